This design comes from an exercise in tuning for small area and a short achievable clock period on the open sky130 flow, not from production work.
At most, simulation tests tie the RTL to the original design; equivalence was not proved.
The runs stand in the order in which they began. Some may have run side by side, so a run need not build on the results above it, and the first need not be the original design.
The series may have gaps, and a smaller design here may also do less where the tests do not look.
For runs 1, 3, 12, 13, 17, 18, 20, 22 and 24, only the layout was checked, not whether the RTL still works.

File: design/flow/run.sh
#!/bin/bash
# synth_recipe.tcl (not shown) runs the flow's synth.tcl, then flattens the netlist and writes it again
# the make line also repeats each setting of config.mk as NAME=value (left out here)
make -C /OpenROAD-flow-scripts/flow DESIGN_CONFIG=/design/flow/config.mk WORK_HOME=/design/flow/orfs CLKGATE_MAP_FILE= SYNTH_SCRIPT=/design/flow/synth_recipe.tcl finish
File: design/flow/config.mk
export PLATFORM = sky130hd
export DESIGN_NAME = SRGL
export DESIGN_NICKNAME = SRGL
export VERILOG_FILES = /design/flow/design.v
export SDC_FILE = /design/flow/constraint.sdc
export NUM_CORES = 4
export LEC_CHECK = 0
export CAP_MARGIN = 20
export CORE_MARGIN = 2
export CORE_UTILIZATION = 40
export SLEW_MARGIN = 20
File: design/flow/constraint.sdc
create_clock -name core_clock -period 90.0 [get_ports {clk}]
set_input_delay 18.0000 -clock core_clock [delete_from_list [all_inputs] [get_ports {clk}]]
set_output_delay 18.0000 -clock core_clock [all_outputs]
set_load 0.01 [all_outputs]
File: design/flow/design.v
module SRGL(
    input wire clk,
    input wire reset,
    input wire mov,  
    input wire signed [31:0] mpu_valor,  
    input wire [7:0] letra_base,  
    input wire mpu_valid,            
    output reg ready,
    output reg [7:0] letra_final
);
localparam signed [31:0] TOLERANCIA_Z = 150;  
localparam signed [31:0] TOLERANCIA_J = 425;  
localparam signed [31:0] TOLERANCIA_H = 150;  
localparam signed [31:0] TOLERANCIA_V = 500;  
localparam signed [31:0] TOLERANCIA_T = 450;  
localparam signed [31:0] TOLERANCIA_K = 150;  
localparam signed [31:0] TOLERANCIA_G = 450;  
reg signed [31:0] mem_rom [29:0];
reg signed [31:0] mem_ram [29:0];
integer i;
reg [4:0] write_ptr;  
reg buffer_full;      
always @(posedge clk or posedge reset) begin
    if (reset) begin
        write_ptr <= 0;
        buffer_full <= 0;
    end else begin
        if (mpu_valid && !buffer_full) begin
            mem_ram[write_ptr] <= mpu_valor;
            if (write_ptr == 29) begin
                buffer_full <= 1;  
            end else begin
                write_ptr <= write_ptr + 1;
            end
        end
        if (!mov) begin 
            write_ptr <= 0;
            buffer_full <= 0;
        end
    end
end
reg signed [31:0] tolerancia_atual;
reg [7:0] letra_alvo_movimento;  
reg verificar_movimento;
always @(*) begin
        verificar_movimento = 0;
        tolerancia_atual = 0;
        letra_alvo_movimento = letra_base;
        for(i=0; i<30; i=i+1) mem_rom[i] = 0;
        case (letra_base)
            "D": begin  
                verificar_movimento = 1;
                letra_alvo_movimento = "Z";
                tolerancia_atual = TOLERANCIA_Z;
                mem_rom[0] = -865; mem_rom[1] = -854; mem_rom[2] = -685;
                mem_rom[3] = -813; mem_rom[4] = -809; mem_rom[5] = -784;
                mem_rom[6] = -836; mem_rom[7] = -781; mem_rom[8] = -598;
                mem_rom[9] = -341; mem_rom[10] = -313; mem_rom[11] = -347;
                mem_rom[12] = -270; mem_rom[13] = -225; mem_rom[14] = -209;
                mem_rom[15] = -283; mem_rom[16] = -472; mem_rom[17] = -886;
                mem_rom[18] = -1141; mem_rom[19] = -873; mem_rom[20] = -757;
                mem_rom[21] = -656; mem_rom[22] = -509; mem_rom[23] = -349;
                mem_rom[24] = -352; mem_rom[25] = -358; mem_rom[26] = -522;
                mem_rom[27] = -556; mem_rom[28] = -612; mem_rom[29] = -550;
            end
            "H": begin
                verificar_movimento = 1;
                letra_alvo_movimento = "K";
                tolerancia_atual = TOLERANCIA_K;
                mem_rom[0] = -674; mem_rom[1] = -601; mem_rom[2] = -628;
                mem_rom[3] = -549; mem_rom[4] = -586; mem_rom[5] = -576;
                mem_rom[6] = -615; mem_rom[7] = -594; mem_rom[8] = -637;
                mem_rom[9] = -592; mem_rom[10] = -685; mem_rom[11] = -577;
                mem_rom[12] = -470; mem_rom[13] = -329; mem_rom[14] = -176;
                mem_rom[15] = -332; mem_rom[16] = -116; mem_rom[17] = -313;
                mem_rom[18] = -470; mem_rom[19] = -513; mem_rom[20] = -469;
                mem_rom[21] = -567; mem_rom[22] = -563; mem_rom[23] = -540;
                mem_rom[24] = -502; mem_rom[25] = -448; mem_rom[26] = -470;
                mem_rom[27] = -381; mem_rom[28] = -353; mem_rom[29] = -380;
            end
            "F": begin
                verificar_movimento = 1;
                letra_alvo_movimento = "T";
                tolerancia_atual = TOLERANCIA_T;
                mem_rom[0] = -642; mem_rom[1] = -535; mem_rom[2] = -446;
                mem_rom[3] = -482; mem_rom[4] = -432; mem_rom[5] = -520;
                mem_rom[6] = -491; mem_rom[7] = -398; mem_rom[8] = -397;
                mem_rom[9] = -216; mem_rom[10] = -185; mem_rom[11] = -165;
                mem_rom[12] = -1; mem_rom[13] = 164; mem_rom[14] = 248;
                mem_rom[15] = 340; mem_rom[16] = 441; mem_rom[17] = 690;
                mem_rom[18] = 600; mem_rom[19] = 540; mem_rom[20] = 476;
                mem_rom[21] = 450; mem_rom[22] = 448; mem_rom[23] = 419;
                mem_rom[24] = 330; mem_rom[25] = 439; mem_rom[26] = 20;
                mem_rom[27] = -165; mem_rom[28] = -433; mem_rom[29] = -420;
            end
            "L": begin
                verificar_movimento = 1;
                letra_alvo_movimento = "G";
                tolerancia_atual = TOLERANCIA_G;
                mem_rom[0] = -503; mem_rom[1] = -376; mem_rom[2] = -276;
                mem_rom[3] = -275; mem_rom[4] = -311; mem_rom[5] = -617;
                mem_rom[6] = -2; mem_rom[7] = -482; mem_rom[8] = -28;
                mem_rom[9] = 199; mem_rom[10] = 489; mem_rom[11] = 540;
                mem_rom[12] = 682; mem_rom[13] = 743; mem_rom[14] = 846;
                mem_rom[15] = 787; mem_rom[16] = 808; mem_rom[17] = 627;
                mem_rom[18] = 491; mem_rom[19] = 397; mem_rom[20] = 253;
                mem_rom[21] = 206; mem_rom[22] = 32; mem_rom[23] = -64;
                mem_rom[24] = -234; mem_rom[25] = -178; mem_rom[26] = -192;
                mem_rom[27] = -361; mem_rom[28] = -354; mem_rom[29] = -381;
            end
        endcase
end
wire signed [31:0] sub, soma_indice, media;
reg signed [31:0] soma_buffer;
reg signed [31:0] soma_modelo;
reg signed [31:0] media_buffer;
reg signed [31:0] media_modelo;
reg signed [31:0] diff_norm;
reg signed [31:0] soma_erro_abs;
reg signed [31:0] erro_final;
always @(*) begin
    soma_buffer = 0;
    soma_modelo = 0;
    soma_erro_abs = 0;
    for (i = 0; i < 30; i = i + 1) begin
        soma_buffer = soma_buffer + mem_ram[i];
        soma_modelo = soma_modelo + mem_rom[i];
    end
    media_buffer = soma_buffer / 30;
    media_modelo = soma_modelo / 30;
    for (i = 0; i < 30; i = i + 1) begin
        diff_norm = (mem_ram[i] - media_buffer) - (mem_rom[i] - media_modelo);
        if (diff_norm < 0) 
            soma_erro_abs = soma_erro_abs - diff_norm;
        else
            soma_erro_abs = soma_erro_abs + diff_norm;
    end
    erro_final = soma_erro_abs / 30;
end
always @(posedge clk or posedge reset) begin
    if (reset) begin
        letra_final <= "?";
        ready <= 0;
    end else begin
        if (buffer_full) begin
            ready <= 1;  
            if (mov && verificar_movimento && (erro_final < tolerancia_atual)) begin
                letra_final <= letra_alvo_movimento;  
            end else begin
                letra_final <= letra_base;  
            end
        end else begin
            ready <= 0;  
            letra_final <= letra_base; 
        end
    end
end
endmodule
==> out/qor.tcl, run 1 <==
set qor(outcome) {finished clean}
set qor(worstPathBufferInverterCount) 31
set qor(routed_wirelength_um) 703000
set qor(htree_num_levels) 4
set qor(worst_path_largest_cell_delay_ns) 0.77
set qor(endpoint_kind) {register}
set qor(floorplan.initialDensity_pct) 40.2
set qor(area.growth.synth_to_final_pct) 8.86
set qor(finalClockSkew_ns) 0.0552
set qor(chipWidth_um) 689
set qor(regToRegStartpoint) {mem_ram[18][1]$_DFFE_PP_}
set qor(route.detailed.wl_per_inst_um) 26.1
set qor(final.min_clock_period_ns) 85.85
set qor(slew_headroom_pct) 10.6
set qor(drt-initial-drc-count) 13200
set qor(design.final.nets) 25000
set qor(detailedPlacementHpwl_um) 619000
set qor(dieArea_um2) 475000
set qor(num_rows) 251
set qor(layout-drive-gt1-share_pct) 5.41
set qor(synth.ff_latch_count) 975
set qor(post_synth_inst_count) 20200
set qor(core_um2) 467000
set qor(tritoncts) {built}
set qor(cts-root-buf) {sky130_fd_sc_hd__clkbuf_16}
set qor(worst_hold_slack_ns) 0.546
set qor(worst_reg2reg_path_endpoint) {letra_final[1]$_DFF_PP1_}
set qor(cts_max_path_buffers) 4
set qor(yosysUniqueCellTypes) 146
set qor(largest_net_degree_at_the_start_of_global_routing) 39
set qor(required_time_at_the_endpoint_of_the_critical_path_ns) 90.77
set qor(synth_async_sr_flop_share_pct) 1.54
set qor(grt_setup_unrepaired) {no}
set qor(insertion_delay_ns) 0.84
set qor(tightest_slew_ns) 1.33
set qor(cts_buffers) 141
set qor(antenna_found_initial) 21
set qor(mostFrequentLayoutCell) {sky130_fd_sc_hd__inv_1}
set qor(achievable-frequency_mhz) 11.6
set qor(critical_path_arrival_ns) 86.62
set qor(post_syn_area_per_cell_um2) 9.30
set qor(first_pass_drt_iterations) 6
set qor(final_cell_mix) {3689 x sky130_fd_sc_hd__inv_1, 2229 x sky130_fd_sc_hd__fa_1, 2041 x sky130_fd_sc_hd__ha_1}
set qor(tritoncts_num_sinks) 975
set qor(grt_first_pass_wirelength_um) 1010000
set qor(clkSlewWorstSetupHoldPaths_ns) 0.08
set qor(pin_count) 53
set qor(cap_violations) 0
set qor(sequential_area_share_after_synthesis_pct) 15.6
set qor(finalWeightedCongestion) 1.01
set qor(critical_path_cell_count) 250
set qor(max_fo_critical_path) 28
set qor(tns_ns) 0
set qor(first_global_vias) 144000
set qor(most_used_flip_flop_cell_after_synthesis) {sky130_fd_sc_hd__edfxtp_1}
set qor(drc_errors) 0
set qor(drt-vias-per-instance) 5.37
set qor(synthesis.yosys.warnings) 3
set qor(critical_path.startpoint_type) {input pin}
set qor(final_hold_viol_count) 0
set qor(route.antenna.remaining_nets) 0
set qor(cts.hold.buffers_added) 0
set qor(port_buffers) 52
set qor(postSynthNetCount) 24500
set qor(dr_total_vias) 145000
set qor(min_period_over_period_pct) 95.4
set qor(worstSetupStartpoint) {letra_base[0]}
set qor(globalRouteOverflowTotal) 0
set qor(synth_enable_flop_cells) 960
set qor(grtUsageTotal_pct) 29.4
set qor(crit_path_end) {letra_final[1]$_DFF_PP1_}
set qor(cpLargestDelayFamily) {compound AO/OA/AOI/OAI gates}
set qor(die-height_um) 689
set qor(reg2reg_slack_ns) 14.97
set qor(fillers) 45600
set qor(finalSetupViolCount) 0
set qor(crit_slowest_cell) {sky130_fd_sc_hd__or4b_2}
set qor(synth.cell_area_um2) 188000
set qor(min_path_type) {reg -> reg}
set qor(critical-path-top-cell-by-count) {sky130_fd_sc_hd__a21oi_1}
set qor(ff2ff_path_depth) 257
set qor(critical_path_class) {in -> reg}
set qor(finalMaxSlewViolations) 0
==> cell usage after synthesis (57+ instances only) <==
library cell	number	area, um^2
sky130_fd_sc_hd__inv_1	3693	13900
sky130_fd_sc_hd__fa_1	2230	44600
sky130_fd_sc_hd__xnor2_1	2087	18300
sky130_fd_sc_hd__ha_1	2043	25600
sky130_fd_sc_hd__a21oi_1	2017	10100
sky130_fd_sc_hd__xor2_1	1035	9060
sky130_fd_sc_hd__o21bai_1	974	7310
sky130_fd_sc_hd__edfxtp_1	960	28800
sky130_fd_sc_hd__nor2_1	780	2930
sky130_fd_sc_hd__o21ai_0	769	3850
sky130_fd_sc_hd__nand2_1	720	2700
sky130_fd_sc_hd__nor3_1	314	1570
sky130_fd_sc_hd__a21o_1	302	2270
sky130_fd_sc_hd__or3_1	232	1450
sky130_fd_sc_hd__clkbuf_1	149	559
sky130_fd_sc_hd__nand3_1	128	641
sky130_fd_sc_hd__nand2b_1	120	751
sky130_fd_sc_hd__and2_1	117	732
sky130_fd_sc_hd__nor2b_1	108	676
sky130_fd_sc_hd__a31oi_1	85	532
sky130_fd_sc_hd__nor4_1	79	494
sky130_fd_sc_hd__or3b_2	76	666
sky130_fd_sc_hd__mux2i_1	58	581
sky130_fd_sc_hd__and3_1	57	357
sky130_fd_sc_hd__or2_2	57	357
==> logic make-up (layout without fill, tap and decap cells) <==
family	Yosys count	count (layout)	share of synthesized area (%)
other cells	0	16	0
compound gates	4806	4806	15.9
xor+xnor	3137	3137	14.7
buf+inv	3892	4443	7.82
simple gates	3016	3016	8.07
flops	975	975	15.6
fa+ha+maj	4280	4280	37.4
mux	84	84	0.490
==> registers in the layout, summed over array words and instances, names as in the netlist <==
signal,count
buffer_full,1
write_ptr,5
ready,1
letra_final,8
mem_ram,960
==> metal layers <==
metal	part of all wire, %	routed length (um)	track usage (%)
met1	41	287000	37.8
met4	7.6	53600	18.1
met5	0.0074	52	0
met3	6.9	48400	4.13
met2	45	314000	46.9
==> cell type report <==
type	instances	area [um^2]	area share, %
timing repair buffer	503	3920	1.92
sequential	975	29200	14.3
antenna	16	40.0	0.0196
clock buffer	164	3700	1.81
inverter	3699	13900	6.79
clock inverter	77	785	0.384
tap	6198	7750	3.79
multi-input combinational	15300	145000	71.0
==> worst min-delay path by stage <==
stage,cells past startpoint,from,endpoint
after global placement,0,buffer_full$_DFFE_PP0P_,ready$_DFF_PP0_
after detailed placement,0,buffer_full$_DFFE_PP0P_,ready$_DFF_PP0_
after global routing,0,buffer_full$_DFFE_PP0P_,ready$_DFF_PP0_
final,0,buffer_full$_DFFE_PP0P_,ready$_DFF_PP0_
after CTS,0,buffer_full$_DFFE_PP0P_,ready$_DFF_PP0_
after floorplan,0,buffer_full$_DFFE_PP0P_,ready$_DFF_PP0_
==> metrics by stage <==
step | utilization [%] | setup slack (ns) | instance area [um^2] | cells
finish | 43.8 | 4.15 | 204000 | 27000
CTS | 43.7 | 3.08 | 204000 | 26900
floorplan | - | 6.09 | 188000 | 20200
detailed placement | 42.7 | 2.44 | 200000 | 26700
global placement | 42.7 | 3.29 | 200000 | 26700
global route | 43.7 | 0.00371 | 204000 | 26900
==> timing repair <==
| action | 4_1_cts | 5_1_grt |
|---|---|---|
| gates resized for setup | 0 | 46 |
| buffers inserted | 0 | 3 |
| endpoints found under the setup margin | 0 | 8 |
Power of run 1 is left out: the tool's default activity adds up to more than one toggle a clock period on the data nets, which glitch-free logic cannot reach.
## Run 2: large edit since run 1, in outline
design/flow/design.v: 158 -> 6236 lines; modules unchanged: 0
  SRGL: edited, 158 -> 6236 lines, shown in part
==> module SRGL, changes in run 2, first 70 of 6372 lines <==
@@ -1,158 +1,6236 @@
 module SRGL(
     input wire clk,
     input wire reset,
-    input wire mov,  
-    input wire signed [31:0] mpu_valor,  
-    input wire [7:0] letra_base,  
-    input wire mpu_valid,            
+    input wire mov,
+    input wire signed [31:0] mpu_valor,
+    input wire [7:0] letra_base,
+    input wire mpu_valid,
     output reg ready,
     output reg [7:0] letra_final
 );
-localparam signed [31:0] TOLERANCIA_Z = 150;  
-localparam signed [31:0] TOLERANCIA_J = 425;  
-localparam signed [31:0] TOLERANCIA_H = 150;  
-localparam signed [31:0] TOLERANCIA_V = 500;  
-localparam signed [31:0] TOLERANCIA_T = 450;  
-localparam signed [31:0] TOLERANCIA_K = 150;  
-localparam signed [31:0] TOLERANCIA_G = 450;  
-reg signed [31:0] mem_rom [29:0];
-reg signed [31:0] mem_ram [29:0];
-integer i;
-reg [4:0] write_ptr;  
-reg buffer_full;      
+reg [4:0] write_ptr;
+reg buffer_full;
+reg [13:0] sr0;
+reg [13:0] sr1;
+reg [13:0] sr2;
+reg [13:0] sr3;
+reg [13:0] sr4;
+reg [13:0] sr5;
+reg [13:0] sr6;
+reg [13:0] sr7;
+reg [13:0] sr8;
+reg [13:0] sr9;
+reg [13:0] sr10;
+reg [13:0] sr11;
+reg [13:0] sr12;
+reg [13:0] sr13;
+reg [13:0] sr14;
+reg [13:0] sr15;
+reg [13:0] sr16;
+reg [13:0] sr17;
+reg [13:0] sr18;
+reg [13:0] sr19;
+reg [13:0] sr20;
+reg [13:0] sr21;
+reg [13:0] sr22;
+reg [13:0] sr23;
+reg [13:0] sr24;
+reg [13:0] sr25;
+reg [13:0] sr26;
+reg [13:0] sr27;
+reg [13:0] sr28;
+reg [13:0] sr29;
+reg [20:0] acc;         
+reg signed [5:0] hmin, hmax;  
+wire en = mpu_valid & ~buffer_full;
+wire first = (write_ptr == 5'd0);
+wire [15:0] x = mpu_valor[15:0];
+wire signed [5:0] xh = mpu_valor[15:10];
 always @(posedge clk or posedge reset) begin
     if (reset) begin
-        write_ptr <= 0;
-        buffer_full <= 0;
+        write_ptr <= 5'd0;
==> run 2 against run 1 <==
  * Non-clock buffer count is 397 lower
  * Flip-flop and latch count down 507
  * Register-to-register slack improved by 53 ns
  * Synthesized cell count down 82%
  * Sequential share of layout area rose by 11 points
  * Hold slack worse by 0.094 ns
  * Cell count down 80%
  * Via count decreased by 83%
  * Critical endpoint is now letra_final[3]$_DFF_PP1_
==> out/qor.tcl, run 2 <==
set qor(cts_max_path_buffers) 3 ;# -1
set qor(critical_path_arrival_ns) 33.49 ;# -53.13 ns
set qor(antenna_found_initial) 1 ;# -95%
set qor(post_synth_most_frequent_cells) {1063 x sky130_fd_sc_hd__fa_1, 916 x sky130_fd_sc_hd__inv_1, 453 x sky130_fd_sc_hd__edfxtp_1}
set qor(finalSetupViolCount) 0 ;# unchanged
set qor(route.detailed.wl_per_inst_um) 20.4 ;# -22%
set qor(finalWeightedCongestion) 0.854 ;# -15%
set qor(pin_count) 53 ;# unchanged
set qor(globalRouteOverflowTotal) 0 ;# unchanged
set qor(flip_flop_count_of_the_largest_register_all_copies_and_words_added) 21 ;# -98%
set qor(worst_path_largest_cell_delay_ns) 0.94 ;# +0.17 ns
set qor(grtUsageTotal_pct) 19.1 ;# -10 points
set qor(post_synth_main_area_contributors) {sky130_fd_sc_hd__fa_1 43%, sky130_fd_sc_hd__edfxtp_1 27%, sky130_fd_sc_hd__inv_1 6.9%}
set qor(max_fo_critical_path) 31 ;# +11%
set qor(outcome) {finished clean}
set qor(num_antenna_cells) 0 ;# -16
set qor(cts-root-buf) {sky130_fd_sc_hd__clkbuf_16}
set qor(yosys.area.top_type) {sky130_fd_sc_hd__fa_1}
set qor(cpLargestDelayFamily) {adder cells}
set qor(min_path_type) {reg -> reg}
set qor(reg2reg_slack_ns) 68.10 ;# +53.13 ns
set qor(slew_headroom_pct) 23.8 ;# +13 points
set qor(largest_net_degree_at_the_start_of_global_routing) 168 ;# +330%
set qor(fillers) 11200 ;# -75%
set qor(synth_largest_type_area_fraction_pct) 42.9 ;# +19 points
set qor(final.min_clock_period_ns) 32.89 ;# -52.96 ns
set qor(mostFrequentLayoutCell) {sky130_fd_sc_hd__fa_1}
set qor(grt_setup_unrepaired) {no}
set qor(most_used_flip_flop_cell_after_synthesis) {sky130_fd_sc_hd__edfxtp_1}
set qor(sequential_area_share_after_synthesis_pct) 28.2 ;# +13 points
set qor(dieArea_um2) 127000 ;# -73%
set qor(drt-initial-drc-count) 1386 ;# -90%
set qor(synth_async_sr_flop_share_pct) 3.21 ;# +1.7 points
set qor(post_syn_area_per_cell_um2) 13.4 ;# +44%
set qor(synthesis.yosys.warnings) 1 ;# -2
set qor(chipWidth_um) 356 ;# -48%
set qor(ctsResizeCount) 0 ;# unchanged
set qor(route.antenna.remaining_nets) 0 ;# unchanged
set qor(tns_ns) 0 ;# unchanged
set qor(cts_buffers) 61 ;# -57%
set qor(endpoint_kind) {register}
set qor(largest-register) {acc}
set qor(cts.hold.buffers_added) 0 ;# unchanged
set qor(detailedPlacementHpwl_um) 91600 ;# -85%
set qor(yosysUniqueCellTypes) 73 ;# -50%
set qor(tightest_slew_ns) 1.14 ;# -0.194 ns
set qor(synth.most_common_cell) {sky130_fd_sc_hd__fa_1}
set qor(final_cell_mix) {1063 x sky130_fd_sc_hd__fa_1, 909 x sky130_fd_sc_hd__inv_1, 453 x sky130_fd_sc_hd__edfxtp_1}
set qor(crit_slowest_cell) {sky130_fd_sc_hd__a211oi_1}
set qor(finalMaxSlewViolations) 0 ;# unchanged
set qor(required_time_at_the_endpoint_of_the_critical_path_ns) 90.60 ;# -0.17 ns
set qor(synth.ff_latch_count) 468 ;# -52%
set qor(final_hold_viol_count) 0 ;# unchanged
set qor(floorplan.initialDensity_pct) 40.2 ;# about the same
set qor(layout-drive-gt1-share_pct) 5.98 ;# +0.57 points
set qor(critical_path.startpoint_type) {input pin}
set qor(clkSlewWorstSetupHoldPaths_ns) 0.06 ;# -0.02 ns
set qor(num_rows) 129 ;# -49%
set qor(grt_first_pass_wirelength_um) 179000 ;# -82%
set qor(core_um2) 123000 ;# -74%
set qor(area.growth.synth_to_final_pct) 9.59
set qor(drc_errors) 0 ;# unchanged
set qor(insertion_delay_ns) 0.69 ;# -0.15 ns
set qor(tritoncts) {built}
set qor(worstPathBufferInverterCount) 18 ;# -42%
set qor(achievable-frequency_mhz) 30.4 ;# +160%
set qor(cap_violations) 0 ;# unchanged
set qor(design.final.nets) 5151 ;# -79%
set qor(first_global_vias) 28300 ;# -80%
set qor(postSynthNetCount) 5046 ;# -79%
set qor(finalClockSkew_ns) 0.0265 ;# -0.0288 ns
set qor(port_buffers) 36 ;# -31%
set qor(critical_path_class) {in -> reg}
set qor(first_pass_drt_iterations) 7 ;# +1
set qor(synth_enable_flop_cells) 453 ;# -53%
set qor(die-height_um) 356 ;# -48%
set qor(dr_total_vias) 25100 ;# -83%
set qor(critical-path-top-cell-by-count) {sky130_fd_sc_hd__fa_1}
set qor(cts_post_setup_buffers_inserted) 0 ;# unchanged
set qor(min_period_over_period_pct) 36.5 ;# -59 points
set qor(post_synth_inst_count) 3710 ;# -82%
set qor(synth.cell_area_um2) 49600 ;# -74%
set qor(tritoncts_num_sinks) 468 ;# -52%
set qor(routed_wirelength_um) 112000 ;# -84%
set qor(drt-vias-per-instance) 4.56 ;# -15%
set qor(htree_num_levels) 2 ;# -2
-- run 2: cell count changes in the layout (fill, tap and decap cells not counted), sizes merged, moves of 721 or more --
cell,delta
inv,-2780
a21oi,-1977
fa,-1167
xnor2,-1758
o21ai,-787
nor2,-721
ha,-1814
o21bai,-971
xor2,-806
-- run 2: worst reg2reg max path: cells and delay by family (launching register included) --
family	cells	cell delay (ns)
AO/OA/AOI/OAI	8	2.17
XOR/XNOR	6	1.53
adder cells (fa/ha/maj)	34	14.71
buffers and inverters	13	1.89
flip-flops	1	0.50
multiplexers	2	0.43
AND/OR/NAND/NOR	4	0.59
-- run 2: area by class of cell --
cell class              count  area, um^2  share of cell area [%]
clock buffers              77        1650                    3.03
clock inverters            37         364                   0.670
inverters                 917        3450                    6.34
multi-input cells        2261       32000                    58.8
flip-flops and latches    468       14000                    25.7
well taps                1637        2050                    3.77
repair buffers            106         893                    1.64
-- run 2: per-stage QoR --
step	instance area [um^2]	instances	util (%)	hold WS [ns]	setup WS [ns]
CTS	54400	5503	44.0	0.454	57.10
detailed placement	52400	5389	42.4	0.435	56.42
floorplan	49600	3710	-	0.387	56.18
finish	54400	5503	44.0	0.452	57.11
global route	54400	5503	44.0	0.464	56.37
global placement	52400	5389	42.4	0.433	56.55
-- run 2: layer usage --
metal	GRT usage [%]	wire length (um)
met1	27.1	50500
met2	30.7	53800
met3	2.45	4430
met5	0	0
met4	5.99	3770
-- run 2: worst paths after layout --
kind                                        start                  endpoint  cells past startpoint
worst max-delay path                letra_base[3]  letra_final[3]$_DFF_PP1_                     52
worst min-delay path             sr0[7]$_DFFE_PP_          sr1[7]$_DFFE_PP_                      0
worst max register to register  acc[13]$_DFFE_PP_  letra_final[3]$_DFF_PP1_                     67
worst min register to register   sr0[7]$_DFFE_PP_          sr1[7]$_DFFE_PP_                      0
max in group asynchronous                   reset  write_ptr[1]$_DFFE_PP0P_                      2
min in group asynchronous                   reset           ready$_DFF_PP0_                      2
-- run 2: logic make-up (layout without fill, tap and decap cells) --
| family | after synthesis | in the layout | synth area share, % |
|---|---|---|---|
| and+or+nand+nor | 220 | 220 | 2.35 |
| buffers and inverters | 981 | 1137 | 7.57 |
| other | 1 | 1 | 0.00756 |
| adders and majority gates | 1317 | 1317 | 49.2 |
| xor gates and xnor gates | 569 | 569 | 10.4 |
| DFF | 468 | 468 | 28.2 |
| AOI/OAI and AO/OA | 138 | 138 | 1.98 |
| muxes | 16 | 16 | 0.333 |
Power of run 2 is left out for the same reason.
==> run 3: too many edits to list; what changed since run 2 <==
design/flow/design.v: 6236 -> 4992 lines; modules unchanged: 0
  SRGL: edited, 6236 -> 4981 lines, shown in part
  srgl_fa: new, 4 lines
  srgl_nor: new, 3 lines
  srgl_ha: new, 4 lines
==> module SRGL, changes in run 3, first 46 of 8755 lines <==
@@ -41,11 +41,11 @@
 reg [13:0] sr28;
 reg [13:0] sr29;
 reg [20:0] acc;         
-reg signed [5:0] hmin, hmax;  
+reg signed [6:0] hmin, hmax;  
 wire en = mpu_valid & ~buffer_full;
 wire first = (write_ptr == 5'd0);
 wire [15:0] x = mpu_valor[15:0];
-wire signed [5:0] xh = mpu_valor[15:10];
+wire signed [6:0] xh = mpu_valor[15:9];
 always @(posedge clk or posedge reset) begin
     if (reset) begin
         write_ptr <= 5'd0;
@@ -65,7 +65,7 @@
 wire [20:0] acc_next;
 always @(posedge clk) begin
     if (en) begin
-        sr0 <= x[13:0];
+        sr0 <= ~x[13:0];
         sr1 <= sr0;
         sr2 <= sr1;
         sr3 <= sr2;
@@ -105,24 +105,35 @@
 wire [4:0] f1 = nsum[6:4] + nsum[3:0];         
 wire [4:0] f2 = f1[4] + f1[3:0];                
 wire [3:0] r15 = (f2 >= 5'd15) ? f2 - 5'd15 : f2[3:0];
-wire [4:0] r30 = (r15[0] == acc[0]) ? {1'b0, r15} : {1'b0, r15} + 5'd15;
+wire [4:0] r30 = (r15[0] == acc[0]) ? {1'b0, r15} : {1'b0, r15} + 5'd15;   
 wire adj = neg & (r30 != 5'd0);
-wire [14:0] dd = acc[14:0] - {10'd0, r30};      
-wire [13:0] yy = dd[14:1];
-wire [13:0] y1 = yy + {yy[9:0], 4'd0};
-wire [13:0] y2 = y1 + {y1[5:0], 8'd0};           
-wire [13:0] zz = y2 - {13'd0, adj};               
-wire [6:0] hspan = {hmax[5], hmax} - {hmin[5], hmin};
-wire span_ok = (hspan <= 7'd15);
+wire [5:0] rem = adj ? {1'b0, r30} - 6'd30 : {1'b0, r30};   
+wire [5:0] nrem = ~rem;
+wire [15:0] zz;                                   
+wire [13:0] nzz = ~zz[13:0];
+wire [6:0] mxh = ~zz[15:9] + {6'd0, (zz[8:0] == 9'd0)};   
+wire [7:0] dmax = {hmax[6], hmax} - {mxh[6], mxh};
+wire [7:0] dmin = {mxh[6], mxh} - {hmin[6], hmin};
+wire span_ok = ($signed(dmax) <= 8'sd15) & ($signed(dmin) <= 8'sd15);
 wire [1:0] msel = {letra_base[3], letra_base[3] ? letra_base[2] : letra_base[1]};    
==> module srgl_fa as of run 3 <==
module srgl_fa(input wire a, input wire b, input wire c, output wire s, output wire co);
assign s = a ^ b ^ c;
assign co = (a & b) | (a & c) | (b & c);
endmodule
==> module srgl_nor as of run 3 <==
module srgl_nor(input wire a, input wire b, output wire y);
assign y = ~(a | b);
endmodule
==> module srgl_ha as of run 3 <==
module srgl_ha(input wire a, input wire b, output wire s, output wire co);
assign s = a ^ b;
assign co = a & b;
endmodule
--- a/design/flow/config.mk
+++ b/design/flow/config.mk
@@ -5,7 +5,10 @@
 export SDC_FILE = /design/flow/constraint.sdc
 export NUM_CORES = 4
 export LEC_CHECK = 0
+export ABC_AREA = 1
 export CAP_MARGIN = 20
 export CORE_MARGIN = 2
 export CORE_UTILIZATION = 40
 export SLEW_MARGIN = 20
+export SYNTH_HIERARCHICAL = 1
+export SYNTH_MINIMUM_KEEP_SIZE = 0
==> run 3 against run 2 <==
  * Still clean on timing, DRC and antenna
  * Fmax decreased by 1.1%
  * Die area fell by 11%
  * Hold slack worse by 0.0074 ns
  * Global-route usage up 0.40 points
  * Non-clock buffer count shrank 16
  * Clock skew up 0.0073 ns
  * Synthesized area is 11% lower
  * Critical endpoint is now letra_final[1]$_DFF_PP1_
==> out/qor.tcl, run 3 <==
set qor(htree_num_levels) 2 ;# unchanged
set qor(synth.ff_latch_count) 470 ;# +0.43%
set qor(flip_flop_count_of_the_largest_register_all_copies_and_words_added) 21 ;# unchanged
set qor(grtUsageTotal_pct) 19.5 ;# +0.40 points
set qor(clkSlewWorstSetupHoldPaths_ns) 0.06 ;# about the same
set qor(critical_path.startpoint_type) {input pin}
set qor(slew_headroom_pct) 26.2 ;# +2.4 points
set qor(cts_post_setup_buffers_inserted) 0 ;# unchanged
set qor(critical_path_arrival_ns) 33.85 ;# +0.36 ns
set qor(post_syn_area_per_cell_um2) 14.7 ;# +9.7%
set qor(final.min_clock_period_ns) 33.27 ;# +0.378 ns
set qor(max_fo_critical_path) 28 ;# -9.7%
set qor(post_synth_main_area_contributors) {sky130_fd_sc_hd__fa_1 49%, sky130_fd_sc_hd__edfxtp_1 31%, sky130_fd_sc_hd__ha_1 6.5%}
set qor(core_um2) 110000 ;# -11%
set qor(worst_path_largest_cell_delay_ns) 0.67 ;# -0.27 ns
set qor(crit_slowest_cell) {sky130_fd_sc_hd__clkdlybuf4s50_1}
set qor(largest-register) {acc}
set qor(finalWeightedCongestion) 0.823 ;# -3.6%
set qor(grt_first_pass_wirelength_um) 162000 ;# -9.6%
set qor(outcome) {finished clean}
set qor(globalRouteOverflowTotal) 0 ;# unchanged
set qor(synthesis.yosys.warnings) 7 ;# +6
set qor(largest_net_degree_at_the_start_of_global_routing) 172 ;# +2.4%
set qor(cts_max_path_buffers) 3 ;# unchanged
set qor(chipWidth_um) 337 ;# -5.4%
set qor(finalMaxSlewViolations) 0 ;# unchanged
set qor(ctsResizeCount) 0 ;# unchanged
set qor(port_buffers) 36 ;# unchanged
set qor(drc_errors) 0 ;# unchanged
set qor(cts_buffers) 59 ;# -3.3%
set qor(min_period_over_period_pct) 37.0 ;# +0.42 points
set qor(yosysUniqueCellTypes) 39 ;# -47%
set qor(sequential_area_share_after_synthesis_pct) 31.7 ;# +3.5 points
set qor(dr_total_vias) 22400 ;# -11%
set qor(endpoint_kind) {register}
set qor(tns_ns) 0 ;# unchanged
set qor(synth.most_common_cell) {sky130_fd_sc_hd__fa_1}
set qor(critical-path-top-cell-by-count) {sky130_fd_sc_hd__fa_1}
set qor(cpLargestDelayFamily) {adder cells}
set qor(finalSetupViolCount) 0 ;# unchanged
set qor(area.growth.synth_to_final_pct) 10.0
set qor(num_rows) 122 ;# -5.4%
set qor(post_synth_most_frequent_cells) {1091 x sky130_fd_sc_hd__fa_1, 486 x sky130_fd_sc_hd__nor2_1, 455 x sky130_fd_sc_hd__edfxtp_1}
set qor(synth_enable_flop_cells) 455 ;# +0.44%
set qor(drt-vias-per-instance) 4.78 ;# +4.7%
set qor(worstPathBufferInverterCount) 10 ;# -8
set qor(finalClockSkew_ns) 0.0338 ;# +0.00732 ns
set qor(insertion_delay_ns) 0.66 ;# -0.03 ns
set qor(route.antenna.remaining_nets) 0 ;# unchanged
set qor(design.final.nets) 4528 ;# -12%
set qor(achievable-frequency_mhz) 30.1 ;# -1.1%
set qor(route.detailed.wl_per_inst_um) 22.1 ;# +7.9%
set qor(drt-initial-drc-count) 1534 ;# +11%
set qor(postSynthNetCount) 4390 ;# -13%
set qor(synth_async_sr_flop_share_pct) 3.19 ;# -0.014 points
set qor(grt_setup_unrepaired) {no}
set qor(first_pass_drt_iterations) 5 ;# -2
set qor(timing.hold.worst.start) {sr0[0]$_DFFE_PP_}
set qor(dpl_cell_area_um2) 47000 ;# -10%
set qor(first_global_vias) 25600 ;# -9.5%
set qor(floorplan.initialDensity_pct) 40.2 ;# about the same
set qor(critical_path_class) {in -> reg}
set qor(tightest_slew_ns) 1.11 ;# -0.0296 ns
set qor(cts-root-buf) {sky130_fd_sc_hd__clkbuf_16}
set qor(dieArea_um2) 114000 ;# -11%
set qor(die-height_um) 337 ;# -5.4%
set qor(cap_violations) 0 ;# unchanged
set qor(pin_count) 53 ;# unchanged
set qor(final_hold_viol_count) 0 ;# unchanged
set qor(cts.hold.buffers_added) 0 ;# unchanged
set qor(post-route-cell-area_um2) 48800 ;# -10%
set qor(antenna_found_initial) 2 ;# +1
set qor(tritoncts) {built}
set qor(min_path_type) {reg -> reg}
set qor(layout-drive-gt1-share_pct) 5.62 ;# -0.36 points
set qor(post_synth_inst_count) 3024 ;# -18%
set qor(yosys.area.top_type) {sky130_fd_sc_hd__fa_1}
set qor(regToRegStartpoint) {acc[20]$_DFFE_PP_}
set qor(routed_wirelength_um) 104000 ;# -7.9%
set qor(fillers) 9856 ;# -12%
set qor(mostFrequentLayoutCell) {sky130_fd_sc_hd__fa_1}
set qor(detailedPlacementHpwl_um) 86000 ;# -6.1%
set qor(final_cell_mix) {1091 x sky130_fd_sc_hd__fa_1, 481 x sky130_fd_sc_hd__nor2_1, 455 x sky130_fd_sc_hd__edfxtp_1}
set qor(worstSetupStartpoint) {letra_base[1]}
set qor(required_time_at_the_endpoint_of_the_critical_path_ns) 90.59 ;# about the same
set qor(most_used_flip_flop_cell_after_synthesis) {sky130_fd_sc_hd__edfxtp_1}
set qor(tritoncts_num_sinks) 470 ;# +0.43%
set qor(synth_largest_type_area_fraction_pct) 49.2 ;# +6.4 points
set qor(synth.cell_area_um2) 44400 ;# -11%
run 3: cell count changes after synthesis, sizes merged, moves of 25 or more:
cell,previous run,this run
maj3,25,0
nand3,10,36
fa,1063,1091
nand2,58,89
nor2,59,489
inv,917,383
xor2,229,81
xnor2,331,43
clkbuf,39,10
run 3: area by class of cell:
type	count	area [um^2]	area share, %
antenna	2	5.00	0.0103
clock buffer	75	1540	3.15
clock inverter	29	270	0.554
inverter	383	1440	2.95
multi-input combinational	2158	28900	59.1
sequential	470	14000	28.8
tap	1488	1860	3.82
timing repair buffer	90	786	1.61
run 3: stage by stage:
stage / worst slack, ns / cells / util, % / hold slack (ns)
after floorplan: 50.61 / 3024 / - / 0.395
after global routing: 56.14 / 4695 / 44.2 / 0.459
final: 56.73 / 4695 / 44.2 / 0.445
after CTS: 56.81 / 4693 / 44.2 / 0.447
after global placement: 56.23 / 4589 / 42.6 / 0.437
after detailed placement: 56.12 / 4589 / 42.6 / 0.432
run 3: logic make-up (layout without fill, tap and decap cells):
| logic type | Yosys count | after routing | share of synthesized area [%] |
|---|---|---|---|
| flops | 470 | 470 | 31.7 |
| buf+inv | 396 | 577 | 3.37 |
| other cells | 1 | 3 | 0.00845 |
| simple gates | 650 | 650 | 5.96 |
| xor+xnor | 124 | 124 | 2.45 |
| compound gates | 61 | 61 | 0.784 |
| fa+ha+maj | 1322 | 1322 | 55.8 |
run 3: Yosys stat by module, one instance, submodules excluded:
module,flip-flops and latches,cells inside
srgl_fa,0,1
srgl_nor,0,1
SRGL,470,1454
srgl_ha,0,1
run 3: path summary, 6_finish.rpt:
check | endpoint | slack (ns) | depth (start not counted)
min in group asynchronous | letra_final[6]$_DFF_PP0_ | 17.70 | 2
max | letra_final[1]$_DFF_PP1_ | 56.73 | 45
max reg2reg | letra_final[1]$_DFF_PP1_ | 67.81 | 72
min | sr1[0]$_DFFE_PP_ | 0.44 | 0
max in group asynchronous | letra_final[5]$_DFF_PP1_ | 71.90 | 2
min reg2reg | sr1[0]$_DFFE_PP_ | 0.44 | 0
run 3: routing by layer:
layer	vias to the layer above	GRT usage [%]	wire, um	share of wire, %
met1	11900	27.1	45200	44
li1	9882	-	-	-
met5	-	0	0	0
met4	0	5.28	2870	2.8
met3	114	3.66	5930	5.7
met2	540	31.6	49600	48
Power of run 3 is left out for the same reason.
==> inputs of run 4 (changes only) <==
--- a/design/flow/design.v
+++ b/design/flow/design.v
@@ -114,7 +114,7 @@
 wire [6:0] mxh = ~zz[15:9] + {6'd0, (zz[8:0] == 9'd0)};   
 wire [7:0] dmax = {hmax[6], hmax} - {mxh[6], mxh};
 wire [7:0] dmin = {mxh[6], mxh} - {hmin[6], hmin};
-wire span_ok = ($signed(dmax) <= 8'sd15) & ($signed(dmin) <= 8'sd15);
+wire span_ok = (dmax[7] | ~|dmax[6:4]) & (dmin[7] | ~|dmin[6:4]);    
 wire [1:0] msel = {letra_base[3], letra_base[3] ? letra_base[2] : letra_base[1]};    
 wire [15:0] mf;
 genvar g;
==> run 4 against run 3 <==
  * Synthesized area about the same
  * Non-clock buffer count increased by 1
  * Hold slack improved by 0.0078 ns
  * Critical path depth decreased by 3
  * Register-to-register slack improved by 0.10 ns
  * Critical endpoint is now letra_final[3]$_DFF_PP1_
  * Synthesized cell count increased by 0.17%
==> out/qor.tcl, run 4 <==
set qor(outcome) {finished clean}
set qor(grtUsageTotal_pct) 19.9 ;# +0.41 points
set qor(insertion_delay_ns) 0.65 ;# about the same
set qor(dieArea_um2) 114000 ;# about the same
set qor(synth_xor_xnor_area_share_pct) 2.50 ;# +0.056 points
set qor(synth.ff_latch_count) 470 ;# unchanged
set qor(reg2reg_slack_ns) 67.91 ;# +0.10 ns
set qor(cts_buffers) 56 ;# -5.1%
set qor(port_buffers) 36 ;# unchanged
set qor(drt-initial-drc-count) 1545 ;# +0.72%
set qor(post_synth_inst_count) 3029 ;# +0.17%
set qor(htree_num_levels) 2 ;# unchanged
set qor(finalClockSkew_ns) 0.0226 ;# -0.0112 ns
set qor(ctsResizeCount) 0 ;# unchanged
set qor(layout-drive-gt1-share_pct) 5.89 ;# +0.28 points
set qor(cap_violations) 0 ;# unchanged
set qor(synth_async_sr_flop_share_pct) 3.19 ;# unchanged
set qor(cts-root-buf) {sky130_fd_sc_hd__clkbuf_16}
set qor(grt_setup_unrepaired) {no}
set qor(cts_max_path_buffers) 3 ;# unchanged
set qor(flip_flop_count_of_the_largest_register_all_copies_and_words_added) 21 ;# unchanged
set qor(tritoncts) {built}
set qor(chipWidth_um) 337 ;# about the same
set qor(synthesized_area_fraction_occupied_by_ao_oa_aoi_and_oai_cells_pct) 0.804 ;# +0.020 points
set qor(synthesis.yosys.warnings) 7 ;# unchanged
set qor(synth.most_common_cell) {sky130_fd_sc_hd__fa_1}
set qor(worst_path_largest_cell_delay_ns) 0.68 ;# about the same
set qor(drc_errors) 0 ;# unchanged
set qor(synth_enable_flop_cells) 455 ;# unchanged
set qor(worst_reg2reg_path_endpoint) {letra_final[3]$_DFF_PP1_}
set qor(route.detailed.wl_per_inst_um) 22.5 ;# +2.0%
set qor(finalMaxSlewViolations) 0 ;# unchanged
set qor(dr_total_vias) 22500 ;# +0.16%
set qor(mostFrequentLayoutCell) {sky130_fd_sc_hd__fa_1}
set qor(yosysUniqueCellTypes) 41 ;# +5.1%
set qor(worstHoldEndpoint) {sr2[0]$_DFFE_PP_}
set qor(slew_headroom_pct) 22.2 ;# -4.0 points
set qor(crit_slowest_cell) {sky130_fd_sc_hd__buf_4}
set qor(sequential_area_share_after_synthesis_pct) 31.7 ;# about the same
set qor(num_rows) 122 ;# unchanged
set qor(largest_net_degree_at_the_start_of_global_routing) 173 ;# +0.58%
set qor(finalWeightedCongestion) 0.858 ;# +4.2%
set qor(endpoint_kind) {register}
set qor(regToRegStartpoint) {acc[20]$_DFFE_PP_}
set qor(final.min_clock_period_ns) 32.69 ;# -0.573 ns
set qor(finalSetupViolCount) 0 ;# unchanged
set qor(num_antenna_cells) 0 ;# -2
set qor(final_cell_mix) {1088 x sky130_fd_sc_hd__fa_1, 470 x sky130_fd_sc_hd__nor2_1, 455 x sky130_fd_sc_hd__edfxtp_1}
set qor(tightest_slew_ns) 1.17 ;# +0.0598 ns
set qor(largest-register) {acc}
set qor(critical_path_arrival_ns) 33.25 ;# -0.60 ns
set qor(critical_path_class) {in -> reg}
set qor(globalRouteOverflowTotal) 0 ;# unchanged
set qor(first_pass_drt_iterations) 5 ;# unchanged
set qor(worstSetupStartpoint) {letra_base[2]}
set qor(final_hold_viol_count) 0 ;# unchanged
set qor(worstHoldPathCells) 0 ;# unchanged
set qor(critical_path.startpoint_type) {input pin}
set qor(synth.cell_area_um2) 44400 ;# about the same
set qor(yosys.area.top_type) {sky130_fd_sc_hd__fa_1}
set qor(postSynthNetCount) 4391 ;# +0.023%
set qor(max_fo_critical_path) 33 ;# +18%
set qor(post_syn_area_per_cell_um2) 14.6 ;# -0.14%
set qor(routed_wirelength_um) 106000 ;# +2.0%
set qor(synth_largest_type_area_fraction_pct) 49.1 ;# -0.10 points
set qor(most_used_flip_flop_cell_after_synthesis) {sky130_fd_sc_hd__edfxtp_1}
set qor(die-height_um) 337 ;# about the same
set qor(drt-vias-per-instance) 4.79 ;# +0.16%
set qor(cts_post_setup_buffers_inserted) 0 ;# unchanged
set qor(critical-path-top-cell-by-count) {sky130_fd_sc_hd__fa_1}
set qor(tritoncts_num_sinks) 470 ;# unchanged
set qor(min_path_type) {reg -> reg}
set qor(tns_ns) 0 ;# unchanged
set qor(cts.hold.buffers_added) 0 ;# unchanged
set qor(synth-simple-area-share_pct) 6.01 ;# +0.049 points
set qor(min_period_over_period_pct) 36.3 ;# -0.64 points
set qor(achievable-frequency_mhz) 30.6 ;# +1.8%
set qor(yosys.area_share.adder_pct) 55.6 ;# -0.16 points
set qor(timing.hold.worst.start) {sr1[0]$_DFFE_PP_}
set qor(post_synth_most_frequent_cells) {1089 x sky130_fd_sc_hd__fa_1, 476 x sky130_fd_sc_hd__nor2_1, 455 x sky130_fd_sc_hd__edfxtp_1}
set qor(detailedPlacementHpwl_um) 86700 ;# +0.72%
set qor(post_synth_main_area_contributors) {sky130_fd_sc_hd__fa_1 49%, sky130_fd_sc_hd__edfxtp_1 31%, sky130_fd_sc_hd__ha_1 6.5%}
set qor(synthMuxAreaShare_pct) 0 ;# unchanged
set qor(design.final.nets) 4528 ;# unchanged
set qor(required_time_at_the_endpoint_of_the_critical_path_ns) 90.56 ;# -0.03 ns
set qor(grt_first_pass_wirelength_um) 164000 ;# +1.7%
set qor(clkSlewWorstSetupHoldPaths_ns) 0.06 ;# about the same
set qor(floorplan.initialDensity_pct) 40.2 ;# about the same
set qor(ff2ff_path_depth) 72 ;# unchanged
set qor(route.antenna.remaining_nets) 0 ;# unchanged
set qor(largest_family_of_logic_cells_by_synthesized_area) {adder cells}
set qor(first_global_vias) 25700 ;# +0.32%
set qor(pin_count) 53 ;# unchanged
set qor(area.growth.synth_to_final_pct) 9.76
set qor(core_um2) 110000 ;# unchanged
set qor(antenna_found_initial) 1 ;# -1
==> run 4: worst max-delay path by stage <==
| stage | end |
|---|---|
| after detailed placement | letra_final[3]$_DFF_PP1_ |
| final | letra_final[3]$_DFF_PP1_ |
| after global routing | letra_final[3]$_DFF_PP1_ |
| after CTS | letra_final[3]$_DFF_PP1_ |
| after floorplan | write_ptr[4]$_DFFE_PP0P_ |
| after global placement | letra_final[3]$_DFF_PP1_ |
==> run 4: critical path: cells and delay by family <==
family | cells | cell delay (ns)
adder cells (fa/ha/maj) | 21 | 9.33
buffers and inverters | 8 | 3.16
AND/OR/NAND/NOR | 8 | 1.33
AO/OA/AOI/OAI | 3 | 1.00
XOR/XNOR | 2 | 0.32
==> run 4: metal layers <==
metal  share of wire [%]  GRT usage, %
met1                  43          27.4
met2                  49          33.1
met3                 5.2          3.01
met4                 2.8          5.37
met5                   0             0
==> run 4: Yosys stat by module (local to each module, per instance) <==
module | flops+latches | cells | area [um^2] | times used
srgl_nor | 0 | 1 | 3.75 | 420
srgl_fa | 0 | 1 | 20.0 | 1072
SRGL | 470 | 1459 | 20400 | 1
srgl_ha | 0 | 1 | 12.5 | 78
==> run 4: kinds of logic (layout without fill, tap and decap cells) <==
family	count (synthesis)	in the layout
buffers and inverters	401	579
xor gates and xnor gates	126	126
AOI/OAI and AO/OA	61	61
adders and majority gates	1318	1318
other	1	1
and+or+nand+nor	652	652
DFF	470	470
==> run 4: area by class of cell <==
class | count | area, um^2
inverters | 389 | 1460
fillers | 9882 | 61700
clock buffers | 67 | 1440
multi-input cells | 2158 | 28900
repair buffers | 91 | 793
flip-flops and latches | 470 | 14000
well taps | 1488 | 1860
clock inverters | 32 | 223
==> run 4: through the flow <==
stage	setup slack, ns	cells	instance area [um^2]	util, %	hold WS (ns)
2_1_floorplan	50.61	3029	44400	-	0.375
3_3_place_gp	56.88	4596	47000	42.6	0.436
3_5_place_dp	56.77	4596	47000	42.6	0.439
4_1_cts	57.44	4695	48700	44.1	0.453
5_1_grt	56.85	4695	48700	44.1	0.463
6_report	57.31	4695	48700	44.1	0.452
Power of run 4 is left out for the same reason.
==> inputs of run 5 (changes only) <==
--- a/design/flow/config.mk
+++ b/design/flow/config.mk
@@ -8,7 +8,7 @@
 export ABC_AREA = 1
 export CAP_MARGIN = 20
 export CORE_MARGIN = 2
-export CORE_UTILIZATION = 40
+export CORE_UTILIZATION = 65
 export SLEW_MARGIN = 20
 export SYNTH_HIERARCHICAL = 1
 export SYNTH_MINIMUM_KEEP_SIZE = 0
==> run 5 against run 4 <==
  * Still clean
  * Clock skew fell by 0.0065 ns
  * Sequential share of layout area rose by 0.38 points
  * Count of clock-buffer cells in the layout rose by 7
  * Synthesized area did not move
  * Fmax fell by 1.1%
  * Cell area fell by 1.3%
  * First-iteration DRC count rose by 20%
  * Setup slack got worse by 0.36 ns
  * Critical endpoint unchanged
  * Largest cell class unchanged
==> out/qor.tcl, run 5 <==
set qor(met1_track_demand_over_resource_pct) 46.6 ;# +19 points
set qor(achievable-frequency_mhz) 30.3 ;# -1.1%
set qor(most_used_flip_flop_cell_after_synthesis) {sky130_fd_sc_hd__edfxtp_1}
set qor(layout-drive-gt1-share_pct) 6.41 ;# +0.51 points
set qor(synth.cell_area_um2) 44400 ;# unchanged
set qor(worst_path_largest_cell_delay_ns) 0.68 ;# about the same
set qor(required_time_at_the_endpoint_of_the_critical_path_ns) 90.55 ;# about the same
set qor(crit_slowest_cell) {sky130_fd_sc_hd__buf_4}
set qor(drt-vias-per-instance) 5.77 ;# +21%
set qor(synth_largest_type_area_fraction_pct) 49.1 ;# unchanged
set qor(endpoint_kind) {register}
set qor(clkSlewWorstSetupHoldPaths_ns) 0.06 ;# about the same
set qor(mostFrequentLayoutCell) {sky130_fd_sc_hd__fa_1}
set qor(synth.most_common_cell) {sky130_fd_sc_hd__fa_1}
set qor(reg2reg_slack_ns) 67.75 ;# -0.16 ns
set qor(worst_hold_slack_ns) 0.448 ;# -0.00452 ns
set qor(grtUsageTotal_pct) 32.5 ;# +13 points
set qor(drt-initial-drc-count) 1858 ;# +20%
set qor(first_global_vias) 26900 ;# +4.8%
set qor(finalMaxSlewViolations) 0 ;# unchanged
set qor(die-height_um) 265 ;# -21%
set qor(globalRouteOverflowTotal) 0 ;# unchanged
set qor(worst_reg2reg_path_endpoint) {letra_final[3]$_DFF_PP1_}
set qor(cts_max_path_buffers) 3 ;# unchanged
set qor(postLayoutCoreUtil_pct) 71.3 ;# +27 points
set qor(routed_wirelength_um) 105000 ;# -0.80%
set qor(final.min_clock_period_ns) 33.05 ;# +0.358 ns
set qor(cts_post_setup_buffers_inserted) 0 ;# unchanged
set qor(post_syn_area_per_cell_um2) 14.6 ;# unchanged
set qor(max_fo_critical_path) 30 ;# -9.1%
set qor(yosys.area.top_type) {sky130_fd_sc_hd__fa_1}
set qor(synth.ff_latch_count) 470 ;# unchanged
set qor(critical_path_class) {in -> reg}
set qor(area.growth.synth_to_final_pct) 8.35
set qor(drc_errors) 0 ;# unchanged
set qor(outcome) {finished clean}
set qor(largest_net_degree_at_the_start_of_global_routing) 83 ;# -52%
set qor(min_period_over_period_pct) 36.7 ;# +0.40 points
set qor(finalWeightedCongestion) 0.895 ;# +4.3%
set qor(synth-simple-area-share_pct) 6.01 ;# unchanged
set qor(port_buffers) 36 ;# unchanged
set qor(finalSetupViolCount) 0 ;# unchanged
set qor(min_path_type) {reg -> reg}
set qor(tightest_slew_ns) 1.08 ;# -0.0867 ns
set qor(final_hold_viol_count) 0 ;# unchanged
set qor(num_antenna_cells) 0 ;# unchanged
set qor(route.detailed.wl_per_inst_um) 25.6 ;# +14%
set qor(insertion_delay_ns) 0.63 ;# -0.02 ns
set qor(critical_path_arrival_ns) 33.60 ;# +0.35 ns
set qor(ff2ff_path_depth) 72 ;# unchanged
set qor(synthesis.yosys.warnings) 7 ;# unchanged
set qor(dr_total_vias) 23600 ;# +5.0%
set qor(final_cell_mix) {1089 x sky130_fd_sc_hd__fa_1, 470 x sky130_fd_sc_hd__nor2_1, 455 x sky130_fd_sc_hd__edfxtp_1}
set qor(post_synth_most_frequent_cells) {1089 x sky130_fd_sc_hd__fa_1, 476 x sky130_fd_sc_hd__nor2_1, 455 x sky130_fd_sc_hd__edfxtp_1}
set qor(timing.hold.worst.start) {sr26[0]$_DFFE_PP_}
set qor(dieArea_um2) 70400 ;# -38%
set qor(largest_family_of_logic_cells_by_synthesized_area) {adder cells}
set qor(sequential_area_share_after_synthesis_pct) 31.7 ;# unchanged
set qor(cap_violations) 0 ;# unchanged
set qor(tns_ns) 0 ;# unchanged
set qor(htree_num_levels) 2 ;# unchanged
set qor(postSynthNetCount) 4391 ;# unchanged
set qor(fin_ws_ns) 56.95 ;# -0.358 ns
set qor(tritoncts) {built}
set qor(num_rows) 95 ;# -22%
set qor(worstHoldEndpoint) {sr27[0]$_DFFE_PP_}
set qor(core_um2) 67400 ;# -39%
set qor(grt_setup_unrepaired) {no}
set qor(detailedPlace.worstSlack_ns) 56.36 ;# -0.411 ns
set qor(tritoncts_num_sinks) 470 ;# unchanged
set qor(cts_buffers) 56 ;# unchanged
set qor(synth_async_sr_flop_share_pct) 3.19 ;# unchanged
set qor(gr-usage-met2_pct) 52.0 ;# +19 points
set qor(synthesized_area_fraction_occupied_by_ao_oa_aoi_and_oai_cells_pct) 0.804 ;# unchanged
set qor(critical_path.startpoint_type) {input pin}
set qor(ctsResizeCount) 0 ;# unchanged
set qor(worstHoldPathCells) 0 ;# unchanged
set qor(antenna_found_initial) 0 ;# -1
set qor(regToRegStartpoint) {acc[20]$_DFFE_PP_}
set qor(busiest_layer) {met2}
set qor(first_pass_drt_iterations) 5 ;# unchanged
set qor(floorplan.initialDensity_pct) 65.8 ;# +26 points
set qor(critical-path-top-cell-by-count) {sky130_fd_sc_hd__fa_1}
set qor(fillers) 4543 ;# -54%
set qor(cts.hold.buffers_added) 0 ;# unchanged
set qor(yosys.area_share.adder_pct) 55.6 ;# unchanged
set qor(synth_enable_flop_cells) 455 ;# unchanged
set qor(yosysUniqueCellTypes) 41 ;# unchanged
set qor(pin_count) 53 ;# unchanged
set qor(slew_headroom_pct) 28.0 ;# +5.8 points
set qor(grt_first_pass_wirelength_um) 165000 ;# +0.16%
set qor(grt.met3_usage_pct) 5.80 ;# +2.8 points
set qor(chipWidth_um) 265 ;# -21%
set qor(detailedPlacementHpwl_um) 86400 ;# -0.35%
set qor(synth_xor_xnor_area_share_pct) 2.50 ;# unchanged
set qor(cts-root-buf) {sky130_fd_sc_hd__clkbuf_16}
set qor(flip_flop_count_of_the_largest_register_all_copies_and_words_added) 21 ;# unchanged
set qor(post_synth_main_area_contributors) {sky130_fd_sc_hd__fa_1 49%, sky130_fd_sc_hd__edfxtp_1 31%, sky130_fd_sc_hd__ha_1 6.5%}
set qor(post_synth_inst_count) 3029 ;# unchanged
set qor(route.antenna.remaining_nets) 0 ;# unchanged
set qor(largest-register) {acc}
set qor(finalClockSkew_ns) 0.0160 ;# -0.00651 ns
set qor(design.final.nets) 4531 ;# +0.066%
set qor(synthMuxAreaShare_pct) 0 ;# unchanged
==> run 5: cell counts after synthesis <==
Identical to the previous run, type by type.
==> run 5: per-stage QoR <==
stage	area, um^2	cells
global route	48100	4088
CTS	48100	4088
finish	48100	4088
detailed placement	46200	3984
global placement	46200	3984
floorplan	44400	3029
==> run 5: how the worst max path moves through the flow <==
stage / startpoint / end / slack [ns] / cells past startpoint
global placement: letra_base[2] / letra_final[3]$_DFF_PP1_ / 56.52 / 43
finish: letra_base[2] / letra_final[3]$_DFF_PP1_ / 56.95 / 43
CTS: letra_base[2] / letra_final[3]$_DFF_PP1_ / 56.98 / 43
floorplan: mpu_valid / write_ptr[4]$_DFFE_PP0P_ / 50.61 / 9
global route: letra_base[2] / letra_final[3]$_DFF_PP1_ / 56.31 / 43
detailed placement: letra_base[2] / letra_final[3]$_DFF_PP1_ / 56.36 / 43
==> run 5: critical path, delay by kind of cell <==
kind	cells	cell delay [ns]
buf+inv	8	3.23
compound gates	3	0.94
xor+xnor	2	0.35
fa+ha+maj	22	9.51
simple gates	8	1.54
==> run 5: cells by family (layout without fill, tap and decap cells) <==
group	count (synthesis)	count (layout)
fa+ha+maj	1318	1318
xor+xnor	126	126
compound gates	61	61
buf+inv	401	587
other cells	1	1
flops	470	470
simple gates	652	652
==> run 5: routing by layer <==
layer | wire [um] | part of all wire [%]
met5 | 0 | 0
met4 | 3910 | 3.7
met3 | 7320 | 7.0
met2 | 50800 | 49
met1 | 42700 | 41
==> run 5: cell type report <==
class	count	area, um^2	area share, %
multi-input combinational	2158	28900	60.0
sequential	470	14000	29.2
clock buffer	74	1560	3.25
inverter	389	1460	3.04
tap	873	1090	2.27
timing repair buffer	94	791	1.65
clock inverter	30	263	0.547
==> run 5: Yosys stat by module (local to each module, per instance) <==
module    flops+latches  times used  cells
SRGL                470           1   1459
srgl_fa               0        1072      1
srgl_ha               0          78      1
srgl_nor              0         420      1
Power of run 5 is left out for the same reason.
==> inputs of run 6 (changes only) <==
--- a/design/flow/config.mk
+++ b/design/flow/config.mk
@@ -9,6 +9,7 @@
 export CAP_MARGIN = 20
 export CORE_MARGIN = 2
 export CORE_UTILIZATION = 65
+export CTS_BUF_LIST = sky130_fd_sc_hd__clkbuf_4
 export SLEW_MARGIN = 20
 export SYNTH_HIERARCHICAL = 1
 export SYNTH_MINIMUM_KEEP_SIZE = 0
==> run 6 against run 5 <==
  * Still clean on timing, DRC and antenna
  * Flip-flop and latch count unchanged
  * Wire length increased by 1.0%
  * Synthesized area unchanged
  * Synthesized cell count unchanged
  * Hold slack got worse by 0.020 ns
  * Via count increased by 2.1%
  * Non-clock buffer count unchanged
  * Critical path depth unchanged
  * Global-route usage increased by 0.56 points
  * Setup slack improved by 0.44 ns
  * Critical path type unchanged
  * Largest cell class unchanged
==> out/qor.tcl, run 6 <==
set qor(ctsResizeCount) 0 ;# unchanged
set qor(route.antenna.remaining_nets) 0 ;# unchanged
set qor(grt_setup_unrepaired) {no}
set qor(reg2reg_slack_ns) 67.79 ;# +0.04 ns
set qor(largest-register) {acc}
set qor(timing.hold.worst.start) {sr22[0]$_DFFE_PP_}
set qor(num_rows) 95 ;# unchanged
set qor(yosys.area.top_type) {sky130_fd_sc_hd__fa_1}
set qor(detailedPlacementHpwl_um) 86400 ;# unchanged
set qor(final.min_clock_period_ns) 32.62 ;# -0.435 ns
set qor(finalClockSkew_ns) 0.0677 ;# +0.0516 ns
set qor(flip_flop_count_of_the_largest_register_all_copies_and_words_added) 21 ;# unchanged
set qor(finalMaxSlewViolations) 0 ;# unchanged
set qor(synth.cell_area_um2) 44400 ;# unchanged
set qor(antenna_found_initial) 2 ;# +2
set qor(endpoint_kind) {register}
set qor(grtUsageTotal_pct) 33.0 ;# +0.56 points
set qor(finalSetupViolCount) 0 ;# unchanged
set qor(htree_num_levels) 4 ;# +2
set qor(finalWeightedCongestion) 0.895 ;# unchanged
set qor(synthesis.yosys.warnings) 7 ;# unchanged
set qor(port_buffers) 36 ;# unchanged
set qor(cap_violations) 0 ;# unchanged
set qor(globalRouteOverflowTotal) 0 ;# unchanged
set qor(design.final.nets) 4617 ;# +1.9%
set qor(synth_async_sr_flop_share_pct) 3.19 ;# unchanged
set qor(max_fo_critical_path) 30 ;# unchanged
set qor(sequential_area_share_after_synthesis_pct) 31.7 ;# unchanged
set qor(ff2ff_path_depth) 72 ;# unchanged
set qor(final_hold_viol_count) 0 ;# unchanged
set qor(largest_net_degree_at_the_start_of_global_routing) 83 ;# unchanged
set qor(cts.hold.buffers_added) 0 ;# unchanged
set qor(drc_errors) 0 ;# unchanged
set qor(min_period_over_period_pct) 36.2 ;# -0.48 points
set qor(pin_count) 53 ;# unchanged
set qor(chipWidth_um) 265 ;# unchanged
set qor(tritoncts) {built}
set qor(yosysUniqueCellTypes) 41 ;# unchanged
set qor(achievable-frequency_mhz) 30.7 ;# +1.3%
set qor(critical-path-top-cell-by-count) {sky130_fd_sc_hd__fa_1}
set qor(dieArea_um2) 70400 ;# unchanged
set qor(synth_enable_flop_cells) 455 ;# unchanged
set qor(fin_ws_ns) 57.38 ;# +0.435 ns
set qor(most_used_flip_flop_cell_after_synthesis) {sky130_fd_sc_hd__edfxtp_1}
set qor(fillers) 4626 ;# +1.8%
set qor(drt-initial-drc-count) 1941 ;# +4.5%
set qor(core_um2) 67400 ;# unchanged
set qor(synth.ff_latch_count) 470 ;# unchanged
set qor(insertion_delay_ns) 1.02 ;# +0.39 ns
set qor(post_synth_inst_count) 3029 ;# unchanged
set qor(first_global_vias) 27700 ;# +2.8%
set qor(drt-vias-per-instance) 5.67 ;# -1.8%
set qor(post_syn_area_per_cell_um2) 14.6 ;# unchanged
set qor(outcome) {finished clean}
set qor(mostFrequentLayoutCell) {sky130_fd_sc_hd__fa_1}
set qor(worstHoldEndpoint) {sr23[0]$_DFFE_PP_}
set qor(synth_largest_type_area_fraction_pct) 49.1 ;# unchanged
set qor(final_cell_mix) {1089 x sky130_fd_sc_hd__fa_1, 470 x sky130_fd_sc_hd__nor2_1, 455 x sky130_fd_sc_hd__edfxtp_1}
set qor(synth.most_common_cell) {sky130_fd_sc_hd__fa_1}
set qor(detailedPlace.worstSlack_ns) 56.36 ;# unchanged
set qor(clkSlewWorstSetupHoldPaths_ns) 0.06 ;# about the same
set qor(floorplan.initialDensity_pct) 65.8 ;# unchanged
set qor(cts_max_path_buffers) 3 ;# unchanged
set qor(area.growth.synth_to_final_pct) 8.60
set qor(dr_total_vias) 24100 ;# +2.1%
set qor(post_synth_main_area_contributors) {sky130_fd_sc_hd__fa_1 49%, sky130_fd_sc_hd__edfxtp_1 31%, sky130_fd_sc_hd__ha_1 6.5%}
set qor(required_time_at_the_endpoint_of_the_critical_path_ns) 90.89 ;# +0.34 ns
set qor(regToRegStartpoint) {acc[20]$_DFFE_PP_}
set qor(tns_ns) 0 ;# unchanged
set qor(first_pass_drt_iterations) 5 ;# unchanged
set qor(critical_path.startpoint_type) {input pin}
set qor(critical_path_class) {in -> reg}
set qor(slew_headroom_pct) 27.5 ;# -0.51 points
set qor(worst_hold_slack_ns) 0.427 ;# -0.0204 ns
set qor(crit_slowest_cell) {sky130_fd_sc_hd__buf_4}
set qor(routed_wirelength_um) 106000 ;# +1.0%
set qor(tritoncts_num_sinks) 470 ;# unchanged
set qor(layout-drive-gt1-share_pct) 10.2 ;# +3.8 points
set qor(worst_reg2reg_path_endpoint) {letra_final[3]$_DFF_PP1_}
set qor(postLayoutCoreUtil_pct) 71.5 ;# +0.17 points
set qor(postSynthNetCount) 4391 ;# unchanged
set qor(worst_path_largest_cell_delay_ns) 0.67 ;# about the same
set qor(route.detailed.wl_per_inst_um) 24.9 ;# -2.8%
set qor(tightest_slew_ns) 1.09 ;# +0.00758 ns
set qor(critical_path_arrival_ns) 33.50 ;# -0.10 ns
set qor(die-height_um) 265 ;# unchanged
set qor(cts-root-buf) {sky130_fd_sc_hd__clkbuf_4}
set qor(post_synth_most_frequent_cells) {1089 x sky130_fd_sc_hd__fa_1, 476 x sky130_fd_sc_hd__nor2_1, 455 x sky130_fd_sc_hd__edfxtp_1}
set qor(cts_post_setup_buffers_inserted) 0 ;# unchanged
set qor(grt_first_pass_wirelength_um) 167000 ;# +1.2%
set qor(min_path_type) {reg -> reg}
set qor(cts_buffers) 142 ;# +150%
set qor(worstHoldPathCells) 0 ;# unchanged
## run 6: logic make-up after synthesis
family | share of synthesized area (%)
AOI/OAI and AO/OA | 0.804
xor gates and xnor gates | 2.50
adders and majority gates | 55.6
buffers and inverters | 3.41
DFF | 31.7
other | 0.00845
and+or+nand+nor | 6.01
## run 6: metrics by stage
step | cells | cell area (um^2)
after floorplan | 3029 | 44400
after global placement | 3984 | 46200
after detailed placement | 3984 | 46200
after CTS | 4242 | 48200
after global routing | 4248 | 48200
final | 4248 | 48200
## run 6: final cells by class
type	count	area, um^2	share of cell area, %
clock buffers	208	1560	3.24
well taps	873	1090	2.27
clock inverters	50	358	0.743
inverters	389	1460	3.03
diodes	6	15.0	0.0312
flip-flops and latches	470	14000	29.2
repair buffers	94	791	1.64
multi-input cells	2158	28900	59.9
## run 6: worst max-delay path, delay by kind of cell
family | cells | cell delay, ns
and+or+nand+nor | 8 | 1.53
buffers and inverters | 8 | 3.24
xor gates and xnor gates | 2 | 0.35
adders and majority gates | 22 | 9.42
AOI/OAI and AO/OA | 3 | 0.91
## run 6: worst max path at each step
| stage | slack, ns | cells past startpoint | start | endpoint |
|---|---|---|---|---|
| 2_1_floorplan | 50.61 | 9 | mpu_valid | write_ptr[4]$_DFFE_PP0P_ |
| 3_3_place_gp | 56.52 | 43 | letra_base[2] | letra_final[3]$_DFF_PP1_ |
| 3_5_place_dp | 56.36 | 43 | letra_base[2] | letra_final[3]$_DFF_PP1_ |
| 4_1_cts | 57.42 | 43 | letra_base[2] | letra_final[3]$_DFF_PP1_ |
| 5_1_grt | 56.68 | 43 | letra_base[2] | letra_final[3]$_DFF_PP1_ |
| 6_report | 57.38 | 43 | letra_base[2] | letra_final[3]$_DFF_PP1_ |
## run 6: Yosys stat by module, one instance, submodules excluded
module / cells inside / flops+latches
SRGL: 1459 / 470
srgl_fa: 1 / 0
srgl_ha: 1 / 0
srgl_nor: 1 / 0
## run 6: metal layers
metal  vias to the layer above  part of all wire (%)  wire [um]  global-route usage (%)
met5                         -                     0          0                       0
met4                         0                   3.6       3760                    11.8
met1                     12800                    41      43100                    46.5
met2                       911                    48      51100                    51.8
met3                       190                   7.5       7930                    7.78
li1                      10200                     -          -                       -
Power of run 6 is left out for the same reason.
==> inputs of run 7 (changes only) <==
--- a/design/flow/config.mk
+++ b/design/flow/config.mk
@@ -9,7 +9,8 @@
 export CAP_MARGIN = 20
 export CORE_MARGIN = 2
 export CORE_UTILIZATION = 65
-export CTS_BUF_LIST = sky130_fd_sc_hd__clkbuf_4
+export CTS_BUF_LIST = sky130_fd_sc_hd__clkbuf_8
+export CTS_CLUSTER_SIZE = 30
 export SLEW_MARGIN = 20
 export SYNTH_HIERARCHICAL = 1
 export SYNTH_MINIMUM_KEEP_SIZE = 0
==> run 7 against run 6 <==
  * Count of clock-buffer cells in the layout is 115 lower
  * Wire length is 0.70% lower
  * Cell area is 0.53% lower
  * Core utilization is 0.38 points lower
  * Fmax is 1.1% lower
  * Global-route usage is 0.37 points lower
  * First-iteration DRC count is 3.8% lower
  * Flip-flop and latch count stayed put
  * Critical path type unchanged
  * Highest routed layer unchanged
==> out/qor.tcl, run 7 <==
set qor(drt-initial-drc-count) 1868 ;# -3.8%
set qor(min_period_over_period_pct) 36.6 ;# +0.39 points
set qor(finalClockSkew_ns) 0.0201 ;# -0.0475 ns
set qor(achievable-frequency_mhz) 30.3 ;# -1.1%
set qor(final.min_clock_period_ns) 32.97 ;# +0.354 ns
set qor(mostFrequentLayoutCell) {sky130_fd_sc_hd__fa_1}
set qor(tritoncts) {built}
set qor(endpoint_kind) {register}
set qor(grt_first_pass_wirelength_um) 165000 ;# -0.76%
set qor(worstHoldEndpoint) {sr1[0]$_DFFE_PP_}
set qor(max_fo_critical_path) 30 ;# unchanged
set qor(post_synth_most_frequent_cells) {1089 x sky130_fd_sc_hd__fa_1, 476 x sky130_fd_sc_hd__nor2_1, 455 x sky130_fd_sc_hd__edfxtp_1}
set qor(largest_net_degree_at_the_start_of_global_routing) 83 ;# unchanged
set qor(grtUsageTotal_pct) 32.7 ;# -0.37 points
set qor(reg2reg_slack_ns) 67.70 ;# -0.09 ns
set qor(die-height_um) 265 ;# unchanged
set qor(globalRouteOverflowTotal) 0 ;# unchanged
set qor(required_time_at_the_endpoint_of_the_critical_path_ns) 90.62 ;# -0.27 ns
set qor(cts.hold.buffers_added) 0 ;# unchanged
set qor(critical_path.startpoint_type) {input pin}
set qor(worst_reg2reg_path_endpoint) {letra_final[3]$_DFF_PP1_}
set qor(worstSetupStartpoint) {letra_base[2]}
set qor(synth.most_common_cell) {sky130_fd_sc_hd__fa_1}
set qor(design.final.nets) 4566 ;# -1.1%
set qor(cts_max_path_buffers) 3 ;# unchanged
set qor(synth.cell_area_um2) 44400 ;# unchanged
set qor(antenna_found_initial) 1 ;# -1
set qor(outcome) {finished clean}
set qor(core_um2) 67400 ;# unchanged
set qor(htree_num_levels) 3 ;# -1
set qor(synth.ff_latch_count) 470 ;# unchanged
set qor(synth_enable_flop_cells) 455 ;# unchanged
set qor(post_synth_main_area_contributors) {sky130_fd_sc_hd__fa_1 49%, sky130_fd_sc_hd__edfxtp_1 31%, sky130_fd_sc_hd__ha_1 6.5%}
set qor(tns_ns) 0 ;# unchanged
set qor(timing.hold.worst.start) {sr0[0]$_DFFE_PP_}
set qor(drt-vias-per-instance) 5.69 ;# +0.42%
set qor(min_path_type) {reg -> reg}
set qor(critical_path_arrival_ns) 33.59 ;# +0.09 ns
set qor(worstHoldPathCells) 0 ;# unchanged
set qor(crit_slowest_cell) {sky130_fd_sc_hd__buf_4}
set qor(dieArea_um2) 70400 ;# unchanged
set qor(yosysUniqueCellTypes) 41 ;# unchanged
set qor(finalSetupViolCount) 0 ;# unchanged
set qor(fillers) 4618 ;# -0.17%
set qor(insertion_delay_ns) 0.70 ;# -0.32 ns
set qor(cts_post_setup_buffers_inserted) 0 ;# unchanged
set qor(pin_count) 53 ;# unchanged
set qor(route.detailed.wl_per_inst_um) 25.4 ;# +1.8%
set qor(post_syn_area_per_cell_um2) 14.6 ;# unchanged
set qor(most_used_flip_flop_cell_after_synthesis) {sky130_fd_sc_hd__edfxtp_1}
set qor(flip_flop_count_of_the_largest_register_all_copies_and_words_added) 21 ;# unchanged
set qor(final_cell_mix) {1089 x sky130_fd_sc_hd__fa_1, 470 x sky130_fd_sc_hd__nor2_1, 455 x sky130_fd_sc_hd__edfxtp_1}
set qor(synth_largest_type_area_fraction_pct) 49.1 ;# unchanged
set qor(post_synth_inst_count) 3029 ;# unchanged
set qor(cts-root-buf) {sky130_fd_sc_hd__clkbuf_8}
set qor(dr_total_vias) 23600 ;# -2.1%
set qor(ff2ff_path_depth) 72 ;# unchanged
set qor(cts_buffers) 91 ;# -36%
set qor(tritoncts_num_sinks) 470 ;# unchanged
set qor(largest-register) {acc}
set qor(critical-path-top-cell-by-count) {sky130_fd_sc_hd__fa_1}
set qor(floorplan.initialDensity_pct) 65.8 ;# unchanged
set qor(first_pass_drt_iterations) 5 ;# unchanged
set qor(finalWeightedCongestion) 0.895 ;# unchanged
set qor(grt_setup_unrepaired) {no}
set qor(clkSlewWorstSetupHoldPaths_ns) 0.05 ;# about the same
set qor(final_hold_viol_count) 0 ;# unchanged
set qor(drc_errors) 0 ;# unchanged
set qor(port_buffers) 36 ;# unchanged
set qor(ctsResizeCount) 0 ;# unchanged
set qor(area.growth.synth_to_final_pct) 8.02
set qor(yosys.area.top_type) {sky130_fd_sc_hd__fa_1}
set qor(first_global_vias) 27100 ;# -2.0%
set qor(slew_headroom_pct) 29.4 ;# +1.9 points
set qor(chipWidth_um) 265 ;# unchanged
set qor(route.antenna.remaining_nets) 0 ;# unchanged
set qor(synth_async_sr_flop_share_pct) 3.19 ;# unchanged
set qor(finalMaxSlewViolations) 0 ;# unchanged
set qor(synthesis.yosys.warnings) 7 ;# unchanged
set qor(tightest_slew_ns) 1.06 ;# -0.0292 ns
set qor(num_rows) 95 ;# unchanged
set qor(regToRegStartpoint) {acc[20]$_DFFE_PP_}
set qor(postSynthNetCount) 4391 ;# unchanged
set qor(routed_wirelength_um) 105000 ;# -0.70%
set qor(sequential_area_share_after_synthesis_pct) 31.7 ;# unchanged
set qor(cap_violations) 0 ;# unchanged
set qor(detailedPlacementHpwl_um) 86400 ;# unchanged
set qor(worst_path_largest_cell_delay_ns) 0.68 ;# about the same
set qor(layout-drive-gt1-share_pct) 6.97 ;# -3.2 points
set qor(critical_path_class) {in -> reg}
run 7: how the worst max path moves through the flow:
stage                          endpoint  slack, ns  cells past startpoint
4_1_cts        letra_final[3]$_DFF_PP1_      57.11                     43
3_3_place_gp   letra_final[3]$_DFF_PP1_      56.52                     43
6_report       letra_final[3]$_DFF_PP1_      57.03                     43
5_1_grt        letra_final[3]$_DFF_PP1_      56.45                     43
2_1_floorplan  write_ptr[4]$_DFFE_PP0P_      50.61                      9
3_5_place_dp   letra_final[3]$_DFF_PP1_      56.36                     43
run 7: critical path, delay by kind of cell:
kind	cells	cell delay, ns
xor gates and xnor gates	2	0.35
and+or+nand+nor	8	1.55
adders and majority gates	22	9.42
AOI/OAI and AO/OA	3	0.97
buffers and inverters	8	3.23
run 7: routing by layer:
| layer | GRT usage (%) | up-vias | routed length [um] | part of all wire [%] |
|---|---|---|---|---|
| met5 | 0 | - | 0 | 0 |
| met4 | 11.2 | 0 | 4210 | 4.0 |
| met3 | 6.95 | 195 | 7620 | 7.3 |
| met2 | 51.5 | 866 | 50300 | 48 |
| met1 | 46.5 | 12500 | 43000 | 41 |
| li1 | - | 9992 | - | - |
run 7: logic make-up (layout without fill, tap and decap cells):
logic type / Yosys count / count (layout) / synth area share, %
other: 1 / 2 / 0.00845
and+or+nand+nor: 652 / 652 / 6.01
buffers and inverters: 401 / 641 / 3.41
DFF: 470 / 470 / 31.7
xor gates and xnor gates: 126 / 126 / 2.50
AOI/OAI and AO/OA: 61 / 61 / 0.804
adders and majority gates: 1318 / 1318 / 55.6
run 7: layout make-up:
| class | instances | area, um^2 | area share (%) |
|---|---|---|---|
| flip-flops and latches | 470 | 14000 | 29.3 |
| multi-input cells | 2158 | 28900 | 60.2 |
| diodes | 1 | 2.50 | 0.00522 |
| well taps | 873 | 1090 | 2.28 |
| clock buffers | 93 | 1280 | 2.67 |
| clock inverters | 65 | 397 | 0.828 |
| repair buffers | 94 | 791 | 1.65 |
| inverters | 389 | 1460 | 3.05 |
run 7: Yosys stat by module, one instance, submodules excluded:
| module | cell area (um^2) | flip-flops and latches |
|---|---|---|
| srgl_ha | 12.5 | 0 |
| srgl_nor | 3.75 | 0 |
| SRGL | 20400 | 470 |
| srgl_fa | 20.0 | 0 |
run 7: through the flow:
step / setup WS [ns] / util (%) / cells / hold slack (ns) / area (um^2)
after global placement: 56.52 / 68.6 / 3984 / 0.434 / 46200
after global routing: 56.45 / 71.1 / 4143 / 0.460 / 47900
after CTS: 57.11 / 71.1 / 4142 / 0.443 / 47900
final: 57.03 / 71.1 / 4143 / 0.445 / 47900
after detailed placement: 56.36 / 68.6 / 3984 / 0.436 / 46200
after floorplan: 50.61 / - / 3029 / 0.375 / 44400
Power of run 7 is left out for the same reason.
==> inputs of run 8 (changes only) <==
--- a/design/flow/config.mk
+++ b/design/flow/config.mk
@@ -9,8 +9,8 @@
 export CAP_MARGIN = 20
 export CORE_MARGIN = 2
 export CORE_UTILIZATION = 65
-export CTS_BUF_LIST = sky130_fd_sc_hd__clkbuf_8
-export CTS_CLUSTER_SIZE = 30
+export CTS_CLUSTER_DIAMETER = 100
+export CTS_CLUSTER_SIZE = 40
 export SLEW_MARGIN = 20
 export SYNTH_HIERARCHICAL = 1
 export SYNTH_MINIMUM_KEEP_SIZE = 0
==> run 8 against run 7 <==
  * Clock skew increased by 0.0032 ns
  * Global-route usage fell by 0.64 points
  * First-iteration DRC count grew 1.9%
  * Critical path depth unchanged
  * Non-clock buffer count unchanged
  * Core utilization down 0.75 points
  * Die area did not move
  * Synthesized cell count unchanged
  * Fmax hardly changed
  * Sequential share of layout area rose by 0.31 points
==> out/qor.tcl, run 8 <==
set qor(min_period_over_period_pct) 36.6 ;# about the same
set qor(largest_net_degree_at_the_start_of_global_routing) 83 ;# unchanged
set qor(final_cell_mix) {1089 x sky130_fd_sc_hd__fa_1, 470 x sky130_fd_sc_hd__nor2_1, 455 x sky130_fd_sc_hd__edfxtp_1}
set qor(cts_buffers) 31 ;# -66%
set qor(endpoint_kind) {register}
set qor(globalRouteOverflowTotal) 0 ;# unchanged
set qor(critical-path-top-cell-by-count) {sky130_fd_sc_hd__fa_1}
set qor(clkSlewWorstSetupHoldPaths_ns) 0.09 ;# +0.04 ns
set qor(detailedPlacementHpwl_um) 86400 ;# unchanged
set qor(worstHoldEndpoint) {sr21[0]$_DFFE_PP_}
set qor(critical_path.startpoint_type) {input pin}
set qor(crit_slowest_cell) {sky130_fd_sc_hd__buf_4}
set qor(grtUsageTotal_pct) 32.0 ;# -0.64 points
set qor(cts.hold.buffers_added) 0 ;# unchanged
set qor(route.antenna.remaining_nets) 0 ;# unchanged
set qor(cts_post_setup_buffers_inserted) 0 ;# unchanged
set qor(drt-initial-drc-count) 1904 ;# +1.9%
set qor(min_path_type) {reg -> reg}
set qor(routed_wirelength_um) 104000 ;# -1.4%
set qor(fillers) 4597 ;# -0.45%
set qor(dieArea_um2) 70400 ;# unchanged
set qor(outcome) {finished clean}
set qor(chipWidth_um) 265 ;# unchanged
set qor(core_um2) 67400 ;# unchanged
set qor(finalMaxSlewViolations) 0 ;# unchanged
set qor(cap_violations) 0 ;# unchanged
set qor(post_synth_inst_count) 3029 ;# unchanged
set qor(critical_path_class) {in -> reg}
set qor(worst_path_largest_cell_delay_ns) 0.67 ;# about the same
set qor(yosys.area.top_type) {sky130_fd_sc_hd__fa_1}
set qor(first_pass_drt_iterations) 7 ;# +2
set qor(mostFrequentLayoutCell) {sky130_fd_sc_hd__fa_1}
set qor(num_antenna_cells) 0 ;# -1
set qor(max_fo_critical_path) 30 ;# unchanged
set qor(post_syn_area_per_cell_um2) 14.6 ;# unchanged
set qor(grt_first_pass_wirelength_um) 163000 ;# -1.5%
set qor(drt-vias-per-instance) 5.75 ;# +0.95%
set qor(worstSetupStartpoint) {letra_base[2]}
set qor(synth_largest_type_area_fraction_pct) 49.1 ;# unchanged
set qor(post_synth_main_area_contributors) {sky130_fd_sc_hd__fa_1 49%, sky130_fd_sc_hd__edfxtp_1 31%, sky130_fd_sc_hd__ha_1 6.5%}
set qor(floorplan.initialDensity_pct) 65.8 ;# unchanged
set qor(largest-register) {acc}
set qor(timing.hold.worst.start) {sr20[0]$_DFFE_PP_}
set qor(slew_headroom_pct) 28.4 ;# -1.0 points
set qor(route.detailed.wl_per_inst_um) 25.6 ;# +1.1%
set qor(synth_async_sr_flop_share_pct) 3.19 ;# unchanged
set qor(final.min_clock_period_ns) 32.98 ;# +0.00650 ns
set qor(postSynthNetCount) 4391 ;# unchanged
set qor(worst_reg2reg_path_endpoint) {letra_final[3]$_DFF_PP1_}
set qor(drc_errors) 0 ;# unchanged
set qor(reg2reg_slack_ns) 67.70 ;# about the same
set qor(cts-root-buf) {sky130_fd_sc_hd__clkbuf_16}
set qor(most_used_flip_flop_cell_after_synthesis) {sky130_fd_sc_hd__edfxtp_1}
set qor(synth.ff_latch_count) 470 ;# unchanged
set qor(synthesis.yosys.warnings) 7 ;# unchanged
set qor(die-height_um) 265 ;# unchanged
set qor(layout-drive-gt1-share_pct) 5.46 ;# -1.5 points
set qor(first_global_vias) 26500 ;# -2.2%
set qor(port_buffers) 36 ;# unchanged
set qor(finalSetupViolCount) 0 ;# unchanged
set qor(grt_setup_unrepaired) {no}
set qor(cts_max_path_buffers) 3 ;# unchanged
set qor(pin_count) 53 ;# unchanged
set qor(achievable-frequency_mhz) 30.3 ;# about the same
set qor(required_time_at_the_endpoint_of_the_critical_path_ns) 90.57 ;# -0.05 ns
set qor(dr_total_vias) 23200 ;# -1.5%
set qor(post_synth_most_frequent_cells) {1089 x sky130_fd_sc_hd__fa_1, 476 x sky130_fd_sc_hd__nor2_1, 455 x sky130_fd_sc_hd__edfxtp_1}
set qor(critical_path_arrival_ns) 33.55 ;# -0.04 ns
set qor(ff2ff_path_depth) 72 ;# unchanged
set qor(finalWeightedCongestion) 0.895 ;# unchanged
set qor(htree_num_levels) 1 ;# -2
set qor(worstHoldPathCells) 0 ;# unchanged
set qor(area.growth.synth_to_final_pct) 6.89
set qor(design.final.nets) 4506 ;# -1.3%
set qor(ctsResizeCount) 0 ;# unchanged
set qor(synth.most_common_cell) {sky130_fd_sc_hd__fa_1}
set qor(finalClockSkew_ns) 0.0233 ;# +0.00316 ns
set qor(tritoncts_num_sinks) 470 ;# unchanged
set qor(insertion_delay_ns) 0.65 ;# -0.05 ns
set qor(final_hold_viol_count) 0 ;# unchanged
set qor(tritoncts) {built}
set qor(multi_input_logic_area_um2) 28900 ;# unchanged
set qor(regToRegStartpoint) {acc[20]$_DFFE_PP_}
set qor(yosysUniqueCellTypes) 41 ;# unchanged
set qor(tightest_slew_ns) 1.07 ;# +0.0150 ns
set qor(tns_ns) 0 ;# unchanged
set qor(num_rows) 95 ;# unchanged
set qor(sequential_area_share_after_synthesis_pct) 31.7 ;# unchanged
set qor(antenna_found_initial) 0 ;# -1
set qor(synth_enable_flop_cells) 455 ;# unchanged
set qor(flip_flop_count_of_the_largest_register_all_copies_and_words_added) 21 ;# unchanged
set qor(synth.cell_area_um2) 44400 ;# unchanged
set qor(total_area_of_sequential_cells_um2) 14000 ;# unchanged
==> run 8: cell counts after synthesis <==
Identical to the previous run, type by type.
==> run 8: layout make-up <==
class                   instances  area share, %
well taps                     873           2.30
repair buffers                 94           1.67
clock buffers                  32           1.66
flip-flops and latches        470           29.6
inverters                     389           3.08
multi-input cells            2158           60.8
clock inverters                25          0.815
==> run 8: kinds of logic after synthesis <==
logic type / synth area share (%)
fa+ha+maj: 55.6
buf+inv: 3.41
compound gates: 0.804
simple gates: 6.01
other cells: 0.00845
flops: 31.7
xor+xnor: 2.50
==> run 8: through the flow <==
step	utilization (%)	setup WS (ns)	std cells	hold WS [ns]	area (um^2)
CTS	70.4	57.05	4041	0.459	47400
global route	70.4	56.40	4041	0.465	47400
floorplan	-	50.61	3029	0.375	44400
global placement	68.6	56.52	3984	0.434	46200
detailed placement	68.6	56.36	3984	0.436	46200
finish	70.4	57.02	4041	0.455	47400
==> run 8: worst max-delay path by stage <==
| stage | depth (start not counted) | endpoint |
|---|---|---|
| 2_1_floorplan | 9 | write_ptr[4]$_DFFE_PP0P_ |
| 3_3_place_gp | 43 | letra_final[3]$_DFF_PP1_ |
| 3_5_place_dp | 43 | letra_final[3]$_DFF_PP1_ |
| 4_1_cts | 43 | letra_final[3]$_DFF_PP1_ |
| 5_1_grt | 43 | letra_final[3]$_DFF_PP1_ |
| 6_report | 43 | letra_final[3]$_DFF_PP1_ |
==> run 8: worst max-delay path, delay by kind of cell <==
| family | cells | cell delay (ns) |
|---|---|---|
| AO/OA/AOI/OAI | 3 | 0.95 |
| AND/OR/NAND/NOR | 8 | 1.54 |
| buffers and inverters | 8 | 3.21 |
| XOR/XNOR | 2 | 0.35 |
| adder cells (fa/ha/maj) | 22 | 9.41 |
==> run 8: per-layer routing <==
metal	routed length (um)	vias up	global-route usage [%]
li1	-	9846	-
met1	43000	12400	46.9
met2	50200	795	51.4
met3	6800	127	5.20
met4	3580	0	8.72
met5	0	-	0
==> run 8: modules after synthesis (local to each module, per instance) <==
module / cell area, um^2 / cells / flops+latches
SRGL: 20400 / 1459 / 470
srgl_fa: 20.0 / 1 / 0
srgl_ha: 12.5 / 1 / 0
srgl_nor: 3.75 / 1 / 0
Power of run 8 is left out for the same reason.
==> run 9: too many edits to list; what changed since run 8 <==
design/flow/design.v: 4992 -> 4962 lines; modules unchanged: 3
  SRGL: edited, 4981 -> 4951 lines, shown in part
==> module SRGL, changes in run 9, first 113 of 1495 lines <==
@@ -110,7 +110,7 @@
 wire [5:0] rem = adj ? {1'b0, r30} - 6'd30 : {1'b0, r30};   
 wire [5:0] nrem = ~rem;
 wire [15:0] zz;                                   
-wire [13:0] nzz = ~zz[13:0];
+wire [13:0] mx = -zz[13:0];
 wire [6:0] mxh = ~zz[15:9] + {6'd0, (zz[8:0] == 9'd0)};   
 wire [7:0] dmax = {hmax[6], hmax} - {mxh[6], mxh};
 wire [7:0] dmin = {mxh[6], mxh} - {hmin[6], hmin};
@@ -203,8 +203,8 @@
 wire fs69;
 wire fc70;
 wire xs71;
-wire fs72;
-wire fc73;
+wire hs72;
+wire hc73;
 wire fs74;
 wire fc75;
 wire fs76;
@@ -274,8 +274,8 @@
 wire pm140;
 wire pm141;
 wire pm142;
-wire fs143;
-wire fc144;
+wire hs143;
+wire hc144;
 wire fs145;
 wire fc146;
 wire fs147;
@@ -345,8 +345,8 @@
 wire pm211;
 wire pm212;
 wire pm213;
-wire fs214;
-wire fc215;
+wire hs214;
+wire hc215;
 wire fs216;
 wire fc217;
 wire fs218;
@@ -416,8 +416,8 @@
 wire pm282;
 wire pm283;
 wire pm284;
-wire fs285;
-wire fc286;
+wire hs285;
+wire hc286;
 wire fs287;
 wire fc288;
 wire fs289;
@@ -485,8 +485,8 @@
 wire pm351;
 wire pm352;
 wire pm353;
-wire fs354;
-wire fc355;
+wire hs354;
+wire hc355;
 wire fs356;
 wire fc357;
 wire fs358;
@@ -556,8 +556,8 @@
 wire pm422;
 wire pm423;
 wire pm424;
-wire fs425;
-wire fc426;
+wire hs425;
+wire hc426;
 wire fs427;
 wire fc428;
 wire fs429;
@@ -625,8 +625,8 @@
 wire pm491;
 wire pm492;
 wire pm493;
-wire fs494;
-wire fc495;
+wire hs494;
+wire hc495;
 wire fs496;
 wire fc497;
 wire fs498;
@@ -696,8 +696,8 @@
 wire pm562;
 wire pm563;
 wire pm564;
-wire fs565;
-wire fc566;
+wire hs565;
+wire hc566;
 wire fs567;
 wire fc568;
 wire fs569;
@@ -767,8 +767,8 @@
 wire pm633;
 wire pm634;
 wire pm635;
-wire fs636;
-wire fc637;
+wire hs636;
+wire hc637;
 wire fs638;
 wire fc639;
 wire fs640;
@@ -838,8 +838,8 @@
 wire pm704;
 wire pm705;
 wire pm706;
-wire fs707;
--- a/design/flow/config.mk
+++ b/design/flow/config.mk
@@ -9,8 +9,8 @@
 export CAP_MARGIN = 20
 export CORE_MARGIN = 2
 export CORE_UTILIZATION = 65
-export CTS_CLUSTER_DIAMETER = 100
-export CTS_CLUSTER_SIZE = 40
+export CTS_CLUSTER_DIAMETER = 80
+export CTS_CLUSTER_SIZE = 30
 export SLEW_MARGIN = 20
 export SYNTH_HIERARCHICAL = 1
 export SYNTH_MINIMUM_KEEP_SIZE = 0
==> run 9 against run 8 <==
  * Cell area about the same
  * Sequential share of layout area about the same
  * Synthesized area down 0.41%
  * Fmax up 1.2%
  * Global-route usage up 1.1 points
  * Count of clock-buffer cells in the layout up 8
  * Core utilization up 0.15 points
  * Setup slack better by 0.39 ns
  * Die area down 0.40%
  * Non-clock buffer count down 7
  * Flip-flop and latch count unchanged
  * Still clean
==> out/qor.tcl, run 9 <==
set qor(outcome) {finished clean}
set qor(flip_flop_count_of_the_largest_register_all_copies_and_words_added) 21 ;# unchanged
set qor(crit_slowest_cell) {sky130_fd_sc_hd__inv_1}
set qor(postSynthNetCount) 4314 ;# -1.8%
set qor(post_synth_most_frequent_cells) {1089 x sky130_fd_sc_hd__fa_1, 474 x sky130_fd_sc_hd__nor2_1, 455 x sky130_fd_sc_hd__edfxtp_1}
set qor(final.min_clock_period_ns) 32.58 ;# -0.391 ns
set qor(post-route-cell-area_um2) 47400 ;# about the same
set qor(cts_max_path_buffers) 3 ;# unchanged
set qor(finalMaxSlewViolations) 0 ;# unchanged
set qor(synth.ff_latch_count) 470 ;# unchanged
set qor(pin_count) 53 ;# unchanged
set qor(synth_xor_xnor_area_share_pct) 2.71 ;# +0.21 points
set qor(synth-simple-area-share_pct) 6.24 ;# +0.23 points
set qor(critical_path_class) {in -> reg}
set qor(detailedPlace.worstSlack_ns) 56.83 ;# +0.477 ns
set qor(layout-drive-gt1-share_pct) 5.89 ;# +0.43 points
set qor(post_synth_inst_count) 2951 ;# -2.6%
set qor(synth_enable_flop_cells) 455 ;# unchanged
set qor(largest_net_degree_at_the_start_of_global_routing) 183 ;# +120%
set qor(synth_async_sr_flop_share_pct) 3.19 ;# unchanged
set qor(route.detailed.wl_per_inst_um) 26.6 ;# +3.8%
set qor(synthesis.yosys.warnings) 7 ;# unchanged
set qor(synth.most_common_cell) {sky130_fd_sc_hd__fa_1}
set qor(sequential_area_share_after_synthesis_pct) 31.8 ;# +0.13 points
set qor(largest_family_of_logic_cells_by_synthesized_area) {adder cells}
set qor(synthesized_area_fraction_occupied_by_ao_oa_aoi_and_oai_cells_pct) 0.765 ;# -0.039 points
set qor(critical_path_arrival_ns) 33.11 ;# -0.44 ns
set qor(post_synth_main_area_contributors) {sky130_fd_sc_hd__fa_1 49%, sky130_fd_sc_hd__edfxtp_1 31%, sky130_fd_sc_hd__ha_1 6.5%}
set qor(core_um2) 67300 ;# -0.18%
set qor(tritoncts_num_sinks) 470 ;# unchanged
set qor(drc_errors) 0 ;# unchanged
set qor(cts.hold.buffers_added) 0 ;# unchanged
set qor(worst_path_largest_cell_delay_ns) 0.59 ;# -0.08 ns
set qor(worstHoldPathCells) 0 ;# unchanged
set qor(ff2ff_path_depth) 74 ;# +2.8%
set qor(regToRegStartpoint) {acc[20]$_DFFE_PP_}
set qor(yosysUniqueCellTypes) 46 ;# +12%
set qor(globalRouteOverflowTotal) 0 ;# unchanged
set qor(finalClockSkew_ns) 0.0391 ;# +0.0158 ns
set qor(ctsResizeCount) 0 ;# unchanged
set qor(required_time_at_the_endpoint_of_the_critical_path_ns) 90.52 ;# -0.05 ns
set qor(antenna_found_initial) 0 ;# unchanged
set qor(first_pass_drt_iterations) 5 ;# -2
set qor(drt-initial-drc-count) 1709 ;# -10%
set qor(worst_reg2reg_path_endpoint) {letra_final[1]$_DFF_PP1_}
set qor(num_antenna_cells) 0 ;# unchanged
set qor(yosys.area_share.adder_pct) 55.9 ;# +0.26 points
set qor(reg2reg_slack_ns) 67.34 ;# -0.36 ns
set qor(finalSetupViolCount) 0 ;# unchanged
set qor(clkSlewWorstSetupHoldPaths_ns) 0.09 ;# about the same
set qor(most_used_flip_flop_cell_after_synthesis) {sky130_fd_sc_hd__edfxtp_1}
set qor(insertion_delay_ns) 0.60 ;# -0.05 ns
set qor(slew_headroom_pct) 28.5 ;# +0.090 points
set qor(min_period_over_period_pct) 36.2 ;# -0.43 points
set qor(post_syn_area_per_cell_um2) 15.0 ;# +2.2%
set qor(htree_num_levels) 2 ;# +1
set qor(critical_path.startpoint_type) {input pin}
set qor(routed_wirelength_um) 106000 ;# +1.8%
set qor(min_path_type) {reg -> reg}
set qor(layoutNonFillerInstCount) 3964 ;# -1.9%
set qor(cts_post_setup_buffers_inserted) 0 ;# unchanged
set qor(grt_setup_unrepaired) {no}
set qor(first_global_vias) 27600 ;# +3.9%
set qor(tritoncts) {built}
set qor(critical-path-top-cell-by-count) {sky130_fd_sc_hd__fa_1}
set qor(route.antenna.remaining_nets) 0 ;# unchanged
set qor(fin_ws_ns) 57.42 ;# +0.391 ns
set qor(grt_first_pass_wirelength_um) 167000 ;# +2.7%
set qor(yosys.area.top_type) {sky130_fd_sc_hd__fa_1}
set qor(endpoint_kind) {register}
set qor(drt-vias-per-instance) 5.91 ;# +2.8%
set qor(design.final.nets) 4428 ;# -1.7%
set qor(cts-root-buf) {sky130_fd_sc_hd__clkbuf_16}
set qor(synthMuxAreaShare_pct) 0 ;# unchanged
set qor(grtUsageTotal_pct) 33.1 ;# +1.1 points
set qor(largest-register) {acc}
set qor(num_rows) 95 ;# unchanged
set qor(area.growth.synth_to_final_pct) 7.37
set qor(tns_ns) 0 ;# unchanged
set qor(cts_buffers) 36 ;# +16%
set qor(floorplan.initialDensity_pct) 65.7 ;# -0.15 points
set qor(chipWidth_um) 265 ;# -0.20%
set qor(placedCellCount) 3900 ;# -2.1%
set qor(fillers) 4482 ;# -2.5%
set qor(mostFrequentLayoutCell) {sky130_fd_sc_hd__fa_1}
set qor(dieArea_um2) 70100 ;# -0.40%
set qor(dr_total_vias) 23400 ;# +0.84%
set qor(tightest_slew_ns) 1.07 ;# -0.00135 ns
set qor(final_hold_viol_count) 0 ;# unchanged
set qor(worstHoldEndpoint) {sr1[0]$_DFFE_PP_}
set qor(final_cell_mix) {1089 x sky130_fd_sc_hd__fa_1, 469 x sky130_fd_sc_hd__nor2_1, 455 x sky130_fd_sc_hd__edfxtp_1}
set qor(finalWeightedCongestion) 0.912 ;# +1.9%
set qor(max_fo_critical_path) 15 ;# -50%
set qor(synth.cell_area_um2) 44200 ;# -0.41%
set qor(detailedPlacementHpwl_um) 88600 ;# +2.6%
set qor(synth_largest_type_area_fraction_pct) 49.3 ;# +0.20 points
set qor(timing.hold.worst.start) {sr0[0]$_DFFE_PP_}
set qor(dpl_cell_area_um2) 46200 ;# about the same
set qor(die-height_um) 265 ;# -0.20%
set qor(cap_violations) 0 ;# unchanged
set qor(port_buffers) 36 ;# unchanged
set qor(achievable-frequency_mhz) 30.7 ;# +1.2%
[run 9: cells by family (layout without fill, tap and decap cells)]
group / after synthesis / count (layout)
other: 1 / 1
flip-flops: 470 / 470
adder cells (fa/ha/maj): 1319 / 1319
XOR/XNOR: 136 / 136
AND/OR/NAND/NOR: 665 / 665
AO/OA/AOI/OAI: 56 / 56
buffers and inverters: 304 / 444
[run 9: worst max-delay path, delay by kind of cell]
| family | cells | cell delay (ns) |
|---|---|---|
| buf+inv | 10 | 2.65 |
| fa+ha+maj | 22 | 9.59 |
| compound gates | 4 | 1.09 |
| simple gates | 8 | 1.27 |
| xor+xnor | 2 | 0.37 |
[run 9: worst max-delay path by stage]
stage	endpoint	slack, ns	startpoint
after floorplan	hmax[0]$_DFFE_PP_	50.66	mpu_valid
after global placement	letra_final[3]$_DFF_PP1_	56.94	letra_base[3]
after detailed placement	letra_final[3]$_DFF_PP1_	56.83	letra_base[3]
after CTS	letra_final[1]$_DFF_PP1_	57.47	letra_base[3]
after global routing	letra_final[3]$_DFF_PP1_	56.66	letra_base[3]
final	letra_final[1]$_DFF_PP1_	57.42	letra_base[3]
[run 9: cell type report]
class                           instances  area (um^2)  area share [%]
Clock buffer                           40          937            1.98
Clock inverter                         24          253           0.533
Inverter                              293         1100            2.32
Multi-Input combinational cell       2177        29300            61.7
Sequential cell                       470        14000            29.6
Tap cell                              873         1090            2.30
Timing Repair Buffer                   87          751            1.58
[run 9: layer usage]
layer / share of wire, % / global-route usage, % / up-vias
li1: - / - / 9694
met1: 39 / 44.9 / 12800
met2: 50 / 54.2 / 773
met3: 6.4 / 5.95 / 192
met4: 5.2 / 13.7 / 0
met5: 0 / 0 / -
[run 9: per-module statistics from Yosys (local to each module, per instance)]
module    flip-flops and latches  cells inside  cell area [um^2]
srgl_ha                        0             1              12.5
srgl_nor                       0             1              3.75
srgl_fa                        0             1              20.0
SRGL                         470          1351             19800
[run 9: stage by stage]
step	hold WS [ns]	utilization, %
after floorplan	0.374	-
after global placement	0.443	68.7
after detailed placement	0.445	68.7
after CTS	0.450	70.5
after global routing	0.466	70.5
final	0.448	70.5
Power of run 9 is left out for the same reason.
==> inputs of run 10 (changes only) <==
--- a/design/flow/config.mk
+++ b/design/flow/config.mk
@@ -5,10 +5,10 @@
 export SDC_FILE = /design/flow/constraint.sdc
 export NUM_CORES = 4
 export LEC_CHECK = 0
-export ABC_AREA = 1
+export ABC_AREA = 0
 export CAP_MARGIN = 20
 export CORE_MARGIN = 2
-export CORE_UTILIZATION = 65
+export CORE_UTILIZATION = 80
 export CTS_CLUSTER_DIAMETER = 80
 export CTS_CLUSTER_SIZE = 30
 export SLEW_MARGIN = 20
==> run 10 against run 9 <==
  * Non-clock buffer count shrank 2
  * Register-to-register slack lost 1.3 ns
  * Still clean
  * Fmax is 0.12% lower
  * Core utilization increased by 16 points
  * Critical path depth is 5 lower
  * Sequential share of layout area increased by 0.17 points
  * Die area down 19%
  * Cell area decreased by 0.57%
==> out/qor.tcl, run 10 <==
set qor(worstHoldEndpoint) {sr23[0]$_DFFE_PP_}
set qor(htree_num_levels) 2 ;# unchanged
set qor(reg2reg_slack_ns) 66.04 ;# -1.30 ns
set qor(critical-path-top-cell-by-count) {sky130_fd_sc_hd__fa_1}
set qor(post_synth_most_frequent_cells) {1089 x sky130_fd_sc_hd__fa_1, 462 x sky130_fd_sc_hd__nor2_1, 455 x sky130_fd_sc_hd__edfxtp_1}
set qor(post_syn_area_per_cell_um2) 15.5 ;# +3.2%
set qor(synth_async_sr_flop_share_pct) 3.19 ;# unchanged
set qor(chipWidth_um) 239 ;# -9.8%
set qor(largest_net_degree_at_the_start_of_global_routing) 163 ;# -11%
set qor(critical_path.startpoint_type) {input pin}
set qor(yosys.area.top_type) {sky130_fd_sc_hd__fa_1}
set qor(dr_total_vias) 24500 ;# +4.6%
set qor(ctsResizeCount) 0 ;# unchanged
set qor(regToRegStartpoint) {acc[20]$_DFFE_PP_}
set qor(port_buffers) 36 ;# unchanged
set qor(dieArea_um2) 57000 ;# -19%
set qor(route.antenna.remaining_nets) 0 ;# unchanged
set qor(floorplan.initialDensity_pct) 80.5 ;# +15 points
set qor(detailedPlacementHpwl_um) 86800 ;# -2.0%
set qor(globalRouteOverflowTotal) 0 ;# unchanged
set qor(cts.hold.buffers_added) 0 ;# unchanged
set qor(dpl_cell_area_um2) 45900 ;# -0.72%
set qor(tritoncts_num_sinks) 470 ;# unchanged
set qor(synth.most_common_cell) {sky130_fd_sc_hd__fa_1}
set qor(slew_headroom_pct) 27.4 ;# -1.1 points
set qor(timing.hold.worst.start) {sr22[0]$_DFFE_PP_}
set qor(tns_ns) 0 ;# unchanged
set qor(cap_violations) 0 ;# unchanged
set qor(post_synth_inst_count) 2854 ;# -3.3%
set qor(synth.ff_latch_count) 470 ;# unchanged
set qor(min_period_over_period_pct) 36.2 ;# +0.043 points
set qor(first_pass_drt_iterations) 6 ;# +1
set qor(min_path_type) {reg -> reg}
set qor(yosysUniqueCellTypes) 65 ;# +41%
set qor(cts_max_path_buffers) 3 ;# unchanged
set qor(finalMaxSlewViolations) 0 ;# unchanged
set qor(cts-root-buf) {sky130_fd_sc_hd__clkbuf_16}
set qor(cts_post_setup_buffers_inserted) 0 ;# unchanged
set qor(largest-register) {acc}
set qor(max_fo_critical_path) 29 ;# +14
set qor(drt-vias-per-instance) 6.63 ;# +12%
set qor(post-route-cell-area_um2) 47200 ;# -0.57%
set qor(final_cell_mix) {1089 x sky130_fd_sc_hd__fa_1, 460 x sky130_fd_sc_hd__nor2_1, 455 x sky130_fd_sc_hd__edfxtp_1}
set qor(route.detailed.wl_per_inst_um) 29.5 ;# +11%
set qor(finalClockSkew_ns) 0.0294 ;# -0.00976 ns
set qor(worst_reg2reg_path_endpoint) {letra_final[2]$_DFF_PP1_}
set qor(ff2ff_path_depth) 66 ;# -11%
set qor(core_um2) 54800 ;# -19%
set qor(required_time_at_the_endpoint_of_the_critical_path_ns) 90.53 ;# about the same
set qor(most_used_flip_flop_cell_after_synthesis) {sky130_fd_sc_hd__edfxtp_1}
set qor(fin_ws_ns) 57.38 ;# -0.0389 ns
set qor(grtUsageTotal_pct) 42.0 ;# +8.9 points
set qor(worstHoldPathCells) 0 ;# unchanged
set qor(insertion_delay_ns) 0.61 ;# about the same
set qor(highest-signal-layer) {met4}
set qor(die-height_um) 239 ;# -9.8%
set qor(sequential_area_share_after_synthesis_pct) 31.8 ;# +0.053 points
set qor(num_antenna_cells) 0 ;# unchanged
set qor(outcome) {finished clean}
set qor(routed_wirelength_um) 109000 ;# +3.1%
set qor(synth_enable_flop_cells) 455 ;# unchanged
set qor(first_global_vias) 28700 ;# +4.1%
set qor(endpoint_kind) {register}
set qor(layout-drive-gt1-share_pct) 5.72 ;# -0.17 points
set qor(critical_path_class) {in -> reg}
set qor(detailroute.wirelength.met2_um) 51900 ;# -0.82%
set qor(clkSlewWorstSetupHoldPaths_ns) 0.09 ;# about the same
set qor(num_rows) 86 ;# -9.5%
set qor(final_hold_viol_count) 0 ;# unchanged
set qor(tritoncts) {built}
set qor(synthesis.yosys.warnings) 7 ;# unchanged
set qor(drc_errors) 0 ;# unchanged
set qor(area.growth.synth_to_final_pct) 6.94
set qor(post_synth_main_area_contributors) {sky130_fd_sc_hd__fa_1 49%, sky130_fd_sc_hd__edfxtp_1 31%, sky130_fd_sc_hd__ha_1 6.5%}
set qor(synth.cell_area_um2) 44100 ;# -0.17%
set qor(crit_slowest_cell) {sky130_fd_sc_hd__xnor2_2}
set qor(drt-initial-drc-count) 2521 ;# +48%
set qor(finalSetupViolCount) 0 ;# unchanged
set qor(pin_count) 53 ;# unchanged
set qor(tightest_slew_ns) 1.08 ;# +0.0109 ns
set qor(antenna_found_initial) 0 ;# unchanged
set qor(flip_flop_count_of_the_largest_register_all_copies_and_words_added) 21 ;# unchanged
set qor(synth_largest_type_area_fraction_pct) 49.4 ;# +0.083 points
set qor(worst_path_largest_cell_delay_ns) 0.81 ;# +0.22 ns
set qor(grt_setup_unrepaired) {no}
set qor(cts_buffers) 37 ;# +2.8%
set qor(final.min_clock_period_ns) 32.62 ;# +0.0389 ns
set qor(design.final.nets) 4328 ;# -2.3%
set qor(critical_path_arrival_ns) 33.15 ;# +0.04 ns
set qor(achievable-frequency_mhz) 30.7 ;# -0.12%
set qor(met1_length_um) 38100 ;# -7.1%
set qor(postSynthNetCount) 4217 ;# -2.2%
set qor(mostFrequentLayoutCell) {sky130_fd_sc_hd__fa_1}
set qor(finalWeightedCongestion) 0.915 ;# +0.38%
set qor(grt_first_pass_wirelength_um) 170000 ;# +1.7%
set qor(detailedPlace.worstSlack_ns) 56.94 ;# +0.109 ns
set qor(met3_wirelength_um) 10700 ;# +57%
==> run 10: how the worst max path moves through the flow <==
stage | start | endpoint | slack, ns | cells after the start
6_report | letra_base[2] | letra_final[2]$_DFF_PP1_ | 57.38 | 41
3_3_place_gp | letra_base[2] | letra_final[2]$_DFF_PP1_ | 57.25 | 41
2_1_floorplan | letra_base[3] | letra_final[2]$_DFF_PP1_ | 55.58 | 38
5_1_grt | letra_base[2] | letra_final[2]$_DFF_PP1_ | 56.82 | 40
3_5_place_dp | letra_base[2] | letra_final[2]$_DFF_PP1_ | 56.94 | 41
4_1_cts | letra_base[2] | letra_final[2]$_DFF_PP1_ | 57.53 | 39
==> run 10: layout make-up <==
cell class / count / area, um^2
clock buffer: 39 / 933
clock inverter: 26 / 328
fill: 2413 / 7600
inverter: 223 / 850
multi-input combinational: 2148 / 29400
sequential: 470 / 14000
tap: 704 / 881
timing repair buffer: 85 / 736
==> run 10: routing by layer <==
| metal | global-route usage, % | vias to the layer above |
|---|---|---|
| met2 | 64.8 | 1582 |
| met3 | 9.43 | 379 |
| met5 | 0 | - |
| met4 | 25.1 | 0 |
| li1 | - | 9506 |
| met1 | 56.5 | 13000 |
==> run 10: kinds of logic after synthesis <==
| family | count (synthesis) | synth area share [%] |
|---|---|---|
| adders and majority gates | 1319 | 55.9 |
| xor gates and xnor gates | 148 | 2.99 |
| DFF | 470 | 31.8 |
| AOI/OAI and AO/OA | 83 | 1.36 |
| other | 1 | 0.00850 |
| muxes | 7 | 0.167 |
| and+or+nand+nor | 590 | 5.65 |
| buffers and inverters | 236 | 2.03 |
==> run 10: modules after synthesis, one instance, submodules excluded <==
module	cell area, um^2	cells	copies in the design	flops+latches
srgl_ha	12.5	1	108	0
SRGL	19700	1254	1	470
srgl_fa	20.0	1	1072	0
srgl_nor	3.75	1	420	0
==> run 10: worst max-delay path, delay by kind of cell <==
kind / cells / cell delay [ns]
AOI/OAI and AO/OA: 2 / 0.63
xor gates and xnor gates: 2 / 0.99
and+or+nand+nor: 8 / 1.87
muxes: 1 / 0.36
adders and majority gates: 22 / 9.49
buffers and inverters: 6 / 1.75
==> run 10: through the flow <==
stage / cells / hold WS, ns / utilization, %
floorplan: 2854 / 0.386 / -
global placement: 3630 / 0.453 / 83.8
detailed placement: 3630 / 0.443 / 83.8
CTS: 3695 / 0.466 / 86.1
global route: 3695 / 0.482 / 86.1
finish: 3695 / 0.470 / 86.1
Power of run 10 is left out for the same reason.
==> inputs of run 11 (changes only) <==
--- a/design/flow/config.mk
+++ b/design/flow/config.mk
@@ -8,7 +8,7 @@
 export ABC_AREA = 0
 export CAP_MARGIN = 20
 export CORE_MARGIN = 2
-export CORE_UTILIZATION = 80
+export CORE_UTILIZATION = 65
 export CTS_CLUSTER_DIAMETER = 80
 export CTS_CLUSTER_SIZE = 30
 export SLEW_MARGIN = 20
==> run 11 against run 10 <==
  * Still clean
  * Synthesized area stayed put
  * Setup slack better by 0.085 ns
  * Count of clock-buffer cells in the layout is 1 lower
  * Cell area is 0.63% higher
  * Largest cell class unchanged
==> out/qor.tcl, run 11 <==
set qor(clkSlewWorstSetupHoldPaths_ns) 0.10 ;# about the same
set qor(tritoncts) {built}
set qor(cap_violations) 0 ;# unchanged
set qor(max_fo_critical_path) 15 ;# -48%
set qor(placedCellCount) 3807 ;# +4.9%
set qor(route.detailed.wl_per_inst_um) 27.2 ;# -7.6%
set qor(design.final.nets) 4336 ;# +0.18%
set qor(yosys.area.top_type) {sky130_fd_sc_hd__fa_1}
set qor(critical_path_class) {in -> reg}
set qor(synthesis.yosys.warnings) 7 ;# unchanged
set qor(most_used_flip_flop_cell_after_synthesis) {sky130_fd_sc_hd__edfxtp_1}
set qor(grtUsageTotal_pct) 32.9 ;# -9.1 points
set qor(synth_enable_flop_cells) 455 ;# unchanged
set qor(floorplan.initialDensity_pct) 65.7 ;# -15 points
set qor(ctsResizeCount) 0 ;# unchanged
set qor(worst_path_largest_cell_delay_ns) 0.79 ;# -0.02 ns
set qor(cts_buffers) 37 ;# unchanged
set qor(synth_largest_type_area_fraction_pct) 49.4 ;# unchanged
set qor(achievable-frequency_mhz) 30.7 ;# +0.26%
set qor(layout-drive-gt1-share_pct) 5.94 ;# +0.22 points
set qor(critical-path-top-cell-by-count) {sky130_fd_sc_hd__fa_1}
set qor(post_synth_inst_count) 2854 ;# unchanged
set qor(largest-register) {acc}
set qor(grt_first_pass_wirelength_um) 166000 ;# -2.6%
set qor(fin_ws_ns) 57.46 ;# +0.0847 ns
set qor(tightest_slew_ns) 1.06 ;# -0.0244 ns
set qor(pin_count) 53 ;# unchanged
set qor(first_global_vias) 26700 ;# -7.0%
set qor(antenna_found_initial) 1 ;# +1
set qor(cts-root-buf) {sky130_fd_sc_hd__clkbuf_16}
set qor(routed_wirelength_um) 105000 ;# -3.2%
set qor(dieArea_um2) 70000 ;# +23%
set qor(cts_post_setup_buffers_inserted) 0 ;# unchanged
set qor(final.min_clock_period_ns) 32.54 ;# -0.0847 ns
set qor(globalRouteOverflowTotal) 0 ;# unchanged
set qor(met3_wirelength_um) 7180 ;# -33%
set qor(synth.ff_latch_count) 470 ;# unchanged
set qor(mostFrequentLayoutCell) {sky130_fd_sc_hd__fa_1}
set qor(finalWeightedCongestion) 0.907 ;# -0.87%
set qor(required_time_at_the_endpoint_of_the_critical_path_ns) 90.54 ;# about the same
set qor(crit_slowest_cell) {sky130_fd_sc_hd__xnor2_2}
set qor(tritoncts_num_sinks) 470 ;# unchanged
set qor(area.growth.synth_to_final_pct) 7.61
set qor(cts_max_path_buffers) 3 ;# unchanged
set qor(final_cell_mix) {1089 x sky130_fd_sc_hd__fa_1, 460 x sky130_fd_sc_hd__nor2_1, 455 x sky130_fd_sc_hd__edfxtp_1}
set qor(layoutNonFillerInstCount) 3873 ;# +4.8%
set qor(detailedPlacementHpwl_um) 87600 ;# +0.88%
set qor(sequential_area_share_after_synthesis_pct) 31.8 ;# unchanged
set qor(insertion_delay_ns) 0.61 ;# about the same
set qor(post_syn_area_per_cell_um2) 15.5 ;# unchanged
set qor(post_synth_main_area_contributors) {sky130_fd_sc_hd__fa_1 49%, sky130_fd_sc_hd__edfxtp_1 31%, sky130_fd_sc_hd__ha_1 6.5%}
set qor(postSynthNetCount) 4217 ;# unchanged
set qor(synth.cell_area_um2) 44100 ;# unchanged
set qor(synth.most_common_cell) {sky130_fd_sc_hd__fa_1}
set qor(min_path_type) {reg -> reg}
set qor(chipWidth_um) 265 ;# +11%
set qor(synth_async_sr_flop_share_pct) 3.19 ;# unchanged
set qor(endpoint_kind) {register}
set qor(htree_num_levels) 2 ;# unchanged
set qor(dr_total_vias) 22900 ;# -6.7%
set qor(cts.hold.buffers_added) 0 ;# unchanged
set qor(slew_headroom_pct) 29.1 ;# +1.6 points
set qor(tns_ns) 0 ;# unchanged
set qor(final_hold_viol_count) 0 ;# unchanged
set qor(core_um2) 67200 ;# +23%
set qor(outcome) {finished clean}
set qor(first_pass_drt_iterations) 5 ;# -1
set qor(die-height_um) 265 ;# +11%
set qor(finalClockSkew_ns) 0.0324 ;# +0.00301 ns
set qor(post_synth_most_frequent_cells) {1089 x sky130_fd_sc_hd__fa_1, 462 x sky130_fd_sc_hd__nor2_1, 455 x sky130_fd_sc_hd__edfxtp_1}
set qor(largest_net_degree_at_the_start_of_global_routing) 117 ;# -28%
set qor(route.antenna.remaining_nets) 0 ;# unchanged
set qor(drc_errors) 0 ;# unchanged
set qor(drt-vias-per-instance) 5.90 ;# -11%
set qor(yosysUniqueCellTypes) 65 ;# unchanged
set qor(critical_path_arrival_ns) 33.08 ;# -0.07 ns
set qor(finalSetupViolCount) 0 ;# unchanged
set qor(worst_hold_slack_ns) 0.455 ;# -0.0155 ns
set qor(detailedPlace.worstSlack_ns) 56.85 ;# -0.0892 ns
set qor(finalMaxSlewViolations) 0 ;# unchanged
set qor(min_period_over_period_pct) 36.2 ;# -0.094 points
set qor(detailroute.wirelength.met2_um) 51600 ;# -0.52%
set qor(met1_length_um) 42900 ;# +13%
set qor(drt-initial-drc-count) 1872 ;# -26%
set qor(critical_path.startpoint_type) {input pin}
set qor(port_buffers) 36 ;# unchanged
set qor(num_rows) 95 ;# +10%
set qor(grt_setup_unrepaired) {no}
set qor(highest-signal-layer) {met4}
set qor(flip_flop_count_of_the_largest_register_all_copies_and_words_added) 21 ;# unchanged
[run 11: cell types whose count changed in the layout (fill, tap and decap cells not counted), moves of 2 or more]
cell and delta:
sky130_fd_sc_hd__buf_4 +8, sky130_fd_sc_hd__clkinv_1 -2, sky130_fd_sc_hd__clkinv_2 -4, sky130_fd_sc_hd__clkinv_8 -2
sky130_fd_sc_hd__clkinvlp_4 +2, sky130_fd_sc_hd__inv_6 +6, sky130_fd_sc_hd__xnor2_1 +4, sky130_fd_sc_hd__xnor2_2 -4
[run 11: layout make-up]
type	instances	area (um^2)
Sequential cell	470	14000
Fill cell	4476	19700
Inverter	223	850
Antenna cell	1	2.50
Tap cell	873	1090
Clock buffer	38	930
Timing Repair Buffer	93	796
Clock inverter	27	384
Multi-Input combinational cell	2148	29400
[run 11: final timing paths]
path                                     from                  endpoint  slack [ns]  cells past startpoint
min reg2reg                sr11[13]$_DFFE_PP_        sr12[13]$_DFFE_PP_        0.45                      0
max in group asynchronous               reset  write_ptr[4]$_DFFE_PP0P_       71.87                      2
min in group asynchronous               reset           ready$_DFF_PP0_       17.73                      2
max reg2reg                 acc[20]$_DFFE_PP_  letra_final[2]$_DFF_PP1_       66.05                     67
min                        sr11[13]$_DFFE_PP_        sr12[13]$_DFFE_PP_        0.45                      0
max                             letra_base[3]  letra_final[2]$_DFF_PP1_       57.46                     39
[run 11: cells by family after synthesis]
kind of cell,share of synthesized area [%]
mux,0.167
compound gates,1.36
buf+inv,2.03
xor+xnor,2.99
fa+ha+maj,55.9
simple gates,5.65
flops,31.8
other cells,0.00850
[run 11: metal layers]
layer / vias to the layer above / track usage, %
li1: 9543 / -
met1: 12400 / 46.8
met2: 775 / 52.9
met3: 144 / 6.46
met4: 0 / 10.1
met5: - / 0
[run 11: through the flow]
stage,util [%],cell area (um^2)
after floorplan,-,44100
after global placement,68.7,46100
after detailed placement,68.7,46100
after CTS,70.7,47500
after global routing,70.7,47500
final,70.7,47500
[run 11: per-module statistics from Yosys (local to each module, per instance)]
module    copies in the design  flip-flops and latches
SRGL                         1                     470
srgl_ha                    108                       0
srgl_nor                   420                       0
srgl_fa                   1072                       0
[run 11: worst max-delay path: cells and delay by family]
family                     cells  cell delay [ns]
xor gates and xnor gates       2             0.96
and+or+nand+nor                5             1.18
muxes                          1             0.36
adders and majority gates     23            10.17
AOI/OAI and AO/OA              3             0.97
buffers and inverters          5             1.37
Power of run 11 is left out for the same reason.
==> run 12: too many edits to list; what changed since run 11 <==
design/flow/design.v: 4962 -> 6729 lines; modules unchanged: 3
  SRGL: edited, 4951 -> 6697 lines, shown in part
  srgl_inv: new, 3 lines
  srgl_nand: new, 3 lines
  srgl_nor2: new, 3 lines
  srgl_andn: new, 3 lines
  srgl_orn: new, 3 lines
  srgl_aoi: new, 3 lines
  srgl_oai: new, 3 lines
==> module SRGL, changes in run 12, first 141 of 10443 lines <==
@@ -232,75 +232,75 @@
 wire xs98;
 wire hs99;
 wire hc100;
-wire fs101;
-wire fc102;
-wire fs103;
-wire fc104;
-wire fs105;
-wire fc106;
-wire fs107;
-wire fc108;
-wire fs109;
-wire fc110;
-wire fs111;
-wire fc112;
-wire hs113;
-wire hc114;
-wire hs115;
-wire hc116;
-wire fs117;
-wire fc118;
-wire fs119;
-wire fc120;
-wire fs121;
-wire fc122;
-wire fs123;
-wire fc124;
-wire fs125;
-wire fc126;
-wire xs127;
-wire np128;
-wire sat129;
-wire pm130;
-wire pm131;
-wire pm132;
-wire pm133;
-wire pm134;
-wire pm135;
-wire pm136;
-wire pm137;
-wire pm138;
-wire pm139;
-wire pm140;
-wire pm141;
-wire pm142;
-wire hs143;
-wire hc144;
-wire fs145;
-wire fc146;
-wire fs147;
-wire fc148;
-wire fs149;
-wire fc150;
-wire fs151;
-wire fc152;
-wire fs153;
-wire fc154;
-wire fs155;
-wire fc156;
-wire fs157;
-wire fc158;
-wire fs159;
-wire fc160;
-wire fs161;
-wire fc162;
-wire fs163;
-wire fc164;
-wire fs165;
-wire fc166;
-wire fs167;
-wire fc168;
-wire xs169;
+wire hs101;
+wire hc102;
+wire x103;
+wire g104;
+wire x105;
+wire x106;
+wire g107;
+wire g108;
+wire g109;
+wire hs110;
+wire hc111;
+wire x112;
+wire g113;
+wire x114;
+wire x115;
+wire g116;
+wire g117;
+wire g118;
+wire x119;
+wire g120;
+wire x121;
+wire x122;
+wire g123;
+wire g124;
+wire g125;
+wire x126;
+wire g127;
+wire x128;
+wire g129;
+wire hs130;
+wire hc131;
+wire x132;
+wire g133;
+wire x134;
+wire x135;
+wire g136;
+wire g137;
+wire g138;
+wire hs139;
+wire hc140;
+wire x141;
+wire g142;
+wire x143;
+wire x144;
+wire g145;
+wire g146;
+wire g147;
+wire hs148;
+wire hc149;
+wire x150;
+wire g151;
+wire x152;
+wire x153;
+wire np154;
+wire np155;
+wire sat156;
+wire pm157;
+wire pm158;
+wire pm159;
+wire pm160;
+wire pm161;
+wire pm162;
+wire pm163;
+wire pm164;
+wire pm165;
+wire pm166;
+wire pm167;
+wire pm168;
==> module srgl_inv as of run 12 <==
module srgl_inv(input wire a, output wire y);
assign y = ~a;
endmodule
==> module srgl_nand as of run 12 <==
module srgl_nand(input wire a, input wire b, output wire y);
assign y = ~(a & b);
endmodule
==> module srgl_nor2 as of run 12 <==
module srgl_nor2(input wire a, input wire b, output wire y);
assign y = ~(a | b);
endmodule
==> module srgl_andn as of run 12 <==
module srgl_andn(input wire a, input wire b, output wire y);
assign y = a & ~b;
endmodule
==> module srgl_orn as of run 12 <==
module srgl_orn(input wire a, input wire b, output wire y);
assign y = a | ~b;
endmodule
==> module srgl_aoi as of run 12 <==
module srgl_aoi(input wire g, input wire x, input wire c, output wire y);
assign y = ~(g | (x & c));
endmodule
==> module srgl_oai as of run 12 <==
module srgl_oai(input wire pn, input wire cn, input wire gn, output wire y);
assign y = ~((pn | cn) & gn);
endmodule
==> run 12 against run 11 <==
  * Clock skew is 0.0039 ns lower
  * Flip-flop and latch count unchanged
  * Largest cell class unchanged
  * Synthesized area up 8.1%
==> out/qor.tcl, run 12 <==
set qor(tns_ns) 0 ;# unchanged
set qor(min_path_type) {reg -> reg}
set qor(slew_headroom_pct) 29.9 ;# +0.88 points
set qor(synth.ff_latch_count) 470 ;# unchanged
set qor(min_period_over_period_pct) 33.9 ;# -2.2 points
set qor(route.antenna.remaining_nets) 0 ;# unchanged
set qor(post-route-cell-area_um2) 50900 ;# +7.3%
set qor(port_buffers) 36 ;# unchanged
set qor(post_syn_area_per_cell_um2) 12.6 ;# -19%
set qor(met1_track_demand_over_resource_pct) 50.0 ;# +3.2 points
set qor(dr_total_vias) 29300 ;# +28%
set qor(gr-usage-met2_pct) 52.6 ;# -0.22 points
set qor(achievable-frequency_mhz) 32.7 ;# +6.6%
set qor(max_fo_critical_path) 46 ;# +31
set qor(tritoncts_num_sinks) 470 ;# unchanged
set qor(cap_violations) 0 ;# unchanged
set qor(postLayoutCoreUtil_pct) 69.9 ;# -0.76 points
set qor(pin_count) 53 ;# unchanged
set qor(post_synth_main_area_contributors) {sky130_fd_sc_hd__fa_1 33%, sky130_fd_sc_hd__edfxtp_1 29%, sky130_fd_sc_hd__ha_1 7.9%}
set qor(largest_net_degree_at_the_start_of_global_routing) 173 ;# +48%
set qor(drt-vias-per-instance) 6.02 ;# +2.0%
set qor(die-height_um) 275 ;# +3.9%
set qor(routed_wirelength_um) 122000 ;# +16%
set qor(tritoncts) {built}
set qor(postSynthNetCount) 4934 ;# +17%
set qor(synth_async_sr_flop_share_pct) 3.19 ;# unchanged
set qor(chipWidth_um) 275 ;# +3.9%
set qor(outcome) {finished clean}
set qor(mostFrequentLayoutCell) {sky130_fd_sc_hd__fa_1}
set qor(endpoint_kind) {register}
set qor(crit_slowest_cell) {sky130_fd_sc_hd__clkdlybuf4s50_1}
set qor(grtUsageTotal_pct) 34.0 ;# +1.1 points
set qor(cts.hold.buffers_added) 0 ;# unchanged
set qor(synth.cell_area_um2) 47700 ;# +8.1%
set qor(most_used_flip_flop_cell_after_synthesis) {sky130_fd_sc_hd__edfxtp_1}
set qor(globalRouteOverflowTotal) 0 ;# unchanged
set qor(floorplan.initialDensity_pct) 65.5 ;# -0.19 points
set qor(antenna_found_initial) 1 ;# unchanged
set qor(synth_enable_flop_cells) 455 ;# unchanged
set qor(post_synth_inst_count) 3798 ;# +33%
set qor(cts_max_path_buffers) 3 ;# unchanged
set qor(detailedPlace.worstSlack_ns) 59.08 ;# +2.22 ns
set qor(finalSetupViolCount) 0 ;# unchanged
set qor(critical_path_class) {in -> reg}
set qor(first_global_vias) 31600 ;# +19%
set qor(route.detailed.wl_per_inst_um) 25.1 ;# -7.9%
set qor(critical_path_arrival_ns) 31.07 ;# -2.01 ns
set qor(yosysUniqueCellTypes) 71 ;# +9.2%
set qor(drt-initial-drc-count) 2509 ;# +34%
set qor(dieArea_um2) 75600 ;# +8.0%
set qor(synthesis.yosys.warnings) 7 ;# unchanged
set qor(num_antenna_cells) 0 ;# -1
set qor(design.final.nets) 5019 ;# +16%
set qor(drc_errors) 0 ;# unchanged
set qor(ctsResizeCount) 0 ;# unchanged
set qor(final.min_clock_period_ns) 30.54 ;# -2.00 ns
set qor(area.growth.synth_to_final_pct) 6.76
set qor(busiest_layer) {met2}
set qor(cts_post_setup_buffers_inserted) 0 ;# unchanged
set qor(insertion_delay_ns) 0.61 ;# about the same
set qor(clkSlewWorstSetupHoldPaths_ns) 0.08 ;# -0.02 ns
set qor(flip_flop_count_of_the_largest_register_all_copies_and_words_added) 21 ;# unchanged
set qor(cts_buffers) 37 ;# unchanged
set qor(final_hold_viol_count) 0 ;# unchanged
set qor(critical-path-top-cell-by-count) {sky130_fd_sc_hd__fa_1}
set qor(finalClockSkew_ns) 0.0284 ;# -0.00392 ns
set qor(cts-root-buf) {sky130_fd_sc_hd__clkbuf_16}
set qor(grt.met3_usage_pct) 4.25 ;# -2.2 points
set qor(dpl_cell_area_um2) 49600 ;# +7.4%
set qor(fillers) 5180 ;# +16%
set qor(num_rows) 99 ;# +4.2%
set qor(detailedPlacementHpwl_um) 97300 ;# +11%
set qor(fin_ws_ns) 59.46 ;# +2.00 ns
set qor(htree_num_levels) 2 ;# unchanged
set qor(required_time_at_the_endpoint_of_the_critical_path_ns) 90.54 ;# about the same
set qor(synth_largest_type_area_fraction_pct) 33.1 ;# -16 points
set qor(yosys.area.top_type) {sky130_fd_sc_hd__fa_1}
set qor(first_pass_drt_iterations) 6 ;# +1
set qor(finalWeightedCongestion) 0.973 ;# +7.3%
set qor(largest-register) {acc}
set qor(finalMaxSlewViolations) 0 ;# unchanged
set qor(critical_path.startpoint_type) {input pin}
set qor(tightest_slew_ns) 1.05 ;# -0.00793 ns
set qor(sequential_area_share_after_synthesis_pct) 29.4 ;# -2.4 points
set qor(worst_path_largest_cell_delay_ns) 0.90 ;# +0.11 ns
set qor(final_cell_mix) {789 x sky130_fd_sc_hd__fa_1, 615 x sky130_fd_sc_hd__nor2_1, 455 x sky130_fd_sc_hd__edfxtp_1}
set qor(grt_setup_unrepaired) {no}
set qor(post_synth_most_frequent_cells) {789 x sky130_fd_sc_hd__fa_1, 617 x sky130_fd_sc_hd__nor2_1, 455 x sky130_fd_sc_hd__edfxtp_1}
set qor(grt_first_pass_wirelength_um) 189000 ;# +14%
set qor(core_um2) 72800 ;# +8.5%
set qor(synth.most_common_cell) {sky130_fd_sc_hd__fa_1}
set qor(layout-drive-gt1-share_pct) 8.72 ;# +2.8 points
[run 12: routing by layer]
layer | wire (um) | up-vias | part of all wire [%]
met1 | 52100 | 15200 | 43
met2 | 56200 | 1128 | 46
met4 | 5210 | 0 | 4.3
li1 | - | 12800 | -
met3 | 8610 | 206 | 7.0
met5 | 0 | - | 0
[run 12: stage by stage]
step,std cells,hold WS [ns]
global route,4871,0.484
detailed placement,4803,0.451
floorplan,3798,0.393
global placement,4803,0.444
CTS,4871,0.467
finish,4871,0.466
[run 12: cells by family after synthesis]
kind of cell | Yosys count | synth area share [%]
AO/OA/AOI/OAI | 388 | 5.68
flip-flops | 470 | 29.4
multiplexers | 10 | 0.223
AND/OR/NAND/NOR | 961 | 8.77
buffers and inverters | 191 | 1.58
other | 1 | 0.00786
XOR/XNOR | 685 | 13.2
adder cells (fa/ha/maj) | 1092 | 41.1
[run 12: per-module statistics from Yosys (local to each module, per instance)]
| module | cell area, um^2 | cells inside | flops+latches | times used |
|---|---|---|---|---|
| SRGL | 23800 | 1644 | 470 | 1 |
| srgl_fa | 20.0 | 1 | 0 | 772 |
| srgl_andn | 13.8 | 1 | 0 | 15 |
| srgl_ha | 12.5 | 1 | 0 | 234 |
| srgl_aoi | 8.76 | 1 | 0 | 160 |
| srgl_orn | 6.26 | 1 | 0 | 25 |
| srgl_oai | 5.00 | 1 | 0 | 140 |
| srgl_inv | 3.75 | 1 | 0 | 60 |
| srgl_nand | 3.75 | 1 | 0 | 159 |
| srgl_nor | 3.75 | 1 | 0 | 420 |
| srgl_nor2 | 3.75 | 1 | 0 | 169 |
[run 12: area by class of cell]
cell class / instances / area [um^2] / share of cell area (%)
clock buffer: 42 / 997 / 1.96
clock inverter: 26 / 345 / 0.678
inverter: 162 / 616 / 1.21
multi-input combinational: 3137 / 33100 / 64.9
sequential: 470 / 14000 / 27.6
tap: 959 / 1200 / 2.36
timing repair buffer: 75 / 661 / 1.30
[run 12: critical path: cells and delay by family]
family | cells | cell delay, ns
AO/OA/AOI/OAI | 15 | 3.25
multiplexers | 1 | 0.35
buffers and inverters | 6 | 2.52
XOR/XNOR | 2 | 0.40
adder cells (fa/ha/maj) | 10 | 4.79
AND/OR/NAND/NOR | 6 | 1.70
[run 12: final timing paths]
path	start	endpoint	slack, ns	depth (start not counted)
worst max-delay path	letra_base[1]	letra_final[2]$_DFF_PP1_	59.46	40
worst min-delay path	sr1[0]$_DFFE_PP_	sr2[0]$_DFFE_PP_	0.47	0
worst max register to register	acc[20]$_DFFE_PP_	letra_final[2]$_DFF_PP1_	66.60	65
worst min register to register	sr1[0]$_DFFE_PP_	sr2[0]$_DFFE_PP_	0.47	0
max in group asynchronous	reset	letra_final[6]$_DFF_PP0_	71.83	2
min in group asynchronous	reset	buffer_full$_DFFE_PP0P_	17.77	2
Power of run 12 is left out for the same reason.
==> inputs of run 13 (changes only) <==
--- a/design/flow/design.v
+++ b/design/flow/design.v
@@ -117,10 +117,22 @@
 wire span_ok = (dmax[7] | ~|dmax[6:4]) & (dmin[7] | ~|dmin[6:4]);    
 wire [1:0] msel = {letra_base[3], letra_base[3] ? letra_base[2] : letra_base[1]};    
 wire [15:0] mf;
-genvar g;
-generate for (g = 0; g < 16; g = g + 1) begin : mfg
-    assign mf[g] = (msel == 2'd0) ? g[0] : (msel == 2'd1) ? g[1] : (msel == 2'd2) ? g[2] : g[3];
-end endgenerate
+assign mf[0] = letra_base[3] ? 1'b0 : 1'b0;
+assign mf[1] = letra_base[3] ? 1'b0 : ~letra_base[1];
+assign mf[2] = letra_base[3] ? 1'b0 : letra_base[1];
+assign mf[3] = letra_base[3] ? 1'b0 : 1'b1;
+assign mf[4] = letra_base[3] ? ~letra_base[2] : 1'b0;
+assign mf[5] = letra_base[3] ? ~letra_base[2] : ~letra_base[1];
+assign mf[6] = letra_base[3] ? ~letra_base[2] : letra_base[1];
+assign mf[7] = letra_base[3] ? ~letra_base[2] : 1'b1;
+assign mf[8] = letra_base[3] ? letra_base[2] : 1'b0;
+assign mf[9] = letra_base[3] ? letra_base[2] : ~letra_base[1];
+assign mf[10] = letra_base[3] ? letra_base[2] : letra_base[1];
+assign mf[11] = letra_base[3] ? letra_base[2] : 1'b1;
+assign mf[12] = letra_base[3] ? 1'b1 : 1'b0;
+assign mf[13] = letra_base[3] ? 1'b1 : ~letra_base[1];
+assign mf[14] = letra_base[3] ? 1'b1 : letra_base[1];
+assign mf[15] = letra_base[3] ? 1'b1 : 1'b1;
 reg [14:0] qsel;
 always @(*) begin
     case (msel)
==> run 13 against run 12 <==
  * Flip-flop and latch count unchanged
  * Cell count increased by 0.41%
  * Synthesized area down 0.37%
  * Register-to-register slack lost 0.21 ns
  * Fmax is 0.21% higher
  * First-iteration DRC count grew 8.9%
  * Setup slack better by 0.063 ns
  * Count of clock-buffer cells in the layout shrank 1
  * Core utilization barely moved
  * Critical path depth increased by 2
  * Sequential share of layout area about the same
  * Highest routed layer unchanged
==> out/qor.tcl, run 13 <==
set qor(pin_count) 53 ;# unchanged
set qor(largest-register) {acc}
set qor(synth.ff_latch_count) 470 ;# unchanged
set qor(yosys.area.top_type) {sky130_fd_sc_hd__fa_1}
set qor(route.antenna.remaining_nets) 0 ;# unchanged
set qor(drt-initial-drc-count) 2733 ;# +8.9%
set qor(total_area_of_sequential_cells_um2) 14000 ;# unchanged
set qor(grt_first_pass_wirelength_um) 189000 ;# -0.24%
set qor(outcome) {finished clean}
set qor(chipWidth_um) 274 ;# -0.18%
set qor(post_synth_most_frequent_cells) {789 x sky130_fd_sc_hd__fa_1, 624 x sky130_fd_sc_hd__nor2_1, 455 x sky130_fd_sc_hd__edfxtp_1}
set qor(fin_ws_ns) 59.53 ;# +0.0634 ns
set qor(max_fo_critical_path) 23 ;# -50%
set qor(min_period_over_period_pct) 33.9 ;# -0.070 points
set qor(cts.hold.buffers_added) 0 ;# unchanged
set qor(postSynthNetCount) 4947 ;# +0.26%
set qor(synth.most_common_cell) {sky130_fd_sc_hd__fa_1}
set qor(first_global_vias) 31700 ;# +0.095%
set qor(tns_ns) 0 ;# unchanged
set qor(layout-drive-gt1-share_pct) 9.05 ;# +0.34 points
set qor(finalSetupViolCount) 0 ;# unchanged
set qor(synth_async_sr_flop_share_pct) 3.19 ;# unchanged
set qor(finalWeightedCongestion) 0.892 ;# -8.3%
set qor(htree_num_levels) 2 ;# unchanged
set qor(multi_input_logic_area_um2) 32900 ;# -0.50%
set qor(sequential_area_share_after_synthesis_pct) 29.6 ;# +0.11 points
set qor(core_um2) 72700 ;# -0.17%
set qor(required_time_at_the_endpoint_of_the_critical_path_ns) 90.55 ;# about the same
set qor(crit_slowest_cell) {sky130_fd_sc_hd__nor4_1}
set qor(final_cell_mix) {789 x sky130_fd_sc_hd__fa_1, 619 x sky130_fd_sc_hd__nor2_1, 455 x sky130_fd_sc_hd__edfxtp_1}
set qor(tightest_slew_ns) 1.09 ;# +0.0425 ns
set qor(grt_setup_unrepaired) {no}
set qor(num_antenna_cells) 0 ;# unchanged
set qor(dpl_cell_area_um2) 49500 ;# -0.23%
set qor(detailedPlacementHpwl_um) 97700 ;# +0.37%
set qor(largest_net_degree_at_the_start_of_global_routing) 187 ;# +8.1%
set qor(layoutNonFillerInstCount) 4891 ;# +0.41%
set qor(dr_total_vias) 29200 ;# -0.31%
set qor(detailedPlace.worstSlack_ns) 58.98 ;# -0.100 ns
set qor(final.min_clock_period_ns) 30.47 ;# -0.0634 ns
set qor(num_rows) 99 ;# unchanged
set qor(mostFrequentLayoutCell) {sky130_fd_sc_hd__fa_1}
set qor(post-route-cell-area_um2) 50800 ;# -0.16%
set qor(finalMaxSlewViolations) 0 ;# unchanged
set qor(post_synth_inst_count) 3811 ;# +0.34%
set qor(critical_path.startpoint_type) {input pin}
set qor(floorplan.initialDensity_pct) 65.4 ;# -0.13 points
set qor(synth_enable_flop_cells) 455 ;# unchanged
set qor(drt-vias-per-instance) 5.98 ;# -0.72%
set qor(antenna_found_initial) 0 ;# -1
set qor(design.final.nets) 5039 ;# +0.40%
set qor(globalRouteOverflowTotal) 0 ;# unchanged
set qor(critical_path_class) {in -> reg}
set qor(achievable-frequency_mhz) 32.8 ;# +0.21%
set qor(cap_violations) 0 ;# unchanged
set qor(placedCellCount) 4821 ;# +0.37%
set qor(area.growth.synth_to_final_pct) 6.99
set qor(worst_path_largest_cell_delay_ns) 0.82 ;# -0.08 ns
set qor(cts_buffers) 38 ;# +2.7%
set qor(min_path_type) {reg -> reg}
set qor(finalClockSkew_ns) 0.0468 ;# +0.0184 ns
set qor(clkSlewWorstSetupHoldPaths_ns) 0.09 ;# about the same
set qor(drc_errors) 0 ;# unchanged
set qor(synth_largest_type_area_fraction_pct) 33.2 ;# +0.12 points
set qor(cts_post_setup_buffers_inserted) 0 ;# unchanged
set qor(synth.cell_area_um2) 47500 ;# -0.37%
set qor(port_buffers) 36 ;# unchanged
set qor(route.detailed.wl_per_inst_um) 25.0 ;# -0.32%
set qor(critical-path-top-cell-by-count) {sky130_fd_sc_hd__fa_1}
set qor(tritoncts) {built}
set qor(first_pass_drt_iterations) 6 ;# unchanged
set qor(insertion_delay_ns) 0.62 ;# about the same
set qor(dieArea_um2) 75300 ;# -0.37%
set qor(cts_max_path_buffers) 3 ;# unchanged
set qor(tritoncts_num_sinks) 470 ;# unchanged
set qor(routed_wirelength_um) 122000 ;# about the same
set qor(flip_flop_count_of_the_largest_register_all_copies_and_words_added) 21 ;# unchanged
set qor(synthesis.yosys.warnings) 7 ;# unchanged
set qor(cts-root-buf) {sky130_fd_sc_hd__clkbuf_16}
set qor(die-height_um) 274 ;# -0.18%
set qor(slew_headroom_pct) 27.1 ;# -2.8 points
set qor(post_syn_area_per_cell_um2) 12.5 ;# -0.71%
set qor(fillers) 5130 ;# -0.97%
set qor(endpoint_kind) {register}
set qor(yosysUniqueCellTypes) 78 ;# +9.9%
set qor(most_used_flip_flop_cell_after_synthesis) {sky130_fd_sc_hd__edfxtp_1}
set qor(post_synth_main_area_contributors) {sky130_fd_sc_hd__fa_1 33%, sky130_fd_sc_hd__edfxtp_1 29%, sky130_fd_sc_hd__ha_1 8.0%}
set qor(final_hold_viol_count) 0 ;# unchanged
set qor(critical_path_arrival_ns) 31.03 ;# -0.04 ns
set qor(grtUsageTotal_pct) 34.2 ;# +0.14 points
set qor(ctsResizeCount) 0 ;# unchanged
run 13: metal layers:
| layer | track usage [%] | up-vias | wire, um |
|---|---|---|---|
| li1 | - | 12900 | - |
| met3 | 4.90 | 166 | 9270 |
| met5 | 0 | - | 0 |
| met4 | 11.0 | 0 | 4200 |
| met2 | 54.0 | 1132 | 57000 |
| met1 | 49.5 | 15100 | 51800 |
run 13: final timing paths:
check	startpoint	end	slack [ns]	depth (start not counted)
setup / recovery	letra_base[1]	letra_final[2]$_DFF_PP1_	59.53	42
hold / removal	buffer_full$_DFFE_PP0P_	ready$_DFF_PP0_	0.43	0
setup reg to reg	acc[20]$_DFFE_PP_	letra_final[2]$_DFF_PP1_	66.39	69
hold reg to reg	buffer_full$_DFFE_PP0P_	ready$_DFF_PP0_	0.43	0
max in group asynchronous	reset	letra_final[7]$_DFF_PP0_	71.85	2
min in group asynchronous	reset	write_ptr[0]$_DFFE_PP0P_	17.74	2
run 13: per-module statistics from Yosys (local to each module, per instance):
module     flops+latches  cells  copies in the design
SRGL                 470   1657                     1
srgl_aoi               0      1                   160
srgl_nor2              0      1                   169
srgl_nand              0      1                   159
srgl_oai               0      1                   140
srgl_nor               0      1                   420
srgl_inv               0      1                    60
srgl_orn               0      1                    25
srgl_fa                0      1                   772
srgl_ha                0      1                   234
srgl_andn              0      1                    15
run 13: cell families (layout without fill, tap and decap cells):
family | after synthesis | in the layout | synth area share (%)
buffers and inverters | 194 | 315 | 1.59
xor gates and xnor gates | 678 | 678 | 12.6
other | 1 | 1 | 0.00789
adders and majority gates | 1092 | 1092 | 41.2
muxes | 11 | 11 | 0.242
and+or+nand+nor | 967 | 967 | 8.84
DFF | 470 | 470 | 29.6
AOI/OAI and AO/OA | 398 | 398 | 5.94
run 13: final cells by class:
cell class                 instances  area share (%)
clock buffer                      41            1.95
clock inverter                    28           0.704
inverter                         166            1.25
multi-input combinational       3147            64.7
sequential                       470            27.6
tap                              959            2.36
timing repair buffer              80            1.41
run 13: critical path, delay by kind of cell:
family	cells	cell delay (ns)
XOR/XNOR	2	0.47
AND/OR/NAND/NOR	10	2.36
AO/OA/AOI/OAI	12	2.43
adder cells (fa/ha/maj)	10	4.83
buffers and inverters	7	2.54
multiplexers	1	0.32
run 13: metrics by stage:
stage	hold WS [ns]	utilization (%)
global route	0.444	69.9
finish	0.429	69.9
floorplan	0.387	-
global placement	0.410	68.0
CTS	0.434	69.9
detailed placement	0.414	68.0
Power of run 13 is left out for the same reason.
==> run 14: too many edits to list; what changed since run 13 <==
design/flow/design.v: 6741 -> 6666 lines; modules unchanged: 9
  SRGL: edited, 6709 -> 6637 lines, shown in part
  removed: srgl_inv
==> module SRGL, changes in run 14, first 63 of 10519 lines <==
@@ -117,22 +117,10 @@
 wire span_ok = (dmax[7] | ~|dmax[6:4]) & (dmin[7] | ~|dmin[6:4]);    
 wire [1:0] msel = {letra_base[3], letra_base[3] ? letra_base[2] : letra_base[1]};    
 wire [15:0] mf;
-assign mf[0] = letra_base[3] ? 1'b0 : 1'b0;
-assign mf[1] = letra_base[3] ? 1'b0 : ~letra_base[1];
-assign mf[2] = letra_base[3] ? 1'b0 : letra_base[1];
-assign mf[3] = letra_base[3] ? 1'b0 : 1'b1;
-assign mf[4] = letra_base[3] ? ~letra_base[2] : 1'b0;
-assign mf[5] = letra_base[3] ? ~letra_base[2] : ~letra_base[1];
-assign mf[6] = letra_base[3] ? ~letra_base[2] : letra_base[1];
-assign mf[7] = letra_base[3] ? ~letra_base[2] : 1'b1;
-assign mf[8] = letra_base[3] ? letra_base[2] : 1'b0;
-assign mf[9] = letra_base[3] ? letra_base[2] : ~letra_base[1];
-assign mf[10] = letra_base[3] ? letra_base[2] : letra_base[1];
-assign mf[11] = letra_base[3] ? letra_base[2] : 1'b1;
-assign mf[12] = letra_base[3] ? 1'b1 : 1'b0;
-assign mf[13] = letra_base[3] ? 1'b1 : ~letra_base[1];
-assign mf[14] = letra_base[3] ? 1'b1 : letra_base[1];
-assign mf[15] = letra_base[3] ? 1'b1 : 1'b1;
+genvar g;
+generate for (g = 0; g < 16; g = g + 1) begin : mfg
+    assign mf[g] = (msel == 2'd0) ? g[0] : (msel == 2'd1) ? g[1] : (msel == 2'd2) ? g[2] : g[3];
+end endgenerate
 reg [14:0] qsel;
 always @(*) begin
     case (msel)
@@ -298,8 +286,8 @@
 wire x152;
 wire x153;
 wire np154;
-wire np155;
-wire sat156;
+wire sat155;
+wire pm156;
 wire pm157;
 wire pm158;
 wire pm159;
@@ -312,99 +300,99 @@
 wire pm166;
 wire pm167;
 wire pm168;
-wire pm169;
-wire hs170;
-wire hc171;
-wire fs172;
-wire fc173;
-wire fs174;
-wire fc175;
-wire fs176;
-wire fc177;
-wire fs178;
-wire fc179;
-wire fs180;
-wire fc181;
-wire fs182;
-wire fc183;
-wire fs184;
-wire fc185;
-wire fs186;
-wire fc187;
-wire fs188;
-wire fc189;
==> run 14 against run 13 <==
  * Core utilization increased by 0.25 points
  * Critical path depth decreased by 3
  * Register-to-register slack improved by 0.26 ns
  * Via count decreased by 2.1%
  * Synthesized area about the same
  * Setup slack improved by 0.18 ns
  * Synthesized cell count decreased by 1.8%
  * Critical endpoint unchanged
==> out/qor.tcl, run 14 <==
set qor(post_synth_main_area_contributors) {sky130_fd_sc_hd__fa_1 33%, sky130_fd_sc_hd__edfxtp_1 29%, sky130_fd_sc_hd__ha_1 8.0%}
set qor(grt_first_pass_wirelength_um) 184000 ;# -2.4%
set qor(critical-path-top-cell-by-count) {sky130_fd_sc_hd__fa_1}
set qor(min_path_type) {reg -> reg}
set qor(drt-vias-per-instance) 5.91 ;# -1.1%
set qor(tns_ns) 0 ;# unchanged
set qor(tritoncts) {built}
set qor(globalRouteOverflowTotal) 0 ;# unchanged
set qor(cap_violations) 0 ;# unchanged
set qor(post_synth_most_frequent_cells) {789 x sky130_fd_sc_hd__fa_1, 625 x sky130_fd_sc_hd__nor2_1, 455 x sky130_fd_sc_hd__edfxtp_1}
set qor(postLayoutCoreUtil_pct) 70.2 ;# +0.25 points
set qor(endpoint_kind) {register}
set qor(first_global_vias) 31300 ;# -1.0%
set qor(clkSlewWorstSetupHoldPaths_ns) 0.10 ;# about the same
set qor(cts_post_setup_buffers_inserted) 0 ;# unchanged
set qor(synth.cell_area_um2) 47500 ;# about the same
set qor(outcome) {finished clean}
set qor(final_cell_mix) {789 x sky130_fd_sc_hd__fa_1, 623 x sky130_fd_sc_hd__nor2_1, 455 x sky130_fd_sc_hd__edfxtp_1}
set qor(tritoncts_num_sinks) 470 ;# unchanged
set qor(yosysUniqueCellTypes) 75 ;# -3.8%
set qor(flip_flop_count_of_the_largest_register_all_copies_and_words_added) 21 ;# unchanged
set qor(post_syn_area_per_cell_um2) 12.7 ;# +1.7%
set qor(drc_errors) 0 ;# unchanged
set qor(postSynthNetCount) 4880 ;# -1.4%
set qor(tightest_slew_ns) 1.13 ;# +0.0407 ns
set qor(critical_path_arrival_ns) 30.83 ;# -0.20 ns
set qor(route.detailed.wl_per_inst_um) 24.3 ;# -2.6%
set qor(grt_setup_unrepaired) {no}
set qor(insertion_delay_ns) 0.61 ;# about the same
set qor(crit_slowest_cell) {sky130_fd_sc_hd__xnor2_2}
set qor(num_rows) 99 ;# unchanged
set qor(finalWeightedCongestion) 0.870 ;# -2.5%
set qor(routed_wirelength_um) 118000 ;# -3.6%
set qor(finalClockSkew_ns) 0.0418 ;# -0.00498 ns
set qor(cts.hold.buffers_added) 0 ;# unchanged
set qor(chipWidth_um) 274 ;# about the same
set qor(final_hold_viol_count) 0 ;# unchanged
set qor(synth.ff_latch_count) 470 ;# unchanged
set qor(sequential_area_share_after_synthesis_pct) 29.6 ;# about the same
set qor(antenna_found_initial) 0 ;# unchanged
set qor(slew_headroom_pct) 24.4 ;# -2.7 points
set qor(floorplan.initialDensity_pct) 65.4 ;# about the same
set qor(achievable-frequency_mhz) 33.0 ;# +0.61%
set qor(cts_max_path_buffers) 3 ;# unchanged
set qor(finalSetupViolCount) 0 ;# unchanged
set qor(area.growth.synth_to_final_pct) 7.30
set qor(layout-drive-gt1-share_pct) 9.92 ;# +0.87 points
set qor(ctsResizeCount) 0 ;# unchanged
set qor(pin_count) 53 ;# unchanged
set qor(die-height_um) 274 ;# about the same
set qor(dieArea_um2) 75200 ;# about the same
set qor(final.min_clock_period_ns) 30.29 ;# -0.184 ns
set qor(dr_total_vias) 28600 ;# -2.1%
set qor(port_buffers) 36 ;# unchanged
set qor(grtUsageTotal_pct) 33.2 ;# -1.0 points
set qor(max_fo_critical_path) 46 ;# +100%
set qor(required_time_at_the_endpoint_of_the_critical_path_ns) 90.54 ;# about the same
set qor(synth_largest_type_area_fraction_pct) 33.3 ;# about the same
set qor(drt-initial-drc-count) 2283 ;# -16%
set qor(htree_num_levels) 2 ;# unchanged
set qor(finalMaxSlewViolations) 0 ;# unchanged
set qor(cpLargestDelayFamily) {adder cells}
set qor(cts-root-buf) {sky130_fd_sc_hd__clkbuf_16}
set qor(worstPathBufferInverterCount) 4 ;# -3
set qor(num_antenna_cells) 0 ;# unchanged
set qor(design.final.nets) 4988 ;# -1.0%
set qor(synth_enable_flop_cells) 455 ;# unchanged
set qor(route.antenna.remaining_nets) 0 ;# unchanged
set qor(first_pass_drt_iterations) 5 ;# -1
set qor(worst_path_largest_cell_delay_ns) 0.87 ;# +0.05 ns
set qor(critical_path_class) {in -> reg}
set qor(core_um2) 72600 ;# -0.17%
set qor(detailedPlacementHpwl_um) 94500 ;# -3.2%
set qor(min_period_over_period_pct) 33.7 ;# -0.20 points
set qor(synth.most_common_cell) {sky130_fd_sc_hd__fa_1}
set qor(fin_ws_ns) 59.71 ;# +0.184 ns
set qor(synth_async_sr_flop_share_pct) 3.19 ;# unchanged
set qor(synthesis.yosys.warnings) 7 ;# unchanged
set qor(critical_path.startpoint_type) {input pin}
set qor(most_used_flip_flop_cell_after_synthesis) {sky130_fd_sc_hd__edfxtp_1}
set qor(cts_buffers) 38 ;# unchanged
set qor(largest-register) {acc}
set qor(mostFrequentLayoutCell) {sky130_fd_sc_hd__fa_1}
set qor(detailedPlace.worstSlack_ns) 58.92 ;# -0.0563 ns
set qor(largest_net_degree_at_the_start_of_global_routing) 122 ;# -35%
set qor(post_synth_inst_count) 3744 ;# -1.8%
set qor(yosys.area.top_type) {sky130_fd_sc_hd__fa_1}
==> run 14: changes by cell type in the layout (fill, tap and decap cells not counted), moves of 5 or more <==
| cell | previous run | this run |
|---|---|---|
| sky130_fd_sc_hd__nand4_1 | 15 | 9 |
| sky130_fd_sc_hd__inv_12 | 1 | 7 |
| sky130_fd_sc_hd__inv_1 | 159 | 100 |
| sky130_fd_sc_hd__xor2_1 | 264 | 281 |
| sky130_fd_sc_hd__nand2_1 | 180 | 189 |
| sky130_fd_sc_hd__a211oi_1 | 8 | 2 |
| sky130_fd_sc_hd__or2_2 | 7 | 1 |
| sky130_fd_sc_hd__xnor2_4 | 1 | 17 |
| sky130_fd_sc_hd__nand3_1 | 7 | 12 |
| sky130_fd_sc_hd__xnor2_1 | 397 | 362 |
| sky130_fd_sc_hd__buf_4 | 42 | 64 |
==> run 14: cells by family (layout without fill, tap and decap cells) <==
family | Yosys count | in the layout | share of synthesized area (%)
AO/OA/AOI/OAI | 383 | 383 | 5.63
adder cells (fa/ha/maj) | 1092 | 1092 | 41.3
multiplexers | 8 | 8 | 0.203
AND/OR/NAND/NOR | 967 | 967 | 8.77
other | 1 | 1 | 0.00790
flip-flops | 470 | 470 | 29.6
buffers and inverters | 142 | 279 | 1.22
XOR/XNOR | 681 | 681 | 13.3
==> run 14: stage by stage <==
step,hold WS [ns],std cells,instance area [um^2]
after floorplan,0.379,3744,47500
after global placement,0.446,4771,49600
after detailed placement,0.448,4771,49600
after CTS,0.466,4840,50900
after global routing,0.482,4840,50900
final,0.466,4840,50900
==> run 14: routing by layer <==
layer | share of wire [%] | track usage, % | vias to the layer above
met2 | 48 | 54.3 | 988
met5 | 0 | 0 | -
li1 | - | - | 12700
met1 | 42 | 47.4 | 14700
met4 | 3.3 | 9.70 | 0
met3 | 6.5 | 3.93 | 156
==> run 14: cell type report <==
cell class	instances	area, um^2
multi-input cells	3132	33100
fillers	5166	21600
flip-flops and latches	470	14000
well taps	959	1200
clock buffers	41	1010
repair buffers	101	847
inverters	109	417
clock inverters	28	368
==> run 14: final timing paths <==
check / end / slack, ns / cells after the start / from
max in group asynchronous: letra_final[7]$_DFF_PP0_ / 71.81 / 2 / reset
setup reg to reg: letra_final[2]$_DFF_PP1_ / 66.65 / 64 / acc[20]$_DFFE_PP_
min in group asynchronous: write_ptr[2]$_DFFE_PP0P_ / 17.78 / 2 / reset
hold / removal: sr4[0]$_DFFE_PP_ / 0.47 / 0 / sr3[0]$_DFFE_PP_
hold reg to reg: sr4[0]$_DFFE_PP_ / 0.47 / 0 / sr3[0]$_DFFE_PP_
setup / recovery: letra_final[2]$_DFF_PP1_ / 59.71 / 39 / letra_base[2]
==> run 14: per-module statistics from Yosys, one instance, submodules excluded <==
| module | flops+latches | area [um^2] | cells |
|---|---|---|---|
| srgl_nand | 0 | 3.75 | 1 |
| srgl_nor2 | 0 | 3.75 | 1 |
| srgl_orn | 0 | 6.26 | 1 |
| srgl_nor | 0 | 3.75 | 1 |
| srgl_oai | 0 | 5.00 | 1 |
| srgl_andn | 0 | 13.8 | 1 |
| srgl_fa | 0 | 20.0 | 1 |
| srgl_aoi | 0 | 8.76 | 1 |
| SRGL | 470 | 23800 | 1650 |
| srgl_ha | 0 | 12.5 | 1 |
Power of run 14 is left out for the same reason.
## Run 15: large edit since run 14, in outline
design/flow/design.v: 6666 -> 6744 lines; modules unchanged: 9
  SRGL: edited, 6637 -> 6694 lines, shown in part
  srgl_dec: new, 18 lines
  srgl_inv: new, 3 lines
==> module SRGL, changes in run 15, first 114 of 10504 lines <==
@@ -117,10 +117,7 @@
 wire span_ok = (dmax[7] | ~|dmax[6:4]) & (dmin[7] | ~|dmin[6:4]);    
 wire [1:0] msel = {letra_base[3], letra_base[3] ? letra_base[2] : letra_base[1]};    
 wire [15:0] mf;
-genvar g;
-generate for (g = 0; g < 16; g = g + 1) begin : mfg
-    assign mf[g] = (msel == 2'd0) ? g[0] : (msel == 2'd1) ? g[1] : (msel == 2'd2) ? g[2] : g[3];
-end endgenerate
+srgl_dec u_dec (.b(letra_base[3:1]), .mf(mf));
 reg [14:0] qsel;
 always @(*) begin
     case (msel)
@@ -286,8 +283,8 @@
 wire x152;
 wire x153;
 wire np154;
-wire sat155;
-wire pm156;
+wire np155;
+wire sat156;
 wire pm157;
 wire pm158;
 wire pm159;
@@ -300,99 +297,99 @@
 wire pm166;
 wire pm167;
 wire pm168;
-wire hs169;
-wire hc170;
-wire fs171;
-wire fc172;
-wire fs173;
-wire fc174;
-wire fs175;
-wire fc176;
-wire fs177;
-wire fc178;
-wire fs179;
-wire fc180;
-wire fs181;
-wire fc182;
-wire fs183;
-wire fc184;
-wire fs185;
-wire fc186;
-wire fs187;
-wire fc188;
-wire fs189;
-wire fc190;
-wire fs191;
-wire fc192;
-wire fs193;
-wire fc194;
-wire xs195;
-wire hs196;
-wire hc197;
-wire hs198;
-wire hc199;
-wire x200;
-wire g201;
-wire x202;
+wire pm169;
+wire hs170;
+wire hc171;
+wire fs172;
+wire fc173;
+wire fs174;
+wire fc175;
+wire fs176;
+wire fc177;
+wire fs178;
+wire fc179;
+wire fs180;
+wire fc181;
+wire fs182;
+wire fc183;
+wire fs184;
+wire fc185;
+wire fs186;
+wire fc187;
+wire fs188;
+wire fc189;
+wire fs190;
+wire fc191;
+wire fs192;
+wire fc193;
+wire fs194;
+wire fc195;
+wire xs196;
+wire hs197;
+wire hc198;
+wire hs199;
+wire hc200;
+wire x201;
+wire g202;
 wire x203;
-wire g204;
+wire x204;
 wire g205;
 wire g206;
-wire hs207;
-wire hc208;
-wire x209;
-wire g210;
-wire x211;
+wire g207;
+wire hs208;
+wire hc209;
+wire x210;
+wire g211;
 wire x212;
-wire g213;
+wire x213;
 wire g214;
==> module srgl_dec as of run 15 <==
module srgl_dec(input wire [3:1] b, output wire [15:0] mf);
assign mf[0] = b[3] ? 1'b0 : 1'b0;
assign mf[1] = b[3] ? 1'b0 : ~b[1];
assign mf[2] = b[3] ? 1'b0 : b[1];
assign mf[3] = b[3] ? 1'b0 : 1'b1;
assign mf[4] = b[3] ? ~b[2] : 1'b0;
assign mf[5] = b[3] ? ~b[2] : ~b[1];
assign mf[6] = b[3] ? ~b[2] : b[1];
assign mf[7] = b[3] ? ~b[2] : 1'b1;
assign mf[8] = b[3] ? b[2] : 1'b0;
assign mf[9] = b[3] ? b[2] : ~b[1];
assign mf[10] = b[3] ? b[2] : b[1];
assign mf[11] = b[3] ? b[2] : 1'b1;
assign mf[12] = b[3] ? 1'b1 : 1'b0;
assign mf[13] = b[3] ? 1'b1 : ~b[1];
assign mf[14] = b[3] ? 1'b1 : b[1];
assign mf[15] = b[3] ? 1'b1 : 1'b1;
endmodule
==> module srgl_inv as of run 15 <==
module srgl_inv(input wire a, output wire y);
assign y = ~a;
endmodule
==> run 15 against run 14 <==
  * Sequential share of layout area about the same
  * Clock skew is 0.019 ns lower
  * Non-clock buffer count shrank 28
  * Setup slack better by 0.19 ns
  * Global-route usage barely moved
  * Die area is 0.15% higher
  * Count of clock-buffer cells in the layout up 3
  * Fmax up 0.64%
  * Register-to-register slack better by 0.70 ns
  * Cell count grew 0.72%
  * Critical path depth increased by 2
  * Hold slack worse by 0.031 ns
  * Critical path type unchanged
==> out/qor.tcl, run 15 <==
set qor(outcome) {finished clean}
set qor(first_pass_drt_iterations) 6 ;# +1
set qor(min_period_over_period_pct) 33.4 ;# -0.21 points
set qor(worst_reg2reg_path_endpoint) {letra_final[2]$_DFF_PP1_}
set qor(cts_buffers) 38 ;# unchanged
set qor(cts.hold.buffers_added) 0 ;# unchanged
set qor(achievable-frequency_mhz) 33.2 ;# +0.64%
set qor(max_fo_critical_path) 43 ;# -6.5%
set qor(ctsResizeCount) 0 ;# unchanged
set qor(clkSlewWorstSetupHoldPaths_ns) 0.08 ;# -0.02 ns
set qor(post_synth_inst_count) 3809 ;# +1.7%
set qor(cpLargestDelayFamily) {adder cells}
set qor(dr_total_vias) 28800 ;# +0.69%
set qor(postSynthNetCount) 4945 ;# +1.3%
set qor(critical_path_arrival_ns) 30.62 ;# -0.21 ns
set qor(layout-drive-gt1-share_pct) 8.81 ;# -1.1 points
set qor(antenna_found_initial) 0 ;# unchanged
set qor(drt-vias-per-instance) 5.91 ;# about the same
set qor(tightest_slew_ns) 1.10 ;# -0.0366 ns
set qor(crit_path_end) {letra_final[2]$_DFF_PP1_}
set qor(area.growth.synth_to_final_pct) 7.00
set qor(tns_ns) 0 ;# unchanged
set qor(detailedPlacementHpwl_um) 96500 ;# +2.1%
set qor(first_global_vias) 31000 ;# -1.1%
set qor(tritoncts_num_sinks) 470 ;# unchanged
set qor(critical-path-top-cell-by-count) {sky130_fd_sc_hd__fa_1}
set qor(dieArea_um2) 75300 ;# +0.15%
set qor(final_hold_viol_count) 0 ;# unchanged
set qor(slew_headroom_pct) 26.8 ;# +2.4 points
set qor(drc_errors) 0 ;# unchanged
set qor(routed_wirelength_um) 119000 ;# +0.72%
set qor(design.final.nets) 5024 ;# +0.72%
set qor(worst_path_largest_cell_delay_ns) 0.61 ;# -0.26 ns
set qor(layoutNonFillerInstCount) 4875 ;# +0.72%
set qor(final.min_clock_period_ns) 30.09 ;# -0.193 ns
set qor(flip_flop_count_of_the_largest_register_all_copies_and_words_added) 21 ;# unchanged
set qor(port_buffers) 36 ;# unchanged
set qor(finalSetupViolCount) 0 ;# unchanged
set qor(cts_post_setup_buffers_inserted) 0 ;# unchanged
set qor(floorplan.initialDensity_pct) 65.4 ;# about the same
set qor(grt_first_pass_wirelength_um) 184000 ;# -0.17%
set qor(critical_path_class) {in -> reg}
set qor(finalClockSkew_ns) 0.0229 ;# -0.0190 ns
set qor(num_rows) 99 ;# unchanged
set qor(route.detailed.wl_per_inst_um) 24.3 ;# about the same
set qor(worstSetupStartpoint) {letra_base[3]}
set qor(required_time_at_the_endpoint_of_the_critical_path_ns) 90.52 ;# -0.02 ns
set qor(largest_net_degree_at_the_start_of_global_routing) 172 ;# +41%
set qor(critical_path.startpoint_type) {input pin}
set qor(grtUsageTotal_pct) 33.2 ;# about the same
set qor(chipWidth_um) 274 ;# about the same
set qor(regToRegStartpoint) {acc[20]$_DFFE_PP_}
set qor(route.antenna.remaining_nets) 0 ;# unchanged
set qor(cap_violations) 0 ;# unchanged
set qor(insertion_delay_ns) 0.61 ;# about the same
set qor(die-height_um) 274 ;# about the same
set qor(cts-root-buf) {sky130_fd_sc_hd__clkbuf_16}
set qor(finalWeightedCongestion) 0.905 ;# +4.0%
set qor(num_antenna_cells) 0 ;# unchanged
set qor(reg2reg_slack_ns) 67.35 ;# +0.70 ns
set qor(endpoint_kind) {register}
set qor(crit_slowest_cell) {sky130_fd_sc_hd__buf_4}
set qor(globalRouteOverflowTotal) 0 ;# unchanged
set qor(mostFrequentLayoutCell) {sky130_fd_sc_hd__fa_1}
set qor(min_path_type) {reg -> reg}
set qor(worstPathBufferInverterCount) 7 ;# +3
set qor(finalMaxSlewViolations) 0 ;# unchanged
set qor(post_syn_area_per_cell_um2) 12.5 ;# -1.6%
set qor(pin_count) 53 ;# unchanged
set qor(ff2ff_path_depth) 68 ;# +6.3%
set qor(synth.cell_area_um2) 47500 ;# +0.15%
set qor(tritoncts) {built}
set qor(placedCellCount) 4807 ;# +0.75%
set qor(critical_path_cell_count) 41 ;# +5.1%
set qor(cts_max_path_buffers) 3 ;# unchanged
set qor(synthesis.yosys.warnings) 7 ;# unchanged
set qor(largest-register) {acc}
set qor(core_um2) 72700 ;# +0.17%
set qor(grt_setup_unrepaired) {no}
set qor(final_cell_mix) {789 x sky130_fd_sc_hd__fa_1, 626 x sky130_fd_sc_hd__nor2_1, 455 x sky130_fd_sc_hd__edfxtp_1}
set qor(drt-initial-drc-count) 2347 ;# +2.8%
set qor(fillers) 5178 ;# +0.23%
set qor(htree_num_levels) 2 ;# unchanged
[run 15: layout make-up]
type | instances | area, um^2 | area share [%]
Multi-Input combinational cell | 3140 | 32900 | 64.6
Sequential cell | 470 | 14000 | 27.6
Timing Repair Buffer | 73 | 646 | 1.27
Clock inverter | 24 | 400 | 0.787
Tap cell | 959 | 1200 | 2.36
Inverter | 165 | 628 | 1.23
Clock buffer | 44 | 1070 | 2.10
[run 15: metal layers]
layer	wire, um	vias up	global-route usage [%]	share of wire, %
li1	-	12800	-	-
met1	51000	14900	47.8	43
met2	55500	963	52.8	47
met3	7580	169	3.94	6.4
met4	4560	0	11.4	3.8
met5	0	-	0	0
[run 15: how the worst min path moves through the flow]
stage / to / slack, ns / startpoint / cells past startpoint
6_report: ready$_DFF_PP0_ / 0.43 / buffer_full$_DFFE_PP0P_ / 0
5_1_grt: ready$_DFF_PP0_ / 0.45 / buffer_full$_DFFE_PP0P_ / 0
4_1_cts: ready$_DFF_PP0_ / 0.44 / buffer_full$_DFFE_PP0P_ / 0
3_5_place_dp: ready$_DFF_PP0_ / 0.41 / buffer_full$_DFFE_PP0P_ / 0
3_3_place_gp: ready$_DFF_PP0_ / 0.41 / buffer_full$_DFFE_PP0P_ / 0
2_1_floorplan: ready$_DFF_PP0_ / 0.39 / buffer_full$_DFFE_PP0P_ / 0
[run 15: metrics by stage]
| step | worst slack, ns | util (%) | area [um^2] | hold WS [ns] |
|---|---|---|---|---|
| floorplan | 60.76 | - | 47500 | 0.387 |
| global placement | 59.65 | 68.0 | 49400 | 0.409 |
| detailed placement | 59.48 | 68.0 | 49400 | 0.415 |
| CTS | 60.09 | 70.0 | 50900 | 0.441 |
| global route | 59.31 | 70.0 | 50900 | 0.447 |
| finish | 59.91 | 70.0 | 50900 | 0.435 |
Power of run 15 is left out for the same reason.
==> inputs of run 16 (changes only) <==
--- a/design/flow/config.mk
+++ b/design/flow/config.mk
@@ -5,7 +5,7 @@
 export SDC_FILE = /design/flow/constraint.sdc
 export NUM_CORES = 4
 export LEC_CHECK = 0
-export ABC_AREA = 0
+export ABC_AREA = 1
 export CAP_MARGIN = 20
 export CORE_MARGIN = 2
 export CORE_UTILIZATION = 65
==> run 16 against run 15 <==
  * Synthesized area shrank 0.48%
  * Setup slack gained 0.21 ns
  * Hold slack gained 0.014 ns
  * Flip-flop and latch count is the same
  * Global-route usage shrank 0.076 points
  * Sequential share of layout area grew 0.20 points
  * Synthesized cell count grew 2.8%
  * Critical endpoint is now letra_final[1]$_DFF_PP1_
==> out/qor.tcl, run 16 <==
set qor(outcome) {finished clean}
set qor(htree_num_levels) 2 ;# unchanged
set qor(flip_flop_count_of_the_largest_register_all_copies_and_words_added) 21 ;# unchanged
set qor(dr_total_vias) 29000 ;# +0.60%
set qor(first_global_vias) 31600 ;# +2.0%
set qor(min_period_over_period_pct) 33.2 ;# -0.23 points
set qor(drt-initial-drc-count) 2565 ;# +9.3%
set qor(globalRouteOverflowTotal) 0 ;# unchanged
set qor(required_time_at_the_endpoint_of_the_critical_path_ns) 90.54 ;# +0.02 ns
set qor(num_antenna_cells) 0 ;# unchanged
set qor(critical_path.startpoint_type) {input pin}
set qor(grtUsageTotal_pct) 33.1 ;# -0.076 points
set qor(final_cell_mix) {789 x sky130_fd_sc_hd__fa_1, 637 x sky130_fd_sc_hd__nor2_1, 455 x sky130_fd_sc_hd__edfxtp_1}
set qor(postSynthNetCount) 5052 ;# +2.2%
set qor(tightest_slew_ns) 0.997 ;# -0.101 ns
set qor(final_hold_viol_count) 0 ;# unchanged
set qor(min_path_type) {reg -> reg}
set qor(tritoncts_num_sinks) 470 ;# unchanged
set qor(insertion_delay_ns) 0.62 ;# about the same
set qor(clkSlewWorstSetupHoldPaths_ns) 0.10 ;# +0.02 ns
set qor(finalClockSkew_ns) 0.0411 ;# +0.0182 ns
set qor(critical_path_class) {in -> reg}
set qor(cts-root-buf) {sky130_fd_sc_hd__clkbuf_16}
set qor(cts_max_path_buffers) 3 ;# unchanged
set qor(drt-vias-per-instance) 5.82 ;# -1.5%
set qor(route.antenna.remaining_nets) 0 ;# unchanged
set qor(largest_net_degree_at_the_start_of_global_routing) 85 ;# -51%
set qor(tritoncts) {built}
set qor(port_buffers) 36 ;# unchanged
set qor(post_synth_inst_count) 3916 ;# +2.8%
set qor(slew_headroom_pct) 33.5 ;# +6.7 points
set qor(tns_ns) 0 ;# unchanged
set qor(core_um2) 71700 ;# -1.3%
set qor(max_fo_critical_path) 51 ;# +19%
set qor(placedCellCount) 4910 ;# +2.1%
set qor(floorplan.initialDensity_pct) 66.0 ;# +0.58 points
set qor(crit_slowest_cell) {sky130_fd_sc_hd__buf_4}
set qor(cts_buffers) 38 ;# unchanged
set qor(detailedPlacementHpwl_um) 94900 ;# -1.6%
set qor(num_rows) 98 ;# -1.0%
set qor(drc_errors) 0 ;# unchanged
set qor(finalWeightedCongestion) 0.917 ;# +1.4%
set qor(finalMaxSlewViolations) 0 ;# unchanged
set qor(total_area_of_sequential_cells_um2) 14000 ;# unchanged
set qor(cts.hold.buffers_added) 0 ;# unchanged
set qor(first_pass_drt_iterations) 6 ;# unchanged
set qor(fillers) 5018 ;# -3.1%
set qor(grt_first_pass_wirelength_um) 183000 ;# -0.44%
set qor(cap_violations) 0 ;# unchanged
set qor(design.final.nets) 5136 ;# +2.2%
set qor(route.detailed.wl_per_inst_um) 23.7 ;# -2.8%
set qor(worst_path_largest_cell_delay_ns) 0.70 ;# +0.09 ns
set qor(endpoint_kind) {register}
set qor(finalSetupViolCount) 0 ;# unchanged
set qor(mostFrequentLayoutCell) {sky130_fd_sc_hd__fa_1}
set qor(die-height_um) 274 ;# -0.24%
set qor(ctsResizeCount) 0 ;# unchanged
set qor(achievable-frequency_mhz) 33.5 ;# +0.70%
set qor(cts_post_setup_buffers_inserted) 0 ;# unchanged
set qor(final.min_clock_period_ns) 29.89 ;# -0.209 ns
set qor(routed_wirelength_um) 118000 ;# -0.76%
set qor(largest-register) {acc}
set qor(critical_path_arrival_ns) 30.42 ;# -0.20 ns
set qor(layout-drive-gt1-share_pct) 8.15 ;# -0.66 points
set qor(multi_input_logic_area_um2) 32300 ;# -1.6%
set qor(layoutNonFillerInstCount) 4977 ;# +2.1%
set qor(antenna_found_initial) 1 ;# +1
set qor(synthesis.yosys.warnings) 7 ;# unchanged
set qor(chipWidth_um) 274 ;# -0.24%
set qor(area.growth.synth_to_final_pct) 6.75
set qor(post_syn_area_per_cell_um2) 12.1 ;# -3.2%
set qor(synth.cell_area_um2) 47300 ;# -0.48%
set qor(grt_setup_unrepaired) {no}
set qor(dieArea_um2) 75000 ;# -0.47%
set qor(pin_count) 53 ;# unchanged
==> run 16: cell types whose count changed in the layout (fill, tap and decap cells not counted), moves of 7 or more <==
cell and delta:
sky130_fd_sc_hd__xor2_4 +10, sky130_fd_sc_hd__nor2b_4 -15, sky130_fd_sc_hd__nor2_1 +11, sky130_fd_sc_hd__xor2_1 +18, sky130_fd_sc_hd__nand2b_1 -32, sky130_fd_sc_hd__nand3_1 +35, sky130_fd_sc_hd__a21o_1 -17, sky130_fd_sc_hd__nor2b_1 -23
sky130_fd_sc_hd__nand2_2 +7, sky130_fd_sc_hd__nand4_1 +8, sky130_fd_sc_hd__nor2_2 +14, sky130_fd_sc_hd__inv_1 +92, sky130_fd_sc_hd__nand2_1 +109, sky130_fd_sc_hd__xnor2_1 -41
==> run 16: through the flow <==
step                area [um^2]  setup slack (ns)  hold WS (ns)  utilization (%)
finish                    50500             60.11         0.449             70.4
global route              50500             59.80         0.472             70.4
CTS                       50500             60.32         0.453             70.4
detailed placement        49200             59.70         0.447             68.6
global placement          49200             59.95         0.439             68.6
floorplan                 47300             51.09         0.375                -
==> run 16: area by class of cell <==
cell class,instances,share of cell area (%)
Timing Repair Buffer,73,1.27
Clock buffer,39,1.93
Inverter,256,1.90
Clock inverter,28,0.698
Sequential cell,470,27.8
Multi-Input combinational cell,3161,64.0
Tap cell,950,2.35
==> run 16: path summary, 6_finish.rpt <==
| path | slack, ns | startpoint | cells after the start | endpoint |
|---|---|---|---|---|
| hold reg to reg | 0.45 | sr28[0]$_DFFE_PP_ | 0 | sr29[0]$_DFFE_PP_ |
| setup / recovery | 60.11 | letra_base[3] | 40 | letra_final[1]$_DFF_PP1_ |
| setup reg to reg | 67.35 | acc[20]$_DFFE_PP_ | 73 | letra_final[1]$_DFF_PP1_ |
| hold / removal | 0.45 | sr28[0]$_DFFE_PP_ | 0 | sr29[0]$_DFFE_PP_ |
| min in group asynchronous | 17.77 | reset | 2 | letra_final[6]$_DFF_PP0_ |
| max in group asynchronous | 71.80 | reset | 2 | letra_final[7]$_DFF_PP0_ |
==> run 16: critical path, delay by kind of cell <==
kind | cells | cell delay (ns)
adders and majority gates | 9 | 4.27
AOI/OAI and AO/OA | 15 | 2.87
buffers and inverters | 6 | 2.00
xor gates and xnor gates | 2 | 0.39
and+or+nand+nor | 8 | 2.83
==> run 16: routing by layer <==
| metal | GRT usage (%) | wire, um | up-vias |
|---|---|---|---|
| met5 | 0 | 13 | - |
| met4 | 9.55 | 3630 | 2 |
| met3 | 3.92 | 7840 | 147 |
| met2 | 53.2 | 55800 | 962 |
| met1 | 48.1 | 50500 | 14900 |
| li1 | - | - | 13000 |
Power of run 16 is left out for the same reason.
==> inputs of run 17 (changes only) <==
--- a/design/flow/design.v
+++ b/design/flow/design.v
@@ -6669,8 +6669,9 @@
 srgl_fa u_fs3729 (.a(fc3670), .b(fs3701), .c(fc3700), .s(fs3729), .co(fc3730));
 wire [13:0] row_a = {fs3729, fs3727, fs3725, fs3723, fs3721, fs3719, fs3717, fs3715, fs3713, fs3711, fs3709, fs3707, fs3705, hs3675};
 wire [13:0] row_b = {fc3728, fc3726, fc3724, fc3722, fc3720, fc3718, fc3716, fc3714, fc3712, fc3710, fc3708, fc3706, hc3704, hs3703};
-wire [14:0] row_sum = {1'b0, row_a} + {1'b0, row_b};
-wire big = fc3428 | fc3430 | fc3432 | fc3532 | fc3534 | fc3536 | fc3538 | fc3616 | fc3618 | fc3620 | fc3672 | fc3674 | fc3702 | fc3730 | sat156 | sat261 | sat361 | sat460 | sat565 | sat664 | sat761 | sat866 | sat971 | sat1076 | sat1179 | sat1284 | sat1384 | sat1471 | sat1565 | sat1659 | sat1753 | sat1843 | sat1945 | sat2043 | sat2145 | sat2237 | sat2327 | sat2416 | sat2510 | sat2602 | sat2694 | sat2786 | sat2875 | sat2969 | row_sum[14];
+wire row_co;
+srgl_cout u_cout (.a(row_a), .b(row_b), .co(row_co));
+wire big = fc3428 | fc3430 | fc3432 | fc3532 | fc3534 | fc3536 | fc3538 | fc3616 | fc3618 | fc3620 | fc3672 | fc3674 | fc3702 | fc3730 | sat156 | sat261 | sat361 | sat460 | sat565 | sat664 | sat761 | sat866 | sat971 | sat1076 | sat1179 | sat1284 | sat1384 | sat1471 | sat1565 | sat1659 | sat1753 | sat1843 | sat1945 | sat2043 | sat2145 | sat2237 | sat2327 | sat2416 | sat2510 | sat2602 | sat2694 | sat2786 | sat2875 | sat2969 | row_co;
 wire match = ~big & span_ok;
 wire is_model = (letra_base == "D") | (letra_base == "H") | (letra_base == "F") | (letra_base == "L");
 reg [7:0] target;
@@ -6717,6 +6718,22 @@
 assign mf[14] = b[3] ? 1'b1 : b[1];
 assign mf[15] = b[3] ? 1'b1 : 1'b1;
 endmodule
+module srgl_cout(input wire [13:0] a, input wire [13:0] b, output wire co);
+wire [13:0] g0 = a & b, p0 = a | b;
+wire [13:0] g1, p1, g2, p2, g3, p3, g4;
+genvar i;
+generate for (i = 0; i < 14; i = i + 1) begin : pf
+    if (i >= 1) begin assign g1[i] = g0[i] | (p0[i] & g0[i-1]); assign p1[i] = p0[i] & p0[i-1]; end
+    else begin assign g1[i] = g0[i]; assign p1[i] = p0[i]; end
+    if (i >= 2) begin assign g2[i] = g1[i] | (p1[i] & g1[i-2]); assign p2[i] = p1[i] & p1[i-2]; end
+    else begin assign g2[i] = g1[i]; assign p2[i] = p1[i]; end
+    if (i >= 4) begin assign g3[i] = g2[i] | (p2[i] & g2[i-4]); assign p3[i] = p2[i] & p2[i-4]; end
+    else begin assign g3[i] = g2[i]; assign p3[i] = p2[i]; end
+    if (i >= 8) begin assign g4[i] = g3[i] | (p3[i] & g3[i-8]); end
+    else begin assign g4[i] = g3[i]; end
+end endgenerate
+assign co = g4[13];
+endmodule
 module srgl_inv(input wire a, output wire y);
 assign y = ~a;
 endmodule
==> run 17 against run 16 <==
  * Core utilization fell by 0.79 points
  * Cell area rose by 0.23%
  * Synthesized cell count rose by 1.1%
  * Non-clock buffer count rose by 1
  * Global-route usage fell by 0.20 points
  * Flip-flop and latch count did not move
  * Clock skew fell by 0.0055 ns
  * Largest cell class unchanged
  * Wire length barely moved
  * Die area rose by 0.50%
  * Synthesized area rose by 0.51%
  * First-iteration DRC count fell by 6.3%
  * Still clean on timing, DRC and antenna
==> out/qor.tcl, run 17 <==
set qor(postLayoutCoreUtil_pct) 69.6 ;# -0.79 points
set qor(flip_flop_count_of_the_largest_register_all_copies_and_words_added) 21 ;# unchanged
set qor(grt_first_pass_wirelength_um) 182000 ;# -0.71%
set qor(cts-root-buf) {sky130_fd_sc_hd__clkbuf_16}
set qor(dr_total_vias) 29100 ;# +0.35%
set qor(first_pass_drt_iterations) 5 ;# -1
set qor(finalWeightedCongestion) 0.911 ;# -0.72%
set qor(fillers) 5169 ;# +3.0%
set qor(ctsResizeCount) 0 ;# unchanged
set qor(dieArea_um2) 75400 ;# +0.50%
set qor(die-height_um) 275 ;# +0.25%
set qor(largest-register) {acc}
set qor(cts_post_setup_buffers_inserted) 0 ;# unchanged
set qor(mostFrequentLayoutCell) {sky130_fd_sc_hd__fa_1}
set qor(clkSlewWorstSetupHoldPaths_ns) 0.09 ;# about the same
set qor(final_hold_viol_count) 0 ;# unchanged
set qor(critical_path.startpoint_type) {input pin}
set qor(fin_ws_ns) 59.47 ;# -0.640 ns
set qor(area.growth.synth_to_final_pct) 6.45
set qor(insertion_delay_ns) 0.61 ;# about the same
set qor(critical_path_arrival_ns) 31.08 ;# +0.66 ns
set qor(finalClockSkew_ns) 0.0355 ;# -0.00553 ns
set qor(tritoncts_num_sinks) 470 ;# unchanged
set qor(finalMaxSlewViolations) 0 ;# unchanged
set qor(antenna_found_initial) 0 ;# -1
set qor(design.final.nets) 5165 ;# +0.56%
set qor(synth.cell_area_um2) 47600 ;# +0.51%
set qor(drc_errors) 0 ;# unchanged
set qor(cap_violations) 0 ;# unchanged
set qor(tns_ns) 0 ;# unchanged
set qor(route.detailed.wl_per_inst_um) 23.4 ;# -1.1%
set qor(highest-signal-layer) {met4}
set qor(tightest_slew_ns) 1.04 ;# +0.0430 ns
set qor(core_um2) 72700 ;# +1.4%
set qor(chipWidth_um) 275 ;# +0.25%
set qor(achievable-frequency_mhz) 32.8 ;# -2.1%
set qor(final_cell_mix) {789 x sky130_fd_sc_hd__fa_1, 644 x sky130_fd_sc_hd__nor2_1, 455 x sky130_fd_sc_hd__edfxtp_1}
set qor(route.antenna.remaining_nets) 0 ;# unchanged
set qor(post_synth_inst_count) 3958 ;# +1.1%
set qor(pin_count) 53 ;# unchanged
set qor(cts.hold.buffers_added) 0 ;# unchanged
set qor(worst_path_largest_cell_delay_ns) 0.60 ;# -0.10 ns
set qor(routed_wirelength_um) 118000 ;# about the same
set qor(cts_buffers) 37 ;# -2.6%
set qor(cts_max_path_buffers) 3 ;# unchanged
set qor(detailedPlace.worstSlack_ns) 59.02 ;# -0.681 ns
set qor(port_buffers) 36 ;# unchanged
set qor(htree_num_levels) 2 ;# unchanged
set qor(min_path_type) {reg -> reg}
set qor(first_global_vias) 31200 ;# -1.3%
set qor(num_antenna_cells) 0 ;# unchanged
set qor(endpoint_kind) {register}
set qor(detailedPlacementHpwl_um) 96000 ;# +1.1%
set qor(slew_headroom_pct) 30.7 ;# -2.9 points
set qor(met1_length_um) 50300 ;# -0.30%
set qor(layout-drive-gt1-share_pct) 8.72 ;# +0.58 points
set qor(synthesis.yosys.warnings) 7 ;# unchanged
set qor(critical_path_class) {in -> reg}
set qor(max_fo_critical_path) 35 ;# -31%
set qor(final.min_clock_period_ns) 30.53 ;# +0.640 ns
set qor(drt-vias-per-instance) 5.78 ;# -0.67%
set qor(met3_wirelength_um) 8740 ;# +11%
set qor(outcome) {finished clean}
set qor(postSynthNetCount) 5081 ;# +0.57%
set qor(drt-initial-drc-count) 2404 ;# -6.3%
set qor(globalRouteOverflowTotal) 0 ;# unchanged
set qor(min_period_over_period_pct) 33.9 ;# +0.71 points
set qor(num_rows) 99 ;# +1.0%
set qor(grtUsageTotal_pct) 32.9 ;# -0.20 points
set qor(tritoncts) {built}
set qor(finalSetupViolCount) 0 ;# unchanged
set qor(required_time_at_the_endpoint_of_the_critical_path_ns) 90.56 ;# +0.02 ns
set qor(crit_slowest_cell) {sky130_fd_sc_hd__clkdlybuf4s50_1}
set qor(detailroute.wirelength.met2_um) 53500 ;# -4.1%
set qor(largest_net_degree_at_the_start_of_global_routing) 169 ;# +99%
set qor(grt_setup_unrepaired) {no}
set qor(post_syn_area_per_cell_um2) 12.0 ;# -0.56%
set qor(floorplan.initialDensity_pct) 65.4 ;# -0.56 points
==> run 17: worst max-delay path: cells and delay by family <==
family	cells	cell delay, ns
adders and majority gates	8	4.02
and+or+nand+nor	16	3.44
AOI/OAI and AO/OA	14	2.72
buffers and inverters	6	2.45
xor gates and xnor gates	2	0.36
==> run 17: layout make-up <==
cell class	count	area (um^2)	area share [%]
Multi-Input combinational cell	3195	32500	64.3
Sequential cell	470	14000	27.7
Tap cell	959	1200	2.37
Inverter	264	993	1.96
Clock buffer	40	937	1.85
Timing Repair Buffer	74	653	1.29
Clock inverter	26	263	0.519
==> run 17: path summary, 6_finish.rpt <==
kind	from	endpoint	slack, ns	cells after the start
worst max-delay path	letra_base[2]	letra_final[3]$_DFF_PP1_	59.47	46
worst min-delay path	sr17[0]$_DFFE_PP_	sr18[0]$_DFFE_PP_	0.46	0
worst min register to register	sr17[0]$_DFFE_PP_	sr18[0]$_DFFE_PP_	0.46	0
worst max register to register	acc[20]$_DFFE_PP_	letra_final[3]$_DFF_PP1_	66.84	80
min in group asynchronous	reset	buffer_full$_DFFE_PP0P_	17.79	2
max in group asynchronous	reset	letra_final[6]$_DFF_PP0_	71.78	2
==> run 17: per-stage QoR <==
stage | area [um^2] | instances | hold slack (ns)
4_1_cts | 50600 | 5028 | 0.462
5_1_grt | 50600 | 5028 | 0.482
3_3_place_gp | 49400 | 4962 | 0.437
3_5_place_dp | 49400 | 4962 | 0.443
6_report | 50600 | 5028 | 0.460
2_1_floorplan | 47600 | 3958 | 0.375
==> run 17: routing by layer <==
metal,vias to the layer above,track usage (%)
met2,1037,50.8
met5,-,0
met1,14800,47.8
met4,0,12.5
li1,13100,-
met3,193,4.89
Power of run 17 is left out for the same reason.
==> run 18: too many edits to list; what changed since run 17 <==
design/flow/design.v: 6761 -> 6884 lines; modules unchanged: 11
  SRGL: edited, 6695 -> 6834 lines, shown in part
  removed: srgl_cout
==> module SRGL, changes in run 18, first 142 of 11266 lines <==
@@ -233,63 +233,63 @@
 wire hc102;
 wire x103;
 wire g104;
-wire x105;
-wire x106;
-wire g107;
+wire hs105;
+wire hc106;
+wire x107;
 wire g108;
 wire g109;
-wire hs110;
-wire hc111;
-wire x112;
-wire g113;
-wire x114;
-wire x115;
-wire g116;
-wire g117;
+wire g110;
+wire hs111;
+wire hc112;
+wire x113;
+wire g114;
+wire hs115;
+wire hc116;
+wire x117;
 wire g118;
-wire x119;
+wire g119;
 wire g120;
 wire x121;
-wire x122;
-wire g123;
-wire g124;
-wire g125;
-wire x126;
+wire g122;
+wire hs123;
+wire hc124;
+wire x125;
+wire g126;
 wire g127;
-wire x128;
-wire g129;
-wire hs130;
-wire hc131;
-wire x132;
-wire g133;
-wire x134;
+wire g128;
+wire x129;
+wire g130;
+wire x131;
+wire g132;
+wire hs133;
+wire hc134;
 wire x135;
 wire g136;
-wire g137;
-wire g138;
-wire hs139;
-wire hc140;
-wire x141;
+wire hs137;
+wire hc138;
+wire x139;
+wire g140;
+wire g141;
 wire g142;
-wire x143;
-wire x144;
-wire g145;
+wire hs143;
+wire hc144;
+wire x145;
 wire g146;
-wire g147;
-wire hs148;
-wire hc149;
-wire x150;
+wire hs147;
+wire hc148;
+wire x149;
+wire g150;
 wire g151;
-wire x152;
-wire x153;
-wire np154;
-wire np155;
-wire sat156;
-wire pm157;
-wire pm158;
-wire pm159;
-wire pm160;
-wire pm161;
+wire g152;
+wire hs153;
+wire hc154;
+wire x155;
+wire g156;
+wire x157;
+wire x158;
+wire np159;
+wire np160;
+wire sat161;
 wire pm162;
 wire pm163;
 wire pm164;
@@ -298,76 +298,76 @@
 wire pm167;
 wire pm168;
 wire pm169;
-wire hs170;
-wire hc171;
-wire fs172;
-wire fc173;
-wire fs174;
-wire fc175;
-wire fs176;
-wire fc177;
-wire fs178;
-wire fc179;
-wire fs180;
-wire fc181;
-wire fs182;
-wire fc183;
-wire fs184;
-wire fc185;
-wire fs186;
-wire fc187;
-wire fs188;
-wire fc189;
-wire fs190;
-wire fc191;
-wire fs192;
-wire fc193;
-wire fs194;
-wire fc195;
-wire xs196;
-wire hs197;
==> run 18 against run 17 <==
  * Global-route usage down 0.069 points
  * First-iteration DRC count down 6.0%
  * Synthesized area up 1.1%
  * Highest routed layer unchanged
  * Hold slack about the same
  * Count of clock-buffer cells in the layout up 4
  * Critical path type unchanged
  * Critical endpoint is now letra_final[1]$_DFF_PP1_
==> out/qor.tcl, run 18 <==
set qor(dr_total_vias) 29000 ;# -0.15%
set qor(cts.hold.buffers_added) 0 ;# unchanged
set qor(outcome) {finished clean}
set qor(finalSetupViolCount) 0 ;# unchanged
set qor(endpoint_kind) {register}
set qor(floorplan.initialDensity_pct) 65.8 ;# +0.36 points
set qor(max_fo_critical_path) 28 ;# -20%
set qor(synthesis.yosys.warnings) 7 ;# unchanged
set qor(route.detailed.wl_per_inst_um) 23.7 ;# +1.4%
set qor(min_period_over_period_pct) 33.5 ;# -0.47 points
set qor(area.growth.synth_to_final_pct) 6.80
set qor(critical-path-top-cell-by-count) {sky130_fd_sc_hd__fa_1}
set qor(cts_post_setup_buffers_inserted) 0 ;# unchanged
set qor(post_syn_area_per_cell_um2) 12.4 ;# +2.8%
set qor(postSynthNetCount) 5168 ;# +1.7%
set qor(final_hold_viol_count) 0 ;# unchanged
set qor(synth.cell_area_um2) 48100 ;# +1.1%
set qor(fillers) 5064 ;# -2.0%
set qor(post_synth_inst_count) 3892 ;# -1.7%
set qor(worst_path_largest_cell_delay_ns) 0.58 ;# -0.02 ns
set qor(grt_first_pass_wirelength_um) 184000 ;# +0.92%
set qor(grt_setup_unrepaired) {no}
set qor(reg2reg_slack_ns) 67.34 ;# +0.50 ns
set qor(die-height_um) 276 ;# +0.52%
set qor(critical_path.startpoint_type) {input pin}
set qor(drt-initial-drc-count) 2259 ;# -6.0%
set qor(final_cell_mix) {789 x sky130_fd_sc_hd__fa_1, 643 x sky130_fd_sc_hd__nor2_1, 455 x sky130_fd_sc_hd__edfxtp_1}
set qor(largest-register) {acc}
set qor(flip_flop_count_of_the_largest_register_all_copies_and_words_added) 21 ;# unchanged
set qor(insertion_delay_ns) 0.61 ;# about the same
set qor(num_rows) 99 ;# unchanged
set qor(finalWeightedCongestion) 0.921 ;# +1.2%
set qor(mostFrequentLayoutCell) {sky130_fd_sc_hd__fa_1}
set qor(finalMaxSlewViolations) 0 ;# unchanged
set qor(htree_num_levels) 2 ;# unchanged
set qor(tritoncts_num_sinks) 470 ;# unchanged
set qor(first_global_vias) 31800 ;# +1.9%
set qor(achievable-frequency_mhz) 33.2 ;# +1.4%
set qor(finalClockSkew_ns) 0.0275 ;# -0.00802 ns
set qor(first_pass_drt_iterations) 5 ;# unchanged
set qor(largest_net_degree_at_the_start_of_global_routing) 88 ;# -48%
set qor(route.antenna.remaining_nets) 0 ;# unchanged
set qor(clkSlewWorstSetupHoldPaths_ns) 0.09 ;# about the same
set qor(layout-drive-gt1-share_pct) 8.73 ;# about the same
set qor(design.final.nets) 5268 ;# +2.0%
set qor(crit_slowest_cell) {sky130_fd_sc_hd__buf_2}
set qor(globalRouteOverflowTotal) 0 ;# unchanged
set qor(cap_violations) 0 ;# unchanged
set qor(final.min_clock_period_ns) 30.11 ;# -0.419 ns
set qor(min_path_type) {reg -> reg}
set qor(tritoncts) {built}
set qor(slew_headroom_pct) 28.2 ;# -2.4 points
set qor(cts-root-buf) {sky130_fd_sc_hd__clkbuf_16}
set qor(drt-vias-per-instance) 5.83 ;# +0.81%
set qor(critical_path_arrival_ns) 30.62 ;# -0.46 ns
set qor(num_antenna_cells) 0 ;# unchanged
set qor(pin_count) 53 ;# unchanged
set qor(drc_errors) 0 ;# unchanged
set qor(grtUsageTotal_pct) 32.8 ;# -0.069 points
set qor(chipWidth_um) 276 ;# +0.52%
set qor(cts_buffers) 38 ;# +2.7%
set qor(routed_wirelength_um) 118000 ;# +0.48%
set qor(cts_max_path_buffers) 3 ;# unchanged
set qor(port_buffers) 36 ;# unchanged
set qor(tns_ns) 0 ;# unchanged
set qor(dieArea_um2) 76100 ;# +1.0%
set qor(critical_path_class) {in -> reg}
set qor(tightest_slew_ns) 1.08 ;# +0.0367 ns
set qor(core_um2) 73100 ;# +0.51%
set qor(antenna_found_initial) 0 ;# unchanged
set qor(ctsResizeCount) 0 ;# unchanged
set qor(detailedPlacementHpwl_um) 96700 ;# +0.67%
set qor(required_time_at_the_endpoint_of_the_critical_path_ns) 90.52 ;# -0.04 ns
set qor(worst_hold_slack_ns) 0.461 ;# +0.000482 ns
run 18: through the flow:
step	setup WS (ns)	std cells	utilization, %	area (um^2)
detailed placement	59.44	4911	68.4	50000
CTS	60.04	4980	70.2	51300
finish	59.89	4980	70.2	51300
floorplan	50.61	3892	-	48100
global route	59.58	4980	70.2	51300
global placement	59.77	4911	68.4	50000
run 18: final cells by class:
type	instances	area (um^2)	area share, %
multi-input cells	3020	32700	63.6
flip-flops and latches	470	14000	27.4
inverters	391	1470	2.86
well taps	959	1200	2.34
clock buffers	44	1040	2.02
repair buffers	71	622	1.21
clock inverters	25	308	0.600
run 18: worst paths after layout:
kind / start / end / depth (start not counted)
max in group asynchronous: reset / write_ptr[2]$_DFFE_PP0P_ / 2
worst max register to register: acc[20]$_DFFE_PP_ / letra_final[1]$_DFF_PP1_ / 71
worst min-delay path: sr28[0]$_DFFE_PP_ / sr29[0]$_DFFE_PP_ / 0
min in group asynchronous: reset / buffer_full$_DFFE_PP0P_ / 2
worst min register to register: sr28[0]$_DFFE_PP_ / sr29[0]$_DFFE_PP_ / 0
worst max-delay path: letra_base[3] / letra_final[1]$_DFF_PP1_ / 41
run 18: worst max-delay path: cells and delay by family:
family,cells,cell delay [ns]
simple gates,8,2.42
buf+inv,6,1.88
compound gates,15,2.98
xor+xnor,2,0.39
fa+ha+maj,10,4.82
run 18: per-layer routing:
layer	share of wire [%]	routed length (um)	up-vias	global-route usage, %
met5	0	0	-	0.0627
met4	4.1	4820	0	12.0
met3	6.6	7830	197	4.03
met2	46	54400	957	51.2
met1	43	51200	14900	48.1
li1	-	-	13000	-
Power of run 18 is left out for the same reason.
==> inputs of run 19 (changes only) <==
==> design/flow/design.v: back to that of run 15 <==
--- a/design/flow/config.mk
+++ b/design/flow/config.mk
@@ -11,6 +11,7 @@
 export CORE_UTILIZATION = 65
 export CTS_CLUSTER_DIAMETER = 80
 export CTS_CLUSTER_SIZE = 30
+export PLACE_DENSITY = 0.88
 export SLEW_MARGIN = 20
 export SYNTH_HIERARCHICAL = 1
 export SYNTH_MINIMUM_KEEP_SIZE = 0
==> run 19 against run 18 <==
  * Count of clock-buffer cells in the layout shrank 10
  * Cell area down 2.0%
  * Synthesized cell count grew 0.62%
  * Flip-flop and latch count stayed put
  * Clock skew down 0.0015 ns
  * Highest routed layer unchanged
  * Via count grew 4.0%
  * Critical path depth shrank 3
  * Global-route usage decreased by 0.67 points
==> out/qor.tcl, run 19 <==
set qor(largest-register) {acc}
set qor(drt-initial-drc-count) 3381 ;# +50%
set qor(num_antenna_cells) 0 ;# unchanged
set qor(synthesis.yosys.warnings) 7 ;# unchanged
set qor(min_path_type) {reg -> reg}
set qor(post_synth_inst_count) 3916 ;# +0.62%
set qor(ff2ff_path_depth) 73 ;# +2.8%
set qor(met1_track_demand_over_resource_pct) 43.4 ;# -4.7 points
set qor(htree_num_levels) 1 ;# -1
set qor(route.detailed.wl_per_inst_um) 23.3 ;# -1.7%
set qor(drt-vias-per-instance) 6.08 ;# +4.3%
set qor(regToRegStartpoint) {acc[20]$_DFFE_PP_}
set qor(outcome) {finished clean}
set qor(crit_path_end) {letra_final[1]$_DFF_PP1_}
set qor(endpoint_kind) {register}
set qor(antenna_found_initial) 0 ;# unchanged
set qor(worst_hold_slack_ns) 0.463 ;# +0.00249 ns
set qor(synth.cell_area_um2) 47300 ;# -1.6%
set qor(tritoncts) {built}
set qor(worst_reg2reg_path_endpoint) {letra_final[1]$_DFF_PP1_}
set qor(tightest_slew_ns) 1.08 ;# +0.00749 ns
set qor(final_cell_mix) {789 x sky130_fd_sc_hd__fa_1, 637 x sky130_fd_sc_hd__nor2_1, 455 x sky130_fd_sc_hd__edfxtp_1}
set qor(cpLargestDelayFamily) {adder cells}
set qor(critical_path_arrival_ns) 30.26 ;# -0.36 ns
set qor(final_hold_viol_count) 0 ;# unchanged
set qor(grtUsageTotal_pct) 32.2 ;# -0.67 points
set qor(post_syn_area_per_cell_um2) 12.1 ;# -2.2%
set qor(grt_first_pass_wirelength_um) 182000 ;# -0.89%
set qor(first_pass_drt_iterations) 5 ;# unchanged
set qor(first_global_vias) 32600 ;# +2.5%
set qor(cts_buffers) 31 ;# -18%
set qor(dieArea_um2) 75000 ;# -1.5%
set qor(layout-drive-gt1-share_pct) 7.92 ;# -0.81 points
set qor(globalRouteOverflowTotal) 0 ;# unchanged
set qor(insertion_delay_ns) 0.65 ;# +0.04 ns
set qor(critical_path.startpoint_type) {input pin}
set qor(num_rows) 98 ;# -1.0%
set qor(die-height_um) 274 ;# -0.77%
set qor(worstSetupStartpoint) {letra_base[2]}
set qor(finalSetupViolCount) 0 ;# unchanged
set qor(cts.hold.buffers_added) 0 ;# unchanged
set qor(area.growth.synth_to_final_pct) 6.27
set qor(largest_net_degree_at_the_start_of_global_routing) 80 ;# -9.1%
set qor(reg2reg_slack_ns) 67.68 ;# +0.34 ns
set qor(design.final.nets) 5130 ;# -2.6%
set qor(finalClockSkew_ns) 0.0260 ;# -0.00148 ns
set qor(fillers) 4504 ;# -11%
set qor(grt.met3_usage_pct) 4.96 ;# +0.93 points
set qor(final.min_clock_period_ns) 29.69 ;# -0.419 ns
set qor(finalMaxSlewViolations) 0 ;# unchanged
set qor(tritoncts_num_sinks) 470 ;# unchanged
set qor(tns_ns) 0 ;# unchanged
set qor(critical_path_class) {in -> reg}
set qor(min_period_over_period_pct) 33.0 ;# -0.47 points
set qor(dr_total_vias) 30200 ;# +4.0%
set qor(core_um2) 71700 ;# -1.8%
set qor(worstPathBufferInverterCount) 4 ;# -2
set qor(critical_path_cell_count) 38 ;# -7.3%
set qor(postSynthNetCount) 5052 ;# -2.2%
set qor(route.antenna.remaining_nets) 0 ;# unchanged
set qor(cap_violations) 0 ;# unchanged
set qor(finalWeightedCongestion) 0.940 ;# +2.1%
set qor(floorplan.initialDensity_pct) 66.0 ;# +0.20 points
set qor(achievable-frequency_mhz) 33.7 ;# +1.4%
set qor(critical-path-top-cell-by-count) {sky130_fd_sc_hd__fa_1}
set qor(ctsResizeCount) 0 ;# unchanged
set qor(post-route-cell-area_um2) 50300 ;# -2.0%
set qor(routed_wirelength_um) 116000 ;# -2.0%
set qor(drc_errors) 0 ;# unchanged
set qor(required_time_at_the_endpoint_of_the_critical_path_ns) 90.57 ;# +0.05 ns
set qor(gr-usage-met2_pct) 51.0 ;# -0.17 points
set qor(total_area_of_sequential_cells_um2) 14000 ;# unchanged
set qor(cts_post_setup_buffers_inserted) 0 ;# unchanged
set qor(cts_max_path_buffers) 3 ;# unchanged
set qor(pin_count) 53 ;# unchanged
set qor(multi_input_logic_area_um2) 32300 ;# -0.94%
set qor(busiest_layer) {met2}
set qor(port_buffers) 36 ;# unchanged
set qor(dpl_cell_area_um2) 49200 ;# -1.6%
set qor(crit_slowest_cell) {sky130_fd_sc_hd__clkdlybuf4s50_1}
set qor(max_fo_critical_path) 45 ;# +61%
set qor(grt_setup_unrepaired) {no}
set qor(flip_flop_count_of_the_largest_register_all_copies_and_words_added) 21 ;# unchanged
set qor(detailedPlacementHpwl_um) 92300 ;# -4.5%
set qor(fin_ws_ns) 60.31 ;# +0.419 ns
set qor(chipWidth_um) 274 ;# -0.77%
set qor(worst_path_largest_cell_delay_ns) 0.66 ;# +0.08 ns
set qor(cts-root-buf) {sky130_fd_sc_hd__clkbuf_16}
set qor(clkSlewWorstSetupHoldPaths_ns) 0.10 ;# about the same
set qor(slew_headroom_pct) 27.7 ;# -0.50 points
set qor(mostFrequentLayoutCell) {sky130_fd_sc_hd__fa_1}
set qor(detailedPlace.worstSlack_ns) 59.97 ;# +0.534 ns
## run 19: per-stage QoR
step,cells,util (%)
after floorplan,3916,-
after global placement,4911,68.6
after detailed placement,4911,68.6
after CTS,4967,70.1
after global routing,4967,70.1
final,4967,70.1
## run 19: layer usage
metal / vias up / wire length (um) / share of wire, %
li1: 13000 / - / -
met4: 0 / 7220 / 6.2
met3: 312 / 11600 / 10
met1: 15200 / 43000 / 37
met5: - / 0 / 0
met2: 1695 / 54100 / 47
## run 19: how the worst min path moves through the flow
stage | to | slack, ns | startpoint | cells past startpoint
floorplan | ready$_DFF_PP0_ | 0.37 | buffer_full$_DFFE_PP0P_ | 0
global placement | sr2[0]$_DFFE_PP_ | 0.44 | sr1[0]$_DFFE_PP_ | 0
detailed placement | sr1[0]$_DFFE_PP_ | 0.44 | sr0[0]$_DFFE_PP_ | 0
CTS | sr1[0]$_DFFE_PP_ | 0.46 | sr0[0]$_DFFE_PP_ | 0
global route | sr1[0]$_DFFE_PP_ | 0.49 | sr0[0]$_DFFE_PP_ | 0
finish | sr1[0]$_DFFE_PP_ | 0.46 | sr0[0]$_DFFE_PP_ | 0
## run 19: cell type report
| class | count | share of cell area [%] |
|---|---|---|
| multi-input cells | 3161 | 64.3 |
| inverters | 256 | 1.91 |
| clock inverters | 22 | 0.610 |
| repair buffers | 74 | 1.27 |
| flip-flops and latches | 470 | 27.9 |
| well taps | 950 | 2.36 |
| clock buffers | 34 | 1.58 |
Power of run 19 is left out for the same reason.
==> inputs of run 20 (changes only) <==
--- a/design/flow/design.v
+++ b/design/flow/design.v
@@ -128,7 +128,7 @@
     endcase
 end
 wire [14:0] qr = qsel + {{9{rem[5]}}, rem};
-wire [13:0] cc = ~qr[14:1];
+wire [12:0] cc = ~qr[13:1];                      
 wire fs1;
 wire fc2;
 wire fs3;
@@ -3571,14 +3571,14 @@
 wire fc3440;
 wire fs3441;
 wire fc3442;
-wire fs3443;
-wire fc3444;
+wire hs3443;
+wire hc3444;
 wire fs3445;
 wire fc3446;
 wire fs3447;
 wire fc3448;
-wire hs3449;
-wire hc3450;
+wire fs3449;
+wire fc3450;
 wire fs3451;
 wire fc3452;
 wire fs3453;
@@ -3655,28 +3655,28 @@
 wire fc3524;
 wire fs3525;
 wire fc3526;
-wire fs3527;
-wire fc3528;
+wire hs3527;
+wire hc3528;
 wire fs3529;
 wire fc3530;
 wire fs3531;
 wire fc3532;
-wire fs3533;
-wire fc3534;
+wire hs3533;
+wire hc3534;
 wire fs3535;
 wire fc3536;
 wire fs3537;
 wire fc3538;
 wire fs3539;
 wire fc3540;
-wire hs3541;
-wire hc3542;
+wire fs3541;
+wire fc3542;
 wire fs3543;
 wire fc3544;
 wire fs3545;
 wire fc3546;
-wire hs3547;
-wire hc3548;
+wire fs3547;
+wire fc3548;
 wire fs3549;
 wire fc3550;
 wire fs3551;
@@ -3733,8 +3733,8 @@
 wire fc3602;
 wire fs3603;
 wire fc3604;
-wire fs3605;
-wire fc3606;
+wire hs3605;
+wire hc3606;
 wire fs3607;
 wire fc3608;
 wire fs3609;
@@ -3753,8 +3753,8 @@
 wire fc3622;
 wire fs3623;
 wire fc3624;
-wire hs3625;
-wire hc3626;
+wire fs3625;
+wire fc3626;
 wire fs3627;
 wire fc3628;
 wire fs3629;
@@ -3779,8 +3779,8 @@
 wire fc3648;
 wire fs3649;
 wire fc3650;
-wire fs3651;
-wire fc3652;
+wire hs3651;
+wire hc3652;
 wire fs3653;
 wire fc3654;
 wire fs3655;
@@ -3803,10 +3803,10 @@
 wire fc3672;
 wire fs3673;
 wire fc3674;
-wire hs3675;
-wire hc3676;
-wire fs3677;
-wire fc3678;
+wire fs3675;
+wire fc3676;
+wire hs3677;
+wire hc3678;
 wire fs3679;
 wire fc3680;
 wire fs3681;
@@ -3859,8 +3859,8 @@
 wire fc3728;
 wire fs3729;
 wire fc3730;
-wire hs3731;
-wire hc3732;
+wire fs3731;
+wire fc3732;
 wire fs3733;
 wire fc3734;
 wire fs3735;
@@ -3871,57 +3871,29 @@
 wire fc3740;
 wire fs3741;
 wire fc3742;
-wire fs3743;
-wire fc3744;
-wire fs3745;
-wire fc3746;
-wire fs3747;
-wire fc3748;
-wire fs3749;
-wire fc3750;
-wire fs3751;
-wire fc3752;
-wire fs3753;
-wire fc3754;
-wire fs3755;
-wire fc3756;
-wire fs3757;
-wire fc3758;
-wire fs3759;
-wire fc3760;
-wire fs3761;
-wire fc3762;
-wire fs3763;
-wire fc3764;
-wire fs3765;
-wire fc3766;
-wire fs3767;
-wire fc3768;
-wire fs3769;
-wire fc3770;
-wire xs3771;
-srgl_ha u_hs3731 (.a(acc_base[0]), .b(x[0]), .s(hs3731), .co(hc3732));
-srgl_fa u_fs3733 (.a(acc_base[1]), .b(x[1]), .c(hc3732), .s(fs3733), .co(fc3734));
-srgl_fa u_fs3735 (.a(acc_base[2]), .b(x[2]), .c(fc3734), .s(fs3735), .co(fc3736));
-srgl_fa u_fs3737 (.a(acc_base[3]), .b(x[3]), .c(fc3736), .s(fs3737), .co(fc3738));
-srgl_fa u_fs3739 (.a(acc_base[4]), .b(x[4]), .c(fc3738), .s(fs3739), .co(fc3740));
-srgl_fa u_fs3741 (.a(acc_base[5]), .b(x[5]), .c(fc3740), .s(fs3741), .co(fc3742));
-srgl_fa u_fs3743 (.a(acc_base[6]), .b(x[6]), .c(fc3742), .s(fs3743), .co(fc3744));
-srgl_fa u_fs3745 (.a(acc_base[7]), .b(x[7]), .c(fc3744), .s(fs3745), .co(fc3746));
-srgl_fa u_fs3747 (.a(acc_base[8]), .b(x[8]), .c(fc3746), .s(fs3747), .co(fc3748));
-srgl_fa u_fs3749 (.a(acc_base[9]), .b(x[9]), .c(fc3748), .s(fs3749), .co(fc3750));
-srgl_fa u_fs3751 (.a(acc_base[10]), .b(x[10]), .c(fc3750), .s(fs3751), .co(fc3752));
-srgl_fa u_fs3753 (.a(acc_base[11]), .b(x[11]), .c(fc3752), .s(fs3753), .co(fc3754));
-srgl_fa u_fs3755 (.a(acc_base[12]), .b(x[12]), .c(fc3754), .s(fs3755), .co(fc3756));
-srgl_fa u_fs3757 (.a(acc_base[13]), .b(x[13]), .c(fc3756), .s(fs3757), .co(fc3758));
-srgl_fa u_fs3759 (.a(acc_base[14]), .b(x[14]), .c(fc3758), .s(fs3759), .co(fc3760));
-srgl_fa u_fs3761 (.a(acc_base[15]), .b(x[15]), .c(fc3760), .s(fs3761), .co(fc3762));
-srgl_fa u_fs3763 (.a(acc_base[16]), .b(x[15]), .c(fc3762), .s(fs3763), .co(fc3764));
-srgl_fa u_fs3765 (.a(acc_base[17]), .b(x[15]), .c(fc3764), .s(fs3765), .co(fc3766));
-srgl_fa u_fs3767 (.a(acc_base[18]), .b(x[15]), .c(fc3766), .s(fs3767), .co(fc3768));
-srgl_fa u_fs3769 (.a(acc_base[19]), .b(x[15]), .c(fc3768), .s(fs3769), .co(fc3770));
-assign xs3771 = acc_base[20] ^ x[15] ^ fc3770;
-assign acc_next = {xs3771, fs3769, fs3767, fs3765, fs3763, fs3761, fs3759, fs3757, fs3755, fs3753, fs3751, fs3749, fs3747, fs3745, fs3743, fs3741, fs3739, fs3737, fs3735, fs3733, hs3731};
+wire xs3743;
+srgl_ha u_hs3703 (.a(acc_base[0]), .b(x[0]), .s(hs3703), .co(hc3704));
+srgl_fa u_fs3705 (.a(acc_base[1]), .b(x[1]), .c(hc3704), .s(fs3705), .co(fc3706));
+srgl_fa u_fs3707 (.a(acc_base[2]), .b(x[2]), .c(fc3706), .s(fs3707), .co(fc3708));
+srgl_fa u_fs3709 (.a(acc_base[3]), .b(x[3]), .c(fc3708), .s(fs3709), .co(fc3710));
+srgl_fa u_fs3711 (.a(acc_base[4]), .b(x[4]), .c(fc3710), .s(fs3711), .co(fc3712));
+srgl_fa u_fs3713 (.a(acc_base[5]), .b(x[5]), .c(fc3712), .s(fs3713), .co(fc3714));
+srgl_fa u_fs3715 (.a(acc_base[6]), .b(x[6]), .c(fc3714), .s(fs3715), .co(fc3716));
+srgl_fa u_fs3717 (.a(acc_base[7]), .b(x[7]), .c(fc3716), .s(fs3717), .co(fc3718));
+srgl_fa u_fs3719 (.a(acc_base[8]), .b(x[8]), .c(fc3718), .s(fs3719), .co(fc3720));
+srgl_fa u_fs3721 (.a(acc_base[9]), .b(x[9]), .c(fc3720), .s(fs3721), .co(fc3722));
+srgl_fa u_fs3723 (.a(acc_base[10]), .b(x[10]), .c(fc3722), .s(fs3723), .co(fc3724));
+srgl_fa u_fs3725 (.a(acc_base[11]), .b(x[11]), .c(fc3724), .s(fs3725), .co(fc3726));
+srgl_fa u_fs3727 (.a(acc_base[12]), .b(x[12]), .c(fc3726), .s(fs3727), .co(fc3728));
+srgl_fa u_fs3729 (.a(acc_base[13]), .b(x[13]), .c(fc3728), .s(fs3729), .co(fc3730));
+srgl_fa u_fs3731 (.a(acc_base[14]), .b(x[14]), .c(fc3730), .s(fs3731), .co(fc3732));
+srgl_fa u_fs3733 (.a(acc_base[15]), .b(x[15]), .c(fc3732), .s(fs3733), .co(fc3734));
+srgl_fa u_fs3735 (.a(acc_base[16]), .b(x[15]), .c(fc3734), .s(fs3735), .co(fc3736));
+srgl_fa u_fs3737 (.a(acc_base[17]), .b(x[15]), .c(fc3736), .s(fs3737), .co(fc3738));
+srgl_fa u_fs3739 (.a(acc_base[18]), .b(x[15]), .c(fc3738), .s(fs3739), .co(fc3740));
+srgl_fa u_fs3741 (.a(acc_base[19]), .b(x[15]), .c(fc3740), .s(fs3741), .co(fc3742));
+assign xs3743 = acc_base[20] ^ x[15] ^ fc3742;
+assign acc_next = {xs3743, fs3741, fs3739, fs3737, fs3735, fs3733, fs3731, fs3729, fs3727, fs3725, fs3723, fs3721, fs3719, fs3717, fs3715, fs3713, fs3711, fs3709, fs3707, fs3705, hs3703};
 assign fs1 = ~(acc[0] ^ nrem[0]);
 assign fc2 = acc[0] | nrem[0];
 srgl_fa u_fs3 (.a(acc[1]), .b(nrem[1]), .c(fc2), .s(fs3), .co(fc4));
@@ -6515,162 +6487,148 @@
 srgl_fa u_fs3421 (.a(fs3277), .b(fc3244), .c(fc3246), .s(fs3421), .co(fc3422));
 srgl_fa u_fs3423 (.a(fc3248), .b(fc3250), .c(fc3252), .s(fs3423), .co(fc3424));
 srgl_fa u_fs3425 (.a(fc3254), .b(fc3256), .c(fc3258), .s(fs3425), .co(fc3426));
-srgl_fa u_fs3427 (.a(cc[13]), .b(fc3054), .c(fc3056), .s(fs3427), .co(fc3428));
-srgl_fa u_fs3429 (.a(fc3058), .b(fc3262), .c(fc3264), .s(fs3429), .co(fc3430));
-srgl_fa u_fs3431 (.a(fc3266), .b(fc3268), .c(fc3270), .s(fs3431), .co(fc3432));
-srgl_fa u_fs3433 (.a(pm2787), .b(pm2876), .c(pm2970), .s(fs3433), .co(fc3434));
-srgl_fa u_fs3435 (.a(fs2983), .b(hs2985), .c(fs3059), .s(fs3435), .co(fc3436));
-srgl_fa u_fs3437 (.a(fc3060), .b(fc3062), .c(fc3064), .s(fs3437), .co(fc3438));
-srgl_fa u_fs3439 (.a(fc3066), .b(hc3068), .c(fs3285), .s(fs3439), .co(fc3440));
-srgl_fa u_fs3441 (.a(fs3287), .b(fs3289), .c(fs3291), .s(fs3441), .co(fc3442));
-srgl_fa u_fs3443 (.a(fc3080), .b(fc3082), .c(fs3295), .s(fs3443), .co(fc3444));
-srgl_fa u_fs3445 (.a(fs3297), .b(fs3299), .c(fs3301), .s(fs3445), .co(fc3446));
-srgl_fa u_fs3447 (.a(fs3303), .b(hs3305), .c(fc3286), .s(fs3447), .co(fc3448));
-srgl_ha u_hs3449 (.a(fc3288), .b(fc3290), .s(hs3449), .co(hc3450));
-srgl_fa u_fs3451 (.a(fc3098), .b(fs3307), .c(fs3309), .s(fs3451), .co(fc3452));
-srgl_fa u_fs3453 (.a(fs3311), .b(fs3313), .c(fs3315), .s(fs3453), .co(fc3454));
-srgl_fa u_fs3455 (.a(fs3317), .b(fc3296), .c(fc3298), .s(fs3455), .co(fc3456));
-srgl_fa u_fs3457 (.a(fc3300), .b(fc3302), .c(fc3304), .s(fs3457), .co(fc3458));
-srgl_fa u_fs3459 (.a(hc3116), .b(fs3319), .c(fs3321), .s(fs3459), .co(fc3460));
-srgl_fa u_fs3461 (.a(fs3323), .b(fs3325), .c(fs3327), .s(fs3461), .co(fc3462));
-srgl_fa u_fs3463 (.a(fs3329), .b(fc3308), .c(fc3310), .s(fs3463), .co(fc3464));
-srgl_fa u_fs3465 (.a(fc3312), .b(fc3314), .c(fc3316), .s(fs3465), .co(fc3466));
-srgl_fa u_fs3467 (.a(fc3134), .b(fs3331), .c(fs3333), .s(fs3467), .co(fc3468));
-srgl_fa u_fs3469 (.a(fs3335), .b(fs3337), .c(fs3339), .s(fs3469), .co(fc3470));
-srgl_fa u_fs3471 (.a(fs3341), .b(fc3320), .c(fc3322), .s(fs3471), .co(fc3472));
-srgl_fa u_fs3473 (.a(fc3324), .b(fc3326), .c(fc3328), .s(fs3473), .co(fc3474));
-srgl_fa u_fs3475 (.a(fc3152), .b(fs3343), .c(fs3345), .s(fs3475), .co(fc3476));
-srgl_fa u_fs3477 (.a(fs3347), .b(fs3349), .c(fs3351), .s(fs3477), .co(fc3478));
-srgl_fa u_fs3479 (.a(fs3353), .b(fc3332), .c(fc3334), .s(fs3479), .co(fc3480));
-srgl_fa u_fs3481 (.a(fc3336), .b(fc3338), .c(fc3340), .s(fs3481), .co(fc3482));
-srgl_fa u_fs3483 (.a(fc3170), .b(fs3355), .c(fs3357), .s(fs3483), .co(fc3484));
-srgl_fa u_fs3485 (.a(fs3359), .b(fs3361), .c(fs3363), .s(fs3485), .co(fc3486));
-srgl_fa u_fs3487 (.a(fs3365), .b(fc3344), .c(fc3346), .s(fs3487), .co(fc3488));
-srgl_fa u_fs3489 (.a(fc3348), .b(fc3350), .c(fc3352), .s(fs3489), .co(fc3490));
-srgl_fa u_fs3491 (.a(fc3188), .b(fs3367), .c(fs3369), .s(fs3491), .co(fc3492));
-srgl_fa u_fs3493 (.a(fs3371), .b(fs3373), .c(fs3375), .s(fs3493), .co(fc3494));
-srgl_fa u_fs3495 (.a(fs3377), .b(fc3356), .c(fc3358), .s(fs3495), .co(fc3496));
-srgl_fa u_fs3497 (.a(fc3360), .b(fc3362), .c(fc3364), .s(fs3497), .co(fc3498));
-srgl_fa u_fs3499 (.a(fc3206), .b(fs3379), .c(fs3381), .s(fs3499), .co(fc3500));
-srgl_fa u_fs3501 (.a(fs3383), .b(fs3385), .c(fs3387), .s(fs3501), .co(fc3502));
-srgl_fa u_fs3503 (.a(fs3389), .b(fc3368), .c(fc3370), .s(fs3503), .co(fc3504));
-srgl_fa u_fs3505 (.a(fc3372), .b(fc3374), .c(fc3376), .s(fs3505), .co(fc3506));
-srgl_fa u_fs3507 (.a(fc3224), .b(fs3391), .c(fs3393), .s(fs3507), .co(fc3508));
-srgl_fa u_fs3509 (.a(fs3395), .b(fs3397), .c(fs3399), .s(fs3509), .co(fc3510));
-srgl_fa u_fs3511 (.a(fs3401), .b(fc3380), .c(fc3382), .s(fs3511), .co(fc3512));
-srgl_fa u_fs3513 (.a(fc3384), .b(fc3386), .c(fc3388), .s(fs3513), .co(fc3514));
-srgl_fa u_fs3515 (.a(fc3242), .b(fs3403), .c(fs3405), .s(fs3515), .co(fc3516));
-srgl_fa u_fs3517 (.a(fs3407), .b(fs3409), .c(fs3411), .s(fs3517), .co(fc3518));
-srgl_fa u_fs3519 (.a(fs3413), .b(fc3392), .c(fc3394), .s(fs3519), .co(fc3520));
-srgl_fa u_fs3521 (.a(fc3396), .b(fc3398), .c(fc3400), .s(fs3521), .co(fc3522));
-srgl_fa u_fs3523 (.a(fc3260), .b(fs3415), .c(fs3417), .s(fs3523), .co(fc3524));
-srgl_fa u_fs3525 (.a(fs3419), .b(fs3421), .c(fs3423), .s(fs3525), .co(fc3526));
-srgl_fa u_fs3527 (.a(fs3425), .b(fc3404), .c(fc3406), .s(fs3527), .co(fc3528));
-srgl_fa u_fs3529 (.a(fc3408), .b(fc3410), .c(fc3412), .s(fs3529), .co(fc3530));
-srgl_fa u_fs3531 (.a(fc3272), .b(fc3274), .c(fc3276), .s(fs3531), .co(fc3532));
-srgl_fa u_fs3533 (.a(fc3278), .b(fs3427), .c(fs3429), .s(fs3533), .co(fc3534));
-srgl_fa u_fs3535 (.a(fs3431), .b(fc3416), .c(fc3418), .s(fs3535), .co(fc3536));
-srgl_fa u_fs3537 (.a(fc3420), .b(fc3422), .c(fc3424), .s(fs3537), .co(fc3538));
-srgl_fa u_fs3539 (.a(fs3061), .b(fs3063), .c(fs3065), .s(fs3539), .co(fc3540));
-srgl_ha u_hs3541 (.a(hs3067), .b(fs3279), .s(hs3541), .co(hc3542));
-srgl_fa u_fs3543 (.a(hs3293), .b(fc3280), .c(fc3282), .s(fs3543), .co(fc3544));
-srgl_fa u_fs3545 (.a(fc3284), .b(fs3437), .c(fs3439), .s(fs3545), .co(fc3546));
-srgl_ha u_hs3547 (.a(fs3441), .b(fc3434), .s(hs3547), .co(hc3548));
-srgl_fa u_fs3549 (.a(fc3292), .b(hc3294), .c(fs3443), .s(fs3549), .co(fc3550));
-srgl_fa u_fs3551 (.a(fs3445), .b(fs3447), .c(hs3449), .s(fs3551), .co(fc3552));
-srgl_fa u_fs3553 (.a(fc3438), .b(fc3440), .c(fc3442), .s(fs3553), .co(fc3554));
-srgl_fa u_fs3555 (.a(hc3306), .b(fs3451), .c(fs3453), .s(fs3555), .co(fc3556));
-srgl_fa u_fs3557 (.a(fs3455), .b(fs3457), .c(fc3444), .s(fs3557), .co(fc3558));
-srgl_fa u_fs3559 (.a(fc3446), .b(fc3448), .c(hc3450), .s(fs3559), .co(fc3560));
-srgl_fa u_fs3561 (.a(fc3318), .b(fs3459), .c(fs3461), .s(fs3561), .co(fc3562));
-srgl_fa u_fs3563 (.a(fs3463), .b(fs3465), .c(fc3452), .s(fs3563), .co(fc3564));
-srgl_fa u_fs3565 (.a(fc3454), .b(fc3456), .c(fc3458), .s(fs3565), .co(fc3566));
-srgl_fa u_fs3567 (.a(fc3330), .b(fs3467), .c(fs3469), .s(fs3567), .co(fc3568));
-srgl_fa u_fs3569 (.a(fs3471), .b(fs3473), .c(fc3460), .s(fs3569), .co(fc3570));
-srgl_fa u_fs3571 (.a(fc3462), .b(fc3464), .c(fc3466), .s(fs3571), .co(fc3572));
-srgl_fa u_fs3573 (.a(fc3342), .b(fs3475), .c(fs3477), .s(fs3573), .co(fc3574));
-srgl_fa u_fs3575 (.a(fs3479), .b(fs3481), .c(fc3468), .s(fs3575), .co(fc3576));
-srgl_fa u_fs3577 (.a(fc3470), .b(fc3472), .c(fc3474), .s(fs3577), .co(fc3578));
-srgl_fa u_fs3579 (.a(fc3354), .b(fs3483), .c(fs3485), .s(fs3579), .co(fc3580));
-srgl_fa u_fs3581 (.a(fs3487), .b(fs3489), .c(fc3476), .s(fs3581), .co(fc3582));
-srgl_fa u_fs3583 (.a(fc3478), .b(fc3480), .c(fc3482), .s(fs3583), .co(fc3584));
-srgl_fa u_fs3585 (.a(fc3366), .b(fs3491), .c(fs3493), .s(fs3585), .co(fc3586));
-srgl_fa u_fs3587 (.a(fs3495), .b(fs3497), .c(fc3484), .s(fs3587), .co(fc3588));
-srgl_fa u_fs3589 (.a(fc3486), .b(fc3488), .c(fc3490), .s(fs3589), .co(fc3590));
-srgl_fa u_fs3591 (.a(fc3378), .b(fs3499), .c(fs3501), .s(fs3591), .co(fc3592));
-srgl_fa u_fs3593 (.a(fs3503), .b(fs3505), .c(fc3492), .s(fs3593), .co(fc3594));
-srgl_fa u_fs3595 (.a(fc3494), .b(fc3496), .c(fc3498), .s(fs3595), .co(fc3596));
-srgl_fa u_fs3597 (.a(fc3390), .b(fs3507), .c(fs3509), .s(fs3597), .co(fc3598));
-srgl_fa u_fs3599 (.a(fs3511), .b(fs3513), .c(fc3500), .s(fs3599), .co(fc3600));
-srgl_fa u_fs3601 (.a(fc3502), .b(fc3504), .c(fc3506), .s(fs3601), .co(fc3602));
-srgl_fa u_fs3603 (.a(fc3402), .b(fs3515), .c(fs3517), .s(fs3603), .co(fc3604));
-srgl_fa u_fs3605 (.a(fs3519), .b(fs3521), .c(fc3508), .s(fs3605), .co(fc3606));
-srgl_fa u_fs3607 (.a(fc3510), .b(fc3512), .c(fc3514), .s(fs3607), .co(fc3608));
-srgl_fa u_fs3609 (.a(fc3414), .b(fs3523), .c(fs3525), .s(fs3609), .co(fc3610));
-srgl_fa u_fs3611 (.a(fs3527), .b(fs3529), .c(fc3516), .s(fs3611), .co(fc3612));
-srgl_fa u_fs3613 (.a(fc3518), .b(fc3520), .c(fc3522), .s(fs3613), .co(fc3614));
-srgl_fa u_fs3615 (.a(fc3426), .b(fs3531), .c(fs3533), .s(fs3615), .co(fc3616));
-srgl_fa u_fs3617 (.a(fs3535), .b(fs3537), .c(fc3524), .s(fs3617), .co(fc3618));
-srgl_fa u_fs3619 (.a(fc3526), .b(fc3528), .c(fc3530), .s(fs3619), .co(fc3620));
-srgl_fa u_fs3621 (.a(fs3281), .b(fs3283), .c(fs3433), .s(fs3621), .co(fc3622));
-srgl_fa u_fs3623 (.a(fc3436), .b(fs3543), .c(fs3545), .s(fs3623), .co(fc3624));
-srgl_ha u_hs3625 (.a(hs3547), .b(fc3540), .s(hs3625), .co(hc3626));
-srgl_fa u_fs3627 (.a(fs3549), .b(fs3551), .c(fs3553), .s(fs3627), .co(fc3628));
-srgl_fa u_fs3629 (.a(fc3544), .b(fc3546), .c(hc3548), .s(fs3629), .co(fc3630));
-srgl_fa u_fs3631 (.a(fs3555), .b(fs3557), .c(fs3559), .s(fs3631), .co(fc3632));
-srgl_fa u_fs3633 (.a(fc3550), .b(fc3552), .c(fc3554), .s(fs3633), .co(fc3634));
-srgl_fa u_fs3635 (.a(fs3561), .b(fs3563), .c(fs3565), .s(fs3635), .co(fc3636));
-srgl_fa u_fs3637 (.a(fc3556), .b(fc3558), .c(fc3560), .s(fs3637), .co(fc3638));
-srgl_fa u_fs3639 (.a(fs3567), .b(fs3569), .c(fs3571), .s(fs3639), .co(fc3640));
-srgl_fa u_fs3641 (.a(fc3562), .b(fc3564), .c(fc3566), .s(fs3641), .co(fc3642));
-srgl_fa u_fs3643 (.a(fs3573), .b(fs3575), .c(fs3577), .s(fs3643), .co(fc3644));
-srgl_fa u_fs3645 (.a(fc3568), .b(fc3570), .c(fc3572), .s(fs3645), .co(fc3646));
-srgl_fa u_fs3647 (.a(fs3579), .b(fs3581), .c(fs3583), .s(fs3647), .co(fc3648));
-srgl_fa u_fs3649 (.a(fc3574), .b(fc3576), .c(fc3578), .s(fs3649), .co(fc3650));
-srgl_fa u_fs3651 (.a(fs3585), .b(fs3587), .c(fs3589), .s(fs3651), .co(fc3652));
-srgl_fa u_fs3653 (.a(fc3580), .b(fc3582), .c(fc3584), .s(fs3653), .co(fc3654));
-srgl_fa u_fs3655 (.a(fs3591), .b(fs3593), .c(fs3595), .s(fs3655), .co(fc3656));
-srgl_fa u_fs3657 (.a(fc3586), .b(fc3588), .c(fc3590), .s(fs3657), .co(fc3658));
-srgl_fa u_fs3659 (.a(fs3597), .b(fs3599), .c(fs3601), .s(fs3659), .co(fc3660));
-srgl_fa u_fs3661 (.a(fc3592), .b(fc3594), .c(fc3596), .s(fs3661), .co(fc3662));
-srgl_fa u_fs3663 (.a(fs3603), .b(fs3605), .c(fs3607), .s(fs3663), .co(fc3664));
-srgl_fa u_fs3665 (.a(fc3598), .b(fc3600), .c(fc3602), .s(fs3665), .co(fc3666));
-srgl_fa u_fs3667 (.a(fs3609), .b(fs3611), .c(fs3613), .s(fs3667), .co(fc3668));
-srgl_fa u_fs3669 (.a(fc3604), .b(fc3606), .c(fc3608), .s(fs3669), .co(fc3670));
-srgl_fa u_fs3671 (.a(fs3615), .b(fs3617), .c(fs3619), .s(fs3671), .co(fc3672));
-srgl_fa u_fs3673 (.a(fc3610), .b(fc3612), .c(fc3614), .s(fs3673), .co(fc3674));
-srgl_ha u_hs3675 (.a(fs3435), .b(fs3539), .s(hs3675), .co(hc3676));
-srgl_fa u_fs3677 (.a(hc3542), .b(fs3623), .c(hs3625), .s(fs3677), .co(fc3678));
-srgl_fa u_fs3679 (.a(fs3627), .b(fs3629), .c(fc3624), .s(fs3679), .co(fc3680));
-srgl_fa u_fs3681 (.a(fs3631), .b(fs3633), .c(fc3628), .s(fs3681), .co(fc3682));
-srgl_fa u_fs3683 (.a(fs3635), .b(fs3637), .c(fc3632), .s(fs3683), .co(fc3684));
-srgl_fa u_fs3685 (.a(fs3639), .b(fs3641), .c(fc3636), .s(fs3685), .co(fc3686));
-srgl_fa u_fs3687 (.a(fs3643), .b(fs3645), .c(fc3640), .s(fs3687), .co(fc3688));
-srgl_fa u_fs3689 (.a(fs3647), .b(fs3649), .c(fc3644), .s(fs3689), .co(fc3690));
-srgl_fa u_fs3691 (.a(fs3651), .b(fs3653), .c(fc3648), .s(fs3691), .co(fc3692));
-srgl_fa u_fs3693 (.a(fs3655), .b(fs3657), .c(fc3652), .s(fs3693), .co(fc3694));
-srgl_fa u_fs3695 (.a(fs3659), .b(fs3661), .c(fc3656), .s(fs3695), .co(fc3696));
-srgl_fa u_fs3697 (.a(fs3663), .b(fs3665), .c(fc3660), .s(fs3697), .co(fc3698));
-srgl_fa u_fs3699 (.a(fs3667), .b(fs3669), .c(fc3664), .s(fs3699), .co(fc3700));
-srgl_fa u_fs3701 (.a(fs3671), .b(fs3673), .c(fc3668), .s(fs3701), .co(fc3702));
-srgl_ha u_hs3703 (.a(hs3541), .b(fs3621), .s(hs3703), .co(hc3704));
-srgl_fa u_fs3705 (.a(fc3622), .b(fs3677), .c(hc3676), .s(fs3705), .co(fc3706));
-srgl_fa u_fs3707 (.a(hc3626), .b(fs3679), .c(fc3678), .s(fs3707), .co(fc3708));
-srgl_fa u_fs3709 (.a(fc3630), .b(fs3681), .c(fc3680), .s(fs3709), .co(fc3710));
-srgl_fa u_fs3711 (.a(fc3634), .b(fs3683), .c(fc3682), .s(fs3711), .co(fc3712));
-srgl_fa u_fs3713 (.a(fc3638), .b(fs3685), .c(fc3684), .s(fs3713), .co(fc3714));
-srgl_fa u_fs3715 (.a(fc3642), .b(fs3687), .c(fc3686), .s(fs3715), .co(fc3716));
-srgl_fa u_fs3717 (.a(fc3646), .b(fs3689), .c(fc3688), .s(fs3717), .co(fc3718));
-srgl_fa u_fs3719 (.a(fc3650), .b(fs3691), .c(fc3690), .s(fs3719), .co(fc3720));
-srgl_fa u_fs3721 (.a(fc3654), .b(fs3693), .c(fc3692), .s(fs3721), .co(fc3722));
-srgl_fa u_fs3723 (.a(fc3658), .b(fs3695), .c(fc3694), .s(fs3723), .co(fc3724));
-srgl_fa u_fs3725 (.a(fc3662), .b(fs3697), .c(fc3696), .s(fs3725), .co(fc3726));
-srgl_fa u_fs3727 (.a(fc3666), .b(fs3699), .c(fc3698), .s(fs3727), .co(fc3728));
-srgl_fa u_fs3729 (.a(fc3670), .b(fs3701), .c(fc3700), .s(fs3729), .co(fc3730));
-wire [13:0] row_a = {fs3729, fs3727, fs3725, fs3723, fs3721, fs3719, fs3717, fs3715, fs3713, fs3711, fs3709, fs3707, fs3705, hs3675};
-wire [13:0] row_b = {fc3728, fc3726, fc3724, fc3722, fc3720, fc3718, fc3716, fc3714, fc3712, fc3710, fc3708, fc3706, hc3704, hs3703};
-wire [14:0] row_sum = {1'b0, row_a} + {1'b0, row_b};
-wire big = fc3428 | fc3430 | fc3432 | fc3532 | fc3534 | fc3536 | fc3538 | fc3616 | fc3618 | fc3620 | fc3672 | fc3674 | fc3702 | fc3730 | sat156 | sat261 | sat361 | sat460 | sat565 | sat664 | sat761 | sat866 | sat971 | sat1076 | sat1179 | sat1284 | sat1384 | sat1471 | sat1565 | sat1659 | sat1753 | sat1843 | sat1945 | sat2043 | sat2145 | sat2237 | sat2327 | sat2416 | sat2510 | sat2602 | sat2694 | sat2786 | sat2875 | sat2969 | row_sum[14];
+srgl_fa u_fs3427 (.a(pm2787), .b(pm2876), .c(pm2970), .s(fs3427), .co(fc3428));
+srgl_fa u_fs3429 (.a(fs2983), .b(hs2985), .c(fs3059), .s(fs3429), .co(fc3430));
+srgl_fa u_fs3431 (.a(fc3060), .b(fc3062), .c(fc3064), .s(fs3431), .co(fc3432));
+srgl_fa u_fs3433 (.a(fc3066), .b(hc3068), .c(fs3285), .s(fs3433), .co(fc3434));
+srgl_fa u_fs3435 (.a(fs3287), .b(fs3289), .c(fs3291), .s(fs3435), .co(fc3436));
+srgl_fa u_fs3437 (.a(fc3080), .b(fc3082), .c(fs3295), .s(fs3437), .co(fc3438));
+srgl_fa u_fs3439 (.a(fs3297), .b(fs3299), .c(fs3301), .s(fs3439), .co(fc3440));
+srgl_fa u_fs3441 (.a(fs3303), .b(hs3305), .c(fc3286), .s(fs3441), .co(fc3442));
+srgl_ha u_hs3443 (.a(fc3288), .b(fc3290), .s(hs3443), .co(hc3444));
+srgl_fa u_fs3445 (.a(fc3098), .b(fs3307), .c(fs3309), .s(fs3445), .co(fc3446));
+srgl_fa u_fs3447 (.a(fs3311), .b(fs3313), .c(fs3315), .s(fs3447), .co(fc3448));
+srgl_fa u_fs3449 (.a(fs3317), .b(fc3296), .c(fc3298), .s(fs3449), .co(fc3450));
+srgl_fa u_fs3451 (.a(fc3300), .b(fc3302), .c(fc3304), .s(fs3451), .co(fc3452));
+srgl_fa u_fs3453 (.a(hc3116), .b(fs3319), .c(fs3321), .s(fs3453), .co(fc3454));
+srgl_fa u_fs3455 (.a(fs3323), .b(fs3325), .c(fs3327), .s(fs3455), .co(fc3456));
+srgl_fa u_fs3457 (.a(fs3329), .b(fc3308), .c(fc3310), .s(fs3457), .co(fc3458));
+srgl_fa u_fs3459 (.a(fc3312), .b(fc3314), .c(fc3316), .s(fs3459), .co(fc3460));
+srgl_fa u_fs3461 (.a(fc3134), .b(fs3331), .c(fs3333), .s(fs3461), .co(fc3462));
+srgl_fa u_fs3463 (.a(fs3335), .b(fs3337), .c(fs3339), .s(fs3463), .co(fc3464));
+srgl_fa u_fs3465 (.a(fs3341), .b(fc3320), .c(fc3322), .s(fs3465), .co(fc3466));
+srgl_fa u_fs3467 (.a(fc3324), .b(fc3326), .c(fc3328), .s(fs3467), .co(fc3468));
+srgl_fa u_fs3469 (.a(fc3152), .b(fs3343), .c(fs3345), .s(fs3469), .co(fc3470));
+srgl_fa u_fs3471 (.a(fs3347), .b(fs3349), .c(fs3351), .s(fs3471), .co(fc3472));
+srgl_fa u_fs3473 (.a(fs3353), .b(fc3332), .c(fc3334), .s(fs3473), .co(fc3474));
+srgl_fa u_fs3475 (.a(fc3336), .b(fc3338), .c(fc3340), .s(fs3475), .co(fc3476));
+srgl_fa u_fs3477 (.a(fc3170), .b(fs3355), .c(fs3357), .s(fs3477), .co(fc3478));
+srgl_fa u_fs3479 (.a(fs3359), .b(fs3361), .c(fs3363), .s(fs3479), .co(fc3480));
+srgl_fa u_fs3481 (.a(fs3365), .b(fc3344), .c(fc3346), .s(fs3481), .co(fc3482));
+srgl_fa u_fs3483 (.a(fc3348), .b(fc3350), .c(fc3352), .s(fs3483), .co(fc3484));
+srgl_fa u_fs3485 (.a(fc3188), .b(fs3367), .c(fs3369), .s(fs3485), .co(fc3486));
+srgl_fa u_fs3487 (.a(fs3371), .b(fs3373), .c(fs3375), .s(fs3487), .co(fc3488));
+srgl_fa u_fs3489 (.a(fs3377), .b(fc3356), .c(fc3358), .s(fs3489), .co(fc3490));
+srgl_fa u_fs3491 (.a(fc3360), .b(fc3362), .c(fc3364), .s(fs3491), .co(fc3492));
+srgl_fa u_fs3493 (.a(fc3206), .b(fs3379), .c(fs3381), .s(fs3493), .co(fc3494));
+srgl_fa u_fs3495 (.a(fs3383), .b(fs3385), .c(fs3387), .s(fs3495), .co(fc3496));
+srgl_fa u_fs3497 (.a(fs3389), .b(fc3368), .c(fc3370), .s(fs3497), .co(fc3498));
+srgl_fa u_fs3499 (.a(fc3372), .b(fc3374), .c(fc3376), .s(fs3499), .co(fc3500));
+srgl_fa u_fs3501 (.a(fc3224), .b(fs3391), .c(fs3393), .s(fs3501), .co(fc3502));
+srgl_fa u_fs3503 (.a(fs3395), .b(fs3397), .c(fs3399), .s(fs3503), .co(fc3504));
+srgl_fa u_fs3505 (.a(fs3401), .b(fc3380), .c(fc3382), .s(fs3505), .co(fc3506));
+srgl_fa u_fs3507 (.a(fc3384), .b(fc3386), .c(fc3388), .s(fs3507), .co(fc3508));
+srgl_fa u_fs3509 (.a(fc3242), .b(fs3403), .c(fs3405), .s(fs3509), .co(fc3510));
+srgl_fa u_fs3511 (.a(fs3407), .b(fs3409), .c(fs3411), .s(fs3511), .co(fc3512));
+srgl_fa u_fs3513 (.a(fs3413), .b(fc3392), .c(fc3394), .s(fs3513), .co(fc3514));
+srgl_fa u_fs3515 (.a(fc3396), .b(fc3398), .c(fc3400), .s(fs3515), .co(fc3516));
+srgl_fa u_fs3517 (.a(fc3260), .b(fs3415), .c(fs3417), .s(fs3517), .co(fc3518));
+srgl_fa u_fs3519 (.a(fs3419), .b(fs3421), .c(fs3423), .s(fs3519), .co(fc3520));
+srgl_fa u_fs3521 (.a(fs3425), .b(fc3404), .c(fc3406), .s(fs3521), .co(fc3522));
+srgl_fa u_fs3523 (.a(fc3408), .b(fc3410), .c(fc3412), .s(fs3523), .co(fc3524));
+srgl_fa u_fs3525 (.a(fs3061), .b(fs3063), .c(fs3065), .s(fs3525), .co(fc3526));
+srgl_ha u_hs3527 (.a(hs3067), .b(fs3279), .s(hs3527), .co(hc3528));
+srgl_fa u_fs3529 (.a(hs3293), .b(fc3280), .c(fc3282), .s(fs3529), .co(fc3530));
+srgl_fa u_fs3531 (.a(fc3284), .b(fs3431), .c(fs3433), .s(fs3531), .co(fc3532));
+srgl_ha u_hs3533 (.a(fs3435), .b(fc3428), .s(hs3533), .co(hc3534));
+srgl_fa u_fs3535 (.a(fc3292), .b(hc3294), .c(fs3437), .s(fs3535), .co(fc3536));
+srgl_fa u_fs3537 (.a(fs3439), .b(fs3441), .c(hs3443), .s(fs3537), .co(fc3538));
+srgl_fa u_fs3539 (.a(fc3432), .b(fc3434), .c(fc3436), .s(fs3539), .co(fc3540));
+srgl_fa u_fs3541 (.a(hc3306), .b(fs3445), .c(fs3447), .s(fs3541), .co(fc3542));
+srgl_fa u_fs3543 (.a(fs3449), .b(fs3451), .c(fc3438), .s(fs3543), .co(fc3544));
+srgl_fa u_fs3545 (.a(fc3440), .b(fc3442), .c(hc3444), .s(fs3545), .co(fc3546));
+srgl_fa u_fs3547 (.a(fc3318), .b(fs3453), .c(fs3455), .s(fs3547), .co(fc3548));
+srgl_fa u_fs3549 (.a(fs3457), .b(fs3459), .c(fc3446), .s(fs3549), .co(fc3550));
+srgl_fa u_fs3551 (.a(fc3448), .b(fc3450), .c(fc3452), .s(fs3551), .co(fc3552));
+srgl_fa u_fs3553 (.a(fc3330), .b(fs3461), .c(fs3463), .s(fs3553), .co(fc3554));
+srgl_fa u_fs3555 (.a(fs3465), .b(fs3467), .c(fc3454), .s(fs3555), .co(fc3556));
+srgl_fa u_fs3557 (.a(fc3456), .b(fc3458), .c(fc3460), .s(fs3557), .co(fc3558));
+srgl_fa u_fs3559 (.a(fc3342), .b(fs3469), .c(fs3471), .s(fs3559), .co(fc3560));
+srgl_fa u_fs3561 (.a(fs3473), .b(fs3475), .c(fc3462), .s(fs3561), .co(fc3562));
+srgl_fa u_fs3563 (.a(fc3464), .b(fc3466), .c(fc3468), .s(fs3563), .co(fc3564));
+srgl_fa u_fs3565 (.a(fc3354), .b(fs3477), .c(fs3479), .s(fs3565), .co(fc3566));
+srgl_fa u_fs3567 (.a(fs3481), .b(fs3483), .c(fc3470), .s(fs3567), .co(fc3568));
+srgl_fa u_fs3569 (.a(fc3472), .b(fc3474), .c(fc3476), .s(fs3569), .co(fc3570));
+srgl_fa u_fs3571 (.a(fc3366), .b(fs3485), .c(fs3487), .s(fs3571), .co(fc3572));
+srgl_fa u_fs3573 (.a(fs3489), .b(fs3491), .c(fc3478), .s(fs3573), .co(fc3574));
+srgl_fa u_fs3575 (.a(fc3480), .b(fc3482), .c(fc3484), .s(fs3575), .co(fc3576));
+srgl_fa u_fs3577 (.a(fc3378), .b(fs3493), .c(fs3495), .s(fs3577), .co(fc3578));
+srgl_fa u_fs3579 (.a(fs3497), .b(fs3499), .c(fc3486), .s(fs3579), .co(fc3580));
+srgl_fa u_fs3581 (.a(fc3488), .b(fc3490), .c(fc3492), .s(fs3581), .co(fc3582));
+srgl_fa u_fs3583 (.a(fc3390), .b(fs3501), .c(fs3503), .s(fs3583), .co(fc3584));
+srgl_fa u_fs3585 (.a(fs3505), .b(fs3507), .c(fc3494), .s(fs3585), .co(fc3586));
+srgl_fa u_fs3587 (.a(fc3496), .b(fc3498), .c(fc3500), .s(fs3587), .co(fc3588));
+srgl_fa u_fs3589 (.a(fc3402), .b(fs3509), .c(fs3511), .s(fs3589), .co(fc3590));
+srgl_fa u_fs3591 (.a(fs3513), .b(fs3515), .c(fc3502), .s(fs3591), .co(fc3592));
+srgl_fa u_fs3593 (.a(fc3504), .b(fc3506), .c(fc3508), .s(fs3593), .co(fc3594));
+srgl_fa u_fs3595 (.a(fc3414), .b(fs3517), .c(fs3519), .s(fs3595), .co(fc3596));
+srgl_fa u_fs3597 (.a(fs3521), .b(fs3523), .c(fc3510), .s(fs3597), .co(fc3598));
+srgl_fa u_fs3599 (.a(fc3512), .b(fc3514), .c(fc3516), .s(fs3599), .co(fc3600));
+srgl_fa u_fs3601 (.a(fs3281), .b(fs3283), .c(fs3427), .s(fs3601), .co(fc3602));
+srgl_fa u_fs3603 (.a(fc3430), .b(fs3529), .c(fs3531), .s(fs3603), .co(fc3604));
+srgl_ha u_hs3605 (.a(hs3533), .b(fc3526), .s(hs3605), .co(hc3606));
+srgl_fa u_fs3607 (.a(fs3535), .b(fs3537), .c(fs3539), .s(fs3607), .co(fc3608));
+srgl_fa u_fs3609 (.a(fc3530), .b(fc3532), .c(hc3534), .s(fs3609), .co(fc3610));
+srgl_fa u_fs3611 (.a(fs3541), .b(fs3543), .c(fs3545), .s(fs3611), .co(fc3612));
+srgl_fa u_fs3613 (.a(fc3536), .b(fc3538), .c(fc3540), .s(fs3613), .co(fc3614));
+srgl_fa u_fs3615 (.a(fs3547), .b(fs3549), .c(fs3551), .s(fs3615), .co(fc3616));
+srgl_fa u_fs3617 (.a(fc3542), .b(fc3544), .c(fc3546), .s(fs3617), .co(fc3618));
+srgl_fa u_fs3619 (.a(fs3553), .b(fs3555), .c(fs3557), .s(fs3619), .co(fc3620));
+srgl_fa u_fs3621 (.a(fc3548), .b(fc3550), .c(fc3552), .s(fs3621), .co(fc3622));
+srgl_fa u_fs3623 (.a(fs3559), .b(fs3561), .c(fs3563), .s(fs3623), .co(fc3624));
+srgl_fa u_fs3625 (.a(fc3554), .b(fc3556), .c(fc3558), .s(fs3625), .co(fc3626));
+srgl_fa u_fs3627 (.a(fs3565), .b(fs3567), .c(fs3569), .s(fs3627), .co(fc3628));
+srgl_fa u_fs3629 (.a(fc3560), .b(fc3562), .c(fc3564), .s(fs3629), .co(fc3630));
+srgl_fa u_fs3631 (.a(fs3571), .b(fs3573), .c(fs3575), .s(fs3631), .co(fc3632));
+srgl_fa u_fs3633 (.a(fc3566), .b(fc3568), .c(fc3570), .s(fs3633), .co(fc3634));
+srgl_fa u_fs3635 (.a(fs3577), .b(fs3579), .c(fs3581), .s(fs3635), .co(fc3636));
+srgl_fa u_fs3637 (.a(fc3572), .b(fc3574), .c(fc3576), .s(fs3637), .co(fc3638));
+srgl_fa u_fs3639 (.a(fs3583), .b(fs3585), .c(fs3587), .s(fs3639), .co(fc3640));
+srgl_fa u_fs3641 (.a(fc3578), .b(fc3580), .c(fc3582), .s(fs3641), .co(fc3642));
+srgl_fa u_fs3643 (.a(fs3589), .b(fs3591), .c(fs3593), .s(fs3643), .co(fc3644));
+srgl_fa u_fs3645 (.a(fc3584), .b(fc3586), .c(fc3588), .s(fs3645), .co(fc3646));
+srgl_fa u_fs3647 (.a(fs3595), .b(fs3597), .c(fs3599), .s(fs3647), .co(fc3648));
+srgl_fa u_fs3649 (.a(fc3590), .b(fc3592), .c(fc3594), .s(fs3649), .co(fc3650));
+srgl_ha u_hs3651 (.a(fs3429), .b(fs3525), .s(hs3651), .co(hc3652));
+srgl_fa u_fs3653 (.a(hc3528), .b(fs3603), .c(hs3605), .s(fs3653), .co(fc3654));
+srgl_fa u_fs3655 (.a(fs3607), .b(fs3609), .c(fc3604), .s(fs3655), .co(fc3656));
+srgl_fa u_fs3657 (.a(fs3611), .b(fs3613), .c(fc3608), .s(fs3657), .co(fc3658));
+srgl_fa u_fs3659 (.a(fs3615), .b(fs3617), .c(fc3612), .s(fs3659), .co(fc3660));
+srgl_fa u_fs3661 (.a(fs3619), .b(fs3621), .c(fc3616), .s(fs3661), .co(fc3662));
+srgl_fa u_fs3663 (.a(fs3623), .b(fs3625), .c(fc3620), .s(fs3663), .co(fc3664));
+srgl_fa u_fs3665 (.a(fs3627), .b(fs3629), .c(fc3624), .s(fs3665), .co(fc3666));
+srgl_fa u_fs3667 (.a(fs3631), .b(fs3633), .c(fc3628), .s(fs3667), .co(fc3668));
+srgl_fa u_fs3669 (.a(fs3635), .b(fs3637), .c(fc3632), .s(fs3669), .co(fc3670));
+srgl_fa u_fs3671 (.a(fs3639), .b(fs3641), .c(fc3636), .s(fs3671), .co(fc3672));
+srgl_fa u_fs3673 (.a(fs3643), .b(fs3645), .c(fc3640), .s(fs3673), .co(fc3674));
+srgl_fa u_fs3675 (.a(fs3647), .b(fs3649), .c(fc3644), .s(fs3675), .co(fc3676));
+srgl_ha u_hs3677 (.a(hs3527), .b(fs3601), .s(hs3677), .co(hc3678));
+srgl_fa u_fs3679 (.a(fc3602), .b(fs3653), .c(hc3652), .s(fs3679), .co(fc3680));
+srgl_fa u_fs3681 (.a(hc3606), .b(fs3655), .c(fc3654), .s(fs3681), .co(fc3682));
+srgl_fa u_fs3683 (.a(fc3610), .b(fs3657), .c(fc3656), .s(fs3683), .co(fc3684));
+srgl_fa u_fs3685 (.a(fc3614), .b(fs3659), .c(fc3658), .s(fs3685), .co(fc3686));
+srgl_fa u_fs3687 (.a(fc3618), .b(fs3661), .c(fc3660), .s(fs3687), .co(fc3688));
+srgl_fa u_fs3689 (.a(fc3622), .b(fs3663), .c(fc3662), .s(fs3689), .co(fc3690));
+srgl_fa u_fs3691 (.a(fc3626), .b(fs3665), .c(fc3664), .s(fs3691), .co(fc3692));
+srgl_fa u_fs3693 (.a(fc3630), .b(fs3667), .c(fc3666), .s(fs3693), .co(fc3694));
+srgl_fa u_fs3695 (.a(fc3634), .b(fs3669), .c(fc3668), .s(fs3695), .co(fc3696));
+srgl_fa u_fs3697 (.a(fc3638), .b(fs3671), .c(fc3670), .s(fs3697), .co(fc3698));
+srgl_fa u_fs3699 (.a(fc3642), .b(fs3673), .c(fc3672), .s(fs3699), .co(fc3700));
+srgl_fa u_fs3701 (.a(fc3646), .b(fs3675), .c(fc3674), .s(fs3701), .co(fc3702));
+wire [12:0] row_a = {fs3701, fs3699, fs3697, fs3695, fs3693, fs3691, fs3689, fs3687, fs3685, fs3683, fs3681, fs3679, hs3651};
+wire [12:0] row_b = {fc3700, fc3698, fc3696, fc3694, fc3692, fc3690, fc3688, fc3686, fc3684, fc3682, fc3680, hc3678, hs3677};
+wire [13:0] row_sum = {1'b0, row_a} + {1'b0, row_b};
+wire big = fc3054 | fc3056 | fc3058 | fc3262 | fc3264 | fc3266 | fc3268 | fc3270 | fc3272 | fc3274 | fc3276 | fc3278 | fc3416 | fc3418 | fc3420 | fc3422 | fc3424 | fc3426 | fc3518 | fc3520 | fc3522 | fc3524 | fc3596 | fc3598 | fc3600 | fc3648 | fc3650 | fc3676 | fc3702 | sat156 | sat261 | sat361 | sat460 | sat565 | sat664 | sat761 | sat866 | sat971 | sat1076 | sat1179 | sat1284 | sat1384 | sat1471 | sat1565 | sat1659 | sat1753 | sat1843 | sat1945 | sat2043 | sat2145 | sat2237 | sat2327 | sat2416 | sat2510 | sat2602 | sat2694 | sat2786 | sat2875 | sat2969 | row_sum[13];
 wire match = ~big & span_ok;
 wire is_model = (letra_base == "D") | (letra_base == "H") | (letra_base == "F") | (letra_base == "L");
 reg [7:0] target;
--- a/design/flow/config.mk
+++ b/design/flow/config.mk
@@ -11,7 +11,7 @@
 export CORE_UTILIZATION = 65
 export CTS_CLUSTER_DIAMETER = 80
 export CTS_CLUSTER_SIZE = 30
-export PLACE_DENSITY = 0.88
+export PLACE_DENSITY = 0.75
 export SLEW_MARGIN = 20
 export SYNTH_HIERARCHICAL = 1
 export SYNTH_MINIMUM_KEEP_SIZE = 0
==> run 20 against run 19 <==
  * First-iteration DRC count shrank 26%
  * Clock skew grew 0.0050 ns
  * Via count shrank 3.9%
  * Critical path type unchanged
  * Still clean
==> out/qor.tcl, run 20 <==
set qor(outcome) {finished clean}
set qor(min_path_type) {reg -> reg}
set qor(slew_headroom_pct) 32.0 ;# +4.3 points
set qor(largest-register) {acc}
set qor(fillers) 5216 ;# +16%
set qor(area.growth.synth_to_final_pct) 6.65
set qor(chipWidth_um) 274 ;# about the same
set qor(core_um2) 72600 ;# +1.2%
set qor(drc_errors) 0 ;# unchanged
set qor(synth.cell_area_um2) 47400 ;# +0.16%
set qor(critical_path_class) {in -> reg}
set qor(first_pass_drt_iterations) 5 ;# unchanged
set qor(ctsResizeCount) 0 ;# unchanged
set qor(postSynthNetCount) 5050 ;# -0.040%
set qor(cts_buffers) 37 ;# +19%
set qor(tritoncts_num_sinks) 470 ;# unchanged
set qor(die-height_um) 274 ;# about the same
set qor(cpLargestDelayFamily) {adder cells}
set qor(grt.met3_usage_pct) 3.52 ;# -1.4 points
set qor(met1_track_demand_over_resource_pct) 46.9 ;# +3.5 points
set qor(critical_path.startpoint_type) {input pin}
set qor(num_rows) 99 ;# +1.0%
set qor(grt_first_pass_wirelength_um) 176000 ;# -3.3%
set qor(crit_slowest_cell) {sky130_fd_sc_hd__nand2_2}
set qor(final.min_clock_period_ns) 29.82 ;# +0.133 ns
set qor(post_synth_inst_count) 3930 ;# +0.36%
set qor(globalRouteOverflowTotal) 0 ;# unchanged
set qor(htree_num_levels) 2 ;# +1
set qor(max_fo_critical_path) 42 ;# -6.7%
set qor(finalMaxSlewViolations) 0 ;# unchanged
set qor(final_cell_mix) {775 x sky130_fd_sc_hd__fa_1, 640 x sky130_fd_sc_hd__nor2_1, 455 x sky130_fd_sc_hd__edfxtp_1}
set qor(busiest_layer) {met2}
set qor(finalSetupViolCount) 0 ;# unchanged
set qor(required_time_at_the_endpoint_of_the_critical_path_ns) 90.54 ;# -0.03 ns
set qor(grtUsageTotal_pct) 31.6 ;# -0.57 points
set qor(tns_ns) 0 ;# unchanged
set qor(endpoint_kind) {register}
set qor(dieArea_um2) 75100 ;# +0.16%
set qor(drt-initial-drc-count) 2511 ;# -26%
set qor(cts_post_setup_buffers_inserted) 0 ;# unchanged
set qor(route.antenna.remaining_nets) 0 ;# unchanged
set qor(dr_total_vias) 29000 ;# -3.9%
set qor(worstPathBufferInverterCount) 7 ;# +3
set qor(clkSlewWorstSetupHoldPaths_ns) 0.09 ;# about the same
set qor(worst_path_largest_cell_delay_ns) 0.62 ;# -0.04 ns
set qor(gr-usage-met2_pct) 49.9 ;# -1.1 points
set qor(critical_path_arrival_ns) 30.36 ;# +0.10 ns
set qor(synthesis.yosys.warnings) 7 ;# unchanged
set qor(mostFrequentLayoutCell) {sky130_fd_sc_hd__fa_1}
set qor(design.final.nets) 5133 ;# +0.058%
set qor(cts-root-buf) {sky130_fd_sc_hd__clkbuf_16}
set qor(floorplan.initialDensity_pct) 65.3 ;# -0.67 points
set qor(tightest_slew_ns) 1.02 ;# -0.0642 ns
set qor(achievable-frequency_mhz) 33.5 ;# -0.45%
set qor(num_antenna_cells) 0 ;# unchanged
set qor(grt_setup_unrepaired) {no}
set qor(cts_max_path_buffers) 3 ;# unchanged
set qor(antenna_found_initial) 1 ;# +1
set qor(cap_violations) 0 ;# unchanged
set qor(port_buffers) 36 ;# unchanged
set qor(largest_net_degree_at_the_start_of_global_routing) 162 ;# +100%
set qor(post_syn_area_per_cell_um2) 12.1 ;# -0.19%
set qor(routed_wirelength_um) 113000 ;# -2.8%
set qor(finalClockSkew_ns) 0.0310 ;# +0.00495 ns
set qor(first_global_vias) 30100 ;# -7.6%
set qor(pin_count) 53 ;# unchanged
set qor(min_period_over_period_pct) 33.1 ;# +0.15 points
set qor(insertion_delay_ns) 0.60 ;# -0.05 ns
set qor(layout-drive-gt1-share_pct) 8.67 ;# +0.75 points
set qor(critical-path-top-cell-by-count) {sky130_fd_sc_hd__fa_1}
set qor(tritoncts) {built}
set qor(route.detailed.wl_per_inst_um) 22.6 ;# -3.4%
set qor(drt-vias-per-instance) 5.81 ;# -4.4%
set qor(cts.hold.buffers_added) 0 ;# unchanged
set qor(final_hold_viol_count) 0 ;# unchanged
set qor(detailedPlacementHpwl_um) 90600 ;# -1.8%
set qor(flip_flop_count_of_the_largest_register_all_copies_and_words_added) 21 ;# unchanged
set qor(finalWeightedCongestion) 0.913 ;# -2.9%
==> run 20: metrics by stage <==
stage               setup slack, ns  utilization [%]  instance area, um^2  cells  hold WS [ns]
floorplan                     50.63                -                47400   3930         0.375
global placement              60.12             67.9                49300   4933         0.440
detailed placement            59.88             67.9                49300   4933         0.443
CTS                           60.44             69.6                50600   4997         0.467
global route                  59.74             69.6                50600   4997         0.481
finish                        60.18             69.6                50600   4997         0.462
==> run 20: path summary, 6_finish.rpt <==
path	startpoint	end	slack, ns	cells past startpoint
max	letra_base[3]	letra_final[4]$_DFF_PP1_	60.18	45
min	sr11[0]$_DFFE_PP_	sr12[0]$_DFFE_PP_	0.46	0
max reg2reg	acc[20]$_DFFE_PP_	letra_final[4]$_DFF_PP1_	67.97	79
min reg2reg	sr11[0]$_DFFE_PP_	sr12[0]$_DFFE_PP_	0.46	0
max in group asynchronous	reset	write_ptr[3]$_DFFE_PP0P_	71.77	2
min in group asynchronous	reset	buffer_full$_DFFE_PP0P_	17.78	2
==> run 20: per-layer routing <==
layer | vias up | share of wire [%]
met1 | 14800 | 43
met3 | 148 | 6.9
met4 | 0 | 3.2
met5 | - | 0
li1 | 13100 | -
met2 | 1034 | 47
==> run 20: final cells by class <==
type	instances	area, um^2	share of cell area, %
clock buffer	38	930	1.84
clock inverter	26	342	0.676
inverter	251	943	1.87
multi-input combinational	3179	32400	64.2
sequential	470	14000	27.8
tap	959	1200	2.37
timing repair buffer	74	653	1.29
Power of run 20 is left out for the same reason.
==> inputs of run 21 (changes only) <==
==> design/flow/design.v: back to that of run 15 <==
==> run 21 against run 20 <==
  * Synthesized cell count shrank 0.36%
  * Hold slack gained 0.00096 ns
  * Setup slack gained 0.44 ns
  * Core utilization grew 0.70 points
  * Via count shrank 1.1%
  * Fmax grew 1.5%
  * Sequential share of layout area grew 0.051 points
  * Die area shrank 0.16%
  * Flip-flop and latch count is the same
  * Clock skew grew 0.0027 ns
  * Global-route usage shrank 0.30 points
==> out/qor.tcl, run 21 <==
set qor(outcome) {finished clean}
set qor(grtUsageTotal_pct) 31.3 ;# -0.30 points
set qor(critical_path.startpoint_type) {input pin}
set qor(core_um2) 71700 ;# -1.2%
set qor(max_fo_critical_path) 26 ;# -38%
set qor(worst_path_largest_cell_delay_ns) 0.57 ;# -0.05 ns
set qor(tns_ns) 0 ;# unchanged
set qor(crit_slowest_cell) {sky130_fd_sc_hd__fa_1}
set qor(synth.cell_area_um2) 47300 ;# -0.16%
set qor(critical_path_class) {in -> reg}
set qor(mostFrequentLayoutCell) {sky130_fd_sc_hd__fa_1}
set qor(drt-initial-drc-count) 2590 ;# +3.1%
set qor(finalMaxSlewViolations) 0 ;# unchanged
set qor(insertion_delay_ns) 0.61 ;# about the same
set qor(design.final.nets) 5136 ;# +0.058%
set qor(cts_post_setup_buffers_inserted) 0 ;# unchanged
set qor(cts.hold.buffers_added) 0 ;# unchanged
set qor(first_global_vias) 29300 ;# -2.5%
set qor(pin_count) 53 ;# unchanged
set qor(grt_setup_unrepaired) {no}
set qor(fillers) 5064 ;# -2.9%
set qor(placedCellCount) 4911 ;# -0.45%
set qor(required_time_at_the_endpoint_of_the_critical_path_ns) 90.51 ;# -0.03 ns
set qor(route.detailed.wl_per_inst_um) 22.4 ;# -0.76%
set qor(multi_input_logic_area_um2) 32300 ;# -0.28%
set qor(cts-root-buf) {sky130_fd_sc_hd__clkbuf_16}
set qor(flip_flop_count_of_the_largest_register_all_copies_and_words_added) 21 ;# unchanged
set qor(tritoncts) {built}
set qor(first_pass_drt_iterations) 6 ;# +1
set qor(chipWidth_um) 274 ;# about the same
set qor(final.min_clock_period_ns) 29.38 ;# -0.437 ns
set qor(num_rows) 98 ;# -1.0%
set qor(tightest_slew_ns) 1.05 ;# +0.0252 ns
set qor(die-height_um) 274 ;# about the same
set qor(tritoncts_num_sinks) 470 ;# unchanged
set qor(min_period_over_period_pct) 32.6 ;# -0.49 points
set qor(post_syn_area_per_cell_um2) 12.1 ;# +0.19%
set qor(largest_net_degree_at_the_start_of_global_routing) 166 ;# +2.5%
set qor(globalRouteOverflowTotal) 0 ;# unchanged
set qor(achievable-frequency_mhz) 34.0 ;# +1.5%
set qor(clkSlewWorstSetupHoldPaths_ns) 0.08 ;# about the same
set qor(grt_first_pass_wirelength_um) 173000 ;# -1.8%
set qor(dieArea_um2) 75000 ;# -0.16%
set qor(layoutNonFillerInstCount) 4978 ;# -0.38%
set qor(cts_buffers) 37 ;# unchanged
set qor(cts_max_path_buffers) 3 ;# unchanged
set qor(largest-register) {acc}
set qor(layout-drive-gt1-share_pct) 8.14 ;# -0.52 points
set qor(slew_headroom_pct) 30.3 ;# -1.7 points
set qor(final_cell_mix) {789 x sky130_fd_sc_hd__fa_1, 637 x sky130_fd_sc_hd__nor2_1, 455 x sky130_fd_sc_hd__edfxtp_1}
set qor(detailedPlacementHpwl_um) 90100 ;# -0.50%
set qor(critical_path_arrival_ns) 29.89 ;# -0.47 ns
set qor(final_hold_viol_count) 0 ;# unchanged
set qor(ctsResizeCount) 0 ;# unchanged
set qor(synthesis.yosys.warnings) 7 ;# unchanged
set qor(finalClockSkew_ns) 0.0336 ;# +0.00266 ns
set qor(min_path_type) {reg -> reg}
set qor(floorplan.initialDensity_pct) 66.0 ;# +0.67 points
set qor(postSynthNetCount) 5052 ;# +0.040%
set qor(htree_num_levels) 2 ;# unchanged
set qor(critical-path-top-cell-by-count) {sky130_fd_sc_hd__fa_1}
set qor(antenna_found_initial) 0 ;# -1
set qor(postLayoutCoreUtil_pct) 70.3 ;# +0.70 points
set qor(route.antenna.remaining_nets) 0 ;# unchanged
set qor(cap_violations) 0 ;# unchanged
set qor(worst_hold_slack_ns) 0.463 ;# +0.000961 ns
set qor(endpoint_kind) {register}
set qor(routed_wirelength_um) 111000 ;# -1.1%
set qor(num_antenna_cells) 0 ;# unchanged
set qor(finalSetupViolCount) 0 ;# unchanged
set qor(drt-vias-per-instance) 5.77 ;# -0.70%
set qor(total_area_of_sequential_cells_um2) 14000 ;# unchanged
set qor(dr_total_vias) 28700 ;# -1.1%
set qor(port_buffers) 36 ;# unchanged
set qor(post_synth_inst_count) 3916 ;# -0.36%
set qor(finalWeightedCongestion) 0.891 ;# -2.4%
set qor(area.growth.synth_to_final_pct) 6.63 ;# about the same
set qor(drc_errors) 0 ;# unchanged
-- run 21: per-stage QoR --
stage	cell area, um^2	setup slack (ns)
floorplan	47300	51.09
CTS	50500	60.68
global placement	49200	60.26
global route	50500	60.09
detailed placement	49200	60.09
finish	50500	60.62
-- run 21: layout make-up --
| class | count | share of cell area (%) |
|---|---|---|
| Timing Repair Buffer | 74 | 1.29 |
| Clock inverter | 26 | 0.511 |
| Clock buffer | 41 | 1.99 |
| Tap cell | 950 | 2.36 |
| Sequential cell | 470 | 27.8 |
| Multi-Input combinational cell | 3161 | 64.1 |
| Inverter | 256 | 1.91 |
-- run 21: final timing paths --
check / startpoint / to / slack [ns] / depth (start not counted)
max: letra_base[3] / letra_final[1]$_DFF_PP1_ / 60.62 / 39
min: sr21[0]$_DFFE_PP_ / sr22[0]$_DFFE_PP_ / 0.46 / 0
max reg2reg: acc[20]$_DFFE_PP_ / letra_final[1]$_DFF_PP1_ / 67.84 / 73
min reg2reg: sr21[0]$_DFFE_PP_ / sr22[0]$_DFFE_PP_ / 0.46 / 0
max in group asynchronous: reset / letra_final[7]$_DFF_PP0_ / 71.74 / 2
min in group asynchronous: reset / buffer_full$_DFFE_PP0P_ / 17.82 / 2
-- run 21: metal layers --
metal	wire [um]	vias to the layer above	GRT usage, %	part of all wire, %
met2	49500	1082	46.8	44
met4	4970	0	12.3	4.5
li1	-	13000	-	-
met3	8690	181	4.51	7.8
met5	0	-	0	0
met1	48300	14500	46.8	43
-- run 21: critical path, delay by kind of cell --
family          cells  cell delay [ns]
buf+inv             5             1.52
simple gates        8             2.67
compound gates     15             2.92
fa+ha+maj           9             4.32
xor+xnor            2             0.42
Power of run 21 is left out for the same reason.
==> inputs of run 22 (changes only) <==
--- a/design/flow/design.v
+++ b/design/flow/design.v
@@ -128,7 +128,7 @@
     endcase
 end
 wire [14:0] qr = qsel + {{9{rem[5]}}, rem};
-wire [13:0] cc = ~qr[14:1];
+wire [12:0] cc = ~qr[13:1];                      
 wire fs1;
 wire fc2;
 wire fs3;
@@ -3571,14 +3571,14 @@
 wire fc3440;
 wire fs3441;
 wire fc3442;
-wire fs3443;
-wire fc3444;
+wire hs3443;
+wire hc3444;
 wire fs3445;
 wire fc3446;
 wire fs3447;
 wire fc3448;
-wire hs3449;
-wire hc3450;
+wire fs3449;
+wire fc3450;
 wire fs3451;
 wire fc3452;
 wire fs3453;
@@ -3655,28 +3655,28 @@
 wire fc3524;
 wire fs3525;
 wire fc3526;
-wire fs3527;
-wire fc3528;
+wire hs3527;
+wire hc3528;
 wire fs3529;
 wire fc3530;
 wire fs3531;
 wire fc3532;
-wire fs3533;
-wire fc3534;
+wire hs3533;
+wire hc3534;
 wire fs3535;
 wire fc3536;
 wire fs3537;
 wire fc3538;
 wire fs3539;
 wire fc3540;
-wire hs3541;
-wire hc3542;
+wire fs3541;
+wire fc3542;
 wire fs3543;
 wire fc3544;
 wire fs3545;
 wire fc3546;
-wire hs3547;
-wire hc3548;
+wire fs3547;
+wire fc3548;
 wire fs3549;
 wire fc3550;
 wire fs3551;
@@ -3733,8 +3733,8 @@
 wire fc3602;
 wire fs3603;
 wire fc3604;
-wire fs3605;
-wire fc3606;
+wire hs3605;
+wire hc3606;
 wire fs3607;
 wire fc3608;
 wire fs3609;
@@ -3753,8 +3753,8 @@
 wire fc3622;
 wire fs3623;
 wire fc3624;
-wire hs3625;
-wire hc3626;
+wire fs3625;
+wire fc3626;
 wire fs3627;
 wire fc3628;
 wire fs3629;
@@ -3779,8 +3779,8 @@
 wire fc3648;
 wire fs3649;
 wire fc3650;
-wire fs3651;
-wire fc3652;
+wire hs3651;
+wire hc3652;
 wire fs3653;
 wire fc3654;
 wire fs3655;
@@ -3803,10 +3803,10 @@
 wire fc3672;
 wire fs3673;
 wire fc3674;
-wire hs3675;
-wire hc3676;
-wire fs3677;
-wire fc3678;
+wire fs3675;
+wire fc3676;
+wire hs3677;
+wire hc3678;
 wire fs3679;
 wire fc3680;
 wire fs3681;
@@ -3833,52 +3833,52 @@
 wire fc3702;
 wire hs3703;
 wire hc3704;
-wire fs3705;
-wire fc3706;
-wire fs3707;
-wire fc3708;
-wire fs3709;
-wire fc3710;
-wire fs3711;
-wire fc3712;
-wire fs3713;
-wire fc3714;
-wire fs3715;
-wire fc3716;
-wire fs3717;
-wire fc3718;
-wire fs3719;
-wire fc3720;
-wire fs3721;
-wire fc3722;
-wire fs3723;
-wire fc3724;
-wire fs3725;
-wire fc3726;
-wire fs3727;
-wire fc3728;
-wire fs3729;
-wire fc3730;
-wire hs3731;
-wire hc3732;
-wire fs3733;
-wire fc3734;
-wire fs3735;
-wire fc3736;
-wire fs3737;
-wire fc3738;
-wire fs3739;
-wire fc3740;
-wire fs3741;
-wire fc3742;
-wire fs3743;
-wire fc3744;
-wire fs3745;
-wire fc3746;
-wire fs3747;
-wire fc3748;
-wire fs3749;
-wire fc3750;
+wire hs3705;
+wire hc3706;
+wire hs3707;
+wire hc3708;
+wire hs3709;
+wire hc3710;
+wire hs3711;
+wire hc3712;
+wire hs3713;
+wire hc3714;
+wire hs3715;
+wire hc3716;
+wire hs3717;
+wire hc3718;
+wire hs3719;
+wire hc3720;
+wire hs3721;
+wire hc3722;
+wire hs3723;
+wire hc3724;
+wire hs3725;
+wire hc3726;
+wire hs3727;
+wire hc3728;
+wire g3729;
+wire g3730;
+wire g3731;
+wire g3732;
+wire g3733;
+wire g3734;
+wire g3735;
+wire g3736;
+wire g3737;
+wire g3738;
+wire g3739;
+wire g3740;
+wire g3741;
+wire g3742;
+wire g3743;
+wire g3744;
+wire g3745;
+wire g3746;
+wire g3747;
+wire g3748;
+wire hs3749;
+wire hc3750;
 wire fs3751;
 wire fc3752;
 wire fs3753;
@@ -3899,29 +3899,47 @@
 wire fc3768;
 wire fs3769;
 wire fc3770;
-wire xs3771;
-srgl_ha u_hs3731 (.a(acc_base[0]), .b(x[0]), .s(hs3731), .co(hc3732));
-srgl_fa u_fs3733 (.a(acc_base[1]), .b(x[1]), .c(hc3732), .s(fs3733), .co(fc3734));
-srgl_fa u_fs3735 (.a(acc_base[2]), .b(x[2]), .c(fc3734), .s(fs3735), .co(fc3736));
-srgl_fa u_fs3737 (.a(acc_base[3]), .b(x[3]), .c(fc3736), .s(fs3737), .co(fc3738));
-srgl_fa u_fs3739 (.a(acc_base[4]), .b(x[4]), .c(fc3738), .s(fs3739), .co(fc3740));
-srgl_fa u_fs3741 (.a(acc_base[5]), .b(x[5]), .c(fc3740), .s(fs3741), .co(fc3742));
-srgl_fa u_fs3743 (.a(acc_base[6]), .b(x[6]), .c(fc3742), .s(fs3743), .co(fc3744));
-srgl_fa u_fs3745 (.a(acc_base[7]), .b(x[7]), .c(fc3744), .s(fs3745), .co(fc3746));
-srgl_fa u_fs3747 (.a(acc_base[8]), .b(x[8]), .c(fc3746), .s(fs3747), .co(fc3748));
-srgl_fa u_fs3749 (.a(acc_base[9]), .b(x[9]), .c(fc3748), .s(fs3749), .co(fc3750));
-srgl_fa u_fs3751 (.a(acc_base[10]), .b(x[10]), .c(fc3750), .s(fs3751), .co(fc3752));
-srgl_fa u_fs3753 (.a(acc_base[11]), .b(x[11]), .c(fc3752), .s(fs3753), .co(fc3754));
-srgl_fa u_fs3755 (.a(acc_base[12]), .b(x[12]), .c(fc3754), .s(fs3755), .co(fc3756));
-srgl_fa u_fs3757 (.a(acc_base[13]), .b(x[13]), .c(fc3756), .s(fs3757), .co(fc3758));
-srgl_fa u_fs3759 (.a(acc_base[14]), .b(x[14]), .c(fc3758), .s(fs3759), .co(fc3760));
-srgl_fa u_fs3761 (.a(acc_base[15]), .b(x[15]), .c(fc3760), .s(fs3761), .co(fc3762));
-srgl_fa u_fs3763 (.a(acc_base[16]), .b(x[15]), .c(fc3762), .s(fs3763), .co(fc3764));
-srgl_fa u_fs3765 (.a(acc_base[17]), .b(x[15]), .c(fc3764), .s(fs3765), .co(fc3766));
-srgl_fa u_fs3767 (.a(acc_base[18]), .b(x[15]), .c(fc3766), .s(fs3767), .co(fc3768));
-srgl_fa u_fs3769 (.a(acc_base[19]), .b(x[15]), .c(fc3768), .s(fs3769), .co(fc3770));
-assign xs3771 = acc_base[20] ^ x[15] ^ fc3770;
-assign acc_next = {xs3771, fs3769, fs3767, fs3765, fs3763, fs3761, fs3759, fs3757, fs3755, fs3753, fs3751, fs3749, fs3747, fs3745, fs3743, fs3741, fs3739, fs3737, fs3735, fs3733, hs3731};
+wire fs3771;
+wire fc3772;
+wire fs3773;
+wire fc3774;
+wire fs3775;
+wire fc3776;
+wire fs3777;
+wire fc3778;
+wire fs3779;
+wire fc3780;
+wire fs3781;
+wire fc3782;
+wire fs3783;
+wire fc3784;
+wire fs3785;
+wire fc3786;
+wire fs3787;
+wire fc3788;
+wire xs3789;
+srgl_ha u_hs3749 (.a(acc_base[0]), .b(x[0]), .s(hs3749), .co(hc3750));
+srgl_fa u_fs3751 (.a(acc_base[1]), .b(x[1]), .c(hc3750), .s(fs3751), .co(fc3752));
+srgl_fa u_fs3753 (.a(acc_base[2]), .b(x[2]), .c(fc3752), .s(fs3753), .co(fc3754));
+srgl_fa u_fs3755 (.a(acc_base[3]), .b(x[3]), .c(fc3754), .s(fs3755), .co(fc3756));
+srgl_fa u_fs3757 (.a(acc_base[4]), .b(x[4]), .c(fc3756), .s(fs3757), .co(fc3758));
+srgl_fa u_fs3759 (.a(acc_base[5]), .b(x[5]), .c(fc3758), .s(fs3759), .co(fc3760));
+srgl_fa u_fs3761 (.a(acc_base[6]), .b(x[6]), .c(fc3760), .s(fs3761), .co(fc3762));
+srgl_fa u_fs3763 (.a(acc_base[7]), .b(x[7]), .c(fc3762), .s(fs3763), .co(fc3764));
+srgl_fa u_fs3765 (.a(acc_base[8]), .b(x[8]), .c(fc3764), .s(fs3765), .co(fc3766));
+srgl_fa u_fs3767 (.a(acc_base[9]), .b(x[9]), .c(fc3766), .s(fs3767), .co(fc3768));
+srgl_fa u_fs3769 (.a(acc_base[10]), .b(x[10]), .c(fc3768), .s(fs3769), .co(fc3770));
+srgl_fa u_fs3771 (.a(acc_base[11]), .b(x[11]), .c(fc3770), .s(fs3771), .co(fc3772));
+srgl_fa u_fs3773 (.a(acc_base[12]), .b(x[12]), .c(fc3772), .s(fs3773), .co(fc3774));
+srgl_fa u_fs3775 (.a(acc_base[13]), .b(x[13]), .c(fc3774), .s(fs3775), .co(fc3776));
+srgl_fa u_fs3777 (.a(acc_base[14]), .b(x[14]), .c(fc3776), .s(fs3777), .co(fc3778));
+srgl_fa u_fs3779 (.a(acc_base[15]), .b(x[15]), .c(fc3778), .s(fs3779), .co(fc3780));
+srgl_fa u_fs3781 (.a(acc_base[16]), .b(x[15]), .c(fc3780), .s(fs3781), .co(fc3782));
+srgl_fa u_fs3783 (.a(acc_base[17]), .b(x[15]), .c(fc3782), .s(fs3783), .co(fc3784));
+srgl_fa u_fs3785 (.a(acc_base[18]), .b(x[15]), .c(fc3784), .s(fs3785), .co(fc3786));
+srgl_fa u_fs3787 (.a(acc_base[19]), .b(x[15]), .c(fc3786), .s(fs3787), .co(fc3788));
+assign xs3789 = acc_base[20] ^ x[15] ^ fc3788;
+assign acc_next = {xs3789, fs3787, fs3785, fs3783, fs3781, fs3779, fs3777, fs3775, fs3773, fs3771, fs3769, fs3767, fs3765, fs3763, fs3761, fs3759, fs3757, fs3755, fs3753, fs3751, hs3749};
 assign fs1 = ~(acc[0] ^ nrem[0]);
 assign fc2 = acc[0] | nrem[0];
 srgl_fa u_fs3 (.a(acc[1]), .b(nrem[1]), .c(fc2), .s(fs3), .co(fc4));
@@ -6515,162 +6533,180 @@
 srgl_fa u_fs3421 (.a(fs3277), .b(fc3244), .c(fc3246), .s(fs3421), .co(fc3422));
 srgl_fa u_fs3423 (.a(fc3248), .b(fc3250), .c(fc3252), .s(fs3423), .co(fc3424));
 srgl_fa u_fs3425 (.a(fc3254), .b(fc3256), .c(fc3258), .s(fs3425), .co(fc3426));
-srgl_fa u_fs3427 (.a(cc[13]), .b(fc3054), .c(fc3056), .s(fs3427), .co(fc3428));
-srgl_fa u_fs3429 (.a(fc3058), .b(fc3262), .c(fc3264), .s(fs3429), .co(fc3430));
-srgl_fa u_fs3431 (.a(fc3266), .b(fc3268), .c(fc3270), .s(fs3431), .co(fc3432));
-srgl_fa u_fs3433 (.a(pm2787), .b(pm2876), .c(pm2970), .s(fs3433), .co(fc3434));
-srgl_fa u_fs3435 (.a(fs2983), .b(hs2985), .c(fs3059), .s(fs3435), .co(fc3436));
-srgl_fa u_fs3437 (.a(fc3060), .b(fc3062), .c(fc3064), .s(fs3437), .co(fc3438));
-srgl_fa u_fs3439 (.a(fc3066), .b(hc3068), .c(fs3285), .s(fs3439), .co(fc3440));
-srgl_fa u_fs3441 (.a(fs3287), .b(fs3289), .c(fs3291), .s(fs3441), .co(fc3442));
-srgl_fa u_fs3443 (.a(fc3080), .b(fc3082), .c(fs3295), .s(fs3443), .co(fc3444));
-srgl_fa u_fs3445 (.a(fs3297), .b(fs3299), .c(fs3301), .s(fs3445), .co(fc3446));
-srgl_fa u_fs3447 (.a(fs3303), .b(hs3305), .c(fc3286), .s(fs3447), .co(fc3448));
-srgl_ha u_hs3449 (.a(fc3288), .b(fc3290), .s(hs3449), .co(hc3450));
-srgl_fa u_fs3451 (.a(fc3098), .b(fs3307), .c(fs3309), .s(fs3451), .co(fc3452));
-srgl_fa u_fs3453 (.a(fs3311), .b(fs3313), .c(fs3315), .s(fs3453), .co(fc3454));
-srgl_fa u_fs3455 (.a(fs3317), .b(fc3296), .c(fc3298), .s(fs3455), .co(fc3456));
-srgl_fa u_fs3457 (.a(fc3300), .b(fc3302), .c(fc3304), .s(fs3457), .co(fc3458));
-srgl_fa u_fs3459 (.a(hc3116), .b(fs3319), .c(fs3321), .s(fs3459), .co(fc3460));
-srgl_fa u_fs3461 (.a(fs3323), .b(fs3325), .c(fs3327), .s(fs3461), .co(fc3462));
-srgl_fa u_fs3463 (.a(fs3329), .b(fc3308), .c(fc3310), .s(fs3463), .co(fc3464));
-srgl_fa u_fs3465 (.a(fc3312), .b(fc3314), .c(fc3316), .s(fs3465), .co(fc3466));
-srgl_fa u_fs3467 (.a(fc3134), .b(fs3331), .c(fs3333), .s(fs3467), .co(fc3468));
-srgl_fa u_fs3469 (.a(fs3335), .b(fs3337), .c(fs3339), .s(fs3469), .co(fc3470));
-srgl_fa u_fs3471 (.a(fs3341), .b(fc3320), .c(fc3322), .s(fs3471), .co(fc3472));
-srgl_fa u_fs3473 (.a(fc3324), .b(fc3326), .c(fc3328), .s(fs3473), .co(fc3474));
-srgl_fa u_fs3475 (.a(fc3152), .b(fs3343), .c(fs3345), .s(fs3475), .co(fc3476));
-srgl_fa u_fs3477 (.a(fs3347), .b(fs3349), .c(fs3351), .s(fs3477), .co(fc3478));
-srgl_fa u_fs3479 (.a(fs3353), .b(fc3332), .c(fc3334), .s(fs3479), .co(fc3480));
-srgl_fa u_fs3481 (.a(fc3336), .b(fc3338), .c(fc3340), .s(fs3481), .co(fc3482));
-srgl_fa u_fs3483 (.a(fc3170), .b(fs3355), .c(fs3357), .s(fs3483), .co(fc3484));
-srgl_fa u_fs3485 (.a(fs3359), .b(fs3361), .c(fs3363), .s(fs3485), .co(fc3486));
-srgl_fa u_fs3487 (.a(fs3365), .b(fc3344), .c(fc3346), .s(fs3487), .co(fc3488));
-srgl_fa u_fs3489 (.a(fc3348), .b(fc3350), .c(fc3352), .s(fs3489), .co(fc3490));
-srgl_fa u_fs3491 (.a(fc3188), .b(fs3367), .c(fs3369), .s(fs3491), .co(fc3492));
-srgl_fa u_fs3493 (.a(fs3371), .b(fs3373), .c(fs3375), .s(fs3493), .co(fc3494));
-srgl_fa u_fs3495 (.a(fs3377), .b(fc3356), .c(fc3358), .s(fs3495), .co(fc3496));
-srgl_fa u_fs3497 (.a(fc3360), .b(fc3362), .c(fc3364), .s(fs3497), .co(fc3498));
-srgl_fa u_fs3499 (.a(fc3206), .b(fs3379), .c(fs3381), .s(fs3499), .co(fc3500));
-srgl_fa u_fs3501 (.a(fs3383), .b(fs3385), .c(fs3387), .s(fs3501), .co(fc3502));
-srgl_fa u_fs3503 (.a(fs3389), .b(fc3368), .c(fc3370), .s(fs3503), .co(fc3504));
-srgl_fa u_fs3505 (.a(fc3372), .b(fc3374), .c(fc3376), .s(fs3505), .co(fc3506));
-srgl_fa u_fs3507 (.a(fc3224), .b(fs3391), .c(fs3393), .s(fs3507), .co(fc3508));
-srgl_fa u_fs3509 (.a(fs3395), .b(fs3397), .c(fs3399), .s(fs3509), .co(fc3510));
-srgl_fa u_fs3511 (.a(fs3401), .b(fc3380), .c(fc3382), .s(fs3511), .co(fc3512));
-srgl_fa u_fs3513 (.a(fc3384), .b(fc3386), .c(fc3388), .s(fs3513), .co(fc3514));
-srgl_fa u_fs3515 (.a(fc3242), .b(fs3403), .c(fs3405), .s(fs3515), .co(fc3516));
-srgl_fa u_fs3517 (.a(fs3407), .b(fs3409), .c(fs3411), .s(fs3517), .co(fc3518));
-srgl_fa u_fs3519 (.a(fs3413), .b(fc3392), .c(fc3394), .s(fs3519), .co(fc3520));
-srgl_fa u_fs3521 (.a(fc3396), .b(fc3398), .c(fc3400), .s(fs3521), .co(fc3522));
-srgl_fa u_fs3523 (.a(fc3260), .b(fs3415), .c(fs3417), .s(fs3523), .co(fc3524));
-srgl_fa u_fs3525 (.a(fs3419), .b(fs3421), .c(fs3423), .s(fs3525), .co(fc3526));
-srgl_fa u_fs3527 (.a(fs3425), .b(fc3404), .c(fc3406), .s(fs3527), .co(fc3528));
-srgl_fa u_fs3529 (.a(fc3408), .b(fc3410), .c(fc3412), .s(fs3529), .co(fc3530));
-srgl_fa u_fs3531 (.a(fc3272), .b(fc3274), .c(fc3276), .s(fs3531), .co(fc3532));
-srgl_fa u_fs3533 (.a(fc3278), .b(fs3427), .c(fs3429), .s(fs3533), .co(fc3534));
-srgl_fa u_fs3535 (.a(fs3431), .b(fc3416), .c(fc3418), .s(fs3535), .co(fc3536));
-srgl_fa u_fs3537 (.a(fc3420), .b(fc3422), .c(fc3424), .s(fs3537), .co(fc3538));
-srgl_fa u_fs3539 (.a(fs3061), .b(fs3063), .c(fs3065), .s(fs3539), .co(fc3540));
-srgl_ha u_hs3541 (.a(hs3067), .b(fs3279), .s(hs3541), .co(hc3542));
-srgl_fa u_fs3543 (.a(hs3293), .b(fc3280), .c(fc3282), .s(fs3543), .co(fc3544));
-srgl_fa u_fs3545 (.a(fc3284), .b(fs3437), .c(fs3439), .s(fs3545), .co(fc3546));
-srgl_ha u_hs3547 (.a(fs3441), .b(fc3434), .s(hs3547), .co(hc3548));
-srgl_fa u_fs3549 (.a(fc3292), .b(hc3294), .c(fs3443), .s(fs3549), .co(fc3550));
-srgl_fa u_fs3551 (.a(fs3445), .b(fs3447), .c(hs3449), .s(fs3551), .co(fc3552));
-srgl_fa u_fs3553 (.a(fc3438), .b(fc3440), .c(fc3442), .s(fs3553), .co(fc3554));
-srgl_fa u_fs3555 (.a(hc3306), .b(fs3451), .c(fs3453), .s(fs3555), .co(fc3556));
-srgl_fa u_fs3557 (.a(fs3455), .b(fs3457), .c(fc3444), .s(fs3557), .co(fc3558));
-srgl_fa u_fs3559 (.a(fc3446), .b(fc3448), .c(hc3450), .s(fs3559), .co(fc3560));
-srgl_fa u_fs3561 (.a(fc3318), .b(fs3459), .c(fs3461), .s(fs3561), .co(fc3562));
-srgl_fa u_fs3563 (.a(fs3463), .b(fs3465), .c(fc3452), .s(fs3563), .co(fc3564));
-srgl_fa u_fs3565 (.a(fc3454), .b(fc3456), .c(fc3458), .s(fs3565), .co(fc3566));
-srgl_fa u_fs3567 (.a(fc3330), .b(fs3467), .c(fs3469), .s(fs3567), .co(fc3568));
-srgl_fa u_fs3569 (.a(fs3471), .b(fs3473), .c(fc3460), .s(fs3569), .co(fc3570));
-srgl_fa u_fs3571 (.a(fc3462), .b(fc3464), .c(fc3466), .s(fs3571), .co(fc3572));
-srgl_fa u_fs3573 (.a(fc3342), .b(fs3475), .c(fs3477), .s(fs3573), .co(fc3574));
-srgl_fa u_fs3575 (.a(fs3479), .b(fs3481), .c(fc3468), .s(fs3575), .co(fc3576));
-srgl_fa u_fs3577 (.a(fc3470), .b(fc3472), .c(fc3474), .s(fs3577), .co(fc3578));
-srgl_fa u_fs3579 (.a(fc3354), .b(fs3483), .c(fs3485), .s(fs3579), .co(fc3580));
-srgl_fa u_fs3581 (.a(fs3487), .b(fs3489), .c(fc3476), .s(fs3581), .co(fc3582));
-srgl_fa u_fs3583 (.a(fc3478), .b(fc3480), .c(fc3482), .s(fs3583), .co(fc3584));
-srgl_fa u_fs3585 (.a(fc3366), .b(fs3491), .c(fs3493), .s(fs3585), .co(fc3586));
-srgl_fa u_fs3587 (.a(fs3495), .b(fs3497), .c(fc3484), .s(fs3587), .co(fc3588));
-srgl_fa u_fs3589 (.a(fc3486), .b(fc3488), .c(fc3490), .s(fs3589), .co(fc3590));
-srgl_fa u_fs3591 (.a(fc3378), .b(fs3499), .c(fs3501), .s(fs3591), .co(fc3592));
-srgl_fa u_fs3593 (.a(fs3503), .b(fs3505), .c(fc3492), .s(fs3593), .co(fc3594));
-srgl_fa u_fs3595 (.a(fc3494), .b(fc3496), .c(fc3498), .s(fs3595), .co(fc3596));
-srgl_fa u_fs3597 (.a(fc3390), .b(fs3507), .c(fs3509), .s(fs3597), .co(fc3598));
-srgl_fa u_fs3599 (.a(fs3511), .b(fs3513), .c(fc3500), .s(fs3599), .co(fc3600));
-srgl_fa u_fs3601 (.a(fc3502), .b(fc3504), .c(fc3506), .s(fs3601), .co(fc3602));
-srgl_fa u_fs3603 (.a(fc3402), .b(fs3515), .c(fs3517), .s(fs3603), .co(fc3604));
-srgl_fa u_fs3605 (.a(fs3519), .b(fs3521), .c(fc3508), .s(fs3605), .co(fc3606));
-srgl_fa u_fs3607 (.a(fc3510), .b(fc3512), .c(fc3514), .s(fs3607), .co(fc3608));
-srgl_fa u_fs3609 (.a(fc3414), .b(fs3523), .c(fs3525), .s(fs3609), .co(fc3610));
-srgl_fa u_fs3611 (.a(fs3527), .b(fs3529), .c(fc3516), .s(fs3611), .co(fc3612));
-srgl_fa u_fs3613 (.a(fc3518), .b(fc3520), .c(fc3522), .s(fs3613), .co(fc3614));
-srgl_fa u_fs3615 (.a(fc3426), .b(fs3531), .c(fs3533), .s(fs3615), .co(fc3616));
-srgl_fa u_fs3617 (.a(fs3535), .b(fs3537), .c(fc3524), .s(fs3617), .co(fc3618));
-srgl_fa u_fs3619 (.a(fc3526), .b(fc3528), .c(fc3530), .s(fs3619), .co(fc3620));
-srgl_fa u_fs3621 (.a(fs3281), .b(fs3283), .c(fs3433), .s(fs3621), .co(fc3622));
-srgl_fa u_fs3623 (.a(fc3436), .b(fs3543), .c(fs3545), .s(fs3623), .co(fc3624));
-srgl_ha u_hs3625 (.a(hs3547), .b(fc3540), .s(hs3625), .co(hc3626));
-srgl_fa u_fs3627 (.a(fs3549), .b(fs3551), .c(fs3553), .s(fs3627), .co(fc3628));
-srgl_fa u_fs3629 (.a(fc3544), .b(fc3546), .c(hc3548), .s(fs3629), .co(fc3630));
-srgl_fa u_fs3631 (.a(fs3555), .b(fs3557), .c(fs3559), .s(fs3631), .co(fc3632));
-srgl_fa u_fs3633 (.a(fc3550), .b(fc3552), .c(fc3554), .s(fs3633), .co(fc3634));
-srgl_fa u_fs3635 (.a(fs3561), .b(fs3563), .c(fs3565), .s(fs3635), .co(fc3636));
-srgl_fa u_fs3637 (.a(fc3556), .b(fc3558), .c(fc3560), .s(fs3637), .co(fc3638));
-srgl_fa u_fs3639 (.a(fs3567), .b(fs3569), .c(fs3571), .s(fs3639), .co(fc3640));
-srgl_fa u_fs3641 (.a(fc3562), .b(fc3564), .c(fc3566), .s(fs3641), .co(fc3642));
-srgl_fa u_fs3643 (.a(fs3573), .b(fs3575), .c(fs3577), .s(fs3643), .co(fc3644));
-srgl_fa u_fs3645 (.a(fc3568), .b(fc3570), .c(fc3572), .s(fs3645), .co(fc3646));
-srgl_fa u_fs3647 (.a(fs3579), .b(fs3581), .c(fs3583), .s(fs3647), .co(fc3648));
-srgl_fa u_fs3649 (.a(fc3574), .b(fc3576), .c(fc3578), .s(fs3649), .co(fc3650));
-srgl_fa u_fs3651 (.a(fs3585), .b(fs3587), .c(fs3589), .s(fs3651), .co(fc3652));
-srgl_fa u_fs3653 (.a(fc3580), .b(fc3582), .c(fc3584), .s(fs3653), .co(fc3654));
-srgl_fa u_fs3655 (.a(fs3591), .b(fs3593), .c(fs3595), .s(fs3655), .co(fc3656));
-srgl_fa u_fs3657 (.a(fc3586), .b(fc3588), .c(fc3590), .s(fs3657), .co(fc3658));
-srgl_fa u_fs3659 (.a(fs3597), .b(fs3599), .c(fs3601), .s(fs3659), .co(fc3660));
-srgl_fa u_fs3661 (.a(fc3592), .b(fc3594), .c(fc3596), .s(fs3661), .co(fc3662));
-srgl_fa u_fs3663 (.a(fs3603), .b(fs3605), .c(fs3607), .s(fs3663), .co(fc3664));
-srgl_fa u_fs3665 (.a(fc3598), .b(fc3600), .c(fc3602), .s(fs3665), .co(fc3666));
-srgl_fa u_fs3667 (.a(fs3609), .b(fs3611), .c(fs3613), .s(fs3667), .co(fc3668));
-srgl_fa u_fs3669 (.a(fc3604), .b(fc3606), .c(fc3608), .s(fs3669), .co(fc3670));
-srgl_fa u_fs3671 (.a(fs3615), .b(fs3617), .c(fs3619), .s(fs3671), .co(fc3672));
-srgl_fa u_fs3673 (.a(fc3610), .b(fc3612), .c(fc3614), .s(fs3673), .co(fc3674));
-srgl_ha u_hs3675 (.a(fs3435), .b(fs3539), .s(hs3675), .co(hc3676));
-srgl_fa u_fs3677 (.a(hc3542), .b(fs3623), .c(hs3625), .s(fs3677), .co(fc3678));
-srgl_fa u_fs3679 (.a(fs3627), .b(fs3629), .c(fc3624), .s(fs3679), .co(fc3680));
-srgl_fa u_fs3681 (.a(fs3631), .b(fs3633), .c(fc3628), .s(fs3681), .co(fc3682));
-srgl_fa u_fs3683 (.a(fs3635), .b(fs3637), .c(fc3632), .s(fs3683), .co(fc3684));
-srgl_fa u_fs3685 (.a(fs3639), .b(fs3641), .c(fc3636), .s(fs3685), .co(fc3686));
-srgl_fa u_fs3687 (.a(fs3643), .b(fs3645), .c(fc3640), .s(fs3687), .co(fc3688));
-srgl_fa u_fs3689 (.a(fs3647), .b(fs3649), .c(fc3644), .s(fs3689), .co(fc3690));
-srgl_fa u_fs3691 (.a(fs3651), .b(fs3653), .c(fc3648), .s(fs3691), .co(fc3692));
-srgl_fa u_fs3693 (.a(fs3655), .b(fs3657), .c(fc3652), .s(fs3693), .co(fc3694));
-srgl_fa u_fs3695 (.a(fs3659), .b(fs3661), .c(fc3656), .s(fs3695), .co(fc3696));
-srgl_fa u_fs3697 (.a(fs3663), .b(fs3665), .c(fc3660), .s(fs3697), .co(fc3698));
-srgl_fa u_fs3699 (.a(fs3667), .b(fs3669), .c(fc3664), .s(fs3699), .co(fc3700));
-srgl_fa u_fs3701 (.a(fs3671), .b(fs3673), .c(fc3668), .s(fs3701), .co(fc3702));
-srgl_ha u_hs3703 (.a(hs3541), .b(fs3621), .s(hs3703), .co(hc3704));
-srgl_fa u_fs3705 (.a(fc3622), .b(fs3677), .c(hc3676), .s(fs3705), .co(fc3706));
-srgl_fa u_fs3707 (.a(hc3626), .b(fs3679), .c(fc3678), .s(fs3707), .co(fc3708));
-srgl_fa u_fs3709 (.a(fc3630), .b(fs3681), .c(fc3680), .s(fs3709), .co(fc3710));
-srgl_fa u_fs3711 (.a(fc3634), .b(fs3683), .c(fc3682), .s(fs3711), .co(fc3712));
-srgl_fa u_fs3713 (.a(fc3638), .b(fs3685), .c(fc3684), .s(fs3713), .co(fc3714));
-srgl_fa u_fs3715 (.a(fc3642), .b(fs3687), .c(fc3686), .s(fs3715), .co(fc3716));
-srgl_fa u_fs3717 (.a(fc3646), .b(fs3689), .c(fc3688), .s(fs3717), .co(fc3718));
-srgl_fa u_fs3719 (.a(fc3650), .b(fs3691), .c(fc3690), .s(fs3719), .co(fc3720));
-srgl_fa u_fs3721 (.a(fc3654), .b(fs3693), .c(fc3692), .s(fs3721), .co(fc3722));
-srgl_fa u_fs3723 (.a(fc3658), .b(fs3695), .c(fc3694), .s(fs3723), .co(fc3724));
-srgl_fa u_fs3725 (.a(fc3662), .b(fs3697), .c(fc3696), .s(fs3725), .co(fc3726));
-srgl_fa u_fs3727 (.a(fc3666), .b(fs3699), .c(fc3698), .s(fs3727), .co(fc3728));
-srgl_fa u_fs3729 (.a(fc3670), .b(fs3701), .c(fc3700), .s(fs3729), .co(fc3730));
-wire [13:0] row_a = {fs3729, fs3727, fs3725, fs3723, fs3721, fs3719, fs3717, fs3715, fs3713, fs3711, fs3709, fs3707, fs3705, hs3675};
-wire [13:0] row_b = {fc3728, fc3726, fc3724, fc3722, fc3720, fc3718, fc3716, fc3714, fc3712, fc3710, fc3708, fc3706, hc3704, hs3703};
-wire [14:0] row_sum = {1'b0, row_a} + {1'b0, row_b};
-wire big = fc3428 | fc3430 | fc3432 | fc3532 | fc3534 | fc3536 | fc3538 | fc3616 | fc3618 | fc3620 | fc3672 | fc3674 | fc3702 | fc3730 | sat156 | sat261 | sat361 | sat460 | sat565 | sat664 | sat761 | sat866 | sat971 | sat1076 | sat1179 | sat1284 | sat1384 | sat1471 | sat1565 | sat1659 | sat1753 | sat1843 | sat1945 | sat2043 | sat2145 | sat2237 | sat2327 | sat2416 | sat2510 | sat2602 | sat2694 | sat2786 | sat2875 | sat2969 | row_sum[14];
+srgl_fa u_fs3427 (.a(pm2787), .b(pm2876), .c(pm2970), .s(fs3427), .co(fc3428));
+srgl_fa u_fs3429 (.a(fs2983), .b(hs2985), .c(fs3059), .s(fs3429), .co(fc3430));
+srgl_fa u_fs3431 (.a(fc3060), .b(fc3062), .c(fc3064), .s(fs3431), .co(fc3432));
+srgl_fa u_fs3433 (.a(fc3066), .b(hc3068), .c(fs3285), .s(fs3433), .co(fc3434));
+srgl_fa u_fs3435 (.a(fs3287), .b(fs3289), .c(fs3291), .s(fs3435), .co(fc3436));
+srgl_fa u_fs3437 (.a(fc3080), .b(fc3082), .c(fs3295), .s(fs3437), .co(fc3438));
+srgl_fa u_fs3439 (.a(fs3297), .b(fs3299), .c(fs3301), .s(fs3439), .co(fc3440));
+srgl_fa u_fs3441 (.a(fs3303), .b(hs3305), .c(fc3286), .s(fs3441), .co(fc3442));
+srgl_ha u_hs3443 (.a(fc3288), .b(fc3290), .s(hs3443), .co(hc3444));
+srgl_fa u_fs3445 (.a(fc3098), .b(fs3307), .c(fs3309), .s(fs3445), .co(fc3446));
+srgl_fa u_fs3447 (.a(fs3311), .b(fs3313), .c(fs3315), .s(fs3447), .co(fc3448));
+srgl_fa u_fs3449 (.a(fs3317), .b(fc3296), .c(fc3298), .s(fs3449), .co(fc3450));
+srgl_fa u_fs3451 (.a(fc3300), .b(fc3302), .c(fc3304), .s(fs3451), .co(fc3452));
+srgl_fa u_fs3453 (.a(hc3116), .b(fs3319), .c(fs3321), .s(fs3453), .co(fc3454));
+srgl_fa u_fs3455 (.a(fs3323), .b(fs3325), .c(fs3327), .s(fs3455), .co(fc3456));
+srgl_fa u_fs3457 (.a(fs3329), .b(fc3308), .c(fc3310), .s(fs3457), .co(fc3458));
+srgl_fa u_fs3459 (.a(fc3312), .b(fc3314), .c(fc3316), .s(fs3459), .co(fc3460));
+srgl_fa u_fs3461 (.a(fc3134), .b(fs3331), .c(fs3333), .s(fs3461), .co(fc3462));
+srgl_fa u_fs3463 (.a(fs3335), .b(fs3337), .c(fs3339), .s(fs3463), .co(fc3464));
+srgl_fa u_fs3465 (.a(fs3341), .b(fc3320), .c(fc3322), .s(fs3465), .co(fc3466));
+srgl_fa u_fs3467 (.a(fc3324), .b(fc3326), .c(fc3328), .s(fs3467), .co(fc3468));
+srgl_fa u_fs3469 (.a(fc3152), .b(fs3343), .c(fs3345), .s(fs3469), .co(fc3470));
+srgl_fa u_fs3471 (.a(fs3347), .b(fs3349), .c(fs3351), .s(fs3471), .co(fc3472));
+srgl_fa u_fs3473 (.a(fs3353), .b(fc3332), .c(fc3334), .s(fs3473), .co(fc3474));
+srgl_fa u_fs3475 (.a(fc3336), .b(fc3338), .c(fc3340), .s(fs3475), .co(fc3476));
+srgl_fa u_fs3477 (.a(fc3170), .b(fs3355), .c(fs3357), .s(fs3477), .co(fc3478));
+srgl_fa u_fs3479 (.a(fs3359), .b(fs3361), .c(fs3363), .s(fs3479), .co(fc3480));
+srgl_fa u_fs3481 (.a(fs3365), .b(fc3344), .c(fc3346), .s(fs3481), .co(fc3482));
+srgl_fa u_fs3483 (.a(fc3348), .b(fc3350), .c(fc3352), .s(fs3483), .co(fc3484));
+srgl_fa u_fs3485 (.a(fc3188), .b(fs3367), .c(fs3369), .s(fs3485), .co(fc3486));
+srgl_fa u_fs3487 (.a(fs3371), .b(fs3373), .c(fs3375), .s(fs3487), .co(fc3488));
+srgl_fa u_fs3489 (.a(fs3377), .b(fc3356), .c(fc3358), .s(fs3489), .co(fc3490));
+srgl_fa u_fs3491 (.a(fc3360), .b(fc3362), .c(fc3364), .s(fs3491), .co(fc3492));
+srgl_fa u_fs3493 (.a(fc3206), .b(fs3379), .c(fs3381), .s(fs3493), .co(fc3494));
+srgl_fa u_fs3495 (.a(fs3383), .b(fs3385), .c(fs3387), .s(fs3495), .co(fc3496));
+srgl_fa u_fs3497 (.a(fs3389), .b(fc3368), .c(fc3370), .s(fs3497), .co(fc3498));
+srgl_fa u_fs3499 (.a(fc3372), .b(fc3374), .c(fc3376), .s(fs3499), .co(fc3500));
+srgl_fa u_fs3501 (.a(fc3224), .b(fs3391), .c(fs3393), .s(fs3501), .co(fc3502));
+srgl_fa u_fs3503 (.a(fs3395), .b(fs3397), .c(fs3399), .s(fs3503), .co(fc3504));
+srgl_fa u_fs3505 (.a(fs3401), .b(fc3380), .c(fc3382), .s(fs3505), .co(fc3506));
+srgl_fa u_fs3507 (.a(fc3384), .b(fc3386), .c(fc3388), .s(fs3507), .co(fc3508));
+srgl_fa u_fs3509 (.a(fc3242), .b(fs3403), .c(fs3405), .s(fs3509), .co(fc3510));
+srgl_fa u_fs3511 (.a(fs3407), .b(fs3409), .c(fs3411), .s(fs3511), .co(fc3512));
+srgl_fa u_fs3513 (.a(fs3413), .b(fc3392), .c(fc3394), .s(fs3513), .co(fc3514));
+srgl_fa u_fs3515 (.a(fc3396), .b(fc3398), .c(fc3400), .s(fs3515), .co(fc3516));
+srgl_fa u_fs3517 (.a(fc3260), .b(fs3415), .c(fs3417), .s(fs3517), .co(fc3518));
+srgl_fa u_fs3519 (.a(fs3419), .b(fs3421), .c(fs3423), .s(fs3519), .co(fc3520));
+srgl_fa u_fs3521 (.a(fs3425), .b(fc3404), .c(fc3406), .s(fs3521), .co(fc3522));
+srgl_fa u_fs3523 (.a(fc3408), .b(fc3410), .c(fc3412), .s(fs3523), .co(fc3524));
+srgl_fa u_fs3525 (.a(fs3061), .b(fs3063), .c(fs3065), .s(fs3525), .co(fc3526));
+srgl_ha u_hs3527 (.a(hs3067), .b(fs3279), .s(hs3527), .co(hc3528));
+srgl_fa u_fs3529 (.a(hs3293), .b(fc3280), .c(fc3282), .s(fs3529), .co(fc3530));
+srgl_fa u_fs3531 (.a(fc3284), .b(fs3431), .c(fs3433), .s(fs3531), .co(fc3532));
+srgl_ha u_hs3533 (.a(fs3435), .b(fc3428), .s(hs3533), .co(hc3534));
+srgl_fa u_fs3535 (.a(fc3292), .b(hc3294), .c(fs3437), .s(fs3535), .co(fc3536));
+srgl_fa u_fs3537 (.a(fs3439), .b(fs3441), .c(hs3443), .s(fs3537), .co(fc3538));
+srgl_fa u_fs3539 (.a(fc3432), .b(fc3434), .c(fc3436), .s(fs3539), .co(fc3540));
+srgl_fa u_fs3541 (.a(hc3306), .b(fs3445), .c(fs3447), .s(fs3541), .co(fc3542));
+srgl_fa u_fs3543 (.a(fs3449), .b(fs3451), .c(fc3438), .s(fs3543), .co(fc3544));
+srgl_fa u_fs3545 (.a(fc3440), .b(fc3442), .c(hc3444), .s(fs3545), .co(fc3546));
+srgl_fa u_fs3547 (.a(fc3318), .b(fs3453), .c(fs3455), .s(fs3547), .co(fc3548));
+srgl_fa u_fs3549 (.a(fs3457), .b(fs3459), .c(fc3446), .s(fs3549), .co(fc3550));
+srgl_fa u_fs3551 (.a(fc3448), .b(fc3450), .c(fc3452), .s(fs3551), .co(fc3552));
+srgl_fa u_fs3553 (.a(fc3330), .b(fs3461), .c(fs3463), .s(fs3553), .co(fc3554));
+srgl_fa u_fs3555 (.a(fs3465), .b(fs3467), .c(fc3454), .s(fs3555), .co(fc3556));
+srgl_fa u_fs3557 (.a(fc3456), .b(fc3458), .c(fc3460), .s(fs3557), .co(fc3558));
+srgl_fa u_fs3559 (.a(fc3342), .b(fs3469), .c(fs3471), .s(fs3559), .co(fc3560));
+srgl_fa u_fs3561 (.a(fs3473), .b(fs3475), .c(fc3462), .s(fs3561), .co(fc3562));
+srgl_fa u_fs3563 (.a(fc3464), .b(fc3466), .c(fc3468), .s(fs3563), .co(fc3564));
+srgl_fa u_fs3565 (.a(fc3354), .b(fs3477), .c(fs3479), .s(fs3565), .co(fc3566));
+srgl_fa u_fs3567 (.a(fs3481), .b(fs3483), .c(fc3470), .s(fs3567), .co(fc3568));
+srgl_fa u_fs3569 (.a(fc3472), .b(fc3474), .c(fc3476), .s(fs3569), .co(fc3570));
+srgl_fa u_fs3571 (.a(fc3366), .b(fs3485), .c(fs3487), .s(fs3571), .co(fc3572));
+srgl_fa u_fs3573 (.a(fs3489), .b(fs3491), .c(fc3478), .s(fs3573), .co(fc3574));
+srgl_fa u_fs3575 (.a(fc3480), .b(fc3482), .c(fc3484), .s(fs3575), .co(fc3576));
+srgl_fa u_fs3577 (.a(fc3378), .b(fs3493), .c(fs3495), .s(fs3577), .co(fc3578));
+srgl_fa u_fs3579 (.a(fs3497), .b(fs3499), .c(fc3486), .s(fs3579), .co(fc3580));
+srgl_fa u_fs3581 (.a(fc3488), .b(fc3490), .c(fc3492), .s(fs3581), .co(fc3582));
+srgl_fa u_fs3583 (.a(fc3390), .b(fs3501), .c(fs3503), .s(fs3583), .co(fc3584));
+srgl_fa u_fs3585 (.a(fs3505), .b(fs3507), .c(fc3494), .s(fs3585), .co(fc3586));
+srgl_fa u_fs3587 (.a(fc3496), .b(fc3498), .c(fc3500), .s(fs3587), .co(fc3588));
+srgl_fa u_fs3589 (.a(fc3402), .b(fs3509), .c(fs3511), .s(fs3589), .co(fc3590));
+srgl_fa u_fs3591 (.a(fs3513), .b(fs3515), .c(fc3502), .s(fs3591), .co(fc3592));
+srgl_fa u_fs3593 (.a(fc3504), .b(fc3506), .c(fc3508), .s(fs3593), .co(fc3594));
+srgl_fa u_fs3595 (.a(fc3414), .b(fs3517), .c(fs3519), .s(fs3595), .co(fc3596));
+srgl_fa u_fs3597 (.a(fs3521), .b(fs3523), .c(fc3510), .s(fs3597), .co(fc3598));
+srgl_fa u_fs3599 (.a(fc3512), .b(fc3514), .c(fc3516), .s(fs3599), .co(fc3600));
+srgl_fa u_fs3601 (.a(fs3281), .b(fs3283), .c(fs3427), .s(fs3601), .co(fc3602));
+srgl_fa u_fs3603 (.a(fc3430), .b(fs3529), .c(fs3531), .s(fs3603), .co(fc3604));
+srgl_ha u_hs3605 (.a(hs3533), .b(fc3526), .s(hs3605), .co(hc3606));
+srgl_fa u_fs3607 (.a(fs3535), .b(fs3537), .c(fs3539), .s(fs3607), .co(fc3608));
+srgl_fa u_fs3609 (.a(fc3530), .b(fc3532), .c(hc3534), .s(fs3609), .co(fc3610));
+srgl_fa u_fs3611 (.a(fs3541), .b(fs3543), .c(fs3545), .s(fs3611), .co(fc3612));
+srgl_fa u_fs3613 (.a(fc3536), .b(fc3538), .c(fc3540), .s(fs3613), .co(fc3614));
+srgl_fa u_fs3615 (.a(fs3547), .b(fs3549), .c(fs3551), .s(fs3615), .co(fc3616));
+srgl_fa u_fs3617 (.a(fc3542), .b(fc3544), .c(fc3546), .s(fs3617), .co(fc3618));
+srgl_fa u_fs3619 (.a(fs3553), .b(fs3555), .c(fs3557), .s(fs3619), .co(fc3620));
+srgl_fa u_fs3621 (.a(fc3548), .b(fc3550), .c(fc3552), .s(fs3621), .co(fc3622));
+srgl_fa u_fs3623 (.a(fs3559), .b(fs3561), .c(fs3563), .s(fs3623), .co(fc3624));
+srgl_fa u_fs3625 (.a(fc3554), .b(fc3556), .c(fc3558), .s(fs3625), .co(fc3626));
+srgl_fa u_fs3627 (.a(fs3565), .b(fs3567), .c(fs3569), .s(fs3627), .co(fc3628));
+srgl_fa u_fs3629 (.a(fc3560), .b(fc3562), .c(fc3564), .s(fs3629), .co(fc3630));
+srgl_fa u_fs3631 (.a(fs3571), .b(fs3573), .c(fs3575), .s(fs3631), .co(fc3632));
+srgl_fa u_fs3633 (.a(fc3566), .b(fc3568), .c(fc3570), .s(fs3633), .co(fc3634));
+srgl_fa u_fs3635 (.a(fs3577), .b(fs3579), .c(fs3581), .s(fs3635), .co(fc3636));
+srgl_fa u_fs3637 (.a(fc3572), .b(fc3574), .c(fc3576), .s(fs3637), .co(fc3638));
+srgl_fa u_fs3639 (.a(fs3583), .b(fs3585), .c(fs3587), .s(fs3639), .co(fc3640));
+srgl_fa u_fs3641 (.a(fc3578), .b(fc3580), .c(fc3582), .s(fs3641), .co(fc3642));
+srgl_fa u_fs3643 (.a(fs3589), .b(fs3591), .c(fs3593), .s(fs3643), .co(fc3644));
+srgl_fa u_fs3645 (.a(fc3584), .b(fc3586), .c(fc3588), .s(fs3645), .co(fc3646));
+srgl_fa u_fs3647 (.a(fs3595), .b(fs3597), .c(fs3599), .s(fs3647), .co(fc3648));
+srgl_fa u_fs3649 (.a(fc3590), .b(fc3592), .c(fc3594), .s(fs3649), .co(fc3650));
+srgl_ha u_hs3651 (.a(fs3429), .b(fs3525), .s(hs3651), .co(hc3652));
+srgl_fa u_fs3653 (.a(hc3528), .b(fs3603), .c(hs3605), .s(fs3653), .co(fc3654));
+srgl_fa u_fs3655 (.a(fs3607), .b(fs3609), .c(fc3604), .s(fs3655), .co(fc3656));
+srgl_fa u_fs3657 (.a(fs3611), .b(fs3613), .c(fc3608), .s(fs3657), .co(fc3658));
+srgl_fa u_fs3659 (.a(fs3615), .b(fs3617), .c(fc3612), .s(fs3659), .co(fc3660));
+srgl_fa u_fs3661 (.a(fs3619), .b(fs3621), .c(fc3616), .s(fs3661), .co(fc3662));
+srgl_fa u_fs3663 (.a(fs3623), .b(fs3625), .c(fc3620), .s(fs3663), .co(fc3664));
+srgl_fa u_fs3665 (.a(fs3627), .b(fs3629), .c(fc3624), .s(fs3665), .co(fc3666));
+srgl_fa u_fs3667 (.a(fs3631), .b(fs3633), .c(fc3628), .s(fs3667), .co(fc3668));
+srgl_fa u_fs3669 (.a(fs3635), .b(fs3637), .c(fc3632), .s(fs3669), .co(fc3670));
+srgl_fa u_fs3671 (.a(fs3639), .b(fs3641), .c(fc3636), .s(fs3671), .co(fc3672));
+srgl_fa u_fs3673 (.a(fs3643), .b(fs3645), .c(fc3640), .s(fs3673), .co(fc3674));
+srgl_fa u_fs3675 (.a(fs3647), .b(fs3649), .c(fc3644), .s(fs3675), .co(fc3676));
+srgl_ha u_hs3677 (.a(hs3527), .b(fs3601), .s(hs3677), .co(hc3678));
+srgl_fa u_fs3679 (.a(fc3602), .b(fs3653), .c(hc3652), .s(fs3679), .co(fc3680));
+srgl_fa u_fs3681 (.a(hc3606), .b(fs3655), .c(fc3654), .s(fs3681), .co(fc3682));
+srgl_fa u_fs3683 (.a(fc3610), .b(fs3657), .c(fc3656), .s(fs3683), .co(fc3684));
+srgl_fa u_fs3685 (.a(fc3614), .b(fs3659), .c(fc3658), .s(fs3685), .co(fc3686));
+srgl_fa u_fs3687 (.a(fc3618), .b(fs3661), .c(fc3660), .s(fs3687), .co(fc3688));
+srgl_fa u_fs3689 (.a(fc3622), .b(fs3663), .c(fc3662), .s(fs3689), .co(fc3690));
+srgl_fa u_fs3691 (.a(fc3626), .b(fs3665), .c(fc3664), .s(fs3691), .co(fc3692));
+srgl_fa u_fs3693 (.a(fc3630), .b(fs3667), .c(fc3666), .s(fs3693), .co(fc3694));
+srgl_fa u_fs3695 (.a(fc3634), .b(fs3669), .c(fc3668), .s(fs3695), .co(fc3696));
+srgl_fa u_fs3697 (.a(fc3638), .b(fs3671), .c(fc3670), .s(fs3697), .co(fc3698));
+srgl_fa u_fs3699 (.a(fc3642), .b(fs3673), .c(fc3672), .s(fs3699), .co(fc3700));
+srgl_fa u_fs3701 (.a(fc3646), .b(fs3675), .c(fc3674), .s(fs3701), .co(fc3702));
+wire [12:0] row_a = {fs3701, fs3699, fs3697, fs3695, fs3693, fs3691, fs3689, fs3687, fs3685, fs3683, fs3681, fs3679, hs3651};
+wire [12:0] row_b = {fc3700, fc3698, fc3696, fc3694, fc3692, fc3690, fc3688, fc3686, fc3684, fc3682, fc3680, hc3678, hs3677};
+srgl_ha u_hs3703 (.a(hs3651), .b(hs3677), .s(hs3703), .co(hc3704));
+srgl_ha u_hs3705 (.a(fs3679), .b(hc3678), .s(hs3705), .co(hc3706));
+srgl_ha u_hs3707 (.a(fs3681), .b(fc3680), .s(hs3707), .co(hc3708));
+srgl_ha u_hs3709 (.a(fs3683), .b(fc3682), .s(hs3709), .co(hc3710));
+srgl_ha u_hs3711 (.a(fs3685), .b(fc3684), .s(hs3711), .co(hc3712));
+srgl_ha u_hs3713 (.a(fs3687), .b(fc3686), .s(hs3713), .co(hc3714));
+srgl_ha u_hs3715 (.a(fs3689), .b(fc3688), .s(hs3715), .co(hc3716));
+srgl_ha u_hs3717 (.a(fs3691), .b(fc3690), .s(hs3717), .co(hc3718));
+srgl_ha u_hs3719 (.a(fs3693), .b(fc3692), .s(hs3719), .co(hc3720));
+srgl_ha u_hs3721 (.a(fs3695), .b(fc3694), .s(hs3721), .co(hc3722));
+srgl_ha u_hs3723 (.a(fs3697), .b(fc3696), .s(hs3723), .co(hc3724));
+srgl_ha u_hs3725 (.a(fs3699), .b(fc3698), .s(hs3725), .co(hc3726));
+srgl_ha u_hs3727 (.a(fs3701), .b(fc3700), .s(hs3727), .co(hc3728));
+srgl_ao21 u_g3729 (.a(hs3705), .b(hc3704), .c(hc3706), .y(g3729));
+srgl_ao21 u_g3730 (.a(hs3709), .b(hc3708), .c(hc3710), .y(g3730));
+srgl_and2 u_g3731 (.a(hs3709), .b(hs3707), .y(g3731));
+srgl_ao21 u_g3732 (.a(g3731), .b(g3729), .c(g3730), .y(g3732));
+srgl_ao21 u_g3733 (.a(hs3713), .b(hc3712), .c(hc3714), .y(g3733));
+srgl_and2 u_g3734 (.a(hs3713), .b(hs3711), .y(g3734));
+srgl_ao21 u_g3735 (.a(hs3715), .b(g3733), .c(hc3716), .y(g3735));
+srgl_and2 u_g3736 (.a(hs3715), .b(g3734), .y(g3736));
+srgl_ao21 u_g3737 (.a(g3736), .b(g3732), .c(g3735), .y(g3737));
+srgl_ao21 u_g3738 (.a(hs3719), .b(hc3718), .c(hc3720), .y(g3738));
+srgl_and2 u_g3739 (.a(hs3719), .b(hs3717), .y(g3739));
+srgl_ao21 u_g3740 (.a(hs3721), .b(g3738), .c(hc3722), .y(g3740));
+srgl_and2 u_g3741 (.a(hs3721), .b(g3739), .y(g3741));
+srgl_ao21 u_g3742 (.a(hs3725), .b(hc3724), .c(hc3726), .y(g3742));
+srgl_and2 u_g3743 (.a(hs3725), .b(hs3723), .y(g3743));
+srgl_ao21 u_g3744 (.a(hs3727), .b(g3742), .c(hc3728), .y(g3744));
+srgl_and2 u_g3745 (.a(hs3727), .b(g3743), .y(g3745));
+srgl_ao21 u_g3746 (.a(g3745), .b(g3740), .c(g3744), .y(g3746));
+srgl_and2 u_g3747 (.a(g3745), .b(g3741), .y(g3747));
+srgl_ao21 u_g3748 (.a(g3747), .b(g3737), .c(g3746), .y(g3748));
+wire big = fc3054 | fc3056 | fc3058 | fc3262 | fc3264 | fc3266 | fc3268 | fc3270 | fc3272 | fc3274 | fc3276 | fc3278 | fc3416 | fc3418 | fc3420 | fc3422 | fc3424 | fc3426 | fc3518 | fc3520 | fc3522 | fc3524 | fc3596 | fc3598 | fc3600 | fc3648 | fc3650 | fc3676 | fc3702 | sat156 | sat261 | sat361 | sat460 | sat565 | sat664 | sat761 | sat866 | sat971 | sat1076 | sat1179 | sat1284 | sat1384 | sat1471 | sat1565 | sat1659 | sat1753 | sat1843 | sat1945 | sat2043 | sat2145 | sat2237 | sat2327 | sat2416 | sat2510 | sat2602 | sat2694 | sat2786 | sat2875 | sat2969 | g3748;
 wire match = ~big & span_ok;
 wire is_model = (letra_base == "D") | (letra_base == "H") | (letra_base == "F") | (letra_base == "L");
 reg [7:0] target;
@@ -6717,6 +6753,12 @@
 assign mf[14] = b[3] ? 1'b1 : b[1];
 assign mf[15] = b[3] ? 1'b1 : 1'b1;
 endmodule
+module srgl_ao21(input wire a, input wire b, input wire c, output wire y);
+assign y = (a & b) | c;
+endmodule
+module srgl_and2(input wire a, input wire b, output wire y);
+assign y = a & b;
+endmodule
 module srgl_inv(input wire a, output wire y);
 assign y = ~a;
 endmodule
==> run 22 against run 21 <==
  * Still clean
  * Critical endpoint is now letra_final[4]$_DFF_PP1_
  * Cell count up 0.26%
  * Synthesized cell count rose by 0.54%
  * Register-to-register slack lost 0.34 ns
  * Die area about the same
==> out/qor.tcl, run 22 <==
set qor(core_um2) 71700 ;# unchanged
set qor(worst_hold_slack_ns) 0.465 ;# +0.00278 ns
set qor(slew_headroom_pct) 29.9 ;# -0.45 points
set qor(dr_total_vias) 28700 ;# -0.15%
set qor(area.growth.synth_to_final_pct) 6.60 ;# about the same
set qor(cts.hold.buffers_added) 0 ;# unchanged
set qor(num_rows) 98 ;# unchanged
set qor(worst_path_largest_cell_delay_ns) 0.64 ;# +0.07 ns
set qor(post_synth_inst_count) 3937 ;# +0.54%
set qor(cts_max_path_buffers) 3 ;# unchanged
set qor(busiest_layer) {met2}
set qor(tns_ns) 0 ;# unchanged
set qor(worst_reg2reg_path_endpoint) {letra_final[4]$_DFF_PP1_}
set qor(route.antenna.remaining_nets) 0 ;# unchanged
set qor(insertion_delay_ns) 0.59 ;# -0.02 ns
set qor(postLayoutCoreUtil_pct) 70.3 ;# about the same
set qor(die-height_um) 274 ;# about the same
set qor(design.final.nets) 5137 ;# +0.019%
set qor(grt.met3_usage_pct) 5.11 ;# +0.61 points
set qor(min_path_type) {reg -> reg}
set qor(critical_path_class) {in -> reg}
set qor(cts_post_setup_buffers_inserted) 0 ;# unchanged
set qor(tightest_slew_ns) 1.05 ;# +0.00680 ns
set qor(detailedPlacementHpwl_um) 89000 ;# -1.3%
set qor(drt-vias-per-instance) 5.75 ;# -0.41%
set qor(post-route-cell-area_um2) 50400 ;# about the same
set qor(grtUsageTotal_pct) 31.4 ;# +0.074 points
set qor(first_global_vias) 30300 ;# +3.3%
set qor(worstSetupStartpoint) {letra_base[2]}
set qor(endpoint_kind) {register}
set qor(ctsResizeCount) 0 ;# unchanged
set qor(routed_wirelength_um) 111000 ;# -0.54%
set qor(met1_track_demand_over_resource_pct) 45.9 ;# -0.92 points
set qor(max_fo_critical_path) 45 ;# +73%
set qor(largest-register) {acc}
set qor(tritoncts) {built}
set qor(critical_path.startpoint_type) {input pin}
set qor(first_pass_drt_iterations) 5 ;# -1
set qor(clkSlewWorstSetupHoldPaths_ns) 0.09 ;# about the same
set qor(cts-root-buf) {sky130_fd_sc_hd__clkbuf_16}
set qor(finalMaxSlewViolations) 0 ;# unchanged
set qor(route.detailed.wl_per_inst_um) 22.2 ;# -0.80%
set qor(layout-drive-gt1-share_pct) 9.08 ;# +0.94 points
set qor(finalClockSkew_ns) 0.0224 ;# -0.0112 ns
set qor(finalWeightedCongestion) 0.882 ;# -1.0%
set qor(antenna_found_initial) 0 ;# unchanged
set qor(min_period_over_period_pct) 33.3 ;# +0.69 points
set qor(num_antenna_cells) 0 ;# unchanged
set qor(critical-path-top-cell-by-count) {sky130_fd_sc_hd__nand2_1}
set qor(dpl_cell_area_um2) 49200 ;# about the same
set qor(reg2reg_slack_ns) 67.50 ;# -0.34 ns
set qor(required_time_at_the_endpoint_of_the_critical_path_ns) 90.52 ;# about the same
set qor(largest_net_degree_at_the_start_of_global_routing) 154 ;# -7.2%
set qor(pin_count) 53 ;# unchanged
set qor(regToRegStartpoint) {acc[20]$_DFFE_PP_}
set qor(port_buffers) 36 ;# unchanged
set qor(chipWidth_um) 274 ;# about the same
set qor(globalRouteOverflowTotal) 0 ;# unchanged
set qor(htree_num_levels) 2 ;# unchanged
set qor(crit_path_end) {letra_final[4]$_DFF_PP1_}
set qor(cts_buffers) 36 ;# -2.7%
set qor(critical_path_arrival_ns) 30.52 ;# +0.63 ns
set qor(gr-usage-met2_pct) 48.8 ;# +2.0 points
set qor(drc_errors) 0 ;# unchanged
set qor(synth.cell_area_um2) 47300 ;# about the same
set qor(outcome) {finished clean}
set qor(postSynthNetCount) 5058 ;# +0.12%
set qor(flip_flop_count_of_the_largest_register_all_copies_and_words_added) 21 ;# unchanged
set qor(achievable-frequency_mhz) 33.3 ;# -2.1%
set qor(synthesis.yosys.warnings) 7 ;# unchanged
set qor(final.min_clock_period_ns) 30.00 ;# +0.617 ns
set qor(final_cell_mix) {775 x sky130_fd_sc_hd__fa_1, 633 x sky130_fd_sc_hd__nor2_1, 455 x sky130_fd_sc_hd__edfxtp_1}
set qor(timing.hold.worst.start) {buffer_full$_DFFE_PP0P_}
set qor(dieArea_um2) 75000 ;# about the same
set qor(post_syn_area_per_cell_um2) 12.0 ;# -0.54%
set qor(drt-initial-drc-count) 2451 ;# -5.4%
set qor(finalSetupViolCount) 0 ;# unchanged
set qor(ff2ff_path_depth) 80 ;# +9.6%
set qor(tritoncts_num_sinks) 470 ;# unchanged
set qor(final_hold_viol_count) 0 ;# unchanged
set qor(crit_slowest_cell) {sky130_fd_sc_hd__fa_1}
set qor(floorplan.initialDensity_pct) 66.0 ;# about the same
set qor(cap_violations) 0 ;# unchanged
set qor(mostFrequentLayoutCell) {sky130_fd_sc_hd__fa_1}
set qor(grt_setup_unrepaired) {no}
set qor(grt_first_pass_wirelength_um) 174000 ;# +0.86%
[run 22: cell type report]
class	count	area, um^2
multi-input cells	3174	32300
fillers	5059	21300
clock buffers	37	926
inverters	264	992
clock inverters	26	353
repair buffers	70	623
well taps	950	1190
flip-flops and latches	470	14000
[run 22: routing by layer]
layer / up-vias / routed length (um)
li1: 13000 / -
met2: 1012 / 50700
met1: 14500 / 47800
met3: 148 / 8580
met4: 0 / 3680
met5: - / 0
[run 22: worst max-delay path, delay by kind of cell]
kind,cells,cell delay [ns]
compound gates,12,2.13
xor+xnor,2,0.35
fa+ha+maj,10,5.08
buf+inv,5,1.74
simple gates,18,3.16
[run 22: how the worst min path moves through the flow]
stage / cells after the start / slack (ns) / endpoint
after detailed placement: 0 / 0.44 / ready$_DFF_PP0_
after global placement: 0 / 0.44 / sr2[0]$_DFFE_PP_
final: 0 / 0.47 / ready$_DFF_PP0_
after global routing: 0 / 0.48 / sr16[0]$_DFFE_PP_
after CTS: 0 / 0.47 / ready$_DFF_PP0_
after floorplan: 0 / 0.37 / ready$_DFF_PP0_
[run 22: per-stage QoR]
stage / setup WS (ns) / instances
after detailed placement: 59.55 / 4928
after CTS: 60.15 / 4991
after global routing: 59.46 / 4991
after floorplan: 50.59 / 3937
final: 60.00 / 4991
after global placement: 59.69 / 4928
Power of run 22 is left out for the same reason.
==> inputs of run 23 (changes only) <==
--- a/design/flow/design.v
+++ b/design/flow/design.v
@@ -129,6 +129,8 @@
 end
 wire [14:0] qr = qsel + {{9{rem[5]}}, rem};
 wire [12:0] cc = ~qr[13:1];                      
+wire is_model = (letra_base == "D") | (letra_base == "H") | (letra_base == "F") | (letra_base == "L");
+wire ok_early = buffer_full & mov & is_model & span_ok;
 wire fs1;
 wire fc2;
 wire fs3;
@@ -6706,9 +6708,9 @@
 srgl_ao21 u_g3746 (.a(g3745), .b(g3740), .c(g3744), .y(g3746));
 srgl_and2 u_g3747 (.a(g3745), .b(g3741), .y(g3747));
 srgl_ao21 u_g3748 (.a(g3747), .b(g3737), .c(g3746), .y(g3748));
-wire big = fc3054 | fc3056 | fc3058 | fc3262 | fc3264 | fc3266 | fc3268 | fc3270 | fc3272 | fc3274 | fc3276 | fc3278 | fc3416 | fc3418 | fc3420 | fc3422 | fc3424 | fc3426 | fc3518 | fc3520 | fc3522 | fc3524 | fc3596 | fc3598 | fc3600 | fc3648 | fc3650 | fc3676 | fc3702 | sat156 | sat261 | sat361 | sat460 | sat565 | sat664 | sat761 | sat866 | sat971 | sat1076 | sat1179 | sat1284 | sat1384 | sat1471 | sat1565 | sat1659 | sat1753 | sat1843 | sat1945 | sat2043 | sat2145 | sat2237 | sat2327 | sat2416 | sat2510 | sat2602 | sat2694 | sat2786 | sat2875 | sat2969 | g3748;
-wire match = ~big & span_ok;
-wire is_model = (letra_base == "D") | (letra_base == "H") | (letra_base == "F") | (letra_base == "L");
+wire big_early = fc3054 | fc3056 | fc3058 | fc3262 | fc3264 | fc3266 | fc3268 | fc3270 | fc3272 | fc3274 | fc3276 | fc3278 | fc3416 | fc3418 | fc3420 | fc3422 | fc3424 | fc3426 | fc3518 | fc3520 | fc3522 | fc3524 | fc3596 | fc3598 | fc3600 | fc3648 | fc3650 | sat156 | sat261 | sat361 | sat460 | sat565 | sat664 | sat761 | sat866 | sat971 | sat1076 | sat1179 | sat1284 | sat1384 | sat1471 | sat1565 | sat1659 | sat1753 | sat1843 | sat1945 | sat2043 | sat2145 | sat2237 | sat2327 | sat2416 | sat2510 | sat2602 | sat2694 | sat2786 | sat2875 | sat2969;
+wire sel;
+srgl_sel u_sel (.en(ok_early), .big(big_early), .late({fc3676, fc3702, g3748}), .sel(sel));
 reg [7:0] target;
 always @(*) begin
     case (msel)
@@ -6724,7 +6726,7 @@
         ready <= 1'b0;
     end else begin
         ready <= buffer_full;
-        letra_final <= (buffer_full & mov & is_model & match) ? target : letra_base;
+        letra_final <= sel ? target : letra_base;
     end
 end
 endmodule
@@ -6753,6 +6755,9 @@
 assign mf[14] = b[3] ? 1'b1 : b[1];
 assign mf[15] = b[3] ? 1'b1 : 1'b1;
 endmodule
+module srgl_sel(input wire en, input wire big, input wire [2:0] late, output wire sel);
+assign sel = en & ~big & ~|late;
+endmodule
 module srgl_ao21(input wire a, input wire b, input wire c, output wire y);
 assign y = (a & b) | c;
 endmodule
==> run 23 against run 22 <==
  * Still clean on timing, DRC and antenna
  * Clock skew up 0.0074 ns
  * Cell area down 0.34%
  * Fmax up 1.8%
  * Via count up 1.0%
  * Register-to-register slack better by 0.21 ns
  * Critical path depth down 2
  * Wire length up 1.1%
==> out/qor.tcl, run 23 <==
set qor(pin_count) 53 ;# unchanged
set qor(post_synth_inst_count) 3942 ;# +0.13%
set qor(finalSetupViolCount) 0 ;# unchanged
set qor(drc_errors) 0 ;# unchanged
set qor(worstHoldEndpoint) {ready$_DFF_PP0_}
set qor(cts-root-buf) {sky130_fd_sc_hd__clkbuf_16}
set qor(reg2reg_slack_ns) 67.71 ;# +0.21 ns
set qor(crit_slowest_cell) {sky130_fd_sc_hd__buf_4}
set qor(core_um2) 71600 ;# -0.17%
set qor(critical_path_class) {in -> reg}
set qor(largest_net_degree_at_the_start_of_global_routing) 72 ;# -53%
set qor(finalWeightedCongestion) 0.917 ;# +4.0%
set qor(layout-drive-gt1-share_pct) 8.39 ;# -0.70 points
set qor(tns_ns) 0 ;# unchanged
set qor(routed_wirelength_um) 112000 ;# +1.1%
set qor(worstPathBufferInverterCount) 9 ;# +4
set qor(max_fo_critical_path) 46 ;# +2.2%
set qor(clkSlewWorstSetupHoldPaths_ns) 0.09 ;# about the same
set qor(tritoncts_num_sinks) 470 ;# unchanged
set qor(critical_path.startpoint_type) {input pin}
set qor(first_global_vias) 29900 ;# -1.3%
set qor(min_path_type) {reg -> reg}
set qor(cts_max_path_buffers) 3 ;# unchanged
set qor(grt_setup_unrepaired) {no}
set qor(dr_total_vias) 29000 ;# +1.0%
set qor(critical_path_arrival_ns) 30.00 ;# -0.52 ns
set qor(tightest_slew_ns) 0.968 ;# -0.0834 ns
set qor(timing.hold.worst.start) {buffer_full$_DFFE_PP0P_}
set qor(tritoncts) {built}
set qor(area.growth.synth_to_final_pct) 6.72
set qor(globalRouteOverflowTotal) 0 ;# unchanged
set qor(final_cell_mix) {775 x sky130_fd_sc_hd__fa_1, 641 x sky130_fd_sc_hd__nor2_1, 455 x sky130_fd_sc_hd__edfxtp_1}
set qor(synth.cell_area_um2) 47100 ;# -0.46%
set qor(cts_buffers) 37 ;# +2.8%
set qor(final.min_clock_period_ns) 29.48 ;# -0.519 ns
set qor(outcome) {finished clean}
set qor(synthesis.yosys.warnings) 7 ;# unchanged
set qor(mostFrequentLayoutCell) {sky130_fd_sc_hd__fa_1}
set qor(cts.hold.buffers_added) 0 ;# unchanged
set qor(port_buffers) 36 ;# unchanged
set qor(cts_post_setup_buffers_inserted) 0 ;# unchanged
set qor(min_period_over_period_pct) 32.8 ;# -0.58 points
set qor(insertion_delay_ns) 0.59 ;# about the same
set qor(finalClockSkew_ns) 0.0298 ;# +0.00743 ns
set qor(ff2ff_path_depth) 83 ;# +3.8%
set qor(cpLargestDelayFamily) {adder cells}
set qor(grtUsageTotal_pct) 31.5 ;# +0.14 points
set qor(grt_first_pass_wirelength_um) 174000 ;# about the same
set qor(drt-initial-drc-count) 2621 ;# +6.9%
set qor(required_time_at_the_endpoint_of_the_critical_path_ns) 90.52 ;# about the same
set qor(flip_flop_count_of_the_largest_register_all_copies_and_words_added) 21 ;# unchanged
set qor(chipWidth_um) 273 ;# -0.22%
set qor(endpoint_kind) {register}
set qor(floorplan.initialDensity_pct) 65.8 ;# -0.19 points
set qor(final_hold_viol_count) 0 ;# unchanged
set qor(die-height_um) 273 ;# -0.22%
set qor(regToRegStartpoint) {acc[20]$_DFFE_PP_}
set qor(dpl_cell_area_um2) 49000 ;# -0.36%
set qor(worstHoldPathCells) 0 ;# unchanged
set qor(layoutNonFillerInstCount) 5004 ;# +0.26%
set qor(post_syn_area_per_cell_um2) 11.9 ;# -0.58%
set qor(design.final.nets) 5149 ;# +0.23%
set qor(postSynthNetCount) 5063 ;# +0.099%
set qor(dieArea_um2) 74600 ;# -0.45%
set qor(htree_num_levels) 2 ;# unchanged
set qor(achievable-frequency_mhz) 33.9 ;# +1.8%
set qor(placedCellCount) 4938 ;# +0.20%
set qor(largest-register) {acc}
set qor(drt-vias-per-instance) 5.79 ;# +0.73%
set qor(detailedPlacementHpwl_um) 90200 ;# +1.4%
set qor(slew_headroom_pct) 35.4 ;# +5.6 points
set qor(cap_violations) 0 ;# unchanged
set qor(worst_reg2reg_path_endpoint) {letra_final[3]$_DFF_PP1_}
set qor(num_rows) 98 ;# unchanged
set qor(ctsResizeCount) 0 ;# unchanged
set qor(postLayoutCoreUtil_pct) 70.2 ;# -0.12 points
set qor(post-route-cell-area_um2) 50300 ;# -0.34%
set qor(first_pass_drt_iterations) 5 ;# unchanged
set qor(finalMaxSlewViolations) 0 ;# unchanged
set qor(route.antenna.remaining_nets) 0 ;# unchanged
set qor(antenna_found_initial) 0 ;# unchanged
set qor(num_antenna_cells) 0 ;# unchanged
set qor(worst_path_largest_cell_delay_ns) 0.67 ;# +0.03 ns
set qor(route.detailed.wl_per_inst_um) 22.4 ;# +0.84%
set qor(critical-path-top-cell-by-count) {sky130_fd_sc_hd__nand2_1}
-- run 23: area by class of cell --
class	instances	area (um^2)
clock inverters	27	333
clock buffers	38	930
multi-input cells	3167	32100
flip-flops and latches	470	14000
fillers	5124	21300
well taps	950	1190
repair buffers	73	646
inverters	279	1050
-- run 23: worst max path at each step --
stage | slack (ns) | depth (start not counted) | startpoint | end
after global placement | 60.30 | 45 | letra_base[3] | letra_final[1]$_DFF_PP1_
after floorplan | 50.66 | 4 | mpu_valid | hmax[0]$_DFFE_PP_
final | 60.52 | 45 | letra_base[3] | letra_final[3]$_DFF_PP1_
after global routing | 59.85 | 45 | letra_base[3] | letra_final[3]$_DFF_PP1_
after CTS | 60.71 | 45 | letra_base[3] | letra_final[3]$_DFF_PP1_
after detailed placement | 60.13 | 45 | letra_base[3] | letra_final[3]$_DFF_PP1_
-- run 23: layer usage --
metal  routed length, um  GRT usage [%]
met5                   0              0
met4                4240           10.6
met3                8800           4.82
met2               51100           48.5
met1               47900           46.5
-- run 23: per-stage QoR --
stage | hold WS (ns) | worst slack (ns)
finish | 0.456 | 60.52
floorplan | 0.375 | 50.66
CTS | 0.463 | 60.71
global route | 0.478 | 59.85
global placement | 0.436 | 60.30
detailed placement | 0.443 | 60.13
Power of run 23 is left out for the same reason.
--- run 24: outline of the changes from run 23 ---
design/flow/design.v: 6791 -> 6816 lines; modules unchanged: 14
  SRGL: edited, 6732 -> 6748 lines, shown in part
  srgl_xor2: new, 3 lines
  srgl_xnor2: new, 3 lines
  srgl_or2: new, 3 lines
==> module SRGL, changes in run 24, first 132 of 1647 lines <==
@@ -284,8 +284,8 @@
 wire g151;
 wire x152;
 wire x153;
-wire np154;
-wire np155;
+wire g154;
+wire g155;
 wire sat156;
 wire pm157;
 wire pm158;
@@ -389,8 +389,8 @@
 wire g256;
 wire x257;
 wire x258;
-wire np259;
-wire np260;
+wire g259;
+wire g260;
 wire sat261;
 wire pm262;
 wire pm263;
@@ -489,8 +489,8 @@
 wire g356;
 wire x357;
 wire x358;
-wire np359;
-wire np360;
+wire g359;
+wire g360;
 wire sat361;
 wire pm362;
 wire pm363;
@@ -588,8 +588,8 @@
 wire g455;
 wire x456;
 wire x457;
-wire np458;
-wire np459;
+wire g458;
+wire g459;
 wire sat460;
 wire pm461;
 wire pm462;
@@ -693,8 +693,8 @@
 wire g560;
 wire x561;
 wire x562;
-wire np563;
-wire np564;
+wire g563;
+wire g564;
 wire sat565;
 wire pm566;
 wire pm567;
@@ -792,8 +792,8 @@
 wire g659;
 wire x660;
 wire x661;
-wire np662;
-wire np663;
+wire g662;
+wire g663;
 wire sat664;
 wire pm665;
 wire pm666;
@@ -889,8 +889,8 @@
 wire g756;
 wire x757;
 wire x758;
-wire np759;
-wire np760;
+wire g759;
+wire g760;
 wire sat761;
 wire pm762;
 wire pm763;
@@ -994,8 +994,8 @@
 wire g861;
 wire x862;
 wire x863;
-wire np864;
-wire np865;
+wire g864;
+wire g865;
 wire sat866;
 wire pm867;
 wire pm868;
@@ -1099,8 +1099,8 @@
 wire g966;
 wire x967;
 wire x968;
-wire np969;
-wire np970;
+wire g969;
+wire g970;
 wire sat971;
 wire pm972;
 wire pm973;
@@ -1204,8 +1204,8 @@
 wire g1071;
 wire x1072;
 wire x1073;
-wire np1074;
-wire np1075;
+wire g1074;
+wire g1075;
 wire sat1076;
 wire pm1077;
 wire pm1078;
@@ -1307,8 +1307,8 @@
 wire g1174;
 wire x1175;
 wire x1176;
-wire np1177;
-wire np1178;
+wire g1177;
+wire g1178;
 wire sat1179;
 wire pm1180;
 wire pm1181;
@@ -1412,8 +1412,8 @@
 wire g1279;
 wire x1280;
 wire x1281;
-wire np1282;
-wire np1283;
+wire g1282;
+wire g1283;
 wire sat1284;
 wire pm1285;
 wire pm1286;
==> module srgl_xor2 as of run 24 <==
module srgl_xor2(input wire a, input wire b, output wire y);
assign y = a ^ b;
endmodule
==> module srgl_xnor2 as of run 24 <==
module srgl_xnor2(input wire a, input wire b, output wire y);
assign y = ~(a ^ b);
endmodule
==> module srgl_or2 as of run 24 <==
module srgl_or2(input wire a, input wire b, output wire y);
assign y = a | b;
endmodule
==> run 24 against run 23 <==
  * Still clean
  * Flip-flop and latch count did not move
  * Wire length grew 1.6%
  * Synthesized area increased by 1.8%
  * Hold slack improved by 0.0057 ns
  * Sequential share of layout area decreased by 0.51 points
  * Clock skew shrank 0.0035 ns
  * Core utilization about the same
  * Fmax hardly changed
  * Synthesized cell count grew 5.1%
  * Die area grew 1.8%
  * Global-route usage is 0.23 points higher
  * Register-to-register slack got worse by 0.20 ns
==> out/qor.tcl, run 24 <==
set qor(largest-register) {acc}
set qor(antenna_found_initial) 0 ;# unchanged
set qor(globalRouteOverflowTotal) 0 ;# unchanged
set qor(cts_buffers) 38 ;# +2.7%
set qor(core_um2) 73000 ;# +1.9%
set qor(ctsResizeCount) 0 ;# unchanged
set qor(die-height_um) 276 ;# +0.88%
set qor(tritoncts) {built}
set qor(critical-path-top-cell-by-count) {sky130_fd_sc_hd__a21oi_2}
set qor(synthesis.yosys.warnings) 7 ;# unchanged
set qor(finalClockSkew_ns) 0.0264 ;# -0.00349 ns
set qor(floorplan.initialDensity_pct) 65.7 ;# about the same
set qor(critical_path_class) {in -> reg}
set qor(achievable-frequency_mhz) 33.9 ;# about the same
set qor(final_hold_viol_count) 0 ;# unchanged
set qor(fillers) 5122 ;# -0.039%
set qor(tritoncts_num_sinks) 470 ;# unchanged
set qor(finalWeightedCongestion) 0.918 ;# about the same
set qor(min_period_over_period_pct) 32.8 ;# about the same
set qor(drt-initial-drc-count) 2936 ;# +12%
set qor(drc_errors) 0 ;# unchanged
set qor(synth.cell_area_um2) 48000 ;# +1.8%
set qor(detailedPlacementHpwl_um) 91400 ;# +1.3%
set qor(cts_max_path_buffers) 3 ;# unchanged
set qor(min_path_type) {reg -> reg}
set qor(num_antenna_cells) 0 ;# unchanged
set qor(tns_ns) 0 ;# unchanged
set qor(route.antenna.remaining_nets) 0 ;# unchanged
set qor(crit_slowest_cell) {sky130_fd_sc_hd__inv_1}
set qor(flip_flop_count_of_the_largest_register_all_copies_and_words_added) 21 ;# unchanged
set qor(post_synth_inst_count) 4142 ;# +5.1%
set qor(route.detailed.wl_per_inst_um) 21.8 ;# -2.4%
set qor(slew_headroom_pct) 27.5 ;# -7.9 points
set qor(tightest_slew_ns) 1.09 ;# +0.119 ns
set qor(routed_wirelength_um) 114000 ;# +1.6%
set qor(post_syn_area_per_cell_um2) 11.6 ;# -3.1%
set qor(num_rows) 99 ;# +1.0%
set qor(chipWidth_um) 276 ;# +0.88%
set qor(cts.hold.buffers_added) 0 ;# unchanged
set qor(layout-drive-gt1-share_pct) 8.56 ;# +0.17 points
set qor(insertion_delay_ns) 0.59 ;# about the same
set qor(critical_path.startpoint_type) {input pin}
set qor(final_cell_mix) {775 x sky130_fd_sc_hd__fa_1, 643 x sky130_fd_sc_hd__nor2_1, 477 x sky130_fd_sc_hd__nand2_1}
set qor(cap_violations) 0 ;# unchanged
set qor(design.final.nets) 5346 ;# +3.8%
set qor(grt_setup_unrepaired) {no}
set qor(reg2reg_slack_ns) 67.51 ;# -0.20 ns
set qor(area.growth.synth_to_final_pct) 6.78 ;# about the same
set qor(grt_first_pass_wirelength_um) 179000 ;# +2.4%
set qor(endpoint_kind) {register}
set qor(largest_net_degree_at_the_start_of_global_routing) 152 ;# +110%
set qor(dieArea_um2) 76000 ;# +1.8%
set qor(finalSetupViolCount) 0 ;# unchanged
set qor(critical_path_arrival_ns) 29.98 ;# -0.02 ns
set qor(max_fo_critical_path) 45 ;# -2.2%
set qor(htree_num_levels) 2 ;# unchanged
set qor(port_buffers) 36 ;# unchanged
set qor(mostFrequentLayoutCell) {sky130_fd_sc_hd__fa_1}
set qor(finalMaxSlewViolations) 0 ;# unchanged
set qor(dr_total_vias) 30000 ;# +3.6%
set qor(final.min_clock_period_ns) 29.48 ;# -0.00110 ns
set qor(grtUsageTotal_pct) 31.7 ;# +0.23 points
set qor(postSynthNetCount) 5263 ;# +4.0%
set qor(required_time_at_the_endpoint_of_the_critical_path_ns) 90.50 ;# -0.02 ns
set qor(outcome) {finished clean}
set qor(clkSlewWorstSetupHoldPaths_ns) 0.09 ;# about the same
set qor(pin_count) 53 ;# unchanged
set qor(cts_post_setup_buffers_inserted) 0 ;# unchanged
set qor(first_pass_drt_iterations) 6 ;# +1
set qor(cts-root-buf) {sky130_fd_sc_hd__clkbuf_16}
set qor(worst_path_largest_cell_delay_ns) 0.68 ;# about the same
set qor(drt-vias-per-instance) 5.76 ;# -0.55%
set qor(first_global_vias) 30900 ;# +3.2%
-- run 24: area by class of cell --
type                       instances  area (um^2)  area share, %
clock inverter                    30          432          0.843
inverter                         328         1230           2.41
clock buffer                      39          976           1.91
timing repair buffer              69          616           1.20
tap                              959         1200           2.34
sequential                       470        14000           27.4
multi-input combinational       3318        32700           63.9
-- run 24: worst max-delay path: cells and delay by family --
family | cells | cell delay [ns]
simple gates | 6 | 1.13
fa+ha+maj | 10 | 4.99
buf+inv | 9 | 2.53
compound gates | 18 | 3.30
-- run 24: metrics by stage --
stage | instance area [um^2] | worst slack (ns) | utilization, % | cells | hold slack, ns
after floorplan | 48000 | 50.66 | - | 4142 | 0.374
after global placement | 49800 | 60.25 | 68.2 | 5144 | 0.438
after detailed placement | 49800 | 60.09 | 68.2 | 5144 | 0.443
after CTS | 51200 | 60.63 | 70.2 | 5213 | 0.466
after global routing | 51200 | 60.06 | 70.2 | 5213 | 0.473
final | 51200 | 60.52 | 70.2 | 5213 | 0.461
-- run 24: worst paths after layout --
check                                        start                        to  cells past startpoint
hold / removal             buffer_full$_DFFE_PP0P_           ready$_DFF_PP0_                      0
hold reg to reg            buffer_full$_DFFE_PP0P_           ready$_DFF_PP0_                      0
setup reg to reg                 acc[20]$_DFFE_PP_  letra_final[2]$_DFF_PP1_                     80
max in group asynchronous                    reset  write_ptr[1]$_DFFE_PP0P_                      2
setup / recovery                     letra_base[2]  letra_final[2]$_DFF_PP1_                     43
min in group asynchronous                    reset           ready$_DFF_PP0_                      2
-- run 24: metal layers --
| metal | up-vias | GRT usage [%] | share of wire, % |
|---|---|---|---|
| li1 | 13600 | - | - |
| met1 | 15100 | 47.0 | 43 |
| met2 | 1103 | 49.8 | 46 |
| met3 | 171 | 3.87 | 7.4 |
| met4 | 0 | 9.89 | 3.4 |
| met5 | - | 0 | 0 |
Power of run 24 is left out for the same reason.
--- run 25: outline of the changes from run 24 ---
design/flow/design.v: 6816 -> 6791 lines; modules unchanged: 13
  SRGL: edited, 6748 -> 6732 lines, shown in part
  srgl_dec: edited, 18 -> 18 lines
  removed: srgl_xor2, srgl_xnor2, srgl_or2
==> module SRGL, changes in run 25, first 132 of 1647 lines <==
@@ -284,8 +284,8 @@
 wire g151;
 wire x152;
 wire x153;
-wire g154;
-wire g155;
+wire np154;
+wire np155;
 wire sat156;
 wire pm157;
 wire pm158;
@@ -389,8 +389,8 @@
 wire g256;
 wire x257;
 wire x258;
-wire g259;
-wire g260;
+wire np259;
+wire np260;
 wire sat261;
 wire pm262;
 wire pm263;
@@ -489,8 +489,8 @@
 wire g356;
 wire x357;
 wire x358;
-wire g359;
-wire g360;
+wire np359;
+wire np360;
 wire sat361;
 wire pm362;
 wire pm363;
@@ -588,8 +588,8 @@
 wire g455;
 wire x456;
 wire x457;
-wire g458;
-wire g459;
+wire np458;
+wire np459;
 wire sat460;
 wire pm461;
 wire pm462;
@@ -693,8 +693,8 @@
 wire g560;
 wire x561;
 wire x562;
-wire g563;
-wire g564;
+wire np563;
+wire np564;
 wire sat565;
 wire pm566;
 wire pm567;
@@ -792,8 +792,8 @@
 wire g659;
 wire x660;
 wire x661;
-wire g662;
-wire g663;
+wire np662;
+wire np663;
 wire sat664;
 wire pm665;
 wire pm666;
@@ -889,8 +889,8 @@
 wire g756;
 wire x757;
 wire x758;
-wire g759;
-wire g760;
+wire np759;
+wire np760;
 wire sat761;
 wire pm762;
 wire pm763;
@@ -994,8 +994,8 @@
 wire g861;
 wire x862;
 wire x863;
-wire g864;
-wire g865;
+wire np864;
+wire np865;
 wire sat866;
 wire pm867;
 wire pm868;
@@ -1099,8 +1099,8 @@
 wire g966;
 wire x967;
 wire x968;
-wire g969;
-wire g970;
+wire np969;
+wire np970;
 wire sat971;
 wire pm972;
 wire pm973;
@@ -1204,8 +1204,8 @@
 wire g1071;
 wire x1072;
 wire x1073;
-wire g1074;
-wire g1075;
+wire np1074;
+wire np1075;
 wire sat1076;
 wire pm1077;
 wire pm1078;
@@ -1307,8 +1307,8 @@
 wire g1174;
 wire x1175;
 wire x1176;
-wire g1177;
-wire g1178;
+wire np1177;
+wire np1178;
 wire sat1179;
 wire pm1180;
 wire pm1181;
@@ -1412,8 +1412,8 @@
 wire g1279;
 wire x1280;
 wire x1281;
-wire g1282;
-wire g1283;
+wire np1282;
+wire np1283;
 wire sat1284;
 wire pm1285;
 wire pm1286;
==> module srgl_dec as of run 25 <==
module srgl_dec(input wire [3:1] b, output wire [15:0] mf);
assign mf[0] = 1'b0;
assign mf[1] = ~b[3] & ~b[1];
assign mf[2] = b[1];
assign mf[3] = ~b[3];
assign mf[4] = ~b[2];
assign mf[5] = ~b[1] & ~(b[3] & b[2]);
assign mf[6] = ~b[2] | b[1];
assign mf[7] = ~b[3] | ~b[2];
assign mf[8] = b[3] & b[2];
assign mf[9] = b[2] & ~b[1];
assign mf[10] = b[1] | (b[3] & b[2]);
assign mf[11] = b[2];
assign mf[12] = b[3];
assign mf[13] = ~b[1];
assign mf[14] = b[3] | b[1];
assign mf[15] = 1'b1;
endmodule
==> run 25 against run 24 <==
  * Setup slack got worse by 0.087 ns
  * Flip-flop and latch count unchanged
  * Cell count shrank 4.1%
  * Wire length down 2.4%
  * Fmax shrank 0.29%
  * Via count is 4.3% lower
  * Synthesized area decreased by 1.7%
  * Count of clock-buffer cells in the layout fell by 3
  * Sequential share of layout area increased by 0.58 points
  * Critical path type unchanged
  * Critical endpoint unchanged
  * Highest routed layer unchanged
==> out/qor.tcl, run 25 <==
set qor(outcome) {finished clean}
set qor(chipWidth_um) 273 ;# -0.86%
set qor(drt-initial-drc-count) 2532 ;# -14%
set qor(tritoncts_num_sinks) 470 ;# unchanged
set qor(endpoint_kind) {register}
set qor(max_fo_critical_path) 39 ;# -13%
set qor(area.growth.synth_to_final_pct) 6.41
set qor(antenna_found_initial) 0 ;# unchanged
set qor(worst_path_largest_cell_delay_ns) 0.64 ;# -0.04 ns
set qor(first_pass_drt_iterations) 6 ;# unchanged
set qor(route.detailed.wl_per_inst_um) 22.2 ;# +1.8%
set qor(ctsResizeCount) 0 ;# unchanged
set qor(largest-register) {acc}
set qor(cts.hold.buffers_added) 0 ;# unchanged
set qor(slew_headroom_pct) 32.5 ;# +4.9 points
set qor(final_cell_mix) {775 x sky130_fd_sc_hd__fa_1, 643 x sky130_fd_sc_hd__nor2_1, 455 x sky130_fd_sc_hd__edfxtp_1}
set qor(largest_net_degree_at_the_start_of_global_routing) 166 ;# +9.2%
set qor(layoutNonFillerInstCount) 4998 ;# -4.1%
set qor(synthesis.yosys.warnings) 7 ;# unchanged
set qor(timing.hold.worst.start) {buffer_full$_DFFE_PP0P_}
set qor(ff2ff_path_depth) 84 ;# +5.0%
set qor(routed_wirelength_um) 111000 ;# -2.4%
set qor(crit_slowest_cell) {sky130_fd_sc_hd__nand2_2}
set qor(worstHoldPathCells) 0 ;# unchanged
set qor(reg2reg_slack_ns) 67.76 ;# +0.25 ns
set qor(design.final.nets) 5143 ;# -3.8%
set qor(port_buffers) 36 ;# unchanged
set qor(grtUsageTotal_pct) 31.3 ;# -0.42 points
set qor(pin_count) 53 ;# unchanged
set qor(layout-drive-gt1-share_pct) 8.42 ;# -0.13 points
set qor(num_rows) 98 ;# -1.0%
set qor(drc_errors) 0 ;# unchanged
set qor(clkSlewWorstSetupHoldPaths_ns) 0.08 ;# about the same
set qor(num_antenna_cells) 0 ;# unchanged
set qor(post_synth_inst_count) 3941 ;# -4.9%
set qor(cts_buffers) 35 ;# -7.9%
set qor(final.min_clock_period_ns) 29.57 ;# +0.0871 ns
set qor(cts_post_setup_buffers_inserted) 0 ;# unchanged
set qor(floorplan.initialDensity_pct) 65.8 ;# +0.077 points
set qor(regToRegStartpoint) {acc[20]$_DFFE_PP_}
set qor(finalSetupViolCount) 0 ;# unchanged
set qor(critical-path-top-cell-by-count) {sky130_fd_sc_hd__nand2_1}
set qor(finalWeightedCongestion) 0.906 ;# -1.2%
set qor(route.antenna.remaining_nets) 0 ;# unchanged
set qor(tritoncts) {built}
set qor(drt-vias-per-instance) 5.75 ;# -0.16%
set qor(grt_setup_unrepaired) {no}
set qor(critical_path_arrival_ns) 30.10 ;# +0.12 ns
set qor(post_syn_area_per_cell_um2) 12.0 ;# +3.3%
set qor(die-height_um) 273 ;# -0.86%
set qor(tightest_slew_ns) 1.01 ;# -0.0739 ns
set qor(worst_reg2reg_path_endpoint) {letra_final[2]$_DFF_PP1_}
set qor(synth.cell_area_um2) 47100 ;# -1.7%
set qor(required_time_at_the_endpoint_of_the_critical_path_ns) 90.53 ;# +0.03 ns
set qor(detailedPlacementHpwl_um) 89300 ;# -2.3%
set qor(worstHoldEndpoint) {ready$_DFF_PP0_}
set qor(tns_ns) 0 ;# unchanged
set qor(postLayoutCoreUtil_pct) 70.0 ;# -0.16 points
set qor(placedCellCount) 4935 ;# -4.1%
set qor(critical_path_class) {in -> reg}
set qor(insertion_delay_ns) 0.60 ;# about the same
set qor(globalRouteOverflowTotal) 0 ;# unchanged
set qor(flip_flop_count_of_the_largest_register_all_copies_and_words_added) 21 ;# unchanged
set qor(final_hold_viol_count) 0 ;# unchanged
set qor(mostFrequentLayoutCell) {sky130_fd_sc_hd__fa_1}
set qor(min_period_over_period_pct) 32.9 ;# +0.097 points
set qor(finalClockSkew_ns) 0.0203 ;# -0.00606 ns
set qor(achievable-frequency_mhz) 33.8 ;# -0.29%
set qor(dr_total_vias) 28700 ;# -4.3%
set qor(critical_path.startpoint_type) {input pin}
set qor(core_um2) 71600 ;# -1.9%
set qor(grt_first_pass_wirelength_um) 174000 ;# -2.8%
set qor(finalMaxSlewViolations) 0 ;# unchanged
set qor(first_global_vias) 29700 ;# -3.7%
set qor(postSynthNetCount) 5062 ;# -3.8%
set qor(cts_max_path_buffers) 3 ;# unchanged
set qor(cts-root-buf) {sky130_fd_sc_hd__clkbuf_16}
set qor(dieArea_um2) 74700 ;# -1.7%
set qor(cap_violations) 0 ;# unchanged
set qor(min_path_type) {reg -> reg}
set qor(htree_num_levels) 2 ;# unchanged
## run 25: worst max-delay path, delay by kind of cell
kind / cells / cell delay [ns]
AOI/OAI and AO/OA: 11 / 1.98
xor gates and xnor gates: 2 / 0.35
and+or+nand+nor: 15 / 2.48
adders and majority gates: 10 / 4.82
buffers and inverters: 8 / 2.34
## run 25: per-stage QoR
step / hold slack [ns] / worst slack (ns) / instance area (um^2)
after floorplan: 0.375 / 50.66 / 47100
after global placement: 0.436 / 60.11 / 49000
after detailed placement: 0.447 / 60.03 / 49000
after CTS: 0.465 / 60.62 / 50100
after global routing: 0.490 / 59.87 / 50100
final: 0.460 / 60.43 / 50100
## run 25: layout make-up
| type | instances | area, um^2 |
|---|---|---|
| multi-input combinational | 3164 | 32100 |
| fill | 5114 | 21500 |
| sequential | 470 | 14000 |
| tap | 950 | 1190 |
| inverter | 279 | 1050 |
| clock buffer | 36 | 880 |
| timing repair buffer | 72 | 628 |
| clock inverter | 27 | 255 |
## run 25: worst max-delay path by stage
stage | from | to | slack [ns] | cells past startpoint
after detailed placement | letra_base[2] | letra_final[2]$_DFF_PP1_ | 60.03 | 46
after global placement | letra_base[2] | letra_final[2]$_DFF_PP1_ | 60.11 | 46
final | letra_base[2] | letra_final[2]$_DFF_PP1_ | 60.43 | 46
after CTS | letra_base[2] | letra_final[2]$_DFF_PP1_ | 60.62 | 46
after floorplan | mpu_valid | hmax[0]$_DFFE_PP_ | 50.66 | 4
after global routing | letra_base[2] | letra_final[2]$_DFF_PP1_ | 59.87 | 46
## run 25: routing by layer
layer | track usage (%) | vias up | share of wire, %
met3 | 4.58 | 149 | 7.7
met2 | 48.4 | 992 | 46
met1 | 46.4 | 14600 | 43
met4 | 10.0 | 0 | 3.5
li1 | - | 13000 | -
met5 | 0 | - | 0
Power of run 25 is left out for the same reason.
==> inputs of run 26 (changes only) <==
--- a/design/flow/config.mk
+++ b/design/flow/config.mk
@@ -8,10 +8,10 @@
 export ABC_AREA = 1
 export CAP_MARGIN = 20
 export CORE_MARGIN = 2
-export CORE_UTILIZATION = 65
+export CORE_UTILIZATION = 75
 export CTS_CLUSTER_DIAMETER = 80
 export CTS_CLUSTER_SIZE = 30
-export PLACE_DENSITY = 0.75
+export PLACE_DENSITY = 0.8
 export SLEW_MARGIN = 20
 export SYNTH_HIERARCHICAL = 1
 export SYNTH_MINIMUM_KEEP_SIZE = 0
==> run 26 against run 25 <==
  * Still clean on timing, DRC and antenna
  * Setup slack got worse by 0.19 ns
  * Cell count decreased by 2.3%
  * Hold slack improved by 0.0021 ns
  * First-iteration DRC count increased by 35%
  * Die area decreased by 13%
  * Cell area about the same
  * Flip-flop and latch count unchanged
  * Wire length increased by 5.3%
  * Synthesized cell count unchanged
  * Non-clock buffer count decreased by 2
  * Highest routed layer is now met5
==> out/qor.tcl, run 26 <==
set qor(layout-drive-gt1-share_pct) 8.40 ;# -0.023 points
set qor(synthesis.yosys.warnings) 7 ;# unchanged
set qor(die-height_um) 255 ;# -6.8%
set qor(finalClockSkew_ns) 0.0316 ;# +0.0113 ns
set qor(largest_net_degree_at_the_start_of_global_routing) 178 ;# +7.2%
set qor(tritoncts_num_sinks) 470 ;# unchanged
set qor(endpoint_kind) {register}
set qor(cts_max_path_buffers) 3 ;# unchanged
set qor(tightest_slew_ns) 1.08 ;# +0.0646 ns
set qor(route.detailed.wl_per_inst_um) 24.0 ;# +7.7%
set qor(cts.hold.buffers_added) 0 ;# unchanged
set qor(flip_flop_count_of_the_largest_register_all_copies_and_words_added) 21 ;# unchanged
set qor(detailedPlacementHpwl_um) 93400 ;# +4.6%
set qor(antenna_found_initial) 1 ;# +1
set qor(grt_first_pass_wirelength_um) 183000 ;# +5.2%
set qor(post_synth_inst_count) 3941 ;# unchanged
set qor(postSynthNetCount) 5062 ;# unchanged
set qor(finalWeightedCongestion) 0.952 ;# +5.0%
set qor(htree_num_levels) 2 ;# unchanged
set qor(worst_path_largest_cell_delay_ns) 0.68 ;# +0.04 ns
set qor(mostFrequentLayoutCell) {sky130_fd_sc_hd__fa_1}
set qor(critical_path.startpoint_type) {input pin}
set qor(cts-root-buf) {sky130_fd_sc_hd__clkbuf_16}
set qor(final.min_clock_period_ns) 29.76 ;# +0.187 ns
set qor(achievable-frequency_mhz) 33.6 ;# -0.63%
set qor(slew_headroom_pct) 28.1 ;# -4.3 points
set qor(max_fo_critical_path) 36 ;# -7.7%
set qor(synth.cell_area_um2) 47100 ;# unchanged
set qor(insertion_delay_ns) 0.60 ;# about the same
set qor(largest-register) {acc}
set qor(required_time_at_the_endpoint_of_the_critical_path_ns) 90.51 ;# -0.02 ns
set qor(cts_post_setup_buffers_inserted) 0 ;# unchanged
set qor(first_pass_drt_iterations) 6 ;# unchanged
set qor(critical_path_class) {in -> reg}
set qor(min_path_type) {reg -> reg}
set qor(globalRouteOverflowTotal) 0 ;# unchanged
set qor(dr_total_vias) 30100 ;# +4.6%
set qor(min_period_over_period_pct) 33.1 ;# +0.21 points
set qor(grt_setup_unrepaired) {no}
set qor(design.final.nets) 5142 ;# -0.019%
set qor(port_buffers) 36 ;# unchanged
set qor(route.antenna.remaining_nets) 0 ;# unchanged
set qor(floorplan.initialDensity_pct) 76.1 ;# +10 points
set qor(core_um2) 61900 ;# -14%
set qor(finalMaxSlewViolations) 0 ;# unchanged
set qor(cap_violations) 0 ;# unchanged
set qor(chipWidth_um) 255 ;# -6.8%
set qor(drt-initial-drc-count) 3408 ;# +35%
set qor(cts_buffers) 36 ;# +2.9%
set qor(drc_errors) 0 ;# unchanged
set qor(clkSlewWorstSetupHoldPaths_ns) 0.08 ;# about the same
set qor(critical_path_arrival_ns) 30.27 ;# +0.17 ns
set qor(routed_wirelength_um) 117000 ;# +5.3%
set qor(final_hold_viol_count) 0 ;# unchanged
set qor(post-route-cell-area_um2) 50200 ;# about the same
set qor(drt-vias-per-instance) 6.15 ;# +7.0%
set qor(tns_ns) 0 ;# unchanged
set qor(first_global_vias) 32600 ;# +9.7%
set qor(area.growth.synth_to_final_pct) 6.50 ;# about the same
set qor(num_antenna_cells) 0 ;# unchanged
set qor(critical-path-top-cell-by-count) {sky130_fd_sc_hd__nand2_1}
set qor(dieArea_um2) 64800 ;# -13%
set qor(final_cell_mix) {775 x sky130_fd_sc_hd__fa_1, 643 x sky130_fd_sc_hd__nor2_1, 455 x sky130_fd_sc_hd__edfxtp_1}
set qor(ctsResizeCount) 0 ;# unchanged
set qor(tritoncts) {built}
set qor(crit_slowest_cell) {sky130_fd_sc_hd__fa_1}
set qor(finalSetupViolCount) 0 ;# unchanged
set qor(post_syn_area_per_cell_um2) 12.0 ;# unchanged
set qor(dpl_cell_area_um2) 48900 ;# -0.30%
set qor(num_rows) 91 ;# -7.1%
set qor(pin_count) 53 ;# unchanged
set qor(outcome) {finished clean}
set qor(grtUsageTotal_pct) 38.3 ;# +7.0 points
run 26: worst paths after layout:
| path | from | end | slack (ns) | depth (start not counted) |
|---|---|---|---|---|
| hold reg to reg | sr18[0]$_DFFE_PP_ | sr19[0]$_DFFE_PP_ | 0.46 | 0 |
| setup reg to reg | acc[20]$_DFFE_PP_ | letra_final[2]$_DFF_PP1_ | 67.36 | 84 |
| hold / removal | sr18[0]$_DFFE_PP_ | sr19[0]$_DFFE_PP_ | 0.46 | 0 |
| setup / recovery | letra_base[2] | letra_final[2]$_DFF_PP1_ | 60.24 | 46 |
| max in group asynchronous | reset | letra_final[7]$_DFF_PP0_ | 71.68 | 2 |
| min in group asynchronous | reset | write_ptr[2]$_DFFE_PP0P_ | 17.82 | 2 |
run 26: critical path: cells and delay by family:
| kind | cells | cell delay, ns |
|---|---|---|
| AO/OA/AOI/OAI | 11 | 2.03 |
| XOR/XNOR | 2 | 0.37 |
| buffers and inverters | 8 | 2.71 |
| adder cells (fa/ha/maj) | 10 | 5.03 |
| AND/OR/NAND/NOR | 15 | 2.04 |
run 26: metrics by stage:
stage	util [%]	instances	setup slack (ns)	hold slack, ns
after floorplan	-	3941	50.66	0.375
after global placement	78.9	4820	60.23	0.439
after global routing	81.0	4884	59.76	0.465
after CTS	81.0	4884	60.49	0.460
after detailed placement	78.9	4820	60.00	0.441
final	81.0	4884	60.24	0.462
run 26: metal layers:
metal	up-vias	GRT usage (%)	part of all wire, %
met4	2	18.6	5.5
li1	13000	-	-
met2	1557	60.0	46
met3	286	6.71	9.3
met5	-	0	0.011
met1	15200	53.0	39
run 26: cell type report:
cell class	instances	area [um^2]
well taps	837	1050
inverters	279	1050
fillers	3664	11800
clock buffers	38	940
repair buffers	70	626
multi-input cells	3164	32100
clock inverters	26	380
flip-flops and latches	470	14000
Power of run 26 is left out for the same reason.

## afterwards: timing with drivers on the ports
The flow's constraints put no driver on any port. The routed layouts listed below were extracted and timed again, unchanged, in two steps. Step 1 (the two cells are an assumption about what drives the block):
set clk [get_ports {clk}]
set_driving_cell -lib_cell sky130_fd_sc_hd__clkbuf_16 $clk
set_driving_cell -lib_cell sky130_fd_sc_hd__buf_2 [delete_from_list [all_inputs] $clk]
Step 2 times the ports against the registers' clock, not the clock port: input delays grow and output delays shrink by t, the midpoint of the rising clock arrivals with the driver on. Three values: ideal, step 1, step 2; two values: the first two.
run | shift t [ns] | setup WS [ns] | clock arrival spread, ns | slew at the worst register clock pin (ns)
run 1 | 0.949 | 4.154 / 4.242 / 3.293 | 0.100 / 0.100 | 0.08 / 0.08
run 2 | 0.748 | 57.111 / 57.158 / 56.410 | 0.034 / 0.034 | 0.07 / 0.07
run 3 | 0.705 | 56.734 / 56.776 / 56.071 | 0.038 / 0.038 | 0.06 / 0.06
run 4 | 0.702 | 57.307 / 57.351 / 56.649 | 0.029 / 0.029 | 0.07 / 0.07
run 5 | 0.684 | 56.949 / 56.995 / 56.311 | 0.020 / 0.020 | 0.07 / 0.07
run 6 | 1.044 | 57.384 / 57.430 / 56.385 | 0.083 / 0.083 | 0.08 / 0.08
run 7 | 0.752 | 57.031 / 57.076 / 56.323 | 0.023 / 0.023 | 0.07 / 0.07
run 8 | 0.702 | 57.024 / 57.070 / 56.368 | 0.035 / 0.035 | 0.12 / 0.12
run 9 | 0.642 | 57.415 / 57.457 / 56.815 | 0.040 / 0.040 | 0.10 / 0.10
run 10 | 0.655 | 57.376 / 57.411 / 56.756 | 0.033 / 0.032 | 0.10 / 0.10
run 11 | 0.659 | 57.461 / 57.505 / 56.846 | 0.035 / 0.035 | 0.10 / 0.10
run 12 | 0.664 | 59.465 / 59.504 / 58.840 | 0.031 / 0.032 | 0.10 / 0.10
run 13 | 0.664 | 59.528 / 59.549 / 58.884 | 0.047 / 0.047 | 0.10 / 0.10
run 14 | 0.662 | 59.712 / 59.761 / 59.099 | 0.042 / 0.042 | 0.11 / 0.11
run 15 | 0.662 | 59.905 / 59.948 / 59.286 | 0.042 / 0.042 | 0.09 / 0.09
run 16 | 0.668 | 60.114 / 60.156 / 59.488 | 0.044 / 0.044 | 0.10 / 0.10
run 17 | 0.661 | 59.474 / 59.517 / 58.855 | 0.037 / 0.037 | 0.10 / 0.10
run 18 | 0.660 | 59.894 / 59.936 / 59.276 | 0.035 / 0.034 | 0.10 / 0.10
run 19 | 0.702 | 60.312 / 60.353 / 59.652 | 0.035 / 0.035 | 0.11 / 0.11
run 20 | 0.655 | 60.179 / 60.221 / 59.565 | 0.035 / 0.035 | 0.10 / 0.10
run 21 | 0.664 | 60.616 / 60.661 / 59.997 | 0.038 / 0.038 | 0.10 / 0.10
run 22 | 0.641 | 59.999 / 60.038 / 59.396 | 0.025 / 0.025 | 0.10 / 0.10
run 23 | 0.652 | 60.518 / 60.563 / 59.911 | 0.041 / 0.040 | 0.10 / 0.10
run 24 | 0.648 | 60.519 / 60.554 / 59.906 | 0.033 / 0.032 | 0.11 / 0.11
run 25 | 0.654 | 60.432 / 60.468 / 59.814 | 0.027 / 0.026 | 0.10 / 0.10
run 26 | 0.656 | 60.244 / 60.274 / 59.618 | 0.041 / 0.042 | 0.11 / 0.11
After both steps every run listed still meets setup and hold. For run 6, which loses most, drivers alone change the setup slack by +0.046 ns; drivers and shift together by -0.999 ns.
